Source: an optimization exercise on an open RTL-to-GDS flow (aim: small area and a short achievable clock period). Production flows keep margins and buffers that such runs may drop.
RTL that was checked went through simulation tests only; none was proved equivalent to the original.
The runs stand in the order in which they began. Some may have run side by side, so a run need not build on the results above it, and the first need not be the original design.
Some runs may be left out. An edit can pass the tests and still lose a function that they never use.
For runs 5, 6, 12 to 14, 17 to 19, 22 to 25, 30, 31, 34 and 35, only the layout was checked, not whether the RTL still works.

==> flow/design.v <==
module mas_radix_encoder (
  input        [31:0] in1,
  input        [2:0]  in2,
  output logic        flag,
  output logic [32:0] res
);
always@(*) begin
  case(in2)
    3'b000 : begin 
      res  <= 0;
      flag <= 0;
    end
    3'b001 : begin 
      res  <= in1;
      flag <= 0;
    end
    3'b010 : begin 
      res  <= in1;
      flag <= 0;
    end
    3'b011 : begin 
      res  <= in1+in1;
      flag <= 0;
    end
    3'b100 : begin 
      res  <= in1+in1;
      flag <= 1;
    end
    3'b101 : begin 
      res  <= in1;
      flag <= 1;
    end
    3'b110 : begin 
      res  <= in1;
      flag <= 1;
    end
    3'b111 : begin 
      res  <= 0;
      flag <= 0;
    end
    default: begin 
      res  <= 0;
      flag <= 0;
    end
  endcase
end
endmodule 
module mas_radix_adder (
  input  [63:0] in1,
  input  [63:0] in2,
  input  [63:0] in3,
  input  [63:0] in4,
  input         flag1,
  input         flag2,
  input         flag3,
  input         flag4,
  output [63:0] res
);
assign res = (flag1 ? -in1 : in1) +
             (flag2 ? -in2 : in2) +
             (flag3 ? -in3 : in3) +
             (flag4 ? -in4 : in4); 
endmodule
module mas_mul_radix_top (
  input               clk,
  input               rstn,
  input        [31:0] in1,
  input        [31:0] in2,
  output logic [63:0] res
);
logic [31:0] in1_r;
logic [31:0] in2_r;
wire         flag0;
wire         flag1;
wire         flag2;
wire         flag3;
wire         flag4;
wire         flag5;
wire         flag6;
wire         flag7;
wire         flag8;
wire         flag9;
wire         flag10;
wire         flag11;
wire         flag12;
wire         flag13;
wire         flag14;
wire         flag15;
wire         flag16;
wire  [32:0] res0;
wire  [32:0] res1;
wire  [32:0] res2;
wire  [32:0] res3;
wire  [32:0] res4;
wire  [32:0] res5;
wire  [32:0] res6;
wire  [32:0] res7;
wire  [32:0] res8;
wire  [32:0] res9;
wire  [32:0] res10;
wire  [32:0] res11;
wire  [32:0] res12;
wire  [32:0] res13;
wire  [32:0] res14;
wire  [32:0] res15;
wire  [32:0] res16;
wire  [63:0] res_w;
wire  [63:0] tmp0;
wire  [63:0] tmp1;
wire  [63:0] tmp2;
wire  [63:0] tmp3;
wire  [63:0] tmp4;
mas_radix_encoder enc0  (in1, {in2[1:0],1'b0}, flag0 , res0 );
mas_radix_encoder enc1  (in1, in2[3:1]       , flag1 , res1 );
mas_radix_encoder enc2  (in1, in2[5:3]       , flag2 , res2 );
mas_radix_encoder enc3  (in1, in2[7:5]       , flag3 , res3 );
mas_radix_encoder enc4  (in1, in2[9:7]       , flag4 , res4 );
mas_radix_encoder enc5  (in1, in2[11:9]      , flag5 , res5 );
mas_radix_encoder enc6  (in1, in2[13:11]     , flag6 , res6 );
mas_radix_encoder enc7  (in1, in2[15:13]     , flag7 , res7 );
mas_radix_encoder enc8  (in1, in2[17:15]     , flag8 , res8 );
mas_radix_encoder enc9  (in1, in2[19:17]     , flag9 , res9 );
mas_radix_encoder enc10 (in1, in2[21:19]     , flag10, res10);
mas_radix_encoder enc11 (in1, in2[23:21]     , flag11, res11);
mas_radix_encoder enc12 (in1, in2[25:23]     , flag12, res12);
mas_radix_encoder enc13 (in1, in2[27:25]     , flag13, res13);
mas_radix_encoder enc14 (in1, in2[29:27]     , flag14, res14);
mas_radix_encoder enc15 (in1, in2[31:29]     , flag15, res15);
mas_radix_encoder enc16 (in1, {2'b0,in2[31]} , flag16, res16);
mas_radix_adder 
add0
(
.in1    ({31'b0,res0}),
.in2    ({29'b0,res1,2'b0}),
.in3    ({27'b0,res2,4'b0}),
.in4    ({25'b0,res3,6'b0}),
.flag1  (flag0),
.flag2  (flag1),
.flag3  (flag2),
.flag4  (flag3),
.res    (tmp0)
);
mas_radix_adder 
add1
(
.in1    (tmp0),
.in2    ({23'b0,res4,8'b0}),
.in3    ({21'b0,res5,10'b0}),
.in4    ({19'b0,res6,12'b0}),
.flag1  (1'b0),
.flag2  (flag4),
.flag3  (flag5),
.flag4  (flag6),
.res    (tmp1)
);
mas_radix_adder 
add2
(
.in1    (tmp1),
.in2    ({17'b0,res7,14'b0}),
.in3    ({15'b0,res8,16'b0}),
.in4    ({13'b0,res9,18'b0}),
.flag1  (1'b0),
.flag2  (flag7),
.flag3  (flag8),
.flag4  (flag9),
.res    (tmp2)
);
mas_radix_adder 
add3
(
.in1    (tmp2),
.in2    ({11'b0,res10,20'b0}),
.in3    ({9'b0,res11,22'b0}),
.in4    ({7'b0,res12,24'b0}),
.flag1  (1'b0),
.flag2  (flag10),
.flag3  (flag11),
.flag4  (flag12),
.res    (tmp3)
);
mas_radix_adder 
add4
(
.in1    (tmp3),
.in2    ({5'b0,res13,26'b0}),
.in3    ({3'b0,res14,28'b0}),
.in4    ({1'b0,res15,30'b0}),
.flag1  (1'b0),
.flag2  (flag13),
.flag3  (flag14),
.flag4  (flag15),
.res    (tmp4)
);
assign res_w = (flag16 ? {-res16,31'b0} : {res16,32'b0}) + tmp4;
always_ff@(posedge clk, negedge rstn)
begin
  if(!rstn)
  begin
    in1_r <= '0;
    in2_r <= '0;
    res   <= '0;
  end
  else 
  begin
    in1_r <= in1;
    in2_r <= in2;
    res   <= res_w;
  end
end
endmodule
==> flow/run.sh <==
#!/bin/bash
# synth_recipe.tcl (not shown) runs the flow's synth.tcl, then flattens the netlist and writes it again
# the make line also repeats each setting of config.mk as NAME=value (left out here)
make -C /OpenROAD-flow-scripts/flow DESIGN_CONFIG=/design/flow/config.mk WORK_HOME=/design/flow/orfs CLKGATE_MAP_FILE= SYNTH_SCRIPT=/design/flow/synth_recipe.tcl finish
==> flow/config.mk <==
export PLATFORM = sky130hd
export DESIGN_NAME = mas_mul_radix_top
export DESIGN_NICKNAME = mas_mul_radix_top
export VERILOG_FILES = /design/flow/design.v
export SDC_FILE = /design/flow/constraint.sdc
export NUM_CORES = 4
export LEC_CHECK = 0
export CAP_MARGIN = 20
export CORE_MARGIN = 2
export CORE_UTILIZATION = 30
export SLEW_MARGIN = 20
==> flow/constraint.sdc <==
create_clock -name core_clock -period 13.5 [get_ports {clk}]
set_input_delay 2.7000 -clock core_clock [delete_from_list [all_inputs] [get_ports {clk}]]
set_output_delay 2.7000 -clock core_clock [all_outputs]
set_load 0.01 [all_outputs]
==> results of run 1 <==
-- final timing paths --
path                       startpoint      end  cells after the start
min in group core_clock        in2[0]   res[0]                      3
hold / removal                   rstn  res[62]                      1
setup / recovery              in2[14]  res[62]                     38
max in group asynchronous        rstn  res[17]                      2
-- routing by layer --
layer | up-vias | routed length (microns) | track usage
met4 | 20 | 14200 | 0.137
met5 | - | 128 | 0
met3 | 744 | 37200 | 0.0919
li1 | 22700 | - | -
met1 | 26700 | 108000 | 0.425
met2 | 4216 | 113000 | 0.461
-- logic make-up after synthesis --
family | share of synthesized area
flops | 0.0322
buf+inv | 0.112
compound gates | 0.274
fa+ha+maj | 0.306
xor+xnor | 0.112
mux | 0.00529
simple gates | 0.158
-- layout make-up --
cell class | instances | area, sq um | share of cell area
Inverter | 827 | 3100 | 0.0569
Multi-Input combinational cell | 5146 | 42800 | 0.784
Antenna cell | 12 | 30.0 | 0.000550
Tap cell | 2189 | 2740 | 0.0502
Clock inverter | 4 | 45.0 | 0.000826
Sequential cell | 64 | 1600 | 0.0294
Clock buffer | 12 | 236 | 0.00433
Timing Repair Buffer | 513 | 4040 | 0.0741
-- stage by stage --
stage / TNS [ns] / utilization / instance area [sq um] / setup WS (ns)
after floorplan: 0 / - / 49700 / 1.06
after global placement: -0.0452 / 0.329 / 54200 / -0.0452
after detailed placement: -0.0632 / 0.329 / 54200 / -0.0632
after CTS: 0 / 0.331 / 54500 / 0.351
after global routing: -0.0223 / 0.331 / 54500 / -0.0223
final: 0 / 0.331 / 54600 / 0.496
-- repair_timing --
| action | in CTS | in global routing |
|---|---|---|
| hold buffers | 0 | 0 |
| setup buffers | 0 | 0 |
| setup endpoints to repair | 0 | 8 |
| gates resized for setup | 0 | 9 |
-- cell usage in the layout, fill, tap and decap left out, drive strengths merged, types with 69 or more instances in the layout --
cell,n
o21ai,518
nand2,668
fa,666
ha,152
a31oi,76
a22oi,221
clkdlybuf4s50,86
a21o,69
xor2,177
o31ai,80
inv,815
xnor2,453
nor2,435
a222oi,144
nand3,86
a21oi,343
buf,426
==> impl_results.md, run 1 <==
* Outcome: timing/DRC/antenna clean
* Final setup fails at 0
* CP Data Arrival Time at 13.29 ns
* CP dominant cell by count: fa_1
* Path category of the worst min-delay check: in2async
* Area Growth Syn to Fin at 9.73%
* Die Y at 411 microns
* Total length of routed wires at 272000 microns
* CP max stage cell: fa_1
* Period minus WS final at 13.00 ns
* CP Launch Type: primary input
* Max reg flops at 64
* Clk sinks at 64
* DR WL/cell at 31.0 microns
* Post-synth EDFFs at 0
* Initial antenna violation count at 24
* Gr ovfl total at 0
* DRT Pass-1 Iters at 12
* Drt drc at 0
* PortBufs at 129
* Slew @ Worst Pin at 1.13 ns
* Layout fillers at 17.7k
* Main flop type after synthesis: dfrtp_1
* Top cell type's share of synthesized area at 0.268
* Synth cell types at 105
* Largest reg by FF count: res
* CTS buffer count at 9
* Mapped cell area at 49700 sq um
* Max cap viols at 0
* Yosys Warn Count at 2
* DR iter-0 viols at 9878
* Vias in the first global route at 51.4k
* Global-route wire length before repair at 386000 microns
* Crit path max-delay family: adder cells
* Non-filler cells, final at 8767
* GRT Resource Usage Total at 0.314
* FMAX at 76.9 MHz
* Core Region at 165000 sq um
* Detail Placement HPWL at 218000 microns
* Required @ worst endpoint at 13.79 ns
* Final nets at 7445
* Cell taking the most area after synthesis: fa_1
* Vias at 54.4k
* Max Root-Sink Buffers at 2
* Hold_ws at 2.16 ns
* Synth async-reset ratio at 1.00
* Layout cells sized above 1 at 0.0888
* Leading cell types by count after synthesis: inv_1, nand2_1, fa_1
* Max incr delay on CP at 0.68 ns
* CTS tree: yes
* Placed cells at 8739
* Setup crit end kind: register
* Fin crit share at 0.963
* Final Hold Viols at 0
* CP max FO at 5
* Largest net degree at the start of global routing at 52
* Pins Over Slew Limit at 0
* Synth Area per Inst at 7.45 sq um
* Worst slew margin at 0.241
* Row count at 149
* Routed vias/inst at 6.20
* H-tree levels at 3
* Initial Utilization at 0.302
* Root Driver: clkbuf_16
* Die ar. at 169000 sq um
* Final ANT Viol Nets at 0
* # IOs at 130
* Synthesized instance count at 6674
* Register bit count reported by yosys at 64
* Most frequent cell after synthesis: inv_1
* WP buf/inv at 9
* Sequential share of the synthesized area at 0.0322
* Die X at 411 microns
* Top flop regs: res x64
* Clock Pin Slew Worst Setup and Hold Paths at 0.07 ns
* Top post-synthesis cells by area: fa_1, xnor2_1, inv_1
* GPL Wtd Cong at 1.04
* Kind of critical path: in2reg
Power of run 1 is left out: the tool's default activity adds up to more than one toggle a clock period on the data nets, which glitch-free logic cannot reach.
--- run 2: outline of the changes from run 1 ---
flow/design.v: 211 -> 2506 lines; modules unchanged: 0
  mas_radix_encoder: edited, 47 -> 12 lines
  mas_radix_adder: edited, 16 -> 10 lines
  mas_radix_ha: new, 9 lines
  mas_mul_radix_top: edited, 148 -> 2475 lines, shown in part
==> module mas_radix_encoder as of run 2 <==
module mas_radix_encoder (
  input  [31:0] in1,
  input  [2:0]  in2,
  output        flag,
  output [32:0] res
);
wire one = in2[0] ^ in2[1];
wire two = (in2[2] & ~in2[1] & ~in2[0]) | (~in2[2] & in2[1] & in2[0]);
assign flag = in2[2] & ~(in2[1] & in2[0]);
wire [33:0] u = {{1'b0, in1} ^ {33{flag}}, flag};
assign res = ({33{one}} & u[33:1]) | ({33{two}} & u[32:0]);
endmodule
==> module mas_radix_adder as of run 2 <==
module mas_radix_adder (
  input  a,
  input  b,
  input  ci,
  output s,
  output co
);
assign s  = a ^ b ^ ci;
assign co = (a & b) | (a & ci) | (b & ci);
endmodule
==> module mas_radix_ha as of run 2 <==
module mas_radix_ha (
  input  a,
  input  b,
  output s,
  output co
);
assign s  = a ^ b;
assign co = a & b;
endmodule
==> module mas_mul_radix_top as of run 2, first 162 of 2475 lines <==
module mas_mul_radix_top (
  input               clk,
  input               rstn,
  input        [31:0] in1,
  input        [31:0] in2,
  output logic [63:0] res
);
wire ng2;
wire ng4;
wire ng6;
wire ng8;
wire ng10;
wire ng12;
wire ng14;
wire ng16;
wire ng18;
wire ng20;
wire ng22;
wire ng24;
wire ng26;
wire ng28;
wire ng30;
wire ng32;
wire s33;
wire c34;
wire s35;
wire c36;
wire s37;
wire c38;
wire s39;
wire c40;
wire s41;
wire c42;
wire s43;
wire c44;
wire s45;
wire c46;
wire s47;
wire c48;
wire s49;
wire c50;
wire s51;
wire c52;
wire s53;
wire c54;
wire s55;
wire c56;
wire s57;
wire c58;
wire s59;
wire c60;
wire s61;
wire c62;
wire s63;
wire c64;
wire s65;
wire c66;
wire s67;
wire c68;
wire s69;
wire c70;
wire s71;
wire c72;
wire s73;
wire c74;
wire s75;
wire c76;
wire s77;
wire c78;
wire s79;
wire c80;
wire s81;
wire c82;
wire s83;
wire c84;
wire s85;
wire c86;
wire s87;
wire c88;
wire s89;
wire c90;
wire s91;
wire c92;
wire s93;
wire c94;
wire s95;
wire c96;
wire s97;
wire c98;
wire s99;
wire c100;
wire s101;
wire c102;
wire s103;
wire c104;
wire s105;
wire c106;
wire s107;
wire c108;
wire s109;
wire c110;
wire s111;
wire c112;
wire s113;
wire c114;
wire s115;
wire c116;
wire s117;
wire c118;
wire s119;
wire c120;
wire s121;
wire c122;
wire s123;
wire c124;
wire s125;
wire c126;
wire s127;
wire c128;
wire s129;
wire c130;
wire s131;
wire c132;
wire s133;
wire c134;
wire s135;
wire c136;
wire s137;
wire c138;
wire s139;
wire c140;
wire s141;
wire c142;
wire s143;
wire c144;
wire s145;
wire c146;
wire s147;
wire c148;
wire s149;
wire c150;
wire s151;
wire c152;
wire s153;
wire c154;
wire s155;
wire c156;
wire s157;
wire c158;
wire s159;
wire c160;
wire s161;
wire c162;
wire s163;
wire c164;
wire s165;
wire c166;
wire s167;
wire c168;
wire s169;
wire c170;
wire s171;
--- a/flow/config.mk
+++ b/flow/config.mk
@@ -9,3 +9,5 @@
 export CORE_MARGIN = 2
-export CORE_UTILIZATION = 30
+export CORE_UTILIZATION = 45
 export SLEW_MARGIN = 20
+export SYNTH_HIERARCHICAL = 1
+export SYNTH_MINIMUM_KEEP_SIZE = 0
==> impl_results.md, run 2 <==
* Largest family of logic cells by synthesized area: adder cells
* DR WL/cell at 27.1 microns
* Final Hold Viols at 0
* Total length of routed wires at 85100 microns
* Fin crit share at 0.788
* PortBufs at 129
* Max reg flops at 64
* GPL Wtd Cong at 0.969
* Gr ovfl total at 0
* Leading cell types by count after synthesis: xnor2_1, o22ai_1, fa_1
* Die Y at 238 microns
* CP Data Arrival Time at 10.95 ns
* FMAX at 93.9 MHz
* Synth Area per Inst at 10.4 sq um
* Detail Placement HPWL at 65000 microns
* Cell taking the most area after synthesis: fa_1
* Register bit count reported by yosys at 64
* XOR/XNOR Fraction of Synth Area at 0.199
* Most frequent cells in the layout: xnor2_1, o22ai_1, fa_1, ha_1, clkdlybuf4s50_1
* Sequential share of the synthesized area at 0.0652
* Row count at 85
* Setup crit end kind: register
* Mux share of post-synthesis cell area at 0.000407
* Final setup fails at 0
* Final nets at 3112
* Kind of critical path: in2reg
* Die ar. at 56500 sq um
* RSZ-0062 raised after global routing: false
* Root Driver: clkbuf_16
* Antenna diode count at 0
* Setup TNS at 0 ns
* # IOs at 130
* Vias in the first global route at 22.4k
* Routed vias/inst at 6.52
* Largest reg by FF count: res
* Main flop type after synthesis: dfrtp_1
* Slew @ Worst Pin at 1.15 ns
* GRT Resource Usage Total at 0.310
* Top post-synthesis cells by area: fa_1, xnor2_1, o22ai_1
* Outcome: timing/DRC/antenna clean
* H-tree levels at 3
* Setup ws final at 2.86 ns
* Initial Utilization at 0.456
* Final ANT Viol Nets at 0
* Top flop regs: res x64
* CTS Hold Bufs at 0
* CTS buffer count at 9
* Synth Area in Simple Gates at 0.0451
* CTS tree: yes
* Period minus WS final at 10.64 ns
* Path category of the worst min-delay check: in2async
* Synth async-reset ratio at 1.00
* Initial antenna violation count at 3
* Post-Synth Adder-Cell Area at 0.458
* Post-synth EDFFs at 0
* Post-CTS setup buffer count at 0
* Clk sinks at 64
* Drt drc at 0
* Final Util at 0.495
* Worst slew margin at 0.229
* Layout cells sized above 1 at 0.0595
* Max Root-Sink Buffers at 2
* Most common cell after layout, fill and taps aside: xnor2_1
* Required @ worst endpoint at 13.81 ns
* Clock Pin Slew Worst Setup and Hold Paths at 0.06 ns
* Synthesized instance count at 2369
* Largest net degree at the start of global routing at 65
* DR iter-0 viols at 1868
* Max cap viols at 0
* Core Region at 53900 sq um
* Mapped cell area at 24600 sq um
* Vias at 20.4k
* DRT Pass-1 Iters at 7
* # resized after CTS at 0
* Pins Over Slew Limit at 0
* Global-route wire length before repair at 132000 microns
* Pre-CTS setup slack at 2.54 ns
* CP max FO at 24
* Area Growth Syn to Fin at 8.53%
* Synth cell types at 62
* CP Launch Type: primary input
* Hold_ws at 2.44 ns
* Most frequent cell after synthesis: xnor2_1
* Yosys Warn Count at 7
* Synth Area in Compound Gates at 0.176
* Die X at 238 microns
* Top cell type's share of synthesized area at 0.391
==> run 2: cell count changes in the layout (fill, tap and decap cells not counted), sizes merged, moves of 294 or more <==
cell | previous run | this run
inv | 815 | 84
nand2 | 668 | 23
o22ai | 41 | 515
o21ai | 518 | 48
nor2 | 435 | 49
buf | 426 | 85
a21oi | 343 | 49
==> run 2: final cells by class <==
| type | instances | area, sq um |
|---|---|---|
| inverter | 84 | 315 |
| tap | 696 | 871 |
| fill | 4927 | 27200 |
| multi-input combinational | 2076 | 21900 |
| clock buffer | 9 | 225 |
| sequential | 64 | 1600 |
| clock inverter | 5 | 50.0 |
| timing repair buffer | 200 | 1760 |
==> run 2: kinds of logic (layout without fill, tap and decap cells) <==
kind of cell | after synthesis | count (layout)
adders and majority gates | 611 | 611
other | 2 | 20
buffers and inverters | 247 | 298
xor gates and xnor gates | 557 | 557
AOI/OAI and AO/OA | 684 | 684
DFF | 64 | 64
muxes | 1 | 1
and+or+nand+nor | 203 | 203
==> run 2: stage by stage <==
step,cells,instance area (sq um)
after floorplan,2387,24600
after CTS,3134,26700
after detailed placement,3120,26400
after global routing,3134,26700
final,3134,26700
after global placement,3120,26400
==> run 2: final timing paths <==
check                         from      end  slack (ns)  cells past startpoint
min in group core_clock     in1[0]   res[0]        3.54                      5
hold / removal                rstn   res[0]        2.44                      1
max in group asynchronous     rstn  res[47]       10.42                      1
setup / recovery           in2[21]  res[54]        2.86                     22
==> run 2: routing by layer <==
layer  part of all wire  track usage
met1               0.38        0.383
met2               0.47        0.501
met3               0.10       0.0821
met4              0.055        0.157
met5            0.00018            0
==> run 2: per-module statistics from Yosys (local to each module, per instance) <==
module | cell area, sq um | copies in the design
mas_mul_radix_top | 3730 | 1
mas_radix_adder | 20.0 | 480
mas_radix_encoder | 617 | 16
mas_radix_ha | 12.5 | 109
==> run 2: worst max-delay path, stage by stage <==
cell             delay (ns)
clkdlybuf4s50_1        0.72
ha_1                   0.41
nor2b_4                0.89
xnor2_1                0.22
o22ai_1                0.30
fa_1                   0.46
fa_1                   0.40
fa_1                   0.40
fa_1                   0.39
fa_1                   0.50
fa_1                   0.41
ha_1                   0.29
ha_1                   0.34
a21o_1                 0.20
a21o_1                 0.18
a221oi_2               0.39
nor2_2                 0.12
a211oi_4               0.53
a21oi_2                0.23
o21ai_4                0.25
or4b_1                 0.47
o211ai_1               0.11
Power of run 2 is left out for the same reason.
==> run 3: changes to the inputs <==
--- a/flow/config.mk
+++ b/flow/config.mk
@@ -10,2 +10,3 @@
 export CORE_UTILIZATION = 45
+export SETUP_SLACK_MARGIN = 3
 export SLEW_MARGIN = 20
==> impl_results.md, run 3 <==
* Crit-path cells: clkdlybuf4s50_1, and3b_1, a21oi_2, buf_4, o22ai_1, fa_1, fa_1, fa_1, fa_1, fa_1, fa_1, fa_1, ha_1, and4_1, and2_1, nand2_1, nor4_1, o21ai_4, a21oi_2, and2b_1, o21ai_0, xor2_1
* Main flop type after synthesis: dfrtp_1
* Core Region at 53900 sq um
* Path category of the worst min-delay check: in2async
* Post-synth EDFFs at 0
* Max reg flops at 64
* Sequential share of the synthesized area at 0.0652
* Global-route wire length before repair at 133000 microns
* Routed vias/inst at 6.58
* Period minus WS final at 10.22 ns
* # IOs at 130
* Synth cell types at 62
* Largest net degree at the start of global routing at 65
* Slew @ Worst Pin at 1.15 ns
* FMAX at 97.9 MHz
* Initial antenna violation count at 4
* Clk sinks at 64
* Fin crit share at 0.757
* DRT Pass-1 Iters at 6
* Top post-synthesis cells by area: fa_1, xnor2_1, o22ai_1
* Synth async-reset ratio at 1.00
* DR iter-0 viols at 2153
* CTS buffer count at 9
* Synth Area per Inst at 10.4 sq um
* Initial Utilization at 0.456
* CTS tree: yes
* Synthesized instance count at 2369
* Most frequent cells in the layout: xnor2_1, o22ai_1, fa_1, ha_1, clkdlybuf4s50_1
* Antenna diode count at 0
* M1 WL at 32600 microns
* Area of the multi-input gates at 22000 sq um
* Total length of routed wires at 88400 microns
* Die Y at 238 microns
* Final nets at 3133
* Final Hold Viols at 0
* DR WL/cell at 28.0 microns
* Clock Pin Slew Worst Setup and Hold Paths at 0.06 ns
* Vias at 20.8k
* Worst slew margin at 0.222
* Drt drc at 0
* RSZ-0062 raised after global routing: false
* Gr ovfl total at 0
* Outcome: timing/DRC/antenna clean
* Yosys Warn Count at 7
* Register bit count reported by yosys at 64
* CP max stage cell: a21oi_2
* Setup crit end kind: register
* CP Launch Type: primary input
* GPL Wtd Cong at 0.969
* Max cap viols at 0
* CP Data Arrival Time at 10.52 ns
* Most frequent cell after synthesis: xnor2_1
* Final ANT Viol Nets at 0
* Root Driver: clkbuf_16
* Largest reg by FF count: res
* FF/Latch Area at 1600 sq um
* Die X at 238 microns
* GRT Resource Usage Total at 0.314
* Leading cell types by count after synthesis: xnor2_1, o22ai_1, fa_1
* Worst Setup SP: in2[19]
* Top flop regs: res x64
* Max Root-Sink Buffers at 2
* Layout cells sized above 1 at 0.0683
* Cell taking the most area after synthesis: fa_1
* Kind of critical path: in2reg
* PortBufs at 129
* Worst setup endpoint: res[51]
* Mapped cell area at 24600 sq um
* CTS Hold Bufs at 0
* H-tree levels at 3
* Routed wl met3 at 9820 microns
* Required @ worst endpoint at 13.81 ns
* Max incr delay on CP at 0.74 ns
* Top cell type's share of synthesized area at 0.391
* Routed wl met2 at 40900 microns
* CP max FO at 17
* Top routing layer used: met5
* Detail Placement HPWL at 65000 microns
* Layout fillers at 4907
* Area Growth Syn to Fin at 9.64%
* CP dominant cell by count: fa_1
* Setup TNS at 0 ns
* Die ar. at 56500 sq um
* Final setup fails at 0
* Vias in the first global route at 22.4k
* Row count at 85
* Most common cell after layout, fill and taps aside: xnor2_1
* Pins Over Slew Limit at 0
-- run 3: cell counts after synthesis --
No cell type changed its count.
-- run 3: layout make-up --
type,instances,share of cell area
Clock buffer,9,0.00836
Clock inverter,5,0.00186
Inverter,84,0.0118
Multi-Input combinational cell,2087,0.816
Sequential cell,64,0.0594
Tap cell,696,0.0323
Timing Repair Buffer,210,0.0698
-- run 3: how the worst min path moves through the flow --
stage               from     end
CTS                 rstn  res[0]
floorplan           rstn  res[0]
global placement    rstn  res[1]
global route        rstn  res[0]
detailed placement  rstn  res[0]
finish              rstn  res[0]
-- run 3: metrics by stage --
| step | area (sq um) | util | worst slack (ns) | hold WS (ns) | cells |
|---|---|---|---|---|---|
| final | 26900 | 0.500 | 3.28 | 2.45 | 3155 |
| after global routing | 26900 | 0.500 | 3.01 | 2.53 | 3155 |
| after CTS | 26700 | 0.496 | 3.01 | 2.49 | 3139 |
| after detailed placement | 26400 | 0.490 | 2.54 | 2.91 | 3120 |
| after global placement | 26400 | 0.490 | 2.65 | 2.90 | 3120 |
| after floorplan | 24600 | - | 4.64 | 2.40 | 2387 |
-- run 3: logic make-up after synthesis --
group,Yosys count,share of synthesized area
compound gates,684,0.176
xor+xnor,557,0.199
fa+ha+maj,611,0.458
buf+inv,247,0.0573
flops,64,0.0652
mux,1,0.000407
other cells,2,0.000306
simple gates,203,0.0451
-- run 3: modules after synthesis, one instance, submodules excluded --
module             cell area, sq um  flip-flops and latches  copies in the design  cells
mas_mul_radix_top              3730                      64                     1    404
mas_radix_adder                20.0                       0                   480      1
mas_radix_encoder               617                       0                    16     86
mas_radix_ha                   12.5                       0                   109      1
-- run 3: timing repair --
item                       CTS  global route
setup endpoints to repair    2            21
pin swaps                    0             1
cloned                       4             7
gates resized for setup      1             9
setup buffers                1             9
-- run 3: routing by layer --
metal  up-vias  track usage
met5         -            0
met4         2        0.157
met3       357       0.0845
met2      1315        0.506
met1     10500        0.388
li1       8601            -
-- run 3: worst max-delay path: cells and delay by family --
kind	cells	cell delay, ns
buffers and inverters	2	1.07
adders and majority gates	8	3.37
xor gates and xnor gates	1	0.17
and+or+nand+nor	6	1.42
AOI/OAI and AO/OA	5	1.75
Power of run 3 is left out for the same reason.
==> run 4: changes to the inputs <==
--- a/flow/config.mk
+++ b/flow/config.mk
@@ -10,3 +10,3 @@
 export CORE_UTILIZATION = 45
-export SETUP_SLACK_MARGIN = 3
+export SETUP_SLACK_MARGIN = 5
 export SLEW_MARGIN = 20
==> impl_results.md, run 4 <==
* Most frequent cell after synthesis: xnor2_1
* Top cell type's share of synthesized area at 0.391
* RSZ-0062 raised after global routing: true
* Synth cell types at 62
* Register bit count reported by yosys at 64
* Setup crit end kind: register
* Core Region at 53900 sq um
* CP dominant cell by count: fa_2
* DR WL/cell at 29.0 microns
* CP Launch Type: primary input
* Area of the multi-input gates at 25100 sq um
* GRT Resource Usage Total at 0.343
* CTS tree: yes
* Post-Synth Adder-Cell Area at 0.458
* Period minus WS final at 8.72 ns
* Post-synth EDFFs at 0
* CP max stage cell: fa_1
* Max incr delay on CP at 0.50 ns
* WP buf/inv at 5
* Synth Area in Simple Gates at 0.0451
* Synth Area in Compound Gates at 0.176
* Clock Pin Slew Worst Setup and Hold Paths at 0.07 ns
* Antenna diode count at 0
* Synthesized instance count at 2369
* Top flop regs: res x64
* H-tree levels at 3
* Clk sinks at 64
* Die Y at 238 microns
* Max reg flops at 64
* Pins Over Slew Limit at 0
* Initial antenna violation count at 0
* Leading cell types by count after synthesis: xnor2_1, o22ai_1, fa_1
* Root Driver: clkbuf_16
* Max cap viols at 0
* Synth async-reset ratio at 1.00
* Largest reg by FF count: res
* Fin crit share at 0.646
* Final ANT Viol Nets at 0
* Max Root-Sink Buffers at 2
* Detail Placement HPWL at 65500 microns
* CTS Hold Bufs at 0
* Worst slew margin at 0.353
* Mux share of post-synthesis cell area at 0.000407
* Cell taking the most area after synthesis: fa_1
* Worst Setup SP: in2[21]
* Sequential share of the synthesized area at 0.0652
* Yosys Warn Count at 7
* FMAX at 115 MHz
* DR iter-0 viols at 2311
* DRT Pass-1 Iters at 8
* Slew @ Worst Pin at 0.970 ns
* Most frequent cells in the layout: xnor2_1, o22ai_1, fa_1, buf_4, fa_2
* Setup TNS at 0 ns
* Crit path max-delay family: adder cells
* Mapped cell area at 24600 sq um
* PortBufs at 129
* Final setup fails at 0
* FF/Latch Area at 1600 sq um
* Path category of the worst min-delay check: in2async
* # IOs at 130
* Largest family of logic cells by synthesized area: adder cells
* Largest net degree at the start of global routing at 65
* Vias at 22.6k
* Most common cell after layout, fill and taps aside: xnor2_1
* Main flop type after synthesis: dfrtp_1
* Area Growth Syn to Fin at 39.8%
* GPL Wtd Cong at 0.964
* Initial Utilization at 0.456
* Top post-synthesis cells by area: fa_1, xnor2_1, o22ai_1
* Die X at 238 microns
* Layout fillers at 4043
* Worst setup endpoint: res[54]
* Layout cells sized above 1 at 0.346
* Final nets at 3445
* Vias in the first global route at 23.8k
* Crit path depth at 24
* CTS buffer count at 9
* Drt drc at 0
* Total length of routed wires at 101000 microns
* Final Hold Viols at 0
* XOR/XNOR Fraction of Synth Area at 0.199
* Die ar. at 56500 sq um
* Routed vias/inst at 6.53
* Gr ovfl total at 0
* Crit-path cells: buf_6, ha_4, nor2b_4, buf_12, buf_12, buf_16, xnor2_1, o22ai_1, fa_2, fa_2, fa_2, fa_2, fa_1, fa_2, ha_1, ha_1, and3_1, a221o_1, a211oi_4, buf_12, a21oi_4, o21ai_4, or4b_1, o211ai_1
* Global-route wire length before repair at 144000 microns
* Required @ worst endpoint at 13.81 ns
* CP max FO at 9
* Synth Area per Inst at 10.4 sq um
* Row count at 85
* Kind of critical path: in2reg
* CP Data Arrival Time at 9.03 ns
* Outcome: timing/DRC/antenna clean
## run 4: worst min-delay path by stage
stage | start | depth (start not counted) | slack [ns] | end
finish | rstn | 1 | 2.43 | res[12]
global route | rstn | 1 | 2.53 | res[12]
CTS | rstn | 1 | 2.48 | res[12]
detailed placement | rstn | 1 | 2.93 | res[12]
global placement | rstn | 1 | 2.91 | res[11]
floorplan | rstn | 0 | 2.40 | res[0]
## run 4: metrics by stage
step           std cells  setup WS (ns)  hold WS, ns  utilization  cell area (sq um)
6_report            3468           4.78         2.43        0.637              34400
3_5_place_dp        3124           1.95         2.93        0.496              26800
3_3_place_gp        3124           2.11         2.91        0.496              26800
4_1_cts             3335           4.90         2.48        0.592              31900
2_1_floorplan       2387           4.92         2.40            -              25000
5_1_grt             3468           4.61         2.53        0.637              34400
## run 4: cell type report
class	instances	share of cell area
clock buffer	13	0.00787
tap	696	0.0253
inverter	84	0.00950
timing repair buffer	525	0.180
sequential	64	0.0466
multi-input combinational	2084	0.730
clock inverter	2	0.00109
## run 4: layer usage
metal,up-vias,GRT usage,wire length [microns]
met4,0,0.211,7660
met2,1536,0.552,46900
met5,-,0,0
met1,11400,0.415,35200
met3,471,0.0871,10900
li1,9259,-,-
## run 4: cell families after synthesis
kind of cell    after synthesis
compound gates              684
fa+ha+maj                   611
xor+xnor                    557
buf+inv                     247
simple gates                203
flops                        64
other cells                   2
mux                           1
## run 4: timing repair
action	in CTS	in global routing
pin swaps	137	79
endpoints found under the hold margin	0	0
setup endpoints to repair	46	35
setup buffers	173	127
resized for setup	673	228
gates cloned	23	6
## run 4: per-module statistics from Yosys, one instance, submodules excluded
module             copies in the design  area (sq um)
mas_radix_ha                        109          12.5
mas_radix_encoder                    16           617
mas_mul_radix_top                     1          3730
mas_radix_adder                     480          20.0
Power of run 4 is left out for the same reason.
--- run 5: outline of the changes from run 4 ---
flow/design.v: 2506 -> 2346 lines; modules unchanged: 3
  mas_radix_pfx_a: new, 3 lines
  mas_radix_pfx_ap: new, 4 lines
  mas_radix_pfx_o: new, 3 lines
  mas_radix_pfx_op: new, 4 lines
  mas_radix_inv: new, 3 lines
  mas_mul_radix_top: edited, 2475 -> 2298 lines, shown in part
==> module mas_radix_pfx_a as of run 5 <==
module mas_radix_pfx_a (input gh, ph, gl, output g);
assign g = ~(gh | (ph & gl));
endmodule
==> module mas_radix_pfx_ap as of run 5 <==
module mas_radix_pfx_ap (input gh, ph, gl, pl, output g, p);
assign g = ~(gh | (ph & gl));
assign p = ~(ph & pl);
endmodule
==> module mas_radix_pfx_o as of run 5 <==
module mas_radix_pfx_o (input gh, ph, gl, output g);
assign g = ~(gh & (ph | gl));
endmodule
==> module mas_radix_pfx_op as of run 5 <==
module mas_radix_pfx_op (input gh, ph, gl, pl, output g, p);
assign g = ~(gh & (ph | gl));
assign p = ~(ph | pl);
endmodule
==> module mas_radix_inv as of run 5 <==
module mas_radix_inv (input a, output y);
assign y = ~a;
endmodule
==> module mas_mul_radix_top, changes in run 5, first 125 of 2453 lines <==
@@ -1076,385 +1076,327 @@
 wire pg1085;
-wire pp_1086;
-wire pg1087;
-wire pp_1088;
-wire pg1089;
-wire pp_1090;
-wire pg1091;
-wire pp_1092;
-wire pg1093;
-wire pp_1094;
-wire pg1095;
-wire pp_1096;
-wire pg1097;
-wire pp_1098;
-wire pg1099;
-wire pp_1100;
-wire pg1101;
-wire pp_1102;
-wire pg1103;
-wire pp_1104;
-wire pg1105;
-wire pp_1106;
-wire pg1107;
-wire pp_1108;
-wire pg1109;
-wire pp_1110;
-wire pg1111;
-wire pp_1112;
-wire pg1113;
-wire pp_1114;
-wire pg1115;
-wire pp_1116;
-wire pg1117;
-wire pp_1118;
-wire pg1119;
-wire pp_1120;
-wire pg1121;
-wire pp_1122;
-wire pg1123;
-wire pp_1124;
-wire pg1125;
-wire pp_1126;
-wire pg1127;
-wire pp_1128;
-wire pg1129;
-wire pp_1130;
-wire pg1131;
-wire pp_1132;
-wire pg1133;
-wire pp_1134;
-wire pg1135;
-wire pp_1136;
-wire pg1137;
-wire pp_1138;
-wire pg1139;
-wire pp_1140;
-wire pg1141;
-wire pp_1142;
-wire pg1143;
-wire pp_1144;
-wire pg1145;
-wire pp_1146;
+wire pg1086;
+wire pp1087;
+wire pg1088;
+wire pp1089;
+wire pg1090;
+wire pp1091;
+wire pg1092;
+wire pp1093;
+wire pg1094;
+wire pp1095;
+wire pg1096;
+wire pp1097;
+wire pg1098;
+wire pp1099;
+wire pg1100;
+wire pp1101;
+wire pg1102;
+wire pp1103;
+wire pg1104;
+wire pp1105;
+wire pg1106;
+wire pp1107;
+wire pg1108;
+wire pp1109;
+wire pg1110;
+wire pp1111;
+wire pg1112;
+wire pp1113;
+wire pg1114;
+wire pp1115;
+wire pg1116;
+wire pp1117;
+wire pg1118;
+wire pp1119;
+wire pg1120;
+wire pp1121;
+wire pg1122;
+wire pp1123;
+wire pg1124;
+wire pp1125;
+wire pg1126;
+wire pp1127;
+wire pg1128;
+wire pp1129;
+wire pg1130;
+wire pp1131;
+wire pg1132;
+wire pp1133;
+wire pg1134;
+wire pp1135;
+wire pg1136;
+wire pp1137;
+wire pg1138;
+wire pp1139;
+wire pg1140;
+wire pp1141;
+wire pg1142;
+wire pp1143;
+wire pg1144;
+wire pp1145;
+wire pg1146;
 wire pg1147;
--- a/flow/config.mk
+++ b/flow/config.mk
@@ -10,3 +10,2 @@
 export CORE_UTILIZATION = 45
-export SETUP_SLACK_MARGIN = 5
 export SLEW_MARGIN = 20
==> impl_results.md, run 5 <==
* Outcome: timing/DRC/antenna clean
* Synth async-reset ratio at 1.00
* Sequential share of the synthesized area at 0.0631
* Largest net degree at the start of global routing at 65
* CP max FO at 26
* Max incr delay on CP at 0.64 ns
* # resized after CTS at 0
* Die Y at 242 microns
* Placed cells at 3296
* Met2 Use GR at 0.526
* Top cell type's share of synthesized area at 0.378
* Detail Placement HPWL at 75700 microns
* Vias in the first global route at 23.7k
* Non-filler cells, final at 3313
* Setup TNS at 0 ns
* Fin crit share at 0.733
* Crit path max-delay family: adder cells
* Final Hold Viols at 0
* Die X at 242 microns
* H-tree levels at 3
* Kind of critical path: in2reg
* GPL Wtd Cong at 0.966
* Final nets at 3222
* CTS tree: yes
* Routed vias/inst at 6.56
* Most frequent cells in the layout: xnor2_1, o22ai_1, fa_1, a21oi_2, ha_1
* Setup crit end kind: register
* Max Root-Sink Buffers at 2
* Synthesized instance count at 2471
* CTS Hold Bufs at 0
* CP Data Arrival Time at 10.14 ns
* Max cap viols at 0
* Initial antenna violation count at 2
* CP dominant cell by count: fa_1
* Layout cells sized above 1 at 0.131
* Max reg flops at 64
* Initial Utilization at 0.453
* Clock Pin Slew Worst Setup and Hold Paths at 0.06 ns
* Drt drc at 0
* DR iter-0 viols at 2297
* Mapped cell area at 25400 sq um
* Final Util at 0.494
* Main flop type after synthesis: dfrtp_1
* Leading cell types by count after synthesis: xnor2_1, o22ai_1, fa_1
* Crit-path cells: clkdlybuf4s50_1, ha_1, nor2b_4, buf_4, xnor2_1, o22ai_1, fa_1, fa_1, fa_1, fa_1, fa_1, fa_1, ha_1, nand2_1, nor2_1, nand2_1, nor2_1, nand2_1, o21ai_1, a21oi_2, xnor2_1
* Area Growth Syn to Fin at 8.96%
* # IOs at 130
* Worst slew margin at 0.177
* Met3 Use GR at 0.0913
* Final setup fails at 0
* Register bit count reported by yosys at 64
* Slew @ Worst Pin at 1.22 ns
* FMAX at 101 MHz
* CP max stage cell: fa_1
* Most common cell after layout, fill and taps aside: xnor2_1
* Top post-synthesis cells by area: fa_1, xnor2_1, o22ai_1
* Pre-CTS setup slack at 3.44 ns
* Die ar. at 58400 sq um
* DRT Pass-1 Iters at 5
* Largest reg by FF count: res
* Global-route wire length before repair at 150000 microns
* Core Region at 56100 sq um
* Required @ worst endpoint at 13.75 ns
* CP Launch Type: primary input
* Synth cell types at 25
* Worst Setup SP: in2[7]
* Pins Over Slew Limit at 0
* PortBufs at 129
* Met1 Usage GRT at 0.426
* Gr busiest metal: met2
* Clk sinks at 64
* Final ANT Viol Nets at 0
* CTS buffer count at 9
* Most frequent cell after synthesis: xnor2_1
* Post-synth EDFFs at 0
* Root Driver: clkbuf_16
* DR WL/cell at 29.9 microns
* Row count at 87
* Total length of routed wires at 99100 microns
* RSZ-0062 raised after global routing: false
* Yosys Warn Count at 7
* Vias at 21.7k
* Gr ovfl total at 0
* Setup ws final at 3.61 ns
* Synth Area per Inst at 10.3 sq um
* Top flop regs: res x64
* Period minus WS final at 9.89 ns
* WP buf/inv at 2
* GRT Resource Usage Total at 0.342
* Post-CTS setup buffer count at 0
* Path category of the worst min-delay check: in2async
* Cell taking the most area after synthesis: fa_1
run 5: cell types whose count changed after synthesis, sizes merged, moves of 6 or more:
cell    previous run  this run
a21o              13         0
nor3              26        16
nand2             23        72
xor2              14        21
o21ai             48       104
ha               131       125
nor2              49        68
nand3              9         0
xnor2            543       554
o21bai             6         0
a21oi             49       130
run 5: per-module statistics from Yosys, one instance, submodules excluded:
module             cells  cell area (sq um)  flip-flops and latches  times used
mas_radix_pfx_ap       2               12.5                       0          72
mas_radix_ha           1               12.5                       0         109
mas_radix_pfx_op       2               12.5                       0          52
mas_mul_radix_top    180               2480                      64           1
mas_radix_pfx_o        1               5.00                       0          20
mas_radix_inv          1               3.75                       0          16
mas_radix_encoder     86                617                       0          16
mas_radix_adder        1               20.0                       0         480
mas_radix_pfx_a        1               8.76                       0          42
run 5: final cells by class:
class / count / area (sq um)
Timing Repair Buffer: 213 / 1890
Sequential cell: 64 / 1600
Tap cell: 756 / 946
Antenna cell: 1 / 2.50
Fill cell: 5262 / 28400
Multi-Input combinational cell: 2183 / 22700
Clock inverter: 7 / 55.1
Inverter: 80 / 300
Clock buffer: 9 / 225
run 5: how the worst max path moves through the flow:
stage / endpoint / slack [ns] / cells past startpoint
2_1_floorplan: res[55] / 5.63 / 21
3_3_place_gp: res[37] / 3.44 / 21
3_5_place_dp: res[37] / 3.44 / 21
4_1_cts: res[37] / 3.80 / 21
5_1_grt: res[37] / 3.41 / 21
6_report: res[47] / 3.61 / 21
run 5: cells by family after synthesis:
group / synth area share
buf+inv: 0.0550
xor+xnor: 0.198
other cells: 0.000296
flops: 0.0631
fa+ha+maj: 0.440
simple gates: 0.0428
compound gates: 0.201
run 5: metal layers:
| metal | routed length [microns] | vias to the layer above |
|---|---|---|
| met5 | 0 | - |
| met4 | 7800 | 0 |
| met3 | 11000 | 460 |
| met2 | 43800 | 1488 |
| met1 | 36500 | 10900 |
| li1 | - | 8886 |
run 5: through the flow:
| step | cell area (sq um) | hold WS, ns |
|---|---|---|
| finish | 27700 | 2.54 |
| detailed placement | 27400 | 2.96 |
| floorplan | 25500 | 2.40 |
| CTS | 27700 | 2.58 |
| global route | 27700 | 2.64 |
| global placement | 27400 | 2.94 |
Power of run 5 is left out for the same reason.
==> run 6: changes to the inputs <==
==> flow/flow/run.sh (new file) <==
#!/bin/bash
# Own layout flow: the standard synthesis and layout, with the port
# buffers made from plain buffers (buffer_ports -buffer_cell) instead of the
# cell buffer_ports picks by itself.  Each tool's output goes to a log here.
set -euo pipefail
bash standard.sh synth > synth.log 2>&1
bash standard.sh "BUFFER_PORTS_ARGS=-buffer_cell sky130_fd_sc_hd__buf_2" finish > layout.log 2>&1
==> flow/standard.sh (new file) <==
#!/bin/bash
# synth_recipe.tcl (not shown) runs the flow's synth.tcl, then flattens the netlist and writes it again
# the make line also repeats each setting of config.mk as NAME=value (left out here)
make -C /OpenROAD-flow-scripts/flow DESIGN_CONFIG=/design/flow/config.mk WORK_HOME=/design/flow/orfs CLKGATE_MAP_FILE= SYNTH_SCRIPT=/design/flow/synth_recipe.tcl "${@:-finish}"
removed: flow/run.sh
==> impl_results.md, run 6 <==
* Pins Over Slew Limit at 0
* Yosys Warn Count at 7
* Finished Cell Area at 26900 sq um
* Outcome: timing/DRC/antenna clean
* Final ANT Viol Nets at 0
* DR WL/cell at 29.5 microns
* Kind of critical path: in2reg
* Fin crit share at 0.691
* # resized after CTS at 0
* Cell taking the most area after synthesis: fa_1
* Vias at 21.5k
* Row count at 87
* Synth Area per Inst at 10.3 sq um
* Clock Pin Slew Worst Setup and Hold Paths at 0.06 ns
* Period minus WS final at 9.33 ns
* Post-CTS setup buffer count at 0
* GPL Wtd Cong at 0.968
* Clk sinks at 64
* Synthesized instance count at 2471
* Core Region at 56100 sq um
* CP max FO at 36
* Synth async-reset ratio at 1.00
* DR iter-0 viols at 2412
* Most frequent cells in the layout: xnor2_1, o22ai_1, fa_1, a21oi_2, buf_2
* Post-DP Area at 26600 sq um
* CTS Hold Bufs at 0
* Top flop regs: res x64
* Slew @ Worst Pin at 1.02 ns
* Layout fillers at 5247
* H-tree levels at 3
* Global-route wire length before repair at 145000 microns
* FMAX at 107 MHz
* Root Driver: clkbuf_16
* Post-synth EDFFs at 0
* Die X at 242 microns
* Most common cell after layout, fill and taps aside: xnor2_1
* Leading cell types by count after synthesis: xnor2_1, o22ai_1, fa_1
* Area Growth Syn to Fin at 5.93%
* FF/Latch Area at 1600 sq um
* Worst setup endpoint: res[41]
* GRT Resource Usage Total at 0.333
* Worst slew margin at 0.315
* Final setup fails at 0
* RSZ-0062 raised after global routing: false
* Initial antenna violation count at 5
* Area of the multi-input gates at 22700 sq um
* Top post-synthesis cells by area: fa_1, xnor2_1, o22ai_1
* Required @ worst endpoint at 13.74 ns
* Largest net degree at the start of global routing at 65
* Routed vias/inst at 6.53
* Mapped cell area at 25400 sq um
* Final nets at 3195
* Max Root-Sink Buffers at 2
* # IOs at 130
* Total length of routed wires at 97100 microns
* Register bit count reported by yosys at 64
* PortBufs at 129
* Initial Utilization at 0.453
* Largest reg by FF count: res
* Drt drc at 0
* Main flop type after synthesis: dfrtp_1
* Most frequent cell after synthesis: xnor2_1
* Die Y at 242 microns
* CP Data Arrival Time at 9.57 ns
* Gr ovfl total at 0
* Die ar. at 58400 sq um
* Vias in the first global route at 23.0k
* Max cap viols at 0
* Final Util at 0.480
* Detail Placement HPWL at 73400 microns
* Layout cells sized above 1 at 0.171
* Max reg flops at 64
* Worst Setup SP: in2[5]
* CTS tree: yes
* Sequential share of the synthesized area at 0.0631
* Setup crit end kind: register
* Setup TNS at 0 ns
* Final Hold Viols at 0
* DRT Pass-1 Iters at 8
* CTS buffer count at 9
* Top cell type's share of synthesized area at 0.378
* Path category of the worst min-delay check: in2async
* Synth cell types at 25
* CP Launch Type: primary input
run 6: cell counts after synthesis:
No cell type changed its count.
run 6: per-module statistics from Yosys, one instance, submodules excluded:
module	times used	cells
mas_radix_pfx_op	52	2
mas_radix_adder	480	1
mas_radix_pfx_o	20	1
mas_radix_pfx_ap	72	2
mas_radix_inv	16	1
mas_radix_encoder	16	86
mas_radix_pfx_a	42	1
mas_radix_ha	109	1
mas_mul_radix_top	1	180
run 6: through the flow:
| step | cells | setup slack (ns) | hold WS, ns |
|---|---|---|---|
| detailed placement | 3269 | 3.98 | 2.94 |
| global placement | 3269 | 3.97 | 2.91 |
| global route | 3285 | 3.99 | 2.61 |
| CTS | 3285 | 4.29 | 2.56 |
| floorplan | 2490 | 5.63 | 2.40 |
| finish | 3286 | 4.17 | 2.52 |
run 6: area by class of cell:
class,instances,area share
diodes,1,0.0000930
clock buffers,9,0.00837
clock inverters,7,0.00381
inverters,80,0.0112
multi-input cells,2183,0.842
flip-flops and latches,64,0.0595
well taps,756,0.0352
repair buffers,186,0.0399
run 6: worst min-delay path by stage:
stage	to	slack, ns	cells past startpoint
2_1_floorplan	res[0]	2.40	0
3_3_place_gp	res[49]	2.91	2
3_5_place_dp	res[49]	2.94	2
4_1_cts	res[49]	2.56	2
5_1_grt	res[51]	2.61	2
6_report	res[51]	2.52	2
run 6: metal layers:
layer | global-route usage | part of all wire | vias to the layer above
met5 | 0 | 0.00026 | -
met4 | 0.193 | 0.072 | 6
met3 | 0.0945 | 0.11 | 400
met2 | 0.522 | 0.45 | 1452
met1 | 0.411 | 0.37 | 10800
li1 | - | - | 8835
run 6: cells by family after synthesis:
kind of cell	synth area share
AOI/OAI and AO/OA	0.201
other	0.000296
DFF	0.0631
buffers and inverters	0.0550
and+or+nand+nor	0.0428
xor gates and xnor gates	0.198
adders and majority gates	0.440
run 6: worst max-delay path, stage by stage:
cell and delay (ns):
buf_2 0.15, ha_1 0.25, nor2b_4 0.11, buf_4 0.53, o21ai_0 0.18, o21ai_0 0.39, fa_1 0.57, fa_1 0.51
fa_1 0.45, fa_1 0.40, fa_1 0.57, fa_1 0.44, ha_1 0.38, nand2_1 0.13, nor2_1 0.29, nand2_1 0.16
nor2_1 0.48, nand2_1 0.10, o21ai_1 0.49, a21oi_2 0.12, xnor2_1 0.15
Power of run 6 is left out for the same reason.
==> run 7: changes to the inputs <==
--- a/flow/design.v
+++ b/flow/design.v
@@ -6,7 +6,24 @@
 );
-wire one = in2[0] ^ in2[1];
-wire two = (in2[2] & ~in2[1] & ~in2[0]) | (~in2[2] & in2[1] & in2[0]);
+wire one_n = ~(in2[0] ^ in2[1]);
+wire two_n = ~((in2[2] & ~in2[1] & ~in2[0]) | (~in2[2] & in2[1] & in2[0]));
 assign flag = in2[2] & ~(in2[1] & in2[0]);
-wire [33:0] u = {{1'b0, in1} ^ {33{flag}}, flag};
-assign res = ({33{one}} & u[33:1]) | ({33{two}} & u[32:0]);
+wire [33:0] un;
+wire s_n = ~in2[2];
+assign un[0]  = s_n;
+assign un[33] = s_n;
+genvar j;
+generate
+  for (j = 0; j < 32; j = j + 1) begin : g_x
+    mas_radix_xnor x (.a(in1[j]), .b(in2[2]), .y(un[j+1]));
+  end
+  for (j = 0; j < 33; j = j + 1) begin : g_s
+    mas_radix_sel s (.one_n(one_n), .u1_n(un[j+1]), .two_n(two_n), .u2_n(un[j]), .y(res[j]));
+  end
+endgenerate
+endmodule
+module mas_radix_xnor (input a, b, output y);
+assign y = ~(a ^ b);
+endmodule
+module mas_radix_sel (input one_n, u1_n, two_n, u2_n, output y);
+assign y = ~((one_n | u1_n) & (two_n | u2_n));
 endmodule
--- a/flow/config.mk
+++ b/flow/config.mk
@@ -9,3 +9,3 @@
 export CORE_MARGIN = 2
-export CORE_UTILIZATION = 45
+export CORE_UTILIZATION = 60
 export SLEW_MARGIN = 20
==> impl_results.md, run 7 <==
* Synthesized instance count at 2247
* Yosys Warn Count at 7
* # IOs at 130
* Final ANT Viol Nets at 0
* Clk sinks at 64
* Row count at 73
* Sequential share of the synthesized area at 0.0668
* Kind of critical path: in2reg
* Setup TNS at 0 ns
* Fin crit share at 0.714
* Initial Utilization at 0.606
* Worst Setup SP: in2[5]
* Synth async-reset ratio at 1.00
* Gr ovfl total at 0
* RSZ-0062 raised after global routing: false
* FMAX at 104 MHz
* DRT Pass-1 Iters at 8
* Worst setup endpoint: res[43]
* DR iter-0 viols at 2488
* Synth cell types at 17
* Routed vias/inst at 6.99
* Clock Pin Slew Worst Setup and Hold Paths at 0.07 ns
* Most frequent cell after synthesis: xnor2_1
* Top post-synthesis cells by area: fa_1, xnor2_1, o22ai_1
* Max Root-Sink Buffers at 2
* Largest reg by FF count: res
* PortBufs at 129
* Cell taking the most area after synthesis: fa_1
* CP Data Arrival Time at 9.89 ns
* Max cap viols at 0
* Post-synth EDFFs at 0
* Mapped cell area at 24000 sq um
* Detail Placement HPWL at 71500 microns
* Global-route wire length before repair at 135000 microns
* Area Growth Syn to Fin at 8.60%
* GRT Resource Usage Total at 0.450
* Post-CTS setup buffer count at 0
* Worst slew margin at 0.231
* CTS tree: yes
* CP Launch Type: primary input
* H-tree levels at 3
* Top flop regs: res x64
* Drt drc at 0
* Pre-CTS setup slack at 3.72 ns
* Top cell type's share of synthesized area at 0.401
* Vias at 20.8k
* Register bit count reported by yosys at 64
* Largest net degree at the start of global routing at 65
* GPL Wtd Cong at 1.02
* CP max FO at 38
* Synth Area per Inst at 10.7 sq um
* CTS Hold Bufs at 0
* Outcome: timing/DRC/antenna clean
* Required @ worst endpoint at 13.76 ns
* Setup crit end kind: register
* Die X at 204 microns
* Path category of the worst min-delay check: in2async
* Die ar. at 41600 sq um
* Total length of routed wires at 92300 microns
* Setup ws final at 3.86 ns
* Main flop type after synthesis: dfrtp_1
* Max reg flops at 64
* # resized after CTS at 0
* Pins Over Slew Limit at 0
* Die Y at 204 microns
* Final nets at 3119
* Core Region at 39500 sq um
* Most frequent cells in the layout: xnor2_1, o22ai_1, fa_1, a21oi_2, buf_2
* Slew @ Worst Pin at 1.15 ns
* Layout cells sized above 1 at 0.165
* Initial antenna violation count at 1
* Root Driver: clkbuf_16
* Final setup fails at 0
* Period minus WS final at 9.64 ns
* CTS buffer count at 9
* Final Hold Viols at 0
* Leading cell types by count after synthesis: xnor2_1, o22ai_1, fa_1
* Vias in the first global route at 21.1k
* Most common cell after layout, fill and taps aside: xnor2_1
* DR WL/cell at 31.0 microns
run 7: cell types whose count changed in the layout (fill, tap and decap cells not counted), sizes merged, moves of 11 or more:
| cell | previous run | this run |
|---|---|---|
| o21ai | 104 | 72 |
| inv | 82 | 65 |
| a31oi | 16 | 0 |
| nor2 | 68 | 84 |
| nor2b | 16 | 0 |
| nor3 | 16 | 0 |
| o22ai | 512 | 528 |
| buf | 186 | 175 |
run 7: final cells by class:
cell class	instances	area [sq um]
Antenna cell	2	5.00
Clock buffer	9	225
Clock inverter	7	71.3
Fill cell	3192	13500
Inverter	64	240
Multi-Input combinational cell	2134	22200
Sequential cell	64	1600
Tap cell	525	657
Timing Repair Buffer	175	991
run 7: critical path: stages:
cell     delay (ns)
buf_2          0.08
buf_4          0.47
ha_1           0.33
inv_1          0.83
o22ai_1        0.24
fa_1           0.60
fa_1           0.45
fa_1           0.47
fa_1           0.43
fa_1           0.54
fa_1           0.48
ha_1           0.44
nand2_1        0.14
nor2_1         0.29
nand2_1        0.18
nor2_1         0.27
nand2_1        0.09
o21ai_1        0.45
a21oi_2        0.12
xnor2_1        0.27
run 7: through the flow:
stage | instance area (sq um) | cells | util | hold slack (ns)
2_1_floorplan | 24000 | 2265 | - | 2.40
3_3_place_gp | 25700 | 2962 | 0.651 | 2.91
3_5_place_dp | 25700 | 2962 | 0.651 | 2.93
4_1_cts | 26000 | 2978 | 0.658 | 2.54
5_1_grt | 26000 | 2978 | 0.658 | 2.60
6_report | 26000 | 2980 | 0.658 | 2.52
run 7: logic make-up after synthesis:
| family | Yosys count | share of synthesized area |
|---|---|---|
| adders and majority gates | 605 | 0.466 |
| and+or+nand+nor | 204 | 0.0403 |
| xor gates and xnor gates | 575 | 0.210 |
| AOI/OAI and AO/OA | 730 | 0.206 |
| DFF | 64 | 0.0668 |
| buffers and inverters | 67 | 0.0106 |
| other | 2 | 0.000313 |
run 7: Yosys stat by module, one instance, submodules excluded, a selection:
module | cells inside | area (sq um)
mas_radix_adder | 1 | 20.0
mas_radix_encoder | 7 | 41.3
mas_radix_pfx_a | 1 | 8.76
mas_radix_pfx_o | 1 | 5.00
mas_radix_pfx_op | 2 | 12.5
mas_radix_xnor | 1 | 8.76
run 7: metal layers:
metal	routed length, microns	track usage	vias up
met5	103	0.0155	-
li1	-	-	8546
met2	38000	0.633	1706
met4	5550	0.231	4
met1	34100	0.598	10300
met3	14500	0.183	300
run 7: worst min path at each step:
| stage | end | slack, ns | depth (start not counted) |
|---|---|---|---|
| floorplan | res[0] | 2.40 | 0 |
| global placement | res[57] | 2.91 | 2 |
| detailed placement | res[56] | 2.93 | 2 |
| CTS | res[43] | 2.54 | 2 |
| global route | res[43] | 2.60 | 2 |
| finish | res[43] | 2.52 | 2 |
Power of run 7 is left out for the same reason.
==> run 8: changes to the inputs <==
--- a/flow/config.mk
+++ b/flow/config.mk
@@ -10,2 +10,3 @@
 export CORE_UTILIZATION = 60
+export SETUP_SLACK_MARGIN = 3
 export SLEW_MARGIN = 20
==> impl_results.md, run 8 <==
* Largest reg by FF count: res
* PortBufs at 129
* Clock Pin Slew Worst Setup and Hold Paths at 0.07 ns
* Synth cell types at 17
* Required @ worst endpoint at 13.76 ns
* CTS Hold Bufs at 0
* Most frequent cell after synthesis: xnor2_1
* GPL Wtd Cong at 1.02
* Final Util at 0.658
* Top flop regs: res x64
* CTS buffer count at 9
* CP Data Arrival Time at 9.89 ns
* Most frequent cells in the layout: xnor2_1, o22ai_1, fa_1, a21oi_2, buf_2
* XOR/XNOR Fraction of Synth Area at 0.210
* Slew @ Worst Pin at 1.15 ns
* Main flop type after synthesis: dfrtp_1
* Initial antenna violation count at 1
* Synthesized instance count at 2247
* Gr ovfl total at 0
* Setup crit end kind: register
* Path category of the worst min-delay check: in2async
* Final nets at 3119
* Top cell type's share of synthesized area at 0.401
* Yosys Warn Count at 7
* # IOs at 130
* Area Growth Syn to Fin at 8.60%
* Largest family of logic cells by synthesized area: adder cells
* Die X at 204 microns
* Max reg flops at 64
* Post-CTS setup buffer count at 0
* Total length of routed wires at 92300 microns
* Global-route wire length before repair at 135000 microns
* Setup TNS at 0 ns
* Most common cell after layout, fill and taps aside: xnor2_1
* Synth Area per Inst at 10.7 sq um
* CP Launch Type: primary input
* Vias at 20.8k
* Synth Area in Compound Gates at 0.206
* Pre-CTS setup slack at 3.72 ns
* Max Root-Sink Buffers at 2
* Root Driver: clkbuf_16
* Drt drc at 0
* Die ar. at 41600 sq um
* Layout fillers at 3192
* Fin crit share at 0.714
* # resized after CTS at 0
* FMAX at 104 MHz
* Leading cell types by count after synthesis: xnor2_1, o22ai_1, fa_1
* Routed vias/inst at 6.99
* Final ANT Viol Nets at 0
* Register bit count reported by yosys at 64
* DR iter-0 viols at 2488
* Sequential share of the synthesized area at 0.0668
* CTS tree: yes
* Cell taking the most area after synthesis: fa_1
* Post-synth EDFFs at 0
* Row count at 73
* DR WL/cell at 31.0 microns
* Final Hold Viols at 0
* Final setup fails at 0
* Max cap viols at 0
* Setup ws final at 3.86 ns
* Initial Utilization at 0.606
* CP max FO at 38
* Die Y at 204 microns
* Vias in the first global route at 21.1k
* Worst slew margin at 0.231
* RSZ-0062 raised after global routing: false
* Synth Area in Simple Gates at 0.0403
* Synth async-reset ratio at 1.00
* Pins Over Slew Limit at 0
* Detail Placement HPWL at 71500 microns
* Top post-synthesis cells by area: fa_1, xnor2_1, o22ai_1
* DRT Pass-1 Iters at 8
* Clk sinks at 64
* Largest net degree at the start of global routing at 65
* Mux share of post-synthesis cell area at 0
* Mapped cell area at 24000 sq um
* Outcome: timing/DRC/antenna clean
* Core Region at 39500 sq um
* Kind of critical path: in2reg
* Layout cells sized above 1 at 0.165
* H-tree levels at 3
* Post-Synth Adder-Cell Area at 0.466
* Period minus WS final at 9.64 ns
* GRT Resource Usage Total at 0.450
run 8: cell counts after synthesis:
No cell type changed its count.
run 8: stage by stage:
| stage | cell area, sq um | hold slack (ns) | cells |
|---|---|---|---|
| CTS | 26000 | 2.54 | 2978 |
| global route | 26000 | 2.60 | 2978 |
| global placement | 25700 | 2.91 | 2962 |
| finish | 26000 | 2.52 | 2980 |
| detailed placement | 25700 | 2.93 | 2962 |
| floorplan | 24000 | 2.40 | 2265 |
run 8: worst max-delay path, stage by stage:
cell and delay, ns:
buf_2 0.08, buf_4 0.47, ha_1 0.33, inv_1 0.83, o22ai_1 0.24, fa_1 0.60
fa_1 0.45, fa_1 0.47, fa_1 0.43, fa_1 0.54, fa_1 0.48, ha_1 0.44
nand2_1 0.14, nor2_1 0.29, nand2_1 0.18, nor2_1 0.27, nand2_1 0.09, o21ai_1 0.45
a21oi_2 0.12, xnor2_1 0.27
run 8: worst paths after layout:
path / start / endpoint / depth (start not counted)
max in group asynchronous: rstn / res[14] / 2
min in group core_clock: in2[30] / res[63] / 7
worst min-delay path: rstn / res[43] / 2
worst max-delay path: in2[5] / res[43] / 20
run 8: final cells by class:
cell class	instances	area, sq um	share of cell area
multi-input cells	2134	22200	0.854
flip-flops and latches	64	1600	0.0615
repair buffers	175	991	0.0381
well taps	525	657	0.0252
inverters	64	240	0.00923
clock buffers	9	225	0.00865
clock inverters	7	71.3	0.00274
diodes	2	5.00	0.000192
run 8: per-module statistics from Yosys, one instance, submodules excluded:
module | cells inside | flip-flops and latches | cell area [sq um] | times used
mas_radix_pfx_a | 1 | 0 | 8.76 | 42
mas_radix_pfx_ap | 2 | 0 | 12.5 | 72
mas_mul_radix_top | 180 | 64 | 2480 | 1
mas_radix_pfx_o | 1 | 0 | 5.00 | 20
mas_radix_adder | 1 | 0 | 20.0 | 480
mas_radix_xnor | 1 | 0 | 8.76 | 512
mas_radix_ha | 1 | 0 | 12.5 | 109
mas_radix_encoder | 7 | 0 | 41.3 | 16
mas_radix_inv | 1 | 0 | 3.75 | 16
mas_radix_pfx_op | 2 | 0 | 12.5 | 52
mas_radix_sel | 1 | 0 | 6.26 | 528
run 8: cell families after synthesis:
| logic type | Yosys count |
|---|---|
| xor+xnor | 575 |
| simple gates | 204 |
| buf+inv | 67 |
| other cells | 2 |
| fa+ha+maj | 605 |
| compound gates | 730 |
| flops | 64 |
run 8: metal layers:
metal,track usage,part of all wire
met5,0.0155,0.0011
met4,0.231,0.060
met3,0.183,0.16
met2,0.633,0.41
met1,0.598,0.37
Power of run 8 is left out for the same reason.
==> run 9: changes to the inputs <==
--- a/flow/config.mk
+++ b/flow/config.mk
@@ -7,7 +7,6 @@
 export LEC_CHECK = 0
-export CAP_MARGIN = 20
+export CAP_MARGIN = 50
 export CORE_MARGIN = 2
 export CORE_UTILIZATION = 60
-export SETUP_SLACK_MARGIN = 3
-export SLEW_MARGIN = 20
+export SLEW_MARGIN = 75
 export SYNTH_HIERARCHICAL = 1
==> impl_results.md, run 9 <==
* Routed vias/inst at 7.01
* Total length of routed wires at 92800 microns
* # IOs at 130
* Detail Placement HPWL at 72300 microns
* Root Driver: clkbuf_16
* CTS tree: yes
* Non-filler cells, final at 3002
* Max incr delay on CP at 0.52 ns
* DRT Pass-1 Iters at 8
* Synth async-reset ratio at 1.00
* Layout fillers at 3081
* CP Launch Type: primary input
* Setup crit end kind: register
* Largest reg by FF count: res
* Die Y at 204 microns
* Period minus WS final at 8.93 ns
* Gr ovfl total at 0
* Cell taking the most area after synthesis: fa_1
* Placed cells at 2975
* Largest net degree at the start of global routing at 39
* Kind of critical path: in2reg
* Leading cell types by count after synthesis: xnor2_1, o22ai_1, fa_1
* Final Hold Viols at 0
* Register bit count reported by yosys at 64
* Max cap viols at 0
* Clock Pin Slew Worst Setup and Hold Paths at 0.07 ns
* GRT Resource Usage Total at 0.452
* Clk sinks at 64
* CP Data Arrival Time at 9.20 ns
* Main flop type after synthesis: dfrtp_1
* FMAX at 112 MHz
* WP buf/inv at 4
* Final Util at 0.687
* Final ANT Viol Nets at 0
* FF/Latch Area at 1600 sq um
* Top post-synthesis cells by area: fa_1, xnor2_1, o22ai_1
* Layout cells sized above 1 at 0.195
* Area Growth Syn to Fin at 13.3%
* Die ar. at 41600 sq um
* Vias in the first global route at 21.4k
* Final nets at 3142
* Worst Setup SP: in2[23]
* Synth cell types at 17
* Crit-path cells: buf_2, buf_8, buf_12, and3b_1, a21oi_4, buf_4, o22ai_1, fa_1, fa_1, fa_1, fa_1, fa_1, fa_1, ha_1, nand2_1, nor2_1, nand2_1, nor2_1, nand2_1, o21ai_2, a21oi_2, xnor2_1
* Final setup fails at 0
* Synthesized instance count at 2247
* Initial Utilization at 0.606
* Yosys Warn Count at 7
* Post-CTS setup buffer count at 0
* Setup TNS at 0 ns
* Path category of the worst min-delay check: in2async
* Most frequent cell after synthesis: xnor2_1
* Initial antenna violation count at 4
* Pins Over Slew Limit at 0
* CP dominant cell by count: fa_1
* CTS buffer count at 9
* Required @ worst endpoint at 13.77 ns
* Crit path max-delay family: adder cells
* Fin crit share at 0.662
* # resized after CTS at 0
* Global-route wire length before repair at 137000 microns
* Row count at 73
* Synth Area per Inst at 10.7 sq um
* Vias at 21.0k
* H-tree levels at 3
* Drt drc at 0
* Top cell type's share of synthesized area at 0.401
* CP max stage cell: fa_1
* DR iter-0 viols at 2751
* Core Region at 39500 sq um
* Outcome: timing/DRC/antenna clean
* Max Root-Sink Buffers at 2
* GPL Wtd Cong at 1.02
* Mapped cell area at 24000 sq um
* CP max FO at 24
* Area of the multi-input gates at 22600 sq um
* Post-synth EDFFs at 0
* Top flop regs: res x64
* Sequential share of the synthesized area at 0.0668
* Die X at 204 microns
* Max reg flops at 64
* RSZ-0062 raised after global routing: false
* CTS Hold Bufs at 0
* Most frequent cells in the layout: xnor2_1, o22ai_1, fa_1, ha_1, a21oi_2
* PortBufs at 129
* DR WL/cell at 30.9 microns
* Most common cell after layout, fill and taps aside: xnor2_1
[run 9: final cells by class]
class / count / share of cell area
multi-input combinational: 2134 / 0.832
timing repair buffer: 198 / 0.0644
sequential: 64 / 0.0589
tap: 525 / 0.0242
inverter: 64 / 0.00948
clock buffer: 9 / 0.00829
clock inverter: 7 / 0.00262
antenna: 1 / 0.0000921
[run 9: modules after synthesis (local to each module, per instance)]
| module | copies in the design | cell area [sq um] |
|---|---|---|
| mas_mul_radix_top | 1 | 2480 |
| mas_radix_adder | 480 | 20.0 |
| mas_radix_encoder | 16 | 41.3 |
| mas_radix_ha | 109 | 12.5 |
| mas_radix_inv | 16 | 3.75 |
| mas_radix_pfx_a | 42 | 8.76 |
| mas_radix_pfx_ap | 72 | 12.5 |
| mas_radix_pfx_o | 20 | 5.00 |
| mas_radix_pfx_op | 52 | 12.5 |
| mas_radix_sel | 528 | 6.26 |
| mas_radix_xnor | 512 | 8.76 |
[run 9: logic make-up after synthesis]
kind of cell,synth area share
simple gates,0.0403
compound gates,0.206
other cells,0.000313
fa+ha+maj,0.466
flops,0.0668
xor+xnor,0.210
buf+inv,0.0106
[run 9: metrics by stage]
step | hold WS (ns) | setup WS [ns] | cell area (sq um)
2_1_floorplan | 2.40 | 4.86 | 24000
3_3_place_gp | 2.91 | 3.80 | 25700
3_5_place_dp | 2.64 | 4.41 | 26600
4_1_cts | 2.25 | 4.77 | 26900
5_1_grt | 2.26 | 4.37 | 27200
6_report | 2.26 | 4.57 | 27200
[run 9: path summary, 6_finish.rpt]
kind	endpoint	cells past startpoint
setup / recovery	res[47]	22
min in group core_clock	res[1]	4
hold / removal	res[43]	2
max in group asynchronous	res[11]	4
[run 9: metal layers]
metal	vias up	part of all wire	GRT usage
met5	-	0.00055	0
met4	8	0.060	0.217
met3	355	0.16	0.181
met2	1724	0.41	0.643
met1	10300	0.37	0.602
li1	8625	-	-
Power of run 9 is left out for the same reason.
==> run 10: changes to the inputs <==
--- a/flow/config.mk
+++ b/flow/config.mk
@@ -10,2 +10,3 @@
 export CORE_UTILIZATION = 60
+export SETUP_SLACK_MARGIN = 4.5
 export SLEW_MARGIN = 75
==> impl_results.md, run 10 <==
* FF/Latch Area at 1600 sq um
* Pins Over Slew Limit at 0
* Initial antenna violation count at 4
* DRT Pass-1 Iters at 9
* Setup TNS at 0 ns
* Initial Utilization at 0.606
* CTS buffer count at 9
* Max reg flops at 64
* Worst Setup SP: in2[7]
* Global-route wire length before repair at 137000 microns
* Most frequent cell after synthesis: xnor2_1
* Synth Area per Inst at 10.7 sq um
* Leading cell types by count after synthesis: xnor2_1, o22ai_1, fa_1
* Routed vias/inst at 7.04
* Period minus WS final at 8.73 ns
* GRT Resource Usage Total at 0.452
* H-tree levels at 3
* Antenna diode count at 0
* PortBufs at 129
* CP max stage cell: fa_1
* Main flop type after synthesis: dfrtp_1
* Cell taking the most area after synthesis: fa_1
* Most frequent cells in the layout: xnor2_1, o22ai_1, fa_1, ha_1, a21oi_2
* CP Launch Type: primary input
* WP buf/inv at 5
* Row count at 73
* Yosys Warn Count at 7
* Detail Placement HPWL at 72300 microns
* Required @ worst endpoint at 13.77 ns
* Final ANT Viol Nets at 0
* Largest net degree at the start of global routing at 39
* Area Growth Syn to Fin at 13.4%
* Clock Pin Slew Worst Setup and Hold Paths at 0.07 ns
* Max Root-Sink Buffers at 2
* Layout cells sized above 1 at 0.195
* CP Data Arrival Time at 9.00 ns
* Mapped cell area at 24000 sq um
* Worst setup endpoint: res[47]
* Synthesized instance count at 2247
* # IOs at 130
* Final Hold Viols at 0
* CTS tree: yes
* Synth async-reset ratio at 1.00
* Vias at 21.1k
* DR WL/cell at 31.0 microns
* Drt drc at 0
* Total length of routed wires at 92900 microns
* Synth cell types at 17
* GPL Wtd Cong at 1.02
* RSZ-0062 raised after global routing: false
* Path category of the worst min-delay check: in2async
* CP dominant cell by count: fa_1
* Max incr delay on CP at 0.56 ns
* Final nets at 3142
* Die ar. at 41600 sq um
* DR iter-0 viols at 2728
* Die Y at 204 microns
* Core Region at 39500 sq um
* FMAX at 115 MHz
* Area of the multi-input gates at 22600 sq um
* Die X at 204 microns
* Max cap viols at 0
* Root Driver: clkbuf_16
* Sequential share of the synthesized area at 0.0668
* Most common cell after layout, fill and taps aside: xnor2_1
* Top flop regs: res x64
* Layout fillers at 3079
* Crit-path cells: buf_2, buf_8, buf_16, ha_1, inv_1, buf_6, o22ai_1, fa_1, fa_1, fa_1, fa_1, fa_1, fa_1, ha_1, nand2_1, nor2_1, nand2_1, nor2_1, nand2_1, o21ai_2, a21oi_2, xnor2_1
* Post-synth EDFFs at 0
* Kind of critical path: in2reg
* Outcome: timing/DRC/antenna clean
* Register bit count reported by yosys at 64
* Vias in the first global route at 21.4k
* Gr ovfl total at 0
* Largest reg by FF count: res
* Fin crit share at 0.647
* Crit path max-delay family: adder cells
* CP max FO at 33
* Setup crit end kind: register
* Crit path depth at 22
* Final setup fails at 0
* Top post-synthesis cells by area: fa_1, xnor2_1, o22ai_1
* Clk sinks at 64
* Top cell type's share of synthesized area at 0.401
==> run 10: cell type report <==
cell class                      instances  area share
Timing Repair Buffer                  198      0.0645
Clock buffer                            9     0.00829
Clock inverter                          7     0.00262
Inverter                               64     0.00948
Multi-Input combinational cell       2134       0.832
Sequential cell                        64      0.0589
Tap cell                              525      0.0242
==> run 10: per-stage QoR <==
stage	util	hold slack (ns)	std cells	instance area (sq um)	setup WS [ns]
floorplan	-	2.40	2265	24000	4.86
global placement	0.651	2.91	2962	25700	3.80
detailed placement	0.671	2.64	2975	26600	4.41
CTS	0.679	2.25	2991	26900	4.77
global route	0.687	2.26	3001	27200	4.56
finish	0.687	2.26	3001	27200	4.77
==> run 10: worst min path at each step <==
stage / startpoint / end / slack, ns / depth (start not counted)
final: rstn / res[43] / 2.26 / 2
after detailed placement: rstn / res[56] / 2.64 / 2
after global routing: rstn / res[43] / 2.26 / 2
after CTS: rstn / res[43] / 2.25 / 2
after floorplan: rstn / res[0] / 2.40 / 0
after global placement: rstn / res[57] / 2.91 / 2
==> run 10: logic make-up (layout without fill, tap and decap cells) <==
group | count (synthesis) | in the layout | synth area share
fa+ha+maj | 605 | 605 | 0.466
other cells | 2 | 20 | 0.000313
simple gates | 204 | 204 | 0.0403
compound gates | 730 | 730 | 0.206
flops | 64 | 64 | 0.0668
xor+xnor | 575 | 575 | 0.210
buf+inv | 67 | 278 | 0.0106
==> run 10: Yosys stat by module, one instance, submodules excluded <==
module / flops+latches / times used / cell area [sq um] / cells
mas_radix_adder: 0 / 480 / 20.0 / 1
mas_mul_radix_top: 64 / 1 / 2480 / 180
mas_radix_pfx_o: 0 / 20 / 5.00 / 1
mas_radix_pfx_op: 0 / 52 / 12.5 / 2
mas_radix_sel: 0 / 528 / 6.26 / 1
mas_radix_inv: 0 / 16 / 3.75 / 1
mas_radix_ha: 0 / 109 / 12.5 / 1
mas_radix_encoder: 0 / 16 / 41.3 / 7
mas_radix_pfx_ap: 0 / 72 / 12.5 / 2
mas_radix_pfx_a: 0 / 42 / 8.76 / 1
mas_radix_xnor: 0 / 512 / 8.76 / 1
==> run 10: what timing repair did <==
| action | CTS | global route |
|---|---|---|
| buffers inserted | 0 | 0 |
| resized for setup | 0 | 2 |
| hold buffers | 0 | 0 |
| setup endpoints to repair | 0 | 6 |
==> run 10: routing by layer <==
layer	global-route usage	vias up	routed length, microns
li1	-	8626	-
met1	0.602	10300	34100
met2	0.643	1791	38300
met3	0.181	352	15000
met4	0.217	8	5530
met5	0	-	51
Power of run 10 is left out for the same reason.
==> run 11: changes to the inputs <==
==> flow/flow/run.sh (replaced) <==
#!/bin/bash
# Own layout flow: the standard synthesis, then the standard layout
# with port buffers made from plain buffers (buffer_ports -buffer_cell) and
# a larger setup margin for ORFS's timing repair.  Each tool's output goes
# to a log file here.
set -euo pipefail
bash standard.sh synth > synth.log 2>&1
bash standard.sh "BUFFER_PORTS_ARGS=-buffer_cell sky130_fd_sc_hd__buf_2" SETUP_SLACK_MARGIN=5.5  finish > layout.log 2>&1
--- a/flow/config.mk
+++ b/flow/config.mk
@@ -10,3 +10,2 @@
 export CORE_UTILIZATION = 60
-export SETUP_SLACK_MARGIN = 4.5
 export SLEW_MARGIN = 75
==> impl_results.md, run 11 <==
* Gr ovfl total at 0
* H-tree levels at 3
* Register bit count reported by yosys at 64
* RSZ-0062 raised after global routing: true
* Drt drc at 0
* Cell taking the most area after synthesis: fa_1
* Placed cells at 2986
* Die Y at 204 microns
* CTS buffer count at 9
* Initial Utilization at 0.606
* Top post-synthesis cells by area: fa_1, xnor2_1, o22ai_1
* Die X at 204 microns
* Final nets at 3279
* CP max stage cell: fa_1
* Synth cell types at 17
* Global-route wire length before repair at 144000 microns
* Max reg flops at 64
* CTS Hold Bufs at 0
* Outcome: timing/DRC/antenna clean
* Path category of the worst min-delay check: in2async
* Synth Area per Inst at 10.7 sq um
* Fin crit share at 0.599
* Total length of routed wires at 103000 microns
* CP dominant cell by count: fa_1
* Largest net degree at the start of global routing at 39
* Non-filler cells, final at 3138
* Sequential share of the synthesized area at 0.0668
* Yosys Warn Count at 7
* Most frequent cells in the layout: xnor2_1, o22ai_1, fa_1, buf_4, ha_1
* Top flop regs: res x64
* Final ANT Viol Nets at 0
* Detail Placement HPWL at 73300 microns
* Leading cell types by count after synthesis: xnor2_1, o22ai_1, fa_1
* Main flop type after synthesis: dfrtp_1
* Antenna diode count at 0
* Setup TNS at 0 ns
* Final Hold Viols at 0
* GRT Resource Usage Total at 0.476
* Clk sinks at 64
* CTS tree: yes
* DR iter-0 viols at 3193
* FMAX at 124 MHz
* Period minus WS final at 8.08 ns
* Most frequent cell after synthesis: xnor2_1
* Final Util at 0.767
* Top cell type's share of synthesized area at 0.401
* Core Region at 39500 sq um
* Required @ worst endpoint at 13.75 ns
* Area Growth Syn to Fin at 26.4%
* Root Driver: clkbuf_16
* # IOs at 130
* Initial antenna violation count at 1
* Max cap viols at 0
* Die ar. at 41600 sq um
* DR WL/cell at 33.0 microns
* Routed vias/inst at 7.26
* Setup crit end kind: register
* Max incr delay on CP at 0.63 ns
* Max Root-Sink Buffers at 2
* CP Data Arrival Time at 8.34 ns
* Synth async-reset ratio at 1.00
* Clock Pin Slew Worst Setup and Hold Paths at 0.07 ns
* PortBufs at 129
* GPL Wtd Cong at 1.03
* Vias at 22.8k
* CP Launch Type: primary input
* Mapped cell area at 24000 sq um
* Row count at 73
* DRT Pass-1 Iters at 7
* CP max FO at 11
* Crit-path cells: buf_2, buf_12, and3b_1, a21oi_4, buf_6, buf_4, o22ai_1, fa_1, fa_1, fa_1, fa_1, fa_1, ha_1, nand2_1, nor2_1, nand2_1, nor2_2, nand2_1, o21ai_4, a21oi_2, xnor2_1
* Layout cells sized above 1 at 0.300
* Vias in the first global route at 22.5k
* Kind of critical path: in2reg
* Largest reg by FF count: res
* Most common cell after layout, fill and taps aside: xnor2_1
* Final setup fails at 0
* Post-synth EDFFs at 0
* Pins Over Slew Limit at 0
* Synthesized instance count at 2247
==> run 11: cell counts after synthesis <==
Identical to the previous run, type by type.
==> run 11: per-layer routing <==
layer	part of all wire	wire (microns)	vias up	track usage
li1	-	-	8901	-
met4	0.077	8010	6	0.268
met2	0.41	42400	2226	0.682
met5	0.0010	103	-	0
met3	0.17	17400	564	0.196
met1	0.34	35600	11100	0.609
==> run 11: logic make-up after synthesis <==
group	count (synthesis)	synth area share
simple gates	204	0.0403
fa+ha+maj	605	0.466
other cells	2	0.000313
xor+xnor	575	0.210
buf+inv	67	0.0106
compound gates	730	0.206
flops	64	0.0668
==> run 11: metrics by stage <==
stage / worst slack, ns / hold slack (ns) / cell area (sq um)
final: 5.42 / 2.25 / 30300
after global placement: 3.49 / 2.91 / 25800
after global routing: 5.37 / 2.25 / 30300
after detailed placement: 4.12 / 2.63 / 26700
after floorplan: 5.52 / 2.40 / 24200
after CTS: 5.49 / 2.24 / 28300
==> run 11: modules after synthesis (local to each module, per instance) <==
module / flip-flops and latches / cell area, sq um / cells / times used
mas_mul_radix_top: 64 / 2480 / 180 / 1
mas_radix_encoder: 0 / 41.3 / 7 / 16
mas_radix_adder: 0 / 20.0 / 1 / 480
mas_radix_ha: 0 / 12.5 / 1 / 109
mas_radix_pfx_ap: 0 / 12.5 / 2 / 72
mas_radix_pfx_op: 0 / 12.5 / 2 / 52
mas_radix_pfx_a: 0 / 8.76 / 1 / 42
mas_radix_xnor: 0 / 8.76 / 1 / 512
mas_radix_sel: 0 / 6.26 / 1 / 528
mas_radix_pfx_o: 0 / 5.00 / 1 / 20
mas_radix_inv: 0 / 3.75 / 1 / 16
==> run 11: final timing paths <==
check / to / slack (ns) / start
worst max-delay path: res[55] / 5.42 / in2[17]
worst min-delay path: res[48] / 2.25 / rstn
max in group asynchronous: res[6] / 10.65 / rstn
min in group core_clock: res[1] / 3.14 / in1[0]
==> run 11: worst max-delay path, delay by kind of cell <==
kind	cells	cell delay [ns]
adder cells (fa/ha/maj)	6	2.86
XOR/XNOR	1	0.19
buffers and inverters	4	0.67
AND/OR/NAND/NOR	6	1.33
AO/OA/AOI/OAI	4	0.58
==> run 11: cell type report <==
type                    instances  area, sq um
repair inverters                2         17.5
repair buffers                333         3480
clock inverters                 6         68.8
clock buffers                  10          229
multi-input cells            2134        23900
well taps                     525          657
fillers                      2584         9230
inverters                      64          313
flip-flops and latches         64         1600
==> run 11: repair_timing <==
| action | 4_1_cts | 5_1_grt |
|---|---|---|
| buffers inserted | 26 | 83 |
| gates cloned | 11 | 15 |
| pin swaps | 29 | 54 |
| resized for setup | 159 | 188 |
| setup endpoints to repair | 40 | 37 |
Power of run 11 is left out for the same reason.
==> run 12: changes to the inputs <==
--- a/flow/design.v
+++ b/flow/design.v
@@ -6,9 +6,10 @@
 );
-wire one_n = ~(in2[0] ^ in2[1]);
-wire two_n = ~((in2[2] & ~in2[1] & ~in2[0]) | (~in2[2] & in2[1] & in2[0]));
-assign flag = in2[2] & ~(in2[1] & in2[0]);
+wire one_n, two_n, neg_n;
+mas_radix_xnor d1 (.a(in2[0]), .b(in2[1]), .y(one_n));
+mas_radix_two  d2 (.b2(in2[2]), .b1(in2[1]), .one_n(one_n), .y(two_n));
+mas_radix_neg  d3 (.b(in2), .y(flag));
+mas_radix_inv  d4 (.a(flag), .y(neg_n));
 wire [33:0] un;
-wire s_n = ~in2[2];
-assign un[0]  = s_n;
-assign un[33] = s_n;
+assign un[0]  = neg_n;
+assign un[33] = neg_n;
 genvar j;
@@ -16,3 +17,3 @@
   for (j = 0; j < 32; j = j + 1) begin : g_x
-    mas_radix_xnor x (.a(in1[j]), .b(in2[2]), .y(un[j+1]));
+    mas_radix_xnor x (.a(in1[j]), .b(flag), .y(un[j+1]));
   end
@@ -23,2 +24,8 @@
 endmodule
+module mas_radix_two (input b2, b1, one_n, output y);
+assign y = ~(one_n & (b2 ^ b1));
+endmodule
+module mas_radix_neg (input [2:0] b, output y);
+assign y = b[2] & ~(b[1] & b[0]);
+endmodule
 module mas_radix_xnor (input a, b, output y);
==> flow/flow/run.sh (replaced) <==
#!/bin/bash
# Own layout flow: the standard synthesis and layout, with the port
# buffers made from plain buffers (buffer_ports -buffer_cell) instead of the
# cell buffer_ports picks by itself.  Each tool's output goes to a log here.
set -euo pipefail
bash standard.sh synth > synth.log 2>&1
bash standard.sh "BUFFER_PORTS_ARGS=-buffer_cell sky130_fd_sc_hd__buf_2" finish > layout.log 2>&1
--- a/flow/config.mk
+++ b/flow/config.mk
@@ -10,2 +10,3 @@
 export CORE_UTILIZATION = 60
+export SETUP_SLACK_MARGIN = 4.5
 export SLEW_MARGIN = 75
==> impl_results.md, run 12 <==
* Outcome: timing/DRC/antenna clean
* Row count at 73
* Layout cells sized above 1 at 0.198
* Crit-path cells: buf_2, a21boi_4, buf_8, buf_12, inv_1, o22ai_1, fa_1, fa_1, fa_1, fa_1, fa_1, fa_1, ha_1, nand2_1, nor2_1, nand2_1, nor2_1, nand2_1, o21ai_2, a21oi_2, xnor2_1
* Final Hold Viols at 0
* Routed vias/inst at 7.15
* Max Root-Sink Buffers at 2
* Top flop regs: res x64
* Final nets at 3089
* Largest net degree at the start of global routing at 36
* Mapped cell area at 23900 sq um
* Period minus WS final at 8.86 ns
* Final Util at 0.692
* # IOs at 130
* Vias in the first global route at 22.9k
* # resized after CTS at 0
* Root Driver: clkbuf_16
* Kind of critical path: in2reg
* Area of the multi-input gates at 22800 sq um
* Synth Area in Compound Gates at 0.211
* Yosys Warn Count at 7
* Largest family of logic cells by synthesized area: adder cells
* PortBufs at 129
* Total length of routed wires at 94700 microns
* Die ar. at 41400 sq um
* WP buf/inv at 4
* Die X at 204 microns
* GRT Resource Usage Total at 0.463
* CTS Hold Bufs at 0
* Initial antenna violation count at 0
* Path category of the worst min-delay check: in2async
* FMAX at 113 MHz
* CP dominant cell by count: fa_1
* Max reg flops at 64
* Mux share of post-synthesis cell area at 0
* Cell taking the most area after synthesis: fa_1
* Antenna diode count at 0
* Synth Area in Simple Gates at 0.0320
* Setup TNS at 0 ns
* Post-Synth Adder-Cell Area at 0.459
* Core Region at 39500 sq um
* Pre-CTS setup slack at 4.51 ns
* Setup ws final at 4.64 ns
* Most frequent cell after synthesis: xnor2_1
* DR iter-0 viols at 2218
* Main flop type after synthesis: dfrtp_1
* Register bit count reported by yosys at 64
* Largest reg by FF count: res
* Hold_ws at 2.28 ns
* CP Data Arrival Time at 9.09 ns
* Crit path max-delay family: adder cells
* Layout fillers at 3073
* Routed wl met2 at 42800 microns
* M1 WL at 32100 microns
* Initial Utilization at 0.604
* Setup crit end kind: register
* Drt drc at 0
* Top post-synthesis cells by area: fa_1, xnor2_1, o22ai_1
* CTS tree: yes
* Post-synth EDFFs at 0
* CP max stage cell: fa_1
* Fin crit share at 0.657
* Clk sinks at 64
* Synth cell types at 16
* Area Growth Syn to Fin at 14.5%
* Most common cell after layout, fill and taps aside: xnor2_1
* Synthesized instance count at 2215
* Leading cell types by count after synthesis: xnor2_1, o22ai_1, fa_1
* Die Y at 204 microns
* Synth async-reset ratio at 1.00
* Synth Area per Inst at 10.8 sq um
* Pins Over Slew Limit at 0
* CTS buffer count at 9
* Sequential share of the synthesized area at 0.0670
* H-tree levels at 3
* FF/Latch Area at 1600 sq um
* DRT Pass-1 Iters at 7
* RSZ-0062 raised after global routing: false
* CP max FO at 19
* Top routing layer used: met4
* Top cell type's share of synthesized area at 0.402
* DR WL/cell at 31.9 microns
* Global-route wire length before repair at 139000 microns
* Post-CTS setup buffer count at 0
* Most frequent cells in the layout: xnor2_1, o22ai_1, fa_1, ha_1, a21oi_2
* GPL Wtd Cong at 0.974
* Gr ovfl total at 0
* Max incr delay on CP at 0.54 ns
* Required @ worst endpoint at 13.73 ns
* CP Launch Type: primary input
* Clock Pin Slew Worst Setup and Hold Paths at 0.06 ns
* Vias at 21.2k
* XOR/XNOR Fraction of Synth Area at 0.222
* Final ANT Viol Nets at 0
* Final setup fails at 0
* Worst Setup SP: in2[5]
* Detail Placement HPWL at 71200 microns
* Max cap viols at 0
* Routed wl met3 at 11700 microns
[run 12: final cells by class]
type	instances	area share
multi-input cells	2117	0.834
repair buffers	194	0.0653
flip-flops and latches	64	0.0586
well taps	525	0.0240
clock buffers	9	0.00823
inverters	48	0.00659
clock inverters	6	0.00311
[run 12: metal layers]
metal  up-vias  track usage
met3       536        0.139
met1     10600        0.551
li1       8499            -
met2      1575        0.727
met5         -            0
met4         0        0.311
[run 12: through the flow]
stage | cells | cell area (sq um)
6_report | 2963 | 27400
5_1_grt | 2963 | 27400
4_1_cts | 2958 | 27200
3_5_place_dp | 2943 | 26900
3_3_place_gp | 2931 | 25900
2_1_floorplan | 2232 | 24100
[run 12: how the worst max path moves through the flow]
stage | to | depth (start not counted)
3_3_place_gp | res[39] | 20
2_1_floorplan | res[51] | 18
4_1_cts | res[47] | 21
6_report | res[47] | 21
5_1_grt | res[47] | 21
3_5_place_dp | res[47] | 21
[run 12: logic make-up (layout without fill, tap and decap cells)]
kind of cell,count (synthesis),in the layout
fa+ha+maj,589,589
buf+inv,51,257
simple gates,172,172
other cells,2,19
xor+xnor,607,607
flops,64,64
compound gates,730,730
[run 12: modules after synthesis, one instance, submodules excluded, excerpt]
module	cells inside	copies in the design	flip-flops and latches	cell area (sq um)
mas_radix_xnor	1	528	0	8.76
mas_radix_pfx_a	1	42	0	8.76
mas_radix_pfx_o	1	20	0	5.00
mas_radix_ha	1	109	0	12.5
mas_radix_pfx_op	2	52	0	12.5
mas_mul_radix_top	180	1	64	2480
mas_radix_sel	1	528	0	6.26
mas_radix_adder	1	480	0	20.0
mas_radix_pfx_ap	2	72	0	12.5
Power of run 12 is left out for the same reason.
==> run 13: changes to the inputs <==
--- a/flow/config.mk
+++ b/flow/config.mk
@@ -7,7 +7,7 @@
 export LEC_CHECK = 0
-export CAP_MARGIN = 50
+export CAP_MARGIN = 60
 export CORE_MARGIN = 2
-export CORE_UTILIZATION = 60
+export CORE_UTILIZATION = 70
 export SETUP_SLACK_MARGIN = 4.5
-export SLEW_MARGIN = 75
+export SLEW_MARGIN = 85
 export SYNTH_HIERARCHICAL = 1
==> impl_results.md, run 13 <==
* Main flop type after synthesis: dfrtp_1
* Largest family of logic cells by synthesized area: adder cells
* Mapped cell area at 23900 sq um
* Stopped at: 3_5_place_dp
* Stop err: Error: detail_place.tcl, 38 bad optional access
* Initial Utilization at 0.711
* Die Y at 189 microns
* XOR/XNOR Fraction of Synth Area at 0.222
* Most frequent cell after synthesis: xnor2_1
* Synth Area per Inst at 10.8 sq um
* Synth Area in Compound Gates at 0.211
* Top post-synthesis cells by area: fa_1, xnor2_1, o22ai_1
* Top cell type's share of synthesized area at 0.402
* Post-synth EDFFs at 0
* Post-Synth Adder-Cell Area at 0.459
* Yosys Warn Count at 7
* Synth cell types at 16
* Die X at 189 microns
* PortBufs at 129
* Sequential share of the synthesized area at 0.0670
* # IOs at 130
* Cell taking the most area after synthesis: fa_1
* GPL Wtd Cong at 1.04
* Row count at 67
* Outcome: did not finish
* Register bit count reported by yosys at 64
* Leading cell types by count after synthesis: xnor2_1, o22ai_1, fa_1
* Mux share of post-synthesis cell area at 0
* Synth async-reset ratio at 1.00
* Synthesized instance count at 2215
* Synth Area in Simple Gates at 0.0320
run 13: Yosys stat by module (local to each module, per instance), excerpt:
module	cell area, sq um	cells inside	times used	flops+latches
mas_radix_sel	6.26	1	528	0
mas_radix_pfx_o	5.00	1	20	0
mas_radix_two	12.5	2	16	0
mas_radix_ha	12.5	1	109	0
mas_radix_pfx_ap	12.5	2	72	0
mas_radix_inv	3.75	1	32	0
run 13: worst max-delay path by stage:
stage	to	depth (start not counted)	slack (ns)
after global placement	res[37]	20	4.26
after floorplan	res[51]	18	4.61
run 13: kinds of logic after synthesis:
family / after synthesis
AO/OA/AOI/OAI: 730
XOR/XNOR: 607
adder cells (fa/ha/maj): 589
buffers and inverters: 51
flip-flops: 64
other: 2
AND/OR/NAND/NOR: 172
run 13: through the flow:
step,hold WS (ns),cells
2_1_floorplan,2.40,2232
3_3_place_gp,2.92,2855
## Run 14: large edit since run 13, in outline
flow/design.v: 2370 -> 2395 lines; modules unchanged: 11
  mas_radix_encoder: edited, 24 -> 30 lines
  mas_radix_negn: new, 3 lines
  mas_mul_radix_top: edited, 2298 -> 2314 lines, shown in part
==> module mas_radix_encoder as of run 14 <==
module mas_radix_encoder (
  input  [31:0] in1,
  input  [2:0]  in2,
  output        flag,
  output        flag_n,
  output [32:0] res
);
wire one_n_a, two_n_a, neg_a, one_n_b, two_n_b, neg_b;
mas_radix_xnor a1 (.a(in2[0]), .b(in2[1]), .y(one_n_a));
mas_radix_two  a2 (.b2(in2[2]), .b1(in2[1]), .one_n(one_n_a), .y(two_n_a));
mas_radix_neg  a3 (.b(in2), .y(neg_a));
mas_radix_xnor b1 (.a(in2[0]), .b(in2[1]), .y(one_n_b));
mas_radix_two  b2 (.b2(in2[2]), .b1(in2[1]), .one_n(one_n_b), .y(two_n_b));
mas_radix_neg  b3 (.b(in2), .y(neg_b));
mas_radix_negn c3 (.b(in2), .y(flag_n));
assign flag = neg_a;
wire [33:0] un;
assign un[0]  = flag_n;
assign un[33] = flag_n;
genvar j;
generate
  for (j = 0; j < 32; j = j + 1) begin : g_x
    mas_radix_xnor x (.a(in1[j]), .b(j < 16 ? neg_a : neg_b), .y(un[j+1]));
  end
  for (j = 0; j < 33; j = j + 1) begin : g_s
    mas_radix_sel s (.one_n(j < 16 ? one_n_a : one_n_b), .u1_n(un[j+1]),
                     .two_n(j < 16 ? two_n_a : two_n_b), .u2_n(un[j]), .y(res[j]));
  end
endgenerate
endmodule
==> module mas_radix_negn as of run 14 <==
module mas_radix_negn (input [2:0] b, output y);
assign y = ~b[2] | (b[1] & b[0]);
endmodule
==> module mas_mul_radix_top, changes in run 14, first 137 of 2016 lines <==
@@ -8,33 +8,33 @@
 wire ng2;
-wire ng4;
-wire ng6;
+wire nn3;
+wire ng5;
+wire nn6;
 wire ng8;
-wire ng10;
-wire ng12;
+wire nn9;
+wire ng11;
+wire nn12;
 wire ng14;
-wire ng16;
-wire ng18;
+wire nn15;
+wire ng17;
+wire nn18;
 wire ng20;
-wire ng22;
-wire ng24;
+wire nn21;
+wire ng23;
+wire nn24;
 wire ng26;
-wire ng28;
-wire ng30;
+wire nn27;
+wire ng29;
+wire nn30;
 wire ng32;
-wire s33;
-wire c34;
-wire s35;
-wire c36;
-wire s37;
-wire c38;
-wire s39;
-wire c40;
-wire s41;
-wire c42;
-wire s43;
-wire c44;
-wire s45;
-wire c46;
-wire s47;
-wire c48;
+wire nn33;
+wire ng35;
+wire nn36;
+wire ng38;
+wire nn39;
+wire ng41;
+wire nn42;
+wire ng44;
+wire nn45;
+wire ng47;
+wire nn48;
 wire s49;
@@ -1075,19 +1075,19 @@
 wire c1084;
-wire pg1085;
-wire pg1086;
-wire pp1087;
-wire pg1088;
-wire pp1089;
-wire pg1090;
-wire pp1091;
-wire pg1092;
-wire pp1093;
-wire pg1094;
-wire pp1095;
-wire pg1096;
-wire pp1097;
-wire pg1098;
-wire pp1099;
-wire pg1100;
-wire pp1101;
+wire s1085;
+wire c1086;
+wire s1087;
+wire c1088;
+wire s1089;
+wire c1090;
+wire s1091;
+wire c1092;
+wire s1093;
+wire c1094;
+wire s1095;
+wire c1096;
+wire s1097;
+wire c1098;
+wire s1099;
+wire c1100;
+wire pg1101;
 wire pg1102;
@@ -1137,18 +1137,18 @@
 wire pg1146;
-wire pg1147;
-wire pp1148;
-wire pg1149;
-wire pp1150;
-wire pg1151;
-wire pp1152;
-wire pg1153;
-wire pp1154;
-wire pg1155;
-wire pp1156;
-wire pg1157;
-wire pp1158;
-wire pg1159;
-wire pp1160;
-wire pg1161;
-wire pp1162;
+wire pp1147;
+wire pg1148;
+wire pp1149;
+wire pg1150;
+wire pp1151;
+wire pg1152;
+wire pp1153;
+wire pg1154;
+wire pp1155;
+wire pg1156;
+wire pp1157;
+wire pg1158;
+wire pp1159;
+wire pg1160;
+wire pp1161;
+wire pg1162;
 wire pg1163;
@@ -1195,21 +1195,21 @@
 wire pp1204;
-wire iv1205;
-wire pg1206;
+wire pg1205;
--- a/flow/config.mk
+++ b/flow/config.mk
@@ -7,7 +7,7 @@
 export LEC_CHECK = 0
-export CAP_MARGIN = 60
+export CAP_MARGIN = 50
 export CORE_MARGIN = 2
-export CORE_UTILIZATION = 70
+export CORE_UTILIZATION = 60
 export SETUP_SLACK_MARGIN = 4.5
-export SLEW_MARGIN = 85
+export SLEW_MARGIN = 75
 export SYNTH_HIERARCHICAL = 1
==> impl_results.md, run 14 <==
* Yosys Warn Count at 7
* Max reg flops at 64
* # resized after CTS at 0
* Final setup fails at 0
* Synth Area per Inst at 10.8 sq um
* Die X at 206 microns
* Hold_ws at 2.24 ns
* Most frequent cell after synthesis: xnor2_1
* Most common cell after layout, fill and taps aside: xnor2_1
* Pins Over Slew Limit at 0
* Synth cell types at 17
* Register bit count reported by yosys at 64
* GPL Wtd Cong at 1.04
* Fin crit share at 0.655
* Largest net degree at the start of global routing at 38
* Top post-synthesis cells by area: fa_1, xnor2_1, o22ai_1
* Area Growth Syn to Fin at 12.7%
* GRT Resource Usage Total at 0.441
* CTS buffer count at 9
* Largest reg by FF count: res
* Leading cell types by count after synthesis: xnor2_1, o22ai_1, fa_1
* Sequential share of the synthesized area at 0.0655
* Main flop type after synthesis: dfrtp_1
* CP Launch Type: primary input
* Pre-CTS setup slack at 4.34 ns
* Top cell type's share of synthesized area at 0.393
* Mapped cell area at 24500 sq um
* CTS tree: yes
* Synth async-reset ratio at 1.00
* Post-synth EDFFs at 0
* Outcome: timing/DRC/antenna clean
* Drt drc at 0
* Global-route wire length before repair at 136000 microns
* Clk sinks at 64
* Most frequent cells in the layout: xnor2_1, o22ai_1, fa_1, a21oi_2, buf_2
* Die ar. at 42400 sq um
* Initial antenna violation count at 5
* Cell taking the most area after synthesis: fa_1
* Initial Utilization at 0.611
* DR iter-0 viols at 2526
* PortBufs at 129
* CTS Hold Bufs at 0
* Detail Placement HPWL at 74200 microns
* Path category of the worst min-delay check: in2async
* Synthesized instance count at 2263
* Row count at 73
* # IOs at 130
* Max Root-Sink Buffers at 2
* Final nets at 3154
* CP dominant cell by count: fa_1
* Core Region at 40000 sq um
* H-tree levels at 3
* Layout cells sized above 1 at 0.215
* RSZ-0062 raised after global routing: false
* Crit-path cells: buf_2, a21boi_4, buf_2, buf_4, xnor2_1, o22ai_1, fa_1, fa_1, fa_1, fa_1, fa_1, fa_1, ha_1, nand2_1, nor2_1, nand2_1, nor2_1, nand2_1, o21ai_1, a21oi_2, xnor2_1
* DRT Pass-1 Iters at 5
* Routed vias/inst at 6.98
* Period minus WS final at 8.84 ns
* Top flop regs: res x64
* CP max stage cell: fa_1
* Vias at 21.2k
* Max cap viols at 0
* Root Driver: clkbuf_16
* Setup crit end kind: register
* Final ANT Viol Nets at 0
* Kind of critical path: in2reg
* Setup ws final at 4.66 ns
* Setup TNS at 0 ns
* Finished Cell Area at 27600 sq um
* Die Y at 206 microns
* Required @ worst endpoint at 13.73 ns
* Total length of routed wires at 91300 microns
* FMAX at 113 MHz
* Gr ovfl total at 0
* Final Hold Viols at 0
* CP Data Arrival Time at 9.07 ns
* DR WL/cell at 30.1 microns
* Clock Pin Slew Worst Setup and Hold Paths at 0.06 ns
* Vias in the first global route at 22.3k
* Post-CTS setup buffer count at 0
* Post-DP Area at 27000 sq um
* Max incr delay on CP at 0.55 ns
* CP max FO at 10
## run 14: changes by cell type after synthesis, sizes merged
| cell | change |
|---|---|
| xor2 | +16 |
| a21boi | +16 |
| nand2 | +16 |
| xnor2 | +16 |
| inv | -32 |
| a21bo | +16 |
## run 14: Yosys stat by module (local to each module, per instance), a selection
module / flops+latches / cells inside
mas_mul_radix_top: 64 / 164
mas_radix_inv: 0 / 1
mas_radix_sel: 0 / 1
mas_radix_pfx_ap: 0 / 2
mas_radix_pfx_a: 0 / 1
mas_radix_negn: 0 / 1
mas_radix_ha: 0 / 1
mas_radix_neg: 0 / 1
mas_radix_xnor: 0 / 1
mas_radix_adder: 0 / 1
mas_radix_two: 0 / 2
mas_radix_pfx_o: 0 / 1
## run 14: area by class of cell
| cell class | instances | area [sq um] |
|---|---|---|
| antenna | 2 | 5.00 |
| multi-input combinational | 2200 | 23500 |
| sequential | 64 | 1600 |
| fill | 3135 | 12400 |
| clock inverter | 7 | 125 |
| inverter | 16 | 60.1 |
| tap | 525 | 657 |
| clock buffer | 9 | 225 |
| timing repair buffer | 208 | 1440 |
## run 14: per-stage QoR
| stage | cells | utilization |
|---|---|---|
| 2_1_floorplan | 2283 | - |
| 3_3_place_gp | 2993 | 0.657 |
| 3_5_place_dp | 3013 | 0.674 |
| 4_1_cts | 3029 | 0.683 |
| 5_1_grt | 3030 | 0.689 |
| 6_report | 3031 | 0.689 |
## run 14: path summary, 6_finish.rpt
kind                         from      end  depth (start not counted)
min in group core_clock    in1[1]   res[1]                          4
max in group asynchronous    rstn  res[39]                          3
worst min-delay path         rstn  res[15]                          2
worst max-delay path       in2[9]  res[59]                         21
## run 14: cells by family (layout without fill, tap and decap cells)
family / after synthesis / count (layout) / synth area share
AO/OA/AOI/OAI: 762 / 762 / 0.220
XOR/XNOR: 639 / 639 / 0.229
adder cells (fa/ha/maj): 589 / 589 / 0.449
buffers and inverters: 19 / 240 / 0.00307
flip-flops: 64 / 64 / 0.0655
other: 2 / 24 / 0.000307
AND/OR/NAND/NOR: 188 / 188 / 0.0338
## run 14: layer usage
metal  wire length [microns]  track usage
met1                   33900        0.574
met2                   40400        0.674
met3                   10500        0.106
met4                    6520        0.261
met5                      16            0
## run 14: critical path, delay by kind of cell
kind	cells	cell delay, ns
AO/OA/AOI/OAI	4	1.01
XOR/XNOR	2	0.25
adder cells (fa/ha/maj)	7	3.39
buffers and inverters	3	0.72
AND/OR/NAND/NOR	5	1.00
Power of run 14 is left out for the same reason.
==> run 15: changes to the inputs <==
==> flow/design.v: back to that of run 7 <==
--- a/flow/config.mk
+++ b/flow/config.mk
@@ -10,3 +10,3 @@
 export CORE_UTILIZATION = 60
-export SETUP_SLACK_MARGIN = 4.5
+export SETUP_SLACK_MARGIN = 5
 export SLEW_MARGIN = 75
==> impl_results.md, run 15 <==
* CP max stage cell: fa_1
* Most common cell after layout, fill and taps aside: xnor2_1
* WP buf/inv at 3
* Initial Utilization at 0.606
* Final nets at 3143
* Mapped cell area at 24000 sq um
* CTS tree: yes
* Outcome: timing/DRC/antenna clean
* Register bit count reported by yosys at 64
* CP Launch Type: primary input
* Largest reg by FF count: res
* Total length of routed wires at 91600 microns
* CTS Hold Bufs at 0
* Final setup fails at 0
* Synth Area in Simple Gates at 0.0403
* GRT Resource Usage Total at 0.446
* CP max FO at 38
* Period minus WS final at 8.43 ns
* Vias at 21.2k
* Final Util at 0.692
* Vias in the first global route at 21.2k
* Clk sinks at 64
* Fin crit share at 0.625
* Detail Placement HPWL at 70300 microns
* Setup ws final at 5.07 ns
* Pre-CTS setup slack at 4.34 ns
* Setup crit end kind: register
* Max cap viols at 0
* Max reg flops at 64
* Required @ worst endpoint at 13.73 ns
* DR WL/cell at 30.5 microns
* XOR/XNOR Fraction of Synth Area at 0.210
* Sequential share of the synthesized area at 0.0668
* Initial antenna violation count at 2
* Largest net degree at the start of global routing at 39
* DRT Pass-1 Iters at 6
* CTS buffer count at 9
* Largest family of logic cells by synthesized area: adder cells
* Synth async-reset ratio at 1.00
* Path category of the worst min-delay check: in2async
* Gr ovfl total at 0
* Routed vias/inst at 7.05
* CP dominant cell by count: fa_1
* Final Hold Viols at 0
* Global-route wire length before repair at 135000 microns
* Main flop type after synthesis: dfrtp_1
* Synth Area in Compound Gates at 0.206
* GPL Wtd Cong at 1.02
* Most frequent cell after synthesis: xnor2_1
* Worst Setup SP: in2[9]
* Post-DP Area at 26500 sq um
* Most frequent cells in the layout: xnor2_1, o22ai_1, fa_1, a21oi_2, ha_1
* Max Root-Sink Buffers at 2
* Core Region at 39500 sq um
* H-tree levels at 3
* Leading cell types by count after synthesis: xnor2_1, o22ai_1, fa_1
* Final ANT Viol Nets at 0
* Area Growth Syn to Fin at 14.1%
* Synth Area per Inst at 10.7 sq um
* Crit-path cells: buf_2, buf_12, and3b_1, a21oi_2, buf_6, o22ai_1, fa_1, fa_1, fa_1, fa_1, fa_1, fa_1, ha_1, nand2_1, nor2_2, nand2_1, nor2_1, nand2_1, o21ai_2, a21oi_2, xnor2_1
* CP Data Arrival Time at 8.67 ns
* Crit path max-delay family: adder cells
* Die Y at 204 microns
* Worst setup endpoint: res[55]
* Crit path depth at 21
* Post-synth EDFFs at 0
* PortBufs at 129
* Clock Pin Slew Worst Setup and Hold Paths at 0.06 ns
* Drt drc at 0
* RSZ-0062 raised after global routing: false
* Die ar. at 41600 sq um
* Top flop regs: res x64
* Yosys Warn Count at 7
* Setup TNS at 0 ns
* Finished Cell Area at 27400 sq um
* Row count at 73
* Layout cells sized above 1 at 0.205
* # IOs at 130
* Synthesized instance count at 2247
* Kind of critical path: in2reg
* Cell taking the most area after synthesis: fa_1
* Post-CTS setup buffer count at 0
* Max incr delay on CP at 0.53 ns
* Mux share of post-synthesis cell area at 0
* Root Driver: clkbuf_16
* Synth cell types at 17
* Top cell type's share of synthesized area at 0.401
* Post-Synth Adder-Cell Area at 0.466
* DR iter-0 viols at 2755
* Die X at 204 microns
* FMAX at 119 MHz
* Top post-synthesis cells by area: fa_1, xnor2_1, o22ai_1
* Pins Over Slew Limit at 0
-- run 15: cell types whose count changed after synthesis --
| cell | before | now |
|---|---|---|
| inv_1 | 16 | 64 |
| a21bo_1 | 16 | 0 |
| a21boi_2 | 32 | 0 |
| a21oi_1 | 0 | 16 |
| nand2_1 | 104 | 72 |
| xnor2_1 | 586 | 554 |
| ha_1 | 109 | 125 |
| and3b_1 | 0 | 16 |
| nor2_1 | 52 | 84 |
| xor2_1 | 53 | 21 |
-- run 15: stage by stage --
step	std cells	hold slack [ns]
final	3003	2.30
after global routing	3002	2.32
after CTS	2991	2.31
after detailed placement	2975	2.68
after global placement	2969	2.90
after floorplan	2265	2.40
-- run 15: worst min-delay path by stage --
stage / from / endpoint / slack, ns / cells past startpoint
floorplan: rstn / res[0] / 2.40 / 0
global placement: rstn / res[59] / 2.90 / 2
detailed placement: rstn / res[59] / 2.68 / 2
CTS: rstn / res[50] / 2.31 / 2
global route: rstn / res[50] / 2.32 / 2
finish: rstn / res[63] / 2.30 / 2
-- run 15: per-module statistics from Yosys (local to each module, per instance), a selection --
module / cells / cell area, sq um
mas_radix_pfx_a: 1 / 8.76
mas_radix_sel: 1 / 6.26
mas_radix_pfx_ap: 2 / 12.5
mas_radix_xnor: 1 / 8.76
mas_radix_encoder: 7 / 41.3
mas_mul_radix_top: 180 / 2480
mas_radix_pfx_o: 1 / 5.00
mas_radix_pfx_op: 2 / 12.5
-- run 15: cell families (layout without fill, tap and decap cells) --
group,count (synthesis),in the layout
AOI/OAI and AO/OA,730,730
adders and majority gates,605,605
xor gates and xnor gates,575,575
and+or+nand+nor,204,204
buffers and inverters,67,279
DFF,64,64
other,2,21
-- run 15: cell type report --
cell class / instances / area (sq um)
inverter: 64 / 243
sequential: 64 / 1600
antenna: 1 / 2.50
fill: 3087 / 12200
timing repair buffer: 199 / 1840
multi-input combinational: 2134 / 22700
tap: 525 / 657
clock inverter: 7 / 77.6
clock buffer: 9 / 225
-- run 15: repair_timing --
| item | CTS | global route |
|---|---|---|
| pin swaps | 0 | 2 |
| endpoints found under the setup margin | 29 | 30 |
| resized for setup | 17 | 35 |
| gates cloned | 0 | 2 |
-- run 15: layer usage --
layer  vias to the layer above  share of wire  track usage
met5                         -        0.00028            0
met3                       258           0.15        0.169
met1                     10500           0.38        0.609
met2                      1726           0.42        0.643
li1                       8626              -            -
met4                         4          0.046        0.172
Power of run 15 is left out for the same reason.
==> run 16: changes to the inputs <==
--- a/flow/config.mk
+++ b/flow/config.mk
@@ -7,7 +7,7 @@
 export LEC_CHECK = 0
-export CAP_MARGIN = 50
+export CAP_MARGIN = 30
 export CORE_MARGIN = 2
 export CORE_UTILIZATION = 60
-export SETUP_SLACK_MARGIN = 5
-export SLEW_MARGIN = 75
+export SETUP_SLACK_MARGIN = 4.5
+export SLEW_MARGIN = 50
 export SYNTH_HIERARCHICAL = 1
==> impl_results.md, run 16 <==
* Outcome: timing/DRC/antenna clean
* Layout fillers at 3234
* H-tree levels at 3
* Synth Area per Inst at 10.7 sq um
* Sequential share of the synthesized area at 0.0668
* Leading cell types by count after synthesis: xnor2_1, o22ai_1, fa_1
* Most common cell after layout, fill and taps aside: xnor2_1
* Main flop type after synthesis: dfrtp_1
* Max cap viols at 0
* Top flop regs: res x64
* Pins Over Slew Limit at 0
* Path category of the worst min-delay check: in2async
* Vias at 21.0k
* CP Launch Type: primary input
* Root Driver: clkbuf_16
* DR iter-0 viols at 2605
* CTS tree: yes
* DRT Pass-1 Iters at 8
* Layout cells sized above 1 at 0.171
* Final setup fails at 0
* Required @ worst endpoint at 13.75 ns
* Register bit count reported by yosys at 64
* Synth async-reset ratio at 1.00
* Area Growth Syn to Fin at 9.68%
* Total length of routed wires at 92000 microns
* CTS buffer count at 9
* Setup TNS at 0 ns
* Final ANT Viol Nets at 0
* Global-route wire length before repair at 135000 microns
* FMAX at 112 MHz
* # IOs at 130
* Post-CTS setup buffer count at 0
* Cell taking the most area after synthesis: fa_1
* GRT Resource Usage Total at 0.449
* Crit-path cells: buf_2, buf_6, ha_1, inv_1, buf_4, o22ai_1, fa_1, fa_1, fa_1, fa_1, fa_1, fa_1, ha_1, nand2_1, nor2_1, nand2_1, nor2_1, nand2_1, o21ai_2, a21oi_2, xnor2_1
* Kind of critical path: in2reg
* Max reg flops at 64
* Initial Utilization at 0.606
* Top post-synthesis cells by area: fa_1, xnor2_1, o22ai_1
* Mapped cell area at 24000 sq um
* Die ar. at 41600 sq um
* Max Root-Sink Buffers at 2
* CP Data Arrival Time at 9.19 ns
* Most frequent cell after synthesis: xnor2_1
* Max incr delay on CP at 0.58 ns
* Drt drc at 0
* Die Y at 204 microns
* Synthesized instance count at 2247
* Clock Pin Slew Worst Setup and Hold Paths at 0.07 ns
* Detail Placement HPWL at 72000 microns
* Fin crit share at 0.662
* Vias in the first global route at 21.3k
* Yosys Warn Count at 7
* DR WL/cell at 30.8 microns
* Period minus WS final at 8.94 ns
* PortBufs at 129
* Worst slew margin at 0.461
* CTS Hold Bufs at 0
* Largest reg by FF count: res
* Core Region at 39500 sq um
* CP max stage cell: fa_1
* CP max FO at 38
* Non-filler cells, final at 2984
* Top cell type's share of synthesized area at 0.401
* Slew @ Worst Pin at 0.808 ns
* Post-synth EDFFs at 0
* Final Util at 0.665
* Clk sinks at 64
* Initial antenna violation count at 2
* Routed vias/inst at 7.03
* Setup crit end kind: register
* RSZ-0062 raised after global routing: false
* Synth cell types at 17
* Largest net degree at the start of global routing at 65
* Final Hold Viols at 0
* CP dominant cell by count: fa_1
* Row count at 73
* Placed cells at 2965
* Die X at 204 microns
* GPL Wtd Cong at 1.02
* Gr ovfl total at 0
* Final nets at 3123
* Most frequent cells in the layout: xnor2_1, o22ai_1, fa_1, a21oi_2, ha_1
-- run 16: routing by layer --
layer  routed length [microns]  part of all wire  up-vias  GRT usage
li1                          -                 -     8572          -
met1                     33400              0.36    10300      0.593
met2                     37800              0.41     1725      0.633
met3                     15100              0.16      332      0.186
met4                      5620             0.061        4      0.225
met5                        69           0.00075        -     0.0119
-- run 16: cell type report --
cell class / count / area [sq um] / share of cell area
diodes: 2 / 5.00 / 0.000190
clock buffers: 9 / 225 / 0.00856
clock inverters: 7 / 71.3 / 0.00271
inverters: 64 / 254 / 0.00966
multi-input cells: 2134 / 22300 / 0.848
flip-flops and latches: 64 / 1600 / 0.0609
well taps: 525 / 657 / 0.0250
repair buffers: 179 / 1190 / 0.0453
-- run 16: what timing repair did --
| item | CTS | global route |
|---|---|---|
| pin swaps | 0 | 0 |
| endpoints found under the setup margin | 6 | 25 |
| resized for setup | 6 | 23 |
-- run 16: metrics by stage --
step                      cell area [sq um]  worst slack [ns]  hold slack (ns)
final                                 26300              4.56             2.42
after CTS                             26200              4.58             2.43
after detailed placement              25800              3.92             2.81
after global placement                25700              3.80             2.91
after global routing                  26300              4.48             2.47
after floorplan                       24000              4.86             2.40
-- run 16: path summary, 6_finish.rpt --
check                        from  endpoint  slack [ns]  depth (start not counted)
setup / recovery           in2[7]   res[43]        4.56                         21
hold / removal               rstn   res[49]        2.42                          2
max in group asynchronous    rstn   res[11]       10.65                          2
min in group core_clock    in1[0]    res[1]        3.24                          4
-- run 16: cells by family after synthesis --
| kind of cell | Yosys count | share of synthesized area |
|---|---|---|
| compound gates | 730 | 0.206 |
| xor+xnor | 575 | 0.210 |
| fa+ha+maj | 605 | 0.466 |
| buf+inv | 67 | 0.0106 |
| flops | 64 | 0.0668 |
| other cells | 2 | 0.000313 |
| simple gates | 204 | 0.0403 |
-- run 16: critical path: cells and delay by family --
| kind | cells | cell delay [ns] |
|---|---|---|
| fa+ha+maj | 8 | 3.70 |
| simple gates | 5 | 1.00 |
| buf+inv | 4 | 0.90 |
| compound gates | 3 | 0.57 |
| xor+xnor | 1 | 0.26 |
-- run 16: modules after synthesis, one instance, submodules excluded, a selection --
module / flip-flops and latches / copies in the design / area (sq um) / cells inside
mas_radix_adder: 0 / 480 / 20.0 / 1
mas_radix_ha: 0 / 109 / 12.5 / 1
mas_radix_pfx_ap: 0 / 72 / 12.5 / 2
mas_radix_xnor: 0 / 512 / 8.76 / 1
mas_radix_pfx_a: 0 / 42 / 8.76 / 1
mas_radix_pfx_o: 0 / 20 / 5.00 / 1
mas_radix_inv: 0 / 16 / 3.75 / 1
Power of run 16 is left out for the same reason.
--- run 17: outline of the changes from run 16 ---
flow/design.v: 2363 -> 2438 lines; modules unchanged: 9
  mas_radix_encoder: edited, 23 -> 30 lines
  mas_radix_negn: new, 3 lines
  mas_radix_two: new, 3 lines
  mas_radix_neg: new, 3 lines
  mas_mul_radix_top: edited, 2298 -> 2357 lines, shown in part
==> module mas_radix_encoder as of run 17 <==
module mas_radix_encoder (
  input  [31:0] in1,
  input  [2:0]  in2,
  output        flag,
  output        flag_n,
  output [32:0] res
);
wire one_n_a, two_n_a, neg_a, one_n_b, two_n_b, neg_b;
mas_radix_xnor a1 (.a(in2[0]), .b(in2[1]), .y(one_n_a));
mas_radix_two  a2 (.b2(in2[2]), .b1(in2[1]), .one_n(one_n_a), .y(two_n_a));
mas_radix_neg  a3 (.b(in2), .y(neg_a));
mas_radix_xnor b1 (.a(in2[0]), .b(in2[1]), .y(one_n_b));
mas_radix_two  b2 (.b2(in2[2]), .b1(in2[1]), .one_n(one_n_b), .y(two_n_b));
mas_radix_neg  b3 (.b(in2), .y(neg_b));
mas_radix_negn c3 (.b(in2), .y(flag_n));
assign flag = neg_a;
wire [33:0] un;
assign un[0]  = flag_n;
assign un[33] = flag_n;
genvar j;
generate
  for (j = 0; j < 32; j = j + 1) begin : g_x
    mas_radix_xnor x (.a(in1[j]), .b(j < 16 ? neg_a : neg_b), .y(un[j+1]));
  end
  for (j = 0; j < 33; j = j + 1) begin : g_s
    mas_radix_sel s (.one_n(j < 16 ? one_n_a : one_n_b), .u1_n(un[j+1]),
                     .two_n(j < 16 ? two_n_a : two_n_b), .u2_n(un[j]), .y(res[j]));
  end
endgenerate
endmodule
==> module mas_radix_negn as of run 17 <==
module mas_radix_negn (input [2:0] b, output y);
assign y = ~b[2] | (b[1] & b[0]);
endmodule
==> module mas_radix_two as of run 17 <==
module mas_radix_two (input b2, b1, one_n, output y);
assign y = ~(one_n & (b2 ^ b1));
endmodule
==> module mas_radix_neg as of run 17 <==
module mas_radix_neg (input [2:0] b, output y);
assign y = b[2] & ~(b[1] & b[0]);
endmodule
==> module mas_mul_radix_top, changes in run 17, first 138 of 2368 lines <==
@@ -8,33 +8,33 @@
 wire ng2;
-wire ng4;
-wire ng6;
+wire nn3;
+wire ng5;
+wire nn6;
 wire ng8;
-wire ng10;
-wire ng12;
+wire nn9;
+wire ng11;
+wire nn12;
 wire ng14;
-wire ng16;
-wire ng18;
+wire nn15;
+wire ng17;
+wire nn18;
 wire ng20;
-wire ng22;
-wire ng24;
+wire nn21;
+wire ng23;
+wire nn24;
 wire ng26;
-wire ng28;
-wire ng30;
+wire nn27;
+wire ng29;
+wire nn30;
 wire ng32;
-wire s33;
-wire c34;
-wire s35;
-wire c36;
-wire s37;
-wire c38;
-wire s39;
-wire c40;
-wire s41;
-wire c42;
-wire s43;
-wire c44;
-wire s45;
-wire c46;
-wire s47;
-wire c48;
+wire nn33;
+wire ng35;
+wire nn36;
+wire ng38;
+wire nn39;
+wire ng41;
+wire nn42;
+wire ng44;
+wire nn45;
+wire ng47;
+wire nn48;
 wire s49;
@@ -1075,93 +1075,93 @@
 wire c1084;
-wire pg1085;
-wire pg1086;
-wire pp1087;
-wire pg1088;
-wire pp1089;
-wire pg1090;
-wire pp1091;
-wire pg1092;
-wire pp1093;
-wire pg1094;
-wire pp1095;
-wire pg1096;
-wire pp1097;
-wire pg1098;
-wire pp1099;
-wire pg1100;
-wire pp1101;
-wire pg1102;
-wire pp1103;
-wire pg1104;
-wire pp1105;
-wire pg1106;
-wire pp1107;
-wire pg1108;
-wire pp1109;
-wire pg1110;
-wire pp1111;
+wire s1085;
+wire c1086;
+wire s1087;
+wire c1088;
+wire s1089;
+wire c1090;
+wire s1091;
+wire c1092;
+wire s1093;
+wire c1094;
+wire s1095;
+wire c1096;
+wire s1097;
+wire c1098;
+wire s1099;
+wire c1100;
+wire pg1101;
+wire iv1102;
+wire pg1103;
+wire iv1104;
+wire pg1105;
+wire iv1106;
+wire pg1107;
+wire iv1108;
+wire pg1109;
+wire iv1110;
+wire pg1111;
 wire pg1112;
 wire pp1113;
-wire pg1114;
-wire pp1115;
+wire iv1114;
+wire pg1115;
 wire pg1116;
-wire pp1117;
-wire pg1118;
-wire pp1119;
-wire pg1120;
-wire pp1121;
+wire pg1117;
+wire pp1118;
+wire pg1119;
+wire iv1120;
+wire pg1121;
 wire pg1122;
 wire pp1123;
-wire pg1124;
-wire pp1125;
-wire pg1126;
--- a/flow/config.mk
+++ b/flow/config.mk
@@ -10,3 +10,3 @@
 export CORE_UTILIZATION = 60
-export SETUP_SLACK_MARGIN = 4.5
+export SETUP_SLACK_MARGIN = 5
 export SLEW_MARGIN = 50
==> impl_results.md, run 17 <==
* Yosys Warn Count at 7
* Top post-synthesis cells by area: fa_1, xnor2_1, o22ai_1
* Die ar. at 42300 sq um
* Required @ worst endpoint at 13.82 ns
* Largest reg by FF count: res
* Layout cells sized above 1 at 0.209
* Setup TNS at 0 ns
* Top cell type's share of synthesized area at 0.394
* Die Y at 206 microns
* Row count at 73
* CP Launch Type: primary input
* Kind of critical path: in2reg
* Synth async-reset ratio at 1.00
* H-tree levels at 3
* Clock Pin Slew Worst Setup and Hold Paths at 0.07 ns
* Pins Over Slew Limit at 0
* WP buf/inv at 4
* Routed vias/inst at 6.89
* CP max stage cell: fa_1
* CTS tree: yes
* Leading cell types by count after synthesis: xnor2_1, o22ai_1, fa_1
* FMAX at 119 MHz
* CP Data Arrival Time at 8.72 ns
* Area Growth Syn to Fin at 14.3%
* Final setup fails at 0
* Fin crit share at 0.622
* DRT Pass-1 Iters at 6
* Period minus WS final at 8.40 ns
* CP max FO at 10
* Crit-path cells: buf_2, a21boi_4, buf_4, xnor2_1, o22ai_1, fa_1, fa_1, fa_1, fa_1, fa_1, ha_1, a21oi_2, inv_1, a21oi_4, inv_1, a21oi_2, o21ai_2, a21oi_2, xnor2_1
* Crit path depth at 19
* Vias in the first global route at 22.6k
* Synth cell types at 17
* Hold_ws at 2.30 ns
* RSZ-0062 raised after global routing: false
* Final ANT Viol Nets at 0
* Slew @ Worst Pin at 0.783 ns
* GPL Wtd Cong at 1.02
* Clk sinks at 64
* Layout fillers at 3145
* Final Hold Viols at 0
* Max reg flops at 64
* Initial antenna violation count at 5
* Max incr delay on CP at 0.53 ns
* Detail Placement HPWL at 67600 microns
* Sequential share of the synthesized area at 0.0657
* CTS buffer count at 9
* Drt drc at 0
* Register bit count reported by yosys at 64
* Post-synth EDFFs at 0
* Core Region at 39900 sq um
* Top flop regs: res x64
* Path category of the worst min-delay check: in2async
* Main flop type after synthesis: dfrtp_1
* Most frequent cell after synthesis: xnor2_1
* Total length of routed wires at 87000 microns
* Gr ovfl total at 0
* Largest net degree at the start of global routing at 65
* Worst slew margin at 0.478
* Setup crit end kind: register
* Mapped cell area at 24400 sq um
* Most frequent cells in the layout: xnor2_1, o22ai_1, fa_1, ha_1, buf_2
* Initial Utilization at 0.611
* DR iter-0 viols at 2083
* Synthesized instance count at 2277
* Most common cell after layout, fill and taps aside: xnor2_1
* Die X at 206 microns
* Crit path max-delay family: adder cells
* Global-route wire length before repair at 132000 microns
* Max Root-Sink Buffers at 2
* Vias at 21.2k
* Root Driver: clkbuf_16
* Cell taking the most area after synthesis: fa_1
* # IOs at 130
* Outcome: timing/DRC/antenna clean
* Max cap viols at 0
* CP dominant cell by count: fa_1
* DR WL/cell at 28.3 microns
* PortBufs at 129
* GRT Resource Usage Total at 0.424
* Synth Area per Inst at 10.7 sq um
* Final nets at 3199
run 17: cell count changes after synthesis, sizes merged:
cell | before | now
nor2 | 84 | 36
xor2 | 21 | 66
nand2 | 72 | 105
a21boi | 0 | 32
a21oi | 130 | 102
xnor2 | 554 | 573
a21bo | 0 | 16
and3b | 16 | 0
ha | 125 | 109
inv | 64 | 60
o21ai | 72 | 69
run 17: final cells by class:
type                            instances  area, sq um  area share
Inverter                               60          236     0.00848
Antenna cell                            1         2.50   0.0000897
Sequential cell                        64         1600      0.0574
Tap cell                              525          657      0.0236
Clock buffer                           12          246     0.00884
Clock inverter                          4         30.0     0.00108
Multi-Input combinational cell       2170        23400       0.838
Timing Repair Buffer                  239         1750      0.0626
run 17: worst paths after layout:
kind                            to    start  slack, ns
setup / recovery           res[52]  in2[25]       5.10
hold / removal             res[32]     rstn       2.30
max in group asynchronous  res[22]     rstn      10.72
min in group core_clock     res[1]   in1[0]       3.13
run 17: cell families after synthesis:
| logic type | count (synthesis) | synth area share |
|---|---|---|
| compound gates | 747 | 0.213 |
| xor+xnor | 639 | 0.230 |
| fa+ha+maj | 589 | 0.450 |
| simple gates | 173 | 0.0316 |
| flops | 64 | 0.0657 |
| buf+inv | 63 | 0.00985 |
| other cells | 2 | 0.000308 |
run 17: timing repair:
action / in CTS / in global routing
setup buffers: 29 / 24
setup endpoints to repair: 36 / 30
hold endpoints to repair: 0 / 0
hold buffers: 0 / 0
pin swaps: 11 / 13
resized for setup: 30 / 57
run 17: Yosys stat by module (local to each module, per instance), a selection:
module | cells | flip-flops and latches | times used | area (sq um)
mas_radix_ha | 1 | 0 | 109 | 12.5
mas_radix_two | 2 | 0 | 32 | 12.5
mas_radix_inv | 1 | 0 | 60 | 3.75
mas_radix_adder | 1 | 0 | 480 | 20.0
mas_radix_pfx_op | 2 | 0 | 36 | 12.5
mas_radix_neg | 1 | 0 | 32 | 11.3
mas_radix_pfx_o | 1 | 0 | 33 | 5.00
mas_radix_xnor | 1 | 0 | 544 | 8.76
mas_mul_radix_top | 164 | 64 | 1 | 2420
mas_radix_pfx_a | 1 | 0 | 29 | 8.76
mas_radix_negn | 1 | 0 | 16 | 10.0
mas_radix_sel | 1 | 0 | 528 | 6.26
run 17: per-layer routing:
metal  vias up  share of wire  GRT usage
met3       431           0.10      0.107
met5         -        0.00064          0
met1     10600           0.36      0.516
met4         8          0.074      0.271
met2      1390           0.46      0.676
li1       8795              -          -
run 17: through the flow:
step	setup slack, ns	util	std cells	area [sq um]
after global routing	5.00	0.699	3074	27900
final	5.10	0.699	3075	27900
after floorplan	5.01	-	2297	24700
after detailed placement	3.54	0.670	3004	26800
after CTS	5.00	0.686	3049	27400
after global placement	2.93	0.660	2996	26400
Power of run 17 is left out for the same reason.
==> run 18: too many edits to list; what changed since run 17 <==
flow/design.v: 2438 -> 2389 lines; modules unchanged: 12
  mas_radix_encoder: edited, 30 -> 25 lines
  mas_radix_fa1: new, 4 lines
  mas_mul_radix_top: edited, 2357 -> 2309 lines, shown in part
==> module mas_radix_encoder as of run 18 <==
module mas_radix_encoder (
  input  [31:0] in1,
  input  [2:0]  in2,
  output        flag,
  output        flag_n,
  output [32:0] res
);
wire one_n = ~(in2[0] ^ in2[1]);
wire two_n = ~((in2[2] & ~in2[1] & ~in2[0]) | (~in2[2] & in2[1] & in2[0]));
assign flag = in2[2] & ~(in2[1] & in2[0]);
mas_radix_negn c3 (.b(in2), .y(flag_n));
wire [33:0] un;
wire s_n = ~in2[2];
assign un[0]  = s_n;
assign un[33] = s_n;
genvar j;
generate
  for (j = 0; j < 32; j = j + 1) begin : g_x
    mas_radix_xnor x (.a(in1[j]), .b(in2[2]), .y(un[j+1]));
  end
  for (j = 0; j < 33; j = j + 1) begin : g_s
    mas_radix_sel s (.one_n(one_n), .u1_n(un[j+1]), .two_n(two_n), .u2_n(un[j]), .y(res[j]));
  end
endgenerate
endmodule
==> module mas_radix_fa1 as of run 18 <==
module mas_radix_fa1 (input a, b, output s, co);
assign s  = ~(a ^ b);
assign co = a | b;
endmodule
==> module mas_mul_radix_top as of run 18, first 160 of 2309 lines <==
module mas_mul_radix_top (
  input               clk,
  input               rstn,
  input        [31:0] in1,
  input        [31:0] in2,
  output logic [63:0] res
);
wire ng2;
wire nn3;
wire ng5;
wire nn6;
wire ng8;
wire nn9;
wire ng11;
wire nn12;
wire ng14;
wire nn15;
wire ng17;
wire nn18;
wire ng20;
wire nn21;
wire ng23;
wire nn24;
wire ng26;
wire nn27;
wire ng29;
wire nn30;
wire ng32;
wire nn33;
wire ng35;
wire nn36;
wire ng38;
wire nn39;
wire ng41;
wire nn42;
wire ng44;
wire nn45;
wire ng47;
wire nn48;
wire s49;
wire c50;
wire s51;
wire c52;
wire s53;
wire c54;
wire s55;
wire c56;
wire s57;
wire c58;
wire s59;
wire c60;
wire s61;
wire c62;
wire s63;
wire c64;
wire s65;
wire c66;
wire s67;
wire c68;
wire s69;
wire c70;
wire s71;
wire c72;
wire s73;
wire c74;
wire s75;
wire c76;
wire s77;
wire c78;
wire s79;
wire c80;
wire s81;
wire c82;
wire s83;
wire c84;
wire s85;
wire c86;
wire s87;
wire c88;
wire s89;
wire c90;
wire s91;
wire c92;
wire s93;
wire c94;
wire s95;
wire c96;
wire s97;
wire c98;
wire s99;
wire c100;
wire s101;
wire c102;
wire s103;
wire c104;
wire s105;
wire c106;
wire s107;
wire c108;
wire s109;
wire c110;
wire s111;
wire c112;
wire s113;
wire c114;
wire s115;
wire c116;
wire s117;
wire c118;
wire s119;
wire c120;
wire s121;
wire c122;
wire s123;
wire c124;
wire s125;
wire c126;
wire s127;
wire c128;
wire s129;
wire c130;
wire s131;
wire c132;
wire s133;
wire c134;
wire s135;
wire c136;
wire s137;
wire c138;
wire s139;
wire c140;
wire s141;
wire c142;
wire s143;
wire c144;
wire s145;
wire c146;
wire s147;
wire c148;
wire s149;
wire c150;
wire s151;
wire c152;
wire s153;
wire c154;
wire s155;
wire s156;
wire c157;
wire s158;
wire c159;
wire s160;
wire c161;
wire s162;
wire c163;
wire s164;
wire c165;
wire s166;
wire c167;
wire s168;
wire c169;
==> impl_results.md, run 18 <==
* # IOs at 130
* Die ar. at 41800 sq um
* Routed vias/inst at 7.18
* Synth cell types at 18
* Required @ worst endpoint at 13.74 ns
* H-tree levels at 3
* DR iter-0 viols at 2417
* Placed cells at 2998
* Worst slew margin at 0.475
* Clk sinks at 64
* PortBufs at 129
* Top cell type's share of synthesized area at 0.389
* Core Region at 39700 sq um
* Sequential share of the synthesized area at 0.0664
* Antenna diode count at 0
* Synth Area per Inst at 10.5 sq um
* Max cap viols at 0
* Fin crit share at 0.626
* Synthesized instance count at 2290
* Cell taking the most area after synthesis: fa_1
* CP Data Arrival Time at 8.69 ns
* Most frequent cells in the layout: xnor2_1, o22ai_1, fa_1, ha_1, a21oi_2
* Path category of the worst min-delay check: in2async
* Period minus WS final at 8.46 ns
* Setup ws final at 5.04 ns
* Crit-path cells: buf_2, clkbuf_8, buf_12, and3b_1, a21oi_2, buf_6, o22ai_1, fa_1, fa_1, fa_1, fa_1, fa_1, ha_1, nand2_1, nor2_2, nand2_1, nor2_1, nand2_1, o21ai_2, a21oi_2, xnor2_1
* Pins Over Slew Limit at 0
* Layout cells sized above 1 at 0.196
* Post-synth EDFFs at 0
* GPL Wtd Cong at 0.994
* Final ANT Viol Nets at 0
* Kind of critical path: in2reg
* Register bit count reported by yosys at 64
* Clock Pin Slew Worst Setup and Hold Paths at 0.07 ns
* Post-DP Area at 26000 sq um
* Detail Placement HPWL at 72800 microns
* Mapped cell area at 24100 sq um
* Total length of routed wires at 96000 microns
* Setup crit end kind: register
* Non-filler cells, final at 3038
* CP dominant cell by count: fa_1
* Gr ovfl total at 0
* CP max FO at 35
* Max Root-Sink Buffers at 2
* WP buf/inv at 4
* Top post-synthesis cells by area: fa_1, xnor2_1, o22ai_1
* Leading cell types by count after synthesis: xnor2_1, o22ai_1, fa_1
* Synth async-reset ratio at 1.00
* RSZ-0062 raised after global routing: true
* Drt drc at 0
* Most common cell after layout, fill and taps aside: xnor2_1
* Die X at 204 microns
* Main flop type after synthesis: dfrtp_1
* CTS tree: yes
* Layout fillers at 3184
* FMAX at 118 MHz
* Final nets at 3174
* Initial Utilization at 0.607
* CP max stage cell: fa_1
* Final setup fails at 0
* Outcome: timing/DRC/antenna clean
* Max reg flops at 64
* Crit path max-delay family: adder cells
* Global-route wire length before repair at 141000 microns
* CP Launch Type: primary input
* GRT Resource Usage Total at 0.461
* Max incr delay on CP at 0.55 ns
* Area Growth Syn to Fin at 12.6%
* Largest net degree at the start of global routing at 65
* Yosys Warn Count at 7
* FF/Latch Area at 1600 sq um
* Pre-CTS setup slack at 3.69 ns
* Largest reg by FF count: res
* Final Hold Viols at 0
* Slew @ Worst Pin at 0.787 ns
* Finished Cell Area at 27200 sq um
* Top flop regs: res x64
* CTS buffer count at 9
* DR WL/cell at 31.6 microns
* DRT Pass-1 Iters at 8
* Row count at 73
* Vias at 21.8k
* Setup TNS at 0 ns
* Vias in the first global route at 22.8k
* Initial antenna violation count at 2
* Area of the multi-input gates at 22500 sq um
* Most frequent cell after synthesis: xnor2_1
* Die Y at 204 microns
* Root Driver: clkbuf_16
## run 18: path summary, 6_finish.rpt
check,from,endpoint,cells past startpoint
max,in2[31],res[49],21
min,rstn,res[22],2
max in group asynchronous,rstn,res[41],2
min in group core_clock,in2[1],res[0],4
## run 18: layout make-up
cell class                      instances  area share
Multi-Input combinational cell       2130       0.829
Timing Repair Buffer                  205      0.0618
Sequential cell                        64      0.0590
Tap cell                              525      0.0242
Inverter                               97      0.0143
Clock buffer                           10     0.00843
Clock inverter                          6     0.00341
Timing Repair inverter                  1    0.000184
## run 18: kinds of logic (layout without fill, tap and decap cells)
kind of cell	count (synthesis)	in the layout	share of synthesized area
buf+inv	100	319	0.0157
simple gates	204	204	0.0401
other cells	1	5	0.000156
compound gates	746	746	0.211
xor+xnor	575	575	0.209
fa+ha+maj	600	600	0.457
flops	64	64	0.0664
## run 18: Yosys stat by module, one instance, submodules excluded
module / cells inside / flip-flops and latches / times used / cell area, sq um
mas_mul_radix_top: 163 / 64 / 1 / 2410
mas_radix_encoder: 7 / 0 / 16 / 41.3
mas_radix_fa1: 5 / 0 / 11 / 27.5
mas_radix_adder: 1 / 0 / 469 / 20.0
mas_radix_ha: 1 / 0 / 104 / 12.5
mas_radix_pfx_ap: 2 / 0 / 72 / 12.5
mas_radix_pfx_op: 2 / 0 / 52 / 12.5
mas_radix_negn: 1 / 0 / 16 / 10.0
mas_radix_pfx_a: 1 / 0 / 42 / 8.76
mas_radix_xnor: 1 / 0 / 512 / 8.76
mas_radix_sel: 1 / 0 / 528 / 6.26
mas_radix_pfx_o: 1 / 0 / 20 / 5.00
mas_radix_inv: 1 / 0 / 21 / 3.75
## run 18: timing repair
| action | in CTS | in global routing |
|---|---|---|
| gates resized for setup | 90 | 60 |
| setup buffers | 9 | 12 |
| gates cloned | 1 | 2 |
| hold buffers | 0 | 0 |
| pin swaps | 2 | 1 |
| setup endpoints to repair | 40 | 33 |
## run 18: through the flow
stage / util / hold slack (ns)
after floorplan: - / 2.40
after global placement: 0.651 / 2.93
after detailed placement: 0.654 / 2.84
after CTS: 0.672 / 2.47
after global routing: 0.683 / 2.49
final: 0.683 / 2.44
## run 18: metal layers
| layer | GRT usage | up-vias | share of wire |
|---|---|---|---|
| met5 | 0.0143 | - | 0.0012 |
| met1 | 0.573 | 10800 | 0.35 |
| met3 | 0.113 | 527 | 0.11 |
| met4 | 0.290 | 6 | 0.082 |
| met2 | 0.724 | 1696 | 0.45 |
| li1 | - | 8755 | - |
Power of run 18 is left out for the same reason.
--- run 19: outline of the changes from run 18 ---
flow/design.v: 2389 -> 2452 lines; modules unchanged: 14
  mas_mul_radix_top: edited, 2309 -> 2372 lines, shown in part
==> module mas_mul_radix_top, changes in run 19, first 125 of 1072 lines <==
@@ -1087,52 +1087,52 @@
 wire pg1096;
-wire pg1097;
-wire pp1098;
-wire pg1099;
-wire pp1100;
-wire pg1101;
-wire pp1102;
-wire pg1103;
-wire pp1104;
-wire pg1105;
-wire pp1106;
+wire iv1097;
+wire pg1098;
+wire iv1099;
+wire pg1100;
+wire iv1101;
+wire pg1102;
+wire iv1103;
+wire pg1104;
+wire iv1105;
+wire pg1106;
 wire pg1107;
 wire pp1108;
-wire pg1109;
-wire pp1110;
+wire iv1109;
+wire pg1110;
 wire pg1111;
-wire pp1112;
-wire pg1113;
-wire pp1114;
-wire pg1115;
-wire pp1116;
+wire pg1112;
+wire pp1113;
+wire pg1114;
+wire iv1115;
+wire pg1116;
 wire pg1117;
 wire pp1118;
-wire pg1119;
-wire pp1120;
-wire pg1121;
+wire iv1119;
+wire pg1120;
+wire iv1121;
 wire pp1122;
 wire pg1123;
-wire pp1124;
+wire iv1124;
 wire pg1125;
-wire pp1126;
+wire pg1126;
 wire pg1127;
 wire pp1128;
-wire pg1129;
-wire pp1130;
-wire pg1131;
+wire iv1129;
+wire pg1130;
+wire iv1131;
 wire pp1132;
 wire pg1133;
-wire pp1134;
+wire iv1134;
 wire pg1135;
-wire pp1136;
+wire pg1136;
 wire pg1137;
 wire pp1138;
-wire pg1139;
-wire pp1140;
-wire pg1141;
+wire iv1139;
+wire pg1140;
+wire iv1141;
 wire pp1142;
 wire pg1143;
-wire pp1144;
+wire iv1144;
 wire pg1145;
-wire pp1146;
+wire pg1146;
 wire pg1147;
@@ -1141,5 +1141,5 @@
 wire pp1150;
-wire pg1151;
-wire pp1152;
-wire pg1153;
+wire iv1151;
+wire pg1152;
+wire iv1153;
 wire pp1154;
@@ -1148,15 +1148,15 @@
 wire pg1157;
-wire pg1158;
-wire pp1159;
+wire iv1158;
+wire pg1159;
 wire pg1160;
-wire pp1161;
+wire pg1161;
 wire pg1162;
 wire pp1163;
-wire pg1164;
-wire pp1165;
-wire pg1166;
+wire iv1164;
+wire pg1165;
+wire iv1166;
 wire pp1167;
-wire pg1168;
-wire pp1169;
-wire pg1170;
+wire iv1168;
+wire pg1169;
+wire iv1170;
 wire pp1171;
@@ -1164,5 +1164,5 @@
 wire pp1173;
-wire pg1174;
-wire pp1175;
-wire pg1176;
+wire iv1174;
==> impl_results.md, run 19 <==
* Outcome: timing/DRC/antenna clean
* Layout fillers at 3153
* # IOs at 130
* Main flop type after synthesis: dfrtp_1
* Mapped cell area at 24100 sq um
* Clk sinks at 64
* Initial Utilization at 0.607
* Post-synth EDFFs at 0
* Cell taking the most area after synthesis: fa_1
* Die ar. at 41800 sq um
* Most frequent cell after synthesis: xnor2_1
* H-tree levels at 3
* Top post-synthesis cells by area: fa_1, xnor2_1, o22ai_1
* Setup crit end kind: register
* GRT Resource Usage Total at 0.410
* Worst slew margin at 0.469
* Top flop regs: res x64
* Die Y at 204 microns
* Final nets at 3211
* RSZ-0062 raised after global routing: false
* Synth cell types at 18
* Area Growth Syn to Fin at 13.2%
* Routed vias/inst at 6.76
* Synthesized instance count at 2314
* DR WL/cell at 27.4 microns
* Antenna diode count at 0
* Post-DP Area at 26000 sq um
* Top cell type's share of synthesized area at 0.390
* Path category of the worst min-delay check: in2async
* Core Region at 39700 sq um
* Synth async-reset ratio at 1.00
* Setup TNS at 0 ns
* Max Root-Sink Buffers at 2
* Row count at 73
* Gr ovfl total at 0
* Most common cell after layout, fill and taps aside: xnor2_1
* Vias at 20.8k
* DRT Pass-1 Iters at 6
* Required @ worst endpoint at 13.76 ns
* Final ANT Viol Nets at 0
* Register bit count reported by yosys at 64
* Detail Placement HPWL at 62400 microns
* Max reg flops at 64
* Max cap viols at 0
* Leading cell types by count after synthesis: xnor2_1, o22ai_1, fa_1
* Final setup fails at 0
* Kind of critical path: in2reg
* Synth Area per Inst at 10.4 sq um
* Drt drc at 0
* CP Launch Type: primary input
* Slew @ Worst Pin at 0.797 ns
* Layout cells sized above 1 at 0.182
* Largest reg by FF count: res
* PortBufs at 129
* Fin crit share at 0.621
* Global-route wire length before repair at 128000 microns
* CTS buffer count at 9
* CP Data Arrival Time at 8.64 ns
* CTS Hold Bufs at 0
* CP max FO at 41
* GPL Wtd Cong at 0.941
* FMAX at 119 MHz
* Vias in the first global route at 22.3k
* Pins Over Slew Limit at 0
* Clock Pin Slew Worst Setup and Hold Paths at 0.07 ns
* Root Driver: clkbuf_16
* Initial antenna violation count at 0
* Finished Cell Area at 27300 sq um
* Yosys Warn Count at 7
* DR iter-0 viols at 2350
* Die X at 204 microns
* Most frequent cells in the layout: xnor2_1, o22ai_1, fa_1, inv_1, ha_1
* Largest net degree at the start of global routing at 65
* Total length of routed wires at 84300 microns
* Final Hold Viols at 0
* CTS tree: yes
* Sequential share of the synthesized area at 0.0665
* Period minus WS final at 8.38 ns
-- run 19: cell types whose count changed after synthesis, sizes merged --
| cell | change |
|---|---|
| xor2 | +7 |
| xnor2 | -7 |
| inv | +54 |
| nor2 | -17 |
| a21oi | -5 |
| nand2 | +2 |
| o21ai | -10 |
-- run 19: worst max-delay path by stage --
stage / slack [ns] / from / to
2_1_floorplan: 5.00 / in2[9] / res[45]
3_3_place_gp: 2.52 / in2[3] / res[45]
3_5_place_dp: 3.78 / in2[17] / res[51]
4_1_cts: 5.00 / in2[7] / res[45]
5_1_grt: 4.97 / in2[15] / res[50]
6_report: 5.12 / in2[31] / res[50]
-- run 19: Yosys stat by module (local to each module, per instance) --
module	cells	cell area, sq um	times used	flops+latches
mas_radix_sel	1	6.26	528	0
mas_radix_fa1	5	27.5	11	0
mas_radix_pfx_a	1	8.76	35	0
mas_radix_xnor	1	8.76	512	0
mas_radix_ha	1	12.5	104	0
mas_radix_pfx_op	2	12.5	35	0
mas_radix_negn	1	10.0	16	0
mas_radix_pfx_o	1	5.00	27	0
mas_radix_encoder	7	41.3	16	0
mas_mul_radix_top	163	2410	1	64
mas_radix_pfx_ap	2	12.5	74	0
mas_radix_inv	1	3.75	75	0
mas_radix_adder	1	20.0	469	0
-- run 19: cell type report --
type	instances	area (sq um)	share of cell area
Inverter	151	616	0.0226
Timing Repair Buffer	219	1880	0.0691
Multi-Input combinational cell	2100	22200	0.815
Clock buffer	10	239	0.00876
Clock inverter	6	51.3	0.00188
Tap cell	525	657	0.0241
Sequential cell	64	1600	0.0587
-- run 19: cells by family (layout without fill, tap and decap cells) --
family,after synthesis,count (layout),synth area share
xor+xnor,575,575,0.209
other cells,1,5,0.000156
fa+ha+maj,600,600,0.458
compound gates,731,731,0.205
flops,64,64,0.0665
buf+inv,154,386,0.0241
simple gates,189,189,0.0377
-- run 19: worst max-delay path, cell delays in order --
cell and delay [ns]:
buf_2 0.07, buf_4 0.46, and3b_1 0.26, a21oi_2 0.09, buf_4 0.41, o22ai_1 0.19
fa_1 0.54, fa_1 0.46, fa_1 0.51, fa_1 0.57, fa_1 0.41, ha_1 0.34
a21oi_2 0.15, inv_1 0.05, a21oi_2 0.24, inv_1 0.14, a21oi_4 0.15, buf_8 0.22
inv_1 0.15, a21oi_2 0.17, o21ai_2 0.07, xor2_1 0.16
-- run 19: per-stage QoR --
stage | instances | worst slack [ns] | hold WS, ns | utilization
finish | 3075 | 5.12 | 2.31 | 0.686
global route | 3075 | 4.97 | 2.35 | 0.686
CTS | 3048 | 5.00 | 2.33 | 0.670
detailed placement | 3018 | 3.78 | 2.75 | 0.654
global placement | 3014 | 2.52 | 2.87 | 0.650
floorplan | 2318 | 5.00 | 2.40 | -
-- run 19: repair_timing --
action / 4_1_cts / 5_1_grt
resized for setup: 54 / 71
gates cloned: 0 / 4
setup buffers: 14 / 22
pin swaps: 3 / 5
setup endpoints to repair: 33 / 19
-- run 19: per-layer routing --
| metal | vias to the layer above | track usage | wire [microns] |
|---|---|---|---|
| met5 | - | 0 | 0 |
| met4 | 0 | 0.212 | 5450 |
| met3 | 380 | 0.0984 | 8610 |
| met2 | 1338 | 0.682 | 40300 |
| met1 | 10300 | 0.498 | 30000 |
| li1 | 8766 | - | - |
Power of run 19 is left out for the same reason.
==> run 20: changes to the inputs <==
==> flow/design.v: back to that of run 7 <==
==> impl_results.md, run 20 <==
* # IOs at 130
* Synth Area per Inst at 10.7 sq um
* Largest reg by FF count: res
* CP Data Arrival Time at 8.68 ns
* Drt drc at 0
* Largest net degree at the start of global routing at 65
* CP max FO at 38
* Post-synth EDFFs at 0
* Synth async-reset ratio at 1.00
* Sequential share of the synthesized area at 0.0668
* Synthesized instance count at 2247
* Fin crit share at 0.624
* Initial antenna violation count at 2
* Most frequent cells in the layout: xnor2_1, o22ai_1, fa_1, a21oi_2, ha_1
* Clk sinks at 64
* PortBufs at 129
* Final nets at 3131
* DR WL/cell at 30.6 microns
* Final setup fails at 0
* Top cell type's share of synthesized area at 0.401
* Setup crit end kind: register
* Period minus WS final at 8.43 ns
* Synth cell types at 17
* Slew @ Worst Pin at 0.829 ns
* Vias in the first global route at 21.2k
* Yosys Warn Count at 7
* GPL Wtd Cong at 1.02
* Max cap viols at 0
* Final ANT Viol Nets at 0
* Gr ovfl total at 0
* Vias at 21.1k
* Main flop type after synthesis: dfrtp_1
* Die ar. at 41600 sq um
* Layout cells sized above 1 at 0.183
* Pins Over Slew Limit at 0
* CTS tree: yes
* Post-DP Area at 25900 sq um
* Total length of routed wires at 91600 microns
* Outcome: timing/DRC/antenna clean
* Root Driver: clkbuf_16
* Path category of the worst min-delay check: in2async
* H-tree levels at 3
* Most common cell after layout, fill and taps aside: xnor2_1
* Final Hold Viols at 0
* Layout fillers at 3200
* Cell taking the most area after synthesis: fa_1
* Most frequent cell after synthesis: xnor2_1
* Detail Placement HPWL at 70600 microns
* DRT Pass-1 Iters at 6
* Routed vias/inst at 7.06
* Max Root-Sink Buffers at 2
* CTS buffer count at 9
* Register bit count reported by yosys at 64
* Global-route wire length before repair at 136000 microns
* Clock Pin Slew Worst Setup and Hold Paths at 0.07 ns
* Max reg flops at 64
* Initial Utilization at 0.606
* Setup TNS at 0 ns
* Kind of critical path: in2reg
* Required @ worst endpoint at 13.75 ns
* Hold_ws at 2.42 ns
* DR iter-0 viols at 2671
* Die X at 204 microns
* RSZ-0062 raised after global routing: false
* GRT Resource Usage Total at 0.447
* Row count at 73
* Area Growth Syn to Fin at 11.3%
* FMAX at 119 MHz
* Top post-synthesis cells by area: fa_1, xnor2_1, o22ai_1
* Die Y at 204 microns
* Top flop regs: res x64
* Leading cell types by count after synthesis: xnor2_1, o22ai_1, fa_1
* Finished Cell Area at 26700 sq um
* Worst slew margin at 0.447
* CP Launch Type: primary input
* Core Region at 39500 sq um
* Mapped cell area at 24000 sq um
* CTS Hold Bufs at 0
==> run 20: critical path, stage by stage <==
cell and delay (ns):
buf_2 0.10, buf_12 0.27, inv_1 0.26, nor2_1 0.61, inv_1 0.25, fa_1 0.50
fa_1 0.49, fa_1 0.48, fa_1 0.60, fa_1 0.50, ha_1 0.46, nand2_1 0.18
nor2_2 0.23, nand2_1 0.15, nor2_1 0.22, nand2_1 0.10, o21ai_2 0.29, a21oi_2 0.10
xnor2_1 0.13
==> run 20: cell families (layout without fill, tap and decap cells) <==
logic type / count (synthesis) / after routing / synth area share
adder cells (fa/ha/maj): 605 / 605 / 0.466
flip-flops: 64 / 64 / 0.0668
buffers and inverters: 67 / 267 / 0.0106
AND/OR/NAND/NOR: 204 / 204 / 0.0403
AO/OA/AOI/OAI: 730 / 730 / 0.206
XOR/XNOR: 575 / 575 / 0.210
other: 2 / 21 / 0.000313
==> run 20: per-stage QoR <==
step,std cells,utilization,setup slack [ns]
floorplan,2265,-,5.10
global placement,2969,0.652,4.01
detailed placement,2972,0.655,3.98
CTS,2989,0.668,5.01
global route,2990,0.674,4.99
finish,2991,0.675,5.07
==> run 20: layout make-up <==
class / instances / area, sq um / area share
clock buffers: 10 / 239 / 0.00896
flip-flops and latches: 64 / 1600 / 0.0600
multi-input cells: 2134 / 22400 / 0.839
diodes: 1 / 2.50 / 0.0000938
well taps: 525 / 657 / 0.0246
inverters: 64 / 248 / 0.00929
clock inverters: 6 / 91.3 / 0.00342
repair buffers: 187 / 1460 / 0.0548
==> run 20: final timing paths <==
path                       cells after the start  slack, ns  startpoint      end
min in group core_clock                        5       3.24      in2[1]   res[0]
max                                           19       5.07      in2[9]  res[51]
max in group asynchronous                      2      10.65        rstn   res[7]
min                                            2       2.42        rstn  res[48]
==> run 20: timing repair <==
action	in CTS	in global routing
endpoints found under the setup margin	32	30
setup buffers	1	0
pin swaps	0	1
resized for setup	43	65
cloned	0	1
endpoints found under the hold margin	0	0
==> run 20: routing by layer <==
metal | global-route usage | share of wire | vias to the layer above
met5 | 0 | 0.0011 | -
met4 | 0.194 | 0.054 | 6
met3 | 0.171 | 0.16 | 300
met2 | 0.637 | 0.42 | 1786
met1 | 0.609 | 0.37 | 10400
li1 | - | - | 8599
==> run 20: Yosys stat by module (local to each module, per instance) <==
module,copies in the design,flip-flops and latches,cell area (sq um)
mas_radix_encoder,16,0,41.3
mas_radix_adder,480,0,20.0
mas_radix_pfx_op,52,0,12.5
mas_radix_sel,528,0,6.26
mas_radix_pfx_ap,72,0,12.5
mas_radix_inv,16,0,3.75
mas_radix_pfx_o,20,0,5.00
mas_mul_radix_top,1,64,2480
mas_radix_pfx_a,42,0,8.76
mas_radix_ha,109,0,12.5
mas_radix_xnor,512,0,8.76
Power of run 20 is left out for the same reason.
==> run 21: changes to the inputs <==
--- a/flow/config.mk
+++ b/flow/config.mk
@@ -9,3 +9,3 @@
 export CORE_MARGIN = 2
-export CORE_UTILIZATION = 60
+export CORE_UTILIZATION = 66
 export SETUP_SLACK_MARGIN = 5
==> impl_results.md, run 21 <==
* Outcome: timing/DRC/antenna clean
* PortBufs at 129
* Layout cells sized above 1 at 0.191
* GPL Wtd Cong at 1.11
* CP max FO at 38
* Area Growth Syn to Fin at 11.9%
* Die X at 195 microns
* DR WL/cell at 32.0 microns
* Largest reg by FF count: res
* Clock Pin Slew Worst Setup and Hold Paths at 0.06 ns
* DR iter-0 viols at 3210
* Met2 Use GR at 0.711
* Mapped cell area at 24000 sq um
* Leading cell types by count after synthesis: xnor2_1, o22ai_1, fa_1
* GRT Resource Usage Total at 0.494
* Setup crit end kind: register
* Met3 Use GR at 0.194
* Final nets at 3141
* FMAX at 118 MHz
* Top flop regs: res x64
* Synth async-reset ratio at 1.00
* # IOs at 130
* Setup ws final at 5.03 ns
* Initial Utilization at 0.672
* Global-route wire length before repair at 138000 microns
* Total length of routed wires at 93900 microns
* CTS tree: yes
* Max cap viols at 0
* Final Util at 0.752
* Antenna diode count at 0
* DRT Pass-1 Iters at 8
* Most common cell after layout, fill and taps aside: xnor2_1
* Core Region at 35700 sq um
* Final ANT Viol Nets at 0
* CP Data Arrival Time at 8.72 ns
* Vias in the first global route at 22.3k
* Vias at 21.8k
* Post-synth EDFFs at 0
* CTS buffer count at 9
* Top cell type's share of synthesized area at 0.401
* Cell taking the most area after synthesis: fa_1
* Pins Over Slew Limit at 0
* Kind of critical path: in2reg
* Initial antenna violation count at 1
* Final Hold Viols at 0
* Setup TNS at 0 ns
* Top post-synthesis cells by area: fa_1, xnor2_1, o22ai_1
* Pre-CTS setup slack at 3.74 ns
* Gr ovfl total at 0
* Most frequent cell after synthesis: xnor2_1
* Die ar. at 37900 sq um
* Largest net degree at the start of global routing at 65
* Synthesized instance count at 2247
* Routed vias/inst at 7.44
* Slew @ Worst Pin at 0.821 ns
* H-tree levels at 3
* CP Launch Type: primary input
* Register bit count reported by yosys at 64
* Yosys Warn Count at 7
* Die Y at 195 microns
* Main flop type after synthesis: dfrtp_1
* Gr busiest metal: met2
* Required @ worst endpoint at 13.75 ns
* Fin crit share at 0.627
* Period minus WS final at 8.47 ns
* Max Root-Sink Buffers at 2
* Synth cell types at 17
* Sequential share of the synthesized area at 0.0668
* RSZ-0062 raised after global routing: true
* Met1 Usage GRT at 0.631
* Layout fillers at 2500
* Row count at 69
* Worst slew margin at 0.453
* Synth Area per Inst at 10.7 sq um
* Final setup fails at 0
* Max reg flops at 64
* Root Driver: clkbuf_16
* Drt drc at 0
* Detail Placement HPWL at 71000 microns
* CTS Hold Bufs at 0
* Clk sinks at 64
* Most frequent cells in the layout: xnor2_1, o22ai_1, fa_1, a21oi_2, ha_1
* Path category of the worst min-delay check: in2async
==> run 21: cell counts after synthesis <==
Identical to the previous run, type by type.
==> run 21: layout make-up <==
| type | instances | area [sq um] | area share |
|---|---|---|---|
| Timing Repair Buffer | 196 | 1590 | 0.0592 |
| Multi-Input combinational cell | 2134 | 22500 | 0.838 |
| Tap cell | 461 | 577 | 0.0215 |
| Inverter | 64 | 258 | 0.00961 |
| Clock inverter | 6 | 83.8 | 0.00313 |
| Sequential cell | 64 | 1600 | 0.0597 |
| Clock buffer | 10 | 229 | 0.00854 |
| Timing Repair inverter | 1 | 7.51 | 0.000280 |
==> run 21: per-module statistics from Yosys (local to each module, per instance) <==
module	cells	copies in the design	cell area, sq um	flip-flops and latches
mas_mul_radix_top	180	1	2480	64
mas_radix_ha	1	109	12.5	0
mas_radix_pfx_op	2	52	12.5	0
mas_radix_inv	1	16	3.75	0
mas_radix_pfx_ap	2	72	12.5	0
mas_radix_pfx_o	1	20	5.00	0
mas_radix_sel	1	528	6.26	0
mas_radix_encoder	7	16	41.3	0
mas_radix_pfx_a	1	42	8.76	0
mas_radix_xnor	1	512	8.76	0
mas_radix_adder	1	480	20.0	0
==> run 21: layer usage <==
layer	share of wire	up-vias
li1	-	8628
met4	0.077	4
met1	0.34	10600
met2	0.41	2068
met3	0.17	521
met5	0.00087	-
==> run 21: per-stage QoR <==
stage / hold slack [ns] / cell area [sq um] / instances
2_1_floorplan: 2.40 / 24100 / 2265
3_3_place_gp: 2.91 / 25700 / 2900
3_5_place_dp: 2.85 / 25700 / 2900
4_1_cts: 2.47 / 26200 / 2916
5_1_grt: 2.51 / 26800 / 2936
6_report: 2.45 / 26800 / 2936
==> run 21: kinds of logic after synthesis <==
| group | after synthesis | synth area share |
|---|---|---|
| buffers and inverters | 67 | 0.0106 |
| flip-flops | 64 | 0.0668 |
| AND/OR/NAND/NOR | 204 | 0.0403 |
| AO/OA/AOI/OAI | 730 | 0.206 |
| adder cells (fa/ha/maj) | 605 | 0.466 |
| XOR/XNOR | 575 | 0.210 |
| other | 2 | 0.000313 |
==> run 21: what timing repair did <==
action                     4_1_cts  5_1_grt
setup buffers                    0       14
setup endpoints to repair       35       30
resized for setup               55       71
cloned                           0        5
pin swaps                        0        3
==> run 21: final timing paths <==
check / startpoint / end / slack, ns / cells past startpoint
worst min-delay path: rstn / res[62] / 2.45 / 2
min in group core_clock: in2[30] / res[63] / 3.28 / 7
worst max-delay path: in2[29] / res[43] / 5.03 / 20
max in group asynchronous: rstn / res[15] / 10.62 / 2
==> run 21: worst max-delay path, cell delays in order <==
cell and delay [ns]:
buf_2 0.09, buf_6 0.42, and3b_1 0.25, a21oi_2 0.09, buf_4 0.44, o22ai_1 0.21
fa_1 0.60, fa_1 0.44, fa_1 0.48, fa_1 0.56, fa_1 0.44, ha_2 0.45
nand2_1 0.17, nor2_4 0.17, nand2_1 0.13, nor2_2 0.20, nand2_1 0.12, o21ai_4 0.32
a21oi_2 0.10, xnor2_1 0.26
Power of run 21 is left out for the same reason.
## Run 22: large edit since run 21, in outline
flow/design.v: 2363 -> 2491 lines; modules unchanged: 9
  mas_radix_encoder: edited, 23 -> 25 lines
  mas_radix_negn: new, 3 lines
  mas_radix_two: new, 3 lines
  mas_radix_neg: new, 3 lines
  mas_radix_fa1: new, 4 lines
  mas_mul_radix_top: edited, 2298 -> 2411 lines, shown in part
==> module mas_radix_encoder, changes in run 22 <==
@@ -4,2 +4,3 @@
   output        flag,
+  output        flag_n,
   output [32:0] res
@@ -9,2 +10,3 @@
 assign flag = in2[2] & ~(in2[1] & in2[0]);
+mas_radix_inv c3 (.a(flag), .y(flag_n));
 wire [33:0] un;
==> module mas_radix_negn as of run 22 <==
module mas_radix_negn (input [2:0] b, output y);
assign y = ~b[2] | (b[1] & b[0]);
endmodule
==> module mas_radix_two as of run 22 <==
module mas_radix_two (input b2, b1, one_n, output y);
assign y = ~(one_n & (b2 ^ b1));
endmodule
==> module mas_radix_neg as of run 22 <==
module mas_radix_neg (input [2:0] b, output y);
assign y = b[2] & ~(b[1] & b[0]);
endmodule
==> module mas_radix_fa1 as of run 22 <==
module mas_radix_fa1 (input a, b, output s, co);
assign s  = ~(a ^ b);
assign co = a | b;
endmodule
==> module mas_mul_radix_top, changes in run 22, first 150 of 3570 lines <==
@@ -8,33 +8,33 @@
 wire ng2;
-wire ng4;
-wire ng6;
+wire nn3;
+wire ng5;
+wire nn6;
 wire ng8;
-wire ng10;
-wire ng12;
+wire nn9;
+wire ng11;
+wire nn12;
 wire ng14;
-wire ng16;
-wire ng18;
+wire nn15;
+wire ng17;
+wire nn18;
 wire ng20;
-wire ng22;
-wire ng24;
+wire nn21;
+wire ng23;
+wire nn24;
 wire ng26;
-wire ng28;
-wire ng30;
+wire nn27;
+wire ng29;
+wire nn30;
 wire ng32;
-wire s33;
-wire c34;
-wire s35;
-wire c36;
-wire s37;
-wire c38;
-wire s39;
-wire c40;
-wire s41;
-wire c42;
-wire s43;
-wire c44;
-wire s45;
-wire c46;
-wire s47;
-wire c48;
+wire nn33;
+wire ng35;
+wire nn36;
+wire ng38;
+wire nn39;
+wire ng41;
+wire nn42;
+wire ng44;
+wire nn45;
+wire ng47;
+wire nn48;
 wire s49;
@@ -146,233 +146,233 @@
 wire s155;
-wire c156;
-wire s157;
-wire c158;
-wire s159;
-wire c160;
-wire s161;
-wire c162;
-wire s163;
-wire c164;
-wire s165;
-wire c166;
-wire s167;
-wire c168;
-wire s169;
-wire c170;
-wire s171;
-wire c172;
-wire s173;
-wire c174;
-wire s175;
-wire c176;
-wire s177;
-wire c178;
-wire s179;
-wire c180;
-wire s181;
-wire c182;
-wire s183;
-wire c184;
-wire s185;
-wire c186;
-wire s187;
-wire c188;
-wire s189;
-wire c190;
-wire s191;
-wire c192;
-wire s193;
-wire c194;
-wire s195;
-wire c196;
-wire s197;
-wire c198;
-wire s199;
-wire c200;
-wire s201;
-wire c202;
-wire s203;
-wire c204;
-wire s205;
-wire c206;
-wire s207;
-wire c208;
-wire s209;
-wire c210;
-wire s211;
-wire c212;
-wire s213;
-wire c214;
-wire s215;
-wire c216;
-wire s217;
-wire c218;
-wire s219;
-wire c220;
-wire s221;
-wire c222;
-wire s223;
-wire c224;
-wire s225;
-wire c226;
-wire s227;
-wire c228;
-wire s229;
-wire c230;
-wire s231;
-wire c232;
-wire s233;
-wire c234;
-wire s235;
-wire c236;
-wire s237;
-wire c238;
-wire s239;
-wire c240;
-wire s241;
-wire c242;
-wire s243;
--- a/flow/config.mk
+++ b/flow/config.mk
@@ -9,3 +9,3 @@
 export CORE_MARGIN = 2
-export CORE_UTILIZATION = 66
+export CORE_UTILIZATION = 60
 export SETUP_SLACK_MARGIN = 5
==> impl_results.md, run 22 <==
* Post-synth EDFFs at 0
* Yosys Warn Count at 7
* Core Region at 39700 sq um
* Top post-synthesis cells by area: fa_1, xnor2_1, o22ai_1
* Most frequent cells in the layout: xnor2_1, o22ai_1, fa_1, inv_1, ha_1
* Register bit count reported by yosys at 64
* GPL Wtd Cong at 0.953
* Area Growth Syn to Fin at 12.1%
* Most common cell after layout, fill and taps aside: xnor2_1
* DR WL/cell at 26.9 microns
* Final setup fails at 0
* Non-filler cells, final at 3091
* Most frequent cell after synthesis: xnor2_1
* Slew @ Worst Pin at 0.766 ns
* Synth Area per Inst at 10.3 sq um
* H-tree levels at 3
* Root Driver: clkbuf_16
* Max cap viols at 0
* Main flop type after synthesis: dfrtp_1
* Initial Utilization at 0.607
* Final Hold Viols at 0
* Global-route wire length before repair at 128000 microns
* Required @ worst endpoint at 13.81 ns
* PortBufs at 129
* Layout cells sized above 1 at 0.171
* Path category of the worst min-delay check: in2async
* Total length of routed wires at 83100 microns
* Initial antenna violation count at 3
* CTS Hold Bufs at 0
* Top cell type's share of synthesized area at 0.389
* Worst slew margin at 0.489
* Detail Placement HPWL at 60500 microns
* Largest reg by FF count: res
* Vias in the first global route at 21.9k
* CTS tree: yes
* Gr ovfl total at 0
* Placed cells at 3047
* Synth cell types at 17
* Sequential share of the synthesized area at 0.0664
* Pins Over Slew Limit at 0
* DR iter-0 viols at 2249
* Outcome: timing/DRC/antenna clean
* Fin crit share at 0.618
* Leading cell types by count after synthesis: xnor2_1, o22ai_1, fa_1
* RSZ-0062 raised after global routing: false
* CP Data Arrival Time at 8.65 ns
* Clock Pin Slew Worst Setup and Hold Paths at 0.06 ns
* DRT Pass-1 Iters at 8
* Layout fillers at 3219
* Cell taking the most area after synthesis: fa_1
* CP max FO at 25
* FMAX at 120 MHz
* CTS buffer count at 9
* Drt drc at 0
* Setup crit end kind: register
* Largest net degree at the start of global routing at 65
* Die X at 205 microns
* Max reg flops at 64
* Synth async-reset ratio at 1.00
* Setup TNS at 0 ns
* Die ar. at 41800 sq um
* Row count at 73
* Final ANT Viol Nets at 0
* Max Root-Sink Buffers at 2
* CP Launch Type: primary input
* Kind of critical path: in2reg
* Clk sinks at 64
* Top flop regs: res x64
* Routed vias/inst at 6.77
* Final nets at 3228
* Mapped cell area at 24100 sq um
* Period minus WS final at 8.34 ns
* Vias at 20.9k
* Die Y at 205 microns
* GRT Resource Usage Total at 0.412
* Synthesized instance count at 2341
* Antenna diode count at 0
* # IOs at 130
* Final Util at 0.681
-- run 22: worst paths after layout --
kind / start / to / cells past startpoint
worst min-delay path: rstn / res[10] / 1
worst max-delay path: in2[17] / res[43] / 20
max in group asynchronous: rstn / res[49] / 1
min in group core_clock: in2[1] / res[0] / 5
-- run 22: final cells by class --
class / count / area [sq um] / share of cell area
clock buffers: 12 / 256 / 0.00948
clock inverters: 3 / 65.1 / 0.00240
inverters: 164 / 641 / 0.0237
multi-input cells: 2113 / 22100 / 0.818
flip-flops and latches: 64 / 1600 / 0.0592
well taps: 525 / 657 / 0.0243
repair buffers: 209 / 1710 / 0.0631
repair inverters: 1 / 7.51 / 0.000277
-- run 22: per-stage QoR --
step	hold WS (ns)	area [sq um]	setup WS, ns
floorplan	2.40	24200	5.00
global route	2.36	27100	4.98
finish	2.31	27100	5.16
detailed placement	2.77	26000	4.06
global placement	2.88	25900	4.01
CTS	2.35	26600	5.00
-- run 22: worst max-delay path: stages --
cell and delay (ns):
buf_4 0.32, buf_6 0.39, inv_1 0.26, nor2_2 0.38
ha_1 0.31, fa_1 0.48, fa_1 0.42, fa_1 0.52
fa_1 0.42, ha_1 0.34, a21oi_2 0.38, o21ai_2 0.22
a21oi_4 0.34, o21ai_2 0.11, a21oi_2 0.16, buf_8 0.25
clkinvlp_4 0.12, buf_4 0.19, a21oi_2 0.15, xnor2_1 0.13
-- run 22: modules after synthesis, one instance, submodules excluded --
module / flops+latches / times used
mas_radix_xnor: 0 / 512
mas_radix_sel: 0 / 528
mas_radix_fa1: 0 / 11
mas_radix_inv: 0 / 88
mas_mul_radix_top: 64 / 1
mas_radix_ha: 0 / 104
mas_radix_pfx_o: 0 / 40
mas_radix_pfx_ap: 0 / 93
mas_radix_pfx_a: 0 / 22
mas_radix_adder: 0 / 469
mas_radix_encoder: 0 / 16
mas_radix_pfx_op: 0 / 31
-- run 22: timing repair --
item	4_1_cts	5_1_grt
resized for setup	49	50
pin swaps	2	4
cloned	0	2
setup buffers	5	20
endpoints found under the setup margin	31	31
-- run 22: logic make-up after synthesis --
family / share of synthesized area
adders and majority gates: 0.457
and+or+nand+nor: 0.0400
xor gates and xnor gates: 0.209
other: 0.000155
buffers and inverters: 0.0261
DFF: 0.0664
AOI/OAI and AO/OA: 0.202
-- run 22: routing by layer --
layer | up-vias | global-route usage | routed length, microns
met5 | - | 0 | 0
met4 | 0 | 0.200 | 4780
met3 | 367 | 0.0950 | 9310
met2 | 1390 | 0.640 | 37600
met1 | 10400 | 0.546 | 31400
li1 | 8806 | - | -
Power of run 22 is left out for the same reason.
==> run 23: changes to the inputs <==
--- a/flow/design.v
+++ b/flow/design.v
@@ -1227,8 +1227,8 @@
 wire pp1156;
-wire iv1157;
+wire pg1157;
 wire pg1158;
-wire pg1159;
-wire iv1160;
-wire pg1161;
-wire iv1162;
+wire pp1159;
+wire pg1160;
+wire pp1161;
+wire pg1162;
 wire pp1163;
@@ -1236,5 +1236,5 @@
 wire pp1165;
-wire iv1166;
-wire pg1167;
-wire iv1168;
+wire pg1166;
+wire pp1167;
+wire pg1168;
 wire pp1169;
@@ -1242,5 +1242,5 @@
 wire pp1171;
-wire iv1172;
-wire pg1173;
-wire iv1174;
+wire pg1172;
+wire pp1173;
+wire pg1174;
 wire pp1175;
@@ -1248,5 +1248,5 @@
 wire pp1177;
-wire iv1178;
-wire pg1179;
-wire iv1180;
+wire pg1178;
+wire pp1179;
+wire pg1180;
 wire pp1181;
@@ -1254,5 +1254,5 @@
 wire pp1183;
-wire iv1184;
-wire pg1185;
-wire iv1186;
+wire pg1184;
+wire pp1185;
+wire pg1186;
 wire pp1187;
@@ -1260,5 +1260,5 @@
 wire pp1189;
-wire iv1190;
-wire pg1191;
-wire iv1192;
+wire pg1190;
+wire pp1191;
+wire pg1192;
 wire pp1193;
@@ -1266,5 +1266,5 @@
 wire pp1195;
-wire iv1196;
-wire pg1197;
-wire iv1198;
+wire pg1196;
+wire pp1197;
+wire pg1198;
 wire pp1199;
@@ -1272,5 +1272,5 @@
 wire pp1201;
-wire iv1202;
-wire pg1203;
-wire iv1204;
+wire pg1202;
+wire pp1203;
+wire pg1204;
 wire pp1205;
@@ -1278,5 +1278,5 @@
 wire pp1207;
-wire iv1208;
-wire pg1209;
-wire iv1210;
+wire pg1208;
+wire pp1209;
+wire pg1210;
 wire pp1211;
@@ -1284,41 +1284,41 @@
 wire pp1213;
-wire iv1214;
-wire pg1215;
+wire pg1214;
+wire pp1215;
 wire iv1216;
-wire pp1217;
+wire pg1217;
 wire pg1218;
-wire pp1219;
-wire iv1220;
+wire pg1219;
+wire pp1220;
 wire pg1221;
-wire iv1222;
-wire pp1223;
-wire pg1224;
-wire pp1225;
-wire iv1226;
+wire pp1222;
+wire pg1223;
+wire pp1224;
+wire pg1225;
+wire pp1226;
 wire pg1227;
-wire iv1228;
-wire pp1229;
-wire pg1230;
-wire pp1231;
-wire iv1232;
+wire pp1228;
+wire pg1229;
+wire pp1230;
+wire pg1231;
+wire pp1232;
 wire pg1233;
-wire iv1234;
-wire pp1235;
-wire pg1236;
-wire pp1237;
-wire iv1238;
+wire pp1234;
+wire pg1235;
+wire pp1236;
+wire pg1237;
+wire pp1238;
 wire pg1239;
-wire iv1240;
-wire pp1241;
-wire pg1242;
-wire pp1243;
-wire iv1244;
+wire pp1240;
+wire pg1241;
+wire pp1242;
+wire pg1243;
+wire pp1244;
 wire pg1245;
-wire iv1246;
-wire pp1247;
-wire pg1248;
-wire iv1249;
-wire pg1250;
+wire pp1246;
+wire pg1247;
+wire pp1248;
+wire pg1249;
+wire pp1250;
 wire pg1251;
-wire pg1252;
+wire pp1252;
 wire pg1253;
@@ -1327,4 +1327,4 @@
 wire pp1256;
-wire iv1257;
-wire iv1258;
+wire pg1257;
+wire pp1258;
 wire pg1259;
@@ -1337,4 +1337,4 @@
 wire pp1266;
-wire iv1267;
-wire iv1268;
+wire pg1267;
+wire pp1268;
 wire pg1269;
@@ -1344,62 +1344,62 @@
 wire pg1273;
-wire pp1274;
+wire iv1274;
 wire pg1275;
-wire pp1276;
-wire iv1277;
-wire iv1278;
-wire pg1279;
-wire pp1280;
-wire pg1281;
-wire pp1282;
-wire pg1283;
-wire pp1284;
-wire pg1285;
-wire pp1286;
-wire iv1287;
-wire iv1288;
-wire pg1289;
-wire pp1290;
-wire pg1291;
-wire pp1292;
-wire pg1293;
-wire pp1294;
-wire pg1295;
-wire pp1296;
-wire iv1297;
-wire iv1298;
-wire pg1299;
-wire pp1300;
-wire pg1301;
-wire pp1302;
-wire pg1303;
-wire pp1304;
-wire pg1305;
-wire pp1306;
-wire iv1307;
-wire iv1308;
-wire pg1309;
-wire pp1310;
-wire pg1311;
-wire pp1312;
-wire pg1313;
-wire pp1314;
-wire pg1315;
-wire pp1316;
-wire iv1317;
-wire iv1318;
-wire pg1319;
-wire pp1320;
-wire iv1321;
+wire pg1276;
+wire pg1277;
+wire pg1278;
+wire pp1279;
+wire pg1280;
+wire pp1281;
+wire pg1282;
+wire pp1283;
+wire pg1284;
+wire pp1285;
+wire pg1286;
+wire pp1287;
+wire pg1288;
+wire pp1289;
+wire pg1290;
+wire pp1291;
+wire pg1292;
+wire pp1293;
+wire pg1294;
+wire pp1295;
+wire pg1296;
+wire pp1297;
+wire pg1298;
+wire pp1299;
+wire pg1300;
+wire pp1301;
+wire pg1302;
+wire pp1303;
+wire pg1304;
+wire pp1305;
+wire pg1306;
+wire pp1307;
+wire pg1308;
+wire pp1309;
+wire pg1310;
+wire pp1311;
+wire pg1312;
+wire pp1313;
+wire pg1314;
+wire pp1315;
+wire pg1316;
+wire pp1317;
+wire pg1318;
+wire pp1319;
+wire pg1320;
+wire pp1321;
 wire pg1322;
-wire pg1323;
+wire pp1323;
 wire pg1324;
 wire pg1325;
-wire pg1326;
+wire iv1326;
 wire pg1327;
-wire pg1328;
+wire iv1328;
 wire pg1329;
-wire iv1330;
+wire pg1330;
 wire pg1331;
-wire iv1332;
-wire pp1333;
+wire pg1332;
+wire pg1333;
 wire pg1334;
@@ -1418,5 +1418,5 @@
 wire pp1347;
-wire iv1348;
-wire pg1349;
-wire iv1350;
+wire pg1348;
+wire pp1349;
+wire pg1350;
 wire pp1351;
@@ -1435,21 +1435,21 @@
 wire pg1364;
-wire pp1365;
-wire iv1366;
+wire pg1365;
+wire pg1366;
 wire pg1367;
 wire iv1368;
-wire pp1369;
-wire pg1370;
-wire pp1371;
-wire pg1372;
-wire pp1373;
-wire pg1374;
-wire pp1375;
+wire pg1369;
+wire iv1370;
+wire pg1371;
+wire iv1372;
+wire pg1373;
+wire iv1374;
+wire pg1375;
 wire pg1376;
-wire pp1377;
+wire pg1377;
 wire pg1378;
-wire pp1379;
+wire pg1379;
 wire pg1380;
-wire pp1381;
+wire pg1381;
 wire pg1382;
-wire iv1383;
+wire pg1383;
 wire pg1384;
@@ -1461,84 +1461,33 @@
 wire pg1390;
-wire pg1391;
+wire iv1391;
 wire pg1392;
-wire pg1393;
+wire iv1393;
 wire pg1394;
-wire pg1395;
+wire iv1395;
 wire pg1396;
-wire pg1397;
+wire iv1397;
 wire pg1398;
-wire pg1399;
-wire pp1400;
-wire pg1401;
-wire pp1402;
+wire iv1399;
+wire pg1400;
+wire iv1401;
+wire pg1402;
 wire iv1403;
-wire iv1404;
-wire pg1405;
-wire pp1406;
+wire pg1404;
+wire iv1405;
+wire pg1406;
 wire pg1407;
-wire pp1408;
-wire iv1409;
-wire iv1410;
+wire pg1408;
+wire pg1409;
+wire pg1410;
 wire pg1411;
-wire pp1412;
-wire iv1413;
-wire iv1414;
+wire pg1412;
+wire pg1413;
+wire pg1414;
 wire pg1415;
-wire pp1416;
-wire iv1417;
-wire iv1418;
+wire pg1416;
+wire pg1417;
+wire pg1418;
 wire pg1419;
-wire pp1420;
+wire pg1420;
 wire pg1421;
-wire pp1422;
-wire iv1423;
-wire iv1424;
-wire pg1425;
-wire pp1426;
-wire pg1427;
-wire pp1428;
-wire pg1429;
-wire pp1430;
-wire iv1431;
-wire iv1432;
-wire pg1433;
-wire pp1434;
-wire pg1435;
-wire pp1436;
-wire pg1437;
-wire pp1438;
-wire pg1439;
-wire pp1440;
-wire iv1441;
-wire pg1442;
-wire pg1443;
-wire pg1444;
-wire pg1445;
-wire pg1446;
-wire pg1447;
-wire pg1448;
-wire pg1449;
-wire pg1450;
-wire pg1451;
-wire pg1452;
-wire pg1453;
-wire pg1454;
-wire pg1455;
-wire pg1456;
-wire pg1457;
-wire pg1458;
-wire pg1459;
-wire pg1460;
-wire pg1461;
-wire pg1462;
-wire pg1463;
-wire pg1464;
-wire pg1465;
-wire pg1466;
-wire pg1467;
-wire pg1468;
-wire pg1469;
-wire pg1470;
-wire pg1471;
-wire pg1472;
 wire [32:0] pp1;
@@ -2199,224 +2148,173 @@
 mas_radix_pfx_ap npg1155 (.gh(g0[61]), .ph(p0[61]), .gl(g0[60]), .pl(p0[60]), .g(pg1155), .p(pp1156));
-mas_radix_inv iiv1157 (.a(pg1096), .y(iv1157));
-mas_radix_pfx_a npg1158 (.gh(g0[2]), .ph(p0[2]), .gl(iv1157), .g(pg1158));
-mas_radix_pfx_o npg1159 (.gh(pg1097), .ph(pp1098), .gl(pg1096), .g(pg1159));
-mas_radix_inv iiv1160 (.a(pg1099), .y(iv1160));
-mas_radix_inv iiv1162 (.a(pp1100), .y(iv1162));
-mas_radix_pfx_ap npg1161 (.gh(g0[6]), .ph(p0[6]), .gl(iv1160), .pl(iv1162), .g(pg1161), .p(pp1163));
-mas_radix_pfx_op npg1164 (.gh(pg1101), .ph(pp1102), .gl(pg1099), .pl(pp1100), .g(pg1164), .p(pp1165));
-mas_radix_inv iiv1166 (.a(pg1103), .y(iv1166));
-mas_radix_inv iiv1168 (.a(pp1104), .y(iv1168));
-mas_radix_pfx_ap npg1167 (.gh(g0[10]), .ph(p0[10]), .gl(iv1166), .pl(iv1168), .g(pg1167), .p(pp1169));
-mas_radix_pfx_op npg1170 (.gh(pg1105), .ph(pp1106), .gl(pg1103), .pl(pp1104), .g(pg1170), .p(pp1171));
-mas_radix_inv iiv1172 (.a(pg1107), .y(iv1172));
-mas_radix_inv iiv1174 (.a(pp1108), .y(iv1174));
-mas_radix_pfx_ap npg1173 (.gh(g0[14]), .ph(p0[14]), .gl(iv1172), .pl(iv1174), .g(pg1173), .p(pp1175));
-mas_radix_pfx_op npg1176 (.gh(pg1109), .ph(pp1110), .gl(pg1107), .pl(pp1108), .g(pg1176), .p(pp1177));
-mas_radix_inv iiv1178 (.a(pg1111), .y(iv1178));
-mas_radix_inv iiv1180 (.a(pp1112), .y(iv1180));
-mas_radix_pfx_ap npg1179 (.gh(g0[18]), .ph(p0[18]), .gl(iv1178), .pl(iv1180), .g(pg1179), .p(pp1181));
-mas_radix_pfx_op npg1182 (.gh(pg1113), .ph(pp1114), .gl(pg1111), .pl(pp1112), .g(pg1182), .p(pp1183));
-mas_radix_inv iiv1184 (.a(pg1115), .y(iv1184));
-mas_radix_inv iiv1186 (.a(pp1116), .y(iv1186));
-mas_radix_pfx_ap npg1185 (.gh(g0[22]), .ph(p0[22]), .gl(iv1184), .pl(iv1186), .g(pg1185), .p(pp1187));
-mas_radix_pfx_op npg1188 (.gh(pg1117), .ph(pp1118), .gl(pg1115), .pl(pp1116), .g(pg1188), .p(pp1189));
-mas_radix_inv iiv1190 (.a(pg1119), .y(iv1190));
-mas_radix_inv iiv1192 (.a(pp1120), .y(iv1192));
-mas_radix_pfx_ap npg1191 (.gh(g0[26]), .ph(p0[26]), .gl(iv1190), .pl(iv1192), .g(pg1191), .p(pp1193));
-mas_radix_pfx_op npg1194 (.gh(pg1121), .ph(pp1122), .gl(pg1119), .pl(pp1120), .g(pg1194), .p(pp1195));
-mas_radix_inv iiv1196 (.a(pg1123), .y(iv1196));
-mas_radix_inv iiv1198 (.a(pp1124), .y(iv1198));
-mas_radix_pfx_ap npg1197 (.gh(g0[30]), .ph(p0[30]), .gl(iv1196), .pl(iv1198), .g(pg1197), .p(pp1199));
-mas_radix_pfx_op npg1200 (.gh(pg1125), .ph(pp1126), .gl(pg1123), .pl(pp1124), .g(pg1200), .p(pp1201));
-mas_radix_inv iiv1202 (.a(pg1127), .y(iv1202));
-mas_radix_inv iiv1204 (.a(pp1128), .y(iv1204));
-mas_radix_pfx_ap npg1203 (.gh(g0[34]), .ph(p0[34]), .gl(iv1202), .pl(iv1204), .g(pg1203), .p(pp1205));
-mas_radix_pfx_op npg1206 (.gh(pg1129), .ph(pp1130), .gl(pg1127), .pl(pp1128), .g(pg1206), .p(pp1207));
-mas_radix_inv iiv1208 (.a(pg1131), .y(iv1208));
-mas_radix_inv iiv1210 (.a(pp1132), .y(iv1210));
-mas_radix_pfx_ap npg1209 (.gh(g0[38]), .ph(p0[38]), .gl(iv1208), .pl(iv1210), .g(pg1209), .p(pp1211));
-mas_radix_pfx_op npg1212 (.gh(pg1133), .ph(pp1134), .gl(pg1131), .pl(pp1132), .g(pg1212), .p(pp1213));
-mas_radix_inv iiv1214 (.a(pg1135), .y(iv1214));
-mas_radix_inv iiv1216 (.a(pp1136), .y(iv1216));
-mas_radix_pfx_ap npg1215 (.gh(g0[42]), .ph(p0[42]), .gl(iv1214), .pl(iv1216), .g(pg1215), .p(pp1217));
-mas_radix_pfx_op npg1218 (.gh(pg1137), .ph(pp1138), .gl(pg1135), .pl(pp1136), .g(pg1218), .p(pp1219));
-mas_radix_inv iiv1220 (.a(pg1139), .y(iv1220));
-mas_radix_inv iiv1222 (.a(pp1140), .y(iv1222));
-mas_radix_pfx_ap npg1221 (.gh(g0[46]), .ph(p0[46]), .gl(iv1220), .pl(iv1222), .g(pg1221), .p(pp1223));
-mas_radix_pfx_op npg1224 (.gh(pg1141), .ph(pp1142), .gl(pg1139), .pl(pp1140), .g(pg1224), .p(pp1225));
-mas_radix_inv iiv1226 (.a(pg1143), .y(iv1226));
-mas_radix_inv iiv1228 (.a(pp1144), .y(iv1228));
-mas_radix_pfx_ap npg1227 (.gh(g0[50]), .ph(p0[50]), .gl(iv1226), .pl(iv1228), .g(pg1227), .p(pp1229));
-mas_radix_pfx_op npg1230 (.gh(pg1145), .ph(pp1146), .gl(pg1143), .pl(pp1144), .g(pg1230), .p(pp1231));
-mas_radix_inv iiv1232 (.a(pg1147), .y(iv1232));
-mas_radix_inv iiv1234 (.a(pp1148), .y(iv1234));
-mas_radix_pfx_ap npg1233 (.gh(g0[54]), .ph(p0[54]), .gl(iv1232), .pl(iv1234), .g(pg1233), .p(pp1235));
-mas_radix_pfx_op npg1236 (.gh(pg1149), .ph(pp1150), .gl(pg1147), .pl(pp1148), .g(pg1236), .p(pp1237));
-mas_radix_inv iiv1238 (.a(pg1151), .y(iv1238));
-mas_radix_inv iiv1240 (.a(pp1152), .y(iv1240));
-mas_radix_pfx_ap npg1239 (.gh(g0[58]), .ph(p0[58]), .gl(iv1238), .pl(iv1240), .g(pg1239), .p(pp1241));
-mas_radix_pfx_op npg1242 (.gh(pg1153), .ph(pp1154), .gl(pg1151), .pl(pp1152), .g(pg1242), .p(pp1243));
-mas_radix_inv iiv1244 (.a(pg1155), .y(iv1244));
-mas_radix_inv iiv1246 (.a(pp1156), .y(iv1246));
-mas_radix_pfx_ap npg1245 (.gh(g0[62]), .ph(p0[62]), .gl(iv1244), .pl(iv1246), .g(pg1245), .p(pp1247));
-mas_radix_pfx_a npg1248 (.gh(g0[4]), .ph(p0[4]), .gl(pg1159), .g(pg1248));
-mas_radix_inv iiv1249 (.a(pg1159), .y(iv1249));
-mas_radix_pfx_o npg1250 (.gh(pg1099), .ph(pp1100), .gl(iv1249), .g(pg1250));
-mas_radix_pfx_o npg1251 (.gh(pg1161), .ph(pp1163), .gl(iv1249), .g(pg1251));
-mas_radix_pfx_a npg1252 (.gh(pg1164), .ph(pp1165), .gl(pg1159), .g(pg1252));
-mas_radix_pfx_ap npg1253 (.gh(g0[12]), .ph(p0[12]), .gl(pg1170), .pl(pp1171), .g(pg1253), .p(pp1254));
-mas_radix_pfx_ap npg1255 (.gh(iv1172), .ph(iv1174), .gl(pg1170), .pl(pp1171), .g(pg1255), .p(pp1256));
-mas_radix_inv iiv1257 (.a(pg1173), .y(iv1257));
-mas_radix_inv iiv1258 (.a(pp1175), .y(iv1258));
-mas_radix_pfx_ap npg1259 (.gh(iv1257), .ph(iv1258), .gl(pg1170), .pl(pp1171), .g(pg1259), .p(pp1260));
-mas_radix_pfx_ap npg1261 (.gh(pg1176), .ph(pp1177), .gl(pg1170), .pl(pp1171), .g(pg1261), .p(pp1262));
-mas_radix_pfx_ap npg1263 (.gh(g0[20]), .ph(p0[20]), .gl(pg1182), .pl(pp1183), .g(pg1263), .p(pp1264));
-mas_radix_pfx_ap npg1265 (.gh(iv1184), .ph(iv1186), .gl(pg1182), .pl(pp1183), .g(pg1265), .p(pp1266));
-mas_radix_inv iiv1267 (.a(pg1185), .y(iv1267));
-mas_radix_inv iiv1268 (.a(pp1187), .y(iv1268));
-mas_radix_pfx_ap npg1269 (.gh(iv1267), .ph(iv1268), .gl(pg1182), .pl(pp1183), .g(pg1269), .p(pp1270));
-mas_radix_pfx_ap npg1271 (.gh(pg1188), .ph(pp1189), .gl(pg1182), .pl(pp1183), .g(pg1271), .p(pp1272));
-mas_radix_pfx_ap npg1273 (.gh(g0[28]), .ph(p0[28]), .gl(pg1194), .pl(pp1195), .g(pg1273), .p(pp1274));
-mas_radix_pfx_ap npg1275 (.gh(iv1196), .ph(iv1198), .gl(pg1194), .pl(pp1195), .g(pg1275), .p(pp1276));
-mas_radix_inv iiv1277 (.a(pg1197), .y(iv1277));
-mas_radix_inv iiv1278 (.a(pp1199), .y(iv1278));
-mas_radix_pfx_ap npg1279 (.gh(iv1277), .ph(iv1278), .gl(pg1194), .pl(pp1195), .g(pg1279), .p(pp1280));
-mas_radix_pfx_ap npg1281 (.gh(pg1200), .ph(pp1201), .gl(pg1194), .pl(pp1195), .g(pg1281), .p(pp1282));
-mas_radix_pfx_ap npg1283 (.gh(g0[36]), .ph(p0[36]), .gl(pg1206), .pl(pp1207), .g(pg1283), .p(pp1284));
-mas_radix_pfx_ap npg1285 (.gh(iv1208), .ph(iv1210), .gl(pg1206), .pl(pp1207), .g(pg1285), .p(pp1286));
-mas_radix_inv iiv1287 (.a(pg1209), .y(iv1287));
-mas_radix_inv iiv1288 (.a(pp1211), .y(iv1288));
-mas_radix_pfx_ap npg1289 (.gh(iv1287), .ph(iv1288), .gl(pg1206), .pl(pp1207), .g(pg1289), .p(pp1290));
-mas_radix_pfx_ap npg1291 (.gh(pg1212), .ph(pp1213), .gl(pg1206), .pl(pp1207), .g(pg1291), .p(pp1292));
-mas_radix_pfx_ap npg1293 (.gh(g0[44]), .ph(p0[44]), .gl(pg1218), .pl(pp1219), .g(pg1293), .p(pp1294));
-mas_radix_pfx_ap npg1295 (.gh(iv1220), .ph(iv1222), .gl(pg1218), .pl(pp1219), .g(pg1295), .p(pp1296));
-mas_radix_inv iiv1297 (.a(pg1221), .y(iv1297));
-mas_radix_inv iiv1298 (.a(pp1223), .y(iv1298));
-mas_radix_pfx_ap npg1299 (.gh(iv1297), .ph(iv1298), .gl(pg1218), .pl(pp1219), .g(pg1299), .p(pp1300));
-mas_radix_pfx_ap npg1301 (.gh(pg1224), .ph(pp1225), .gl(pg1218), .pl(pp1219), .g(pg1301), .p(pp1302));
-mas_radix_pfx_ap npg1303 (.gh(g0[52]), .ph(p0[52]), .gl(pg1230), .pl(pp1231), .g(pg1303), .p(pp1304));
-mas_radix_pfx_ap npg1305 (.gh(iv1232), .ph(iv1234), .gl(pg1230), .pl(pp1231), .g(pg1305), .p(pp1306));
-mas_radix_inv iiv1307 (.a(pg1233), .y(iv1307));
-mas_radix_inv iiv1308 (.a(pp1235), .y(iv1308));
-mas_radix_pfx_ap npg1309 (.gh(iv1307), .ph(iv1308), .gl(pg1230), .pl(pp1231), .g(pg1309), .p(pp1310));
-mas_radix_pfx_ap npg1311 (.gh(pg1236), .ph(pp1237), .gl(pg1230), .pl(pp1231), .g(pg1311), .p(pp1312));
-mas_radix_pfx_ap npg1313 (.gh(g0[60]), .ph(p0[60]), .gl(pg1242), .pl(pp1243), .g(pg1313), .p(pp1314));
-mas_radix_pfx_ap npg1315 (.gh(iv1244), .ph(iv1246), .gl(pg1242), .pl(pp1243), .g(pg1315), .p(pp1316));
-mas_radix_inv iiv1317 (.a(pg1245), .y(iv1317));
-mas_radix_inv iiv1318 (.a(pp1247), .y(iv1318));
-mas_radix_pfx_ap npg1319 (.gh(iv1317), .ph(iv1318), .gl(pg1242), .pl(pp1243), .g(pg1319), .p(pp1320));
-mas_radix_inv iiv1321 (.a(pg1252), .y(iv1321));
-mas_radix_pfx_a npg1322 (.gh(g0[8]), .ph(p0[8]), .gl(iv1321), .g(pg1322));
-mas_radix_pfx_o npg1323 (.gh(pg1103), .ph(pp1104), .gl(pg1252), .g(pg1323));
-mas_radix_pfx_o npg1324 (.gh(pg1167), .ph(pp1169), .gl(pg1252), .g(pg1324));
-mas_radix_pfx_a npg1325 (.gh(pg1170), .ph(pp1171), .gl(iv1321), .g(pg1325));
-mas_radix_pfx_o npg1326 (.gh(pg1253), .ph(pp1254), .gl(pg1252), .g(pg1326));
-mas_radix_pfx_o npg1327 (.gh(pg1255), .ph(pp1256), .gl(pg1252), .g(pg1327));
-mas_radix_pfx_o npg1328 (.gh(pg1259), .ph(pp1260), .gl(pg1252), .g(pg1328));
-mas_radix_pfx_o npg1329 (.gh(pg1261), .ph(pp1262), .gl(pg1252), .g(pg1329));
-mas_radix_inv iiv1330 (.a(pg1271), .y(iv1330));
-mas_radix_inv iiv1332 (.a(pp1272), .y(iv1332));
-mas_radix_pfx_ap npg1331 (.gh(g0[24]), .ph(p0[24]), .gl(iv1330), .pl(iv1332), .g(pg1331), .p(pp1333));
-mas_radix_pfx_op npg1334 (.gh(pg1119), .ph(pp1120), .gl(pg1271), .pl(pp1272), .g(pg1334), .p(pp1335));
-mas_radix_pfx_op npg1336 (.gh(pg1191), .ph(pp1193), .gl(pg1271), .pl(pp1272), .g(pg1336), .p(pp1337));
-mas_radix_pfx_ap npg1338 (.gh(pg1194), .ph(pp1195), .gl(iv1330), .pl(iv1332), .g(pg1338), .p(pp1339));
-mas_radix_pfx_op npg1340 (.gh(pg1273), .ph(pp1274), .gl(pg1271), .pl(pp1272), .g(pg1340), .p(pp1341));
-mas_radix_pfx_op npg1342 (.gh(pg1275), .ph(pp1276), .gl(pg1271), .pl(pp1272), .g(pg1342), .p(pp1343));
-mas_radix_pfx_op npg1344 (.gh(pg1279), .ph(pp1280), .gl(pg1271), .pl(pp1272), .g(pg1344), .p(pp1345));
-mas_radix_pfx_op npg1346 (.gh(pg1281), .ph(pp1282), .gl(pg1271), .pl(pp1272), .g(pg1346), .p(pp1347));
-mas_radix_inv iiv1348 (.a(pg1291), .y(iv1348));
-mas_radix_inv iiv1350 (.a(pp1292), .y(iv1350));
-mas_radix_pfx_ap npg1349 (.gh(g0[40]), .ph(p0[40]), .gl(iv1348), .pl(iv1350), .g(pg1349), .p(pp1351));
-mas_radix_pfx_op npg1352 (.gh(pg1135), .ph(pp1136), .gl(pg1291), .pl(pp1292), .g(pg1352), .p(pp1353));
-mas_radix_pfx_op npg1354 (.gh(pg1215), .ph(pp1217), .gl(pg1291), .pl(pp1292), .g(pg1354), .p(pp1355));
-mas_radix_pfx_ap npg1356 (.gh(pg1218), .ph(pp1219), .gl(iv1348), .pl(iv1350), .g(pg1356), .p(pp1357));
-mas_radix_pfx_op npg1358 (.gh(pg1293), .ph(pp1294), .gl(pg1291), .pl(pp1292), .g(pg1358), .p(pp1359));
-mas_radix_pfx_op npg1360 (.gh(pg1295), .ph(pp1296), .gl(pg1291), .pl(pp1292), .g(pg1360), .p(pp1361));
-mas_radix_pfx_op npg1362 (.gh(pg1299), .ph(pp1300), .gl(pg1291), .pl(pp1292), .g(pg1362), .p(pp1363));
-mas_radix_pfx_op npg1364 (.gh(pg1301), .ph(pp1302), .gl(pg1291), .pl(pp1292), .g(pg1364), .p(pp1365));
-mas_radix_inv iiv1366 (.a(pg1311), .y(iv1366));
-mas_radix_inv iiv1368 (.a(pp1312), .y(iv1368));
-mas_radix_pfx_ap npg1367 (.gh(g0[56]), .ph(p0[56]), .gl(iv1366), .pl(iv1368), .g(pg1367), .p(pp1369));
-mas_radix_pfx_op npg1370 (.gh(pg1151), .ph(pp1152), .gl(pg1311), .pl(pp1312), .g(pg1370), .p(pp1371));
-mas_radix_pfx_op npg1372 (.gh(pg1239), .ph(pp1241), .gl(pg1311), .pl(pp1312), .g(pg1372), .p(pp1373));
-mas_radix_pfx_ap npg1374 (.gh(pg1242), .ph(pp1243), .gl(iv1366), .pl(iv1368), .g(pg1374), .p(pp1375));
-mas_radix_pfx_op npg1376 (.gh(pg1313), .ph(pp1314), .gl(pg1311), .pl(pp1312), .g(pg1376), .p(pp1377));
-mas_radix_pfx_op npg1378 (.gh(pg1315), .ph(pp1316), .gl(pg1311), .pl(pp1312), .g(pg1378), .p(pp1379));
-mas_radix_pfx_op npg1380 (.gh(pg1319), .ph(pp1320), .gl(pg1311), .pl(pp1312), .g(pg1380), .p(pp1381));
-mas_radix_pfx_a npg1382 (.gh(g0[16]), .ph(p0[16]), .gl(pg1329), .g(pg1382));
-mas_radix_inv iiv1383 (.a(pg1329), .y(iv1383));
-mas_radix_pfx_o npg1384 (.gh(pg1111), .ph(pp1112), .gl(iv1383), .g(pg1384));
-mas_radix_pfx_o npg1385 (.gh(pg1179), .ph(pp1181), .gl(iv1383), .g(pg1385));
-mas_radix_pfx_a npg1386 (.gh(pg1182), .ph(pp1183), .gl(pg1329), .g(pg1386));
-mas_radix_pfx_o npg1387 (.gh(pg1263), .ph(pp1264), .gl(iv1383), .g(pg1387));
-mas_radix_pfx_o npg1388 (.gh(pg1265), .ph(pp1266), .gl(iv1383), .g(pg1388));
-mas_radix_pfx_o npg1389 (.gh(pg1269), .ph(pp1270), .gl(iv1383), .g(pg1389));
-mas_radix_pfx_o npg1390 (.gh(pg1271), .ph(pp1272), .gl(iv1383), .g(pg1390));
-mas_radix_pfx_o npg1391 (.gh(pg1331), .ph(pp1333), .gl(iv1383), .g(pg1391));
-mas_radix_pfx_a npg1392 (.gh(pg1334), .ph(pp1335), .gl(pg1329), .g(pg1392));
-mas_radix_pfx_a npg1393 (.gh(pg1336), .ph(pp1337), .gl(pg1329), .g(pg1393));
-mas_radix_pfx_o npg1394 (.gh(pg1338), .ph(pp1339), .gl(iv1383), .g(pg1394));
-mas_radix_pfx_a npg1395 (.gh(pg1340), .ph(pp1341), .gl(pg1329), .g(pg1395));
-mas_radix_pfx_a npg1396 (.gh(pg1342), .ph(pp1343), .gl(pg1329), .g(pg1396));
-mas_radix_pfx_a npg1397 (.gh(pg1344), .ph(pp1345), .gl(pg1329), .g(pg1397));
-mas_radix_pfx_a npg1398 (.gh(pg1346), .ph(pp1347), .gl(pg1329), .g(pg1398));
-mas_radix_pfx_ap npg1399 (.gh(g0[48]), .ph(p0[48]), .gl(pg1364), .pl(pp1365), .g(pg1399), .p(pp1400));
-mas_radix_pfx_ap npg1401 (.gh(iv1226), .ph(iv1228), .gl(pg1364), .pl(pp1365), .g(pg1401), .p(pp1402));
-mas_radix_inv iiv1403 (.a(pg1227), .y(iv1403));
-mas_radix_inv iiv1404 (.a(pp1229), .y(iv1404));
-mas_radix_pfx_ap npg1405 (.gh(iv1403), .ph(iv1404), .gl(pg1364), .pl(pp1365), .g(pg1405), .p(pp1406));
-mas_radix_pfx_ap npg1407 (.gh(pg1230), .ph(pp1231), .gl(pg1364), .pl(pp1365), .g(pg1407), .p(pp1408));
-mas_radix_inv iiv1409 (.a(pg1303), .y(iv1409));
-mas_radix_inv iiv1410 (.a(pp1304), .y(iv1410));
-mas_radix_pfx_ap npg1411 (.gh(iv1409), .ph(iv1410), .gl(pg1364), .pl(pp1365), .g(pg1411), .p(pp1412));
-mas_radix_inv iiv1413 (.a(pg1305), .y(iv1413));
-mas_radix_inv iiv1414 (.a(pp1306), .y(iv1414));
-mas_radix_pfx_ap npg1415 (.gh(iv1413), .ph(iv1414), .gl(pg1364), .pl(pp1365), .g(pg1415), .p(pp1416));
-mas_radix_inv iiv1417 (.a(pg1309), .y(iv1417));
-mas_radix_inv iiv1418 (.a(pp1310), .y(iv1418));
-mas_radix_pfx_ap npg1419 (.gh(iv1417), .ph(iv1418), .gl(pg1364), .pl(pp1365), .g(pg1419), .p(pp1420));
-mas_radix_pfx_ap npg1421 (.gh(iv1366), .ph(iv1368), .gl(pg1364), .pl(pp1365), .g(pg1421), .p(pp1422));
-mas_radix_inv iiv1423 (.a(pg1367), .y(iv1423));
-mas_radix_inv iiv1424 (.a(pp1369), .y(iv1424));
-mas_radix_pfx_ap npg1425 (.gh(iv1423), .ph(iv1424), .gl(pg1364), .pl(pp1365), .g(pg1425), .p(pp1426));
-mas_radix_pfx_ap npg1427 (.gh(pg1370), .ph(pp1371), .gl(pg1364), .pl(pp1365), .g(pg1427), .p(pp1428));
-mas_radix_pfx_ap npg1429 (.gh(pg1372), .ph(pp1373), .gl(pg1364), .pl(pp1365), .g(pg1429), .p(pp1430));
-mas_radix_inv iiv1431 (.a(pg1374), .y(iv1431));
-mas_radix_inv iiv1432 (.a(pp1375), .y(iv1432));
-mas_radix_pfx_ap npg1433 (.gh(iv1431), .ph(iv1432), .gl(pg1364), .pl(pp1365), .g(pg1433), .p(pp1434));
-mas_radix_pfx_ap npg1435 (.gh(pg1376), .ph(pp1377), .gl(pg1364), .pl(pp1365), .g(pg1435), .p(pp1436));
-mas_radix_pfx_ap npg1437 (.gh(pg1378), .ph(pp1379), .gl(pg1364), .pl(pp1365), .g(pg1437), .p(pp1438));
-mas_radix_pfx_ap npg1439 (.gh(pg1380), .ph(pp1381), .gl(pg1364), .pl(pp1365), .g(pg1439), .p(pp1440));
-mas_radix_inv iiv1441 (.a(pg1398), .y(iv1441));
-mas_radix_pfx_a npg1442 (.gh(g0[32]), .ph(p0[32]), .gl(iv1441), .g(pg1442));
-mas_radix_pfx_o npg1443 (.gh(pg1127), .ph(pp1128), .gl(pg1398), .g(pg1443));
-mas_radix_pfx_o npg1444 (.gh(pg1203), .ph(pp1205), .gl(pg1398), .g(pg1444));
-mas_radix_pfx_a npg1445 (.gh(pg1206), .ph(pp1207), .gl(iv1441), .g(pg1445));
-mas_radix_pfx_o npg1446 (.gh(pg1283), .ph(pp1284), .gl(pg1398), .g(pg1446));
-mas_radix_pfx_o npg1447 (.gh(pg1285), .ph(pp1286), .gl(pg1398), .g(pg1447));
-mas_radix_pfx_o npg1448 (.gh(pg1289), .ph(pp1290), .gl(pg1398), .g(pg1448));
-mas_radix_pfx_o npg1449 (.gh(pg1291), .ph(pp1292), .gl(pg1398), .g(pg1449));
-mas_radix_pfx_o npg1450 (.gh(pg1349), .ph(pp1351), .gl(pg1398), .g(pg1450));
-mas_radix_pfx_a npg1451 (.gh(pg1352), .ph(pp1353), .gl(iv1441), .g(pg1451));
-mas_radix_pfx_a npg1452 (.gh(pg1354), .ph(pp1355), .gl(iv1441), .g(pg1452));
-mas_radix_pfx_o npg1453 (.gh(pg1356), .ph(pp1357), .gl(pg1398), .g(pg1453));
-mas_radix_pfx_a npg1454 (.gh(pg1358), .ph(pp1359), .gl(iv1441), .g(pg1454));
-mas_radix_pfx_a npg1455 (.gh(pg1360), .ph(pp1361), .gl(iv1441), .g(pg1455));
-mas_radix_pfx_a npg1456 (.gh(pg1362), .ph(pp1363), .gl(iv1441), .g(pg1456));
-mas_radix_pfx_a npg1457 (.gh(pg1364), .ph(pp1365), .gl(iv1441), .g(pg1457));
-mas_radix_pfx_o npg1458 (.gh(pg1399), .ph(pp1400), .gl(pg1398), .g(pg1458));
-mas_radix_pfx_o npg1459 (.gh(pg1401), .ph(pp1402), .gl(pg1398), .g(pg1459));
-mas_radix_pfx_o npg1460 (.gh(pg1405), .ph(pp1406), .gl(pg1398), .g(pg1460));
-mas_radix_pfx_o npg1461 (.gh(pg1407), .ph(pp1408), .gl(pg1398), .g(pg1461));
-mas_radix_pfx_o npg1462 (.gh(pg1411), .ph(pp1412), .gl(pg1398), .g(pg1462));
-mas_radix_pfx_o npg1463 (.gh(pg1415), .ph(pp1416), .gl(pg1398), .g(pg1463));
-mas_radix_pfx_o npg1464 (.gh(pg1419), .ph(pp1420), .gl(pg1398), .g(pg1464));
-mas_radix_pfx_o npg1465 (.gh(pg1421), .ph(pp1422), .gl(pg1398), .g(pg1465));
-mas_radix_pfx_o npg1466 (.gh(pg1425), .ph(pp1426), .gl(pg1398), .g(pg1466));
-mas_radix_pfx_o npg1467 (.gh(pg1427), .ph(pp1428), .gl(pg1398), .g(pg1467));
-mas_radix_pfx_o npg1468 (.gh(pg1429), .ph(pp1430), .gl(pg1398), .g(pg1468));
-mas_radix_pfx_o npg1469 (.gh(pg1433), .ph(pp1434), .gl(pg1398), .g(pg1469));
-mas_radix_pfx_o npg1470 (.gh(pg1435), .ph(pp1436), .gl(pg1398), .g(pg1470));
-mas_radix_pfx_o npg1471 (.gh(pg1437), .ph(pp1438), .gl(pg1398), .g(pg1471));
-mas_radix_pfx_o npg1472 (.gh(pg1439), .ph(pp1440), .gl(pg1398), .g(pg1472));
+mas_radix_pfx_o npg1157 (.gh(pg1097), .ph(pp1098), .gl(pg1096), .g(pg1157));
+mas_radix_pfx_op npg1158 (.gh(pg1099), .ph(pp1100), .gl(pg1097), .pl(pp1098), .g(pg1158), .p(pp1159));
+mas_radix_pfx_op npg1160 (.gh(pg1101), .ph(pp1102), .gl(pg1099), .pl(pp1100), .g(pg1160), .p(pp1161));
+mas_radix_pfx_op npg1162 (.gh(pg1103), .ph(pp1104), .gl(pg1101), .pl(pp1102), .g(pg1162), .p(pp1163));
+mas_radix_pfx_op npg1164 (.gh(pg1105), .ph(pp1106), .gl(pg1103), .pl(pp1104), .g(pg1164), .p(pp1165));
+mas_radix_pfx_op npg1166 (.gh(pg1107), .ph(pp1108), .gl(pg1105), .pl(pp1106), .g(pg1166), .p(pp1167));
+mas_radix_pfx_op npg1168 (.gh(pg1109), .ph(pp1110), .gl(pg1107), .pl(pp1108), .g(pg1168), .p(pp1169));
+mas_radix_pfx_op npg1170 (.gh(pg1111), .ph(pp1112), .gl(pg1109), .pl(pp1110), .g(pg1170), .p(pp1171));
+mas_radix_pfx_op npg1172 (.gh(pg1113), .ph(pp1114), .gl(pg1111), .pl(pp1112), .g(pg1172), .p(pp1173));
+mas_radix_pfx_op npg1174 (.gh(pg1115), .ph(pp1116), .gl(pg1113), .pl(pp1114), .g(pg1174), .p(pp1175));
+mas_radix_pfx_op npg1176 (.gh(pg1117), .ph(pp1118), .gl(pg1115), .pl(pp1116), .g(pg1176), .p(pp1177));
+mas_radix_pfx_op npg1178 (.gh(pg1119), .ph(pp1120), .gl(pg1117), .pl(pp1118), .g(pg1178), .p(pp1179));
+mas_radix_pfx_op npg1180 (.gh(pg1121), .ph(pp1122), .gl(pg1119), .pl(pp1120), .g(pg1180), .p(pp1181));
+mas_radix_pfx_op npg1182 (.gh(pg1123), .ph(pp1124), .gl(pg1121), .pl(pp1122), .g(pg1182), .p(pp1183));
+mas_radix_pfx_op npg1184 (.gh(pg1125), .ph(pp1126), .gl(pg1123), .pl(pp1124), .g(pg1184), .p(pp1185));
+mas_radix_pfx_op npg1186 (.gh(pg1127), .ph(pp1128), .gl(pg1125), .pl(pp1126), .g(pg1186), .p(pp1187));
+mas_radix_pfx_op npg1188 (.gh(pg1129), .ph(pp1130), .gl(pg1127), .pl(pp1128), .g(pg1188), .p(pp1189));
+mas_radix_pfx_op npg1190 (.gh(pg1131), .ph(pp1132), .gl(pg1129), .pl(pp1130), .g(pg1190), .p(pp1191));
+mas_radix_pfx_op npg1192 (.gh(pg1133), .ph(pp1134), .gl(pg1131), .pl(pp1132), .g(pg1192), .p(pp1193));
+mas_radix_pfx_op npg1194 (.gh(pg1135), .ph(pp1136), .gl(pg1133), .pl(pp1134), .g(pg1194), .p(pp1195));
+mas_radix_pfx_op npg1196 (.gh(pg1137), .ph(pp1138), .gl(pg1135), .pl(pp1136), .g(pg1196), .p(pp1197));
+mas_radix_pfx_op npg1198 (.gh(pg1139), .ph(pp1140), .gl(pg1137), .pl(pp1138), .g(pg1198), .p(pp1199));
+mas_radix_pfx_op npg1200 (.gh(pg1141), .ph(pp1142), .gl(pg1139), .pl(pp1140), .g(pg1200), .p(pp1201));
+mas_radix_pfx_op npg1202 (.gh(pg1143), .ph(pp1144), .gl(pg1141), .pl(pp1142), .g(pg1202), .p(pp1203));
+mas_radix_pfx_op npg1204 (.gh(pg1145), .ph(pp1146), .gl(pg1143), .pl(pp1144), .g(pg1204), .p(pp1205));
+mas_radix_pfx_op npg1206 (.gh(pg1147), .ph(pp1148), .gl(pg1145), .pl(pp1146), .g(pg1206), .p(pp1207));
+mas_radix_pfx_op npg1208 (.gh(pg1149), .ph(pp1150), .gl(pg1147), .pl(pp1148), .g(pg1208), .p(pp1209));
+mas_radix_pfx_op npg1210 (.gh(pg1151), .ph(pp1152), .gl(pg1149), .pl(pp1150), .g(pg1210), .p(pp1211));
+mas_radix_pfx_op npg1212 (.gh(pg1153), .ph(pp1154), .gl(pg1151), .pl(pp1152), .g(pg1212), .p(pp1213));
+mas_radix_pfx_op npg1214 (.gh(pg1155), .ph(pp1156), .gl(pg1153), .pl(pp1154), .g(pg1214), .p(pp1215));
+mas_radix_inv iiv1216 (.a(pg1096), .y(iv1216));
+mas_radix_pfx_a npg1217 (.gh(pg1158), .ph(pp1159), .gl(iv1216), .g(pg1217));
+mas_radix_pfx_a npg1218 (.gh(pg1160), .ph(pp1161), .gl(pg1157), .g(pg1218));
+mas_radix_pfx_ap npg1219 (.gh(pg1162), .ph(pp1163), .gl(pg1158), .pl(pp1159), .g(pg1219), .p(pp1220));
+mas_radix_pfx_ap npg1221 (.gh(pg1164), .ph(pp1165), .gl(pg1160), .pl(pp1161), .g(pg1221), .p(pp1222));
+mas_radix_pfx_ap npg1223 (.gh(pg1166), .ph(pp1167), .gl(pg1162), .pl(pp1163), .g(pg1223), .p(pp1224));
+mas_radix_pfx_ap npg1225 (.gh(pg1168), .ph(pp1169), .gl(pg1164), .pl(pp1165), .g(pg1225), .p(pp1226));
+mas_radix_pfx_ap npg1227 (.gh(pg1170), .ph(pp1171), .gl(pg1166), .pl(pp1167), .g(pg1227), .p(pp1228));
+mas_radix_pfx_ap npg1229 (.gh(pg1172), .ph(pp1173), .gl(pg1168), .pl(pp1169), .g(pg1229), .p(pp1230));
+mas_radix_pfx_ap npg1231 (.gh(pg1174), .ph(pp1175), .gl(pg1170), .pl(pp1171), .g(pg1231), .p(pp1232));
+mas_radix_pfx_ap npg1233 (.gh(pg1176), .ph(pp1177), .gl(pg1172), .pl(pp1173), .g(pg1233), .p(pp1234));
+mas_radix_pfx_ap npg1235 (.gh(pg1178), .ph(pp1179), .gl(pg1174), .pl(pp1175), .g(pg1235), .p(pp1236));
+mas_radix_pfx_ap npg1237 (.gh(pg1180), .ph(pp1181), .gl(pg1176), .pl(pp1177), .g(pg1237), .p(pp1238));
+mas_radix_pfx_ap npg1239 (.gh(pg1182), .ph(pp1183), .gl(pg1178), .pl(pp1179), .g(pg1239), .p(pp1240));
+mas_radix_pfx_ap npg1241 (.gh(pg1184), .ph(pp1185), .gl(pg1180), .pl(pp1181), .g(pg1241), .p(pp1242));
+mas_radix_pfx_ap npg1243 (.gh(pg1186), .ph(pp1187), .gl(pg1182), .pl(pp1183), .g(pg1243), .p(pp1244));
+mas_radix_pfx_ap npg1245 (.gh(pg1188), .ph(pp1189), .gl(pg1184), .pl(pp1185), .g(pg1245), .p(pp1246));
+mas_radix_pfx_ap npg1247 (.gh(pg1190), .ph(pp1191), .gl(pg1186), .pl(pp1187), .g(pg1247), .p(pp1248));
+mas_radix_pfx_ap npg1249 (.gh(pg1192), .ph(pp1193), .gl(pg1188), .pl(pp1189), .g(pg1249), .p(pp1250));
+mas_radix_pfx_ap npg1251 (.gh(pg1194), .ph(pp1195), .gl(pg1190), .pl(pp1191), .g(pg1251), .p(pp1252));
+mas_radix_pfx_ap npg1253 (.gh(pg1196), .ph(pp1197), .gl(pg1192), .pl(pp1193), .g(pg1253), .p(pp1254));
+mas_radix_pfx_ap npg1255 (.gh(pg1198), .ph(pp1199), .gl(pg1194), .pl(pp1195), .g(pg1255), .p(pp1256));
+mas_radix_pfx_ap npg1257 (.gh(pg1200), .ph(pp1201), .gl(pg1196), .pl(pp1197), .g(pg1257), .p(pp1258));
+mas_radix_pfx_ap npg1259 (.gh(pg1202), .ph(pp1203), .gl(pg1198), .pl(pp1199), .g(pg1259), .p(pp1260));
+mas_radix_pfx_ap npg1261 (.gh(pg1204), .ph(pp1205), .gl(pg1200), .pl(pp1201), .g(pg1261), .p(pp1262));
+mas_radix_pfx_ap npg1263 (.gh(pg1206), .ph(pp1207), .gl(pg1202), .pl(pp1203), .g(pg1263), .p(pp1264));
+mas_radix_pfx_ap npg1265 (.gh(pg1208), .ph(pp1209), .gl(pg1204), .pl(pp1205), .g(pg1265), .p(pp1266));
+mas_radix_pfx_ap npg1267 (.gh(pg1210), .ph(pp1211), .gl(pg1206), .pl(pp1207), .g(pg1267), .p(pp1268));
+mas_radix_pfx_ap npg1269 (.gh(pg1212), .ph(pp1213), .gl(pg1208), .pl(pp1209), .g(pg1269), .p(pp1270));
+mas_radix_pfx_ap npg1271 (.gh(pg1214), .ph(pp1215), .gl(pg1210), .pl(pp1211), .g(pg1271), .p(pp1272));
+mas_radix_pfx_o npg1273 (.gh(pg1219), .ph(pp1220), .gl(pg1096), .g(pg1273));
+mas_radix_inv iiv1274 (.a(pg1157), .y(iv1274));
+mas_radix_pfx_o npg1275 (.gh(pg1221), .ph(pp1222), .gl(iv1274), .g(pg1275));
+mas_radix_pfx_o npg1276 (.gh(pg1223), .ph(pp1224), .gl(pg1217), .g(pg1276));
+mas_radix_pfx_o npg1277 (.gh(pg1225), .ph(pp1226), .gl(pg1218), .g(pg1277));
+mas_radix_pfx_op npg1278 (.gh(pg1227), .ph(pp1228), .gl(pg1219), .pl(pp1220), .g(pg1278), .p(pp1279));
+mas_radix_pfx_op npg1280 (.gh(pg1229), .ph(pp1230), .gl(pg1221), .pl(pp1222), .g(pg1280), .p(pp1281));
+mas_radix_pfx_op npg1282 (.gh(pg1231), .ph(pp1232), .gl(pg1223), .pl(pp1224), .g(pg1282), .p(pp1283));
+mas_radix_pfx_op npg1284 (.gh(pg1233), .ph(pp1234), .gl(pg1225), .pl(pp1226), .g(pg1284), .p(pp1285));
+mas_radix_pfx_op npg1286 (.gh(pg1235), .ph(pp1236), .gl(pg1227), .pl(pp1228), .g(pg1286), .p(pp1287));
+mas_radix_pfx_op npg1288 (.gh(pg1237), .ph(pp1238), .gl(pg1229), .pl(pp1230), .g(pg1288), .p(pp1289));
+mas_radix_pfx_op npg1290 (.gh(pg1239), .ph(pp1240), .gl(pg1231), .pl(pp1232), .g(pg1290), .p(pp1291));
+mas_radix_pfx_op npg1292 (.gh(pg1241), .ph(pp1242), .gl(pg1233), .pl(pp1234), .g(pg1292), .p(pp1293));
+mas_radix_pfx_op npg1294 (.gh(pg1243), .ph(pp1244), .gl(pg1235), .pl(pp1236), .g(pg1294), .p(pp1295));
+mas_radix_pfx_op npg1296 (.gh(pg1245), .ph(pp1246), .gl(pg1237), .pl(pp1238), .g(pg1296), .p(pp1297));
+mas_radix_pfx_op npg1298 (.gh(pg1247), .ph(pp1248), .gl(pg1239), .pl(pp1240), .g(pg1298), .p(pp1299));
+mas_radix_pfx_op npg1300 (.gh(pg1249), .ph(pp1250), .gl(pg1241), .pl(pp1242), .g(pg1300), .p(pp1301));
+mas_radix_pfx_op npg1302 (.gh(pg1251), .ph(pp1252), .gl(pg1243), .pl(pp1244), .g(pg1302), .p(pp1303));
+mas_radix_pfx_op npg1304 (.gh(pg1253), .ph(pp1254), .gl(pg1245), .pl(pp1246), .g(pg1304), .p(pp1305));
+mas_radix_pfx_op npg1306 (.gh(pg1255), .ph(pp1256), .gl(pg1247), .pl(pp1248), .g(pg1306), .p(pp1307));
+mas_radix_pfx_op npg1308 (.gh(pg1257), .ph(pp1258), .gl(pg1249), .pl(pp1250), .g(pg1308), .p(pp1309));
+mas_radix_pfx_op npg1310 (.gh(pg1259), .ph(pp1260), .gl(pg1251), .pl(pp1252), .g(pg1310), .p(pp1311));
+mas_radix_pfx_op npg1312 (.gh(pg1261), .ph(pp1262), .gl(pg1253), .pl(pp1254), .g(pg1312), .p(pp1313));
+mas_radix_pfx_op npg1314 (.gh(pg1263), .ph(pp1264), .gl(pg1255), .pl(pp1256), .g(pg1314), .p(pp1315));
+mas_radix_pfx_op npg1316 (.gh(pg1265), .ph(pp1266), .gl(pg1257), .pl(pp1258), .g(pg1316), .p(pp1317));
+mas_radix_pfx_op npg1318 (.gh(pg1267), .ph(pp1268), .gl(pg1259), .pl(pp1260), .g(pg1318), .p(pp1319));
+mas_radix_pfx_op npg1320 (.gh(pg1269), .ph(pp1270), .gl(pg1261), .pl(pp1262), .g(pg1320), .p(pp1321));
+mas_radix_pfx_op npg1322 (.gh(pg1271), .ph(pp1272), .gl(pg1263), .pl(pp1264), .g(pg1322), .p(pp1323));
+mas_radix_pfx_a npg1324 (.gh(pg1278), .ph(pp1279), .gl(iv1216), .g(pg1324));
+mas_radix_pfx_a npg1325 (.gh(pg1280), .ph(pp1281), .gl(pg1157), .g(pg1325));
+mas_radix_inv iiv1326 (.a(pg1217), .y(iv1326));
+mas_radix_pfx_a npg1327 (.gh(pg1282), .ph(pp1283), .gl(iv1326), .g(pg1327));
+mas_radix_inv iiv1328 (.a(pg1218), .y(iv1328));
+mas_radix_pfx_a npg1329 (.gh(pg1284), .ph(pp1285), .gl(iv1328), .g(pg1329));
+mas_radix_pfx_a npg1330 (.gh(pg1286), .ph(pp1287), .gl(pg1273), .g(pg1330));
+mas_radix_pfx_a npg1331 (.gh(pg1288), .ph(pp1289), .gl(pg1275), .g(pg1331));
+mas_radix_pfx_a npg1332 (.gh(pg1290), .ph(pp1291), .gl(pg1276), .g(pg1332));
+mas_radix_pfx_a npg1333 (.gh(pg1292), .ph(pp1293), .gl(pg1277), .g(pg1333));
+mas_radix_pfx_ap npg1334 (.gh(pg1294), .ph(pp1295), .gl(pg1278), .pl(pp1279), .g(pg1334), .p(pp1335));
+mas_radix_pfx_ap npg1336 (.gh(pg1296), .ph(pp1297), .gl(pg1280), .pl(pp1281), .g(pg1336), .p(pp1337));
+mas_radix_pfx_ap npg1338 (.gh(pg1298), .ph(pp1299), .gl(pg1282), .pl(pp1283), .g(pg1338), .p(pp1339));
+mas_radix_pfx_ap npg1340 (.gh(pg1300), .ph(pp1301), .gl(pg1284), .pl(pp1285), .g(pg1340), .p(pp1341));
+mas_radix_pfx_ap npg1342 (.gh(pg1302), .ph(pp1303), .gl(pg1286), .pl(pp1287), .g(pg1342), .p(pp1343));
+mas_radix_pfx_ap npg1344 (.gh(pg1304), .ph(pp1305), .gl(pg1288), .pl(pp1289), .g(pg1344), .p(pp1345));
+mas_radix_pfx_ap npg1346 (.gh(pg1306), .ph(pp1307), .gl(pg1290), .pl(pp1291), .g(pg1346), .p(pp1347));
+mas_radix_pfx_ap npg1348 (.gh(pg1308), .ph(pp1309), .gl(pg1292), .pl(pp1293), .g(pg1348), .p(pp1349));
+mas_radix_pfx_ap npg1350 (.gh(pg1310), .ph(pp1311), .gl(pg1294), .pl(pp1295), .g(pg1350), .p(pp1351));
+mas_radix_pfx_ap npg1352 (.gh(pg1312), .ph(pp1313), .gl(pg1296), .pl(pp1297), .g(pg1352), .p(pp1353));
+mas_radix_pfx_ap npg1354 (.gh(pg1314), .ph(pp1315), .gl(pg1298), .pl(pp1299), .g(pg1354), .p(pp1355));
+mas_radix_pfx_ap npg1356 (.gh(pg1316), .ph(pp1317), .gl(pg1300), .pl(pp1301), .g(pg1356), .p(pp1357));
+mas_radix_pfx_ap npg1358 (.gh(pg1318), .ph(pp1319), .gl(pg1302), .pl(pp1303), .g(pg1358), .p(pp1359));
+mas_radix_pfx_ap npg1360 (.gh(pg1320), .ph(pp1321), .gl(pg1304), .pl(pp1305), .g(pg1360), .p(pp1361));
+mas_radix_pfx_ap npg1362 (.gh(pg1322), .ph(pp1323), .gl(pg1306), .pl(pp1307), .g(pg1362), .p(pp1363));
+mas_radix_pfx_o npg1364 (.gh(pg1334), .ph(pp1335), .gl(pg1096), .g(pg1364));
+mas_radix_pfx_o npg1365 (.gh(pg1336), .ph(pp1337), .gl(iv1274), .g(pg1365));
+mas_radix_pfx_o npg1366 (.gh(pg1338), .ph(pp1339), .gl(pg1217), .g(pg1366));
+mas_radix_pfx_o npg1367 (.gh(pg1340), .ph(pp1341), .gl(pg1218), .g(pg1367));
+mas_radix_inv iiv1368 (.a(pg1273), .y(iv1368));
+mas_radix_pfx_o npg1369 (.gh(pg1342), .ph(pp1343), .gl(iv1368), .g(pg1369));
+mas_radix_inv iiv1370 (.a(pg1275), .y(iv1370));
+mas_radix_pfx_o npg1371 (.gh(pg1344), .ph(pp1345), .gl(iv1370), .g(pg1371));
+mas_radix_inv iiv1372 (.a(pg1276), .y(iv1372));
+mas_radix_pfx_o npg1373 (.gh(pg1346), .ph(pp1347), .gl(iv1372), .g(pg1373));
+mas_radix_inv iiv1374 (.a(pg1277), .y(iv1374));
+mas_radix_pfx_o npg1375 (.gh(pg1348), .ph(pp1349), .gl(iv1374), .g(pg1375));
+mas_radix_pfx_o npg1376 (.gh(pg1350), .ph(pp1351), .gl(pg1324), .g(pg1376));
+mas_radix_pfx_o npg1377 (.gh(pg1352), .ph(pp1353), .gl(pg1325), .g(pg1377));
+mas_radix_pfx_o npg1378 (.gh(pg1354), .ph(pp1355), .gl(pg1327), .g(pg1378));
+mas_radix_pfx_o npg1379 (.gh(pg1356), .ph(pp1357), .gl(pg1329), .g(pg1379));
+mas_radix_pfx_o npg1380 (.gh(pg1358), .ph(pp1359), .gl(pg1330), .g(pg1380));
+mas_radix_pfx_o npg1381 (.gh(pg1360), .ph(pp1361), .gl(pg1331), .g(pg1381));
+mas_radix_pfx_o npg1382 (.gh(pg1362), .ph(pp1363), .gl(pg1332), .g(pg1382));
+mas_radix_pfx_a npg1383 (.gh(g0[2]), .ph(p0[2]), .gl(iv1216), .g(pg1383));
+mas_radix_pfx_a npg1384 (.gh(g0[4]), .ph(p0[4]), .gl(pg1157), .g(pg1384));
+mas_radix_pfx_a npg1385 (.gh(g0[6]), .ph(p0[6]), .gl(iv1326), .g(pg1385));
+mas_radix_pfx_a npg1386 (.gh(g0[8]), .ph(p0[8]), .gl(iv1328), .g(pg1386));
+mas_radix_pfx_a npg1387 (.gh(g0[10]), .ph(p0[10]), .gl(pg1273), .g(pg1387));
+mas_radix_pfx_a npg1388 (.gh(g0[12]), .ph(p0[12]), .gl(pg1275), .g(pg1388));
+mas_radix_pfx_a npg1389 (.gh(g0[14]), .ph(p0[14]), .gl(pg1276), .g(pg1389));
+mas_radix_pfx_a npg1390 (.gh(g0[16]), .ph(p0[16]), .gl(pg1277), .g(pg1390));
+mas_radix_inv iiv1391 (.a(pg1324), .y(iv1391));
+mas_radix_pfx_a npg1392 (.gh(g0[18]), .ph(p0[18]), .gl(iv1391), .g(pg1392));
+mas_radix_inv iiv1393 (.a(pg1325), .y(iv1393));
+mas_radix_pfx_a npg1394 (.gh(g0[20]), .ph(p0[20]), .gl(iv1393), .g(pg1394));
+mas_radix_inv iiv1395 (.a(pg1327), .y(iv1395));
+mas_radix_pfx_a npg1396 (.gh(g0[22]), .ph(p0[22]), .gl(iv1395), .g(pg1396));
+mas_radix_inv iiv1397 (.a(pg1329), .y(iv1397));
+mas_radix_pfx_a npg1398 (.gh(g0[24]), .ph(p0[24]), .gl(iv1397), .g(pg1398));
+mas_radix_inv iiv1399 (.a(pg1330), .y(iv1399));
+mas_radix_pfx_a npg1400 (.gh(g0[26]), .ph(p0[26]), .gl(iv1399), .g(pg1400));
+mas_radix_inv iiv1401 (.a(pg1331), .y(iv1401));
+mas_radix_pfx_a npg1402 (.gh(g0[28]), .ph(p0[28]), .gl(iv1401), .g(pg1402));
+mas_radix_inv iiv1403 (.a(pg1332), .y(iv1403));
+mas_radix_pfx_a npg1404 (.gh(g0[30]), .ph(p0[30]), .gl(iv1403), .g(pg1404));
+mas_radix_inv iiv1405 (.a(pg1333), .y(iv1405));
+mas_radix_pfx_a npg1406 (.gh(g0[32]), .ph(p0[32]), .gl(iv1405), .g(pg1406));
+mas_radix_pfx_a npg1407 (.gh(g0[34]), .ph(p0[34]), .gl(pg1364), .g(pg1407));
+mas_radix_pfx_a npg1408 (.gh(g0[36]), .ph(p0[36]), .gl(pg1365), .g(pg1408));
+mas_radix_pfx_a npg1409 (.gh(g0[38]), .ph(p0[38]), .gl(pg1366), .g(pg1409));
+mas_radix_pfx_a npg1410 (.gh(g0[40]), .ph(p0[40]), .gl(pg1367), .g(pg1410));
+mas_radix_pfx_a npg1411 (.gh(g0[42]), .ph(p0[42]), .gl(pg1369), .g(pg1411));
+mas_radix_pfx_a npg1412 (.gh(g0[44]), .ph(p0[44]), .gl(pg1371), .g(pg1412));
+mas_radix_pfx_a npg1413 (.gh(g0[46]), .ph(p0[46]), .gl(pg1373), .g(pg1413));
+mas_radix_pfx_a npg1414 (.gh(g0[48]), .ph(p0[48]), .gl(pg1375), .g(pg1414));
+mas_radix_pfx_a npg1415 (.gh(g0[50]), .ph(p0[50]), .gl(pg1376), .g(pg1415));
+mas_radix_pfx_a npg1416 (.gh(g0[52]), .ph(p0[52]), .gl(pg1377), .g(pg1416));
+mas_radix_pfx_a npg1417 (.gh(g0[54]), .ph(p0[54]), .gl(pg1378), .g(pg1417));
+mas_radix_pfx_a npg1418 (.gh(g0[56]), .ph(p0[56]), .gl(pg1379), .g(pg1418));
+mas_radix_pfx_a npg1419 (.gh(g0[58]), .ph(p0[58]), .gl(pg1380), .g(pg1419));
+mas_radix_pfx_a npg1420 (.gh(g0[60]), .ph(p0[60]), .gl(pg1381), .g(pg1420));
+mas_radix_pfx_a npg1421 (.gh(g0[62]), .ph(p0[62]), .gl(pg1382), .g(pg1421));
 wire [63:0] res_w;
@@ -2425,63 +2323,63 @@
 assign res_w[2] = ~p0[2] ^ pg1096;
-assign res_w[3] = ~p0[3] ^ pg1158;
-assign res_w[4] = p0[4] ^ pg1159;
-assign res_w[5] = ~p0[5] ^ pg1248;
-assign res_w[6] = p0[6] ^ pg1250;
-assign res_w[7] = p0[7] ^ pg1251;
-assign res_w[8] = ~p0[8] ^ pg1252;
-assign res_w[9] = ~p0[9] ^ pg1322;
-assign res_w[10] = p0[10] ^ pg1323;
-assign res_w[11] = p0[11] ^ pg1324;
-assign res_w[12] = ~p0[12] ^ pg1325;
-assign res_w[13] = p0[13] ^ pg1326;
-assign res_w[14] = p0[14] ^ pg1327;
-assign res_w[15] = p0[15] ^ pg1328;
-assign res_w[16] = p0[16] ^ pg1329;
-assign res_w[17] = ~p0[17] ^ pg1382;
-assign res_w[18] = p0[18] ^ pg1384;
-assign res_w[19] = p0[19] ^ pg1385;
-assign res_w[20] = ~p0[20] ^ pg1386;
-assign res_w[21] = p0[21] ^ pg1387;
-assign res_w[22] = p0[22] ^ pg1388;
-assign res_w[23] = p0[23] ^ pg1389;
-assign res_w[24] = p0[24] ^ pg1390;
-assign res_w[25] = p0[25] ^ pg1391;
-assign res_w[26] = ~p0[26] ^ pg1392;
-assign res_w[27] = ~p0[27] ^ pg1393;
-assign res_w[28] = p0[28] ^ pg1394;
-assign res_w[29] = ~p0[29] ^ pg1395;
-assign res_w[30] = ~p0[30] ^ pg1396;
-assign res_w[31] = ~p0[31] ^ pg1397;
-assign res_w[32] = ~p0[32] ^ pg1398;
-assign res_w[33] = ~p0[33] ^ pg1442;
-assign res_w[34] = p0[34] ^ pg1443;
-assign res_w[35] = p0[35] ^ pg1444;
-assign res_w[36] = ~p0[36] ^ pg1445;
-assign res_w[37] = p0[37] ^ pg1446;
-assign res_w[38] = p0[38] ^ pg1447;
-assign res_w[39] = p0[39] ^ pg1448;
-assign res_w[40] = p0[40] ^ pg1449;
-assign res_w[41] = p0[41] ^ pg1450;
-assign res_w[42] = ~p0[42] ^ pg1451;
-assign res_w[43] = ~p0[43] ^ pg1452;
-assign res_w[44] = p0[44] ^ pg1453;
-assign res_w[45] = ~p0[45] ^ pg1454;
-assign res_w[46] = ~p0[46] ^ pg1455;
-assign res_w[47] = ~p0[47] ^ pg1456;
-assign res_w[48] = ~p0[48] ^ pg1457;
-assign res_w[49] = p0[49] ^ pg1458;
-assign res_w[50] = p0[50] ^ pg1459;
-assign res_w[51] = p0[51] ^ pg1460;
-assign res_w[52] = p0[52] ^ pg1461;
-assign res_w[53] = p0[53] ^ pg1462;
-assign res_w[54] = p0[54] ^ pg1463;
-assign res_w[55] = p0[55] ^ pg1464;
-assign res_w[56] = p0[56] ^ pg1465;
-assign res_w[57] = p0[57] ^ pg1466;
-assign res_w[58] = p0[58] ^ pg1467;
-assign res_w[59] = p0[59] ^ pg1468;
-assign res_w[60] = p0[60] ^ pg1469;
-assign res_w[61] = p0[61] ^ pg1470;
-assign res_w[62] = p0[62] ^ pg1471;
-assign res_w[63] = p0[63] ^ pg1472;
+assign res_w[3] = ~p0[3] ^ pg1383;
+assign res_w[4] = p0[4] ^ pg1157;
+assign res_w[5] = ~p0[5] ^ pg1384;
+assign res_w[6] = ~p0[6] ^ pg1217;
+assign res_w[7] = ~p0[7] ^ pg1385;
+assign res_w[8] = ~p0[8] ^ pg1218;
+assign res_w[9] = ~p0[9] ^ pg1386;
+assign res_w[10] = p0[10] ^ pg1273;
+assign res_w[11] = ~p0[11] ^ pg1387;
+assign res_w[12] = p0[12] ^ pg1275;
+assign res_w[13] = ~p0[13] ^ pg1388;
+assign res_w[14] = p0[14] ^ pg1276;
+assign res_w[15] = ~p0[15] ^ pg1389;
+assign res_w[16] = p0[16] ^ pg1277;
+assign res_w[17] = ~p0[17] ^ pg1390;
+assign res_w[18] = ~p0[18] ^ pg1324;
+assign res_w[19] = ~p0[19] ^ pg1392;
+assign res_w[20] = ~p0[20] ^ pg1325;
+assign res_w[21] = ~p0[21] ^ pg1394;
+assign res_w[22] = ~p0[22] ^ pg1327;
+assign res_w[23] = ~p0[23] ^ pg1396;
+assign res_w[24] = ~p0[24] ^ pg1329;
+assign res_w[25] = ~p0[25] ^ pg1398;
+assign res_w[26] = ~p0[26] ^ pg1330;
+assign res_w[27] = ~p0[27] ^ pg1400;
+assign res_w[28] = ~p0[28] ^ pg1331;
+assign res_w[29] = ~p0[29] ^ pg1402;
+assign res_w[30] = ~p0[30] ^ pg1332;
+assign res_w[31] = ~p0[31] ^ pg1404;
+assign res_w[32] = ~p0[32] ^ pg1333;
+assign res_w[33] = ~p0[33] ^ pg1406;
+assign res_w[34] = p0[34] ^ pg1364;
+assign res_w[35] = ~p0[35] ^ pg1407;
+assign res_w[36] = p0[36] ^ pg1365;
+assign res_w[37] = ~p0[37] ^ pg1408;
+assign res_w[38] = p0[38] ^ pg1366;
+assign res_w[39] = ~p0[39] ^ pg1409;
+assign res_w[40] = p0[40] ^ pg1367;
+assign res_w[41] = ~p0[41] ^ pg1410;
+assign res_w[42] = p0[42] ^ pg1369;
+assign res_w[43] = ~p0[43] ^ pg1411;
+assign res_w[44] = p0[44] ^ pg1371;
+assign res_w[45] = ~p0[45] ^ pg1412;
+assign res_w[46] = p0[46] ^ pg1373;
+assign res_w[47] = ~p0[47] ^ pg1413;
+assign res_w[48] = p0[48] ^ pg1375;
+assign res_w[49] = ~p0[49] ^ pg1414;
+assign res_w[50] = p0[50] ^ pg1376;
+assign res_w[51] = ~p0[51] ^ pg1415;
+assign res_w[52] = p0[52] ^ pg1377;
+assign res_w[53] = ~p0[53] ^ pg1416;
+assign res_w[54] = p0[54] ^ pg1378;
+assign res_w[55] = ~p0[55] ^ pg1417;
+assign res_w[56] = p0[56] ^ pg1379;
+assign res_w[57] = ~p0[57] ^ pg1418;
+assign res_w[58] = p0[58] ^ pg1380;
+assign res_w[59] = ~p0[59] ^ pg1419;
+assign res_w[60] = p0[60] ^ pg1381;
+assign res_w[61] = ~p0[61] ^ pg1420;
+assign res_w[62] = p0[62] ^ pg1382;
+assign res_w[63] = ~p0[63] ^ pg1421;
 always_ff @(posedge clk, negedge rstn) begin
==> impl_results.md, run 23 <==
* Drt drc at 0
* Synth async-reset ratio at 1.00
* Main flop type after synthesis: dfrtp_1
* # IOs at 130
* Kind of critical path: in2reg
* Vias at 21.5k
* Synth cell types at 17
* Top post-synthesis cells by area: fa_1, xnor2_1, o22ai_1
* Fin crit share at 0.628
* Setup TNS at 0 ns
* Routed vias/inst at 7.10
* Layout fillers at 3237
* CTS tree: yes
* Register bit count reported by yosys at 64
* Area Growth Syn to Fin at 11.9%
* Row count at 73
* PortBufs at 129
* CP max stage cell: fa_1
* GRT Resource Usage Total at 0.463
* Max Root-Sink Buffers at 2
* Top cell type's share of synthesized area at 0.391
* Max reg flops at 64
* Mux share of post-synthesis cell area at 0
* CP dominant cell by count: fa_1
* DR iter-0 viols at 2476
* CTS Hold Bufs at 0
* Final nets at 3165
* Post-Synth Adder-Cell Area at 0.459
* Antenna diode count at 0
* Synth Area in Simple Gates at 0.0402
* Largest reg by FF count: res
* Crit-path cells: buf_2, buf_12, ha_1, clkinvlp_4, buf_4, o22ai_1, fa_1, fa_1, fa_1, fa_1, fa_1, ha_1, nand2_1, nor2_2, nand2_1, nor2_2, nand2_1, o21ai_4, a21oi_2, xnor2_1
* Die Y at 204 microns
* H-tree levels at 3
* Gr ovfl total at 0
* CP Data Arrival Time at 8.77 ns
* Total length of routed wires at 95100 microns
* Initial antenna violation count at 2
* Synth Area in Compound Gates at 0.206
* Hold_ws at 2.44 ns
* Final ANT Viol Nets at 0
* Period minus WS final at 8.48 ns
* CP max FO at 38
* Most frequent cells in the layout: xnor2_1, o22ai_1, fa_1, ha_1, a21oi_2
* Vias in the first global route at 22.3k
* Yosys Warn Count at 7
* Pins Over Slew Limit at 0
* DRT Pass-1 Iters at 7
* Final setup fails at 0
* Setup crit end kind: register
* Mapped cell area at 24000 sq um
* CTS buffer count at 9
* Initial Utilization at 0.606
* Leading cell types by count after synthesis: xnor2_1, o22ai_1, fa_1
* Clk sinks at 64
* Most frequent cell after synthesis: xnor2_1
* Outcome: timing/DRC/antenna clean
* GPL Wtd Cong at 1.03
* Largest family of logic cells by synthesized area: adder cells
* Detail Placement HPWL at 72700 microns
* Root Driver: clkbuf_16
* Path category of the worst min-delay check: in2async
* Largest net degree at the start of global routing at 65
* Sequential share of the synthesized area at 0.0667
* Final Hold Viols at 0
* Die X at 204 microns
* Clock Pin Slew Worst Setup and Hold Paths at 0.06 ns
* Post-synth EDFFs at 0
* DR WL/cell at 31.4 microns
* Core Region at 39600 sq um
* RSZ-0062 raised after global routing: true
* Slew @ Worst Pin at 0.784 ns
* Worst slew margin at 0.476
* Cell taking the most area after synthesis: fa_1
* FMAX at 118 MHz
* CP Launch Type: primary input
* Max cap viols at 0
* Most common cell after layout, fill and taps aside: xnor2_1
* Required @ worst endpoint at 13.78 ns
* Synth Area per Inst at 10.5 sq um
* Top flop regs: res x64
* Die ar. at 41600 sq um
* Global-route wire length before repair at 141000 microns
* Layout cells sized above 1 at 0.190
* Synthesized instance count at 2290
* XOR/XNOR Fraction of Synth Area at 0.210
* Max incr delay on CP at 0.58 ns
==> run 23: layout make-up <==
type | instances | area, sq um | area share
multi-input combinational | 2113 | 22300 | 0.829
sequential | 64 | 1600 | 0.0596
timing repair buffer | 198 | 1600 | 0.0596
tap | 525 | 657 | 0.0244
inverter | 113 | 439 | 0.0163
clock buffer | 9 | 225 | 0.00838
clock inverter | 7 | 72.6 | 0.00270
==> run 23: logic make-up (layout without fill, tap and decap cells) <==
group	after synthesis	after routing
compound gates	730	730
xor+xnor	575	575
fa+ha+maj	600	600
buf+inv	116	327
flops	64	64
other cells	1	4
simple gates	204	204
==> run 23: worst max-delay path: cells and delay by family <==
family	cells	cell delay, ns
AOI/OAI and AO/OA	3	0.82
buffers and inverters	4	0.64
xor gates and xnor gates	1	0.19
and+or+nand+nor	5	1.02
adders and majority gates	7	3.34
==> run 23: per-layer routing <==
layer	vias to the layer above	track usage	wire length, microns
met1	10600	0.610	34400
met5	-	0	23
li1	8692	-	-
met2	1828	0.669	40000
met4	4	0.241	6330
met3	390	0.171	14300
==> run 23: path summary, 6_finish.rpt <==
kind	to	from	slack [ns]
max	res[47]	in2[9]	5.02
min	res[50]	rstn	2.44
max in group asynchronous	res[22]	rstn	10.62
min in group core_clock	res[0]	in2[1]	3.23
==> run 23: timing repair <==
item / 4_1_cts / 5_1_grt
endpoints found under the setup margin: 40 / 32
pin swaps: 0 / 2
cloned: 0 / 1
resized for setup: 62 / 70
buffers inserted: 4 / 9
==> run 23: per-stage QoR <==
stage,instances,setup WS [ns],utilization,instance area [sq um]
2_1_floorplan,2293,5.02,-,24100
3_3_place_gp,2994,3.65,0.649,25700
3_5_place_dp,2999,3.55,0.653,25900
4_1_cts,3019,5.01,0.668,26500
5_1_grt,3029,4.94,0.678,26900
6_report,3029,5.02,0.678,26900
==> run 23: Yosys stat by module (local to each module, per instance) <==
| module | cells | flops+latches |
|---|---|---|
| mas_radix_pfx_op | 2 | 0 |
| mas_radix_ha | 1 | 0 |
| mas_radix_fa1 | 5 | 0 |
| mas_radix_adder | 1 | 0 |
| mas_radix_xnor | 1 | 0 |
| mas_mul_radix_top | 163 | 64 |
| mas_radix_pfx_ap | 2 | 0 |
| mas_radix_pfx_o | 1 | 0 |
| mas_radix_pfx_a | 1 | 0 |
| mas_radix_sel | 1 | 0 |
| mas_radix_encoder | 7 | 0 |
| mas_radix_inv | 1 | 0 |
Power of run 23 is left out for the same reason.
==> run 24: too many edits to list; what changed since run 23 <==
flow/design.v: 2389 -> 2562 lines; modules unchanged: 14
  mas_radix_nand2: new, 3 lines
  mas_mul_radix_top: edited, 2309 -> 2479 lines, shown in part
==> module mas_radix_nand2 as of run 24 <==
module mas_radix_nand2 (input a, b, output y);
assign y = ~(a & b);
endmodule
==> module mas_mul_radix_top, changes in run 24, first 122 of 1224 lines <==
@@ -1147,7 +1147,7 @@
 wire pp1156;
-wire pg1157;
+wire iv1157;
 wire pg1158;
-wire pp1159;
-wire pg1160;
-wire pp1161;
+wire pg1159;
+wire iv1160;
+wire iv1161;
 wire pg1162;
@@ -1156,4 +1156,4 @@
 wire pp1165;
-wire pg1166;
-wire pp1167;
+wire iv1166;
+wire iv1167;
 wire pg1168;
@@ -1162,4 +1162,4 @@
 wire pp1171;
-wire pg1172;
-wire pp1173;
+wire iv1172;
+wire iv1173;
 wire pg1174;
@@ -1168,4 +1168,4 @@
 wire pp1177;
-wire pg1178;
-wire pp1179;
+wire iv1178;
+wire iv1179;
 wire pg1180;
@@ -1174,4 +1174,4 @@
 wire pp1183;
-wire pg1184;
-wire pp1185;
+wire iv1184;
+wire iv1185;
 wire pg1186;
@@ -1180,4 +1180,4 @@
 wire pp1189;
-wire pg1190;
-wire pp1191;
+wire iv1190;
+wire iv1191;
 wire pg1192;
@@ -1186,4 +1186,4 @@
 wire pp1195;
-wire pg1196;
-wire pp1197;
+wire iv1196;
+wire iv1197;
 wire pg1198;
@@ -1192,4 +1192,4 @@
 wire pp1201;
-wire pg1202;
-wire pp1203;
+wire iv1202;
+wire iv1203;
 wire pg1204;
@@ -1198,4 +1198,4 @@
 wire pp1207;
-wire pg1208;
-wire pp1209;
+wire iv1208;
+wire iv1209;
 wire pg1210;
@@ -1204,46 +1204,46 @@
 wire pp1213;
-wire pg1214;
-wire pp1215;
-wire iv1216;
-wire pg1217;
+wire iv1214;
+wire iv1215;
+wire pg1216;
+wire pp1217;
 wire pg1218;
-wire pg1219;
-wire pp1220;
-wire pg1221;
-wire pp1222;
-wire pg1223;
-wire pp1224;
-wire pg1225;
-wire pp1226;
-wire pg1227;
-wire pp1228;
-wire pg1229;
-wire pp1230;
-wire pg1231;
-wire pp1232;
-wire pg1233;
-wire pp1234;
-wire pg1235;
-wire pp1236;
-wire pg1237;
-wire pp1238;
-wire pg1239;
-wire pp1240;
-wire pg1241;
-wire pp1242;
-wire pg1243;
-wire pp1244;
-wire pg1245;
-wire pp1246;
-wire pg1247;
-wire pp1248;
-wire pg1249;
-wire pp1250;
+wire pp1219;
+wire iv1220;
+wire iv1221;
+wire pg1222;
+wire pp1223;
+wire pg1224;
+wire pp1225;
+wire iv1226;
+wire iv1227;
+wire pg1228;
+wire pp1229;
==> impl_results.md, run 24 <==
* Kind of critical path: in2reg
* Sequential share of the synthesized area at 0.0663
* Mapped cell area at 24200 sq um
* Row count at 73
* Fin crit share at 0.624
* Layout cells sized above 1 at 0.169
* Total length of routed wires at 82900 microns
* Gr ovfl total at 0
* Synth cell types at 17
* H-tree levels at 3
* DRT Pass-1 Iters at 7
* Final setup fails at 0
* Final ANT Viol Nets at 0
* Setup TNS at 0 ns
* Initial Utilization at 0.608
* Antenna diode count at 0
* Outcome: timing/DRC/antenna clean
* Post-DP Area at 26100 sq um
* Worst slew margin at 0.480
* Routed vias/inst at 6.68
* M1 WL at 30200 microns
* CTS tree: yes
* Most frequent cell after synthesis: xnor2_1
* Top flop regs: res x64
* Period minus WS final at 8.43 ns
* Required @ worst endpoint at 13.72 ns
* Vias in the first global route at 22.4k
* Routed wl met2 at 38900 microns
* DR WL/cell at 26.3 microns
* Drt drc at 0
* Setup crit end kind: register
* RSZ-0062 raised after global routing: false
* Clock Pin Slew Worst Setup and Hold Paths at 0.07 ns
* Die X at 205 microns
* Synthesized instance count at 2408
* Max Root-Sink Buffers at 2
* Synth async-reset ratio at 1.00
* Cell taking the most area after synthesis: fa_1
* Core Region at 39700 sq um
* Yosys Warn Count at 7
* Clk sinks at 64
* CP Data Arrival Time at 8.64 ns
* GRT Resource Usage Total at 0.408
* FMAX at 119 MHz
* Path category of the worst min-delay check: in2async
* PortBufs at 129
* Most common cell after layout, fill and taps aside: xnor2_1
* GPL Wtd Cong at 0.977
* DR iter-0 viols at 2130
* Largest net degree at the start of global routing at 65
* Die ar. at 41900 sq um
* Finished Cell Area at 26800 sq um
* Pins Over Slew Limit at 0
* Hold_ws at 2.32 ns
* Initial antenna violation count at 1
* CTS Hold Bufs at 0
* Top post-synthesis cells by area: fa_1, xnor2_1, o22ai_1
* Slew @ Worst Pin at 0.780 ns
* Max cap viols at 0
* Routed wl met3 at 9200 microns
* Main flop type after synthesis: dfrtp_1
* CP max FO at 33
* Detail Placement HPWL at 62600 microns
* Vias at 21.0k
* Final Hold Viols at 0
* Die Y at 205 microns
* Largest reg by FF count: res
* Area Growth Syn to Fin at 11.1%
* CP Launch Type: primary input
* # IOs at 130
* Top cell type's share of synthesized area at 0.389
* Global-route wire length before repair at 128000 microns
* Root Driver: clkbuf_16
* Most frequent cells in the layout: xnor2_1, o22ai_1, fa_1, inv_1, nand2_1
* CTS buffer count at 9
* Max reg flops at 64
* Leading cell types by count after synthesis: xnor2_1, o22ai_1, fa_1
* Final nets at 3220
* Top routing layer used: met5
* Register bit count reported by yosys at 64
* Post-synth EDFFs at 0
* Synth Area per Inst at 10.0 sq um
[run 24: cell families after synthesis]
group           share of synthesized area
compound gates                      0.202
xor+xnor                            0.231
fa+ha+maj                           0.424
buf+inv                            0.0267
flops                              0.0663
other cells                      0.000311
simple gates                       0.0496
[run 24: cell type report]
class | instances | area [sq um]
sequential | 64 | 1600
clock inverter | 4 | 76.3
clock buffer | 12 | 256
timing repair inverter | 3 | 20.0
tap | 525 | 657
fill | 3240 | 12900
inverter | 168 | 654
timing repair buffer | 196 | 1360
multi-input combinational | 2175 | 22200
[run 24: metrics by stage]
step | setup WS, ns | utilization | std cells
finish | 5.07 | 0.676 | 3147
global route | 4.95 | 0.676 | 3147
global placement | 3.12 | 0.653 | 3107
CTS | 5.00 | 0.669 | 3139
floorplan | 5.05 | - | 2410
detailed placement | 3.40 | 0.657 | 3115
[run 24: worst paths after layout]
path                         start  slack [ns]  cells past startpoint       to
worst min-delay path          rstn        2.32                      1  res[21]
worst max-delay path       in2[27]        5.07                     19  res[32]
min in group core_clock     in1[1]        3.10                      5   res[1]
max in group asynchronous     rstn       10.74                      1  res[47]
[run 24: routing by layer]
metal / up-vias / track usage
li1: 8927 / -
met1: 10600 / 0.504
met2: 1198 / 0.658
met3: 347 / 0.114
met4: 2 / 0.201
met5: - / 0
[run 24: critical path, stage by stage]
cell,delay [ns]
buf_4,0.28
buf_4,0.43
and3b_1,0.24
a21oi_2,0.10
buf_4,0.39
o22ai_1,0.22
fa_1,0.62
fa_1,0.45
fa_1,0.39
fa_1,0.51
fa_1,0.45
xnor2_1,0.38
nor2_1,0.14
a21oi_2,0.32
o21ai_2,0.11
a21oi_2,0.16
o21ai_4,0.13
buf_8,0.18
xnor2_1,0.43
[run 24: what timing repair did]
item	4_1_cts	5_1_grt
setup buffers	8	4
gates resized for setup	24	49
setup endpoints to repair	32	31
cloned	0	3
pin swaps	4	0
[run 24: per-module statistics from Yosys (local to each module, per instance)]
module | cells inside | area [sq um]
mas_mul_radix_top | 165 | 2420
mas_radix_encoder | 7 | 41.3
mas_radix_fa1 | 5 | 27.5
mas_radix_adder | 1 | 20.0
mas_radix_ha | 1 | 12.5
mas_radix_pfx_ap | 2 | 12.5
mas_radix_pfx_op | 2 | 12.5
mas_radix_pfx_a | 1 | 8.76
mas_radix_xnor | 1 | 8.76
mas_radix_sel | 1 | 6.26
mas_radix_pfx_o | 1 | 5.00
mas_radix_inv | 1 | 3.75
mas_radix_nand2 | 1 | 3.75
Power of run 24 is left out for the same reason.
==> run 25: too many edits to list; what changed since run 24 <==
flow/design.v: 2562 -> 2456 lines; modules unchanged: 15
  mas_mul_radix_top: edited, 2479 -> 2373 lines, shown in part
==> module mas_mul_radix_top, changes in run 25, first 122 of 968 lines <==
@@ -1147,7 +1147,7 @@
 wire pp1156;
-wire iv1157;
+wire pg1157;
 wire pg1158;
-wire pg1159;
-wire iv1160;
-wire iv1161;
+wire pp1159;
+wire pg1160;
+wire pp1161;
 wire pg1162;
@@ -1156,4 +1156,4 @@
 wire pp1165;
-wire iv1166;
-wire iv1167;
+wire pg1166;
+wire pp1167;
 wire pg1168;
@@ -1162,4 +1162,4 @@
 wire pp1171;
-wire iv1172;
-wire iv1173;
+wire pg1172;
+wire pp1173;
 wire pg1174;
@@ -1168,4 +1168,4 @@
 wire pp1177;
-wire iv1178;
-wire iv1179;
+wire pg1178;
+wire pp1179;
 wire pg1180;
@@ -1174,4 +1174,4 @@
 wire pp1183;
-wire iv1184;
-wire iv1185;
+wire pg1184;
+wire pp1185;
 wire pg1186;
@@ -1180,4 +1180,4 @@
 wire pp1189;
-wire iv1190;
-wire iv1191;
+wire pg1190;
+wire pp1191;
 wire pg1192;
@@ -1186,4 +1186,4 @@
 wire pp1195;
-wire iv1196;
-wire iv1197;
+wire pg1196;
+wire pp1197;
 wire pg1198;
@@ -1192,4 +1192,4 @@
 wire pp1201;
-wire iv1202;
-wire iv1203;
+wire pg1202;
+wire pp1203;
 wire pg1204;
@@ -1198,4 +1198,4 @@
 wire pp1207;
-wire iv1208;
-wire iv1209;
+wire pg1208;
+wire pp1209;
 wire pg1210;
@@ -1204,46 +1204,46 @@
 wire pp1213;
-wire iv1214;
-wire iv1215;
-wire pg1216;
-wire pp1217;
+wire pg1214;
+wire pp1215;
+wire iv1216;
+wire pg1217;
 wire pg1218;
-wire pp1219;
-wire iv1220;
-wire iv1221;
-wire pg1222;
-wire pp1223;
-wire pg1224;
-wire pp1225;
-wire iv1226;
-wire iv1227;
-wire pg1228;
-wire pp1229;
-wire pg1230;
-wire pp1231;
-wire iv1232;
-wire iv1233;
-wire pg1234;
-wire pp1235;
-wire pg1236;
-wire pp1237;
-wire iv1238;
-wire iv1239;
-wire pg1240;
-wire pp1241;
-wire pg1242;
-wire pp1243;
-wire iv1244;
-wire iv1245;
-wire pg1246;
-wire pp1247;
-wire pg1248;
-wire iv1249;
-wire pg1250;
+wire pg1219;
+wire pp1220;
+wire pg1221;
+wire pp1222;
+wire pg1223;
+wire pp1224;
+wire pg1225;
+wire pp1226;
+wire pg1227;
+wire pp1228;
+wire pg1229;
==> impl_results.md, run 25 <==
* Outcome: timing/DRC/antenna clean
* Main flop type after synthesis: dfrtp_1
* H-tree levels at 3
* FMAX at 119 MHz
* Gr ovfl total at 0
* Die ar. at 41500 sq um
* Register bit count reported by yosys at 64
* Drt drc at 0
* CTS buffer count at 9
* Total length of routed wires at 98100 microns
* Global-route wire length before repair at 144000 microns
* Die Y at 204 microns
* Final ANT Viol Nets at 0
* CP max FO at 33
* GPL Wtd Cong at 1.06
* Largest net degree at the start of global routing at 65
* Area Growth Syn to Fin at 12.7%
* Clock Pin Slew Worst Setup and Hold Paths at 0.08 ns
* CTS tree: yes
* RSZ-0062 raised after global routing: true
* Most frequent cell after synthesis: xnor2_1
* Yosys Warn Count at 7
* Vias in the first global route at 22.6k
* Mapped cell area at 23900 sq um
* Top post-synthesis cells by area: fa_1, xnor2_1, o22ai_1
* Routed vias/inst at 7.09
* Synth Area per Inst at 10.2 sq um
* Max cap viols at 0
* Root Driver: clkbuf_16
* Top cell type's share of synthesized area at 0.392
* Most frequent cells in the layout: xnor2_1, o22ai_1, fa_1, nand2_1, inv_1
* Cell taking the most area after synthesis: fa_1
* CP Data Arrival Time at 8.71 ns
* Final setup fails at 0
* Most common cell after layout, fill and taps aside: xnor2_1
* Largest reg by FF count: res
* Core Region at 39500 sq um
* DR WL/cell at 31.7 microns
* Initial antenna violation count at 2
* Setup TNS at 0 ns
* Period minus WS final at 8.42 ns
* Layout cells sized above 1 at 0.180
* Final Hold Viols at 0
* Worst Setup SP: in2[21]
* Sequential share of the synthesized area at 0.0669
* DR iter-0 viols at 2800
* Slew @ Worst Pin at 0.770 ns
* Vias at 22.0k
* Leading cell types by count after synthesis: xnor2_1, o22ai_1, fa_1
* PortBufs at 129
* Fin crit share at 0.624
* Pins Over Slew Limit at 0
* Initial Utilization at 0.605
* CP Launch Type: primary input
* Die X at 204 microns
* Max Root-Sink Buffers at 2
* Top flop regs: res x64
* Final nets at 3172
* Post-synth EDFFs at 0
* Max reg flops at 64
* Synth cell types at 17
* Layout fillers at 3174
* Setup crit end kind: register
* # IOs at 130
* Synth async-reset ratio at 1.00
* DRT Pass-1 Iters at 9
* Synthesized instance count at 2355
* Hold_ws at 2.33 ns
* Kind of critical path: in2reg
* Detail Placement HPWL at 75200 microns
* Required @ worst endpoint at 13.79 ns
* Worst slew margin at 0.487
* Row count at 73
* Clk sinks at 64
* Path category of the worst min-delay check: in2async
* GRT Resource Usage Total at 0.480
## run 25: cell types whose count changed after synthesis
cell | before | now
xnor2_1 | 612 | 617
o21ai_2 | 61 | 72
nor2_1 | 93 | 104
xor2_1 | 26 | 21
a21oi_2 | 88 | 72
inv_1 | 168 | 115
nand2_1 | 125 | 114
o21ai_1 | 37 | 42
## run 25: worst paths after layout
kind,end,slack [ns],cells after the start
min,res[23],2.33,1
max in group asynchronous,res[42],10.68,1
max,res[39],5.08,22
min in group core_clock,res[1],3.13,5
## run 25: stage by stage
step / cell area, sq um / utilization / setup slack (ns) / instances
final: 27000 / 0.682 / 5.08 / 3100
after global routing: 27000 / 0.682 / 4.94 / 3099
after CTS: 26400 / 0.668 / 5.00 / 3088
after detailed placement: 25800 / 0.652 / 4.01 / 3069
after global placement: 25800 / 0.651 / 3.91 / 3069
after floorplan: 24000 / - / 5.00 / 2357
## run 25: layout make-up
class                           count  area (sq um)  share of cell area
Multi-Input combinational cell   2175         22300               0.825
Inverter                          115           448              0.0166
Tap cell                          525           657              0.0243
Antenna cell                        1          2.50           0.0000928
Clock buffer                       10           229             0.00849
Clock inverter                      6           108             0.00399
Sequential cell                    64          1600              0.0594
Timing Repair Buffer              204          1660              0.0617
## run 25: Yosys stat by module (local to each module, per instance)
module / cells inside / times used / flip-flops and latches
mas_radix_pfx_ap: 2 / 52 / 0
mas_mul_radix_top: 165 / 1 / 64
mas_radix_pfx_op: 2 / 72 / 0
mas_radix_ha: 1 / 41 / 0
mas_radix_pfx_o: 1 / 42 / 0
mas_radix_inv: 1 / 38 / 0
mas_radix_sel: 1 / 528 / 0
mas_radix_pfx_a: 1 / 20 / 0
mas_radix_fa1: 5 / 11 / 0
mas_radix_nand2: 1 / 62 / 0
mas_radix_encoder: 7 / 16 / 0
mas_radix_xnor: 1 / 575 / 0
mas_radix_adder: 1 / 469 / 0
## run 25: worst max-delay path, stage by stage
cell and delay [ns]:
buf_4 0.30, buf_12 0.27, ha_1 0.27, inv_1 0.07
buf_6 0.30, o22ai_1 0.15, fa_1 0.43, fa_1 0.54
fa_1 0.44, fa_1 0.41, fa_1 0.52, fa_1 0.49
xnor2_2 0.16, buf_4 0.16, nor2_4 0.15, nand2_1 0.13
nor2_2 0.24, nand2_1 0.16, nor2_1 0.22, a21oi_4 0.13
o21ai_1 0.22, xnor2_1 0.15
## run 25: cells by family after synthesis
logic type                 share of synthesized area
other                                       0.000314
adders and majority gates                      0.428
xor gates and xnor gates                       0.233
buffers and inverters                         0.0187
DFF                                           0.0669
and+or+nand+nor                               0.0501
AOI/OAI and AO/OA                              0.203
## run 25: routing by layer
| layer | track usage | share of wire | wire length [microns] | up-vias |
|---|---|---|---|---|
| li1 | - | - | - | 8859 |
| met1 | 0.629 | 0.37 | 36200 | 10700 |
| met2 | 0.683 | 0.41 | 40600 | 1945 |
| met3 | 0.167 | 0.14 | 14100 | 444 |
| met4 | 0.295 | 0.073 | 7200 | 4 |
| met5 | 0 | 0.00083 | 81 | - |
## run 25: repair_timing
| action | 4_1_cts | 5_1_grt |
|---|---|---|
| pin swaps | 0 | 6 |
| hold buffers | 0 | 0 |
| cloned | 0 | 3 |
| gates resized for setup | 67 | 79 |
| buffers inserted | 3 | 6 |
| endpoints found under the setup margin | 44 | 40 |
Power of run 25 is left out for the same reason.
==> run 26: changes to the inputs <==
==> flow/design.v: back to that of run 7 <==
--- a/flow/config.mk
+++ b/flow/config.mk
@@ -7,3 +7,3 @@
 export LEC_CHECK = 0
-export CAP_MARGIN = 30
+export CAP_MARGIN = 20
 export CORE_MARGIN = 2
@@ -11,3 +11,3 @@
 export SETUP_SLACK_MARGIN = 5
-export SLEW_MARGIN = 50
+export SLEW_MARGIN = 20
 export SYNTH_HIERARCHICAL = 1
==> impl_results.md, run 26 <==
* Die Y at 204 microns
* Setup TNS at 0 ns
* GPL Wtd Cong at 1.02
* Worst Setup SP: in2[9]
* Root Driver: clkbuf_16
* Sequential share of the synthesized area at 0.0668
* Core Region at 39500 sq um
* Gr ovfl total at 0
* Final ANT Viol Nets at 0
* Area Growth Syn to Fin at 11.2%
* H-tree levels at 3
* Main flop type after synthesis: dfrtp_1
* Pins Over Slew Limit at 0
* CTS buffer count at 9
* DR iter-0 viols at 2525
* Outcome: timing/DRC/antenna clean
* PortBufs at 129
* M1 WL at 33900 microns
* Largest net degree at the start of global routing at 65
* Final nets at 3133
* Required @ worst endpoint at 13.74 ns
* Max Root-Sink Buffers at 2
* Top routing layer used: met5
* Period minus WS final at 8.49 ns
* Routed wl met2 at 37300 microns
* Total length of routed wires at 91300 microns
* Path category of the worst min-delay check: in2async
* Mapped cell area at 24000 sq um
* Max incr delay on CP at 0.62 ns
* Synth async-reset ratio at 1.00
* CTS tree: yes
* Row count at 73
* Post-DP Area at 25800 sq um
* Routed wl met3 at 14800 microns
* Clock Pin Slew Worst Setup and Hold Paths at 0.07 ns
* Max reg flops at 64
* Global-route wire length before repair at 135000 microns
* Final Hold Viols at 0
* CP max FO at 38
* Die ar. at 41600 sq um
* Top post-synthesis cells by area: fa_1, xnor2_1, o22ai_1
* # IOs at 130
* Most frequent cells in the layout: xnor2_1, o22ai_1, fa_1, a21oi_2, buf_2
* Drt drc at 0
* Top cell type's share of synthesized area at 0.401
* CTS Hold Bufs at 0
* RSZ-0062 raised after global routing: true
* Cell taking the most area after synthesis: fa_1
* Finished Cell Area at 26700 sq um
* CP max stage cell: nor2_1
* Fin crit share at 0.629
* Top flop regs: res x64
* CP dominant cell by count: fa_1
* Synth Area per Inst at 10.7 sq um
* Synth cell types at 17
* Kind of critical path: in2reg
* Setup crit end kind: register
* Layout cells sized above 1 at 0.186
* Worst slew margin at 0.361
* FMAX at 118 MHz
* Initial Utilization at 0.606
* FF/Latch Area at 1600 sq um
* Post-synth EDFFs at 0
* Synthesized instance count at 2247
* Clk sinks at 64
* Detail Placement HPWL at 69900 microns
* Routed vias/inst at 6.95
* Vias at 20.8k
* Final Util at 0.674
* Vias in the first global route at 21.2k
* Register bit count reported by yosys at 64
* Initial antenna violation count at 2
* Most common cell after layout, fill and taps aside: xnor2_1
* Layout fillers at 3195
* Largest reg by FF count: res
* DRT Pass-1 Iters at 6
* Yosys Warn Count at 7
* Most frequent cell after synthesis: xnor2_1
* Max cap viols at 0
* DR WL/cell at 30.5 microns
* Final setup fails at 0
* Hold_ws at 2.53 ns
* Die X at 204 microns
* CP Data Arrival Time at 8.73 ns
* GRT Resource Usage Total at 0.448
* CP Launch Type: primary input
* Slew @ Worst Pin at 0.958 ns
* Crit-path cells: buf_2, buf_12, inv_1, nor2_1, inv_1, fa_1, fa_1, fa_1, fa_1, fa_1, ha_1, nand2_1, nor2_1, nand2_1, nor2_1, nand2_1, o21ai_2, a21oi_2, xnor2_1
* Leading cell types by count after synthesis: xnor2_1, o22ai_1, fa_1
* Area of the multi-input gates at 22400 sq um
run 26: cell types whose count changed after synthesis, sizes merged:
cell	before	now
fa	469	480
nor2	104	84
inv	115	64
ha	68	125
a21oi	88	130
o21ai	114	72
xnor2	617	554
nand2	114	72
run 26: per-layer routing:
| layer | vias up | track usage |
|---|---|---|
| met5 | - | 0 |
| met4 | 2 | 0.194 |
| met3 | 288 | 0.175 |
| met2 | 1712 | 0.636 |
| met1 | 10200 | 0.608 |
| li1 | 8591 | - |
run 26: worst max-delay path: cells and delay by family:
kind | cells | cell delay, ns
XOR/XNOR | 1 | 0.13
AO/OA/AOI/OAI | 2 | 0.38
buffers and inverters | 4 | 0.88
AND/OR/NAND/NOR | 6 | 1.59
adder cells (fa/ha/maj) | 6 | 3.00
run 26: final timing paths:
kind,to,cells after the start,slack (ns)
setup / recovery,res[49],19,5.01
hold / removal,res[48],2,2.53
max in group asynchronous,res[14],2,10.41
min in group core_clock,res[0],5,3.23
run 26: what timing repair did:
| action | in CTS | in global routing |
|---|---|---|
| buffers inserted | 0 | 5 |
| gates resized for setup | 39 | 83 |
| pin swaps | 0 | 1 |
| gates cloned | 0 | 2 |
| endpoints found under the setup margin | 31 | 34 |
run 26: stage by stage:
step	setup WS [ns]	instances
final	5.01	2994
after global routing	4.98	2992
after CTS	4.92	2985
after detailed placement	3.97	2969
after global placement	4.01	2969
after floorplan	5.10	2265
run 26: logic make-up (layout without fill, tap and decap cells):
family	Yosys count	in the layout	synth area share
compound gates	730	730	0.206
buf+inv	67	269	0.0106
fa+ha+maj	605	605	0.466
simple gates	204	204	0.0403
flops	64	64	0.0668
other cells	2	22	0.000313
xor+xnor	575	575	0.210
run 26: cell type report:
| cell class | instances | area share |
|---|---|---|
| Inverter | 64 | 0.00929 |
| Sequential cell | 64 | 0.0601 |
| Timing Repair Buffer | 189 | 0.0532 |
| Tap cell | 525 | 0.0246 |
| Antenna cell | 2 | 0.000188 |
| Clock inverter | 6 | 0.00343 |
| Multi-Input combinational cell | 2134 | 0.840 |
| Clock buffer | 10 | 0.00896 |
run 26: modules after synthesis, one instance, submodules excluded:
module / flip-flops and latches / cell area [sq um]
mas_radix_inv: 0 / 3.75
mas_radix_xnor: 0 / 8.76
mas_radix_pfx_a: 0 / 8.76
mas_radix_ha: 0 / 12.5
mas_radix_encoder: 0 / 41.3
mas_radix_pfx_o: 0 / 5.00
mas_radix_sel: 0 / 6.26
mas_radix_pfx_ap: 0 / 12.5
mas_radix_pfx_op: 0 / 12.5
mas_radix_adder: 0 / 20.0
mas_mul_radix_top: 64 / 2480
Power of run 26 is left out for the same reason.
==> run 27: changes to the inputs <==
--- a/flow/config.mk
+++ b/flow/config.mk
@@ -11,3 +11,3 @@
 export SETUP_SLACK_MARGIN = 5
-export SLEW_MARGIN = 20
+export SLEW_MARGIN = 35
 export SYNTH_HIERARCHICAL = 1
==> impl_results.md, run 27 <==
* Outcome: timing/DRC/antenna clean
* Most frequent cells in the layout: xnor2_1, o22ai_1, fa_1, a21oi_2, buf_2
* Setup TNS at 0 ns
* XOR/XNOR Fraction of Synth Area at 0.210
* Most frequent cell after synthesis: xnor2_1
* CP max FO at 38
* Largest family of logic cells by synthesized area: adder cells
* Synth async-reset ratio at 1.00
* Root Driver: clkbuf_16
* Setup crit end kind: register
* Final Hold Viols at 0
* Max reg flops at 64
* Yosys Warn Count at 7
* Fin crit share at 0.630
* GPL Wtd Cong at 1.02
* Top post-synthesis cells by area: fa_1, xnor2_1, o22ai_1
* Worst slew margin at 0.354
* CP max stage cell: nor2_1
* Global-route wire length before repair at 135000 microns
* Period minus WS final at 8.51 ns
* Detail Placement HPWL at 69900 microns
* Leading cell types by count after synthesis: xnor2_1, o22ai_1, fa_1
* Clk sinks at 64
* Post-synth EDFFs at 0
* Synth cell types at 17
* Register bit count reported by yosys at 64
* Max cap viols at 0
* DR WL/cell at 30.6 microns
* Cell taking the most area after synthesis: fa_1
* Core Region at 39500 sq um
* Layout cells sized above 1 at 0.186
* Area Growth Syn to Fin at 11.3%
* Max Root-Sink Buffers at 2
* H-tree levels at 3
* Vias at 21.0k
* Synthesized instance count at 2247
* Post-Synth Adder-Cell Area at 0.466
* Main flop type after synthesis: dfrtp_1
* GRT Resource Usage Total at 0.448
* Die X at 204 microns
* Crit-path cells: buf_2, buf_12, inv_1, nor2_1, inv_1, fa_1, fa_1, fa_1, fa_1, fa_1, ha_1, nand2_1, nor2_1, nand2_1, nor2_1, nand2_1, o21ai_2, a21oi_2, xnor2_1
* CTS buffer count at 9
* Max incr delay on CP at 0.63 ns
* Post-DP Area at 25800 sq um
* PortBufs at 129
* Most common cell after layout, fill and taps aside: xnor2_1
* Clock Pin Slew Worst Setup and Hold Paths at 0.07 ns
* FMAX at 118 MHz
* RSZ-0062 raised after global routing: true
* Row count at 73
* CTS tree: yes
* Final ANT Viol Nets at 0
* Slew @ Worst Pin at 0.969 ns
* Mux share of post-synthesis cell area at 0
* Initial antenna violation count at 1
* Kind of critical path: in2reg
* # IOs at 130
* DR iter-0 viols at 2691
* Top cell type's share of synthesized area at 0.401
* Worst Setup SP: in2[9]
* Routed vias/inst at 7.00
* Largest net degree at the start of global routing at 65
* Mapped cell area at 24000 sq um
* CP Launch Type: primary input
* Finished Cell Area at 26700 sq um
* Final setup fails at 0
* Top flop regs: res x64
* DRT Pass-1 Iters at 5
* Initial Utilization at 0.606
* Drt drc at 0
* Die ar. at 41600 sq um
* Hold_ws at 2.30 ns
* Synth Area in Compound Gates at 0.206
* Synth Area per Inst at 10.7 sq um
* Final nets at 3134
* Die Y at 204 microns
* CTS Hold Bufs at 0
* Pins Over Slew Limit at 0
* Sequential share of the synthesized area at 0.0668
* Path category of the worst min-delay check: in2async
* CP Data Arrival Time at 8.74 ns
* Worst setup endpoint: res[49]
* Synth Area in Simple Gates at 0.0403
* Largest reg by FF count: res
* Required @ worst endpoint at 13.74 ns
* Gr ovfl total at 0
* CP dominant cell by count: fa_1
* Vias in the first global route at 21.2k
* Total length of routed wires at 91700 microns
-- run 27: final cells by class --
class                           instances  area [sq um]
Multi-Input combinational cell       2134         22400
Antenna cell                            2          5.00
Clock inverter                          6          91.3
Clock buffer                           10           239
Tap cell                              525           657
Inverter                               64           248
Timing Repair Buffer                  190          1450
Fill cell                            3192         12900
Sequential cell                        64          1600
-- run 27: per-module statistics from Yosys, one instance, submodules excluded, excerpt --
| module | cells | times used | area [sq um] | flip-flops and latches |
|---|---|---|---|---|
| mas_radix_encoder | 7 | 16 | 41.3 | 0 |
| mas_radix_pfx_op | 2 | 52 | 12.5 | 0 |
| mas_mul_radix_top | 180 | 1 | 2480 | 64 |
| mas_radix_pfx_a | 1 | 42 | 8.76 | 0 |
| mas_radix_ha | 1 | 109 | 12.5 | 0 |
| mas_radix_inv | 1 | 16 | 3.75 | 0 |
| mas_radix_pfx_ap | 2 | 72 | 12.5 | 0 |
| mas_radix_xnor | 1 | 512 | 8.76 | 0 |
-- run 27: worst min-delay path by stage --
stage | slack, ns | cells past startpoint | to
final | 2.30 | 2 | res[48]
after global routing | 2.32 | 2 | res[48]
after CTS | 2.55 | 2 | res[48]
after detailed placement | 2.93 | 2 | res[53]
after global placement | 2.90 | 2 | res[59]
after floorplan | 2.40 | 0 | res[0]
-- run 27: routing by layer --
metal | share of wire | vias to the layer above | wire, microns | GRT usage
li1 | - | 8604 | - | -
met4 | 0.054 | 0 | 4940 | 0.194
met2 | 0.41 | 1716 | 38000 | 0.636
met1 | 0.37 | 10400 | 34200 | 0.608
met5 | 0 | - | 0 | 0
met3 | 0.16 | 273 | 14600 | 0.175
-- run 27: critical path: cells and delay by family --
| family | cells | cell delay [ns] |
|---|---|---|
| compound gates | 2 | 0.35 |
| simple gates | 6 | 1.60 |
| xor+xnor | 1 | 0.13 |
| buf+inv | 4 | 0.89 |
| fa+ha+maj | 6 | 3.01 |
-- run 27: per-stage QoR --
step	utilization	setup slack (ns)	cells
finish	0.675	4.99	2995
global route	0.675	4.98	2993
CTS	0.664	4.92	2985
detailed placement	0.652	3.97	2969
global placement	0.652	4.01	2969
floorplan	-	5.10	2265
-- run 27: cell families after synthesis --
kind of cell	after synthesis
adders and majority gates	605
xor gates and xnor gates	575
other	2
DFF	64
AOI/OAI and AO/OA	730
and+or+nand+nor	204
buffers and inverters	67
-- run 27: what timing repair did --
action                                  4_1_cts  5_1_grt
gates resized for setup                      39       82
setup buffers                                 0        5
pin swaps                                     0        1
endpoints found under the hold margin         0        0
gates cloned                                  0        2
endpoints found under the setup margin       31       34
Power of run 27 is left out for the same reason.
==> run 28: changes to the inputs <==
==> flow/flow/run.sh (replaced) <==
#!/bin/bash
# Own layout flow: the standard synthesis, then the standard layout
# with port buffers made from plain buffers (buffer_ports -buffer_cell), a
# setup margin for ORFS's timing repair, and timing repair limited to
# resizing and pin swaps.  Each tool's output goes to a log file here.
set -euo pipefail
bash standard.sh synth > synth.log 2>&1
bash standard.sh "BUFFER_PORTS_ARGS=-buffer_cell sky130_fd_sc_hd__buf_2" SETUP_SLACK_MARGIN=5.3 "SETUP_MOVE_SEQUENCE=unbuffer,sizeup,swap" finish > layout.log 2>&1
--- a/flow/config.mk
+++ b/flow/config.mk
@@ -7,7 +7,6 @@
 export LEC_CHECK = 0
-export CAP_MARGIN = 20
+export CAP_MARGIN = 30
 export CORE_MARGIN = 2
 export CORE_UTILIZATION = 60
-export SETUP_SLACK_MARGIN = 5
-export SLEW_MARGIN = 35
+export SLEW_MARGIN = 50
 export SYNTH_HIERARCHICAL = 1
==> impl_results.md, run 28 <==
* Outcome: timing/DRC/antenna clean
* Largest reg by FF count: res
* Root Driver: clkbuf_16
* Required @ worst endpoint at 13.73 ns
* Gr ovfl total at 0
* Detail Placement HPWL at 72400 microns
* DR iter-0 viols at 2647
* Area Growth Syn to Fin at 15.3%
* Max Root-Sink Buffers at 2
* # IOs at 130
* Final ANT Viol Nets at 0
* Most common cell after layout, fill and taps aside: xnor2_1
* Synth async-reset ratio at 1.00
* Path category of the worst min-delay check: in2async
* Total length of routed wires at 94000 microns
* Mapped cell area at 24000 sq um
* CP Data Arrival Time at 8.52 ns
* Most frequent cells in the layout: xnor2_1, o22ai_1, fa_1, a21oi_2
* FMAX at 120 MHz
* Die Y at 204 microns
* Setup ws final at 5.20 ns
* Drt drc at 0
* Mux share of post-synthesis cell area at 0
* H-tree levels at 3
* CTS Hold Bufs at 0
* GPL Wtd Cong at 1.05
* Final nets at 3129
* XOR/XNOR Fraction of Synth Area at 0.210
* Final Util at 0.699
* Post-CTS setup buffer count at 0
* Max reg flops at 64
* Yosys Warn Count at 7
* Fin crit share at 0.615
* Top cell type's share of synthesized area at 0.401
* Core Region at 39500 sq um
* Top flop regs: res x64
* Largest family of logic cells by synthesized area: adder cells
* Period minus WS final at 8.30 ns
* CP max FO at 38
* CTS buffer count at 9
* Synth Area in Simple Gates at 0.0403
* Row count at 73
* Synth Area in Compound Gates at 0.206
* Synth cell types at 17
* Die X at 204 microns
* Vias in the first global route at 21.9k
* Layout cells sized above 1 at 0.226
* Routed vias/inst at 7.08
* Vias at 21.2k
* Clk sinks at 64
* Leading cell types by count after synthesis: xnor2_1, o22ai_1, fa_1
* Final Hold Viols at 0
* Top post-synthesis cells by area: fa_1, xnor2_1, o22ai_1
* Pins Over Slew Limit at 0
* Initial antenna violation count at 3
* Hold_ws at 2.41 ns
* DR WL/cell at 31.4 microns
* Setup crit end kind: register
* Sequential share of the synthesized area at 0.0668
* Setup TNS at 0 ns
* Synthesized instance count at 2247
* Die ar. at 41600 sq um
* Most frequent cell after synthesis: xnor2_1
* DRT Pass-1 Iters at 5
* Global-route wire length before repair at 140000 microns
* GRT Resource Usage Total at 0.460
* CTS tree: yes
* Clock Pin Slew Worst Setup and Hold Paths at 0.07 ns
* Pre-CTS setup slack at 3.51 ns
* Kind of critical path: in2reg
* Worst slew margin at 0.448
* Initial Utilization at 0.606
* CP Launch Type: primary input
* Main flop type after synthesis: dfrtp_1
* Cell taking the most area after synthesis: fa_1
* Final setup fails at 0
* Max cap viols at 0
* Slew @ Worst Pin at 0.829 ns
* Largest net degree at the start of global routing at 65
* PortBufs at 129
* Register bit count reported by yosys at 64
* Post-Synth Adder-Cell Area at 0.466
* Synth Area per Inst at 10.7 sq um
* Post-synth EDFFs at 0
* RSZ-0062 raised after global routing: true
## run 28: stage by stage
| stage | cell area [sq um] | std cells |
|---|---|---|
| after global placement | 25800 | 2967 |
| final | 27600 | 2990 |
| after floorplan | 24100 | 2265 |
| after detailed placement | 25900 | 2972 |
| after CTS | 27100 | 2988 |
| after global routing | 27600 | 2989 |
## run 28: modules after synthesis, one instance, submodules excluded, a selection
module	flip-flops and latches	cells inside
mas_radix_encoder	0	7
mas_radix_xnor	0	1
mas_radix_pfx_a	0	1
mas_radix_inv	0	1
mas_radix_adder	0	1
mas_radix_pfx_op	0	2
mas_radix_sel	0	1
## run 28: critical path, cell delays in order
cell	delay, ns
buf_2	0.10
buf_12	0.25
and3b_2	0.26
a21oi_4	0.48
o22ai_2	0.21
fa_1	0.46
fa_1	0.56
fa_1	0.45
fa_2	0.37
fa_1	0.56
fa_2	0.50
ha_4	0.35
nand2_4	0.09
nor2_4	0.18
nand2_4	0.10
nor2_4	0.14
nand2_2	0.08
o21ai_4	0.25
a21oi_2	0.12
xnor2_2	0.30
## run 28: path summary, 6_finish.rpt
kind                         start  endpoint
worst max-delay path       in2[13]   res[37]
max in group asynchronous     rstn   res[11]
worst min-delay path          rstn   res[48]
min in group core_clock     in1[0]    res[0]
## run 28: cell type report
class / instances / area, sq um
multi-input combinational: 2134 / 23300
inverter: 64 / 251
clock buffer: 10 / 239
sequential: 64 / 1600
tap: 525 / 657
timing repair buffer: 185 / 1520
antenna: 2 / 5.00
clock inverter: 6 / 91.3
fill: 3042 / 11900
## run 28: layer usage
layer / global-route usage / wire length, microns / vias to the layer above / share of wire
met5: 0.0143 / 113 / - / 0.0012
met4: 0.229 / 5240 / 6 / 0.056
met3: 0.169 / 14800 / 344 / 0.16
met2: 0.658 / 39100 / 1809 / 0.42
met1: 0.613 / 34700 / 10400 / 0.37
li1: - / - / 8603 / -
## run 28: timing repair
action                     in CTS  in global routing
pin swaps                      14                 48
setup endpoints to repair      47                 37
gates resized for setup       180                108
## run 28: cells by family (layout without fill, tap and decap cells)
group,count (synthesis),after routing
compound gates,730,730
fa+ha+maj,605,605
xor+xnor,575,575
simple gates,204,204
buf+inv,67,265
flops,64,64
other cells,2,22
Power of run 28 is left out for the same reason.
==> run 29: changes to the inputs <==
==> flow/flow/run.sh (replaced) <==
#!/bin/bash
# Own layout flow: the standard synthesis, then the standard layout
# with port buffers made from plain buffers (buffer_ports -buffer_cell), a
# setup margin for ORFS's timing repair, and no gate cloning in that repair.
# Each tool's output goes to a log file here.
set -euo pipefail
bash standard.sh synth > synth.log 2>&1
bash standard.sh "BUFFER_PORTS_ARGS=-buffer_cell sky130_fd_sc_hd__buf_2" SETUP_SLACK_MARGIN=5.3 SKIP_GATE_CLONING=1 finish > layout.log 2>&1
==> impl_results.md, run 29 <==
* Top flop regs: res x64
* Main flop type after synthesis: dfrtp_1
* Area of the multi-input gates at 22900 sq um
* CTS tree: yes
* Kind of critical path: in2reg
* Gr ovfl total at 0
* Pins Over Slew Limit at 0
* Die X at 204 microns
* Fin crit share at 0.606
* Register bit count reported by yosys at 64
* Worst setup endpoint: res[45]
* GPL Wtd Cong at 1.05
* Yosys Warn Count at 7
* Top post-synthesis cells by area: fa_1, xnor2_1, o22ai_1
* CP max stage cell: fa_1
* Final Hold Viols at 0
* Period minus WS final at 8.18 ns
* Global-route wire length before repair at 140000 microns
* Layout fillers at 3018
* DR WL/cell at 32.0 microns
* Finished Cell Area at 27900 sq um
* Mapped cell area at 24000 sq um
* Clk sinks at 64
* Worst Setup SP: in2[5]
* Leading cell types by count after synthesis: xnor2_1, o22ai_1, fa_1
* Placed cells at 2972
* Largest net degree at the start of global routing at 65
* Crit path max-delay family: adder cells
* Max Root-Sink Buffers at 2
* CTS buffer count at 9
* Row count at 73
* Vias at 21.6k
* Detail Placement HPWL at 72400 microns
* Vias in the first global route at 22.1k
* Path category of the worst min-delay check: in2async
* Setup crit end kind: register
* # IOs at 130
* Routed vias/inst at 7.12
* WP buf/inv at 3
* Synth cell types at 17
* Initial antenna violation count at 2
* CP max FO at 20
* Sequential share of the synthesized area at 0.0668
* Post-DP Area at 25900 sq um
* Most frequent cell after synthesis: xnor2_1
* Required @ worst endpoint at 13.77 ns
* Core Region at 39500 sq um
* Top routing layer used: met5
* Synth async-reset ratio at 1.00
* Final setup fails at 0
* Setup TNS at 0 ns
* Clock Pin Slew Worst Setup and Hold Paths at 0.07 ns
* Crit-path cells: buf_2, buf_12, ha_1, nor2_1, inv_1, fa_1, fa_1, fa_1, fa_1, fa_1, fa_1, ha_1, nand2_2, nor2_2, nand2_1, nor2_2, nand2_1, o21ai_4, a21oi_2, xnor2_1
* H-tree levels at 3
* Area Growth Syn to Fin at 16.2%
* Outcome: timing/DRC/antenna clean
* Initial Utilization at 0.606
* Most common cell after layout, fill and taps aside: xnor2_1
* Most frequent cells in the layout: xnor2_1, o22ai_1, fa_1, a21oi_2, ha_1
* Final ANT Viol Nets at 0
* PortBufs at 129
* Synth Area per Inst at 10.7 sq um
* Routed wl met3 at 15700 microns
* Crit path depth at 20
* Drt drc at 0
* Die ar. at 41600 sq um
* Largest reg by FF count: res
* Max incr delay on CP at 0.56 ns
* Root Driver: clkbuf_16
* CP Launch Type: primary input
* FF/Latch Area at 1600 sq um
* FMAX at 122 MHz
* Slew @ Worst Pin at 0.819 ns
* DRT Pass-1 Iters at 8
* Cell taking the most area after synthesis: fa_1
* Worst slew margin at 0.454
* GRT Resource Usage Total at 0.462
* Synthesized instance count at 2247
* Layout cells sized above 1 at 0.220
* Top cell type's share of synthesized area at 0.401
* Final nets at 3168
* RSZ-0062 raised after global routing: true
* Max reg flops at 64
* Non-filler cells, final at 3027
* Die Y at 204 microns
* M1 WL at 35000 microns
* CP dominant cell by count: fa_1
* CTS Hold Bufs at 0
* CP Data Arrival Time at 8.45 ns
* Max cap viols at 0
* Antenna diode count at 0
* Routed wl met2 at 39900 microns
* DR iter-0 viols at 2796
* Total length of routed wires at 96800 microns
* Post-synth EDFFs at 0
[run 29: per-module statistics from Yosys, one instance, submodules excluded]
| module | cells inside | copies in the design |
|---|---|---|
| mas_radix_ha | 1 | 109 |
| mas_radix_pfx_ap | 2 | 72 |
| mas_mul_radix_top | 180 | 1 |
| mas_radix_pfx_o | 1 | 20 |
| mas_radix_pfx_a | 1 | 42 |
| mas_radix_inv | 1 | 16 |
| mas_radix_adder | 1 | 480 |
| mas_radix_encoder | 7 | 16 |
| mas_radix_pfx_op | 2 | 52 |
| mas_radix_xnor | 1 | 512 |
| mas_radix_sel | 1 | 528 |
[run 29: cells by family (layout without fill, tap and decap cells)]
logic type / after synthesis / count (layout) / share of synthesized area
xor gates and xnor gates: 575 / 575 / 0.210
adders and majority gates: 605 / 605 / 0.466
other: 2 / 20 / 0.000313
buffers and inverters: 67 / 304 / 0.0106
and+or+nand+nor: 204 / 204 / 0.0403
DFF: 64 / 64 / 0.0668
AOI/OAI and AO/OA: 730 / 730 / 0.206
[run 29: timing repair]
item	CTS	global route
pin swaps	1	6
setup endpoints to repair	47	35
setup buffers	18	20
gates resized for setup	129	108
endpoints found under the hold margin	0	0
[run 29: final cells by class]
class,instances,share of cell area
Clock buffer,10,0.00858
Clock inverter,6,0.00328
Inverter,64,0.00916
Multi-Input combinational cell,2134,0.823
Sequential cell,64,0.0575
Tap cell,525,0.0236
Timing Repair Buffer,224,0.0747
[run 29: stage by stage]
| step | hold WS (ns) | utilization | setup WS, ns |
|---|---|---|---|
| after CTS | 2.44 | 0.683 | 5.25 |
| after global routing | 2.48 | 0.704 | 5.26 |
| final | 2.42 | 0.704 | 5.32 |
| after global placement | 2.90 | 0.652 | 3.68 |
| after floorplan | 2.40 | - | 5.42 |
| after detailed placement | 2.81 | 0.656 | 3.51 |
[run 29: how the worst min path moves through the flow]
stage | from | endpoint | depth (start not counted)
after CTS | rstn | res[47] | 2
after floorplan | rstn | res[0] | 0
after global routing | rstn | res[61] | 2
after detailed placement | rstn | res[54] | 2
final | rstn | res[52] | 2
after global placement | rstn | res[54] | 2
[run 29: routing by layer]
layer  track usage  vias to the layer above
met3         0.188                      368
met2         0.663                     1878
li1              -                     8691
met4         0.231                        2
met1         0.605                    10600
met5             0                        -
Power of run 29 is left out for the same reason.
==> run 30: too many edits to list; what changed since run 29 <==
flow/design.v: 2363 -> 2383 lines; modules unchanged: 9
  mas_radix_encoder: edited, 23 -> 25 lines
  mas_radix_nand2: new, 3 lines
  mas_radix_fa1: new, 4 lines
  mas_mul_radix_top: edited, 2298 -> 2309 lines, shown in part
==> module mas_radix_encoder, changes in run 30 <==
@@ -4,2 +4,3 @@
   output        flag,
+  output        flag_n,
   output [32:0] res
@@ -9,2 +10,3 @@
 assign flag = in2[2] & ~(in2[1] & in2[0]);
+mas_radix_inv c3 (.a(flag), .y(flag_n));
 wire [33:0] un;
==> module mas_radix_nand2 as of run 30 <==
module mas_radix_nand2 (input a, b, output y);
assign y = ~(a & b);
endmodule
==> module mas_radix_fa1 as of run 30 <==
module mas_radix_fa1 (input a, b, output s, co);
assign s  = ~(a ^ b);
assign co = a | b;
endmodule
==> module mas_mul_radix_top, changes in run 30, first 150 of 3519 lines <==
@@ -8,33 +8,33 @@
 wire ng2;
-wire ng4;
-wire ng6;
+wire nn3;
+wire ng5;
+wire nn6;
 wire ng8;
-wire ng10;
-wire ng12;
+wire nn9;
+wire ng11;
+wire nn12;
 wire ng14;
-wire ng16;
-wire ng18;
+wire nn15;
+wire ng17;
+wire nn18;
 wire ng20;
-wire ng22;
-wire ng24;
+wire nn21;
+wire ng23;
+wire nn24;
 wire ng26;
-wire ng28;
-wire ng30;
+wire nn27;
+wire ng29;
+wire nn30;
 wire ng32;
-wire s33;
-wire c34;
-wire s35;
-wire c36;
-wire s37;
-wire c38;
-wire s39;
-wire c40;
-wire s41;
-wire c42;
-wire s43;
-wire c44;
-wire s45;
-wire c46;
-wire s47;
-wire c48;
+wire nn33;
+wire ng35;
+wire nn36;
+wire ng38;
+wire nn39;
+wire ng41;
+wire nn42;
+wire ng44;
+wire nn45;
+wire ng47;
+wire nn48;
 wire s49;
@@ -146,233 +146,233 @@
 wire s155;
-wire c156;
-wire s157;
-wire c158;
-wire s159;
-wire c160;
-wire s161;
-wire c162;
-wire s163;
-wire c164;
-wire s165;
-wire c166;
-wire s167;
-wire c168;
-wire s169;
-wire c170;
-wire s171;
-wire c172;
-wire s173;
-wire c174;
-wire s175;
-wire c176;
-wire s177;
-wire c178;
-wire s179;
-wire c180;
-wire s181;
-wire c182;
-wire s183;
-wire c184;
-wire s185;
-wire c186;
-wire s187;
-wire c188;
-wire s189;
-wire c190;
-wire s191;
-wire c192;
-wire s193;
-wire c194;
-wire s195;
-wire c196;
-wire s197;
-wire c198;
-wire s199;
-wire c200;
-wire s201;
-wire c202;
-wire s203;
-wire c204;
-wire s205;
-wire c206;
-wire s207;
-wire c208;
-wire s209;
-wire c210;
-wire s211;
-wire c212;
-wire s213;
-wire c214;
-wire s215;
-wire c216;
-wire s217;
-wire c218;
-wire s219;
-wire c220;
-wire s221;
-wire c222;
-wire s223;
-wire c224;
-wire s225;
-wire c226;
-wire s227;
-wire c228;
-wire s229;
-wire c230;
-wire s231;
-wire c232;
-wire s233;
-wire c234;
-wire s235;
-wire c236;
-wire s237;
-wire c238;
-wire s239;
-wire c240;
-wire s241;
-wire c242;
-wire s243;
==> flow/flow/run.sh (replaced) <==
#!/bin/bash
# Own layout flow: the standard synthesis and layout, with the port
# buffers made from plain buffers (buffer_ports -buffer_cell) instead of the
# cell buffer_ports picks by itself.  Each tool's output goes to a log here.
set -euo pipefail
bash standard.sh synth > synth.log 2>&1
bash standard.sh "BUFFER_PORTS_ARGS=-buffer_cell sky130_fd_sc_hd__buf_2" finish > layout.log 2>&1
--- a/flow/config.mk
+++ b/flow/config.mk
@@ -10,2 +10,3 @@
 export CORE_UTILIZATION = 60
+export SETUP_SLACK_MARGIN = 5
 export SLEW_MARGIN = 50
==> impl_results.md, run 30 <==
* Synthesized instance count at 2290
* CTS Hold Bufs at 0
* Path category of the worst min-delay check: in2async
* Die X at 204 microns
* Layout cells sized above 1 at 0.186
* PortBufs at 129
* Top post-synthesis cells by area: fa_1, xnor2_1, o22ai_1
* Outcome: timing/DRC/antenna clean
* Register bit count reported by yosys at 64
* Sequential share of the synthesized area at 0.0667
* Core Region at 39600 sq um
* Drt drc at 0
* Largest net degree at the start of global routing at 67
* Initial Utilization at 0.606
* Required @ worst endpoint at 13.78 ns
* Gr ovfl total at 0
* Routed vias/inst at 7.08
* FMAX at 119 MHz
* Max reg flops at 64
* Area of the multi-input gates at 22200 sq um
* Die ar. at 41600 sq um
* DR iter-0 viols at 2868
* H-tree levels at 3
* Pre-CTS setup slack at 3.67 ns
* Initial antenna violation count at 0
* Most frequent cells in the layout: xnor2_1, o22ai_1, fa_1, ha_1, a21oi_2
* Kind of critical path: in2reg
* CP Data Arrival Time at 8.69 ns
* Worst setup endpoint: res[45]
* Synth Area per Inst at 10.5 sq um
* Detail Placement HPWL at 73600 microns
* DR WL/cell at 31.8 microns
* # IOs at 130
* CTS buffer count at 9
* Cell taking the most area after synthesis: fa_1
* Synth cell types at 17
* Final Hold Viols at 0
* Most frequent cell after synthesis: xnor2_1
* Max Root-Sink Buffers at 2
* Antenna diode count at 0
* Setup ws final at 5.09 ns
* Vias in the first global route at 21.9k
* DRT Pass-1 Iters at 8
* Worst slew margin at 0.454
* Max cap viols at 0
* FF/Latch Area at 1600 sq um
* Slew @ Worst Pin at 0.819 ns
* Fin crit share at 0.623
* Row count at 73
* Vias at 21.4k
* Worst Setup SP: in2[25]
* Die Y at 204 microns
* Main flop type after synthesis: dfrtp_1
* Root Driver: clkbuf_16
* Post-DP Area at 25900 sq um
* Yosys Warn Count at 7
* Most common cell after layout, fill and taps aside: xnor2_1
* Setup TNS at 0 ns
* Clock Pin Slew Worst Setup and Hold Paths at 0.06 ns
* Top flop regs: res x64
* Mapped cell area at 24000 sq um
* Period minus WS final at 8.41 ns
* CP max FO at 38
* Top cell type's share of synthesized area at 0.391
* Synth async-reset ratio at 1.00
* Setup crit end kind: register
* CTS tree: yes
* GPL Wtd Cong at 1.01
* Final Util at 0.681
* Area Growth Syn to Fin at 12.5%
* Post-synth EDFFs at 0
* Pins Over Slew Limit at 0
* RSZ-0062 raised after global routing: true
* CP Launch Type: primary input
* Global-route wire length before repair at 140000 microns
* Final setup fails at 0
* Largest reg by FF count: res
* Layout fillers at 3187
* Clk sinks at 64
* Final ANT Viol Nets at 0
* Total length of routed wires at 96200 microns
* Final nets at 3159
* Finished Cell Area at 27000 sq um
* GRT Resource Usage Total at 0.465
* Leading cell types by count after synthesis: xnor2_1, o22ai_1, fa_1
## run 30: cell count changes in the layout (fill, tap and decap cells not counted), sizes merged, moves of 3 or more
cell,delta
buf,-36
fa,-11
clkbuf,+3
conb,-16
inv,+51
clkinvlp,-3
ha,+6
## run 30: cell type report
class,instances,area share
timing repair buffer,192,0.0633
multi-input combinational,2113,0.824
tap,525,0.0243
inverter,113,0.0166
clock buffer,9,0.00834
clock inverter,7,0.00463
sequential,64,0.0593
## run 30: how the worst min path moves through the flow
| stage | startpoint | endpoint | slack (ns) | depth (start not counted) |
|---|---|---|---|---|
| after floorplan | rstn | res[0] | 2.40 | 0 |
| after global placement | rstn | res[4] | 2.84 | 1 |
| after detailed placement | rstn | res[5] | 2.73 | 1 |
| after CTS | rstn | res[5] | 2.34 | 1 |
| after global routing | rstn | res[5] | 2.37 | 1 |
| final | rstn | res[4] | 2.32 | 1 |
## run 30: cell families after synthesis
family | Yosys count | synth area share
AOI/OAI and AO/OA | 730 | 0.206
xor gates and xnor gates | 575 | 0.210
adders and majority gates | 600 | 0.459
buffers and inverters | 116 | 0.0183
DFF | 64 | 0.0667
other | 1 | 0.000156
and+or+nand+nor | 204 | 0.0402
## run 30: Yosys stat by module (local to each module, per instance), a selection
| module | cell area (sq um) | copies in the design |
|---|---|---|
| mas_radix_pfx_o | 5.00 | 20 |
| mas_radix_pfx_op | 12.5 | 52 |
| mas_radix_encoder | 41.3 | 16 |
| mas_radix_pfx_a | 8.76 | 42 |
| mas_radix_ha | 12.5 | 104 |
| mas_radix_adder | 20.0 | 469 |
| mas_radix_fa1 | 27.5 | 11 |
| mas_radix_pfx_ap | 12.5 | 72 |
## run 30: timing repair
item                                    4_1_cts  5_1_grt
pin swaps                                     0        2
resized for setup                            71       66
gates cloned                                  0        3
endpoints found under the setup margin       35       33
buffers inserted                              1        5
## run 30: layer usage
layer | up-vias | global-route usage | wire length [microns]
li1 | 8679 | - | -
met5 | - | 0 | 0
met1 | 10500 | 0.593 | 34400
met4 | 0 | 0.262 | 6970
met3 | 389 | 0.200 | 15400
met2 | 1804 | 0.664 | 39300
## run 30: stage by stage
| stage | hold WS, ns | cells |
|---|---|---|
| after floorplan | 2.40 | 2293 |
| after global placement | 2.84 | 2990 |
| after detailed placement | 2.73 | 2997 |
| after CTS | 2.34 | 3014 |
| after global routing | 2.37 | 3023 |
| final | 2.32 | 3023 |
## run 30: critical path: stages
cell and delay, ns:
buf_2 0.10, buf_12 0.26, ha_1 0.31, clkinvlp_4 0.24, buf_6 0.29, o22ai_1 0.15, fa_1 0.52, fa_1 0.54
fa_1 0.58, fa_1 0.44, fa_1 0.59, ha_1 0.42, nand2_1 0.22, nor2_2 0.26, nand2_1 0.15, nor2_2 0.22
nand2_1 0.12, o21ai_4 0.26, a21oi_2 0.10, xnor2_1 0.19
Power of run 30 is left out for the same reason.
==> run 31: changes to the inputs <==
--- a/flow/design.v
+++ b/flow/design.v
@@ -1603,3 +1603,3 @@
 mas_radix_adder fa58 (.a(pp34[4]), .b(pp37[2]), .ci(pp40[0]), .s(s216), .co(c217));
-mas_radix_adder fa59 (.a(c52), .b(ng41), .ci(s55), .s(s218), .co(c219));
+mas_radix_adder fa59 (.a(ng41), .b(c52), .ci(s55), .s(s218), .co(c219));
 mas_radix_adder fa60 (.a(pp16[17]), .b(pp19[15]), .ci(pp22[13]), .s(s220), .co(c221));
@@ -1610,3 +1610,3 @@
 mas_radix_adder fa65 (.a(pp34[6]), .b(pp37[4]), .ci(pp40[2]), .s(s230), .co(c231));
-mas_radix_adder fa66 (.a(pp43[0]), .b(c60), .ci(ng44), .s(s232), .co(c233));
+mas_radix_adder fa66 (.a(pp43[0]), .b(ng44), .ci(c60), .s(s232), .co(c233));
 mas_radix_adder fa67 (.a(s65), .b(c58), .ci(s61), .s(s234), .co(c235));
@@ -1617,4 +1617,4 @@
 mas_radix_adder fa72 (.a(pp34[8]), .b(pp37[6]), .ci(pp40[4]), .s(s244), .co(c245));
-mas_radix_adder fa73 (.a(pp43[2]), .b(pp46[0]), .ci(c72), .s(s246), .co(c247));
-mas_radix_adder fa74 (.a(ng47), .b(s79), .ci(c68), .s(s248), .co(c249));
+mas_radix_adder fa73 (.a(pp43[2]), .b(pp46[0]), .ci(ng47), .s(s246), .co(c247));
+mas_radix_adder fa74 (.a(c72), .b(s79), .ci(c68), .s(s248), .co(c249));
 mas_radix_adder fa75 (.a(c70), .b(s73), .ci(s75), .s(s250), .co(c251));
@@ -1629,3 +1629,3 @@
 mas_radix_adder fa84 (.a(pp40[7]), .b(pp43[5]), .ci(pp46[3]), .s(s268), .co(c269));
-mas_radix_adder fa85 (.a(s97), .b(s105), .ci(nn3), .s(s270), .co(c271));
+mas_radix_adder fa85 (.a(nn3), .b(s97), .ci(s105), .s(s270), .co(c271));
 mas_radix_adder fa86 (.a(c90), .b(c92), .ci(c94), .s(s272), .co(c273));
@@ -1637,3 +1637,3 @@
 mas_radix_adder fa92 (.a(pp40[9]), .b(pp43[7]), .ci(pp46[5]), .s(s284), .co(c285));
-mas_radix_adder fa93 (.a(c108), .b(c116), .ci(nn6), .s(s286), .co(c287));
+mas_radix_adder fa93 (.a(nn6), .b(c108), .ci(c116), .s(s286), .co(c287));
 mas_radix_adder fa94 (.a(c110), .b(c112), .ci(c114), .s(s288), .co(c289));
@@ -1645,4 +1645,4 @@
 mas_radix_adder fa100 (.a(pp34[15]), .b(pp37[13]), .ci(pp40[11]), .s(s300), .co(c301));
-mas_radix_adder fa101 (.a(pp43[9]), .b(pp46[7]), .ci(c126), .s(s302), .co(c303));
-mas_radix_adder fa102 (.a(c132), .b(nn9), .ci(c128), .s(s304), .co(c305));
+mas_radix_adder fa101 (.a(pp43[9]), .b(pp46[7]), .ci(nn9), .s(s302), .co(c303));
+mas_radix_adder fa102 (.a(c126), .b(c132), .ci(c128), .s(s304), .co(c305));
 mas_radix_adder fa103 (.a(c130), .b(s133), .ci(s135), .s(s306), .co(c307));
@@ -1654,4 +1654,4 @@
 mas_radix_adder fa109 (.a(pp37[15]), .b(pp40[13]), .ci(pp43[11]), .s(s318), .co(c319));
-mas_radix_adder fa110 (.a(pp46[9]), .b(c140), .ci(c144), .s(s320), .co(c321));
-mas_radix_adder fa111 (.a(nn12), .b(c142), .ci(s145), .s(s322), .co(c323));
+mas_radix_adder fa110 (.a(pp46[9]), .b(nn12), .ci(c140), .s(s320), .co(c321));
+mas_radix_adder fa111 (.a(c144), .b(c142), .ci(s145), .s(s322), .co(c323));
 mas_radix_adder fa112 (.a(pp22[26]), .b(pp25[24]), .ci(pp28[22]), .s(s324), .co(c325));
@@ -1663,3 +1663,3 @@
 mas_radix_adder fa118 (.a(pp40[15]), .b(pp43[13]), .ci(pp46[11]), .s(s336), .co(c337));
-mas_radix_adder fa119 (.a(c150), .b(c152), .ci(nn15), .s(s338), .co(c339));
+mas_radix_adder fa119 (.a(nn15), .b(c150), .ci(c152), .s(s338), .co(c339));
 mas_radix_adder fa120 (.a(s155), .b(pp16[32]), .ci(pp19[30]), .s(s340), .co(c341));
@@ -1707,4 +1707,4 @@
 mas_radix_adder fa149 (.a(pp16[8]), .b(pp19[6]), .ci(pp22[4]), .s(s423), .co(c424));
-mas_radix_adder fa150 (.a(pp25[2]), .b(pp28[0]), .ci(c159), .s(s425), .co(c426));
-mas_radix_adder fa151 (.a(ng29), .b(s162), .ci(s160), .s(s427), .co(c428));
+mas_radix_adder fa150 (.a(pp25[2]), .b(pp28[0]), .ci(ng29), .s(s425), .co(c426));
+mas_radix_adder fa151 (.a(c159), .b(s162), .ci(s160), .s(s427), .co(c428));
 mas_radix_adder fa152 (.a(pp16[9]), .b(pp19[7]), .ci(pp22[5]), .s(s429), .co(c430));
@@ -1713,3 +1713,3 @@
 mas_radix_adder fa155 (.a(pp25[4]), .b(pp28[2]), .ci(pp31[0]), .s(s435), .co(c436));
-mas_radix_adder fa156 (.a(c167), .b(ng32), .ci(s172), .s(s437), .co(c438));
+mas_radix_adder fa156 (.a(ng32), .b(c167), .ci(s172), .s(s437), .co(c438));
 mas_radix_adder fa157 (.a(c165), .b(s168), .ci(s170), .s(s439), .co(c440));
@@ -1718,3 +1718,3 @@
 mas_radix_adder fa160 (.a(c171), .b(s174), .ci(s176), .s(s445), .co(c446));
-mas_radix_adder fa161 (.a(pp34[0]), .b(c179), .ci(ng35), .s(s447), .co(c448));
+mas_radix_adder fa161 (.a(pp34[0]), .b(ng35), .ci(c179), .s(s447), .co(c448));
 mas_radix_adder fa162 (.a(s186), .b(c175), .ci(c177), .s(s449), .co(c450));
@@ -1728,4 +1728,4 @@
 mas_radix_adder fa170 (.a(s51), .b(c197), .ci(c199), .s(s465), .co(c466));
-mas_radix_adder fa171 (.a(c201), .b(s204), .ci(s206), .s(s467), .co(c468));
-mas_radix_adder fa172 (.a(s208), .b(c203), .ci(s210), .s(s469), .co(c470));
+mas_radix_adder fa171 (.a(c201), .b(c203), .ci(s204), .s(s467), .co(c468));
+mas_radix_adder fa172 (.a(s206), .b(s208), .ci(s210), .s(s469), .co(c470));
 mas_radix_adder fa173 (.a(c205), .b(c207), .ci(c209), .s(s471), .co(c472));
@@ -1743,6 +1743,6 @@
 mas_radix_adder fa185 (.a(c237), .b(c239), .ci(s244), .s(s495), .co(c496));
-mas_radix_adder fa186 (.a(s77), .b(s246), .ci(c241), .s(s497), .co(c498));
+mas_radix_adder fa186 (.a(s246), .b(s77), .ci(c241), .s(s497), .co(c498));
 mas_radix_adder fa187 (.a(c243), .b(s248), .ci(s250), .s(s499), .co(c500));
-mas_radix_adder fa188 (.a(c245), .b(s252), .ci(s85), .s(s501), .co(c502));
-mas_radix_adder fa189 (.a(c247), .b(s254), .ci(c249), .s(s503), .co(c504));
+mas_radix_adder fa188 (.a(c245), .b(c247), .ci(s252), .s(s501), .co(c502));
+mas_radix_adder fa189 (.a(s85), .b(s254), .ci(c249), .s(s503), .co(c504));
 mas_radix_adder fa190 (.a(c251), .b(s256), .ci(s258), .s(s505), .co(c506));
@@ -1755,3 +1755,3 @@
 mas_radix_adder fa197 (.a(c269), .b(s276), .ci(s113), .s(s519), .co(c520));
-mas_radix_adder fa198 (.a(s278), .b(c271), .ci(c273), .s(s521), .co(c522));
+mas_radix_adder fa198 (.a(c271), .b(s278), .ci(c273), .s(s521), .co(c522));
 mas_radix_adder fa199 (.a(c275), .b(s280), .ci(s282), .s(s523), .co(c524));
@@ -1761,13 +1761,13 @@
 mas_radix_adder fa203 (.a(c285), .b(s292), .ci(s129), .s(s531), .co(c532));
-mas_radix_adder fa204 (.a(s294), .b(c287), .ci(c289), .s(s533), .co(c534));
+mas_radix_adder fa204 (.a(c287), .b(s294), .ci(c289), .s(s533), .co(c534));
 mas_radix_adder fa205 (.a(s296), .b(c291), .ci(s298), .s(s535), .co(c536));
 mas_radix_adder fa206 (.a(c293), .b(s300), .ci(s137), .s(s537), .co(c538));
-mas_radix_adder fa207 (.a(c295), .b(s302), .ci(c297), .s(s539), .co(c540));
+mas_radix_adder fa207 (.a(s302), .b(c295), .ci(c297), .s(s539), .co(c540));
 mas_radix_adder fa208 (.a(c299), .b(s304), .ci(s306), .s(s541), .co(c542));
-mas_radix_adder fa209 (.a(c301), .b(s308), .ci(s310), .s(s543), .co(c544));
-mas_radix_adder fa210 (.a(s141), .b(c303), .ci(s312), .s(s545), .co(c546));
+mas_radix_adder fa209 (.a(c301), .b(c303), .ci(s308), .s(s543), .co(c544));
+mas_radix_adder fa210 (.a(s310), .b(s141), .ci(s312), .s(s545), .co(c546));
 mas_radix_adder fa211 (.a(c305), .b(c307), .ci(s314), .s(s547), .co(c548));
 mas_radix_adder fa212 (.a(c309), .b(c311), .ci(s316), .s(s549), .co(c550));
-mas_radix_adder fa213 (.a(s318), .b(s147), .ci(c313), .s(s551), .co(c552));
-mas_radix_adder fa214 (.a(s320), .b(c315), .ci(s322), .s(s553), .co(c554));
+mas_radix_adder fa213 (.a(s318), .b(s147), .ci(s320), .s(s551), .co(c552));
+mas_radix_adder fa214 (.a(c313), .b(c315), .ci(s322), .s(s553), .co(c554));
 mas_radix_adder fa215 (.a(c317), .b(c319), .ci(c148), .s(s555), .co(c556));
@@ -1777,3 +1777,3 @@
 mas_radix_adder fa219 (.a(s153), .b(s332), .ci(s334), .s(s563), .co(c564));
-mas_radix_adder fa220 (.a(s336), .b(c331), .ci(s338), .s(s565), .co(c566));
+mas_radix_adder fa220 (.a(s336), .b(s338), .ci(c331), .s(s565), .co(c566));
 mas_radix_adder fa221 (.a(c154), .b(c333), .ci(c335), .s(s567), .co(c568));
@@ -1787,4 +1787,4 @@
 mas_radix_adder fa229 (.a(c355), .b(s358), .ci(s360), .s(s583), .co(c584));
-mas_radix_adder fa230 (.a(pp46[15]), .b(c357), .ci(c363), .s(s585), .co(c586));
-mas_radix_adder fa231 (.a(nn21), .b(c359), .ci(c361), .s(s587), .co(c588));
+mas_radix_adder fa230 (.a(pp46[15]), .b(nn21), .ci(c357), .s(s585), .co(c586));
+mas_radix_adder fa231 (.a(c363), .b(c359), .ci(c361), .s(s587), .co(c588));
 mas_radix_adder fa232 (.a(s364), .b(s366), .ci(s368), .s(s589), .co(c590));
@@ -1794,3 +1794,3 @@
 mas_radix_adder fa236 (.a(pp40[21]), .b(pp43[19]), .ci(pp46[17]), .s(s597), .co(c598));
-mas_radix_adder fa237 (.a(c371), .b(c375), .ci(nn24), .s(s599), .co(c600));
+mas_radix_adder fa237 (.a(nn24), .b(c371), .ci(c375), .s(s599), .co(c600));
 mas_radix_adder fa238 (.a(c373), .b(s376), .ci(s378), .s(s601), .co(c602));
@@ -1800,4 +1800,4 @@
 mas_radix_adder fa242 (.a(pp34[27]), .b(pp37[25]), .ci(pp40[23]), .s(s609), .co(c610));
-mas_radix_adder fa243 (.a(pp43[21]), .b(pp46[19]), .ci(c381), .s(s611), .co(c612));
-mas_radix_adder fa244 (.a(c383), .b(nn27), .ci(s384), .s(s613), .co(c614));
+mas_radix_adder fa243 (.a(pp43[21]), .b(pp46[19]), .ci(nn27), .s(s611), .co(c612));
+mas_radix_adder fa244 (.a(c381), .b(c383), .ci(s384), .s(s613), .co(c614));
 mas_radix_adder fa245 (.a(s386), .b(pp28[32]), .ci(pp31[30]), .s(s615), .co(c616));
@@ -1827,7 +1827,7 @@
 mas_radix_adder fa260 (.a(pp16[1]), .b(c388), .ci(s389), .s(s662), .co(c663));
-mas_radix_adder fa261 (.a(pp16[2]), .b(pp19[0]), .ci(c390), .s(s664), .co(c665));
-mas_radix_adder fa262 (.a(ng20), .b(s393), .ci(s391), .s(s666), .co(c667));
+mas_radix_adder fa261 (.a(pp16[2]), .b(pp19[0]), .ci(ng20), .s(s664), .co(c665));
+mas_radix_adder fa262 (.a(c390), .b(s393), .ci(s391), .s(s666), .co(c667));
 mas_radix_adder fa263 (.a(pp16[3]), .b(pp19[1]), .ci(c394), .s(s668), .co(c669));
 mas_radix_adder fa264 (.a(s397), .b(c392), .ci(s395), .s(s670), .co(c671));
-mas_radix_adder fa265 (.a(c398), .b(ng23), .ci(s403), .s(s672), .co(c673));
+mas_radix_adder fa265 (.a(ng23), .b(c398), .ci(s403), .s(s672), .co(c673));
 mas_radix_adder fa266 (.a(c396), .b(s399), .ci(s401), .s(s674), .co(c675));
@@ -1841,3 +1841,3 @@
 mas_radix_adder fa274 (.a(s425), .b(c422), .ci(s427), .s(s690), .co(c691));
-mas_radix_adder fa275 (.a(c424), .b(s429), .ci(c426), .s(s692), .co(c693));
+mas_radix_adder fa275 (.a(c424), .b(c426), .ci(s429), .s(s692), .co(c693));
 mas_radix_adder fa276 (.a(s431), .b(c428), .ci(s433), .s(s694), .co(c695));
@@ -1854,3 +1854,3 @@
 mas_radix_adder fa287 (.a(c460), .b(c462), .ci(s465), .s(s716), .co(c717));
-mas_radix_adder fa288 (.a(s467), .b(c464), .ci(s469), .s(s718), .co(c719));
+mas_radix_adder fa288 (.a(c464), .b(s467), .ci(s469), .s(s718), .co(c719));
 mas_radix_adder fa289 (.a(c466), .b(c468), .ci(s471), .s(s720), .co(c721));
@@ -1881,4 +1881,4 @@
 mas_radix_adder fa314 (.a(s545), .b(c542), .ci(s547), .s(s770), .co(c771));
-mas_radix_adder fa315 (.a(c544), .b(s549), .ci(c546), .s(s772), .co(c773));
-mas_radix_adder fa316 (.a(s551), .b(c548), .ci(s553), .s(s774), .co(c775));
+mas_radix_adder fa315 (.a(c544), .b(s549), .ci(s551), .s(s772), .co(c773));
+mas_radix_adder fa316 (.a(c546), .b(c548), .ci(s553), .s(s774), .co(c775));
 mas_radix_adder fa317 (.a(c550), .b(s555), .ci(s557), .s(s776), .co(c777));
@@ -1886,5 +1886,5 @@
 mas_radix_adder fa319 (.a(c556), .b(c558), .ci(s561), .s(s780), .co(c781));
-mas_radix_adder fa320 (.a(s563), .b(c560), .ci(s565), .s(s782), .co(c783));
+mas_radix_adder fa320 (.a(s563), .b(s565), .ci(c560), .s(s782), .co(c783));
 mas_radix_adder fa321 (.a(c562), .b(c564), .ci(s567), .s(s784), .co(c785));
-mas_radix_adder fa322 (.a(s569), .b(c566), .ci(s571), .s(s786), .co(c787));
+mas_radix_adder fa322 (.a(s569), .b(s571), .ci(c566), .s(s786), .co(c787));
 mas_radix_adder fa323 (.a(c568), .b(c570), .ci(s573), .s(s788), .co(c789));
@@ -1893,3 +1893,3 @@
 mas_radix_adder fa326 (.a(s581), .b(c578), .ci(s583), .s(s794), .co(c795));
-mas_radix_adder fa327 (.a(c580), .b(s585), .ci(c582), .s(s796), .co(c797));
+mas_radix_adder fa327 (.a(s585), .b(c580), .ci(c582), .s(s796), .co(c797));
 mas_radix_adder fa328 (.a(c584), .b(s587), .ci(s589), .s(s798), .co(c799));
@@ -1897,15 +1897,15 @@
 mas_radix_adder fa330 (.a(s593), .b(c590), .ci(s595), .s(s802), .co(c803));
-mas_radix_adder fa331 (.a(c592), .b(s597), .ci(c594), .s(s804), .co(c805));
-mas_radix_adder fa332 (.a(s599), .b(c596), .ci(s601), .s(s806), .co(c807));
-mas_radix_adder fa333 (.a(c598), .b(s603), .ci(s605), .s(s808), .co(c809));
-mas_radix_adder fa334 (.a(c600), .b(c602), .ci(s607), .s(s810), .co(c811));
-mas_radix_adder fa335 (.a(c604), .b(s609), .ci(c606), .s(s812), .co(c813));
-mas_radix_adder fa336 (.a(s611), .b(c608), .ci(s613), .s(s814), .co(c815));
-mas_radix_adder fa337 (.a(c610), .b(s615), .ci(s617), .s(s816), .co(c817));
-mas_radix_adder fa338 (.a(c612), .b(c614), .ci(s619), .s(s818), .co(c819));
+mas_radix_adder fa331 (.a(c592), .b(s597), .ci(s599), .s(s804), .co(c805));
+mas_radix_adder fa332 (.a(c594), .b(c596), .ci(s601), .s(s806), .co(c807));
+mas_radix_adder fa333 (.a(c598), .b(s603), .ci(c600), .s(s808), .co(c809));
+mas_radix_adder fa334 (.a(s605), .b(c602), .ci(s607), .s(s810), .co(c811));
+mas_radix_adder fa335 (.a(c604), .b(s609), .ci(s611), .s(s812), .co(c813));
+mas_radix_adder fa336 (.a(c606), .b(c608), .ci(s613), .s(s814), .co(c815));
+mas_radix_adder fa337 (.a(c610), .b(c612), .ci(s615), .s(s816), .co(c817));
+mas_radix_adder fa338 (.a(s617), .b(c614), .ci(s619), .s(s818), .co(c819));
 mas_radix_adder fa339 (.a(c616), .b(c618), .ci(s621), .s(s820), .co(c821));
-mas_radix_adder fa340 (.a(s623), .b(c620), .ci(s625), .s(s822), .co(c823));
+mas_radix_adder fa340 (.a(s623), .b(s625), .ci(c620), .s(s822), .co(c823));
 mas_radix_adder fa341 (.a(s627), .b(s631), .ci(c622), .s(s824), .co(c825));
-mas_radix_adder fa342 (.a(c624), .b(s629), .ci(c626), .s(s826), .co(c827));
-mas_radix_adder fa343 (.a(c628), .b(c632), .ci(nn33), .s(s828), .co(c829));
+mas_radix_adder fa342 (.a(c624), .b(c626), .ci(s629), .s(s826), .co(c827));
+mas_radix_adder fa343 (.a(nn33), .b(c628), .ci(c632), .s(s828), .co(c829));
 mas_radix_adder fa344 (.a(c630), .b(s633), .ci(s635), .s(s830), .co(c831));
@@ -1913,4 +1913,4 @@
 mas_radix_adder fa346 (.a(s639), .b(c634), .ci(c636), .s(s834), .co(c835));
-mas_radix_adder fa347 (.a(pp43[27]), .b(pp46[25]), .ci(c638), .s(s836), .co(c837));
-mas_radix_adder fa348 (.a(c640), .b(nn36), .ci(s641), .s(s838), .co(c839));
+mas_radix_adder fa347 (.a(pp43[27]), .b(pp46[25]), .ci(nn36), .s(s836), .co(c837));
+mas_radix_adder fa348 (.a(c638), .b(c640), .ci(s641), .s(s838), .co(c839));
 mas_radix_adder fa349 (.a(s643), .b(pp37[32]), .ci(pp40[30]), .s(s840), .co(c841));
@@ -1927,3 +1927,3 @@
 mas_radix_adder fa355 (.a(pp7[3]), .b(pp10[1]), .ci(c645), .s(s861), .co(c862));
-mas_radix_adder fa356 (.a(c647), .b(ng14), .ci(s650), .s(s863), .co(c864));
+mas_radix_adder fa356 (.a(ng14), .b(c647), .ci(s650), .s(s863), .co(c864));
 mas_radix_adder fa357 (.a(c651), .b(s654), .ci(c649), .s(s865), .co(c866));
@@ -1961,20 +1961,20 @@
 mas_radix_adder fa389 (.a(c777), .b(s780), .ci(c779), .s(s929), .co(c930));
-mas_radix_adder fa390 (.a(c781), .b(s784), .ci(c783), .s(s931), .co(c932));
+mas_radix_adder fa390 (.a(c781), .b(s784), .ci(s786), .s(s931), .co(c932));
 mas_radix_adder fa391 (.a(c785), .b(s788), .ci(s790), .s(s933), .co(c934));
-mas_radix_adder fa392 (.a(c789), .b(s792), .ci(s794), .s(s935), .co(c936));
+mas_radix_adder fa392 (.a(c789), .b(s792), .ci(c791), .s(s935), .co(c936));
 mas_radix_adder fa393 (.a(c793), .b(s796), .ci(c795), .s(s937), .co(c938));
 mas_radix_adder fa394 (.a(c797), .b(s800), .ci(c799), .s(s939), .co(c940));
-mas_radix_adder fa395 (.a(c801), .b(s804), .ci(c803), .s(s941), .co(c942));
-mas_radix_adder fa396 (.a(s808), .b(c805), .ci(c807), .s(s943), .co(c944));
-mas_radix_adder fa397 (.a(c809), .b(s812), .ci(c811), .s(s945), .co(c946));
-mas_radix_adder fa398 (.a(s816), .b(c813), .ci(c815), .s(s947), .co(c948));
-mas_radix_adder fa399 (.a(c817), .b(s820), .ci(c819), .s(s949), .co(c950));
-mas_radix_adder fa400 (.a(c821), .b(s824), .ci(c823), .s(s951), .co(c952));
-mas_radix_adder fa401 (.a(c825), .b(s828), .ci(s830), .s(s953), .co(c954));
-mas_radix_adder fa402 (.a(s832), .b(c829), .ci(c831), .s(s955), .co(c956));
-mas_radix_adder fa403 (.a(c833), .b(s836), .ci(c835), .s(s957), .co(c958));
-mas_radix_adder fa404 (.a(s840), .b(c837), .ci(c839), .s(s959), .co(c960));
-mas_radix_adder fa405 (.a(c841), .b(s844), .ci(c843), .s(s961), .co(c962));
+mas_radix_adder fa395 (.a(s804), .b(c801), .ci(c803), .s(s941), .co(c942));
+mas_radix_adder fa396 (.a(c805), .b(s808), .ci(c807), .s(s943), .co(c944));
+mas_radix_adder fa397 (.a(s812), .b(c809), .ci(c811), .s(s945), .co(c946));
+mas_radix_adder fa398 (.a(c813), .b(s816), .ci(c815), .s(s947), .co(c948));
+mas_radix_adder fa399 (.a(c817), .b(s820), .ci(s822), .s(s949), .co(c950));
+mas_radix_adder fa400 (.a(c821), .b(s824), .ci(s826), .s(s951), .co(c952));
+mas_radix_adder fa401 (.a(s828), .b(c825), .ci(c827), .s(s953), .co(c954));
+mas_radix_adder fa402 (.a(c829), .b(s832), .ci(c831), .s(s955), .co(c956));
+mas_radix_adder fa403 (.a(s836), .b(c833), .ci(c835), .s(s957), .co(c958));
+mas_radix_adder fa404 (.a(c837), .b(s840), .ci(c839), .s(s959), .co(c960));
+mas_radix_adder fa405 (.a(c841), .b(s844), .ci(s846), .s(s961), .co(c962));
 mas_radix_adder fa406 (.a(s848), .b(s850), .ci(c845), .s(s963), .co(c964));
-mas_radix_adder fa407 (.a(c849), .b(c851), .ci(nn42), .s(s965), .co(c966));
+mas_radix_adder fa407 (.a(nn42), .b(c849), .ci(c851), .s(s965), .co(c966));
 mas_radix_adder fa408 (.a(s854), .b(pp43[32]), .ci(pp46[30]), .s(s967), .co(c968));
@@ -2022,5 +2022,5 @@
 mas_radix_adder fa447 (.a(s782), .b(c928), .ci(s929), .s(s1050), .co(c1051));
-mas_radix_adder fa448 (.a(s786), .b(c930), .ci(s931), .s(s1052), .co(c1053));
+mas_radix_adder fa448 (.a(c783), .b(s931), .ci(c930), .s(s1052), .co(c1053));
 mas_radix_adder fa449 (.a(c787), .b(s933), .ci(c932), .s(s1054), .co(c1055));
-mas_radix_adder fa450 (.a(c791), .b(s935), .ci(c934), .s(s1056), .co(c1057));
+mas_radix_adder fa450 (.a(s794), .b(c934), .ci(s935), .s(s1056), .co(c1057));
 mas_radix_adder fa451 (.a(s798), .b(c936), .ci(s937), .s(s1058), .co(c1059));
@@ -2031,5 +2031,5 @@
 mas_radix_adder fa456 (.a(s818), .b(c946), .ci(s947), .s(s1068), .co(c1069));
-mas_radix_adder fa457 (.a(s822), .b(c948), .ci(s949), .s(s1070), .co(c1071));
-mas_radix_adder fa458 (.a(s826), .b(c950), .ci(s951), .s(s1072), .co(c1073));
-mas_radix_adder fa459 (.a(c827), .b(s953), .ci(c952), .s(s1074), .co(c1075));
+mas_radix_adder fa457 (.a(c819), .b(c948), .ci(s949), .s(s1070), .co(c1071));
+mas_radix_adder fa458 (.a(c823), .b(s951), .ci(c950), .s(s1072), .co(c1073));
+mas_radix_adder fa459 (.a(s830), .b(c952), .ci(s953), .s(s1074), .co(c1075));
 mas_radix_adder fa460 (.a(s834), .b(c954), .ci(s955), .s(s1076), .co(c1077));
@@ -2037,5 +2037,5 @@
 mas_radix_adder fa462 (.a(s842), .b(c958), .ci(s959), .s(s1080), .co(c1081));
-mas_radix_adder fa463 (.a(s846), .b(c960), .ci(s961), .s(s1082), .co(c1083));
+mas_radix_adder fa463 (.a(c843), .b(s961), .ci(c960), .s(s1082), .co(c1083));
 mas_radix_adder fa464 (.a(c847), .b(s963), .ci(c962), .s(s1084), .co(c1085));
-mas_radix_adder fa465 (.a(s852), .b(c964), .ci(s965), .s(s1086), .co(c1087));
+mas_radix_adder fa465 (.a(s852), .b(s965), .ci(c964), .s(s1086), .co(c1087));
 mas_radix_adder fa466 (.a(c853), .b(s967), .ci(c966), .s(s1088), .co(c1089));
==> impl_results.md, run 31 <==
* H-tree levels at 3
* Clk sinks at 64
* Row count at 73
* RSZ-0062 raised after global routing: true
* GPL Wtd Cong at 1.02
* Die ar. at 41600 sq um
* Register bit count reported by yosys at 64
* Top cell type's share of synthesized area at 0.391
* Fin crit share at 0.630
* CP Launch Type: primary input
* Most frequent cell after synthesis: xnor2_1
* CP max FO at 38
* Largest reg by FF count: res
* Initial Utilization at 0.606
* Top post-synthesis cells by area: fa_1, xnor2_1, o22ai_1
* Clock Pin Slew Worst Setup and Hold Paths at 0.07 ns
* Final setup fails at 0
* FMAX at 118 MHz
* Outcome: timing/DRC/antenna clean
* CP Data Arrival Time at 8.79 ns
* Yosys Warn Count at 7
* Final Hold Viols at 0
* Most frequent cells in the layout: xnor2_1, o22ai_1, fa_1, ha_1, a21oi_2
* Die X at 204 microns
* Max cap viols at 0
* Kind of critical path: in2reg
* GRT Resource Usage Total at 0.472
* Synth async-reset ratio at 1.00
* Initial antenna violation count at 1
* Root Driver: clkbuf_16
* Die Y at 204 microns
* Path category of the worst min-delay check: in2async
* Largest net degree at the start of global routing at 65
* Max Root-Sink Buffers at 2
* # IOs at 130
* Layout cells sized above 1 at 0.188
* Post-synth EDFFs at 0
* Slew @ Worst Pin at 0.797 ns
* Pre-CTS setup slack at 3.99 ns
* Area Growth Syn to Fin at 11.7%
* Top flop regs: res x64
* Period minus WS final at 8.51 ns
* DRT Pass-1 Iters at 6
* DR iter-0 viols at 2513
* Leading cell types by count after synthesis: xnor2_1, o22ai_1, fa_1
* Setup ws final at 4.99 ns
* Worst slew margin at 0.469
* CTS buffer count at 9
* Synth cell types at 17
* Detail Placement HPWL at 72600 microns
* Vias in the first global route at 22.6k
* Post-CTS setup buffer count at 0
* Setup TNS at 0 ns
* Final nets at 3153
* Most common cell after layout, fill and taps aside: xnor2_1
* Total length of routed wires at 97300 microns
* PortBufs at 129
* Synthesized instance count at 2290
* Sequential share of the synthesized area at 0.0667
* Synth Area per Inst at 10.5 sq um
* Gr ovfl total at 0
* Vias at 21.6k
* Pins Over Slew Limit at 0
* Core Region at 39600 sq um
* DR WL/cell at 32.3 microns
* Finished Cell Area at 26800 sq um
* CTS tree: yes
* Drt drc at 0
* CTS Hold Bufs at 0
* Routed vias/inst at 7.17
* Post-DP Area at 25800 sq um
* Mapped cell area at 24000 sq um
* Final ANT Viol Nets at 0
* Main flop type after synthesis: dfrtp_1
* Max reg flops at 64
* Final Util at 0.677
* Global-route wire length before repair at 142000 microns
* Cell taking the most area after synthesis: fa_1
* Setup crit end kind: register
* Required @ worst endpoint at 13.78 ns
[run 31: cell counts after synthesis]
No cell type changed its count.
[run 31: critical path, cell delays in order]
cell and delay [ns]:
buf_2 0.11, buf_12 0.25, and3b_1 0.23, a21oi_2 0.11
buf_6 0.30, o22ai_1 0.16, fa_1 0.63, fa_1 0.44
fa_1 0.39, fa_1 0.51, fa_1 0.42, ha_1 0.38
nand2_1 0.25, nor2_1 0.37, nand2_1 0.23, nor2_2 0.36
a21oi_4 0.20, o21ai_1 0.34, a21oi_2 0.10, xnor2_1 0.19
[run 31: cells by family (layout without fill, tap and decap cells)]
family	after synthesis	after routing	synth area share
other	1	5	0.000156
adders and majority gates	600	600	0.459
AOI/OAI and AO/OA	730	730	0.206
xor gates and xnor gates	575	575	0.210
buffers and inverters	116	315	0.0183
and+or+nand+nor	204	204	0.0402
DFF	64	64	0.0667
[run 31: modules after synthesis, one instance, submodules excluded, a selection]
module,flops+latches,area [sq um],times used
mas_radix_pfx_op,0,12.5,52
mas_radix_ha,0,12.5,104
mas_radix_xnor,0,8.76,512
mas_radix_adder,0,20.0,469
mas_radix_sel,0,6.26,528
mas_radix_pfx_a,0,8.76,42
mas_radix_fa1,0,27.5,11
mas_radix_inv,0,3.75,37
mas_mul_radix_top,64,2410,1
mas_radix_pfx_o,0,5.00,20
[run 31: area by class of cell]
type                    instances  area, sq um
diodes                          1         2.50
clock buffers                   9          225
clock inverters                 7         48.8
fillers                      3091        12800
inverters                     113          424
multi-input cells            2113        22300
flip-flops and latches         64         1600
well taps                     525          657
repair buffers                186         1550
[run 31: timing repair]
action,CTS,global route
setup endpoints to repair,40,34
gates cloned,0,2
gates resized for setup,61,86
pin swaps,0,1
[run 31: through the flow]
stage | cells | hold slack [ns]
global placement | 2996 | 2.93
finish | 3018 | 2.31
global route | 3017 | 2.34
detailed placement | 2997 | 2.85
floorplan | 2293 | 2.40
CTS | 3013 | 2.46
[run 31: routing by layer]
metal / vias up / GRT usage / part of all wire
li1: 8648 / - / -
met1: 10800 / 0.583 / 0.35
met2: 1666 / 0.722 / 0.44
met3: 494 / 0.137 / 0.13
met4: 0 / 0.313 / 0.084
met5: - / 0 / 0
[run 31: path summary, 6_finish.rpt]
check / startpoint / endpoint / slack, ns
worst max-delay path: in2[13] / res[57] / 4.99
max in group asynchronous: rstn / res[43] / 10.67
min in group core_clock: in2[30] / res[63] / 3.14
worst min-delay path: rstn / res[4] / 2.31
Power of run 31 is left out for the same reason.
==> run 32: changes to the inputs <==
==> flow/design.v: back to that of run 7 <==
--- a/flow/config.mk
+++ b/flow/config.mk
@@ -10,2 +10,3 @@
 export CORE_UTILIZATION = 60
+export PLACE_DENSITY = 0.8
 export SETUP_SLACK_MARGIN = 5
==> impl_results.md, run 32 <==
* Layout fillers at 3139
* Largest reg by FF count: res
* Placed cells at 2968
* H-tree levels at 3
* Final nets at 3137
* Setup ws final at 4.99 ns
* DR iter-0 viols at 2550
* Pre-CTS setup slack at 4.01 ns
* Root Driver: clkbuf_16
* Max reg flops at 64
* PortBufs at 129
* Global-route wire length before repair at 141000 microns
* Vias in the first global route at 22.3k
* CP Launch Type: primary input
* Layout cells sized above 1 at 0.196
* Detail Placement HPWL at 71800 microns
* Period minus WS final at 8.51 ns
* Most common cell after layout, fill and taps aside: xnor2_1
* Synthesized instance count at 2247
* Setup TNS at 0 ns
* Outcome: timing/DRC/antenna clean
* Top post-synthesis cells by area: fa_1, xnor2_1, o22ai_1
* Largest net degree at the start of global routing at 65
* Post-DP Area at 25900 sq um
* Kind of critical path: in2reg
* Finished Cell Area at 26900 sq um
* Initial Utilization at 0.606
* Yosys Warn Count at 7
* Total length of routed wires at 95400 microns
* CP max FO at 38
* Post-synth EDFFs at 0
* CTS buffer count at 9
* Final setup fails at 0
* Max cap viols at 0
* Gr ovfl total at 0
* Met3 Use GR at 0.199
* Top flop regs: res x64
* # IOs at 130
* Core Region at 39500 sq um
* Worst slew margin at 0.466
* Met1 Usage GRT at 0.601
* Leading cell types by count after synthesis: xnor2_1, o22ai_1, fa_1
* Path category of the worst min-delay check: in2async
* Die X at 204 microns
* CTS Hold Bufs at 0
* Setup crit end kind: register
* Pins Over Slew Limit at 0
* Initial antenna violation count at 3
* Required @ worst endpoint at 13.76 ns
* Die ar. at 41600 sq um
* Slew @ Worst Pin at 0.801 ns
* FMAX at 117 MHz
* RSZ-0062 raised after global routing: true
* Final ANT Viol Nets at 0
* Sequential share of the synthesized area at 0.0668
* Routed vias/inst at 7.13
* CP Data Arrival Time at 8.77 ns
* Main flop type after synthesis: dfrtp_1
* Met2 Use GR at 0.670
* Area Growth Syn to Fin at 12.3%
* Most frequent cell after synthesis: xnor2_1
* Synth Area per Inst at 10.7 sq um
* Mapped cell area at 24000 sq um
* Die Y at 204 microns
* Row count at 73
* Most frequent cells in the layout: xnor2_1, o22ai_1, fa_1, a21oi_2, ha_1
* Top cell type's share of synthesized area at 0.401
* DR WL/cell at 31.8 microns
* GPL Wtd Cong at 1.03
* Register bit count reported by yosys at 64
* Max Root-Sink Buffers at 2
* Gr busiest metal: met2
* DRT Pass-1 Iters at 6
* Synth async-reset ratio at 1.00
* Synth cell types at 17
* CTS tree: yes
* Vias at 21.4k
* Clock Pin Slew Worst Setup and Hold Paths at 0.09 ns
* Clk sinks at 64
* Cell taking the most area after synthesis: fa_1
* Final Hold Viols at 0
* GRT Resource Usage Total at 0.470
* Drt drc at 0
* Fin crit share at 0.631
* Non-filler cells, final at 2996
[run 32: changes by cell type after synthesis]
cell	change
ha_1	-6
fa_1	+11
conb_1	+1
inv_1	-49
[run 32: what timing repair did]
action | 4_1_cts | 5_1_grt
endpoints found under the setup margin | 33 | 33
setup buffers | 3 | 8
pin swaps | 1 | 3
resized for setup | 63 | 93
[run 32: cell families (layout without fill, tap and decap cells)]
| group | count (synthesis) | in the layout | synth area share |
|---|---|---|---|
| AO/OA/AOI/OAI | 730 | 730 | 0.206 |
| XOR/XNOR | 575 | 575 | 0.210 |
| adder cells (fa/ha/maj) | 605 | 605 | 0.466 |
| buffers and inverters | 67 | 272 | 0.0106 |
| flip-flops | 64 | 64 | 0.0668 |
| other | 2 | 21 | 0.000313 |
| AND/OR/NAND/NOR | 204 | 204 | 0.0403 |
[run 32: how the worst max path moves through the flow]
stage / to / from / cells past startpoint / slack [ns]
3_5_place_dp: res[47] / in2[5] / 21 / 4.01
4_1_cts: res[35] / in2[13] / 21 / 5.00
2_1_floorplan: res[53] / in2[23] / 18 / 5.10
6_report: res[55] / in2[1] / 20 / 4.99
3_3_place_gp: res[41] / in2[23] / 19 / 3.59
5_1_grt: res[35] / in2[1] / 21 / 4.94
[run 32: final cells by class]
class	count	area, sq um	area share
diodes	1	2.50	0.0000929
clock buffers	11	233	0.00864
clock inverters	4	70.1	0.00260
inverters	64	269	0.00999
multi-input cells	2134	22600	0.839
flip-flops and latches	64	1600	0.0595
well taps	525	657	0.0244
repair buffers	193	1510	0.0560
[run 32: critical path: stages]
cell,delay (ns)
buf_2,0.12
buf_12,0.19
ha_1,0.35
clkinvlp_4,0.20
buf_6,0.25
o22ai_1,0.28
fa_1,0.53
fa_1,0.49
fa_1,0.39
fa_1,0.45
fa_1,0.61
ha_1,0.45
nand2_1,0.15
nor2_1,0.32
nand2_1,0.26
nor2_2,0.34
a21oi_4,0.14
o21ai_2,0.30
a21oi_2,0.09
xnor2_1,0.13
[run 32: routing by layer]
layer | up-vias | part of all wire | wire, microns
met4 | 2 | 0.065 | 6150
met2 | 1806 | 0.42 | 40300
met1 | 10600 | 0.36 | 33900
met3 | 377 | 0.16 | 15000
met5 | - | 0.00013 | 12
li1 | 8600 | - | -
[run 32: Yosys stat by module (local to each module, per instance), a selection]
module,area [sq um],copies in the design
mas_mul_radix_top,2480,1
mas_radix_adder,20.0,480
mas_radix_encoder,41.3,16
mas_radix_ha,12.5,109
mas_radix_pfx_a,8.76,42
mas_radix_pfx_op,12.5,52
[run 32: per-stage QoR]
stage / util / hold slack, ns
5_1_grt: 0.681 / 2.36
2_1_floorplan: - / 2.40
6_report: 0.681 / 2.31
4_1_cts: 0.669 / 2.34
3_5_place_dp: 0.654 / 2.74
3_3_place_gp: 0.652 / 2.85
Power of run 32 is left out for the same reason.
==> run 33: changes to the inputs <==
--- a/flow/config.mk
+++ b/flow/config.mk
@@ -10,3 +10,3 @@
 export CORE_UTILIZATION = 60
-export PLACE_DENSITY = 0.8
+export GPL_ROUTABILITY_DRIVEN = 0
 export SETUP_SLACK_MARGIN = 5
==> impl_results.md, run 33 <==
* Outcome: timing/DRC/antenna clean
* CP Launch Type: primary input
* Max cap viols at 0
* Leading cell types by count after synthesis: xnor2_1, o22ai_1, fa_1
* Final setup fails at 0
* CP max FO at 33
* CTS buffer count at 9
* Top post-synthesis cells by area: fa_1, xnor2_1, o22ai_1
* PortBufs at 129
* Final nets at 3134
* Yosys Warn Count at 7
* Pre-CTS setup slack at 3.92 ns
* Slew @ Worst Pin at 0.764 ns
* Area of the multi-input gates at 22400 sq um
* Top flop regs: res x64
* Detail Placement HPWL at 70400 microns
* Clk sinks at 64
* RSZ-0062 raised after global routing: true
* Cell taking the most area after synthesis: fa_1
* Max reg flops at 64
* Post-synth EDFFs at 0
* Vias at 21.1k
* Final ANT Viol Nets at 0
* Final Hold Viols at 0
* Root Driver: clkbuf_16
* H-tree levels at 3
* Synth cell types at 17
* Core Region at 39500 sq um
* Setup TNS at 0 ns
* Kind of critical path: in2reg
* CTS Hold Bufs at 0
* FF/Latch Area at 1600 sq um
* DRT Pass-1 Iters at 7
* Main flop type after synthesis: dfrtp_1
* Setup crit end kind: register
* Die ar. at 41600 sq um
* Area Growth Syn to Fin at 11.8%
* Path category of the worst min-delay check: in2async
* DR WL/cell at 30.8 microns
* Initial Utilization at 0.606
* Row count at 73
* Die Y at 204 microns
* Sequential share of the synthesized area at 0.0668
* CP Data Arrival Time at 8.72 ns
* Total length of routed wires at 92000 microns
* Layout fillers at 3223
* DR iter-0 viols at 2583
* Pins Over Slew Limit at 0
* Period minus WS final at 8.47 ns
* # IOs at 130
* Max Root-Sink Buffers at 2
* Gr ovfl total at 0
* Largest reg by FF count: res
* Global-route wire length before repair at 136000 microns
* Mapped cell area at 24000 sq um
* FMAX at 118 MHz
* CTS tree: yes
* Antenna diode count at 0
* Required @ worst endpoint at 13.75 ns
* Most frequent cells in the layout: xnor2_1, o22ai_1, fa_1, a21oi_2, ha_1
* Routed vias/inst at 7.03
* Top cell type's share of synthesized area at 0.401
* Fin crit share at 0.627
* Register bit count reported by yosys at 64
* Die X at 204 microns
* Most common cell after layout, fill and taps aside: xnor2_1
* Largest net degree at the start of global routing at 65
* Drt drc at 0
* Most frequent cell after synthesis: xnor2_1
* Synthesized instance count at 2247
* Initial antenna violation count at 3
* Clock Pin Slew Worst Setup and Hold Paths at 0.06 ns
* Vias in the first global route at 21.4k
* Synth Area per Inst at 10.7 sq um
* Synth async-reset ratio at 1.00
* GRT Resource Usage Total at 0.449
* Setup ws final at 5.03 ns
* Layout cells sized above 1 at 0.188
* Worst slew margin at 0.491
==> run 33: per-module statistics from Yosys, one instance, submodules excluded, a selection <==
| module | cells inside | cell area [sq um] | times used |
|---|---|---|---|
| mas_radix_pfx_a | 1 | 8.76 | 42 |
| mas_mul_radix_top | 180 | 2480 | 1 |
| mas_radix_pfx_o | 1 | 5.00 | 20 |
| mas_radix_pfx_op | 2 | 12.5 | 52 |
| mas_radix_pfx_ap | 2 | 12.5 | 72 |
| mas_radix_ha | 1 | 12.5 | 109 |
| mas_radix_encoder | 7 | 41.3 | 16 |
| mas_radix_adder | 1 | 20.0 | 480 |
| mas_radix_sel | 1 | 6.26 | 528 |
| mas_radix_xnor | 1 | 8.76 | 512 |
==> run 33: layout make-up <==
type	instances	area share
multi-input cells	2134	0.837
clock buffers	10	0.00891
repair buffers	190	0.0569
well taps	525	0.0245
flip-flops and latches	64	0.0597
clock inverters	6	0.00336
inverters	64	0.00952
==> run 33: worst max-delay path, cell delays in order <==
cell	delay (ns)
buf_2	0.17
buf_12	0.21
and3b_1	0.21
a21oi_2	0.15
buf_8	0.28
o22ai_1	0.18
fa_1	0.51
fa_1	0.54
fa_1	0.43
fa_1	0.40
fa_1	0.50
fa_1	0.42
ha_1	0.44
nand2_1	0.18
nor2_2	0.23
nand2_1	0.14
nor2_2	0.25
nand2_1	0.13
o21ai_4	0.24
a21oi_2	0.09
xnor2_1	0.23
==> run 33: metrics by stage <==
stage / utilization / cells / cell area [sq um] / hold WS, ns
2_1_floorplan: - / 2265 / 24100 / 2.40
3_3_place_gp: 0.652 / 2967 / 25800 / 2.90
3_5_place_dp: 0.653 / 2968 / 25800 / 2.81
4_1_cts: 0.668 / 2987 / 26400 / 2.44
5_1_grt: 0.678 / 2993 / 26800 / 2.47
6_report: 0.678 / 2993 / 26800 / 2.42
==> run 33: metal layers <==
metal	vias to the layer above	track usage	routed length, microns
li1	8626	-	-
met5	-	0	60
met4	6	0.213	5670
met2	1655	0.635	37600
met3	338	0.171	14300
met1	10400	0.609	34400
==> run 33: repair_timing <==
item                       in CTS  in global routing
setup buffers                   3                  3
resized for setup              56                 72
pin swaps                       0                  1
setup endpoints to repair      32                 31
gates cloned                    0                  3
==> run 33: logic make-up after synthesis <==
kind of cell / Yosys count / share of synthesized area
and+or+nand+nor: 204 / 0.0403
AOI/OAI and AO/OA: 730 / 0.206
other: 2 / 0.000313
xor gates and xnor gates: 575 / 0.210
DFF: 64 / 0.0668
adders and majority gates: 605 / 0.466
buffers and inverters: 67 / 0.0106
==> run 33: worst max path at each step <==
stage	to	start	slack, ns
floorplan	res[53]	in2[23]	5.10
global placement	res[47]	in2[5]	3.99
detailed placement	res[43]	in2[5]	3.92
CTS	res[43]	in2[9]	4.99
global route	res[55]	in2[9]	4.98
finish	res[43]	in2[9]	5.03
Power of run 33 is left out for the same reason.
==> run 34: too many edits to list; what changed since run 33 <==
flow/design.v: 2363 -> 2167 lines; modules unchanged: 9
  mas_radix_encoder: edited, 23 -> 25 lines
  mas_radix_nand2: new, 3 lines
  mas_radix_fa1: new, 4 lines
  mas_mul_radix_top: edited, 2298 -> 2093 lines, shown in part
==> module mas_radix_encoder, changes in run 34 <==
@@ -4,2 +4,3 @@
   output        flag,
+  output        flag_n,
   output [32:0] res
@@ -9,2 +10,3 @@
 assign flag = in2[2] & ~(in2[1] & in2[0]);
+mas_radix_inv c3 (.a(flag), .y(flag_n));
 wire [33:0] un;
==> module mas_radix_nand2 as of run 34 <==
module mas_radix_nand2 (input a, b, output y);
assign y = ~(a & b);
endmodule
==> module mas_radix_fa1 as of run 34 <==
module mas_radix_fa1 (input a, b, output s, co);
assign s  = ~(a ^ b);
assign co = a | b;
endmodule
==> module mas_mul_radix_top, changes in run 34, first 150 of 3323 lines <==
@@ -8,33 +8,33 @@
 wire ng2;
-wire ng4;
-wire ng6;
+wire nn3;
+wire ng5;
+wire nn6;
 wire ng8;
-wire ng10;
-wire ng12;
+wire nn9;
+wire ng11;
+wire nn12;
 wire ng14;
-wire ng16;
-wire ng18;
+wire nn15;
+wire ng17;
+wire nn18;
 wire ng20;
-wire ng22;
-wire ng24;
+wire nn21;
+wire ng23;
+wire nn24;
 wire ng26;
-wire ng28;
-wire ng30;
+wire nn27;
+wire ng29;
+wire nn30;
 wire ng32;
-wire s33;
-wire c34;
-wire s35;
-wire c36;
-wire s37;
-wire c38;
-wire s39;
-wire c40;
-wire s41;
-wire c42;
-wire s43;
-wire c44;
-wire s45;
-wire c46;
-wire s47;
-wire c48;
+wire nn33;
+wire ng35;
+wire nn36;
+wire ng38;
+wire nn39;
+wire ng41;
+wire nn42;
+wire ng44;
+wire nn45;
+wire ng47;
+wire nn48;
 wire s49;
@@ -146,233 +146,233 @@
 wire s155;
-wire c156;
-wire s157;
-wire c158;
-wire s159;
-wire c160;
-wire s161;
-wire c162;
-wire s163;
-wire c164;
-wire s165;
-wire c166;
-wire s167;
-wire c168;
-wire s169;
-wire c170;
-wire s171;
-wire c172;
-wire s173;
-wire c174;
-wire s175;
-wire c176;
-wire s177;
-wire c178;
-wire s179;
-wire c180;
-wire s181;
-wire c182;
-wire s183;
-wire c184;
-wire s185;
-wire c186;
-wire s187;
-wire c188;
-wire s189;
-wire c190;
-wire s191;
-wire c192;
-wire s193;
-wire c194;
-wire s195;
-wire c196;
-wire s197;
-wire c198;
-wire s199;
-wire c200;
-wire s201;
-wire c202;
-wire s203;
-wire c204;
-wire s205;
-wire c206;
-wire s207;
-wire c208;
-wire s209;
-wire c210;
-wire s211;
-wire c212;
-wire s213;
-wire c214;
-wire s215;
-wire c216;
-wire s217;
-wire c218;
-wire s219;
-wire c220;
-wire s221;
-wire c222;
-wire s223;
-wire c224;
-wire s225;
-wire c226;
-wire s227;
-wire c228;
-wire s229;
-wire c230;
-wire s231;
-wire c232;
-wire s233;
-wire c234;
-wire s235;
-wire c236;
-wire s237;
-wire c238;
-wire s239;
-wire c240;
-wire s241;
-wire c242;
-wire s243;
--- a/flow/config.mk
+++ b/flow/config.mk
@@ -10,3 +10,2 @@
 export CORE_UTILIZATION = 60
-export GPL_ROUTABILITY_DRIVEN = 0
 export SETUP_SLACK_MARGIN = 5
==> impl_results.md, run 34 <==
* FMAX at 118 MHz
* Largest family of logic cells by synthesized area: adder cells
* Max Root-Sink Buffers at 2
* DR iter-0 viols at 2067
* Leading cell types by count after synthesis: xnor2_1, o22ai_1, fa_1
* Outcome: timing/DRC/antenna clean
* CP dominant cell by count: fa_1
* Setup TNS at 0 ns
* Layout cells sized above 1 at 0.193
* Non-filler cells, final at 2932
* Main flop type after synthesis: dfrtp_1
* Root Driver: clkbuf_16
* Hold_ws at 2.31 ns
* Post-DP Area at 25000 sq um
* Final setup fails at 0
* Pins Over Slew Limit at 0
* Max cap viols at 0
* Initial antenna violation count at 2
* Max reg flops at 64
* H-tree levels at 3
* Synth async-reset ratio at 1.00
* Gr ovfl total at 0
* # IOs at 130
* DRT Pass-1 Iters at 5
* CTS Hold Bufs at 0
* Largest net degree at the start of global routing at 65
* Placed cells at 2841
* CTS buffer count at 9
* GPL Wtd Cong at 0.986
* Kind of critical path: in2reg
* Detail Placement HPWL at 59500 microns
* XOR/XNOR Fraction of Synth Area at 0.218
* Clk sinks at 64
* Fin crit share at 0.626
* Vias at 20.3k
* Die Y at 200 microns
* Worst Setup SP: in2[7]
* Post-synth EDFFs at 0
* Most frequent cell after synthesis: xnor2_1
* Mapped cell area at 23100 sq um
* Die X at 200 microns
* Area of the multi-input gates at 21600 sq um
* WP buf/inv at 5
* Clock Pin Slew Worst Setup and Hold Paths at 0.06 ns
* Final ANT Viol Nets at 0
* Setup crit end kind: register
* GRT Resource Usage Total at 0.418
* Vias in the first global route at 21.7k
* Drt drc at 0
* FF/Latch Area at 1600 sq um
* Core Region at 37800 sq um
* CP Data Arrival Time at 8.73 ns
* RSZ-0062 raised after global routing: false
* CP Launch Type: primary input
* Row count at 71
* Final nets at 3081
* Crit-path cells: buf_2, buf_12, ha_4, clkinvlp_4, buf_4, buf_4, o22ai_2, fa_1, fa_2, fa_1, fa_1, fa_1, fa_1, ha_4, nand2_1, nor2_4, nand2_1, nor2_2, a21oi_4, o21ai_4, a21oi_2, o21ai_2, a21oi_2, xnor2_1
* Finished Cell Area at 27000 sq um
* Top flop regs: res x64
* Initial Utilization at 0.611
* Crit path max-delay family: adder cells
* Slew @ Worst Pin at 0.782 ns
* Sequential share of the synthesized area at 0.0693
* Required @ worst endpoint at 13.78 ns
* Max incr delay on CP at 0.58 ns
* Layout fillers at 2898
* Area Growth Syn to Fin at 17.0%
* Post-Synth Adder-Cell Area at 0.477
* Register bit count reported by yosys at 64
* CTS tree: yes
* Yosys Warn Count at 7
* Worst slew margin at 0.479
* Final Hold Viols at 0
* DR WL/cell at 28.7 microns
* Synthesized instance count at 2146
* Most frequent cells in the layout: xnor2_1, o22ai_1, fa_1, ha_1, buf_2
* Synth cell types at 17
* Synth Area in Compound Gates at 0.186
* Top cell type's share of synthesized area at 0.406
* PortBufs at 129
* Cell taking the most area after synthesis: fa_1
* Largest reg by FF count: res
* Die ar. at 40100 sq um
* CP max stage cell: fa_2
* Path category of the worst min-delay check: in2async
* Synth Area per Inst at 10.8 sq um
* Mux share of post-synthesis cell area at 0
* Synth Area in Simple Gates at 0.0301
* CP max FO at 19
* Total length of routed wires at 84100 microns
* Most common cell after layout, fill and taps aside: xnor2_1
* Routed vias/inst at 6.92
* Period minus WS final at 8.45 ns
* Global-route wire length before repair at 126000 microns
* Top post-synthesis cells by area: fa_1, xnor2_1, o22ai_1
run 34: area by class of cell:
cell class / instances / area share
tap: 511 / 0.0237
clock inverter: 3 / 0.00148
antenna: 1 / 0.0000926
multi-input combinational: 1971 / 0.798
inverter: 113 / 0.0164
timing repair buffer: 255 / 0.0908
timing repair inverter: 1 / 0.000278
sequential: 64 / 0.0592
clock buffer: 13 / 0.00963
run 34: kinds of logic (layout without fill, tap and decap cells):
kind of cell | Yosys count | in the layout
adders and majority gates | 600 | 600
other | 1 | 5
and+or+nand+nor | 132 | 132
buffers and inverters | 116 | 385
AOI/OAI and AO/OA | 658 | 660
xor gates and xnor gates | 575 | 575
DFF | 64 | 64
run 34: timing repair:
action | in CTS | in global routing
setup endpoints to repair | 34 | 17
pin swaps | 3 | 13
endpoints found under the hold margin | 0 | 0
buffers inserted | 30 | 24
gates cloned | 9 | 10
resized for setup | 84 | 81
run 34: metal layers:
metal  wire, microns  global-route usage
met2           38400               0.667
met3            9860               0.112
met4            6280               0.248
met1           29600               0.512
met5               0                   0
run 34: worst paths after layout:
path / to / slack (ns) / depth (start not counted)
max in group asynchronous: res[48] / 10.75 / 1
min in group core_clock: res[1] / 3.14 / 4
max: res[63] / 5.05 / 24
min: res[7] / 2.31 / 1
run 34: per-module statistics from Yosys (local to each module, per instance):
module | times used | flops+latches
mas_radix_ha | 104 | 0
mas_radix_pfx_a | 42 | 0
mas_radix_pfx_ap | 36 | 0
mas_radix_xnor | 512 | 0
mas_radix_pfx_o | 20 | 0
mas_radix_sel | 528 | 0
mas_radix_inv | 37 | 0
mas_mul_radix_top | 1 | 64
mas_radix_adder | 469 | 0
mas_radix_encoder | 16 | 0
mas_radix_fa1 | 11 | 0
mas_radix_pfx_op | 16 | 0
run 34: through the flow:
step	worst slack [ns]	utilization
finish	5.05	0.714
global route	4.94	0.714
CTS	5.00	0.691
detailed placement	3.52	0.661
global placement	3.60	0.657
floorplan	5.00	-
Power of run 34 is left out for the same reason.
==> run 35: too many edits to list; what changed since run 34 <==
flow/design.v: 2167 -> 2770 lines; modules unchanged: 12
  mas_mul_radix_top: edited, 2093 -> 2696 lines, shown in part
==> module mas_mul_radix_top, changes in run 35, first 127 of 1182 lines <==
@@ -1148,31 +1148,31 @@
 wire pg1157;
-wire pg1158;
-wire pp1159;
-wire pg1160;
-wire pp1161;
-wire pg1162;
-wire pp1163;
-wire pg1164;
-wire pp1165;
-wire pg1166;
-wire pp1167;
-wire pg1168;
-wire pp1169;
-wire pg1170;
-wire pp1171;
-wire pg1172;
-wire pp1173;
-wire pg1174;
-wire pp1175;
-wire pg1176;
-wire pp1177;
-wire pg1178;
-wire pp1179;
-wire pg1180;
-wire pp1181;
-wire pg1182;
-wire pp1183;
-wire pg1184;
-wire pp1185;
-wire pg1186;
+wire pp1158;
+wire pg1159;
+wire pp1160;
+wire pg1161;
+wire pp1162;
+wire pg1163;
+wire pp1164;
+wire pg1165;
+wire pp1166;
+wire pg1167;
+wire pp1168;
+wire pg1169;
+wire pp1170;
+wire pg1171;
+wire pp1172;
+wire pg1173;
+wire pp1174;
+wire pg1175;
+wire pp1176;
+wire pg1177;
+wire pp1178;
+wire pg1179;
+wire pp1180;
+wire pg1181;
+wire pp1182;
+wire pg1183;
+wire pp1184;
+wire pg1185;
+wire pp1186;
 wire pg1187;
@@ -1190,80 +1190,482 @@
 wire pg1199;
-wire pg1200;
-wire pp1201;
-wire pg1202;
-wire pp1203;
-wire pg1204;
-wire iv1205;
-wire pg1206;
-wire iv1207;
-wire pg1208;
+wire pp1200;
+wire pg1201;
+wire pp1202;
+wire pg1203;
+wire pp1204;
+wire pg1205;
+wire pp1206;
+wire pg1207;
+wire pp1208;
 wire pg1209;
-wire pg1210;
-wire iv1211;
-wire pg1212;
+wire pp1210;
+wire pg1211;
+wire pp1212;
 wire pg1213;
-wire pg1214;
+wire pp1214;
 wire pg1215;
-wire pg1216;
-wire iv1217;
-wire pg1218;
-wire pg1219;
-wire iv1220;
+wire pp1216;
+wire pg1217;
+wire pp1218;
+wire iv1219;
+wire pg1220;
 wire pg1221;
 wire pg1222;
-wire pg1223;
+wire pp1223;
 wire pg1224;
-wire pg1225;
-wire iv1226;
-wire pg1227;
+wire pp1225;
+wire pg1226;
+wire pp1227;
 wire pg1228;
-wire pg1229;
+wire pp1229;
 wire pg1230;
-wire iv1231;
+wire pp1231;
 wire pg1232;
-wire pg1233;
+wire pp1233;
 wire pg1234;
-wire pg1235;
-wire iv1236;
-wire pg1237;
+wire pp1235;
==> impl_results.md, run 35 <==
* Outcome: timing/DRC/antenna clean
* CP dominant cell by count: fa_1
* Synthesized instance count at 2548
* Fin crit share at 0.627
* Max incr delay on CP at 0.57 ns
* Vias in the first global route at 24.0k
* Max reg flops at 64
* Setup crit end kind: register
* Sequential share of the synthesized area at 0.0627
* Vias at 23.3k
* Slew @ Worst Pin at 0.797 ns
* CP Launch Type: primary input
* Worst slew margin at 0.469
* Main flop type after synthesis: dfrtp_1
* Synth cell types at 17
* Global-route wire length before repair at 149000 microns
* Row count at 75
* Mapped cell area at 25500 sq um
* Antenna diode count at 0
* Die ar. at 44200 sq um
* Top post-synthesis cells by area: fa_1, xnor2_1, o22ai_1
* Root Driver: clkbuf_16
* Period minus WS final at 8.47 ns
* Layout fillers at 3381
* Leading cell types by count after synthesis: xnor2_1, o22ai_1, fa_1
* Total length of routed wires at 99800 microns
* Initial Utilization at 0.609
* Top flop regs: res x64
* Crit-path cells: buf_2, clkbuf_8, ha_1, inv_1, buf_4, o22ai_1, fa_1, fa_1, fa_1, fa_1, fa_1, ha_1, nand2_1, nor2_1, nand2_1, nor2_1, nand2_1, o21ai_2, xor2_1
* Clock Pin Slew Worst Setup and Hold Paths at 0.05 ns
* Top cell type's share of synthesized area at 0.368
* Pins Over Slew Limit at 0
* Required @ worst endpoint at 13.76 ns
* Initial antenna violation count at 2
* GPL Wtd Cong at 1.03
* Post-synth EDFFs at 0
* Setup ws final at 5.03 ns
* PortBufs at 129
* DR WL/cell at 30.3 microns
* Die X at 210 microns
* CP max stage cell: fa_1
* CP max FO at 38
* Pre-CTS setup slack at 3.67 ns
* # IOs at 130
* Register bit count reported by yosys at 64
* Die Y at 210 microns
* Synth async-reset ratio at 1.00
* Routed vias/inst at 7.09
* Cell taking the most area after synthesis: fa_1
* Kind of critical path: in2reg
* Largest net degree at the start of global routing at 65
* RSZ-0062 raised after global routing: false
* Layout cells sized above 1 at 0.211
* Core Region at 41900 sq um
* CTS tree: yes
* Final nets at 3415
* Most frequent cell after synthesis: xnor2_1
* Final ANT Viol Nets at 0
* Gr ovfl total at 0
* Most common cell after layout, fill and taps aside: xnor2_1
* Final Hold Viols at 0
* Final setup fails at 0
* Yosys Warn Count at 7
* Detail Placement HPWL at 78300 microns
* H-tree levels at 3
* Area Growth Syn to Fin at 11.0%
* Setup TNS at 0 ns
* Max cap viols at 0
* Max Root-Sink Buffers at 2
* CTS buffer count at 9
* Path category of the worst min-delay check: in2async
* Drt drc at 0
* Largest reg by FF count: res
* DRT Pass-1 Iters at 8
* CP Data Arrival Time at 8.73 ns
* GRT Resource Usage Total at 0.455
* Clk sinks at 64
* Most frequent cells in the layout: xnor2_1, o22ai_1, fa_1, a21oi_2, nand2_1
* Area of the multi-input gates at 23800 sq um
* Synth Area per Inst at 10.0 sq um
* DR iter-0 viols at 3818
* FF/Latch Area at 1600 sq um
* FMAX at 118 MHz
[run 35: cell types whose count changed after synthesis]
cell	change
xor2_1	+21
xnor2_1	-21
nand2_1	+111
a21oi_2	+90
o21ai_1	+21
nor2_1	+90
o21ai_2	+90
[run 35: per-module statistics from Yosys (local to each module, per instance)]
module / flip-flops and latches / cell area (sq um) / copies in the design / cells
mas_mul_radix_top: 64 / 2410 / 1 / 163
mas_radix_xnor: 0 / 8.76 / 512 / 1
mas_radix_adder: 0 / 20.0 / 469 / 1
mas_radix_fa1: 0 / 27.5 / 11 / 5
mas_radix_pfx_a: 0 / 8.76 / 21 / 1
mas_radix_encoder: 0 / 41.3 / 16 / 7
mas_radix_inv: 0 / 3.75 / 37 / 1
mas_radix_sel: 0 / 6.26 / 528 / 1
mas_radix_pfx_op: 0 / 12.5 / 106 / 2
mas_radix_pfx_ap: 0 / 12.5 / 147 / 2
mas_radix_pfx_o: 0 / 5.00 / 41 / 1
mas_radix_ha: 0 / 12.5 / 104 / 1
[run 35: critical path: cells and delay by family]
family	cells	cell delay, ns
AND/OR/NAND/NOR	5	1.03
AO/OA/AOI/OAI	2	0.44
XOR/XNOR	1	0.18
adder cells (fa/ha/maj)	7	3.42
buffers and inverters	4	0.92
[run 35: cells by family (layout without fill, tap and decap cells)]
family	Yosys count	in the layout	share of synthesized area
xor+xnor	575	575	0.197
other cells	1	5	0.000147
compound gates	859	859	0.234
buf+inv	116	318	0.0172
simple gates	333	333	0.0568
fa+ha+maj	600	600	0.432
flops	64	64	0.0627
[run 35: layout make-up]
type,count,area share
sequential,64,0.0565
multi-input combinational,2372,0.839
timing repair buffer,189,0.0525
clock inverter,6,0.00406
tap,539,0.0238
clock buffer,10,0.00843
inverter,113,0.0157
[run 35: routing by layer]
| metal | GRT usage | share of wire |
|---|---|---|
| met1 | 0.591 | 0.36 |
| met2 | 0.666 | 0.42 |
| met3 | 0.147 | 0.14 |
| met4 | 0.273 | 0.075 |
| met5 | 0 | 0.00026 |
[run 35: path summary, 6_finish.rpt]
check	startpoint	endpoint	depth (start not counted)
setup / recovery	in2[27]	res[60]	19
max in group asynchronous	rstn	res[52]	2
min in group core_clock	in1[1]	res[1]	4
hold / removal	rstn	res[6]	2
[run 35: timing repair]
| action | in CTS | in global routing |
|---|---|---|
| endpoints found under the setup margin | 35 | 32 |
| buffers inserted | 3 | 1 |
| resized for setup | 62 | 79 |
| gates cloned | 0 | 1 |
| pin swaps | 0 | 0 |
| hold buffers | 0 | 0 |
[run 35: metrics by stage]
stage / util / cell area (sq um) / cells / hold slack [ns]
2_1_floorplan: - / 25600 / 2552 / 2.40
3_3_place_gp: 0.651 / 27300 / 3269 / 2.90
3_5_place_dp: 0.652 / 27400 / 3270 / 2.82
4_1_cts: 0.667 / 28000 / 3289 / 2.46
5_1_grt: 0.676 / 28400 / 3293 / 2.51
6_report: 0.676 / 28400 / 3293 / 2.44
Power of run 35 is left out for the same reason.
==> run 36: changes to the inputs <==
==> flow/design.v: back to that of run 7 <==
==> flow/flow/run.sh (replaced) <==
#!/bin/bash
# Own layout flow: the standard synthesis, then the standard layout
# with port buffers made from plain buffers (buffer_ports -buffer_cell) and a
# setup margin for ORFS's timing repair.
# Each tool's output goes to a log file here.
set -euo pipefail
bash standard.sh synth > synth.log 2>&1
bash standard.sh "BUFFER_PORTS_ARGS=-buffer_cell sky130_fd_sc_hd__buf_2" SETUP_SLACK_MARGIN=5.15 finish > layout.log 2>&1
--- a/flow/config.mk
+++ b/flow/config.mk
@@ -10,3 +10,2 @@
 export CORE_UTILIZATION = 60
-export SETUP_SLACK_MARGIN = 5
 export SLEW_MARGIN = 50
==> impl_results.md, run 36 <==
* Outcome: timing/DRC/antenna clean
* CP max FO at 33
* Max cap viols at 0
* Slew @ Worst Pin at 0.822 ns
* Routed vias/inst at 7.06
* Yosys Warn Count at 7
* DR iter-0 viols at 2560
* Area Growth Syn to Fin at 12.7%
* Setup TNS at 0 ns
* Row count at 73
* Period minus WS final at 8.27 ns
* Global-route wire length before repair at 138000 microns
* Clock Pin Slew Worst Setup and Hold Paths at 0.06 ns
* Most common cell after layout, fill and taps aside: xnor2_1
* Vias at 21.1k
* Final Hold Viols at 0
* Drt drc at 0
* Final ANT Viol Nets at 0
* DR WL/cell at 31.4 microns
* Layout fillers at 3118
* Clk sinks at 64
* FMAX at 121 MHz
* H-tree levels at 3
* CTS tree: yes
* Pins Over Slew Limit at 0
* # IOs at 130
* CP Data Arrival Time at 8.51 ns
* GRT Resource Usage Total at 0.456
* Top cell type's share of synthesized area at 0.401
* Cell taking the most area after synthesis: fa_1
* Kind of critical path: in2reg
* Die X at 204 microns
* DRT Pass-1 Iters at 8
* Initial antenna violation count at 0
* Most frequent cell after synthesis: xnor2_1
* Max Root-Sink Buffers at 2
* Vias in the first global route at 21.6k
* Detail Placement HPWL at 72300 microns
* Leading cell types by count after synthesis: xnor2_1, o22ai_1, fa_1
* Required @ worst endpoint at 13.74 ns
* Sequential share of the synthesized area at 0.0668
* Synth cell types at 17
* RSZ-0062 raised after global routing: true
* Layout cells sized above 1 at 0.200
* Area of the multi-input gates at 22600 sq um
* Largest net degree at the start of global routing at 65
* Gr ovfl total at 0
* PortBufs at 129
* Path category of the worst min-delay check: in2async
* GPL Wtd Cong at 1.01
* Die ar. at 41600 sq um
* Final setup fails at 0
* Register bit count reported by yosys at 64
* Synth Area per Inst at 10.7 sq um
* Synth async-reset ratio at 1.00
* Setup crit end kind: register
* Post-synth EDFFs at 0
* Worst slew margin at 0.452
* Total length of routed wires at 94100 microns
* Main flop type after synthesis: dfrtp_1
* Top flop regs: res x64
* Largest reg by FF count: res
* Final nets at 3135
* Worst Setup SP: in2[1]
* Core Region at 39500 sq um
* Fin crit share at 0.613
* Die Y at 204 microns
* Mapped cell area at 24000 sq um
* CP Launch Type: primary input
* Max reg flops at 64
* Most frequent cells in the layout: xnor2_1, o22ai_1, fa_1, a21oi_2, ha_1
* Top post-synthesis cells by area: fa_1, xnor2_1, o22ai_1
* Root Driver: clkbuf_16
* FF/Latch Area at 1600 sq um
* Initial Utilization at 0.606
* Synthesized instance count at 2247
* CTS buffer count at 9
[run 36: per-module statistics from Yosys, one instance, submodules excluded]
module             copies in the design  area (sq um)  cells
mas_radix_adder                     480          20.0      1
mas_radix_pfx_a                      42          8.76      1
mas_radix_xnor                      512          8.76      1
mas_radix_encoder                    16          41.3      7
mas_radix_sel                       528          6.26      1
mas_radix_pfx_op                     52          12.5      2
mas_radix_pfx_ap                     72          12.5      2
mas_mul_radix_top                     1          2480    180
mas_radix_pfx_o                      20          5.00      1
mas_radix_inv                        16          3.75      1
mas_radix_ha                        109          12.5      1
[run 36: cell families (layout without fill, tap and decap cells)]
| group | after synthesis | after routing | share of synthesized area |
|---|---|---|---|
| fa+ha+maj | 605 | 605 | 0.466 |
| other cells | 2 | 21 | 0.000313 |
| flops | 64 | 64 | 0.0668 |
| compound gates | 730 | 731 | 0.206 |
| xor+xnor | 575 | 575 | 0.210 |
| simple gates | 204 | 204 | 0.0403 |
| buf+inv | 67 | 270 | 0.0106 |
[run 36: worst max path at each step]
stage,end,cells after the start
2_1_floorplan,res[53],17
3_3_place_gp,res[35],20
3_5_place_dp,res[35],21
4_1_cts,res[35],21
5_1_grt,res[47],21
6_report,res[37],21
[run 36: cell type report]
| class | count | share of cell area |
|---|---|---|
| Antenna cell | 1 | 0.0000926 |
| Clock buffer | 9 | 0.00833 |
| Clock inverter | 7 | 0.00176 |
| Inverter | 64 | 0.00986 |
| Multi-Input combinational cell | 2135 | 0.837 |
| Sequential cell | 64 | 0.0592 |
| Tap cell | 525 | 0.0243 |
| Timing Repair Buffer | 190 | 0.0589 |
[run 36: timing repair]
item,4_1_cts,5_1_grt
pin swaps,0,3
hold buffers,0,0
endpoints found under the hold margin,0,0
setup buffers,5,3
gates resized for setup,84,87
gates cloned,1,5
endpoints found under the setup margin,41,32
[run 36: worst max-delay path, cell delays in order]
cell and delay, ns:
buf_2 0.17, buf_12 0.21, ha_1 0.26, inv_1 0.11
buf_8 0.26, o22ai_1 0.16, fa_1 0.50, fa_1 0.58
fa_1 0.45, fa_1 0.42, fa_1 0.52, fa_1 0.41
ha_1 0.37, nand2_2 0.14, nor2_4 0.16, nand2_1 0.14
nor2_2 0.19, nand2_1 0.11, o21ai_4 0.25, a21oi_2 0.11
xnor2_2 0.25
[run 36: routing by layer]
layer,vias to the layer above,share of wire,track usage,wire length (microns)
met5,-,0,0,0
met4,0,0.064,0.227,6050
met3,361,0.15,0.165,14500
met2,1761,0.42,0.655,39100
met1,10400,0.37,0.610,34400
li1,8611,-,-,-
[run 36: per-stage QoR]
step	setup WS, ns	utilization	instances	instance area (sq um)	hold WS [ns]
floorplan	5.17	-	2265	24100	2.40
global route	5.08	0.683	2994	27000	2.48
detailed placement	3.70	0.654	2964	25900	2.83
finish	5.23	0.684	2995	27000	2.43
CTS	5.04	0.671	2986	26500	2.44
global placement	3.66	0.651	2962	25700	2.91
Power of run 36 is left out for the same reason.
==> run 37: changes to the inputs <==
==> flow/flow/run.sh (replaced) <==
#!/bin/bash
# Own layout flow: the standard synthesis and layout, with the port
# buffers made from plain buffers (buffer_ports -buffer_cell) instead of the
# cell buffer_ports picks by itself.  Each tool's output goes to a log here.
set -euo pipefail
bash standard.sh synth > synth.log 2>&1
bash standard.sh "BUFFER_PORTS_ARGS=-buffer_cell sky130_fd_sc_hd__buf_2" finish > layout.log 2>&1
--- a/flow/config.mk
+++ b/flow/config.mk
@@ -9,3 +9,4 @@
 export CORE_MARGIN = 2
-export CORE_UTILIZATION = 60
+export CORE_UTILIZATION = 55
+export SETUP_SLACK_MARGIN = 5
 export SLEW_MARGIN = 50
==> impl_results.md, run 37 <==
* Post-DP Area at 25900 sq um
* Synth cell types at 17
* Initial antenna violation count at 3
* Core Region at 43100 sq um
* Total length of routed wires at 95200 microns
* Cell taking the most area after synthesis: fa_1
* Root Driver: clkbuf_16
* Register bit count reported by yosys at 64
* Crit-path cells: buf_2, buf_12, ha_1, inv_1, buf_8, o22ai_1, fa_1, fa_1, fa_1, fa_1, fa_1, fa_1, ha_2, nand2_1, nor2_4, nand2_1, nor2_2, nand2_1, o21ai_4, a21oi_2, xnor2_1
* H-tree levels at 3
* CP Launch Type: primary input
* Max reg flops at 64
* Layout fillers at 3655
* Period minus WS final at 8.48 ns
* Finished Cell Area at 26800 sq um
* DR WL/cell at 31.2 microns
* Row count at 76
* Final nets at 3136
* Largest family of logic cells by synthesized area: adder cells
* Layout cells sized above 1 at 0.189
* FMAX at 118 MHz
* Final ANT Viol Nets at 0
* CTS buffer count at 9
* Most common cell after layout, fill and taps aside: xnor2_1
* Area of the multi-input gates at 22500 sq um
* Kind of critical path: in2reg
* GRT Resource Usage Total at 0.428
* XOR/XNOR Fraction of Synth Area at 0.210
* DR iter-0 viols at 2422
* Met3 Use GR at 0.164
* Clock Pin Slew Worst Setup and Hold Paths at 0.06 ns
* Path category of the worst min-delay check: in2async
* Gr busiest metal: met2
* Synth async-reset ratio at 1.00
* Global-route wire length before repair at 139000 microns
* Most frequent cells in the layout: xnor2_1, o22ai_1, fa_1, a21oi_2, ha_1
* Slew @ Worst Pin at 0.813 ns
* Largest net degree at the start of global routing at 65
* Met1 Usage GRT at 0.579
* Sequential share of the synthesized area at 0.0668
* Worst slew margin at 0.458
* CTS tree: yes
* Die X at 213 microns
* Most frequent cell after synthesis: xnor2_1
* Mapped cell area at 24000 sq um
* Vias in the first global route at 21.2k
* Setup crit end kind: register
* Synth Area in Simple Gates at 0.0403
* Synthesized instance count at 2247
* Routed vias/inst at 6.88
* DRT Pass-1 Iters at 8
* FF/Latch Area at 1600 sq um
* Outcome: timing/DRC/antenna clean
* Largest reg by FF count: res
* Max cap viols at 0
* Main flop type after synthesis: dfrtp_1
* Leading cell types by count after synthesis: xnor2_1, o22ai_1, fa_1
* Max incr delay on CP at 0.61 ns
* Met2 Use GR at 0.610
* Yosys Warn Count at 7
* GPL Wtd Cong at 1.03
* Hold_ws at 2.43 ns
* PortBufs at 129
* Mux share of post-synthesis cell area at 0
* CTS Hold Bufs at 0
* Initial Utilization at 0.557
* CP max FO at 38
* Max Root-Sink Buffers at 2
* CP Data Arrival Time at 8.73 ns
* Vias at 21.0k
* Detail Placement HPWL at 73300 microns
* Synth Area in Compound Gates at 0.206
* Post-synth EDFFs at 0
* Worst Setup SP: in2[7]
* Fin crit share at 0.628
* Die ar. at 45300 sq um
* Clk sinks at 64
* Gr ovfl total at 0
* Area Growth Syn to Fin at 11.9%
* Post-Synth Adder-Cell Area at 0.466
* Synth Area per Inst at 10.7 sq um
* Top cell type's share of synthesized area at 0.401
* # IOs at 130
* Die Y at 213 microns
* CP dominant cell by count: fa_1
* Final setup fails at 0
* RSZ-0062 raised after global routing: true
* Pins Over Slew Limit at 0
* Top post-synthesis cells by area: fa_1, xnor2_1, o22ai_1
* Required @ worst endpoint at 13.75 ns
* Setup TNS at 0 ns
* Top flop regs: res x64
* CP max stage cell: fa_1
* Final Hold Viols at 0
* Drt drc at 0
[run 37: changes by cell type in the layout (fill, tap and decap cells not counted), moves of 4 or more]
cell       change
buf_2          -5
nand2_2        -4
nor2_4         -5
nand2_1        +4
clkbuf_16      -4
o22ai_1        +5
o22ai_2        -4
inv_4          -4
nor2_1         +8
buf_4         +15
[run 37: path summary, 6_finish.rpt]
| check | end | cells past startpoint |
|---|---|---|
| max | res[43] | 21 |
| min in group core_clock | res[0] | 4 |
| max in group asynchronous | res[8] | 2 |
| min | res[55] | 2 |
[run 37: logic make-up (layout without fill, tap and decap cells)]
logic type,Yosys count,in the layout
AO/OA/AOI/OAI,730,730
adder cells (fa/ha/maj),605,605
XOR/XNOR,575,575
AND/OR/NAND/NOR,204,204
buffers and inverters,67,272
flip-flops,64,64
other,2,22
[run 37: cell type report]
type / instances / share of cell area
Inverter: 64 / 0.00965
Sequential cell: 64 / 0.0597
Timing Repair Buffer: 192 / 0.0556
Clock buffer: 10 / 0.00853
Antenna cell: 2 / 0.000187
Tap cell: 585 / 0.0273
Clock inverter: 6 / 0.00224
Multi-Input combinational cell: 2134 / 0.837
[run 37: what timing repair did]
| item | in CTS | in global routing |
|---|---|---|
| setup endpoints to repair | 38 | 32 |
| setup buffers | 7 | 4 |
| resized for setup | 57 | 67 |
| gates cloned | 0 | 1 |
| pin swaps | 0 | 2 |
[run 37: modules after synthesis (local to each module, per instance)]
module             flip-flops and latches  area (sq um)
mas_mul_radix_top                      64          2480
mas_radix_adder                         0          20.0
mas_radix_encoder                       0          41.3
mas_radix_ha                            0          12.5
mas_radix_inv                           0          3.75
mas_radix_pfx_a                         0          8.76
mas_radix_pfx_ap                        0          12.5
mas_radix_pfx_o                         0          5.00
mas_radix_pfx_op                        0          12.5
mas_radix_sel                           0          6.26
mas_radix_xnor                          0          8.76
[run 37: stage by stage]
step	instances	worst slack, ns	utilization
finish	3057	5.02	0.623
global route	3055	4.91	0.623
CTS	3049	4.96	0.614
detailed placement	3026	3.77	0.601
global placement	3026	3.86	0.600
floorplan	2265	5.10	-
[run 37: worst max-delay path, delay by kind of cell]
family | cells | cell delay [ns]
AO/OA/AOI/OAI | 3 | 0.49
XOR/XNOR | 1 | 0.26
adder cells (fa/ha/maj) | 8 | 3.67
buffers and inverters | 4 | 0.72
AND/OR/NAND/NOR | 5 | 0.82
[run 37: metal layers]
layer / vias up / share of wire
met5: - / 0.00024
met4: 4 / 0.051
met3: 288 / 0.15
met2: 1685 / 0.42
met1: 10500 / 0.38
li1: 8617 / -
Power of run 37 is left out for the same reason.
==> run 38: changes to the inputs <==
==> flow/flow/run.sh (replaced) <==
#!/bin/bash
# Own layout flow: the standard flow's synthesis script with ABC told to expect a light
# output load (ABC_LOAD_IN_FF=1, so it does not upsize the small gates), then
# the standard layout with port buffers made from plain buffers
# (buffer_ports -buffer_cell) and a setup margin for ORFS's timing repair.
# Each tool's output goes to a log file here.
set -euo pipefail
bash standard.sh ABC_LOAD_IN_FF=1 synth > synth.log 2>&1
bash standard.sh "BUFFER_PORTS_ARGS=-buffer_cell sky130_fd_sc_hd__buf_2" SETUP_SLACK_MARGIN=5 finish > layout.log 2>&1
--- a/flow/config.mk
+++ b/flow/config.mk
@@ -9,4 +9,3 @@
 export CORE_MARGIN = 2
-export CORE_UTILIZATION = 55
-export SETUP_SLACK_MARGIN = 5
+export CORE_UTILIZATION = 60
 export SLEW_MARGIN = 50
==> impl_results.md, run 38 <==
* Fin crit share at 0.625
* Cell taking the most area after synthesis: fa_1
* Outcome: timing/DRC/antenna clean
* DRT Pass-1 Iters at 9
* CP Data Arrival Time at 8.72 ns
* Max cap viols at 0
* Clk sinks at 64
* Max incr delay on CP at 0.54 ns
* M1 WL at 33400 microns
* Path category of the worst min-delay check: in2async
* Routed vias/inst at 7.20
* Die ar. at 40500 sq um
* H-tree levels at 3
* Kind of critical path: in2reg
* PortBufs at 129
* Synth cell types at 15
* Pins Over Slew Limit at 0
* Slew @ Worst Pin at 0.836 ns
* Post-synth EDFFs at 0
* Top flop regs: res x64
* CP dominant cell by count: fa_1
* Area of the multi-input gates at 21900 sq um
* Routed wl met3 at 15400 microns
* Core Region at 38600 sq um
* Setup crit end kind: register
* Largest reg by FF count: res
* RSZ-0062 raised after global routing: true
* Initial Utilization at 0.606
* Final setup fails at 0
* Max Root-Sink Buffers at 2
* Sequential share of the synthesized area at 0.0686
* Gr ovfl total at 0
* Crit-path cells: buf_2, buf_12, ha_1, inv_4, buf_8, o22ai_1, fa_1, fa_1, fa_1, fa_1, fa_1, fa_1, ha_1, nand2_2, nor2_2, nand2_1, nor2_1, nand2_1, o21ai_2, a21oi_1, xnor2_1
* CP max stage cell: fa_1
* Final ANT Viol Nets at 0
* Most common cell after layout, fill and taps aside: xnor2_1
* # IOs at 130
* CTS tree: yes
* Layout fillers at 3101
* Most frequent cells in the layout: xnor2_1, o22ai_1, fa_1, ha_1, buf_2
* Top post-synthesis cells by area: fa_1, xnor2_1, o22ai_1
* Largest net degree at the start of global routing at 65
* Detail Placement HPWL at 73200 microns
* Yosys Warn Count at 7
* GRT Resource Usage Total at 0.479
* CTS Hold Bufs at 0
* Drt drc at 0
* Setup TNS at 0 ns
* Initial antenna violation count at 5
* Most frequent cell after synthesis: xnor2_1
* Row count at 72
* Worst slew margin at 0.443
* Die Y at 201 microns
* CP max FO at 22
* FF/Latch Area at 1600 sq um
* Vias at 21.6k
* Main flop type after synthesis: dfrtp_1
* WP buf/inv at 4
* FMAX at 119 MHz
* Final nets at 3150
* Clock Pin Slew Worst Setup and Hold Paths at 0.07 ns
* Synthesized instance count at 2247
* Synth async-reset ratio at 1.00
* Synth Area per Inst at 10.4 sq um
* Layout cells sized above 1 at 0.134
* Global-route wire length before repair at 142000 microns
* DR iter-0 viols at 2992
* Period minus WS final at 8.43 ns
* Die X at 201 microns
* Mapped cell area at 23400 sq um
* Vias in the first global route at 22.5k
* Top routing layer used: met5
* Crit path max-delay family: adder cells
* GPL Wtd Cong at 1.05
* Register bit count reported by yosys at 64
* CP Launch Type: primary input
* Final Hold Viols at 0
* Max reg flops at 64
* DR WL/cell at 32.4 microns
* Leading cell types by count after synthesis: xnor2_1, o22ai_1, fa_1
* Top cell type's share of synthesized area at 0.411
* CTS buffer count at 9
* Routed wl met2 at 41000 microns
* Root Driver: clkbuf_16
* Required @ worst endpoint at 13.78 ns
* Total length of routed wires at 97300 microns
* Area Growth Syn to Fin at 13.8%
==> run 38: cell count changes after synthesis <==
cell     change
a21oi_1    +114
a21oi_2    -114
o21ai_1     +52
o21ai_2     -52
==> run 38: kinds of logic after synthesis <==
family / after synthesis / synth area share
AO/OA/AOI/OAI: 730 / 0.185
XOR/XNOR: 575 / 0.216
adder cells (fa/ha/maj): 605 / 0.478
buffers and inverters: 67 / 0.0109
flip-flops: 64 / 0.0686
other: 2 / 0.000322
AND/OR/NAND/NOR: 204 / 0.0414
==> run 38: what timing repair did <==
action / CTS / global route
gates cloned: 3 / 6
setup endpoints to repair: 37 / 34
hold endpoints to repair: 0 / 0
gates resized for setup: 89 / 83
buffers inserted: 8 / 10
pin swaps: 0 / 2
==> run 38: Yosys stat by module, one instance, submodules excluded <==
module,copies in the design,area (sq um),cells
mas_radix_xnor,512,8.76,1
mas_radix_inv,16,3.75,1
mas_radix_pfx_o,20,5.00,1
mas_radix_adder,480,20.0,1
mas_radix_pfx_ap,72,8.76,2
mas_mul_radix_top,1,2480,180
mas_radix_pfx_op,52,8.76,2
mas_radix_encoder,16,41.3,7
mas_radix_sel,528,6.26,1
mas_radix_ha,109,12.5,1
mas_radix_pfx_a,42,5.00,1
==> run 38: routing by layer <==
metal,global-route usage,up-vias
li1,-,8648
met1,0.595,10500
met2,0.715,1954
met3,0.186,505
met4,0.275,10
met5,0,-
==> run 38: cell type report <==
class                   instances  share of cell area
diodes                          1           0.0000942
inverters                      64             0.00984
repair buffers                204              0.0694
well taps                     518              0.0244
clock inverters                 6             0.00226
clock buffers                  10             0.00862
multi-input cells            2136               0.825
flip-flops and latches         64              0.0603
==> run 38: path summary, 6_finish.rpt <==
| path | start | endpoint | cells after the start |
|---|---|---|---|
| setup / recovery | in2[17] | res[43] | 21 |
| hold / removal | rstn | res[39] | 1 |
| max in group asynchronous | rstn | res[62] | 1 |
| min in group core_clock | in1[0] | res[0] | 4 |
==> run 38: through the flow <==
stage | utilization | setup WS, ns | instance area (sq um) | hold WS, ns | cells
floorplan | - | 5.00 | 23400 | 2.40 | 2265
global placement | 0.652 | 3.74 | 25100 | 2.85 | 2957
global route | 0.689 | 4.94 | 26600 | 2.38 | 3002
finish | 0.689 | 5.07 | 26600 | 2.33 | 3003
CTS | 0.674 | 4.97 | 26000 | 2.35 | 2985
detailed placement | 0.654 | 3.78 | 25200 | 2.74 | 2958
Power of run 38 is left out for the same reason.
==> run 39: changes to the inputs <==
--- a/flow/flow/run.sh
+++ b/flow/flow/run.sh
@@ -8,2 +8,2 @@
 bash standard.sh ABC_LOAD_IN_FF=1 synth > synth.log 2>&1
-bash standard.sh "BUFFER_PORTS_ARGS=-buffer_cell sky130_fd_sc_hd__buf_2" SETUP_SLACK_MARGIN=5 finish > layout.log 2>&1
+bash standard.sh "BUFFER_PORTS_ARGS=-buffer_cell sky130_fd_sc_hd__buf_2" SETUP_SLACK_MARGIN=5.15 finish > layout.log 2>&1
==> impl_results.md, run 39 <==
* Max Root-Sink Buffers at 2
* Clock Pin Slew Worst Setup and Hold Paths at 0.06 ns
* Path category of the worst min-delay check: in2async
* Period minus WS final at 8.36 ns
* Setup crit end kind: register
* Die Y at 201 microns
* Kind of critical path: in2reg
* Register bit count reported by yosys at 64
* Top routing layer used: met5
* Post-DP Area at 25200 sq um
* Initial antenna violation count at 4
* Root Driver: clkbuf_16
* CP Launch Type: primary input
* Routed wl met3 at 16000 microns
* Required @ worst endpoint at 13.72 ns
* Most common cell after layout, fill and taps aside: xnor2_1
* Vias in the first global route at 22.1k
* Yosys Warn Count at 7
* # IOs at 130
* Synth cell types at 15
* Global-route wire length before repair at 140000 microns
* Finished Cell Area at 26700 sq um
* FMAX at 120 MHz
* GPL Wtd Cong at 1.04
* Setup TNS at 0 ns
* Largest net degree at the start of global routing at 65
* Post-synth EDFFs at 0
* Max cap viols at 0
* Synth async-reset ratio at 1.00
* Detail Placement HPWL at 73900 microns
* DRT Pass-1 Iters at 7
* CTS tree: yes
* Worst slew margin at 0.452
* H-tree levels at 3
* Crit-path cells: buf_4, buf_12, and3b_1, a21oi_2, buf_6, o22ai_1, fa_1, fa_1, fa_1, fa_1, fa_1, ha_2, nand2_1, nor2_1, nand2_1, nor2_2, nand2_1, o21ai_1, a21oi_1, xnor2_1
* CP max FO at 41
* Largest reg by FF count: res
* Leading cell types by count after synthesis: xnor2_1, o22ai_1, fa_1
* Die ar. at 40500 sq um
* M1 WL at 34300 microns
* Outcome: timing/DRC/antenna clean
* Routed vias/inst at 7.11
* Pins Over Slew Limit at 0
* Top post-synthesis cells by area: fa_1, xnor2_1, o22ai_1
* Initial Utilization at 0.606
* Max incr delay on CP at 0.58 ns
* Vias at 21.3k
* CP dominant cell by count: fa_1
* Die X at 201 microns
* PortBufs at 129
* CP Data Arrival Time at 8.57 ns
* Most frequent cells in the layout: xnor2_1, o22ai_1, fa_1, ha_1, buf_2
* Most frequent cell after synthesis: xnor2_1
* Top flop regs: res x64
* Max reg flops at 64
* Slew @ Worst Pin at 0.822 ns
* DR WL/cell at 32.2 microns
* CP max stage cell: fa_1
* Layout cells sized above 1 at 0.140
* Synth Area per Inst at 10.4 sq um
* Core Region at 38600 sq um
* Row count at 72
* Top cell type's share of synthesized area at 0.411
* Drt drc at 0
* Synthesized instance count at 2247
* Gr ovfl total at 0
* Routed wl met2 at 39600 microns
* Area Growth Syn to Fin at 14.3%
* RSZ-0062 raised after global routing: true
* Final ANT Viol Nets at 0
* Final Hold Viols at 0
* Sequential share of the synthesized area at 0.0686
* DR iter-0 viols at 2780
* Final setup fails at 0
* Clk sinks at 64
* GRT Resource Usage Total at 0.475
* Total length of routed wires at 96500 microns
* Fin crit share at 0.619
* CTS buffer count at 9
* Final nets at 3147
* CTS Hold Bufs at 0
* Main flop type after synthesis: dfrtp_1
* Mapped cell area at 23400 sq um
* Cell taking the most area after synthesis: fa_1
[run 39: worst max-delay path, delay by kind of cell]
family / cells / cell delay [ns]
compound gates: 4 / 0.70
simple gates: 6 / 0.99
xor+xnor: 1 / 0.15
fa+ha+maj: 6 / 2.98
buf+inv: 3 / 0.95
[run 39: cell type report]
cell class	instances	area (sq um)
Timing Repair Buffer	203	1800
Sequential cell	64	1600
Multi-Input combinational cell	2134	22100
Clock inverter	6	70.1
Antenna cell	1	2.50
Inverter	64	255
Fill cell	3084	11900
Clock buffer	10	229
Tap cell	518	648
[run 39: Yosys stat by module, one instance, submodules excluded, a selection]
module	cell area, sq um	cells inside	copies in the design	flops+latches
mas_radix_inv	3.75	1	16	0
mas_radix_xnor	8.76	1	512	0
mas_radix_pfx_o	5.00	1	20	0
mas_radix_pfx_ap	8.76	2	72	0
mas_radix_ha	12.5	1	109	0
mas_radix_adder	20.0	1	480	0
[run 39: layer usage]
layer / global-route usage / vias up
met1: 0.620 / 10400
met2: 0.685 / 1862
li1: - / 8634
met4: 0.244 / 4
met5: 0 / -
met3: 0.191 / 387
[run 39: what timing repair did]
action / CTS / global route
pin swaps: 2 / 9
setup buffers: 12 / 5
gates cloned: 1 / 6
endpoints found under the setup margin: 38 / 33
resized for setup: 87 / 100
[run 39: path summary, 6_finish.rpt]
path / slack, ns / end / from
setup / recovery: 5.14 / res[47] / in2[31]
hold / removal: 2.34 / res[12] / rstn
max in group asynchronous: 10.74 / res[53] / rstn
min in group core_clock: 3.21 / res[1] / in2[1]
[run 39: cells by family after synthesis]
kind of cell / share of synthesized area
xor+xnor: 0.216
buf+inv: 0.0109
flops: 0.0686
other cells: 0.000322
compound gates: 0.185
fa+ha+maj: 0.478
simple gates: 0.0414
[run 39: per-stage QoR]
step,setup slack [ns],std cells,utilization,hold WS [ns]
6_report,5.14,3000,0.692,2.34
5_1_grt,5.09,3000,0.692,2.38
3_5_place_dp,3.73,2957,0.653,2.72
4_1_cts,5.13,2986,0.674,2.36
2_1_floorplan,5.24,2265,-,2.40
3_3_place_gp,3.79,2955,0.651,2.83
Power of run 39 is left out for the same reason.

==> re-timing with driven ports <==
In the flow no input, the clock included, has a driving cell. The finished layouts below were timed again as built, in two steps.
Step 1 sets driving cells, clkbuf_16 on the clock port and buf_2 on the other inputs (assumed; they add their load-dependent delay and slew).
Step 2 moves the port delays by t, midway between the first and last clock arrival at a register: inputs arrive t later, outputs are due t later. That takes back most of the time a late clock gives input paths.
Slacks: no drivers / after step 1 / after step 2; pairs: no drivers / after step 1.
run	t (ns)	setup slack, ns	worst setup path after step 2	clock arrival spread, ns
run 1	0.459	0.496 / 0.507 / 0.048	input to register	0.014 / 0.013
run 2	0.447	2.855 / 2.895 / 2.449	input to register	0.008 / 0.009
run 3	0.449	3.284 / 3.320 / 2.871	input to register	0.007 / 0.007
run 4	0.463	4.779 / 4.808 / 4.345	input to register	0.014 / 0.013
run 5	0.404	3.610 / 3.628 / 3.224	input to register	0.023 / 0.022
run 6	0.391	4.168 / 4.187 / 3.796	input to register	0.013 / 0.012
run 7	0.402	3.864 / 3.881 / 3.479	input to register	0.015 / 0.016
run 8	0.402	3.864 / 3.881 / 3.479	input to register	0.015 / 0.016
run 9	0.400	4.567 / 4.595 / 4.194	input to register	0.016 / 0.015
run 10	0.400	4.771 / 4.800 / 4.400	input to register	0.017 / 0.016
run 11	0.396	5.418 / 5.427 / 5.031	input to register	0.016 / 0.015
run 12	0.399	4.636 / 4.665 / 4.266	input to register	0.011 / 0.011
run 14	0.396	4.662 / 4.678 / 4.282	input to register	0.010 / 0.010
run 15	0.394	5.066 / 5.090 / 4.696	input to register	0.011 / 0.012
run 16	0.403	4.563 / 4.590 / 4.187	input to register	0.018 / 0.018
run 17	0.444	5.100 / 5.130 / 4.687	input to register	0.013 / 0.013
run 18	0.399	5.043 / 5.072 / 4.673	input to register	0.012 / 0.012
run 19	0.439	5.120 / 5.147 / 4.708	input to register	0.013 / 0.012
run 20	0.394	5.069 / 5.095 / 4.702	input to register	0.019 / 0.019
run 21	0.396	5.029 / 5.047 / 4.651	input to register	0.013 / 0.013
run 22	0.445	5.158 / 5.189 / 4.744	input to register	0.015 / 0.016
run 23	0.406	5.016 / 5.035 / 4.629	input to register	0.016 / 0.016
run 24	0.446	5.073 / 5.106 / 4.660	input to register	0.010 / 0.011
run 25	0.425	5.078 / 5.108 / 4.683	input to register	0.021 / 0.022
run 26	0.395	5.009 / 5.034 / 4.640	input to register	0.015 / 0.015
run 27	0.395	4.994 / 5.019 / 4.624	input to register	0.015 / 0.015
run 28	0.396	5.201 / 5.215 / 4.819	input to register	0.020 / 0.020
run 29	0.397	5.324 / 5.336 / 4.939	input to register	0.021 / 0.021
run 30	0.411	5.089 / 5.116 / 4.705	input to register	0.020 / 0.019
run 31	0.414	4.991 / 5.014 / 4.600	input to register	0.016 / 0.017
run 32	0.445	4.985 / 5.025 / 4.580	input to register	0.033 / 0.034
run 33	0.392	5.030 / 5.052 / 4.661	input to register	0.011 / 0.011
run 34	0.442	5.050 / 5.088 / 4.647	input to register	0.013 / 0.013
run 35	0.384	5.032 / 5.053 / 4.669	input to register	0.010 / 0.009
run 36	0.406	5.229 / 5.258 / 4.852	input to register	0.014 / 0.013
run 37	0.399	5.016 / 5.045 / 4.646	input to register	0.010 / 0.009
run 38	0.420	5.065 / 5.107 / 4.687	input to register	0.018 / 0.018
run 39	0.408	5.144 / 5.188 / 4.780	input to register	0.007 / 0.008
After both steps every run listed still meets setup and hold. The setup slack of run 1, which loses most, moves by +0.011 ns with the drivers and by -0.448 ns with both steps.
